Source: an optimization exercise on an open RTL-to-GDS flow (aim: small area and a short achievable clock period). Production flows keep margins and buffers that such runs may drop. At most, simulation tests tie the RTL to the original design; equivalence was not proved. The runs stand in the order in which they began. Some may have run side by side, so a run need not build on the results above it, and the first need not be the original design. Not every run is shown, and edits may drop behaviour that the tests do not exercise. The RTL of runs 3, 5 to 8, 11, 12, 17 to 19, 22 to 25, 29, 30 and 34 was laid out without a check of its function. No activity file was given, so power comes from the tool's default toggle rates.

==> design/flow/design.v <==
module cmx_add (
    input [31:0] a,
    input [31:0] b,
    input sub_flag,
    output [31:0] c
  );
  wire signed [15:0] a_real = a[15:0];
  wire signed [15:0] a_img = a[31:16];
  wire signed [15:0] b_real = b[15:0];
  wire signed [15:0] b_img = b[31:16];
  wire [15:0] c_real = (sub_flag)? (a_real - b_real):
       a_real + b_real;
  wire [15:0] c_img = (sub_flag)? (a_img - b_img):
       a_img + b_img;
  assign c = {c_img, c_real};     
endmodule
module bfu_internal(
    input [31:0] a,
    input [31:0] b,
    output [31:0] c_plus,
    output [31:0] c_minus
  );
  cmx_add u0_cmx_add_plus(
    .a(a),
    .b(b),
    .sub_flag(1'h0),
    .c(c_plus)
  );
  cmx_add u1_cmx_add_minus(
    .a(a),
    .b(b),
    .sub_flag(1'h1),
    .c(c_minus)
  );
endmodule
module cmx_mult # (parameter AWIDTH = 16, BWIDTH = 16)
  (
    input clk,
    input reset_n,
    input signed [AWIDTH-1:0]      ar, ai,
    input signed [BWIDTH-1:0]      br, bi,
    output signed [AWIDTH+BWIDTH:0] pr, pi
  );
  reg signed [AWIDTH-1:0] ai_d, ai_dd, ai_ddd, ai_dddd   ;
  reg signed [AWIDTH-1:0] ar_d, ar_dd, ar_ddd, ar_dddd   ;
  reg signed [BWIDTH-1:0] bi_d, bi_dd, bi_ddd, br_d, br_dd, br_ddd ;
  reg signed [AWIDTH:0]  addcommon     ;
  reg signed [BWIDTH:0]  addr, addi     ;
  reg signed [AWIDTH+BWIDTH:0] mult0, multr, multi, pr_int, pi_int  ;
  reg signed [AWIDTH+BWIDTH:0] common, commonr1, commonr2   ;
  always @(posedge clk or negedge reset_n)
  begin
    if (!reset_n)
    begin
      ar_d   <= 'h0;
      ar_dd  <= 'h0;
      ai_d   <= 'h0;
      ai_dd  <= 'h0;
      br_d   <= 'h0;
      br_dd  <= 'h0;
      br_ddd <= 'h0;
      bi_d   <= 'h0;
      bi_dd  <= 'h0;
      bi_ddd <= 'h0;
    end
    else
    begin
      ar_d   <= ar;
      ar_dd  <= ar_d;
      ai_d   <= ai;
      ai_dd  <= ai_d;
      br_d   <= br;
      br_dd  <= br_d;
      br_ddd <= br_dd;
      bi_d   <= bi;
      bi_dd  <= bi_d;
      bi_ddd <= bi_dd;
    end
  end
  always @(posedge clk or negedge reset_n)
  begin
    if (!reset_n)
    begin
      addcommon <= 'h0;
      mult0     <= 'h0;
      common    <= 'h0;
    end
    else
    begin
      addcommon <= ar_d - ai_d;
      mult0     <= addcommon * bi_dd;
      common    <= mult0;
    end
  end
  always @(posedge clk or negedge reset_n)
  begin
    if (!reset_n)
    begin
      ar_ddd   <= 'h0;
      ar_dddd  <= 'h0;
      addr     <= 'h0;
      multr    <= 'h0;
      commonr1 <= 'h0;
      pr_int   <= 'h0;
    end
    else
    begin
      ar_ddd   <= ar_dd;
      ar_dddd  <= ar_ddd;
      addr     <= br_ddd - bi_ddd;
      multr    <= addr * ar_dddd;
      commonr1 <= common;
      pr_int   <= multr + commonr1;
    end
  end
  always @(posedge clk or negedge reset_n)
  begin
    if (!reset_n)
    begin
      ai_ddd   <= 'h0;
      ai_dddd  <= 'h0;
      addi     <= 'h0;
      multi    <= 'h0;
      commonr2 <= 'h0;
      pi_int   <= 'h0;
    end
    else
    begin
      ai_ddd   <= ai_dd;
      ai_dddd  <= ai_ddd;
      addi     <= br_ddd + bi_ddd;
      multi    <= addi * ai_dddd;
      commonr2 <= common;
      pi_int   <= multi + commonr2;
    end
  end
  assign pr = pr_int;
  assign pi = pi_int;
endmodule  
module delay_buffer #(
    parameter  BIT_WIDTH = 32,
    parameter  DELAY_STAGES = 6
  ) (
    input clk,
    input reset_n,
    input [BIT_WIDTH-1:0] buf_in,
    output [BIT_WIDTH-1:0] buf_out
  );
  reg [BIT_WIDTH-1:0] r_stages [0:DELAY_STAGES-1];
  integer  i;
  always @(posedge clk or negedge reset_n)
  begin
    if (!reset_n)
    begin
      for (i=0; i<DELAY_STAGES; i=i+1)
      begin
        r_stages[i] <= 'h0;
      end
    end
    else
    begin
      r_stages[0] <= buf_in;
      for (i=0; i<(DELAY_STAGES-1); i=i+1)
      begin
        r_stages[i+1] <= r_stages[i];
      end
    end
  end
  assign buf_out = r_stages[DELAY_STAGES-1];
endmodule
module rom_async (
	addr,
	data
);
	parameter WIDTH = 8;
	parameter DEPTH = 256;
	parameter INIT_F = "";
	localparam ADDRW = $clog2(DEPTH);
	input wire [ADDRW - 1:0] addr;
	output reg [WIDTH - 1:0] data;
	reg [WIDTH - 1:0] memory [0:DEPTH - 1];
	initial begin
		$readmemh("tw_rom_p_8_st_1_q_8.mem", memory);
	end
	always @(*) data = memory[addr];
endmodule
module tw_rom #(parameter ROM_DEPTH = 4,
                  parameter ROM_WIDTH = 32,
                  parameter ROM_FILE = "tw_rom.mem",
                  parameter A_WIDTH = $clog2(ROM_DEPTH)
                 ) (
                   input [A_WIDTH-1:0] addr,
                   output  signed [15:0] tw_real,
                   output  signed [15:0] tw_img
                 );
  rom_async #(
              .WIDTH(ROM_WIDTH),
              .DEPTH(ROM_DEPTH),
              .INIT_F(ROM_FILE)
            ) tw_rom(
              .addr(addr),
              .data({tw_img, tw_real})
            );
endmodule
module bfu_dif_top
  #(parameter  Q_POINT = 8,
    parameter  TW_ROM_DEPTH = 4,
    parameter ADDR_W = $clog2(TW_ROM_DEPTH),
    parameter TW_ROM_FILE = "tw_rom_p_8_st_1_q_8.mem")
   (
     input clk,
     input reset_n,
     input [31:0] a,
     input [31:0] b,
     input [ADDR_W-1:0] tw_addr,
     output [31:0] c_plus,
     output [31:0] c_minus
   );
  reg [31:0] a1, b1;
  reg [1:0]  tw1;
  reg [31:0] p2;
  reg signed [15:0] dr2, di2;
  reg [1:0]  tw2;
  reg [31:0] p3;
  reg signed [16:0] ur3;
  reg signed [17:0] ui3;
  reg k3;
  reg [31:0] p4, p5, p6;
  reg [31:0] m4, m5, m6;
  wire [15:0] sr = a1[15:0] + b1[15:0];
  wire [15:0] si = a1[31:16] + b1[31:16];
  wire [15:0] dr = a1[15:0] - b1[15:0];
  wire [15:0] di = a1[31:16] - b1[31:16];
  reg signed [16:0] ur;
  reg signed [17:0] ui;
  always @(*) begin
    case (tw2)
      2'd0: begin ur = dr2;       ui = di2;        end
      2'd1: begin ur = dr2 + di2; ui = di2 - dr2;  end
      2'd2: begin ur = di2;       ui = -dr2;       end
      default: begin ur = di2 - dr2; ui = -dr2 - di2; end
    endcase
  end
  wire signed [23:0] ur_x = ur3;
  wire signed [23:0] ui_x = ui3;
  wire [23:0] pr = k3 ? (ur_x <<< 8) - (ur_x <<< 6) - (ur_x <<< 4) + (ur_x <<< 2) + ur_x : (ur_x <<< 8);
  wire [23:0] pi = k3 ? (ui_x <<< 8) - (ui_x <<< 6) - (ui_x <<< 4) + (ui_x <<< 2) + ui_x : (ui_x <<< 8);
  always @(posedge clk) begin
    a1 <= a; b1 <= b; tw1 <= tw_addr;
    p2 <= {si, sr}; dr2 <= dr; di2 <= di; tw2 <= tw1;
    p3 <= p2; ur3 <= ur; ui3 <= ui; k3 <= tw2[0];
    p4 <= p3; m4 <= {pi[23:8], pr[23:8]};
    p5 <= p4; m5 <= m4;
    p6 <= p5; m6 <= m5;
  end
  assign c_plus = p6;
  assign c_minus = m6;
endmodule
==> design/flow/tw_rom_p_8_st_1_q_8.mem <==
00000100
FF4B00B5
FF000000
FF4BFF4B
==> design/flow/run.sh <==
#!/bin/bash
# synth_recipe.tcl (not shown) runs the flow's synth.tcl, then flattens the netlist and writes it again
# the make line also repeats each setting of config.mk as NAME=value (left out here)
make -C /OpenROAD-flow-scripts/flow DESIGN_CONFIG=/design/flow/config.mk WORK_HOME=/design/flow/orfs CLKGATE_MAP_FILE= SYNTH_SCRIPT=/design/flow/synth_recipe.tcl finish
==> design/flow/config.mk <==
export PLATFORM = sky130hd
export DESIGN_NAME = bfu_dif_top
export DESIGN_NICKNAME = bfu_dif_top
export VERILOG_FILES = /design/flow/design.v
export SDC_FILE = /design/flow/constraint.sdc
export NUM_CORES = 4
export LEC_CHECK = 0
export CAP_MARGIN = 20
export CORE_MARGIN = 2
export CORE_UTILIZATION = 40
export SLEW_MARGIN = 20
==> design/flow/constraint.sdc <==
create_clock -name core_clock -period 6.5 [get_ports {clk}]
set_input_delay 1.3000 -clock core_clock [delete_from_list [all_inputs] [get_ports {clk}]]
set_output_delay 1.3000 -clock core_clock [all_outputs]
set_load 0.01 [all_outputs]
==> results.json, run 1 <==
{
  "status": "timing/DRC/antenna clean",
  "dieArea_mm2": 0.0479,
  "routed_via_density": 4.73,
  "fin_crit_sh_pct": 71.3,
  "r2r_cells": 17,
  "synth_area_mm2": 0.0185,
  "reg2reg_slack_ps": 1870,
  "wl_um": 36100,
  "clock-sinks": 390,
  "insertion_delay_ps": 580,
  "min_period_ps": 4630,
  "rsz0062_at_grt": "no",
  "cp_top_family": "adder cells",
  "grt_max_degree": 64,
  "max_freq_ghz": 0.216,
  "ant_nets": 0,
  "firstDrtPassIters": 7,
  "r2r-end": "m4[15]",
  "core_area_mm2": 0.0455,
  "synth-main-ff-cell": "dfxtp_1",
  "drive_gt1_share_pct": 5.12,
  "postCtsHoldBufs": 0,
  "synthCells": 1789,
  "cp-startpoint": "ur3[1]",
  "finalNetCount": 2271,
  "cts_buffer_depth": 3,
  "grtUsageTotal_pct": 15.6,
  "synth_edf_count": 0,
  "setup_viol": 0,
  "start_util_pct": 40.6,
  "syn_to_final_growth_pct": 17.8,
  "cts_buffers": 41,
  "clkTransAtPathRegs_ps": 60,
  "critPathLaunchType": "register",
  "synth_top_area_share_pct": 42.2,
  "yosys.area.top_type": "dfxtp_1",
  "cap_viol_max_count": 0,
  "async_flop_share_pct": 0,
  "ys_ff_latch": 390,
  "synth_area_leaders": "dfxtp_1 (42%), ha_1 (12%), fa_1 (10%)",
  "die_w_um": 219,
  "crit_chain": "inv_1, fa_1, inv_1, fa_1, inv_1, fa_1, inv_1, ha_1, a21o_1, a21o_1, a21oi_1, o21ai_0, a211oi_1, o221ai_1, a21oi_1, xnor2_1, a21oi_1",
  "postCtsSetupBuffers": 0,
  "worst_slew_pin_slew_ps": 771,
  "cts_tree": "built",
  "hold_path_class": "reg2reg",
  "cpPeakStageDelay_ps": 540,
  "cts_max_level": 2,
  "antenna_found_initial": 0,
  "path_class": "reg2reg",
  "finClkSkew_ps": 26.8,
  "first_global_vias": 12300,
  "place.gp.congestion": 0.893,
  "netlist_top_cells_count": "dfxtp_1 (390), inv_1 (303), ha_1 (184)",
  "fin_tns_setup_ps": 0,
  "cp_num_cells": 17,
  "first_iter_violations": 560,
  "synth.net_count": 2136,
  "hpwlAfterDp_um": 28100,
  "crit_path_frequent_cell": "inv_1",
  "path_max_fanout": 4,
  "endpoint": "m4[15]",
  "critPathRequiredTime_ps": 6910,
  "slew_headroom_pct": 48.6,
  "path_buf_inv": 4,
  "die_y_um": 219,
  "slowest_stage": "fa_1",
  "ys_warn_count": 1,
  "n_antenna_cell": 0,
  "synth.distinct_cells": 68,
  "io_pins": 132,
  "cp-end-kind": "register",
  "dr_total_vias": 12100,
  "grt_pass1_wl_um": 60200,
  "hold_violations": 0,
  "ys_seq_area_share_pct": 42.2,
  "rows": 78,
  "gr-total-overflow": 0,
  "cts_root_buf": "clkbuf_16",
  "drc": 0,
  "syn_avg_cell_area_um2": 10.3,
  "routedWlPerCell_um": 14.1,
  "slew_violations": 0,
  "port_buffers": 130,
  "arrival_ps": 5050,
  "synth_most_common_cell": "dfxtp_1",
  "timing.rr.start": "ur3[1]",
  "cts_resized": 0
}
final cells by class:
cell class | count | area [um2]
fill | 4250 | 23700
multi-input combinational | 1054 | 9380
sequential | 390 | 7810
timing repair buffer | 133 | 1320
inverter | 304 | 1140
clock buffer | 49 | 1110
tap | 600 | 751
clock inverter | 23 | 255
registers in the layout, summed over array words and instances (netlist names):
signal  flops
dr2        16
p5         32
m5         32
a1         32
tw1         2
m4         32
k3          1
di2        16
p2         30
ur3        17
p3         32
tw2         2
p4         32
ui3        18
m6         32
p6         32
b1         32
metrics by stage:
step           setup slack, ps  hold slack, ps  area [um2]  instances  utilization (%)
2_1_floorplan             2390             310       18500       1789                -
3_3_place_gp              1950             310       20400       2481             44.9
3_5_place_dp              1890             312       20400       2481             44.9
4_1_cts                   1840             309       21800       2553             47.9
5_1_grt                   1590             316       21800       2553             47.9
6_report                  1870             315       21800       2553             47.9
worst reg2reg max path: cells and delay by family (launching register included):
family                     cells  cell delay, ps
adders and majority gates      4            1850
AOI/OAI and AO/OA              8            1790
DFF                            1             390
buffers and inverters          4             290
xor gates and xnor gates       1             130
layer usage:
metal	global-route usage (%)	vias up	part of all wire, %
li1	-	6114	-
met4	6.08	0	2.8
met2	26.2	248	47
met1	20.1	5641	47
met5	0	-	0
met3	2.48	61	3.8
cell families (layout without fill, tap and decap cells):
kind of cell               count (synthesis)  after routing  synth area share (%)
DFF                                      390            390                  42.2
buffers and inverters                    345            509                  7.01
AOI/OAI and AO/OA                        318            318                  10.9
and+or+nand+nor                          287            287                  7.45
adders and majority gates                279            279                  22.7
xor gates and xnor gates                 130            130                  6.16
muxes                                     40             40                  3.45
worst min path at each step:
stage / from / end / slack [ps] / depth (start not counted)
6_report: p5[9] / p6[9] / 320 / 0
3_5_place_dp: p3[21] / p4[21] / 310 / 0
2_1_floorplan: m4[0] / m5[0] / 310 / 0
5_1_grt: p4[8] / p5[8] / 320 / 0
3_3_place_gp: p2[20] / p3[20] / 310 / 0
4_1_cts: p3[7] / p4[7] / 310 / 0
layout by cell type, fill, tap and decap left out, types with 42 or more instances in the layout:
cell             count
clkbuf_16           42
xnor2_1             96
inv_1              303
nand2_1             54
ha_1               184
o21ai_0             68
clkdlybuf4s50_1    130
a21oi_1            101
dfxtp_1            388
fa_1                95
nor2_1              96
Power of run 1 is not shown: default switching activity piles up to over one toggle a cycle in this logic, so the estimate is an artifact.
==> inputs of run 2 (changes only) <==
--- a/design/flow/config.mk
+++ b/design/flow/config.mk
@@ -9,3 +9,4 @@
 export CORE_MARGIN = 2
 export CORE_UTILIZATION = 40
+export SETUP_SLACK_MARGIN = 3.8
 export SLEW_MARGIN = 20
==> run 2 against run 1 <==
  * Clock skew is essentially flat
  * Count of clock-buffer cells in the layout grew 7
  * Hold slack gained 7.0 ps
  * Sequential cell count is the same
  * Final cell count grew 4.2%
  * Synthesized cell count is the same
  * Worst setup slack gained 740 ps
  * First-iteration DRC count shrank 11%
  * Global-route usage grew 1.0 points
  * Highest routed layer unchanged
==> results.json, run 2 <==
{
  "clkTransAtPathRegs_ps": 60,
  "layout_setup_ws_ps": 2610,
  "ys_seq_area_share_pct": 42.2,
  "path_max_fanout": 3,
  "synth.distinct_cells": 68,
  "status": "timing/DRC/antenna clean",
  "critPathRequiredTime_ps": 6930,
  "start_util_pct": 40.6,
  "max_freq_ghz": 0.257,
  "met2_usage_pct": 28.7,
  "port_buffers": 130,
  "cts_root_buf": "clkbuf_16",
  "synth_most_common_cell": "dfxtp_1",
  "synth_area_leaders": "dfxtp_1 (42%), ha_1 (12%), fa_1 (10%)",
  "finClkSkew_ps": 26.9,
  "fin_crit_sh_pct": 59.9,
  "synth_top_family_by_area": "adder cells",
  "dp_slack_ps": 2540,
  "layout_commonest_cell": "dfxtp_1",
  "async_flop_share_pct": 0,
  "netlist_top_cells_count": "dfxtp_1 (390), inv_1 (303), ha_1 (184)",
  "fin_tns_setup_ps": 0,
  "n_antenna_cell": 0,
  "synth_edf_count": 0,
  "routedWlPerCell_um": 14.7,
  "io_pins": 132,
  "rows": 78,
  "syn_avg_cell_area_um2": 10.3,
  "wl_um": 39200,
  "hold_ws_ps": 322,
  "clock-sinks": 390,
  "synth-main-ff-cell": "dfxtp_1",
  "cts_tree": "built",
  "grt_max_degree": 64,
  "synthCells": 1789,
  "insertion_delay_ps": 570,
  "synth-compound-area-share_pct": 10.9,
  "slew_violations": 0,
  "instances_no_fill": 2659,
  "routed_via_density": 4.76,
  "timing.rr.start": "ur3[5]",
  "synth.net_count": 2136,
  "cts_buffer_depth": 3,
  "drive_gt1_share_pct": 23.8,
  "grtUsageTotal_pct": 16.6,
  "cp-end-kind": "register",
  "firstDrtPassIters": 5,
  "ant_nets": 0,
  "dp_cells": 2481,
  "die_y_um": 219,
  "min_period_ps": 3890,
  "cp-startpoint": "ur3[5]",
  "cap_viol_max_count": 0,
  "arrival_ps": 4320,
  "ys_ff_latch": 390,
  "dieArea_mm2": 0.0479,
  "critPathLaunchType": "register",
  "synth_xor_area_share_pct": 6.16,
  "grt_pass1_wl_um": 64400,
  "place.gp.congestion": 0.901,
  "finalNetCount": 2374,
  "hold_path_class": "reg2reg",
  "setup_viol": 0,
  "synthAdderAreaFrac_pct": 22.7,
  "synthMuxAreaShare_pct": 3.45,
  "cts_buffers": 41,
  "grt-busiest-layer": "met2",
  "layout_common_cells": "dfxtp_1 (348), inv_1 (258), ha_1 (140)",
  "synth_area_mm2": 0.0185,
  "ys_warn_count": 1,
  "gr-total-overflow": 0,
  "worstHoldStart": "m4[16]",
  "worst_slew_pin_slew_ps": 818,
  "yosys.area.top_type": "dfxtp_1",
  "core_area_mm2": 0.0455,
  "first_iter_violations": 499,
  "path_class": "reg2reg",
  "grt_use_met1_pct": 21.0,
  "first_global_vias": 13200,
  "syn_to_final_growth_pct": 30.9,
  "cts_max_level": 2,
  "slew_headroom_pct": 45.4,
  "postCtsHoldBufs": 0,
  "yosys.area_share.simple_pct": 7.45,
  "hold_violations": 0,
  "hpwlAfterDp_um": 28400,
  "die_w_um": 219,
  "grtUsageMet3_pct": 2.33,
  "fill_cells": 3978,
  "synth_top_area_share_pct": 42.2,
  "rsz0062_at_grt": "yes",
  "antenna_found_initial": 0,
  "dr_total_vias": 12600,
  "drc": 0
}
run 2: cell counts after synthesis:
No cell type changed its count.
run 2: timing repair:
action                     in CTS  in global routing
pin swaps                     103                 83
setup endpoints to repair     125                 64
resized for setup             237                126
cloned                          0                  0
buffers inserted               66                 37
run 2: metal layers:
metal	share of wire [%]	up-vias	wire (um)
met4	3.1	0	1220
met3	3.9	88	1510
met2	48	249	18900
met5	0	-	0
met1	45	5983	17500
li1	-	6328	-
run 2: critical path: stages, from the launching register on:
cell and delay, ps:
dfxtp_4 360, fa_1 550, inv_2 50, fa_1 490, inv_2 40, fa_1 490
inv_2 50, ha_4 210, a21o_1 160, a21o_1 160, a21oi_2 170, buf_4 140
o21a_1 110, nand2_2 90, buf_4 160, a21o_1 180, a21oi_2 130, xor2_1 140
mux2i_1 90
run 2: final cells by class:
cell class	count	area [um2]	share of cell area [%]
inverter	304	1180	4.89
timing repair buffer	236	2080	8.62
tap	600	751	3.10
clock inverter	19	243	1.00
clock buffer	56	1160	4.81
multi-input combinational	1054	10800	44.8
sequential	390	7930	32.8
run 2: cells by family after synthesis:
| group | after synthesis |
|---|---|
| flops | 390 |
| buf+inv | 345 |
| fa+ha+maj | 279 |
| compound gates | 318 |
| simple gates | 287 |
| xor+xnor | 130 |
| mux | 40 |
run 2: per-stage QoR:
| stage | util, % | area, um2 |
|---|---|---|
| 3_3_place_gp | 45.8 | 20800 |
| 3_5_place_dp | 45.8 | 20800 |
| 6_report | 53.2 | 24200 |
| 4_1_cts | 51.2 | 23300 |
| 5_1_grt | 53.2 | 24200 |
| 2_1_floorplan | - | 18900 |
run 2: final timing paths:
| kind | endpoint | slack (ps) | depth (start not counted) |
|---|---|---|---|
| worst max register to register | m4[9] | 2610 | 18 |
| worst min-delay path | m5[16] | 320 | 0 |
| worst max-delay path | m4[9] | 2610 | 18 |
| worst min register to register | m5[16] | 320 | 0 |
Power of run 2 is left out for the same reason.
==> inputs of run 3 (changes only) <==
--- a/design/flow/design.v
+++ b/design/flow/design.v
@@ -217,40 +217,213 @@
      output [31:0] c_minus
    );
-  reg [31:0] a1, b1;
-  reg [1:0]  tw1;
+  function [11:0] kmul;
+    input k;
+    input [3:0] n;
+    begin
+      kmul[0] = (k & ~n[3] & ~n[2] & ~n[1] & n[0]) | (k & ~n[3] & ~n[2] & n[1] & n[0]) | (k & ~n[3] & n[2] & ~n[1] & n[0]) | (k & ~n[3] & n[2] & n[1] & n[0]) | (k & n[3] & ~n[2] & ~n[1] & n[0]) | (k & n[3] & ~n[2] & n[1] & n[0]) | (k & n[3] & n[2] & ~n[1] & n[0]) | (k & n[3] & n[2] & n[1] & n[0]);
+      kmul[1] = (k & ~n[3] & ~n[2] & n[1] & ~n[0]) | (k & ~n[3] & ~n[2] & n[1] & n[0]) | (k & ~n[3] & n[2] & n[1] & ~n[0]) | (k & ~n[3] & n[2] & n[1] & n[0]) | (k & n[3] & ~n[2] & n[1] & ~n[0]) | (k & n[3] & ~n[2] & n[1] & n[0]) | (k & n[3] & n[2] & n[1] & ~n[0]) | (k & n[3] & n[2] & n[1] & n[0]);
+      kmul[2] = (k & ~n[3] & ~n[2] & ~n[1] & n[0]) | (k & ~n[3] & ~n[2] & n[1] & n[0]) | (k & ~n[3] & n[2] & ~n[1] & ~n[0]) | (k & ~n[3] & n[2] & n[1] & ~n[0]) | (k & n[3] & ~n[2] & ~n[1] & n[0]) | (k & n[3] & ~n[2] & n[1] & n[0]) | (k & n[3] & n[2] & ~n[1] & ~n[0]) | (k & n[3] & n[2] & n[1] & ~n[0]);
+      kmul[3] = (k & ~n[3] & ~n[2] & n[1] & ~n[0]) | (k & ~n[3] & ~n[2] & n[1] & n[0]) | (k & ~n[3] & n[2] & ~n[1] & n[0]) | (k & ~n[3] & n[2] & n[1] & ~n[0]) | (k & n[3] & ~n[2] & ~n[1] & ~n[0]) | (k & n[3] & ~n[2] & ~n[1] & n[0]) | (k & n[3] & n[2] & ~n[1] & ~n[0]) | (k & n[3] & n[2] & n[1] & n[0]);
+      kmul[4] = (k & ~n[3] & ~n[2] & ~n[1] & n[0]) | (k & ~n[3] & ~n[2] & n[1] & n[0]) | (k & ~n[3] & n[2] & ~n[1] & ~n[0]) | (k & ~n[3] & n[2] & n[1] & ~n[0]) | (k & ~n[3] & n[2] & n[1] & n[0]) | (k & n[3] & ~n[2] & ~n[1] & n[0]) | (k & n[3] & ~n[2] & n[1] & ~n[0]) | (k & n[3] & n[2] & ~n[1] & ~n[0]) | (k & n[3] & n[2] & ~n[1] & n[0]) | (k & n[3] & n[2] & n[1] & n[0]);
+      kmul[5] = (k & ~n[3] & ~n[2] & ~n[1] & n[0]) | (k & ~n[3] & ~n[2] & n[1] & ~n[0]) | (k & ~n[3] & n[2] & n[1] & ~n[0]) | (k & ~n[3] & n[2] & n[1] & n[0]) | (k & n[3] & ~n[2] & ~n[1] & ~n[0]) | (k & n[3] & n[2] & ~n[1] & ~n[0]) | (k & n[3] & n[2] & ~n[1] & n[0]) | (k & n[3] & n[2] & n[1] & ~n[0]);
+      kmul[6] = (k & ~n[3] & ~n[2] & n[1] & ~n[0]) | (k & ~n[3] & n[2] & ~n[1] & ~n[0]) | (k & ~n[3] & n[2] & n[1] & n[0]) | (k & n[3] & ~n[2] & ~n[1] & n[0]) | (k & n[3] & ~n[2] & n[1] & n[0]) | (k & n[3] & n[2] & ~n[1] & ~n[0]) | (k & n[3] & n[2] & n[1] & ~n[0]);
+      kmul[7] = (k & ~n[3] & ~n[2] & ~n[1] & n[0]) | (k & ~n[3] & n[2] & ~n[1] & ~n[0]) | (k & ~n[3] & n[2] & ~n[1] & n[0]) | (k & ~n[3] & n[2] & n[1] & n[0]) | (k & n[3] & ~n[2] & ~n[1] & ~n[0]) | (k & n[3] & ~n[2] & n[1] & n[0]) | (k & n[3] & n[2] & n[1] & ~n[0]) | (k & n[3] & n[2] & n[1] & n[0]);
+      kmul[8] = (~k & ~n[3] & ~n[2] & ~n[1] & n[0]) | (~k & ~n[3] & ~n[2] & n[1] & n[0]) | (~k & ~n[3] & n[2] & ~n[1] & n[0]) | (~k & ~n[3] & n[2] & n[1] & n[0]) | (~k & n[3] & ~n[2] & ~n[1] & n[0]) | (~k & n[3] & ~n[2] & n[1] & n[0]) | (~k & n[3] & n[2] & ~n[1] & n[0]) | (~k & n[3] & n[2] & n[1] & n[0]) | (k & ~n[3] & ~n[2] & n[1] & ~n[0]) | (k & ~n[3] & n[2] & ~n[1] & n[0]) | (k & n[3] & ~n[2] & ~n[1] & ~n[0]) | (k & n[3] & ~n[2] & n[1] & ~n[0]) | (k & n[3] & ~n[2] & n[1] & n[0]) | (k & n[3] & n[2] & ~n[1] & n[0]) | (k & n[3] & n[2] & n[1] & ~n[0]);
+      kmul[9] = (~k & ~n[3] & ~n[2] & n[1] & ~n[0]) | (~k & ~n[3] & ~n[2] & n[1] & n[0]) | (~k & ~n[3] & n[2] & n[1] & ~n[0]) | (~k & ~n[3] & n[2] & n[1] & n[0]) | (~k & n[3] & ~n[2] & n[1] & ~n[0]) | (~k & n[3] & ~n[2] & n[1] & n[0]) | (~k & n[3] & n[2] & n[1] & ~n[0]) | (~k & n[3] & n[2] & n[1] & n[0]) | (k & ~n[3] & ~n[2] & n[1] & n[0]) | (k & ~n[3] & n[2] & ~n[1] & ~n[0]) | (k & ~n[3] & n[2] & ~n[1] & n[0]) | (k & n[3] & ~n[2] & ~n[1] & n[0]) | (k & n[3] & ~n[2] & n[1] & ~n[0]) | (k & n[3] & ~n[2] & n[1] & n[0]) | (k & n[3] & n[2] & n[1] & n[0]);
+      kmul[10] = (~k & ~n[3] & n[2] & ~n[1] & ~n[0]) | (~k & ~n[3] & n[2] & ~n[1] & n[0]) | (~k & ~n[3] & n[2] & n[1] & ~n[0]) | (~k & ~n[3] & n[2] & n[1] & n[0]) | (~k & n[3] & n[2] & ~n[1] & ~n[0]) | (~k & n[3] & n[2] & ~n[1] & n[0]) | (~k & n[3] & n[2] & n[1] & ~n[0]) | (~k & n[3] & n[2] & n[1] & n[0]) | (k & ~n[3] & n[2] & n[1] & ~n[0]) | (k & ~n[3] & n[2] & n[1] & n[0]) | (k & n[3] & ~n[2] & ~n[1] & ~n[0]) | (k & n[3] & ~n[2] & ~n[1] & n[0]) | (k & n[3] & ~n[2] & n[1] & ~n[0]) | (k & n[3] & ~n[2] & n[1] & n[0]);
+      kmul[11] = (~k & n[3] & ~n[2] & ~n[1] & ~n[0]) | (~k & n[3] & ~n[2] & ~n[1] & n[0]) | (~k & n[3] & ~n[2] & n[1] & ~n[0]) | (~k & n[3] & ~n[2] & n[1] & n[0]) | (~k & n[3] & n[2] & ~n[1] & ~n[0]) | (~k & n[3] & n[2] & ~n[1] & n[0]) | (~k & n[3] & n[2] & n[1] & ~n[0]) | (~k & n[3] & n[2] & n[1] & n[0]) | (k & n[3] & n[2] & ~n[1] & ~n[0]) | (k & n[3] & n[2] & ~n[1] & n[0]) | (k & n[3] & n[2] & n[1] & ~n[0]) | (k & n[3] & n[2] & n[1] & n[0]);
+    end
+  endfunction
+  function [7:0] kmul_top;
+    input k;
+    input [1:0] n;
+    begin
+      kmul_top[0] = (k & ~n[1] & n[0]) | (k & n[1] & n[0]);
+      kmul_top[1] = (k & n[1] & ~n[0]) | (k & n[1] & n[0]);
+      kmul_top[2] = (k & ~n[1] & n[0]) | (k & n[1] & ~n[0]);
+      kmul_top[3] = (k & n[1] & n[0]);
+      kmul_top[4] = (k & ~n[1] & n[0]) | (k & n[1] & ~n[0]);
+      kmul_top[5] = (k & ~n[1] & n[0]);
+      kmul_top[6] = (k & n[1] & n[0]);
+      kmul_top[7] = (k & ~n[1] & n[0]) | (k & n[1] & ~n[0]);
+    end
+  endfunction
+  function [7:0] kmul_lo;
+    input k;
+    input [7:0] n;
+    reg [11:0] t0, t1;
+    reg [12:0] s;
+    begin
+      t0 = kmul(k, n[3:0]);
+      t1 = kmul(k, n[7:4]);
+      s = {1'b0, t1} + {5'd0, t0[11:4]};
+      kmul_lo = s[11:4];
+    end
+  endfunction
+  wire [8:0] srL = {1'b0, a[7:0]} + {1'b0, b[7:0]};
+  wire [8:0] siL = {1'b0, a[23:16]} + {1'b0, b[23:16]};
+  wire [8:0] ndL = {1'b0, b[7:0]} + {1'b0, ~a[7:0]} + {1'b1};
+  wire [8:0] diL = {1'b0, a[23:16]} + {1'b0, ~b[23:16]} + {1'b1};
+  reg [7:0] sr1, si1, nd1, di1;
+  reg csr1, csi1, cnd1, cdi1;
+  reg [7:0] arh1, aih1, brh1, bih1;
+  reg r1_z2, r1_t3, r1_z0, r1_c;
+  reg i1_nz0, i1_nz2, i1_nt3;
+  reg k1;
+  always @(posedge clk) begin
+    sr1 <= srL[7:0]; si1 <= siL[7:0]; nd1 <= ndL[7:0]; di1 <= diL[7:0];
+    csr1 <= srL[8]; csi1 <= siL[8]; cnd1 <= ndL[8]; cdi1 <= diL[8];
+    arh1 <= a[15:8]; aih1 <= a[31:24]; brh1 <= b[15:8]; bih1 <= b[31:24];
+    r1_z2 <= tw_addr == 2'd2; r1_t3 <= tw_addr == 2'd3; r1_z0 <= tw_addr == 2'd0; r1_c <= ~tw_addr[1];
+    i1_nz0 <= tw_addr != 2'd0; i1_nz2 <= tw_addr != 2'd2; i1_nt3 <= tw_addr != 2'd3;
+    k1 <= tw_addr[0];
+  end
+  wire [8:0] srH = {1'b0, arh1} + {1'b0, brh1} + {csr1};
+  wire [8:0] siH = {1'b0, aih1} + {1'b0, bih1} + {csi1};
+  wire [8:0] ndH = {1'b0, brh1} + {1'b0, ~arh1} + {cnd1};
+  wire [8:0] diH = {1'b0, aih1} + {1'b0, ~bih1} + {cdi1};
+  wire [7:0] xrL = r1_z2 ? 8'd0 : (r1_t3 ? nd1 : ~nd1);
+  wire [7:0] yrL = r1_z0 ? 8'd0 : di1;
+  wire [7:0] xiL = i1_nz0 ? nd1 : 8'd0;
+  wire [7:0] yiL = i1_nz2 ? (i1_nt3 ? di1 : ~di1) : 8'd0;
+  wire [8:0] urL = {1'b0, xrL} + {1'b0, yrL} + {r1_c};
+  wire [8:0] uiL = {1'b0, xiL} + {1'b0, yiL} + {~i1_nt3};
   reg [31:0] p2;
-  reg signed [15:0] dr2, di2;
-  reg [1:0]  tw2;
+  reg [7:0] ndh2, dih2, url2, uil2;
+  reg cur2, cui2, ndz2;
+  reg r2_z2, r2_t3, r2_z0;
+  reg i2_nz0, i2_nz2, i2_nt3;
+  reg k2, nk2;
+  always @(posedge clk) begin
+    p2 <= {siH[7:0], si1, srH[7:0], sr1};
+    ndh2 <= ndH[7:0]; dih2 <= diH[7:0];
+    url2 <= urL[7:0]; uil2 <= uiL[7:0]; cur2 <= urL[8]; cui2 <= uiL[8];
+    ndz2 <= nd1 != 8'd0;
+    r2_z2 <= r1_z2; r2_t3 <= r1_t3; r2_z0 <= r1_z0;
+    i2_nz0 <= i1_nz0; i2_nz2 <= i1_nz2; i2_nt3 <= i1_nt3;
+    k2 <= k1; nk2 <= ~k1;
+  end
+  wire nd_neg = ndh2[7] & (ndh2[6:0] != 7'd0 | ndz2);
+  wire [9:0] ndxH = {{2{nd_neg}}, ndh2};
+  wire [9:0] dixH = {{2{dih2[7]}}, dih2};
+  wire [9:0] xrH = r2_z2 ? 10'd0 : (r2_t3 ? ndxH : ~ndxH);
+  wire [9:0] yrH = r2_z0 ? 10'd0 : dixH;
+  wire [9:0] xiH = i2_nz0 ? ndxH : 10'd0;
+  wire [9:0] yiH = i2_nz2 ? (i2_nt3 ? dixH : ~dixH) : 10'd0;
+  wire [10:0] urH = {1'b0, xrH} + {1'b0, yrH} + {cur2};
+  wire [10:0] uiH = {1'b0, xiH} + {1'b0, yiH} + {cui2};
   reg [31:0] p3;
-  reg signed [16:0] ur3;
-  reg signed [17:0] ui3;
-  reg k3;
-  reg [31:0] p4, p5, p6;
-  reg [31:0] m4, m5, m6;
-  wire [15:0] sr = a1[15:0] + b1[15:0];
-  wire [15:0] si = a1[31:16] + b1[31:16];
-  wire [15:0] dr = a1[15:0] - b1[15:0];
-  wire [15:0] di = a1[31:16] - b1[31:16];
-  reg signed [16:0] ur;
-  reg signed [17:0] ui;
-  always @(*) begin
-    case (tw2)
-      2'd0: begin ur = dr2;       ui = di2;        end
-      2'd1: begin ur = dr2 + di2; ui = di2 - dr2;  end
-      2'd2: begin ur = di2;       ui = -dr2;       end
-      default: begin ur = di2 - dr2; ui = -dr2 - di2; end
-    endcase
-  end
-  wire signed [23:0] ur_x = ur3;
-  wire signed [23:0] ui_x = ui3;
-  wire [23:0] pr = k3 ? (ur_x <<< 8) - (ur_x <<< 6) - (ur_x <<< 4) + (ur_x <<< 2) + ur_x : (ur_x <<< 8);
-  wire [23:0] pi = k3 ? (ui_x <<< 8) - (ui_x <<< 6) - (ui_x <<< 4) + (ui_x <<< 2) + ui_x : (ui_x <<< 8);
-  always @(posedge clk) begin
-    a1 <= a; b1 <= b; tw1 <= tw_addr;
-    p2 <= {si, sr}; dr2 <= dr; di2 <= di; tw2 <= tw1;
-    p3 <= p2; ur3 <= ur; ui3 <= ui; k3 <= tw2[0];
-    p4 <= p3; m4 <= {pi[23:8], pr[23:8]};
-    p5 <= p4; m5 <= m4;
-    p6 <= p5; m6 <= m5;
+  reg [9:0] urh3, uih3;
+  reg [7:0] rq3, iq3;
+  reg k3, nk3;
+  always @(posedge clk) begin
+    p3 <= p2;
+    urh3 <= urH[9:0]; uih3 <= uiH[9:0];
+    rq3 <= kmul_lo(k2, url2); iq3 <= kmul_lo(~nk2, uil2);
+    k3 <= k2; nk3 <= nk2;
+  end
+  wire [11:0] rT2 = kmul(k3, urh3[3:0]), rT3 = kmul(k3, urh3[7:4]);
+  wire [7:0] rT4 = kmul_top(k3, urh3[9:8]);
+  wire rb_cs0 = rq3[0] ^ rT2[0] ^ 1'b0;
+  wire rb_cc0 = (rq3[0] & rT2[0]) | (rq3[0] & 1'b0) | (rT2[0] & 1'b0);
+  wire rb_cs1 = rq3[1] ^ rT2[1] ^ 1'b0;
+  wire rb_cc1 = (rq3[1] & rT2[1]) | (rq3[1] & 1'b0) | (rT2[1] & 1'b0);
+  wire rb_cs2 = rq3[2] ^ rT2[2] ^ 1'b0;
+  wire rb_cc2 = (rq3[2] & rT2[2]) | (rq3[2] & 1'b0) | (rT2[2] & 1'b0);
+  wire rb_cs3 = rq3[3] ^ rT2[3] ^ 1'b0;
+  wire rb_cc3 = (rq3[3] & rT2[3]) | (rq3[3] & 1'b0) | (rT2[3] & 1'b0);
+  wire rb_cs4 = rq3[4] ^ rT2[4] ^ rT3[0];
+  wire rb_cc4 = (rq3[4] & rT2[4]) | (rq3[4] & rT3[0]) | (rT2[4] & rT3[0]);
+  wire rb_cs5 = rq3[5] ^ rT2[5] ^ rT3[1];
+  wire rb_cc5 = (rq3[5] & rT2[5]) | (rq3[5] & rT3[1]) | (rT2[5] & rT3[1]);
+  wire rb_cs6 = rq3[6] ^ rT2[6] ^ rT3[2];
+  wire rb_cc6 = (rq3[6] & rT2[6]) | (rq3[6] & rT3[2]) | (rT2[6] & rT3[2]);
+  wire rb_cs7 = rq3[7] ^ rT2[7] ^ rT3[3];
+  wire rb_cc7 = (rq3[7] & rT2[7]) | (rq3[7] & rT3[3]) | (rT2[7] & rT3[3]);
+  wire [7:0] rbS = {rb_cs7, rb_cs6, rb_cs5, rb_cs4, rb_cs3, rb_cs2, rb_cs1, rb_cs0};
+  wire [7:0] rbC = {rb_cc6, rb_cc5, rb_cc4, rb_cc3, rb_cc2, rb_cc1, rb_cc0, 1'b0};
+  wire [8:0] rsb = {1'b0, rbS} + {1'b0, rbC};
+  wire [7:0] rsbv = rsb[7:0];
+  wire rcba = rsb[8], rcbb = rb_cc7;
+  wire rc_cs0 = rT2[8] ^ rT3[4] ^ rT4[0];
+  wire rc_cc0 = (rT2[8] & rT3[4]) | (rT2[8] & rT4[0]) | (rT3[4] & rT4[0]);
+  wire rc_cs1 = rT2[9] ^ rT3[5] ^ rT4[1];
+  wire rc_cc1 = (rT2[9] & rT3[5]) | (rT2[9] & rT4[1]) | (rT3[5] & rT4[1]);
+  wire rc_cs2 = rT2[10] ^ rT3[6] ^ rT4[2];
+  wire rc_cc2 = (rT2[10] & rT3[6]) | (rT2[10] & rT4[2]) | (rT3[6] & rT4[2]);
+  wire rc_cs3 = rT2[11] ^ rT3[7] ^ rT4[3];
+  wire rc_cc3 = (rT2[11] & rT3[7]) | (rT2[11] & rT4[3]) | (rT3[7] & rT4[3]);
+  wire rc_cs4 = 1'b0 ^ rT3[8] ^ rT4[4];
+  wire rc_cc4 = (1'b0 & rT3[8]) | (1'b0 & rT4[4]) | (rT3[8] & rT4[4]);
+  wire rc_cs5 = 1'b0 ^ rT3[9] ^ rT4[5];
+  wire rc_cc5 = (1'b0 & rT3[9]) | (1'b0 & rT4[5]) | (rT3[9] & rT4[5]);
+  wire rc_cs6 = 1'b0 ^ rT3[10] ^ rT4[6];
+  wire rc_cc6 = (1'b0 & rT3[10]) | (1'b0 & rT4[6]) | (rT3[10] & rT4[6]);
+  wire rc_cs7 = 1'b0 ^ rT3[11] ^ rT4[7];
+  wire rc_cc7 = (1'b0 & rT3[11]) | (1'b0 & rT4[7]) | (rT3[11] & rT4[7]);
+  wire [7:0] rcS = {rc_cs7, rc_cs6, rc_cs5, rc_cs4, rc_cs3, rc_cs2, rc_cs1, rc_cs0};
+  wire [7:0] rcC = {rc_cc6, rc_cc5, rc_cc4, rc_cc3, rc_cc2, rc_cc1, rc_cc0, 1'b0};
+  wire [8:0] rsc = {1'b0, rcS} + {1'b0, rcC};
+  wire [7:0] rscv = rsc[7:0];
+  wire [11:0] iT2 = kmul(~nk3, uih3[3:0]), iT3 = kmul(~nk3, uih3[7:4]);
+  wire [7:0] iT4 = kmul_top(~nk3, uih3[9:8]);
+  wire ib_cs0 = iq3[0] ^ iT2[0] ^ 1'b0;
+  wire ib_cc0 = (iq3[0] & iT2[0]) | (iq3[0] & 1'b0) | (iT2[0] & 1'b0);
+  wire ib_cs1 = iq3[1] ^ iT2[1] ^ 1'b0;
+  wire ib_cc1 = (iq3[1] & iT2[1]) | (iq3[1] & 1'b0) | (iT2[1] & 1'b0);
+  wire ib_cs2 = iq3[2] ^ iT2[2] ^ 1'b0;
+  wire ib_cc2 = (iq3[2] & iT2[2]) | (iq3[2] & 1'b0) | (iT2[2] & 1'b0);
+  wire ib_cs3 = iq3[3] ^ iT2[3] ^ 1'b0;
+  wire ib_cc3 = (iq3[3] & iT2[3]) | (iq3[3] & 1'b0) | (iT2[3] & 1'b0);
+  wire ib_cs4 = iq3[4] ^ iT2[4] ^ iT3[0];
+  wire ib_cc4 = (iq3[4] & iT2[4]) | (iq3[4] & iT3[0]) | (iT2[4] & iT3[0]);
+  wire ib_cs5 = iq3[5] ^ iT2[5] ^ iT3[1];
+  wire ib_cc5 = (iq3[5] & iT2[5]) | (iq3[5] & iT3[1]) | (iT2[5] & iT3[1]);
+  wire ib_cs6 = iq3[6] ^ iT2[6] ^ iT3[2];
+  wire ib_cc6 = (iq3[6] & iT2[6]) | (iq3[6] & iT3[2]) | (iT2[6] & iT3[2]);
+  wire ib_cs7 = iq3[7] ^ iT2[7] ^ iT3[3];
+  wire ib_cc7 = (iq3[7] & iT2[7]) | (iq3[7] & iT3[3]) | (iT2[7] & iT3[3]);
+  wire [7:0] ibS = {ib_cs7, ib_cs6, ib_cs5, ib_cs4, ib_cs3, ib_cs2, ib_cs1, ib_cs0};
+  wire [7:0] ibC = {ib_cc6, ib_cc5, ib_cc4, ib_cc3, ib_cc2, ib_cc1, ib_cc0, 1'b0};
+  wire [8:0] isb = {1'b0, ibS} + {1'b0, ibC};
+  wire [7:0] isbv = isb[7:0];
+  wire icba = isb[8], icbb = ib_cc7;
+  wire ic_cs0 = iT2[8] ^ iT3[4] ^ iT4[0];
+  wire ic_cc0 = (iT2[8] & iT3[4]) | (iT2[8] & iT4[0]) | (iT3[4] & iT4[0]);
+  wire ic_cs1 = iT2[9] ^ iT3[5] ^ iT4[1];
+  wire ic_cc1 = (iT2[9] & iT3[5]) | (iT2[9] & iT4[1]) | (iT3[5] & iT4[1]);
+  wire ic_cs2 = iT2[10] ^ iT3[6] ^ iT4[2];
+  wire ic_cc2 = (iT2[10] & iT3[6]) | (iT2[10] & iT4[2]) | (iT3[6] & iT4[2]);
+  wire ic_cs3 = iT2[11] ^ iT3[7] ^ iT4[3];
+  wire ic_cc3 = (iT2[11] & iT3[7]) | (iT2[11] & iT4[3]) | (iT3[7] & iT4[3]);
+  wire ic_cs4 = 1'b0 ^ iT3[8] ^ iT4[4];
+  wire ic_cc4 = (1'b0 & iT3[8]) | (1'b0 & iT4[4]) | (iT3[8] & iT4[4]);
+  wire ic_cs5 = 1'b0 ^ iT3[9] ^ iT4[5];
+  wire ic_cc5 = (1'b0 & iT3[9]) | (1'b0 & iT4[5]) | (iT3[9] & iT4[5]);
+  wire ic_cs6 = 1'b0 ^ iT3[10] ^ iT4[6];
+  wire ic_cc6 = (1'b0 & iT3[10]) | (1'b0 & iT4[6]) | (iT3[10] & iT4[6]);
+  wire ic_cs7 = 1'b0 ^ iT3[11] ^ iT4[7];
+  wire ic_cc7 = (1'b0 & iT3[11]) | (1'b0 & iT4[7]) | (iT3[11] & iT4[7]);
+  wire [7:0] icS = {ic_cs7, ic_cs6, ic_cs5, ic_cs4, ic_cs3, ic_cs2, ic_cs1, ic_cs0};
+  wire [7:0] icC = {ic_cc6, ic_cc5, ic_cc4, ic_cc3, ic_cc2, ic_cc1, ic_cc0, 1'b0};
+  wire [8:0] isc = {1'b0, icS} + {1'b0, icC};
+  wire [7:0] iscv = isc[7:0];
+  reg [31:0] p4;
+  reg [7:0] rb4, ib4, rr4, ir4;
+  reg rc4a, rc4b, ic4a, ic4b;
+  always @(posedge clk) begin
+    p4 <= p3;
+    rb4 <= rsbv; ib4 <= isbv; rr4 <= rscv; ir4 <= iscv;
+    rc4a <= rcba; rc4b <= rcbb; ic4a <= icba; ic4b <= icbb;
+  end
+  reg [31:0] p5, m5;
+  always @(posedge clk) begin
+    p5 <= p4;
+    m5 <= {ir4 + {6'd0, ic4a} + {6'd0, ic4b}, ib4, rr4 + {6'd0, rc4a} + {6'd0, rc4b}, rb4};
+  end
+  reg [31:0] p6, m6;
+  always @(posedge clk) begin
+    p6 <= p5;
+    m6 <= m5;
   end
   assign c_plus = p6;
--- a/design/flow/config.mk
+++ b/design/flow/config.mk
@@ -9,4 +9,3 @@
 export CORE_MARGIN = 2
 export CORE_UTILIZATION = 40
-export SETUP_SLACK_MARGIN = 3.8
 export SLEW_MARGIN = 20
==> run 3 against run 2 <==
  * Utilization is 5.4 points lower
  * Final area is 15% lower
  * Via count is 12% lower
  * Synthesized area is 6.4% lower
  * Die area is 6.2% lower
  * Final cell count is 8.6% lower
  * Still clean
  * Critical path depth is 6 lower
  * Maximum frequency is 8.7% higher
  * Count of clock-buffer cells in the layout is 1 higher
  * Sequential share of layout area is 7.8 points higher
  * Clock skew is 12 ps lower
  * Sequential cell count is 25 higher
  * Critical path type unchanged
==> results.json, run 3 <==
{
  "cts_max_level": 2,
  "async_flop_share_pct": 0,
  "cts_buffer_depth": 3,
  "fin_tns_setup_ps": 0,
  "crit_path_frequent_cell": "a21oi_1",
  "synth_top_area_share_pct": 48.0,
  "insertion_delay_ps": 560,
  "hold_ws_ps": 320,
  "finalPower_mw": 10.3,
  "antenna_found_initial": 0,
  "drive_gt1_share_pct": 4.50,
  "path_class": "reg2reg",
  "grtUsageTotal_pct": 13.9,
  "synthMuxAreaShare_pct": 0.231,
  "rsz0062_at_grt": "no",
  "clkTransAtPathRegs_ps": 60,
  "hold_path_depth": 0,
  "path_max_fanout": 22,
  "worstHoldStart": "p3[27]",
  "hold_violations": 0,
  "dr_total_vias": 11100,
  "layout_commonest_cell": "dfxtp_1",
  "die_w_um": 212,
  "dp_slack_ps": 2990,
  "slowest_stage": "dfxtp_1",
  "critPathRequiredTime_ps": 6920,
  "slew_headroom_pct": 34.9,
  "arrival_ps": 4000,
  "status": "timing/DRC/antenna clean",
  "cap_viol_max_count": 0,
  "place.gp.congestion": 0.832,
  "start_util_pct": 40.4,
  "timing.rr.start": "k2",
  "grt_max_degree": 33,
  "netlist_top_cells_count": "dfxtp_1 (415), inv_1 (169), ha_1 (142)",
  "fin_crit_sh_pct": 55.1,
  "yosys.area_share.simple_pct": 9.59,
  "ys_warn_count": 1,
  "postCtsHoldBufs": 0,
  "grt_pass1_wl_um": 51200,
  "critPathLaunchType": "register",
  "clock-sinks": 415,
  "synth-compound-area-share_pct": 12.7,
  "postCtsSetupBuffers": 0,
  "synth_xor_area_share_pct": 8.91,
  "synth_edf_count": 0,
  "max_freq_ghz": 0.279,
  "first_global_vias": 11000,
  "finalNetCount": 2064,
  "ys_ff_latch": 415,
  "synth_most_common_cell": "dfxtp_1",
  "synth_area_mm2": 0.0173,
  "synth_top_family_by_area": "adder cells",
  "hpwlAfterDp_um": 22700,
  "worst_slew_pin_slew_ps": 975,
  "p_leak_nw": 9.17,
  "power.density_mw_per_mm2": 504,
  "cpPeakStageDelay_ps": 760,
  "hold_end": "p4[27]",
  "layout_common_cells": "dfxtp_1 (415), inv_1 (169), ha_1 (142)",
  "syn_avg_cell_area_um2": 10.2,
  "peakVddDrop_mv": 0.261,
  "min_period_ps": 3580,
  "gr-total-overflow": 0,
  "cts_buffers": 42,
  "synth-main-ff-cell": "dfxtp_1",
  "cts_root_buf": "clkbuf_16",
  "dieArea_mm2": 0.0450,
  "core_area_mm2": 0.0429,
  "hold_path_class": "reg2reg",
  "ys_seq_area_share_pct": 48.0,
  "die_y_um": 212,
  "synthAdderAreaFrac_pct": 15.5,
  "ant_nets": 0,
  "finClkSkew_ps": 14.7,
  "crit_chain": "inv_1, a21oi_1, o31ai_1, a21oi_1, ha_1, nand4_1, a311o_1, nor4bb_2, o31a_2, or2_1, o31ai_2, a222oi_1",
  "slew_violations": 0,
  "routed_via_density": 4.57,
  "setup_viol": 0,
  "synthCells": 1696,
  "cts_tree": "built",
  "r2r_cells": 12,
  "reg2reg_slack_ps": 2920,
  "syn_to_final_growth_pct": 18.4,
  "routedWlPerCell_um": 12.5,
  "first_iter_violations": 461,
  "cp-end-kind": "register",
  "firstDrtPassIters": 5,
  "layout_setup_ws_ps": 2920,
  "cts_resized": 0,
  "synth_area_leaders": "dfxtp_1 (48%), ha_1 (10%), xnor2_1 (6.3%)",
  "io_pins": 132,
  "synth.distinct_cells": 68,
  "rows": 76,
  "n_antenna_cell": 0,
  "synth.net_count": 1948,
  "wl_um": 30300,
  "drc": 0,
  "yosys.area.top_type": "dfxtp_1",
  "port_buffers": 130,
  "r2r-end": "rq3[5]"
}
-- run 3: cell type report --
cell class / count / area (um2)
clock inverters: 19 / 185
well taps: 585 / 732
multi-input cells: 1053 / 8120
inverters: 170 / 638
fillers: 3986 / 22400
flip-flops and latches: 415 / 8310
repair buffers: 130 / 1300
clock buffers: 57 / 1210
-- run 3: per-stage QoR --
| step | area (um2) | utilization [%] | instances |
|---|---|---|---|
| 6_report | 20500 | 47.8 | 2429 |
| 5_1_grt | 20500 | 47.8 | 2429 |
| 4_1_cts | 20500 | 47.8 | 2429 |
| 3_5_place_dp | 19100 | 44.5 | 2353 |
| 3_3_place_gp | 19100 | 44.5 | 2353 |
| 2_1_floorplan | 17300 | - | 1696 |
-- run 3: how the worst max path moves through the flow --
stage	from	to	cells after the start
2_1_floorplan	urh3[5]	rr4[7]	13
3_3_place_gp	k2	rq3[5]	12
3_5_place_dp	uih3[6]	ir4[7]	14
4_1_cts	uih3[6]	ir4[7]	14
5_1_grt	url2[5]	rq3[5]	13
6_report	k2	rq3[5]	12
-- run 3: worst max-delay path: cells and delay by family, from the launching register on --
kind	cells	cell delay [ps]
flops	1	760
buf+inv	1	350
simple gates	3	650
fa+ha+maj	1	150
compound gates	7	1530
-- run 3: report_power, final --
| group | switching [mW] | total (mW) | internal (mW) |
|---|---|---|---|
| Combinational | 1.97 | 3.93 | 1.96 |
| Sequential | 0.631 | 4.03 | 3.40 |
| Clock | 0.977 | 2.37 | 1.39 |
| Total | 3.58 | 10.3 | 6.75 |
-- run 3: kinds of logic after synthesis --
| group | count (synthesis) |
|---|---|
| DFF | 415 |
| adders and majority gates | 190 |
| AOI/OAI and AO/OA | 349 |
| buffers and inverters | 228 |
| muxes | 4 |
| xor gates and xnor gates | 176 |
| and+or+nand+nor | 334 |
-- run 3: layer usage --
layer | global-route usage [%] | vias to the layer above | routed length [um] | share of wire [%]
met3 | 3.40 | 53 | 1450 | 4.8
met1 | 18.1 | 5046 | 14300 | 47
met5 | 0 | - | 0 | 0
li1 | - | 5823 | - | -
met4 | 4.61 | 0 | 692 | 2.3
met2 | 22.6 | 182 | 13900 | 46
==> inputs of run 4 (changes only) <==
--- a/design/flow/design.v
+++ b/design/flow/design.v
@@ -249,101 +249,237 @@
     end
   endfunction
-  function [7:0] kmul_lo;
-    input k;
-    input [7:0] n;
-    reg [11:0] t0, t1;
-    reg [12:0] s;
-    begin
-      t0 = kmul(k, n[3:0]);
-      t1 = kmul(k, n[7:4]);
-      s = {1'b0, t1} + {5'd0, t0[11:4]};
-      kmul_lo = s[11:4];
-    end
-  endfunction
-  wire [8:0] srL = {1'b0, a[7:0]} + {1'b0, b[7:0]};
-  wire [8:0] siL = {1'b0, a[23:16]} + {1'b0, b[23:16]};
-  wire [8:0] ndL = {1'b0, b[7:0]} + {1'b0, ~a[7:0]} + {1'b1};
-  wire [8:0] diL = {1'b0, a[23:16]} + {1'b0, ~b[23:16]} + {1'b1};
-  reg [7:0] sr1, si1, nd1, di1;
-  reg csr1, csi1, cnd1, cdi1;
-  reg [7:0] arh1, aih1, brh1, bih1;
-  reg r1_z2, r1_t3, r1_z0, r1_c;
-  reg i1_nz0, i1_nz2, i1_nt3;
-  reg k1;
-  always @(posedge clk) begin
-    sr1 <= srL[7:0]; si1 <= siL[7:0]; nd1 <= ndL[7:0]; di1 <= diL[7:0];
-    csr1 <= srL[8]; csi1 <= siL[8]; cnd1 <= ndL[8]; cdi1 <= diL[8];
-    arh1 <= a[15:8]; aih1 <= a[31:24]; brh1 <= b[15:8]; bih1 <= b[31:24];
-    r1_z2 <= tw_addr == 2'd2; r1_t3 <= tw_addr == 2'd3; r1_z0 <= tw_addr == 2'd0; r1_c <= ~tw_addr[1];
-    i1_nz0 <= tw_addr != 2'd0; i1_nz2 <= tw_addr != 2'd2; i1_nt3 <= tw_addr != 2'd3;
-    k1 <= tw_addr[0];
-  end
-  wire [8:0] srH = {1'b0, arh1} + {1'b0, brh1} + {csr1};
-  wire [8:0] siH = {1'b0, aih1} + {1'b0, bih1} + {csi1};
-  wire [8:0] ndH = {1'b0, brh1} + {1'b0, ~arh1} + {cnd1};
-  wire [8:0] diH = {1'b0, aih1} + {1'b0, ~bih1} + {cdi1};
-  wire [7:0] xrL = r1_z2 ? 8'd0 : (r1_t3 ? nd1 : ~nd1);
-  wire [7:0] yrL = r1_z0 ? 8'd0 : di1;
-  wire [7:0] xiL = i1_nz0 ? nd1 : 8'd0;
-  wire [7:0] yiL = i1_nz2 ? (i1_nt3 ? di1 : ~di1) : 8'd0;
-  wire [8:0] urL = {1'b0, xrL} + {1'b0, yrL} + {r1_c};
-  wire [8:0] uiL = {1'b0, xiL} + {1'b0, yiL} + {~i1_nt3};
-  reg [31:0] p2;
-  reg [7:0] ndh2, dih2, url2, uil2;
-  reg cur2, cui2, ndz2;
-  reg r2_z2, r2_t3, r2_z0;
-  reg i2_nz0, i2_nz2, i2_nt3;
-  reg k2, nk2;
-  always @(posedge clk) begin
-    p2 <= {siH[7:0], si1, srH[7:0], sr1};
-    ndh2 <= ndH[7:0]; dih2 <= diH[7:0];
-    url2 <= urL[7:0]; uil2 <= uiL[7:0]; cur2 <= urL[8]; cui2 <= uiL[8];
-    ndz2 <= nd1 != 8'd0;
-    r2_z2 <= r1_z2; r2_t3 <= r1_t3; r2_z0 <= r1_z0;
-    i2_nz0 <= i1_nz0; i2_nz2 <= i1_nz2; i2_nt3 <= i1_nt3;
-    k2 <= k1; nk2 <= ~k1;
-  end
-  wire nd_neg = ndh2[7] & (ndh2[6:0] != 7'd0 | ndz2);
-  wire [9:0] ndxH = {{2{nd_neg}}, ndh2};
-  wire [9:0] dixH = {{2{dih2[7]}}, dih2};
-  wire [9:0] xrH = r2_z2 ? 10'd0 : (r2_t3 ? ndxH : ~ndxH);
-  wire [9:0] yrH = r2_z0 ? 10'd0 : dixH;
-  wire [9:0] xiH = i2_nz0 ? ndxH : 10'd0;
-  wire [9:0] yiH = i2_nz2 ? (i2_nt3 ? dixH : ~dixH) : 10'd0;
-  wire [10:0] urH = {1'b0, xrH} + {1'b0, yrH} + {cur2};
-  wire [10:0] uiH = {1'b0, xiH} + {1'b0, yiH} + {cui2};
+  reg [31:0] a1, b1;
+  reg [1:0] tw1;
+  always @(posedge clk) begin
+    a1 <= a; b1 <= b; tw1 <= tw_addr;
+  end
+  wire [8:0] srL = {1'b0, a1[7:0]} + {1'b0, b1[7:0]};
+  wire [8:0] siL = {1'b0, a1[23:16]} + {1'b0, b1[23:16]};
+  wire [8:0] ndL = {1'b0, b1[7:0]} + {1'b0, ~a1[7:0]} + {1'b1};
+  wire [8:0] diL = {1'b0, a1[23:16]} + {1'b0, ~b1[23:16]} + {1'b1};
+  reg [7:0] sr2, si2, nd2, di2;
+  reg csr2, csi2, cnd2, cdi2;
+  reg [7:0] arh2, aih2, brh2, bih2;
+  reg [1:0] tw2;
+  always @(posedge clk) begin
+    sr2 <= srL[7:0]; si2 <= siL[7:0]; nd2 <= ndL[7:0]; di2 <= diL[7:0];
+    csr2 <= srL[8]; csi2 <= siL[8]; cnd2 <= ndL[8]; cdi2 <= diL[8];
+    arh2 <= a1[15:8]; aih2 <= a1[31:24]; brh2 <= b1[15:8]; bih2 <= b1[31:24];
+    tw2 <= tw1;
+  end
+  wire [8:0] srH = {1'b0, arh2} + {1'b0, brh2} + {csr2};
+  wire [8:0] siH = {1'b0, aih2} + {1'b0, bih2} + {csi2};
+  wire [8:0] ndH = {1'b0, brh2} + {1'b0, ~arh2} + {cnd2};
+  wire [8:0] diH = {1'b0, aih2} + {1'b0, ~bih2} + {cdi2};
+  wire t2_0 = tw2 == 2'd0, t2_2 = tw2 == 2'd2, t2_3 = tw2 == 2'd3;
+  wire [7:0] xrL = t2_2 ? 8'd0 : (t2_3 ? nd2 : ~nd2);
+  wire [7:0] yrL = t2_0 ? 8'd0 : di2;
+  wire [7:0] xiL = t2_0 ? 8'd0 : nd2;
+  wire [7:0] yiL = t2_2 ? 8'd0 : (t2_3 ? ~di2 : di2);
+  wire [8:0] urL = {1'b0, xrL} + {1'b0, yrL} + {~tw2[1]};
+  wire [8:0] uiL = {1'b0, xiL} + {1'b0, yiL} + {t2_3};
   reg [31:0] p3;
-  reg [9:0] urh3, uih3;
-  reg [7:0] rq3, iq3;
-  reg k3, nk3;
-  always @(posedge clk) begin
-    p3 <= p2;
-    urh3 <= urH[9:0]; uih3 <= uiH[9:0];
-    rq3 <= kmul_lo(k2, url2); iq3 <= kmul_lo(~nk2, uil2);
-    k3 <= k2; nk3 <= nk2;
-  end
-  wire [11:0] rT2 = kmul(k3, urh3[3:0]), rT3 = kmul(k3, urh3[7:4]);
-  wire [7:0] rT4 = kmul_top(k3, urh3[9:8]);
-  wire rb_cs0 = rq3[0] ^ rT2[0] ^ 1'b0;
-  wire rb_cc0 = (rq3[0] & rT2[0]) | (rq3[0] & 1'b0) | (rT2[0] & 1'b0);
-  wire rb_cs1 = rq3[1] ^ rT2[1] ^ 1'b0;
-  wire rb_cc1 = (rq3[1] & rT2[1]) | (rq3[1] & 1'b0) | (rT2[1] & 1'b0);
-  wire rb_cs2 = rq3[2] ^ rT2[2] ^ 1'b0;
-  wire rb_cc2 = (rq3[2] & rT2[2]) | (rq3[2] & 1'b0) | (rT2[2] & 1'b0);
-  wire rb_cs3 = rq3[3] ^ rT2[3] ^ 1'b0;
-  wire rb_cc3 = (rq3[3] & rT2[3]) | (rq3[3] & 1'b0) | (rT2[3] & 1'b0);
-  wire rb_cs4 = rq3[4] ^ rT2[4] ^ rT3[0];
-  wire rb_cc4 = (rq3[4] & rT2[4]) | (rq3[4] & rT3[0]) | (rT2[4] & rT3[0]);
-  wire rb_cs5 = rq3[5] ^ rT2[5] ^ rT3[1];
-  wire rb_cc5 = (rq3[5] & rT2[5]) | (rq3[5] & rT3[1]) | (rT2[5] & rT3[1]);
-  wire rb_cs6 = rq3[6] ^ rT2[6] ^ rT3[2];
-  wire rb_cc6 = (rq3[6] & rT2[6]) | (rq3[6] & rT3[2]) | (rT2[6] & rT3[2]);
-  wire rb_cs7 = rq3[7] ^ rT2[7] ^ rT3[3];
-  wire rb_cc7 = (rq3[7] & rT2[7]) | (rq3[7] & rT3[3]) | (rT2[7] & rT3[3]);
+  reg [7:0] ndh3, dih3, url3, uil3;
+  reg cur3, cui3, ndz3;
+  reg [1:0] tw3;
+  always @(posedge clk) begin
+    p3 <= {siH[7:0], si2, srH[7:0], sr2};
+    ndh3 <= ndH[7:0]; dih3 <= diH[7:0];
+    url3 <= urL[7:0]; uil3 <= uiL[7:0]; cur3 <= urL[8]; cui3 <= uiL[8];
+    ndz3 <= nd2 != 8'd0;
+    tw3 <= tw2;
+  end
+  wire nd_neg = ndh3[7] & (ndh3[6:0] != 7'd0 | ndz3);
+  wire [9:0] ndxH = {{2{nd_neg}}, ndh3};
+  wire [9:0] dixH = {{2{dih3[7]}}, dih3};
+  wire t3_0 = tw3 == 2'd0, t3_2 = tw3 == 2'd2, t3_3 = tw3 == 2'd3;
+  wire [9:0] xrH = t3_2 ? 10'd0 : (t3_3 ? ndxH : ~ndxH);
+  wire [9:0] yrH = t3_0 ? 10'd0 : dixH;
+  wire [9:0] xiH = t3_0 ? 10'd0 : ndxH;
+  wire [9:0] yiH = t3_2 ? 10'd0 : (t3_3 ? ~dixH : dixH);
+  wire [10:0] urH = {1'b0, xrH} + {1'b0, yrH} + {cur3};
+  wire [10:0] uiH = {1'b0, xiH} + {1'b0, yiH} + {cui3};
+  reg [31:0] p4;
+  reg [17:0] ur4, ui4;
+  reg k4;
+  always @(posedge clk) begin
+    p4 <= p3;
+    ur4 <= {urH[9:0], url3}; ui4 <= {uiH[9:0], uil3};
+    k4 <= tw3[0];
+  end
+  wire [11:0] rt0 = kmul(k4, ur4[3:0]);
+  wire [11:0] rt1 = kmul(k4, ur4[7:4]);
+  wire [11:0] rt2 = kmul(k4, ur4[11:8]);
+  wire [11:0] rt3 = kmul(k4, ur4[15:12]);
+  wire [4:0] rca = rt0[7:4] + rt1[3:0];
+  wire rb_cs0 = rt1[4] ^ rt2[0] ^ rt0[8];
+  wire rb_cc0 = (rt1[4] & rt2[0]) | (rt1[4] & rt0[8]) | (rt2[0] & rt0[8]);
+  wire rb_cs1 = rt1[5] ^ rt2[1] ^ rt0[9];
+  wire rb_cc1 = (rt1[5] & rt2[1]) | (rt1[5] & rt0[9]) | (rt2[1] & rt0[9]);
+  wire rb_cs2 = rt1[6] ^ rt2[2] ^ rt0[10];
+  wire rb_cc2 = (rt1[6] & rt2[2]) | (rt1[6] & rt0[10]) | (rt2[2] & rt0[10]);
+  wire rb_cs3 = rt1[7] ^ rt2[3] ^ rt0[11];
+  wire rb_cc3 = (rt1[7] & rt2[3]) | (rt1[7] & rt0[11]) | (rt2[3] & rt0[11]);
+  wire rb_cs4 = rt1[8] ^ rt2[4] ^ rt3[0];
+  wire rb_cc4 = (rt1[8] & rt2[4]) | (rt1[8] & rt3[0]) | (rt2[4] & rt3[0]);
+  wire rb_cs5 = rt1[9] ^ rt2[5] ^ rt3[1];
+  wire rb_cc5 = (rt1[9] & rt2[5]) | (rt1[9] & rt3[1]) | (rt2[5] & rt3[1]);
+  wire rb_cs6 = rt1[10] ^ rt2[6] ^ rt3[2];
+  wire rb_cc6 = (rt1[10] & rt2[6]) | (rt1[10] & rt3[2]) | (rt2[6] & rt3[2]);
+  wire rb_cs7 = rt1[11] ^ rt2[7] ^ rt3[3];
+  wire rb_cc7 = (rt1[11] & rt2[7]) | (rt1[11] & rt3[3]) | (rt2[7] & rt3[3]);
   wire [7:0] rbS = {rb_cs7, rb_cs6, rb_cs5, rb_cs4, rb_cs3, rb_cs2, rb_cs1, rb_cs0};
-  wire [7:0] rbC = {rb_cc6, rb_cc5, rb_cc4, rb_cc3, rb_cc2, rb_cc1, rb_cc0, 1'b0};
-  wire [8:0] rsb = {1'b0, rbS} + {1'b0, rbC};
-  wire [7:0] rsbv = rsb[7:0];
-  wire rcba = rsb[8], rcbb = rb_cc7;
+  wire [7:0] rbC = {rb_cc6, rb_cc5, rb_cc4, rb_cc3, rb_cc2, rb_cc1, rb_cc0, rca[4]};
+  wire [7:0] rsb_a = rbS;
+  wire [7:0] rsb_b = rbC;
+  wire rsb_p0 = rsb_a[0] ^ rsb_b[0];
+  wire rsb_g0 = rsb_a[0] & rsb_b[0];
+  wire rsb_p1 = rsb_a[1] ^ rsb_b[1];
+  wire rsb_g1 = rsb_a[1] & rsb_b[1];
+  wire rsb_p2 = rsb_a[2] ^ rsb_b[2];
+  wire rsb_g2 = rsb_a[2] & rsb_b[2];
+  wire rsb_p3 = rsb_a[3] ^ rsb_b[3];
+  wire rsb_g3 = rsb_a[3] & rsb_b[3];
+  wire rsb_p4 = rsb_a[4] ^ rsb_b[4];
+  wire rsb_g4 = rsb_a[4] & rsb_b[4];
+  wire rsb_p5 = rsb_a[5] ^ rsb_b[5];
+  wire rsb_g5 = rsb_a[5] & rsb_b[5];
+  wire rsb_p6 = rsb_a[6] ^ rsb_b[6];
+  wire rsb_g6 = rsb_a[6] & rsb_b[6];
+  wire rsb_p7 = rsb_a[7] ^ rsb_b[7];
+  wire rsb_g7 = rsb_a[7] & rsb_b[7];
+  wire rsb_G0_1 = rsb_g1 | (rsb_p1 & rsb_g0);
+  wire rsb_G0_2 = rsb_g2 | (rsb_p2 & rsb_g1);
+  wire rsb_P0_2 = rsb_p2 & rsb_p1;
+  wire rsb_G0_3 = rsb_g3 | (rsb_p3 & rsb_g2);
+  wire rsb_P0_3 = rsb_p3 & rsb_p2;
+  wire rsb_G0_4 = rsb_g4 | (rsb_p4 & rsb_g3);
+  wire rsb_P0_4 = rsb_p4 & rsb_p3;
+  wire rsb_G0_5 = rsb_g5 | (rsb_p5 & rsb_g4);
+  wire rsb_P0_5 = rsb_p5 & rsb_p4;
+  wire rsb_G0_6 = rsb_g6 | (rsb_p6 & rsb_g5);
+  wire rsb_P0_6 = rsb_p6 & rsb_p5;
+  wire rsb_G0_7 = rsb_g7 | (rsb_p7 & rsb_g6);
+  wire rsb_P0_7 = rsb_p7 & rsb_p6;
+  wire rsb_G1_2 = rsb_G0_2 | (rsb_P0_2 & rsb_g0);
+  wire rsb_G1_3 = rsb_G0_3 | (rsb_P0_3 & rsb_G0_1);
+  wire rsb_G1_4 = rsb_G0_4 | (rsb_P0_4 & rsb_G0_2);
+  wire rsb_P1_4 = rsb_P0_4 & rsb_P0_2;
+  wire rsb_G1_5 = rsb_G0_5 | (rsb_P0_5 & rsb_G0_3);
+  wire rsb_P1_5 = rsb_P0_5 & rsb_P0_3;
+  wire rsb_G1_6 = rsb_G0_6 | (rsb_P0_6 & rsb_G0_4);
+  wire rsb_P1_6 = rsb_P0_6 & rsb_P0_4;
+  wire rsb_G1_7 = rsb_G0_7 | (rsb_P0_7 & rsb_G0_5);
+  wire rsb_P1_7 = rsb_P0_7 & rsb_P0_5;
+  wire rsb_G2_4 = rsb_G1_4 | (rsb_P1_4 & rsb_g0);
+  wire rsb_G2_5 = rsb_G1_5 | (rsb_P1_5 & rsb_G0_1);
+  wire rsb_G2_6 = rsb_G1_6 | (rsb_P1_6 & rsb_G1_2);
+  wire rsb_G2_7 = rsb_G1_7 | (rsb_P1_7 & rsb_G1_3);
+  wire rsb_s0 = rsb_p0;
+  wire rsb_s1 = rsb_p1 ^ rsb_g0;
+  wire rsb_s2 = rsb_p2 ^ rsb_G0_1;
+  wire rsb_s3 = rsb_p3 ^ rsb_G1_2;
+  wire rsb_s4 = rsb_p4 ^ rsb_G1_3;
+  wire rsb_s5 = rsb_p5 ^ rsb_G2_4;
+  wire rsb_s6 = rsb_p6 ^ rsb_G2_5;
+  wire rsb_s7 = rsb_p7 ^ rsb_G2_6;
+  wire [7:0] rsb = {rsb_s7, rsb_s6, rsb_s5, rsb_s4, rsb_s3, rsb_s2, rsb_s1, rsb_s0};
+  wire rsb_co = rsb_G2_7;
+  wire [7:0] rsbv = rsb;
+  wire rcba = rsb_co, rcbb = rb_cc7;
+  wire [11:0] it0 = kmul(k4, ui4[3:0]);
+  wire [11:0] it1 = kmul(k4, ui4[7:4]);
+  wire [11:0] it2 = kmul(k4, ui4[11:8]);
+  wire [11:0] it3 = kmul(k4, ui4[15:12]);
+  wire [4:0] ica = it0[7:4] + it1[3:0];
+  wire ib_cs0 = it1[4] ^ it2[0] ^ it0[8];
+  wire ib_cc0 = (it1[4] & it2[0]) | (it1[4] & it0[8]) | (it2[0] & it0[8]);
+  wire ib_cs1 = it1[5] ^ it2[1] ^ it0[9];
+  wire ib_cc1 = (it1[5] & it2[1]) | (it1[5] & it0[9]) | (it2[1] & it0[9]);
+  wire ib_cs2 = it1[6] ^ it2[2] ^ it0[10];
+  wire ib_cc2 = (it1[6] & it2[2]) | (it1[6] & it0[10]) | (it2[2] & it0[10]);
+  wire ib_cs3 = it1[7] ^ it2[3] ^ it0[11];
+  wire ib_cc3 = (it1[7] & it2[3]) | (it1[7] & it0[11]) | (it2[3] & it0[11]);
+  wire ib_cs4 = it1[8] ^ it2[4] ^ it3[0];
+  wire ib_cc4 = (it1[8] & it2[4]) | (it1[8] & it3[0]) | (it2[4] & it3[0]);
+  wire ib_cs5 = it1[9] ^ it2[5] ^ it3[1];
+  wire ib_cc5 = (it1[9] & it2[5]) | (it1[9] & it3[1]) | (it2[5] & it3[1]);
+  wire ib_cs6 = it1[10] ^ it2[6] ^ it3[2];
+  wire ib_cc6 = (it1[10] & it2[6]) | (it1[10] & it3[2]) | (it2[6] & it3[2]);
+  wire ib_cs7 = it1[11] ^ it2[7] ^ it3[3];
+  wire ib_cc7 = (it1[11] & it2[7]) | (it1[11] & it3[3]) | (it2[7] & it3[3]);
+  wire [7:0] ibS = {ib_cs7, ib_cs6, ib_cs5, ib_cs4, ib_cs3, ib_cs2, ib_cs1, ib_cs0};
+  wire [7:0] ibC = {ib_cc6, ib_cc5, ib_cc4, ib_cc3, ib_cc2, ib_cc1, ib_cc0, ica[4]};
+  wire [7:0] isb_a = ibS;
+  wire [7:0] isb_b = ibC;
+  wire isb_p0 = isb_a[0] ^ isb_b[0];
+  wire isb_g0 = isb_a[0] & isb_b[0];
+  wire isb_p1 = isb_a[1] ^ isb_b[1];
+  wire isb_g1 = isb_a[1] & isb_b[1];
+  wire isb_p2 = isb_a[2] ^ isb_b[2];
+  wire isb_g2 = isb_a[2] & isb_b[2];
+  wire isb_p3 = isb_a[3] ^ isb_b[3];
+  wire isb_g3 = isb_a[3] & isb_b[3];
+  wire isb_p4 = isb_a[4] ^ isb_b[4];
+  wire isb_g4 = isb_a[4] & isb_b[4];
+  wire isb_p5 = isb_a[5] ^ isb_b[5];
+  wire isb_g5 = isb_a[5] & isb_b[5];
+  wire isb_p6 = isb_a[6] ^ isb_b[6];
+  wire isb_g6 = isb_a[6] & isb_b[6];
+  wire isb_p7 = isb_a[7] ^ isb_b[7];
+  wire isb_g7 = isb_a[7] & isb_b[7];
+  wire isb_G0_1 = isb_g1 | (isb_p1 & isb_g0);
+  wire isb_G0_2 = isb_g2 | (isb_p2 & isb_g1);
+  wire isb_P0_2 = isb_p2 & isb_p1;
+  wire isb_G0_3 = isb_g3 | (isb_p3 & isb_g2);
+  wire isb_P0_3 = isb_p3 & isb_p2;
+  wire isb_G0_4 = isb_g4 | (isb_p4 & isb_g3);
+  wire isb_P0_4 = isb_p4 & isb_p3;
+  wire isb_G0_5 = isb_g5 | (isb_p5 & isb_g4);
+  wire isb_P0_5 = isb_p5 & isb_p4;
+  wire isb_G0_6 = isb_g6 | (isb_p6 & isb_g5);
+  wire isb_P0_6 = isb_p6 & isb_p5;
+  wire isb_G0_7 = isb_g7 | (isb_p7 & isb_g6);
+  wire isb_P0_7 = isb_p7 & isb_p6;
+  wire isb_G1_2 = isb_G0_2 | (isb_P0_2 & isb_g0);
+  wire isb_G1_3 = isb_G0_3 | (isb_P0_3 & isb_G0_1);
+  wire isb_G1_4 = isb_G0_4 | (isb_P0_4 & isb_G0_2);
+  wire isb_P1_4 = isb_P0_4 & isb_P0_2;
+  wire isb_G1_5 = isb_G0_5 | (isb_P0_5 & isb_G0_3);
+  wire isb_P1_5 = isb_P0_5 & isb_P0_3;
+  wire isb_G1_6 = isb_G0_6 | (isb_P0_6 & isb_G0_4);
+  wire isb_P1_6 = isb_P0_6 & isb_P0_4;
+  wire isb_G1_7 = isb_G0_7 | (isb_P0_7 & isb_G0_5);
+  wire isb_P1_7 = isb_P0_7 & isb_P0_5;
+  wire isb_G2_4 = isb_G1_4 | (isb_P1_4 & isb_g0);
+  wire isb_G2_5 = isb_G1_5 | (isb_P1_5 & isb_G0_1);
+  wire isb_G2_6 = isb_G1_6 | (isb_P1_6 & isb_G1_2);
+  wire isb_G2_7 = isb_G1_7 | (isb_P1_7 & isb_G1_3);
+  wire isb_s0 = isb_p0;
+  wire isb_s1 = isb_p1 ^ isb_g0;
+  wire isb_s2 = isb_p2 ^ isb_G0_1;
+  wire isb_s3 = isb_p3 ^ isb_G1_2;
+  wire isb_s4 = isb_p4 ^ isb_G1_3;
+  wire isb_s5 = isb_p5 ^ isb_G2_4;
+  wire isb_s6 = isb_p6 ^ isb_G2_5;
+  wire isb_s7 = isb_p7 ^ isb_G2_6;
+  wire [7:0] isb = {isb_s7, isb_s6, isb_s5, isb_s4, isb_s3, isb_s2, isb_s1, isb_s0};
+  wire isb_co = isb_G2_7;
+  wire [7:0] isbv = isb;
+  wire icba = isb_co, icbb = ib_cc7;
+  reg [31:0] p5;
+  reg [7:0] rb5, ib5;
+  reg rc5a, rc5b, ic5a, ic5b;
+  reg [9:0] rh5, ih5;
+  reg k5;
+  always @(posedge clk) begin
+    p5 <= p4;
+    rb5 <= rsbv; ib5 <= isbv;
+    rc5a <= rcba; rc5b <= rcbb; ic5a <= icba; ic5b <= icbb;
+    rh5 <= ur4[17:8]; ih5 <= ui4[17:8];
+    k5 <= k4;
+  end
+  wire [11:0] rT2 = kmul(k5, rh5[3:0]), rT3 = kmul(k5, rh5[7:4]);
+  wire [7:0] rT4 = kmul_top(k5, rh5[9:8]);
   wire rc_cs0 = rT2[8] ^ rT3[4] ^ rT4[0];
   wire rc_cc0 = (rT2[8] & rT3[4]) | (rT2[8] & rT4[0]) | (rT3[4] & rT4[0]);
@@ -363,30 +499,63 @@
   wire rc_cc7 = (1'b0 & rT3[11]) | (1'b0 & rT4[7]) | (rT3[11] & rT4[7]);
   wire [7:0] rcS = {rc_cs7, rc_cs6, rc_cs5, rc_cs4, rc_cs3, rc_cs2, rc_cs1, rc_cs0};
-  wire [7:0] rcC = {rc_cc6, rc_cc5, rc_cc4, rc_cc3, rc_cc2, rc_cc1, rc_cc0, 1'b0};
-  wire [8:0] rsc = {1'b0, rcS} + {1'b0, rcC};
-  wire [7:0] rscv = rsc[7:0];
-  wire [11:0] iT2 = kmul(~nk3, uih3[3:0]), iT3 = kmul(~nk3, uih3[7:4]);
-  wire [7:0] iT4 = kmul_top(~nk3, uih3[9:8]);
-  wire ib_cs0 = iq3[0] ^ iT2[0] ^ 1'b0;
-  wire ib_cc0 = (iq3[0] & iT2[0]) | (iq3[0] & 1'b0) | (iT2[0] & 1'b0);
-  wire ib_cs1 = iq3[1] ^ iT2[1] ^ 1'b0;
-  wire ib_cc1 = (iq3[1] & iT2[1]) | (iq3[1] & 1'b0) | (iT2[1] & 1'b0);
-  wire ib_cs2 = iq3[2] ^ iT2[2] ^ 1'b0;
-  wire ib_cc2 = (iq3[2] & iT2[2]) | (iq3[2] & 1'b0) | (iT2[2] & 1'b0);
-  wire ib_cs3 = iq3[3] ^ iT2[3] ^ 1'b0;
-  wire ib_cc3 = (iq3[3] & iT2[3]) | (iq3[3] & 1'b0) | (iT2[3] & 1'b0);
-  wire ib_cs4 = iq3[4] ^ iT2[4] ^ iT3[0];
-  wire ib_cc4 = (iq3[4] & iT2[4]) | (iq3[4] & iT3[0]) | (iT2[4] & iT3[0]);
-  wire ib_cs5 = iq3[5] ^ iT2[5] ^ iT3[1];
-  wire ib_cc5 = (iq3[5] & iT2[5]) | (iq3[5] & iT3[1]) | (iT2[5] & iT3[1]);
-  wire ib_cs6 = iq3[6] ^ iT2[6] ^ iT3[2];
-  wire ib_cc6 = (iq3[6] & iT2[6]) | (iq3[6] & iT3[2]) | (iT2[6] & iT3[2]);
-  wire ib_cs7 = iq3[7] ^ iT2[7] ^ iT3[3];
-  wire ib_cc7 = (iq3[7] & iT2[7]) | (iq3[7] & iT3[3]) | (iT2[7] & iT3[3]);
-  wire [7:0] ibS = {ib_cs7, ib_cs6, ib_cs5, ib_cs4, ib_cs3, ib_cs2, ib_cs1, ib_cs0};
-  wire [7:0] ibC = {ib_cc6, ib_cc5, ib_cc4, ib_cc3, ib_cc2, ib_cc1, ib_cc0, 1'b0};
-  wire [8:0] isb = {1'b0, ibS} + {1'b0, ibC};
-  wire [7:0] isbv = isb[7:0];
-  wire icba = isb[8], icbb = ib_cc7;
+  wire [7:0] rcC = {rc_cc6, rc_cc5, rc_cc4, rc_cc3, rc_cc2, rc_cc1, rc_cc0, rc5a};
+  wire [7:0] rsc_a = rcS;
+  wire [7:0] rsc_b = rcC;
+  wire rsc_p0 = rsc_a[0] ^ rsc_b[0];
+  wire rsc_g0 = (rsc_a[0] & rsc_b[0]) | (rc5b & (rsc_a[0] ^ rsc_b[0]));
+  wire rsc_p1 = rsc_a[1] ^ rsc_b[1];
+  wire rsc_g1 = rsc_a[1] & rsc_b[1];
+  wire rsc_p2 = rsc_a[2] ^ rsc_b[2];
+  wire rsc_g2 = rsc_a[2] & rsc_b[2];
+  wire rsc_p3 = rsc_a[3] ^ rsc_b[3];
+  wire rsc_g3 = rsc_a[3] & rsc_b[3];
+  wire rsc_p4 = rsc_a[4] ^ rsc_b[4];
+  wire rsc_g4 = rsc_a[4] & rsc_b[4];
+  wire rsc_p5 = rsc_a[5] ^ rsc_b[5];
+  wire rsc_g5 = rsc_a[5] & rsc_b[5];
+  wire rsc_p6 = rsc_a[6] ^ rsc_b[6];
+  wire rsc_g6 = rsc_a[6] & rsc_b[6];
+  wire rsc_p7 = rsc_a[7] ^ rsc_b[7];
+  wire rsc_g7 = rsc_a[7] & rsc_b[7];
+  wire rsc_G0_1 = rsc_g1 | (rsc_p1 & rsc_g0);
+  wire rsc_G0_2 = rsc_g2 | (rsc_p2 & rsc_g1);
+  wire rsc_P0_2 = rsc_p2 & rsc_p1;
+  wire rsc_G0_3 = rsc_g3 | (rsc_p3 & rsc_g2);
+  wire rsc_P0_3 = rsc_p3 & rsc_p2;
+  wire rsc_G0_4 = rsc_g4 | (rsc_p4 & rsc_g3);
+  wire rsc_P0_4 = rsc_p4 & rsc_p3;
+  wire rsc_G0_5 = rsc_g5 | (rsc_p5 & rsc_g4);
+  wire rsc_P0_5 = rsc_p5 & rsc_p4;
+  wire rsc_G0_6 = rsc_g6 | (rsc_p6 & rsc_g5);
+  wire rsc_P0_6 = rsc_p6 & rsc_p5;
+  wire rsc_G0_7 = rsc_g7 | (rsc_p7 & rsc_g6);
+  wire rsc_P0_7 = rsc_p7 & rsc_p6;
+  wire rsc_G1_2 = rsc_G0_2 | (rsc_P0_2 & rsc_g0);
+  wire rsc_G1_3 = rsc_G0_3 | (rsc_P0_3 & rsc_G0_1);
+  wire rsc_G1_4 = rsc_G0_4 | (rsc_P0_4 & rsc_G0_2);
+  wire rsc_P1_4 = rsc_P0_4 & rsc_P0_2;
+  wire rsc_G1_5 = rsc_G0_5 | (rsc_P0_5 & rsc_G0_3);
+  wire rsc_P1_5 = rsc_P0_5 & rsc_P0_3;
+  wire rsc_G1_6 = rsc_G0_6 | (rsc_P0_6 & rsc_G0_4);
+  wire rsc_P1_6 = rsc_P0_6 & rsc_P0_4;
+  wire rsc_G1_7 = rsc_G0_7 | (rsc_P0_7 & rsc_G0_5);
+  wire rsc_P1_7 = rsc_P0_7 & rsc_P0_5;
+  wire rsc_G2_4 = rsc_G1_4 | (rsc_P1_4 & rsc_g0);
+  wire rsc_G2_5 = rsc_G1_5 | (rsc_P1_5 & rsc_G0_1);
+  wire rsc_G2_6 = rsc_G1_6 | (rsc_P1_6 & rsc_G1_2);
+  wire rsc_G2_7 = rsc_G1_7 | (rsc_P1_7 & rsc_G1_3);
+  wire rsc_s0 = rsc_p0 ^ rc5b;
+  wire rsc_s1 = rsc_p1 ^ rsc_g0;
+  wire rsc_s2 = rsc_p2 ^ rsc_G0_1;
+  wire rsc_s3 = rsc_p3 ^ rsc_G1_2;
+  wire rsc_s4 = rsc_p4 ^ rsc_G1_3;
+  wire rsc_s5 = rsc_p5 ^ rsc_G2_4;
+  wire rsc_s6 = rsc_p6 ^ rsc_G2_5;
+  wire rsc_s7 = rsc_p7 ^ rsc_G2_6;
+  wire [7:0] rsc = {rsc_s7, rsc_s6, rsc_s5, rsc_s4, rsc_s3, rsc_s2, rsc_s1, rsc_s0};
+  wire rsc_co = rsc_G2_7;
+  wire [7:0] rscv = rsc;
+  wire [11:0] iT2 = kmul(k5, ih5[3:0]), iT3 = kmul(k5, ih5[7:4]);
+  wire [7:0] iT4 = kmul_top(k5, ih5[9:8]);
   wire ic_cs0 = iT2[8] ^ iT3[4] ^ iT4[0];
   wire ic_cc0 = (iT2[8] & iT3[4]) | (iT2[8] & iT4[0]) | (iT3[4] & iT4[0]);
@@ -406,24 +575,65 @@
   wire ic_cc7 = (1'b0 & iT3[11]) | (1'b0 & iT4[7]) | (iT3[11] & iT4[7]);
   wire [7:0] icS = {ic_cs7, ic_cs6, ic_cs5, ic_cs4, ic_cs3, ic_cs2, ic_cs1, ic_cs0};
-  wire [7:0] icC = {ic_cc6, ic_cc5, ic_cc4, ic_cc3, ic_cc2, ic_cc1, ic_cc0, 1'b0};
-  wire [8:0] isc = {1'b0, icS} + {1'b0, icC};
-  wire [7:0] iscv = isc[7:0];
-  reg [31:0] p4;
-  reg [7:0] rb4, ib4, rr4, ir4;
-  reg rc4a, rc4b, ic4a, ic4b;
-  always @(posedge clk) begin
-    p4 <= p3;
-    rb4 <= rsbv; ib4 <= isbv; rr4 <= rscv; ir4 <= iscv;
-    rc4a <= rcba; rc4b <= rcbb; ic4a <= icba; ic4b <= icbb;
-  end
-  reg [31:0] p5, m5;
-  always @(posedge clk) begin
-    p5 <= p4;
-    m5 <= {ir4 + {6'd0, ic4a} + {6'd0, ic4b}, ib4, rr4 + {6'd0, rc4a} + {6'd0, rc4b}, rb4};
-  end
+  wire [7:0] icC = {ic_cc6, ic_cc5, ic_cc4, ic_cc3, ic_cc2, ic_cc1, ic_cc0, ic5a};
+  wire [7:0] isc_a = icS;
+  wire [7:0] isc_b = icC;
+  wire isc_p0 = isc_a[0] ^ isc_b[0];
+  wire isc_g0 = (isc_a[0] & isc_b[0]) | (ic5b & (isc_a[0] ^ isc_b[0]));
+  wire isc_p1 = isc_a[1] ^ isc_b[1];
+  wire isc_g1 = isc_a[1] & isc_b[1];
+  wire isc_p2 = isc_a[2] ^ isc_b[2];
+  wire isc_g2 = isc_a[2] & isc_b[2];
+  wire isc_p3 = isc_a[3] ^ isc_b[3];
+  wire isc_g3 = isc_a[3] & isc_b[3];
+  wire isc_p4 = isc_a[4] ^ isc_b[4];
+  wire isc_g4 = isc_a[4] & isc_b[4];
+  wire isc_p5 = isc_a[5] ^ isc_b[5];
+  wire isc_g5 = isc_a[5] & isc_b[5];
+  wire isc_p6 = isc_a[6] ^ isc_b[6];
+  wire isc_g6 = isc_a[6] & isc_b[6];
+  wire isc_p7 = isc_a[7] ^ isc_b[7];
+  wire isc_g7 = isc_a[7] & isc_b[7];
+  wire isc_G0_1 = isc_g1 | (isc_p1 & isc_g0);
+  wire isc_G0_2 = isc_g2 | (isc_p2 & isc_g1);
+  wire isc_P0_2 = isc_p2 & isc_p1;
+  wire isc_G0_3 = isc_g3 | (isc_p3 & isc_g2);
+  wire isc_P0_3 = isc_p3 & isc_p2;
+  wire isc_G0_4 = isc_g4 | (isc_p4 & isc_g3);
+  wire isc_P0_4 = isc_p4 & isc_p3;
+  wire isc_G0_5 = isc_g5 | (isc_p5 & isc_g4);
+  wire isc_P0_5 = isc_p5 & isc_p4;
+  wire isc_G0_6 = isc_g6 | (isc_p6 & isc_g5);
+  wire isc_P0_6 = isc_p6 & isc_p5;
+  wire isc_G0_7 = isc_g7 | (isc_p7 & isc_g6);
+  wire isc_P0_7 = isc_p7 & isc_p6;
+  wire isc_G1_2 = isc_G0_2 | (isc_P0_2 & isc_g0);
+  wire isc_G1_3 = isc_G0_3 | (isc_P0_3 & isc_G0_1);
+  wire isc_G1_4 = isc_G0_4 | (isc_P0_4 & isc_G0_2);
+  wire isc_P1_4 = isc_P0_4 & isc_P0_2;
+  wire isc_G1_5 = isc_G0_5 | (isc_P0_5 & isc_G0_3);
+  wire isc_P1_5 = isc_P0_5 & isc_P0_3;
+  wire isc_G1_6 = isc_G0_6 | (isc_P0_6 & isc_G0_4);
+  wire isc_P1_6 = isc_P0_6 & isc_P0_4;
+  wire isc_G1_7 = isc_G0_7 | (isc_P0_7 & isc_G0_5);
+  wire isc_P1_7 = isc_P0_7 & isc_P0_5;
+  wire isc_G2_4 = isc_G1_4 | (isc_P1_4 & isc_g0);
+  wire isc_G2_5 = isc_G1_5 | (isc_P1_5 & isc_G0_1);
+  wire isc_G2_6 = isc_G1_6 | (isc_P1_6 & isc_G1_2);
+  wire isc_G2_7 = isc_G1_7 | (isc_P1_7 & isc_G1_3);
+  wire isc_s0 = isc_p0 ^ ic5b;
+  wire isc_s1 = isc_p1 ^ isc_g0;
+  wire isc_s2 = isc_p2 ^ isc_G0_1;
+  wire isc_s3 = isc_p3 ^ isc_G1_2;
+  wire isc_s4 = isc_p4 ^ isc_G1_3;
+  wire isc_s5 = isc_p5 ^ isc_G2_4;
+  wire isc_s6 = isc_p6 ^ isc_G2_5;
+  wire isc_s7 = isc_p7 ^ isc_G2_6;
+  wire [7:0] isc = {isc_s7, isc_s6, isc_s5, isc_s4, isc_s3, isc_s2, isc_s1, isc_s0};
+  wire isc_co = isc_G2_7;
+  wire [7:0] iscv = isc;
   reg [31:0] p6, m6;
   always @(posedge clk) begin
     p6 <= p5;
-    m6 <= m5;
+    m6 <= {iscv, ib5, rscv, rb5};
   end
   assign c_plus = p6;
==> run 4 against run 3 <==
  * Still clean on timing, DRC and antenna
  * Largest cell class unchanged
  * Critical path type unchanged
  * Final cell count is 2.9% lower
  * Sequential power is 6.5% lower
  * Count of clock-buffer cells in the layout is 3 higher
  * Critical endpoint is now rc5a
==> results.json, run 4 <==
{
  "synth_xor_area_share_pct": 5.75,
  "layout_common_cells": "dfxtp_1 (409), inv_1 (132), clkdlybuf4s50_1 (130)",
  "place.gp.congestion": 0.846,
  "synth_top_family_by_area": "adder cells",
  "async_flop_share_pct": 0,
  "pwr-share-seq_pct": 35.4,
  "synth-main-ff-cell": "dfxtp_1",
  "postCtsHoldBufs": 0,
  "synth_top_area_share_pct": 48.0,
  "rsz0062_at_grt": "no",
  "antenna_found_initial": 1,
  "path_buf_inv": 2,
  "routed_via_density": 4.73,
  "cpPeakStageDelay_ps": 440,
  "hpwlAfterDp_um": 22700,
  "clkTransAtPathRegs_ps": 70,
  "comb_power_share_pct": 39.3,
  "n_antenna_cell": 0,
  "wl_um": 30600,
  "port_buffers": 130,
  "setup_viol": 0,
  "yosys.area.top_type": "dfxtp_1",
  "sw_frac_of_total_pct": 34.4,
  "start_util_pct": 40.6,
  "cts_buffer_depth": 3,
  "core_area_mm2": 0.0420,
  "io_pins": 132,
  "ant_nets": 0,
  "critPathRequiredTime_ps": 6990,
  "synth_most_common_cell": "dfxtp_1",
  "crit_path_frequent_cell": "a21oi_1",
  "synth-compound-area-share_pct": 13.7,
  "max_freq_ghz": 0.286,
  "synth.net_count": 1911,
  "grtUsageTotal_pct": 14.0,
  "firstDrtPassIters": 5,
  "cts_tree": "built",
  "ys_warn_count": 1,
  "finalPower_mw": 10.7,
  "fin_tns_setup_ps": 0,
  "instances_no_fill": 2358,
  "dieArea_mm2": 0.0443,
  "routedWlPerCell_um": 13.0,
  "synth_edf_count": 0,
  "cts_root_buf": "clkbuf_16",
  "grt_pass1_wl_um": 51300,
  "slew_violations": 0,
  "slew_headroom_pct": 38.4,
  "fill_cells": 3868,
  "dr_total_vias": 11100,
  "ys_ff_latch": 409,
  "arrival_ps": 3980,
  "slowest_stage": "dfxtp_1",
  "p_sw_mw": 3.67,
  "power.density_mw_per_mm2": 522,
  "postCtsSetupBuffers": 0,
  "finalNetCount": 2028,
  "hold_ws_ps": 322,
  "layout_commonest_cell": "dfxtp_1",
  "cts_resized": 0,
  "min_period_ps": 3490,
  "crit_chain": "inv_1, nor2_1, nand2_1, o311ai_0, a21oi_1, ha_1, nand3_1, a311oi_1, a21oi_1, o21ai_1, ha_1, inv_1, fa_1, nor2b_1, o21ai_1, a21boi_0, o21ai_0, a21oi_1",
  "synthAdderAreaFrac_pct": 15.3,
  "cap_viol_max_count": 0,
  "syn_to_final_growth_pct": 19.6,
  "netlist_top_cells_count": "dfxtp_1 (409), inv_1 (132), ha_1 (126)",
  "synthMuxAreaShare_pct": 0.998,
  "dp_cells": 2278,
  "die_y_um": 211,
  "drive_gt1_share_pct": 5.17,
  "peakVddDrop_mv": 0.223,
  "gr-total-overflow": 0,
  "grt_max_degree": 46,
  "fin_crit_sh_pct": 53.7,
  "synth_area_mm2": 0.0171,
  "clock-sinks": 409,
  "die_w_um": 211,
  "status": "timing/DRC/antenna clean",
  "syn_avg_cell_area_um2": 10.2,
  "finClkSkew_ps": 13.9,
  "first_iter_violations": 600,
  "p_leak_nw": 9.09,
  "hold_violations": 0,
  "path_class": "reg2reg",
  "critPathLaunchType": "register",
  "insertion_delay_ps": 560,
  "drc": 0,
  "synth_area_leaders": "dfxtp_1 (48%), ha_1 (9.2%), fa_1 (5.9%)",
  "path_max_fanout": 7,
  "synth.distinct_cells": 64,
  "synthCells": 1667,
  "worst_slew_pin_slew_ps": 921,
  "clockPowerShare_pct": 25.3,
  "cp-end-kind": "register",
  "cts_max_level": 2,
  "cts_buffers": 43,
  "p_int_mw": 6.99,
  "cp_top_family": "compound AO/OA/AOI/OAI gates",
  "rows": 75,
  "first_global_vias": 10900,
  "ys_seq_area_share_pct": 48.0,
  "hold_path_class": "reg2reg",
  "yosys.area_share.simple_pct": 11.8
}
run 4: worst paths after layout:
check          from    end  slack, ps  depth (start not counted)
max          ur4[1]   rc5a       3010                         18
min          sr2[1]  p3[1]        320                          0
max reg2reg  ur4[1]   rc5a       3010                         18
min reg2reg  sr2[1]  p3[1]        320                          0
run 4: through the flow:
step / utilization, % / instance area [um2] / setup WS, ps
6_report: 48.5 / 20400 / 3010
2_1_floorplan: - / 17100 / 3410
4_1_cts: 48.5 / 20400 / 3020
5_1_grt: 48.5 / 20400 / 2680
3_3_place_gp: 44.7 / 18800 / 3120
3_5_place_dp: 44.7 / 18800 / 3050
run 4: cell families after synthesis:
| logic type | after synthesis |
|---|---|
| AND/OR/NAND/NOR | 394 |
| AO/OA/AOI/OAI | 360 |
| buffers and inverters | 196 |
| adder cells (fa/ha/maj) | 179 |
| XOR/XNOR | 112 |
| flip-flops | 409 |
| multiplexers | 17 |
run 4: area by class of cell:
class,count,area [um2],area share [%]
Inverter,135,507,2.48
Tap cell,539,674,3.31
Clock buffer,60,1250,6.13
Clock inverter,20,355,1.74
Sequential cell,409,8190,40.1
Timing Repair Buffer,133,1320,6.49
Multi-Input combinational cell,1062,8110,39.7
run 4: metal layers:
metal | global-route usage, % | wire [um]
met2 | 23.0 | 14000
met4 | 5.71 | 837
met1 | 18.3 | 14500
met5 | 0 | 0
met3 | 2.56 | 1260
run 4: power by group through the flow:
stage | combinational [mW] | sequential, mW | clock (mW)
after floorplan | 3.27 | 3.60 | 0
after global placement | 4.12 | 3.80 | 0
after detailed placement | 4.21 | 3.83 | 0
after CTS | 4.25 | 3.78 | 2.78
after global routing | 4.80 | 3.88 | 2.87
final | 4.19 | 3.77 | 2.69
==> inputs of run 5 (changes only) <==
==> design/flow/design.v: back to that of run 3 <==
--- a/design/flow/config.mk
+++ b/design/flow/config.mk
@@ -9,3 +9,4 @@
 export CORE_MARGIN = 2
 export CORE_UTILIZATION = 40
+export SETUP_SLACK_MARGIN = 3.7
 export SLEW_MARGIN = 20
==> run 5 against run 4 <==
  * Still clean
  * Routed wire length grew 7.4%
  * Final area grew 8.2%
  * Combinational power grew 18%
  * Critical path depth shrank 5
  * First-iteration DRC count shrank 27%
  * Utilization grew 2.9 points
  * Die area grew 1.4%
  * Critical path type unchanged
==> results.json, run 5 <==
{
  "ant_nets": 0,
  "hold_path_class": "reg2reg",
  "antenna_found_initial": 1,
  "critPathRequiredTime_ps": 6950,
  "crit_path_frequent_cell": "a211oi_2",
  "cpPeakStageDelay_ps": 370,
  "core_area_mm2": 0.0429,
  "synth.net_count": 1948,
  "wl_um": 32900,
  "n_antenna_cell": 0,
  "synth-main-ff-cell": "dfxtp_1",
  "fin_tns_setup_ps": 0,
  "cts_max_level": 2,
  "layout_setup_ws_ps": 3580,
  "crit_chain": "inv_4, nor2_4, nor2_1, a211oi_2, a211oi_2, ha_1, nand4_1, a311o_1, nor4bb_4, o31a_2, a311oi_1, a211o_1, a222oi_1",
  "finalNetCount": 2165,
  "utilization_pct": 51.5,
  "slew_headroom_pct": 63.6,
  "worstHoldStart": "p5[16]",
  "firstDrtPassIters": 5,
  "cts_buffers": 43,
  "syn_to_final_growth_pct": 27.5,
  "grt_pass1_wl_um": 53300,
  "synth_edf_count": 0,
  "synth_top_area_share_pct": 48.0,
  "ys_ff_latch": 415,
  "min_period_ps": 2920,
  "layout_commonest_cell": "dfxtp_1",
  "comb_power_share_pct": 42.4,
  "pwr-share-seq_pct": 34.3,
  "arrival_ps": 3360,
  "hold_path_depth": 0,
  "start_util_pct": 40.4,
  "drc": 0,
  "io_pins": 132,
  "drive_gt1_share_pct": 17.3,
  "synth_area_mm2": 0.0173,
  "cp-end-kind": "register",
  "hold_end": "p6[16]",
  "dr_total_vias": 11700,
  "cts_buffer_depth": 3,
  "routedWlPerCell_um": 13.0,
  "p_int_mw": 7.68,
  "fill_cells": 3852,
  "sw_frac_of_total_pct": 34.1,
  "reg2reg_slack_ps": 3580,
  "r2r-end": "rq3[5]",
  "max_freq_ghz": 0.343,
  "netlist_top_cells_count": "dfxtp_1 (415), inv_1 (169), ha_1 (142)",
  "rsz0062_at_grt": "yes",
  "layout_common_cells": "dfxtp_1 (374), inv_1 (154), ha_1 (137)",
  "path_class": "reg2reg",
  "clockPowerShare_pct": 23.2,
  "hpwlAfterDp_um": 22900,
  "cap_viol_max_count": 0,
  "p_sw_mw": 3.98,
  "ys_warn_count": 1,
  "synthCells": 1696,
  "hold_violations": 0,
  "peakVddDrop_mv": 0.230,
  "grt_max_degree": 33,
  "die_y_um": 212,
  "worst_slew_pin_slew_ps": 546,
  "hold_ws_ps": 322,
  "slowest_stage": "dfxtp_4",
  "fin_crit_sh_pct": 44.9,
  "rows": 76,
  "place.gp.congestion": 0.831,
  "synth_most_common_cell": "dfxtp_1",
  "clkTransAtPathRegs_ps": 60,
  "postCtsHoldBufs": 0,
  "cp_top_family": "compound AO/OA/AOI/OAI gates",
  "status": "timing/DRC/antenna clean",
  "dieArea_mm2": 0.0450,
  "path_max_fanout": 5,
  "grtUsageTotal_pct": 14.4,
  "clock-sinks": 415,
  "power.density_mw_per_mm2": 528,
  "synth_area_leaders": "dfxtp_1 (48%), ha_1 (10%), xnor2_1 (6.3%)",
  "path_buf_inv": 1,
  "cts_root_buf": "clkbuf_16",
  "p_leak_nw": 9.86,
  "setup_viol": 0,
  "r2r_cells": 13,
  "cts_tree": "built",
  "timing.rr.start": "url2[1]",
  "finClkSkew_ps": 18.3,
  "routed_via_density": 4.61,
  "yosys.area.top_type": "dfxtp_1",
  "slew_violations": 0,
  "first_global_vias": 11400,
  "insertion_delay_ps": 570,
  "dp_slack_ps": 3100,
  "port_buffers": 130,
  "gr-total-overflow": 0,
  "syn_avg_cell_area_um2": 10.2,
  "async_flop_share_pct": 0,
  "synth.distinct_cells": 68,
  "first_iter_violations": 441,
  "critPathLaunchType": "register",
  "die_w_um": 212,
  "ys_seq_area_share_pct": 48.0
}
## run 5: cell types whose count changed after synthesis, moves of 18 or more
| cell | delta |
|---|---|
| xnor2_1 | +64 |
| inv_1 | +37 |
| nand2_1 | -30 |
| nor2b_1 | -29 |
| nor2_1 | +27 |
| nor3_1 | -23 |
| o21bai_1 | +23 |
| a21oi_1 | +21 |
| and2_1 | +18 |
## run 5: logic make-up (layout without fill, tap and decap cells)
logic type | count (synthesis) | count (layout) | synth area share (%)
AO/OA/AOI/OAI | 349 | 350 | 12.7
AND/OR/NAND/NOR | 334 | 334 | 9.59
buffers and inverters | 228 | 476 | 5.10
flip-flops | 415 | 415 | 48.0
adder cells (fa/ha/maj) | 190 | 190 | 15.5
XOR/XNOR | 176 | 176 | 8.91
multiplexers | 4 | 4 | 0.231
## run 5: through the flow
stage / std cells / total power [mW] / cell area (um2)
floorplan: 1696 / 7.09 / 17500
global placement: 2353 / 8.05 / 19200
detailed placement: 2353 / 8.15 / 19200
CTS: 2474 / 11.3 / 21300
global route: 2530 / 12.6 / 22100
finish: 2530 / 11.7 / 22100
## run 5: metal layers
| metal | GRT usage (%) | wire (um) | vias up |
|---|---|---|---|
| met4 | 4.95 | 888 | 2 |
| met1 | 18.2 | 14900 | 5327 |
| met5 | 0 | 13 | - |
| li1 | - | - | 6024 |
| met2 | 24.0 | 15400 | 238 |
| met3 | 3.41 | 1600 | 74 |
## run 5: worst reg2reg max path: stages (launching register included)
cell and delay (ps):
dfxtp_4 370, inv_4 60, nor2_4 110, nor2_1 60, a211oi_2 180, a211oi_2 70
ha_1 300, nand4_1 80, a311o_1 350, nor4bb_4 330, o31a_2 250, a311oi_1 60
a211o_1 240, a222oi_1 320
## run 5: power groups by stage
stage | Combinational (mW) | Sequential, mW | Clock, mW
3_5_place_dp | 4.05 | 4.09 | 0
3_3_place_gp | 3.97 | 4.08 | 0
4_1_cts | 4.45 | 4.02 | 2.80
5_1_grt | 5.56 | 4.11 | 2.90
6_report | 4.95 | 4.00 | 2.71
2_1_floorplan | 3.33 | 3.76 | 0
## run 5: how the worst max path moves through the flow
| stage | startpoint | depth (start not counted) | end |
|---|---|---|---|
| final | url2[1] | 13 | rq3[5] |
| after global routing | url2[1] | 13 | rq3[5] |
| after CTS | url2[2] | 11 | rq3[5] |
| after detailed placement | uil2[2] | 12 | iq3[5] |
| after global placement | a[16] | 11 | cdi1 |
| after floorplan | uih3[3] | 16 | ir4[7] |
## run 5: timing repair
| item | 4_1_cts | 5_1_grt |
|---|---|---|
| pin swaps | 21 | 62 |
| cloned | 1 | 0 |
| setup buffers | 43 | 56 |
| endpoints found under the setup margin | 32 | 34 |
| resized for setup | 91 | 100 |
## run 5: cell type report
type	count	area (um2)	area share [%]
well taps	585	732	3.32
flip-flops and latches	415	8450	38.3
inverters	170	662	3.00
repair buffers	229	2050	9.27
clock inverters	23	414	1.88
clock buffers	54	1190	5.38
multi-input cells	1054	8580	38.9
==> inputs of run 6 (changes only) <==
--- a/design/flow/config.mk
+++ b/design/flow/config.mk
@@ -8,5 +8,6 @@
 export CAP_MARGIN = 20
 export CORE_MARGIN = 2
-export CORE_UTILIZATION = 40
+export CORE_UTILIZATION = 55
+export CTS_BUF_LIST = sky130_fd_sc_hd__clkbuf_8
 export SETUP_SLACK_MARGIN = 3.7
 export SLEW_MARGIN = 20
==> run 6 against run 5 <==
  * Sequential share of layout area is 0.76 points higher
  * Largest power group unchanged
  * Critical path depth stayed put
  * Worst setup slack worse by 47 ps
  * Non-clock buffer count is 11 lower
  * Power is 3.3% lower
  * First-iteration DRC count is 11% lower
  * Sequential cell count stayed put
  * Count of clock-buffer cells in the layout is 23 higher
  * Sequential power hardly changed
  * Maximum frequency is 1.6% lower
==> results.json, run 6 <==
{
  "status": "timing/DRC/antenna clean",
  "synth-main-ff-cell": "dfxtp_1",
  "max_freq_ghz": 0.337,
  "gr-total-overflow": 0,
  "ys_ff_latch": 415,
  "clockPowerShare_pct": 21.0,
  "ys_seq_area_share_pct": 48.0,
  "antenna_found_initial": 1,
  "path_max_fanout": 5,
  "grt_max_degree": 33,
  "p_int_mw": 7.33,
  "drive_gt1_share_pct": 17.9,
  "netlist_top_cells_count": "dfxtp_1 (415), inv_1 (169), ha_1 (142)",
  "finalNetCount": 2177,
  "first_iter_violations": 391,
  "finClkSkew_ps": 41.3,
  "cts_tree": "built",
  "fin_tns_setup_ps": 0,
  "place.gp.congestion": 0.854,
  "hold_path_class": "reg2reg",
  "peakVddDrop_mv": 0.259,
  "layout_commonest_cell": "dfxtp_1",
  "ant_nets": 0,
  "layout_common_cells": "dfxtp_1 (375), inv_1 (168), ha_1 (135)",
  "cp-end-kind": "register",
  "drc": 0,
  "cts_buffers": 66,
  "multi_input_area_mm2": 0.00858,
  "synth_edf_count": 0,
  "start_util_pct": 56.3,
  "critPathRequiredTime_ps": 6940,
  "synth_most_common_cell": "dfxtp_1",
  "synth_area_leaders": "dfxtp_1 (48%), ha_1 (10%), xnor2_1 (6.3%)",
  "clock-sinks": 415,
  "fin_crit_sh_pct": 45.6,
  "dieArea_mm2": 0.0329,
  "path_class": "reg2reg",
  "setup_viol": 0,
  "synth.net_count": 1948,
  "insertion_delay_ps": 590,
  "hpwlAfterDp_um": 21500,
  "dr_total_vias": 11700,
  "cts_max_level": 3,
  "port_buffers": 130,
  "first_global_vias": 11500,
  "n_antenna_cell": 0,
  "cts_buffer_depth": 3,
  "core_area_mm2": 0.0307,
  "worst_slew_pin_slew_ps": 565,
  "die_w_um": 181,
  "p_sw_mw": 3.94,
  "firstDrtPassIters": 4,
  "routedWlPerCell_um": 13.2,
  "routed_via_density": 4.93,
  "async_flop_share_pct": 0,
  "min_period_ps": 2970,
  "seq_area_mm2": 0.00845,
  "pwr-share-seq_pct": 35.5,
  "power.density_mw_per_mm2": 521,
  "comb_power_share_pct": 43.5,
  "yosys.area.top_type": "dfxtp_1",
  "wl_um": 31300,
  "p_leak_nw": 9.88,
  "synthCells": 1696,
  "hold_violations": 0,
  "postCtsHoldBufs": 0,
  "syn_to_final_growth_pct": 25.1,
  "io_pins": 132,
  "rsz0062_at_grt": "yes",
  "sw_frac_of_total_pct": 35.0,
  "hold_ws_ps": 302,
  "arrival_ps": 3410,
  "synth_area_mm2": 0.0173,
  "cts_root_buf": "clkbuf_8",
  "critPathLaunchType": "register",
  "ys_warn_count": 1,
  "grt_pass1_wl_um": 52400,
  "clkTransAtPathRegs_ps": 70,
  "die_y_um": 181,
  "grtUsageTotal_pct": 19.1,
  "slew_headroom_pct": 62.3,
  "synth.distinct_cells": 68,
  "slew_violations": 0,
  "fill_cells": 2392,
  "syn_avg_cell_area_um2": 10.2,
  "synth_top_area_share_pct": 48.0,
  "cap_viol_max_count": 0,
  "rows": 64
}
[run 6: area by class of cell]
type / instances / area share, %
clock buffers: 77 / 4.90
inverters: 170 / 3.04
clock inverters: 42 / 1.90
repair buffers: 218 / 9.19
well taps: 396 / 2.29
flip-flops and latches: 415 / 39.0
multi-input cells: 1054 / 39.7
[run 6: repair_timing]
action                                  in CTS  in global routing
pin swaps                                   36                 53
resized for setup                          106                101
endpoints found under the setup margin      28                 40
setup buffers                               53                 35
cloned                                       1                  0
[run 6: cells by family (layout without fill, tap and decap cells)]
family / Yosys count / after routing / synth area share [%]
buf+inv: 228 / 507 / 5.10
flops: 415 / 415 / 48.0
simple gates: 334 / 334 / 9.59
mux: 4 / 4 / 0.231
xor+xnor: 176 / 176 / 8.91
compound gates: 349 / 350 / 12.7
fa+ha+maj: 190 / 190 / 15.5
[run 6: path summary, 6_finish.rpt]
check / from / endpoint / slack [ps] / depth (start not counted)
max: url2[1] / rq3[5] / 3530 / 13
min: p2[0] / p3[0] / 300 / 0
max reg2reg: url2[1] / rq3[5] / 3530 / 13
min reg2reg: p2[0] / p3[0] / 300 / 0
[run 6: per-stage QoR]
step                      area, um2  setup slack [ps]  power (mW)  utilization, %  std cells
after floorplan               17500              3660        7.09               -       1696
after global placement        19000              3110        7.96            61.6       2164
after detailed placement      19000              3070        8.08            61.6       2164
after CTS                     21100              3560        10.9            68.6       2337
after global routing          21600              3380        12.2            70.4       2372
final                         21600              3530        11.3            70.4       2372
[run 6: power groups by stage]
stage                     registers [mW]  logic, mW  clock network [mW]
after floorplan                     3.76       3.33                   0
after global placement              4.06       3.90                   0
after detailed placement            4.09       4.00                   0
after CTS                           4.01       4.48                2.45
after global routing                4.11       5.51                2.57
final                               4.00       4.91                2.36
[run 6: worst max-delay path, stage by stage, from the launching register on]
cell	delay (ps)
dfxtp_4	390
inv_6	50
nor2_4	120
nor2_1	50
a211oi_1	170
a211oi_1	80
ha_1	310
nand4_1	90
a311o_1	350
nor4bb_2	350
o31a_2	280
or2_4	180
o31ai_2	70
a222oi_1	350
[run 6: per-layer routing]
metal	track usage (%)	vias to the layer above	part of all wire (%)	wire, um
met5	0	-	0	0
met4	6.28	0	2.2	674
met3	4.79	65	5.1	1600
met2	31.9	235	47	14700
met1	24.2	5329	46	14300
li1	-	6062	-	-
==> run 7: too many edits to list; what changed since run 6 <==
design/flow/design.v: 431 -> 1239 lines; modules unchanged: 6
  bfu_dif_top: edited, 227 -> 1035 lines, shown in part
==> module bfu_dif_top, changes in run 7, first 44 of 918 lines <==
@@ -57,8 +57,204 @@
     end
   endfunction
-  wire [8:0] srL = {1'b0, a[7:0]} + {1'b0, b[7:0]};
-  wire [8:0] siL = {1'b0, a[23:16]} + {1'b0, b[23:16]};
-  wire [8:0] ndL = {1'b0, b[7:0]} + {1'b0, ~a[7:0]} + {1'b1};
-  wire [8:0] diL = {1'b0, a[23:16]} + {1'b0, ~b[23:16]} + {1'b1};
+  wire [7:0] srL_a = a[7:0];
+  wire [7:0] srL_b = b[7:0];
+  wire srL_p0 = srL_a[0] ^ srL_b[0];
+  wire srL_g0 = srL_a[0] & srL_b[0];
+  wire srL_p1 = srL_a[1] ^ srL_b[1];
+  wire srL_g1 = srL_a[1] & srL_b[1];
+  wire srL_p2 = srL_a[2] ^ srL_b[2];
+  wire srL_g2 = srL_a[2] & srL_b[2];
+  wire srL_p3 = srL_a[3] ^ srL_b[3];
+  wire srL_g3 = srL_a[3] & srL_b[3];
+  wire srL_p4 = srL_a[4] ^ srL_b[4];
+  wire srL_g4 = srL_a[4] & srL_b[4];
+  wire srL_p5 = srL_a[5] ^ srL_b[5];
+  wire srL_g5 = srL_a[5] & srL_b[5];
+  wire srL_p6 = srL_a[6] ^ srL_b[6];
+  wire srL_g6 = srL_a[6] & srL_b[6];
+  wire srL_p7 = srL_a[7] ^ srL_b[7];
+  wire srL_g7 = srL_a[7] & srL_b[7];
+  wire srL_U0_1 = srL_g1 | (srL_p1 & srL_g0);
+  wire srL_V0_1 = srL_p1 & srL_p0;
+  wire srL_U0_3 = srL_g3 | (srL_p3 & srL_g2);
+  wire srL_V0_3 = srL_p3 & srL_p2;
+  wire srL_U0_5 = srL_g5 | (srL_p5 & srL_g4);
+  wire srL_V0_5 = srL_p5 & srL_p4;
+  wire srL_U0_7 = srL_g7 | (srL_p7 & srL_g6);
+  wire srL_V0_7 = srL_p7 & srL_p6;
+  wire srL_U1_3 = srL_U0_3 | (srL_V0_3 & srL_U0_1);
+  wire srL_V1_3 = srL_V0_3 & srL_V0_1;
+  wire srL_U1_7 = srL_U0_7 | (srL_V0_7 & srL_U0_5);
+  wire srL_V1_7 = srL_V0_7 & srL_V0_5;
+  wire srL_U2_7 = srL_U1_7 | (srL_V1_7 & srL_U1_3);
+  wire srL_V2_7 = srL_V1_7 & srL_V1_3;
+  wire srL_D4_5 = srL_U0_5 | (srL_V0_5 & srL_U1_3);
+  wire srL_E4_5 = srL_V0_5 & srL_V1_3;
+  wire srL_D5_2 = srL_g2 | (srL_p2 & srL_U0_1);
+  wire srL_E5_2 = srL_p2 & srL_V0_1;
+  wire srL_D5_4 = srL_g4 | (srL_p4 & srL_U1_3);
--- a/design/flow/config.mk
+++ b/design/flow/config.mk
@@ -8,6 +8,5 @@
 export CAP_MARGIN = 20
 export CORE_MARGIN = 2
-export CORE_UTILIZATION = 55
-export CTS_BUF_LIST = sky130_fd_sc_hd__clkbuf_8
+export CORE_UTILIZATION = 40
 export SETUP_SLACK_MARGIN = 3.7
 export SLEW_MARGIN = 20
==> run 7 against run 6 <==
  * Register-to-register slack got worse by 240 ps
  * Die area up 34%
  * Largest power group unchanged
  * Synthesized cell count down 8.0%
  * Synthesized area down 2.2%
  * Final cell count is 0.55% lower
  * Hold slack improved by 20 ps
  * Critical path depth up 3
  * Still clean
  * Non-clock buffer count increased by 14
  * Maximum frequency decreased by 7.5%
  * Via count decreased by 6.1%
  * Sequential share of layout area fell by 0.091 points
  * Combinational power decreased by 4.9%
==> results.json, run 7 <==
{
  "grt_max_degree": 34,
  "cts_root_buf": "clkbuf_16",
  "synth_most_common_cell": "dfxtp_1",
  "io_pins": 132,
  "wl_um": 31300,
  "hold_path_class": "reg2reg",
  "finClkSkew_ps": 15.9,
  "synth-main-ff-cell": "dfxtp_1",
  "hold_violations": 0,
  "dr_total_vias": 11000,
  "insertion_delay_ps": 570,
  "firstDrtPassIters": 5,
  "critPathRequiredTime_ps": 6950,
  "ant_nets": 0,
  "n_antenna_cell": 0,
  "utilization_pct": 51.9,
  "ys_warn_count": 1,
  "die_w_um": 210,
  "status": "timing/DRC/antenna clean",
  "netlist_top_cells_count": "dfxtp_1 (415), inv_1 (172), ha_1 (122)",
  "synth_area_leaders": "dfxtp_1 (49%), fa_1 (11%), ha_1 (9.0%)",
  "cap_viol_max_count": 0,
  "port_buffers": 130,
  "async_flop_share_pct": 0,
  "max_freq_ghz": 0.312,
  "gr-total-overflow": 0,
  "cts_max_level": 2,
  "seq_area_mm2": 0.00846,
  "instances_no_fill": 2359,
  "synth_xor_area_share_pct": 6.47,
  "postCtsHoldBufs": 0,
  "syn_to_final_growth_pct": 28.3,
  "slew_violations": 0,
  "die_y_um": 210,
  "setup_viol": 0,
  "synthCells": 1560,
  "rsz0062_at_grt": "yes",
  "p_leak_nw": 9.82,
  "ys_seq_area_share_pct": 49.1,
  "synth_edf_count": 0,
  "synth.net_count": 1840,
  "place.gp.congestion": 0.799,
  "synth_top_area_share_pct": 49.1,
  "cts_tree": "built",
  "core_area_mm2": 0.0419,
  "synth_area_mm2": 0.0169,
  "cts_buffer_depth": 3,
  "start_util_pct": 40.5,
  "multi_input_area_mm2": 0.00840,
  "path_class": "reg2reg",
  "cts_buffers": 44,
  "routed_via_density": 4.66,
  "min_period_ps": 3210,
  "yosys.area.top_type": "dfxtp_1",
  "antenna_found_initial": 0,
  "fin_tns_setup_ps": 0,
  "critPathLaunchType": "register",
  "clock-sinks": 415,
  "slew_headroom_pct": 60.8,
  "hpwlAfterDp_um": 22100,
  "rows": 75,
  "syn_avg_cell_area_um2": 10.9,
  "dieArea_mm2": 0.0440,
  "arrival_ps": 3660,
  "grtUsageTotal_pct": 14.5,
  "fin_crit_sh_pct": 49.3,
  "first_global_vias": 11300,
  "path_max_fanout": 3,
  "grt_pass1_wl_um": 52800,
  "clkTransAtPathRegs_ps": 60,
  "ys_ff_latch": 415,
  "synth.distinct_cells": 64,
  "synth_top_family_by_area": "adder cells",
  "yosys.area_share.simple_pct": 8.99,
  "drive_gt1_share_pct": 19.8,
  "power.density_mw_per_mm2": 511,
  "synthMuxAreaShare_pct": 0.236,
  "synth-compound-area-share_pct": 10.5,
  "worst_slew_pin_slew_ps": 573,
  "drc": 0,
  "cp-end-kind": "register",
  "fill_cells": 3728,
  "layout_commonest_cell": "dfxtp_1",
  "routedWlPerCell_um": 13.3,
  "finalPower_mw": 11.1,
  "peakVddDrop_mv": 0.207,
  "first_iter_violations": 399,
  "synthAdderAreaFrac_pct": 19.8,
  "dp_cells": 2179,
  "layout_common_cells": "dfxtp_1 (369), inv_1 (153), ha_1 (116), clkdlybuf4s50_1 (116), buf_4 (89)",
  "finalNetCount": 2068
}
-- run 7: cell types whose count changed after synthesis, moves of 10 or more --
cell | previous run | this run
xnor2_1 | 124 | 77
fa_1 | 42 | 90
a21oi_1 | 126 | 72
a21o_1 | 32 | 47
o21bai_1 | 40 | 20
ha_1 | 142 | 122
nand2_1 | 74 | 64
nor2_1 | 100 | 90
-- run 7: kinds of logic after synthesis --
kind of cell | after synthesis
buf+inv | 222
mux | 4
simple gates | 309
xor+xnor | 125
compound gates | 271
flops | 415
fa+ha+maj | 214
-- run 7: worst paths after layout --
path                start      to  slack [ps]  cells past startpoint
setup reg to reg  uih3[7]  ir4[7]        3290                     16
setup / recovery  uih3[7]  ir4[7]        3290                     16
hold / removal     p2[19]  p3[19]         320                      0
hold reg to reg    p2[19]  p3[19]         320                      0
-- run 7: what timing repair did --
item                                   CTS  global route
pin swaps                               68            71
setup endpoints to repair               55            42
resized for setup                      156            88
endpoints found under the hold margin    0             0
setup buffers                           64            38
-- run 7: power breakdown --
part / switching [mW] / total, mW / internal, mW
clock network: 1.01 / 2.42 / 1.41
registers: 0.567 / 4.02 / 3.45
logic: 2.27 / 4.67 / 2.39
total: 3.85 / 11.1 / 7.25
-- run 7: cell type report --
| class | instances | share of cell area, % |
|---|---|---|
| multi-input cells | 923 | 38.7 |
| well taps | 539 | 3.11 |
| clock buffers | 56 | 5.37 |
| inverters | 172 | 3.13 |
| flip-flops and latches | 415 | 38.9 |
| clock inverters | 22 | 1.18 |
| repair buffers | 232 | 9.61 |
-- run 7: metal layers --
layer  vias up  GRT usage, %  wire length (um)
met5         -             0                 0
met4         0          5.18               758
met3        66          4.06              1710
met2       210          24.7             15200
met1      5186          17.7             13600
li1       5521             -                 -
-- run 7: worst max-delay path, cell delays in order, from the launching register on --
cell and delay, ps:
dfxtp_4 350, nand2b_4 150, nor2_4 130, a21oi_2 40
o21ai_1 160, nand2b_1 100, fa_1 510, inv_1 60
ha_1 270, a21o_1 160, a21o_1 190, a21o_1 170
a21oi_2 160, fa_2 240, xor2_2 150, xnor2_1 150
xnor2_1 90
-- run 7: metrics by stage --
step                hold slack (ps)  setup slack (ps)  cell area (um2)
CTS                             323              3250            21100
floorplan                       310              3420            17200
finish                          322              3290            21700
global placement                310              2730            18900
global route                    321              3120            21700
detailed placement              312              2700            18900
==> inputs of run 8 (changes only) <==
==> design/flow/design.v: back to that of run 3 <==
==> design/flow/flow/run.sh (new file) <==
#!/bin/bash
# Standard layout, with the ports buffered by buf_2 cells instead of the
# cell buffer_ports picks by default. Each ORFS step logs under orfs/logs/.
set -euo pipefail
bash standard.sh BUFFER_PORTS_ARGS="-buffer_cell sky130_fd_sc_hd__buf_2" finish > standard.log 2>&1
==> design/flow/standard.sh (new file) <==
#!/bin/bash
# synth_recipe.tcl (not shown) runs the flow's synth.tcl, then flattens the netlist and writes it again
# the make line also repeats each setting of config.mk as NAME=value (left out here)
make -C /OpenROAD-flow-scripts/flow DESIGN_CONFIG=/design/flow/config.mk WORK_HOME=/design/flow/orfs CLKGATE_MAP_FILE= SYNTH_SCRIPT=/design/flow/synth_recipe.tcl "${@:-finish}"
removed: design/flow/run.sh
==> run 8 against run 7 <==
  * Utilization decreased by 2.4 points
  * Final area decreased by 2.3%
  * Sequential cell count unchanged
  * Sequential power about the same
  * Register-to-register slack improved by 250 ps
  * Synthesized cell count increased by 8.7%
  * Sequential share of layout area increased by 0.84 points
  * Highest routed layer is now met5
==> results.json, run 8 <==
{
  "status": "timing/DRC/antenna clean",
  "slew_headroom_pct": 72.5,
  "rsz0062_at_grt": "yes",
  "critPathRequiredTime_ps": 6940,
  "cpPeakStageDelay_ps": 390,
  "max_freq_ghz": 0.339,
  "cts_root_buf": "clkbuf_16",
  "first_global_vias": 11400,
  "cts_max_level": 2,
  "fin_tns_setup_ps": 0,
  "antenna_found_initial": 1,
  "cts_tree": "built",
  "critPathLaunchType": "register",
  "synth-main-ff-cell": "dfxtp_1",
  "insertion_delay_ps": 580,
  "io_pins": 132,
  "min_period_ps": 2950,
  "ys_ff_latch": 415,
  "synth_area_mm2": 0.0173,
  "netlist_top_cells_count": "dfxtp_1 (415), inv_1 (169), ha_1 (142)",
  "routedWlPerCell_um": 12.9,
  "layout_commonest_cell": "dfxtp_1",
  "async_flop_share_pct": 0,
  "path_max_fanout": 5,
  "cts_buffer_depth": 3,
  "crit_path_frequent_cell": "a211oi_2",
  "finalNetCount": 2147,
  "slew_violations": 0,
  "start_util_pct": 40.4,
  "routed_via_density": 4.63,
  "clock-sinks": 415,
  "hold_violations": 0,
  "port_buffers": 130,
  "synth.distinct_cells": 68,
  "wl_um": 32500,
  "placed_cell_area_mm2": 0.0186,
  "cts_buffers": 44,
  "place.gp.congestion": 0.871,
  "core_area_mm2": 0.0429,
  "fin_crit_sh_pct": 45.4,
  "worst_slew_pin_slew_ps": 407,
  "synthCells": 1696,
  "peakVddDrop_mv": 0.222,
  "first_iter_violations": 460,
  "grt_pass1_wl_um": 53300,
  "firstDrtPassIters": 5,
  "hold_path_class": "reg2reg",
  "clkTransAtPathRegs_ps": 60,
  "ant_nets": 0,
  "hpwlAfterDp_um": 22600,
  "ys_seq_area_share_pct": 48.0,
  "cap_viol_max_count": 0,
  "dr_total_vias": 11600,
  "p_leak_nw": 9.71,
  "drive_gt1_share_pct": 22.5,
  "grt_max_degree": 33,
  "final_area_mm2": 0.0212,
  "n_antenna_cell": 0,
  "grtUsageTotal_pct": 14.3,
  "power.density_mw_per_mm2": 534,
  "arrival_ps": 3390,
  "dieArea_mm2": 0.0450,
  "utilization_pct": 49.5,
  "die_w_um": 212,
  "die_y_um": 212,
  "gr-total-overflow": 0,
  "slowest_stage": "dfxtp_4",
  "drc": 0,
  "setup_viol": 0,
  "synth_top_area_share_pct": 48.0,
  "synth_area_leaders": "dfxtp_1 (48%), ha_1 (10%), xnor2_1 (6.3%)",
  "cp-end-kind": "register",
  "synth_most_common_cell": "dfxtp_1",
  "layout_common_cells": "dfxtp_1 (376), inv_1 (157), ha_1 (139)",
  "finalPower_mw": 11.3,
  "ys_warn_count": 1,
  "path_class": "reg2reg",
  "finClkSkew_ps": 21.7,
  "syn_to_final_growth_pct": 22.6,
  "synth_edf_count": 0,
  "synth.net_count": 1948,
  "yosys.area.top_type": "dfxtp_1",
  "postCtsHoldBufs": 0,
  "syn_avg_cell_area_um2": 10.2,
  "crit_chain": "inv_6, nor2_4, nor2_2, a211oi_2, a211oi_2, ha_1, nand4_1, a311o_1, nor4bb_2, o31a_2, a311oi_1, a211o_1, a222oi_1",
  "rows": 76
}
## run 8: cell types whose count changed after synthesis, moves of 8 or more
cell and change:
nor3_1 -8, nor2b_1 +8, a21oi_1 +54, nand2_1 +10
o21bai_1 +20, a21o_1 -15, ha_1 +20, nor2_1 +10
fa_1 -48, xnor2_1 +47
## run 8: layer usage
metal  GRT usage (%)  vias to the layer above  wire length, um
li1                -                     5979                -
met1            18.3                     5342            14800
met2            23.7                      242            15100
met3            3.57                       75             1710
met4            4.78                        2              872
met5               0                        -               13
## run 8: kinds of logic after synthesis
logic type      Yosys count  synth area share, %
mux                       4                0.231
compound gates          349                 12.7
fa+ha+maj               190                 15.5
simple gates            334                 9.59
flops                   415                 48.0
buf+inv                 228                 5.10
xor+xnor                176                 8.91
## run 8: per-stage QoR
stage	std cells	hold WS (ps)	worst slack, ps
3_5_place_dp	2354	312	3130
6_report	2513	316	3550
4_1_cts	2476	319	3510
2_1_floorplan	1696	310	3660
5_1_grt	2513	323	3410
3_3_place_gp	2354	310	3150
## run 8: what timing repair did
action	CTS	global route
resized for setup	78	108
setup buffers	42	37
pin swaps	25	55
endpoints found under the setup margin	27	28
cloned	1	0
## run 8: path summary, 6_finish.rpt
kind / cells past startpoint / slack (ps) / end / from
worst max-delay path: 13 / 3550 / rq3[5] / url2[1]
worst min-delay path: 0 / 320 / p3[16] / p2[16]
worst max register to register: 13 / 3550 / rq3[5] / url2[1]
worst min register to register: 0 / 320 / p3[16] / p2[16]
## run 8: where the power goes
part / internal, mW / total, mW / switching [mW]
Combinational: 2.33 / 4.77 / 2.44
Clock: 1.51 / 2.54 / 1.02
Sequential: 3.46 / 4.02 / 0.562
## run 8: final cells by class
class | count | area, um2
Inverter | 170 | 662
Tap cell | 585 | 732
Timing Repair Buffer | 210 | 1250
Clock inverter | 23 | 300
Multi-Input combinational cell | 1054 | 8600
Sequential cell | 415 | 8440
Fill cell | 3897 | 21700
Clock buffer | 56 | 1230
## run 8: worst max-delay path, delay by kind of cell (launching register included)
| kind | cells | cell delay, ps |
|---|---|---|
| adder cells (fa/ha/maj) | 1 | 310 |
| buffers and inverters | 1 | 50 |
| flip-flops | 1 | 390 |
| AND/OR/NAND/NOR | 4 | 620 |
| AO/OA/AOI/OAI | 7 | 1450 |
==> inputs of run 9 (changes only) <==
--- a/design/flow/design.v
+++ b/design/flow/design.v
@@ -249,14 +249,25 @@
     end
   endfunction
-  function [7:0] kmul_lo;
+  function kmul_c;
     input k;
     input [7:0] n;
     reg [11:0] t0, t1;
-    reg [12:0] s;
+    reg [4:0] s;
     begin
       t0 = kmul(k, n[3:0]);
       t1 = kmul(k, n[7:4]);
-      s = {1'b0, t1} + {5'd0, t0[11:4]};
-      kmul_lo = s[11:4];
+      s = {1'b0, t1[3:0]} + {1'b0, t0[7:4]};
+      kmul_c = s[4];
+    end
+  endfunction
+  function [7:0] kmul_q;
+    input k;
+    input [7:0] n;
+    input c;
+    reg [11:0] t0, t1;
+    begin
+      t0 = kmul(k, n[3:0]);
+      t1 = kmul(k, n[7:4]);
+      kmul_q = t1[11:4] + {4'd0, t0[11:8]} + {7'd0, c};
     end
   endfunction
@@ -315,30 +326,42 @@
   reg [31:0] p3;
   reg [9:0] urh3, uih3;
-  reg [7:0] rq3, iq3;
+  reg [7:0] url3, uil3;
+  reg rqc3, iqc3;
   reg k3, nk3;
   always @(posedge clk) begin
     p3 <= p2;
     urh3 <= urH[9:0]; uih3 <= uiH[9:0];
-    rq3 <= kmul_lo(k2, url2); iq3 <= kmul_lo(~nk2, uil2);
+    url3 <= url2; uil3 <= uil2;
+    rqc3 <= kmul_c(k2, url2); iqc3 <= kmul_c(~nk2, uil2);
     k3 <= k2; nk3 <= nk2;
   end
-  wire [11:0] rT2 = kmul(k3, urh3[3:0]), rT3 = kmul(k3, urh3[7:4]);
-  wire [7:0] rT4 = kmul_top(k3, urh3[9:8]);
-  wire rb_cs0 = rq3[0] ^ rT2[0] ^ 1'b0;
-  wire rb_cc0 = (rq3[0] & rT2[0]) | (rq3[0] & 1'b0) | (rT2[0] & 1'b0);
-  wire rb_cs1 = rq3[1] ^ rT2[1] ^ 1'b0;
-  wire rb_cc1 = (rq3[1] & rT2[1]) | (rq3[1] & 1'b0) | (rT2[1] & 1'b0);
-  wire rb_cs2 = rq3[2] ^ rT2[2] ^ 1'b0;
-  wire rb_cc2 = (rq3[2] & rT2[2]) | (rq3[2] & 1'b0) | (rT2[2] & 1'b0);
-  wire rb_cs3 = rq3[3] ^ rT2[3] ^ 1'b0;
-  wire rb_cc3 = (rq3[3] & rT2[3]) | (rq3[3] & 1'b0) | (rT2[3] & 1'b0);
-  wire rb_cs4 = rq3[4] ^ rT2[4] ^ rT3[0];
-  wire rb_cc4 = (rq3[4] & rT2[4]) | (rq3[4] & rT3[0]) | (rT2[4] & rT3[0]);
-  wire rb_cs5 = rq3[5] ^ rT2[5] ^ rT3[1];
-  wire rb_cc5 = (rq3[5] & rT2[5]) | (rq3[5] & rT3[1]) | (rT2[5] & rT3[1]);
-  wire rb_cs6 = rq3[6] ^ rT2[6] ^ rT3[2];
-  wire rb_cc6 = (rq3[6] & rT2[6]) | (rq3[6] & rT3[2]) | (rT2[6] & rT3[2]);
-  wire rb_cs7 = rq3[7] ^ rT2[7] ^ rT3[3];
-  wire rb_cc7 = (rq3[7] & rT2[7]) | (rq3[7] & rT3[3]) | (rT2[7] & rT3[3]);
+  reg [31:0] p4;
+  reg [9:0] urh4, uih4;
+  reg [7:0] rq4, iq4;
+  reg k4, nk4;
+  always @(posedge clk) begin
+    p4 <= p3;
+    urh4 <= urh3; uih4 <= uih3;
+    rq4 <= kmul_q(k3, url3, rqc3); iq4 <= kmul_q(~nk3, uil3, iqc3);
+    k4 <= k3; nk4 <= nk3;
+  end
+  wire [11:0] rT2 = kmul(k4, urh4[3:0]), rT3 = kmul(k4, urh4[7:4]);
+  wire [7:0] rT4 = kmul_top(k4, urh4[9:8]);
+  wire rb_cs0 = rq4[0] ^ rT2[0] ^ 1'b0;
+  wire rb_cc0 = (rq4[0] & rT2[0]) | (rq4[0] & 1'b0) | (rT2[0] & 1'b0);
+  wire rb_cs1 = rq4[1] ^ rT2[1] ^ 1'b0;
+  wire rb_cc1 = (rq4[1] & rT2[1]) | (rq4[1] & 1'b0) | (rT2[1] & 1'b0);
+  wire rb_cs2 = rq4[2] ^ rT2[2] ^ 1'b0;
+  wire rb_cc2 = (rq4[2] & rT2[2]) | (rq4[2] & 1'b0) | (rT2[2] & 1'b0);
+  wire rb_cs3 = rq4[3] ^ rT2[3] ^ 1'b0;
+  wire rb_cc3 = (rq4[3] & rT2[3]) | (rq4[3] & 1'b0) | (rT2[3] & 1'b0);
+  wire rb_cs4 = rq4[4] ^ rT2[4] ^ rT3[0];
+  wire rb_cc4 = (rq4[4] & rT2[4]) | (rq4[4] & rT3[0]) | (rT2[4] & rT3[0]);
+  wire rb_cs5 = rq4[5] ^ rT2[5] ^ rT3[1];
+  wire rb_cc5 = (rq4[5] & rT2[5]) | (rq4[5] & rT3[1]) | (rT2[5] & rT3[1]);
+  wire rb_cs6 = rq4[6] ^ rT2[6] ^ rT3[2];
+  wire rb_cc6 = (rq4[6] & rT2[6]) | (rq4[6] & rT3[2]) | (rT2[6] & rT3[2]);
+  wire rb_cs7 = rq4[7] ^ rT2[7] ^ rT3[3];
+  wire rb_cc7 = (rq4[7] & rT2[7]) | (rq4[7] & rT3[3]) | (rT2[7] & rT3[3]);
   wire [7:0] rbS = {rb_cs7, rb_cs6, rb_cs5, rb_cs4, rb_cs3, rb_cs2, rb_cs1, rb_cs0};
   wire [7:0] rbC = {rb_cc6, rb_cc5, rb_cc4, rb_cc3, rb_cc2, rb_cc1, rb_cc0, 1'b0};
@@ -363,25 +386,23 @@
   wire rc_cc7 = (1'b0 & rT3[11]) | (1'b0 & rT4[7]) | (rT3[11] & rT4[7]);
   wire [7:0] rcS = {rc_cs7, rc_cs6, rc_cs5, rc_cs4, rc_cs3, rc_cs2, rc_cs1, rc_cs0};
-  wire [7:0] rcC = {rc_cc6, rc_cc5, rc_cc4, rc_cc3, rc_cc2, rc_cc1, rc_cc0, 1'b0};
-  wire [8:0] rsc = {1'b0, rcS} + {1'b0, rcC};
-  wire [7:0] rscv = rsc[7:0];
-  wire [11:0] iT2 = kmul(~nk3, uih3[3:0]), iT3 = kmul(~nk3, uih3[7:4]);
-  wire [7:0] iT4 = kmul_top(~nk3, uih3[9:8]);
-  wire ib_cs0 = iq3[0] ^ iT2[0] ^ 1'b0;
-  wire ib_cc0 = (iq3[0] & iT2[0]) | (iq3[0] & 1'b0) | (iT2[0] & 1'b0);
-  wire ib_cs1 = iq3[1] ^ iT2[1] ^ 1'b0;
-  wire ib_cc1 = (iq3[1] & iT2[1]) | (iq3[1] & 1'b0) | (iT2[1] & 1'b0);
-  wire ib_cs2 = iq3[2] ^ iT2[2] ^ 1'b0;
-  wire ib_cc2 = (iq3[2] & iT2[2]) | (iq3[2] & 1'b0) | (iT2[2] & 1'b0);
-  wire ib_cs3 = iq3[3] ^ iT2[3] ^ 1'b0;
-  wire ib_cc3 = (iq3[3] & iT2[3]) | (iq3[3] & 1'b0) | (iT2[3] & 1'b0);
-  wire ib_cs4 = iq3[4] ^ iT2[4] ^ iT3[0];
-  wire ib_cc4 = (iq3[4] & iT2[4]) | (iq3[4] & iT3[0]) | (iT2[4] & iT3[0]);
-  wire ib_cs5 = iq3[5] ^ iT2[5] ^ iT3[1];
-  wire ib_cc5 = (iq3[5] & iT2[5]) | (iq3[5] & iT3[1]) | (iT2[5] & iT3[1]);
-  wire ib_cs6 = iq3[6] ^ iT2[6] ^ iT3[2];
-  wire ib_cc6 = (iq3[6] & iT2[6]) | (iq3[6] & iT3[2]) | (iT2[6] & iT3[2]);
-  wire ib_cs7 = iq3[7] ^ iT2[7] ^ iT3[3];
-  wire ib_cc7 = (iq3[7] & iT2[7]) | (iq3[7] & iT3[3]) | (iT2[7] & iT3[3]);
+  wire [6:0] rcC = {rc_cc6, rc_cc5, rc_cc4, rc_cc3, rc_cc2, rc_cc1, rc_cc0};
+  wire [11:0] iT2 = kmul(~nk4, uih4[3:0]), iT3 = kmul(~nk4, uih4[7:4]);
+  wire [7:0] iT4 = kmul_top(~nk4, uih4[9:8]);
+  wire ib_cs0 = iq4[0] ^ iT2[0] ^ 1'b0;
+  wire ib_cc0 = (iq4[0] & iT2[0]) | (iq4[0] & 1'b0) | (iT2[0] & 1'b0);
+  wire ib_cs1 = iq4[1] ^ iT2[1] ^ 1'b0;
+  wire ib_cc1 = (iq4[1] & iT2[1]) | (iq4[1] & 1'b0) | (iT2[1] & 1'b0);
+  wire ib_cs2 = iq4[2] ^ iT2[2] ^ 1'b0;
+  wire ib_cc2 = (iq4[2] & iT2[2]) | (iq4[2] & 1'b0) | (iT2[2] & 1'b0);
+  wire ib_cs3 = iq4[3] ^ iT2[3] ^ 1'b0;
+  wire ib_cc3 = (iq4[3] & iT2[3]) | (iq4[3] & 1'b0) | (iT2[3] & 1'b0);
+  wire ib_cs4 = iq4[4] ^ iT2[4] ^ iT3[0];
+  wire ib_cc4 = (iq4[4] & iT2[4]) | (iq4[4] & iT3[0]) | (iT2[4] & iT3[0]);
+  wire ib_cs5 = iq4[5] ^ iT2[5] ^ iT3[1];
+  wire ib_cc5 = (iq4[5] & iT2[5]) | (iq4[5] & iT3[1]) | (iT2[5] & iT3[1]);
+  wire ib_cs6 = iq4[6] ^ iT2[6] ^ iT3[2];
+  wire ib_cc6 = (iq4[6] & iT2[6]) | (iq4[6] & iT3[2]) | (iT2[6] & iT3[2]);
+  wire ib_cs7 = iq4[7] ^ iT2[7] ^ iT3[3];
+  wire ib_cc7 = (iq4[7] & iT2[7]) | (iq4[7] & iT3[3]) | (iT2[7] & iT3[3]);
   wire [7:0] ibS = {ib_cs7, ib_cs6, ib_cs5, ib_cs4, ib_cs3, ib_cs2, ib_cs1, ib_cs0};
   wire [7:0] ibC = {ib_cc6, ib_cc5, ib_cc4, ib_cc3, ib_cc2, ib_cc1, ib_cc0, 1'b0};
@@ -406,24 +427,18 @@
   wire ic_cc7 = (1'b0 & iT3[11]) | (1'b0 & iT4[7]) | (iT3[11] & iT4[7]);
   wire [7:0] icS = {ic_cs7, ic_cs6, ic_cs5, ic_cs4, ic_cs3, ic_cs2, ic_cs1, ic_cs0};
-  wire [7:0] icC = {ic_cc6, ic_cc5, ic_cc4, ic_cc3, ic_cc2, ic_cc1, ic_cc0, 1'b0};
-  wire [8:0] isc = {1'b0, icS} + {1'b0, icC};
-  wire [7:0] iscv = isc[7:0];
-  reg [31:0] p4;
-  reg [7:0] rb4, ib4, rr4, ir4;
-  reg rc4a, rc4b, ic4a, ic4b;
-  always @(posedge clk) begin
-    p4 <= p3;
-    rb4 <= rsbv; ib4 <= isbv; rr4 <= rscv; ir4 <= iscv;
-    rc4a <= rcba; rc4b <= rcbb; ic4a <= icba; ic4b <= icbb;
-  end
-  reg [31:0] p5, m5;
+  wire [6:0] icC = {ic_cc6, ic_cc5, ic_cc4, ic_cc3, ic_cc2, ic_cc1, ic_cc0};
+  reg [31:0] p5;
+  reg [7:0] rb5, ib5, rs5, is5;
+  reg [6:0] rk5, ik5;
+  reg rc5a, rc5b, ic5a, ic5b;
   always @(posedge clk) begin
     p5 <= p4;
-    m5 <= {ir4 + {6'd0, ic4a} + {6'd0, ic4b}, ib4, rr4 + {6'd0, rc4a} + {6'd0, rc4b}, rb4};
+    rb5 <= rsbv; ib5 <= isbv; rs5 <= rcS; is5 <= icS; rk5 <= rcC; ik5 <= icC;
+    rc5a <= rcba; rc5b <= rcbb; ic5a <= icba; ic5b <= icbb;
   end
   reg [31:0] p6, m6;
   always @(posedge clk) begin
     p6 <= p5;
-    m6 <= m5;
+    m6 <= {is5 + {ik5, ic5a} + {7'd0, ic5b}, ib5, rs5 + {rk5, rc5a} + {7'd0, rc5b}, rb5};
   end
   assign c_plus = p6;
==> run 9 against run 8 <==
  * Sequential power up 5%
  * Final area down 2.9%
  * Synthesized area up 1.7%
  * Die area up 1.7%
  * Utilization down 1.9 points
  * Global-route usage down 0.65 points
  * Non-clock buffer count down 76
  * Sequential share of layout area up 3.0 points
  * Final cell count down 2.7%
==> results.json, run 9 <==
{
  "drc": 0,
  "first_global_vias": 11000,
  "clockPowerShare_pct": 26.7,
  "timing.rr.start": "uih4[1]",
  "fin_tns_setup_ps": 0,
  "synthCells": 1688,
  "synth_edf_count": 0,
  "synth_top_area_share_pct": 49.7,
  "critPathRequiredTime_ps": 6980,
  "reg2reg_slack_ps": 3830,
  "drive_gt1_share_pct": 14.3,
  "dp_slack_ps": 3170,
  "cp-end-kind": "register",
  "netlist_top_cells_count": "dfxtp_1 (437), ha_1 (138), inv_1 (129)",
  "r2r_cells": 9,
  "layout_commonest_cell": "dfxtp_1",
  "pwr-share-seq_pct": 40.1,
  "ant_nets": 0,
  "wl_met3_um": 1650,
  "synth_area_mm2": 0.0176,
  "start_util_pct": 40.7,
  "layout_setup_ws_ps": 3830,
  "insertion_delay_ps": 590,
  "path_class": "reg2reg",
  "dr_total_vias": 11100,
  "core_area_mm2": 0.0433,
  "fill_cells": 3940,
  "layout_common_cells": "dfxtp_1 (411), ha_1 (138), buf_2 (130)",
  "ys_ff_latch": 437,
  "final_area_mm2": 0.0206,
  "routedLengthMet1_um": 14200,
  "cpPeakStageDelay_ps": 510,
  "seq_area_mm2": 0.00880,
  "routed_via_density": 4.54,
  "slowest_stage": "fa_1",
  "endpoint": "ib5[6]",
  "gr-total-overflow": 0,
  "syn_to_final_growth_pct": 17.0,
  "yosys.area.top_type": "dfxtp_1",
  "ys_seq_area_share_pct": 49.7,
  "hpwlAfterDp_um": 22500,
  "p_int_mw": 6.99,
  "fin_crit_sh_pct": 41.1,
  "routedWlPerCell_um": 12.5,
  "finalNetCount": 2075,
  "placed_cell_area_mm2": 0.0188,
  "cts_tree": "built",
  "place.gp.congestion": 0.813,
  "syn_avg_cell_area_um2": 10.4,
  "synth_most_common_cell": "dfxtp_1",
  "sw_frac_of_total_pct": 33.4,
  "crit_chain": "nor2b_1, xor2_1, nor2_1, a211o_1, fa_1, inv_1, ha_1, or2_2, o21a_1",
  "power.density_mw_per_mm2": 509,
  "slew_violations": 0,
  "hold_path_class": "reg2reg",
  "cts_buffer_depth": 3,
  "p_leak_nw": 9.38,
  "p_sw_mw": 3.50,
  "synth_area_leaders": "dfxtp_1 (50%), ha_1 (9.8%), xnor2_1 (5.3%)",
  "clkTransAtPathRegs_ps": 60,
  "cts_root_buf": "clkbuf_16",
  "slew_headroom_pct": 60.3,
  "worst_slew_pin_slew_ps": 580,
  "ys_warn_count": 1,
  "cap_viol_max_count": 0,
  "die_w_um": 214,
  "wl_met2_um": 13900,
  "cts_buffers": 46,
  "max_freq_ghz": 0.374,
  "grt_pass1_wl_um": 51000,
  "rsz0062_at_grt": "yes",
  "clock-sinks": 437,
  "grtUsageTotal_pct": 13.7,
  "arrival_ps": 3150,
  "io_pins": 132,
  "die_y_um": 214,
  "antenna_found_initial": 1,
  "min_period_ps": 2670,
  "first_iter_violations": 374,
  "status": "timing/DRC/antenna clean",
  "grt_max_degree": 34,
  "cp-startpoint": "uih4[1]",
  "setup_viol": 0,
  "r2r-end": "ib5[6]",
  "multi_input_area_mm2": 0.00823,
  "synth-main-ff-cell": "dfxtp_1",
  "async_flop_share_pct": 0,
  "critPathLaunchType": "register",
  "cts_max_level": 2,
  "port_buffers": 130,
  "hold_violations": 0,
  "comb_power_share_pct": 33.1,
  "peakVddDrop_mv": 0.248,
  "finClkSkew_ps": 25.8,
  "synth.distinct_cells": 60,
  "synth.net_count": 1940,
  "top_layer": "met4",
  "utilization_pct": 47.6,
  "rows": 76,
  "wl_um": 30500,
  "path_max_fanout": 13,
  "firstDrtPassIters": 5,
  "dieArea_mm2": 0.0457
}
[run 9: cell types whose count changed in the layout (fill, tap and decap cells not counted), sizes merged, moves of 5 or more]
cell	change
o21a	+13
and2	+8
o21bai	-17
o31ai	-10
nor3	+9
nor2b	+25
dfxtp	+22
xnor2	-17
buf	-76
inv	-33
a21o	-5
nor2	+23
a21oi	-24
[run 9: area by class of cell]
type	count	area share, %
antenna	1	0.0121
clock buffer	55	6.00
clock inverter	30	2.08
inverter	130	2.38
multi-input combinational	1074	39.9
sequential	437	42.7
tap	585	3.55
timing repair buffer	134	3.30
[run 9: cell families (layout without fill, tap and decap cells)]
group                    after synthesis  after routing  synth area share [%]
other                                  0              1                     0
AO/OA/AOI/OAI                        315            315                  11.4
buffers and inverters                177            349                  3.85
flip-flops                           437            437                  49.7
adder cells (fa/ha/maj)              188            188                  15.3
XOR/XNOR                             163            163                  8.11
multiplexers                           4              4                 0.227
AND/OR/NAND/NOR                      404            404                  11.4
[run 9: power groups by stage]
stage	logic, mW	registers, mW	clock network, mW
finish	3.48	4.21	2.81
global route	4.02	4.33	3.01
CTS	3.49	4.22	2.90
detailed placement	3.45	4.25	0
global placement	3.38	4.23	0
floorplan	2.83	3.97	0
[run 9: per-stage QoR]
stage	instances	hold WS [ps]	power, mW
after global placement	2356	310	7.61
final	2446	316	10.5
after CTS	2441	313	10.6
after detailed placement	2356	312	7.70
after floorplan	1688	310	6.81
after global routing	2445	321	11.4
[run 9: worst max-delay path, delay by kind of cell, from the launching register on]
kind,cells,cell delay (ps)
flip-flops,1,470
adder cells (fa/ha/maj),2,800
AND/OR/NAND/NOR,3,620
AO/OA/AOI/OAI,2,450
buffers and inverters,1,50
XOR/XNOR,1,180
[run 9: per-layer routing]
| layer | GRT usage, % | vias to the layer above |
|---|---|---|
| li1 | - | 5847 |
| met1 | 17.3 | 5014 |
| met2 | 22.5 | 197 |
| met3 | 3.18 | 55 |
| met4 | 5.48 | 0 |
| met5 | 0 | - |
[run 9: worst min-delay path by stage]
stage	from	end	slack, ps	depth (start not counted)
after detailed placement	p4[17]	p5[17]	310	0
after floorplan	rb5[0]	m6[0]	310	0
after CTS	uih3[3]	uih4[3]	310	0
after global routing	uih3[3]	uih4[3]	320	0
final	uih3[3]	uih4[3]	320	0
after global placement	p3[3]	p4[3]	310	0
[run 9: what timing repair did]
| action | in CTS | in global routing |
|---|---|---|
| pin swaps | 0 | 4 |
| cloned | 0 | 0 |
| buffers inserted | 0 | 4 |
| resized for setup | 27 | 27 |
| hold buffers | 0 | 0 |
| endpoints found under the setup margin | 13 | 16 |
==> inputs of run 10 (changes only) <==
--- a/design/flow/config.mk
+++ b/design/flow/config.mk
@@ -9,4 +9,4 @@
 export CORE_MARGIN = 2
 export CORE_UTILIZATION = 40
-export SETUP_SLACK_MARGIN = 3.7
+export SETUP_SLACK_MARGIN = 4.0
 export SLEW_MARGIN = 20
==> run 10 against run 9 <==
  * Die area unchanged
  * Clock power fell by 9.6%
  * Synthesized area unchanged
  * Sequential share of layout area shrank 0.94 points
  * Sequential cell count unchanged
  * Maximum frequency is 7.0% higher
  * Routed wire length grew 1.9%
  * Count of clock-buffer cells in the layout increased by 4
  * Clock skew is 9.5 ps lower
  * Critical path type unchanged
  * Critical endpoint is now rq4[6]
==> results.json, run 10 <==
{
  "status": "timing/DRC/antenna clean",
  "drive_gt1_share_pct": 19.9,
  "synthAdderAreaFrac_pct": 15.3,
  "synthCells": 1688,
  "layout_common_cells": "dfxtp_1 (401), buf_2 (131), ha_1 (128)",
  "ys_seq_area_share_pct": 49.7,
  "placed_cell_area_mm2": 0.0190,
  "cts_root_buf": "clkbuf_16",
  "min_period_ps": 2500,
  "syn_to_final_growth_pct": 20.3,
  "synth_most_common_cell": "dfxtp_1",
  "synth_xor_area_share_pct": 8.11,
  "cts_tree": "built",
  "utilization_pct": 48.9,
  "critPathRequiredTime_ps": 6990,
  "insertion_delay_ps": 570,
  "synth-main-ff-cell": "dfxtp_1",
  "hold_violations": 0,
  "cp-end-kind": "register",
  "final_area_mm2": 0.0212,
  "core_area_mm2": 0.0433,
  "finClkSkew_ps": 16.3,
  "rsz0062_at_grt": "yes",
  "synthMuxAreaShare_pct": 0.227,
  "power.density_mw_per_mm2": 508,
  "grt_max_degree": 34,
  "dieArea_mm2": 0.0457,
  "grt_pass1_wl_um": 51400,
  "slew_headroom_pct": 62.1,
  "ys_warn_count": 1,
  "routedWlPerCell_um": 12.5,
  "die_w_um": 214,
  "arrival_ps": 2990,
  "critPathLaunchType": "register",
  "cap_viol_max_count": 0,
  "io_pins": 132,
  "yosys.area.top_type": "dfxtp_1",
  "yosys.area_share.simple_pct": 11.4,
  "cts_max_level": 2,
  "async_flop_share_pct": 0,
  "synth.net_count": 1940,
  "setup_viol": 0,
  "cts_buffers": 45,
  "synth_edf_count": 0,
  "place.gp.congestion": 0.833,
  "path_max_fanout": 4,
  "wl_um": 31100,
  "synth_area_leaders": "dfxtp_1 (50%), ha_1 (9.8%), xnor2_1 (5.3%)",
  "synth_top_area_share_pct": 49.7,
  "hpwlAfterDp_um": 22700,
  "hold_path_class": "reg2reg",
  "worst_slew_pin_slew_ps": 555,
  "peakVddDrop_mv": 0.252,
  "grtUsageTotal_pct": 13.7,
  "synth.distinct_cells": 60,
  "first_global_vias": 11200,
  "drc": 0,
  "rows": 76,
  "start_util_pct": 40.7,
  "gr-total-overflow": 0,
  "p_leak_nw": 9.56,
  "synth-compound-area-share_pct": 11.4,
  "netlist_top_cells_count": "dfxtp_1 (437), ha_1 (138), inv_1 (129)",
  "clock-sinks": 437,
  "fin_crit_sh_pct": 38.4,
  "fin_tns_setup_ps": 0,
  "syn_avg_cell_area_um2": 10.4,
  "path_class": "reg2reg",
  "antenna_found_initial": 2,
  "dr_total_vias": 11300,
  "ys_ff_latch": 437,
  "synth_top_family_by_area": "adder cells",
  "firstDrtPassIters": 5,
  "layout_commonest_cell": "dfxtp_1",
  "ant_nets": 0,
  "finalNetCount": 2115,
  "synth_area_mm2": 0.0176,
  "slew_violations": 0,
  "routed_via_density": 4.54,
  "clkTransAtPathRegs_ps": 60,
  "cts_buffer_depth": 3,
  "port_buffers": 130,
  "first_iter_violations": 299,
  "max_freq_ghz": 0.401,
  "die_y_um": 214
}
run 10: kinds of logic after synthesis:
family / count (synthesis)
muxes: 4
AOI/OAI and AO/OA: 315
buffers and inverters: 177
DFF: 437
adders and majority gates: 188
xor gates and xnor gates: 163
and+or+nand+nor: 404
run 10: critical path: stages (launching register included):
cell	delay (ps)
dfxtp_2	320
inv_2	80
a21oi_2	60
o21ai_1	140
o31ai_1	80
a22o_1	240
fa_2	390
fa_2	370
a21o_1	160
a21o_1	170
buf_4	150
o211a_1	120
o22ai_1	130
run 10: what timing repair did:
action,CTS,global route
hold buffers,0,0
pin swaps,19,29
buffers inserted,25,20
endpoints found under the setup margin,23,21
gates resized for setup,77,54
run 10: per-layer routing:
metal	vias up	global-route usage [%]	wire, um
li1	5934	-	-
met1	5116	17.3	14200
met2	178	22.8	14500
met3	54	3.81	1640
met4	2	4.38	665
met5	-	0	13
run 10: final cells by class:
| cell class | instances | area (um2) |
|---|---|---|
| flip-flops and latches | 437 | 8850 |
| inverters | 130 | 515 |
| well taps | 585 | 732 |
| repair buffers | 175 | 990 |
| multi-input cells | 1074 | 8610 |
| clock inverters | 22 | 249 |
| fillers | 3935 | 22100 |
| clock buffers | 59 | 1230 |
| diodes | 1 | 2.50 |
run 10: stage by stage:
step | power [mW] | instances | hold WS [ps] | worst slack [ps]
finish | 10.8 | 2483 | 321 | 4000
floorplan | 6.86 | 1688 | 310 | 3870
detailed placement | 7.75 | 2356 | 312 | 3520
global route | 11.6 | 2482 | 328 | 3840
global placement | 7.65 | 2356 | 310 | 3540
CTS | 10.6 | 2462 | 322 | 3980
run 10: worst paths after layout:
kind	startpoint	end	slack (ps)	cells past startpoint
worst max-delay path	url3[1]	rq4[6]	4000	12
worst min-delay path	p4[25]	p5[25]	320	0
worst max register to register	url3[1]	rq4[6]	4000	12
worst min register to register	p4[25]	p5[25]	320	0
run 10: where the power goes:
group | switching (mW) | internal (mW) | total (mW)
Sequential | 0.593 | 3.61 | 4.20
Combinational | 2.00 | 2.02 | 4.01
Clock | 1.04 | 1.50 | 2.54
Total | 3.63 | 7.13 | 10.8
==> inputs of run 11 (changes only) <==
--- a/design/flow/design.v
+++ b/design/flow/design.v
@@ -387,4 +387,6 @@
   wire [7:0] rcS = {rc_cs7, rc_cs6, rc_cs5, rc_cs4, rc_cs3, rc_cs2, rc_cs1, rc_cs0};
   wire [6:0] rcC = {rc_cc6, rc_cc5, rc_cc4, rc_cc3, rc_cc2, rc_cc1, rc_cc0};
+  wire [8:0] rsc = {1'b0, rcS} + {1'b0, {rcC, 1'b0}};
+  wire [7:0] rscv = rsc[7:0];
   wire [11:0] iT2 = kmul(~nk4, uih4[3:0]), iT3 = kmul(~nk4, uih4[7:4]);
   wire [7:0] iT4 = kmul_top(~nk4, uih4[9:8]);
@@ -428,11 +430,12 @@
   wire [7:0] icS = {ic_cs7, ic_cs6, ic_cs5, ic_cs4, ic_cs3, ic_cs2, ic_cs1, ic_cs0};
   wire [6:0] icC = {ic_cc6, ic_cc5, ic_cc4, ic_cc3, ic_cc2, ic_cc1, ic_cc0};
+  wire [8:0] isc = {1'b0, icS} + {1'b0, {icC, 1'b0}};
+  wire [7:0] iscv = isc[7:0];
   reg [31:0] p5;
   reg [7:0] rb5, ib5, rs5, is5;
-  reg [6:0] rk5, ik5;
   reg rc5a, rc5b, ic5a, ic5b;
   always @(posedge clk) begin
     p5 <= p4;
-    rb5 <= rsbv; ib5 <= isbv; rs5 <= rcS; is5 <= icS; rk5 <= rcC; ik5 <= icC;
+    rb5 <= rsbv; ib5 <= isbv; rs5 <= rscv; is5 <= iscv;
     rc5a <= rcba; rc5b <= rcbb; ic5a <= icba; ic5b <= icbb;
   end
@@ -440,5 +443,5 @@
   always @(posedge clk) begin
     p6 <= p5;
-    m6 <= {is5 + {ik5, ic5a} + {7'd0, ic5b}, ib5, rs5 + {rk5, rc5a} + {7'd0, rc5b}, rb5};
+    m6 <= {is5 + {7'd0, ic5a} + {7'd0, ic5b}, ib5, rs5 + {7'd0, rc5a} + {7'd0, rc5b}, rb5};
   end
   assign c_plus = p6;
==> design/flow/flow/run.sh (replaced) <==
#!/bin/bash
# Standard layout, with the ports buffered by buf_2 cells instead of the
# cell buffer_ports picks by default, and a clock tree with larger sink
# clusters and no dummy loads. Each ORFS step logs under orfs/logs/.
set -euo pipefail
bash standard.sh BUFFER_PORTS_ARGS="-buffer_cell sky130_fd_sc_hd__buf_2" \
  CTS_ARGS="-sink_clustering_enable -repair_clock_nets -dont_use_dummy_load -sink_clustering_size 30 -sink_clustering_max_diameter 80" \
  finish > standard.log 2>&1
==> run 11 against run 10 <==
  * Die area is 0.37% lower
  * Combinational power is 21% higher
  * Still clean on timing, DRC and antenna
  * Critical path type unchanged
  * Maximum frequency is 5.9% lower
  * Global-route usage is 0.12 points lower
  * Sequential power is 3% lower
  * Non-clock buffer count is 40 higher
  * Synthesized cell count is 2.0% higher
  * Worst setup slack worse by 160 ps
==> results.json, run 11 <==
{
  "rsz0062_at_grt": "yes",
  "hold_path_class": "reg2reg",
  "drc": 0,
  "r2r-end": "rq4[5]",
  "synth_area_mm2": 0.0175,
  "critPathRequiredTime_ps": 6870,
  "layout_common_cells": "dfxtp_1 (384), inv_1 (135), buf_2 (133)",
  "first_iter_violations": 457,
  "instances_no_fill": 2502,
  "cts_root_buf": "clkbuf_16",
  "synth.net_count": 1976,
  "firstDrtPassIters": 5,
  "path_class": "reg2reg",
  "path_max_fanout": 5,
  "start_util_pct": 40.6,
  "ys_warn_count": 1,
  "min_period_ps": 2650,
  "fin_tns_setup_ps": 0,
  "yosys.area.top_type": "dfxtp_1",
  "clkTransAtPathRegs_ps": 70,
  "port_buffers": 130,
  "grtUsageTotal_pct": 13.6,
  "gr-total-overflow": 0,
  "critPathLaunchType": "register",
  "fin_crit_sh_pct": 40.8,
  "wl_met3_um": 1370,
  "ys_seq_area_share_pct": 48.3,
  "routedLengthMet1_um": 14400,
  "drive_gt1_share_pct": 21.4,
  "worst_slew_pin_slew_ps": 463,
  "die_w_um": 213,
  "synth_edf_count": 0,
  "cts_buffers": 23,
  "routedWlPerCell_um": 12.7,
  "finalPower_mw": 10.3,
  "rows": 76,
  "dr_total_vias": 11600,
  "hold_path_depth": 0,
  "hold_violations": 0,
  "cap_viol_max_count": 0,
  "first_global_vias": 11300,
  "wl_met2_um": 15100,
  "cts_buffer_depth": 3,
  "finalNetCount": 2171,
  "setup_viol": 0,
  "routed_via_density": 4.63,
  "place.gp.congestion": 0.810,
  "clock-sinks": 423,
  "synthCells": 1722,
  "ys_ff_latch": 423,
  "grt_max_degree": 33,
  "die_y_um": 213,
  "syn_avg_cell_area_um2": 10.2,
  "ant_nets": 0,
  "arrival_ps": 3020,
  "hpwlAfterDp_um": 22700,
  "cts_max_level": 1,
  "core_area_mm2": 0.0432,
  "peakVddDrop_mv": 0.222,
  "dp_slack_ps": 3360,
  "power.density_mw_per_mm2": 497,
  "grt_pass1_wl_um": 51800,
  "r2r_cells": 12,
  "top_layer": "met4",
  "cts_tree": "built",
  "timing.rr.start": "url3[6]",
  "synth_top_area_share_pct": 48.3,
  "dp_cells": 2392,
  "worstHoldStart": "uih3[7]",
  "utilization_pct": 48.0,
  "io_pins": 132,
  "finClkSkew_ps": 71.5,
  "async_flop_share_pct": 0,
  "cp-end-kind": "register",
  "syn_to_final_growth_pct": 18.2,
  "slew_violations": 0,
  "synth_most_common_cell": "dfxtp_1",
  "hold_end": "uih4[7]",
  "synth.distinct_cells": 65,
  "synth_area_leaders": "dfxtp_1 (48%), ha_1 (10%), xnor2_1 (5.6%)",
  "layout_setup_ws_ps": 3850,
  "postCtsHoldBufs": 0,
  "reg2reg_slack_ps": 3850,
  "p_leak_nw": 9.34,
  "netlist_top_cells_count": "dfxtp_1 (423), inv_1 (147), ha_1 (140)",
  "synth-main-ff-cell": "dfxtp_1",
  "wl_um": 31700,
  "insertion_delay_ps": 570,
  "antenna_found_initial": 1,
  "slew_headroom_pct": 68.3,
  "status": "timing/DRC/antenna clean",
  "dieArea_mm2": 0.0455,
  "max_freq_ghz": 0.377,
  "layout_commonest_cell": "dfxtp_1"
}
## run 11: area by class of cell
cell class,count,area (um2)
clock buffers,23,576
fillers,3964,22400
flip-flops and latches,423,8590
repair buffers,215,1320
diodes,2,5.00
inverters,155,611
multi-input cells,1099,8910
well taps,585,732
## run 11: cell families after synthesis
kind of cell | share of synthesized area, %
adder cells (fa/ha/maj) | 15.5
XOR/XNOR | 8.39
flip-flops | 48.3
AO/OA/AOI/OAI | 11.9
AND/OR/NAND/NOR | 11.5
multiplexers | 0.114
buffers and inverters | 4.35
## run 11: critical path, stage by stage (launching register included)
cell and delay [ps]:
dfxtp_4 340, nand2b_4 140, or2_4 230, o21ai_1 70
nor2_1 50, o21a_1 190, fa_2 370, buf_6 140
a211oi_4 310, o21bai_4 130, buf_4 150, o32ai_1 250
a21oi_1 110
## run 11: repair_timing
item | 4_1_cts | 5_1_grt
setup endpoints to repair | 34 | 28
setup buffers | 37 | 48
gates resized for setup | 76 | 95
pin swaps | 27 | 68
## run 11: how the worst max path moves through the flow
| stage | startpoint | to | slack [ps] | depth (start not counted) |
|---|---|---|---|---|
| after floorplan | uih4[5] | is5[7] | 3870 | 15 |
| after global placement | k4 | rs5[7] | 3340 | 12 |
| after detailed placement | k4 | rs5[7] | 3360 | 12 |
| after CTS | url3[6] | rq4[6] | 3780 | 13 |
| after global routing | urh4[4] | rs5[7] | 3710 | 10 |
| final | url3[6] | rq4[5] | 3850 | 12 |
## run 11: layer usage
metal	vias up	GRT usage (%)
met2	192	23.6
met3	51	2.67
li1	6035	-
met5	-	0
met4	0	3.66
met1	5304	17.3
## run 11: per-stage QoR
| stage | instance area, um2 | hold slack [ps] |
|---|---|---|
| after floorplan | 17800 | 309 |
| after global placement | 19000 | 309 |
| after detailed placement | 19000 | 312 |
| after CTS | 20000 | 315 |
| after global routing | 20700 | 319 |
| final | 20700 | 314 |
## run 11: report_power, final
| part | total (mW) | internal (mW) | switching [mW] |
|---|---|---|---|
| sequential | 4.07 | 3.51 | 0.563 |
| clock | 1.39 | 0.629 | 0.763 |
| combinational | 4.84 | 2.43 | 2.41 |
==> inputs of run 12 (changes only) <==
--- a/design/flow/design.v
+++ b/design/flow/design.v
@@ -280,5 +280,4 @@
   reg [7:0] arh1, aih1, brh1, bih1;
   reg r1_z2, r1_t3, r1_z0, r1_c;
-  reg i1_nz0, i1_nz2, i1_nt3;
   reg k1;
   always @(posedge clk) begin
@@ -287,5 +286,4 @@
     arh1 <= a[15:8]; aih1 <= a[31:24]; brh1 <= b[15:8]; bih1 <= b[31:24];
     r1_z2 <= tw_addr == 2'd2; r1_t3 <= tw_addr == 2'd3; r1_z0 <= tw_addr == 2'd0; r1_c <= ~tw_addr[1];
-    i1_nz0 <= tw_addr != 2'd0; i1_nz2 <= tw_addr != 2'd2; i1_nt3 <= tw_addr != 2'd3;
     k1 <= tw_addr[0];
   end
@@ -296,14 +294,13 @@
   wire [7:0] xrL = r1_z2 ? 8'd0 : (r1_t3 ? nd1 : ~nd1);
   wire [7:0] yrL = r1_z0 ? 8'd0 : di1;
-  wire [7:0] xiL = i1_nz0 ? nd1 : 8'd0;
-  wire [7:0] yiL = i1_nz2 ? (i1_nt3 ? di1 : ~di1) : 8'd0;
+  wire [7:0] xiL = ~r1_z0 ? nd1 : 8'd0;
+  wire [7:0] yiL = ~r1_z2 ? (~r1_t3 ? di1 : ~di1) : 8'd0;
   wire [8:0] urL = {1'b0, xrL} + {1'b0, yrL} + {r1_c};
-  wire [8:0] uiL = {1'b0, xiL} + {1'b0, yiL} + {~i1_nt3};
+  wire [8:0] uiL = {1'b0, xiL} + {1'b0, yiL} + {r1_t3};
   reg [31:0] p2;
   reg [7:0] ndh2, dih2, url2, uil2;
   reg cur2, cui2, ndz2;
   reg r2_z2, r2_t3, r2_z0;
-  reg i2_nz0, i2_nz2, i2_nt3;
-  reg k2, nk2;
+  reg k2;
   always @(posedge clk) begin
     p2 <= {siH[7:0], si1, srH[7:0], sr1};
@@ -312,6 +309,5 @@
     ndz2 <= nd1 != 8'd0;
     r2_z2 <= r1_z2; r2_t3 <= r1_t3; r2_z0 <= r1_z0;
-    i2_nz0 <= i1_nz0; i2_nz2 <= i1_nz2; i2_nt3 <= i1_nt3;
-    k2 <= k1; nk2 <= ~k1;
+    k2 <= k1;
   end
   wire nd_neg = ndh2[7] & (ndh2[6:0] != 7'd0 | ndz2);
@@ -320,6 +316,6 @@
   wire [9:0] xrH = r2_z2 ? 10'd0 : (r2_t3 ? ndxH : ~ndxH);
   wire [9:0] yrH = r2_z0 ? 10'd0 : dixH;
-  wire [9:0] xiH = i2_nz0 ? ndxH : 10'd0;
-  wire [9:0] yiH = i2_nz2 ? (i2_nt3 ? dixH : ~dixH) : 10'd0;
+  wire [9:0] xiH = ~r2_z0 ? ndxH : 10'd0;
+  wire [9:0] yiH = ~r2_z2 ? (~r2_t3 ? dixH : ~dixH) : 10'd0;
   wire [10:0] urH = {1'b0, xrH} + {1'b0, yrH} + {cur2};
   wire [10:0] uiH = {1'b0, xiH} + {1'b0, yiH} + {cui2};
@@ -328,21 +324,21 @@
   reg [7:0] url3, uil3;
   reg rqc3, iqc3;
-  reg k3, nk3;
+  reg k3;
   always @(posedge clk) begin
     p3 <= p2;
     urh3 <= urH[9:0]; uih3 <= uiH[9:0];
     url3 <= url2; uil3 <= uil2;
-    rqc3 <= kmul_c(k2, url2); iqc3 <= kmul_c(~nk2, uil2);
-    k3 <= k2; nk3 <= nk2;
+    rqc3 <= kmul_c(k2, url2); iqc3 <= kmul_c(k2, uil2);
+    k3 <= k2;
   end
   reg [31:0] p4;
   reg [9:0] urh4, uih4;
   reg [7:0] rq4, iq4;
-  reg k4, nk4;
+  reg k4;
   always @(posedge clk) begin
     p4 <= p3;
     urh4 <= urh3; uih4 <= uih3;
-    rq4 <= kmul_q(k3, url3, rqc3); iq4 <= kmul_q(~nk3, uil3, iqc3);
-    k4 <= k3; nk4 <= nk3;
+    rq4 <= kmul_q(k3, url3, rqc3); iq4 <= kmul_q(k3, uil3, iqc3);
+    k4 <= k3;
   end
   wire [11:0] rT2 = kmul(k4, urh4[3:0]), rT3 = kmul(k4, urh4[7:4]);
@@ -389,6 +385,6 @@
   wire [8:0] rsc = {1'b0, rcS} + {1'b0, {rcC, 1'b0}};
   wire [7:0] rscv = rsc[7:0];
-  wire [11:0] iT2 = kmul(~nk4, uih4[3:0]), iT3 = kmul(~nk4, uih4[7:4]);
-  wire [7:0] iT4 = kmul_top(~nk4, uih4[9:8]);
+  wire [11:0] iT2 = kmul(k4, uih4[3:0]), iT3 = kmul(k4, uih4[7:4]);
+  wire [7:0] iT4 = kmul_top(k4, uih4[9:8]);
   wire ib_cs0 = iq4[0] ^ iT2[0] ^ 1'b0;
   wire ib_cc0 = (iq4[0] & iT2[0]) | (iq4[0] & 1'b0) | (iT2[0] & 1'b0);
==> run 12 against run 11 <==
  * Still clean
  * Clock power increased by 6%
  * Hold slack worse by 40 ps
  * Synthesized area grew 0.86%
  * Power down 0.18%
  * Global-route usage is 0.56 points higher
  * Register-to-register slack worse by 60 ps
  * Sequential power decreased by 1%
  * Final cell count rose by 1.9%
==> results.json, run 12 <==
{
  "rsz0062_at_grt": "yes",
  "hold_ws_ps": 275,
  "ys_seq_area_share_pct": 46.8,
  "cts_buffer_depth": 3,
  "drive_gt1_share_pct": 20.6,
  "min_period_ps": 2710,
  "insertion_delay_ps": 590,
  "path_max_fanout": 10,
  "grt_max_degree": 31,
  "peakVddDrop_mv": 0.248,
  "synth_edf_count": 0,
  "hold_end": "p4[22]",
  "critPathLaunchType": "register",
  "timing.rr.start": "k4",
  "met2_usage_pct": 25.2,
  "fill_cells": 4128,
  "reg2reg_slack_ps": 3790,
  "ys_warn_count": 1,
  "seq_area_mm2": 0.00841,
  "grtUsageMet3_pct": 2.35,
  "routed_via_density": 4.73,
  "path_class": "reg2reg",
  "synth.net_count": 2037,
  "yosys.area.top_type": "dfxtp_1",
  "finalNetCount": 2213,
  "ant_nets": 0,
  "synthCells": 1783,
  "layout_commonest_cell": "dfxtp_1",
  "syn_to_final_growth_pct": 17.7,
  "synth_most_common_cell": "dfxtp_1",
  "hold_path_depth": 0,
  "synth_area_leaders": "dfxtp_1 (47%), ha_1 (9.9%), fa_1 (5.2%)",
  "setup_viol": 0,
  "firstDrtPassIters": 5,
  "fin_tns_setup_ps": 0,
  "slew_headroom_pct": 69.4,
  "dp_slack_ps": 3060,
  "die_y_um": 214,
  "p_leak_nw": 9.39,
  "r2r_cells": 9,
  "synth_area_mm2": 0.0177,
  "critPathRequiredTime_ps": 6950,
  "first_global_vias": 12100,
  "fin_crit_sh_pct": 41.7,
  "cts_max_level": 1,
  "rows": 77,
  "core_area_mm2": 0.0439,
  "grtUsageTotal_pct": 14.2,
  "clkTransAtPathRegs_ps": 100,
  "synth.distinct_cells": 70,
  "drc": 0,
  "cap_viol_max_count": 0,
  "utilization_pct": 47.4,
  "hold_violations": 0,
  "max_freq_ghz": 0.369,
  "power.density_mw_per_mm2": 494,
  "cp-end-kind": "register",
  "grt_pass1_wl_um": 55500,
  "gr-total-overflow": 0,
  "multi_input_area_mm2": 0.00898,
  "io_pins": 132,
  "hold_path_class": "reg2reg",
  "cts_tree": "built",
  "first_iter_violations": 403,
  "worst_slew_pin_slew_ps": 454,
  "layout_setup_ws_ps": 3790,
  "ys_ff_latch": 414,
  "synth_top_area_share_pct": 46.8,
  "r2r-end": "ib5[7]",
  "syn_avg_cell_area_um2": 9.92,
  "place.gp.congestion": 0.820,
  "dp_cells": 2443,
  "port_buffers": 130,
  "finClkSkew_ps": 67.6,
  "start_util_pct": 40.3,
  "slew_violations": 0,
  "instances_no_fill": 2549,
  "worstHoldStart": "p3[22]",
  "status": "timing/DRC/antenna clean",
  "dr_total_vias": 12100,
  "hpwlAfterDp_um": 23300,
  "grt_use_met1_pct": 17.7,
  "dieArea_mm2": 0.0459,
  "cts_root_buf": "clkbuf_16",
  "async_flop_share_pct": 0,
  "routedWlPerCell_um": 12.8,
  "antenna_found_initial": 0,
  "wl_um": 32700,
  "die_w_um": 214,
  "arrival_ps": 3160,
  "cts_buffers": 26,
  "clock-sinks": 414,
  "layout_common_cells": "dfxtp_1 (375), inv_1 (139), buf_2 (130)",
  "netlist_top_cells_count": "dfxtp_1 (414), inv_1 (163), ha_1 (140)",
  "synth-main-ff-cell": "dfxtp_1",
  "grt-busiest-layer": "met2",
  "n_antenna_cell": 0
}
## run 12: changes by cell type after synthesis, moves of 10 or more
cell | previous run | this run
a21oi_1 | 112 | 98
and2_1 | 39 | 17
buf_2 | 2 | 23
inv_1 | 147 | 163
nand2_1 | 80 | 118
nand2b_1 | 36 | 14
nor3_1 | 18 | 35
o211ai_1 | 13 | 29
o21ai_0 | 46 | 71
o21ai_1 | 35 | 1
xnor2_1 | 112 | 93
xor2_1 | 56 | 66
## run 12: repair_timing
action / in CTS / in global routing
gates resized for setup: 99 / 56
buffers inserted: 49 / 27
hold buffers: 0 / 0
gates cloned: 4 / 0
pin swaps: 29 / 29
setup endpoints to repair: 48 / 30
## run 12: final cells by class
| cell class | instances | area share [%] |
|---|---|---|
| Timing Repair inverter | 1 | 0.0240 |
| Clock buffer | 26 | 3.12 |
| Sequential cell | 414 | 40.4 |
| Timing Repair Buffer | 211 | 6.59 |
| Inverter | 164 | 3.18 |
| Multi-Input combinational cell | 1141 | 43.1 |
| Tap cell | 592 | 3.56 |
## run 12: power breakdown
part	internal [mW]	switching, mW	leakage (nW)
Sequential	3.45	0.566	3.50
Clock	0.705	0.768	0.320
Combinational	2.33	2.46	5.57
Total	6.49	3.79	9.39
## run 12: worst max path at each step
stage,start,endpoint,cells past startpoint
after floorplan,uil3[6],iq4[6],12
after global placement,k4,rs5[7],13
after detailed placement,k4,rs5[7],13
after CTS,k4,rs5[7],13
after global routing,urh4[5],rs5[7],11
final,k4,ib5[7],9
## run 12: worst max-delay path, cell delays in order, from the launching register on
cell and delay, ps:
dfxtp_4 360, buf_12 120, clkinvlp_2 390, a21oi_1 340, fa_1 460, ha_1 330, a21oi_1 210, o21bai_1 90
a21oi_1 180, xnor2_1 130
## run 12: through the flow
stage / power (mW) / instance area (um2)
after floorplan: 7.23 / 18100
after global placement: 7.98 / 19000
after detailed placement: 8.10 / 19000
after CTS: 9.98 / 20400
after global routing: 11.2 / 20800
final: 10.3 / 20800
## run 12: cell families (layout without fill, tap and decap cells)
family	count (synthesis)	in the layout	share of synthesized area [%]
flops	414	414	46.8
simple gates	428	428	11.3
xor+xnor	159	159	7.87
fa+ha+maj	193	193	15.5
mux	3	3	0.170
buf+inv	228	402	5.11
compound gates	358	358	13.2
## run 12: per-layer routing
layer  up-vias  part of all wire (%)
li1       6261                     -
met1      5566                    46
met2       176                    48
met3        50                   3.8
met4         0                   2.3
met5         -                     0
==> inputs of run 13 (changes only) <==
==> design/flow/design.v: back to that of run 9 <==
--- a/design/flow/config.mk
+++ b/design/flow/config.mk
@@ -9,4 +9,4 @@
 export CORE_MARGIN = 2
 export CORE_UTILIZATION = 40
-export SETUP_SLACK_MARGIN = 4.0
+export SETUP_SLACK_MARGIN = 4.2
 export SLEW_MARGIN = 20
==> run 13 against run 12 <==
  * Synthesized area is 0.48% lower
  * Via count fell by 6.5%
  * Utilization is 1.0 points higher
  * Sequential share of layout area grew 2.1 points
  * Combinational power shrank 12%
  * Final cell count is 4.0% lower
  * Register-to-register slack improved by 150 ps
  * Worst setup slack better by 150 ps
  * Routed wire length down 5.4%
  * Critical endpoint is now rq4[6]
  * Final area increased by 0.64%
  * Global-route usage decreased by 0.52 points
  * Power shrank 3.8%
==> results.json, run 13 <==
{
  "layout_setup_ws_ps": 3940,
  "seq_area_mm2": 0.00890,
  "first_iter_violations": 365,
  "utilization_pct": 48.4,
  "cts_buffers": 25,
  "hpwlAfterDp_um": 22800,
  "io_pins": 132,
  "cts_max_level": 1,
  "cts_root_buf": "clkbuf_16",
  "worst_slew_pin_slew_ps": 498,
  "slew_headroom_pct": 66.7,
  "finalNetCount": 2115,
  "cts_buffer_depth": 3,
  "final_area_mm2": 0.0210,
  "min_period_ps": 2560,
  "layout_common_cells": "dfxtp_1 (368), ha_1 (124), inv_1 (117), nor2_1 (117), xnor2_1 (105)",
  "n_antenna_cell": 0,
  "cap_viol_max_count": 0,
  "clkTransAtPathRegs_ps": 90,
  "firstDrtPassIters": 4,
  "syn_avg_cell_area_um2": 10.4,
  "first_global_vias": 11100,
  "async_flop_share_pct": 0,
  "placed_cell_area_mm2": 0.0192,
  "ys_warn_count": 1,
  "finalPower_mw": 9.89,
  "cp-end-kind": "register",
  "wl_um": 30900,
  "die_w_um": 214,
  "layout_commonest_cell": "dfxtp_1",
  "gr-total-overflow": 0,
  "drive_gt1_share_pct": 22.2,
  "ys_seq_area_share_pct": 49.7,
  "finClkSkew_ps": 71.5,
  "routedWlPerCell_um": 12.6,
  "path_max_fanout": 5,
  "ys_ff_latch": 437,
  "multi_input_area_mm2": 0.00878,
  "antenna_found_initial": 1,
  "grtUsageTotal_pct": 13.6,
  "crit_chain": "inv_2, a21oi_2, o21ai_1, o31ai_1, a22o_1, fa_2, fa_2, a21o_1, a21o_1, a21oi_2, nor2_1, a21oi_1, o22ai_1",
  "dp_slack_ps": 3520,
  "path_class": "reg2reg",
  "fin_crit_sh_pct": 39.4,
  "hold_violations": 0,
  "synth_area_leaders": "dfxtp_1 (50%), ha_1 (9.8%), xnor2_1 (5.3%)",
  "routed_via_density": 4.61,
  "drc": 0,
  "cpPeakStageDelay_ps": 390,
  "clock-sinks": 437,
  "synth_edf_count": 0,
  "setup_viol": 0,
  "reg2reg_slack_ps": 3940,
  "dr_total_vias": 11300,
  "fill_cells": 3965,
  "fin_tns_setup_ps": 0,
  "path_buf_inv": 1,
  "synth_top_area_share_pct": 49.7,
  "synth_most_common_cell": "dfxtp_1",
  "insertion_delay_ps": 590,
  "core_area_mm2": 0.0433,
  "cts_tree": "built",
  "grt_pass1_wl_um": 51800,
  "synth_area_mm2": 0.0176,
  "synthCells": 1688,
  "yosys.area.top_type": "dfxtp_1",
  "power.density_mw_per_mm2": 472,
  "synth-main-ff-cell": "dfxtp_1",
  "die_y_um": 214,
  "rows": 76,
  "cp_top_family": "compound AO/OA/AOI/OAI gates",
  "peakVddDrop_mv": 0.236,
  "dieArea_mm2": 0.0457,
  "grt_max_degree": 34,
  "arrival_ps": 2960,
  "start_util_pct": 40.7,
  "max_freq_ghz": 0.391,
  "netlist_top_cells_count": "dfxtp_1 (437), ha_1 (138), inv_1 (129)",
  "rsz0062_at_grt": "yes",
  "synth.net_count": 1940,
  "critPathRequiredTime_ps": 6910,
  "slew_violations": 0,
  "status": "timing/DRC/antenna clean",
  "syn_to_final_growth_pct": 19.0,
  "slowest_stage": "fa_2",
  "hold_path_class": "reg2reg",
  "p_leak_nw": 9.37,
  "place.gp.congestion": 0.810,
  "critPathLaunchType": "register",
  "synth.distinct_cells": 60,
  "port_buffers": 130,
  "ant_nets": 0
}
## run 13: cell types whose count changed in the layout (fill, tap and decap cells not counted), sizes merged, moves of 15 or more
| cell | delta |
|---|---|
| dfxtp | +23 |
| inv | -30 |
| nor3 | -15 |
| nand2 | -40 |
| buf | -15 |
| and2 | +27 |
| o211ai | -21 |
| nor2b | +15 |
| nand2b | +15 |
## run 13: logic make-up after synthesis
| group | synth area share [%] |
|---|---|
| and+or+nand+nor | 11.4 |
| adders and majority gates | 15.3 |
| DFF | 49.7 |
| xor gates and xnor gates | 8.11 |
| muxes | 0.227 |
| buffers and inverters | 3.85 |
| AOI/OAI and AO/OA | 11.4 |
## run 13: path summary, 6_finish.rpt
path | startpoint | to | cells past startpoint
worst max-delay path | url3[1] | rq4[6] | 13
worst min-delay path | si1[5] | p2[21] | 0
worst max register to register | url3[1] | rq4[6] | 13
worst min register to register | si1[5] | p2[21] | 0
## run 13: where the power goes
part,switching (mW),internal [mW],total [mW]
sequential,0.605,3.62,4.23
clock,0.791,0.681,1.47
combinational,2.03,2.17,4.20
## run 13: metal layers
layer,share of wire (%),vias to the layer above,track usage [%]
met5,0.042,-,0
met4,2.3,2,3.50
met3,4.7,42,2.61
met2,47,176,23.3
met1,46,5159,17.7
li1,-,5889,-
## run 13: metrics by stage
step | std cells | hold WS, ps
global placement | 2356 | 310
floorplan | 1688 | 310
detailed placement | 2356 | 312
CTS | 2425 | 269
global route | 2446 | 263
finish | 2446 | 265
## run 13: cell type report
class | count | share of cell area [%]
Tap cell | 585 | 3.49
Sequential cell | 437 | 42.5
Clock buffer | 25 | 2.99
Timing Repair Buffer | 195 | 6.62
Inverter | 130 | 2.53
Multi-Input combinational cell | 1074 | 41.9
## run 13: timing repair
item	CTS	global route
pin swaps	37	65
hold endpoints to repair	0	0
hold buffers	0	0
buffers inserted	44	21
gates cloned	0	0
endpoints found under the setup margin	75	82
gates resized for setup	125	80
## run 13: worst reg2reg max path: stages, from the launching register on
cell	delay [ps]
dfxtp_2	330
inv_2	90
a21oi_2	60
o21ai_1	130
o31ai_1	90
a22o_1	260
fa_2	390
fa_2	370
a21o_1	170
a21o_1	180
a21oi_2	130
nor2_1	50
a21oi_1	140
o22ai_1	80
==> inputs of run 14 (changes only) <==
--- a/design/flow/config.mk
+++ b/design/flow/config.mk
@@ -9,4 +9,4 @@
 export CORE_MARGIN = 2
 export CORE_UTILIZATION = 40
-export SETUP_SLACK_MARGIN = 4.2
+export SETUP_SLACK_MARGIN = 4.0
 export SLEW_MARGIN = 20
==> run 14 against run 13 <==
  * Hold slack better by 7.9 ps
  * Sequential share of layout area is 0.80 points higher
  * Die area stayed put
  * Largest power group unchanged
  * Still clean on timing, DRC and antenna
==> results.json, run 14 <==
{
  "status": "timing/DRC/antenna clean",
  "p_int_mw": 6.32,
  "multi_input_area_mm2": 0.00864,
  "hpwlAfterDp_um": 22700,
  "gr-total-overflow": 0,
  "max_freq_ghz": 0.398,
  "synthCells": 1688,
  "finClkSkew_ps": 51.1,
  "insertion_delay_ps": 560,
  "p_sw_mw": 3.38,
  "synth_area_leaders": "dfxtp_1 (50%), ha_1 (9.8%), xnor2_1 (5.3%)",
  "finalNetCount": 2107,
  "clock-sinks": 437,
  "grt_max_degree": 34,
  "dr_total_vias": 11100,
  "drc": 0,
  "drive_gt1_share_pct": 18.6,
  "fin_crit_sh_pct": 38.6,
  "hold_violations": 0,
  "start_util_pct": 40.7,
  "cap_viol_max_count": 0,
  "layout_common_cells": "dfxtp_1 (401), buf_2 (130), ha_1 (128)",
  "core_area_mm2": 0.0433,
  "ant_nets": 0,
  "syn_to_final_growth_pct": 16.2,
  "min_period_ps": 2510,
  "clockPowerShare_pct": 15.1,
  "dieArea_mm2": 0.0457,
  "die_y_um": 214,
  "async_flop_share_pct": 0,
  "cts_root_buf": "clkbuf_16",
  "synth-main-ff-cell": "dfxtp_1",
  "worst_slew_pin_slew_ps": 537,
  "grt_pass1_wl_um": 50200,
  "port_buffers": 130,
  "grtUsageTotal_pct": 13.3,
  "sw_frac_of_total_pct": 34.9,
  "critPathRequiredTime_ps": 6940,
  "first_global_vias": 11000,
  "cts_buffer_depth": 3,
  "synth.net_count": 1940,
  "cp-startpoint": "uil3[5]",
  "final_area_mm2": 0.0205,
  "pwr-share-seq_pct": 43.3,
  "path_max_fanout": 5,
  "cts_max_level": 1,
  "hold_path_class": "reg2reg",
  "syn_avg_cell_area_um2": 10.4,
  "fill_cells": 3993,
  "clkTransAtPathRegs_ps": 100,
  "ys_ff_latch": 437,
  "routed_via_density": 4.56,
  "placed_cell_area_mm2": 0.0190,
  "setup_viol": 0,
  "io_pins": 132,
  "wl_um": 30400,
  "yosys.area.top_type": "dfxtp_1",
  "seq_area_mm2": 0.00885,
  "arrival_ps": 2950,
  "synth_edf_count": 0,
  "ys_warn_count": 1,
  "comb_power_share_pct": 41.6,
  "antenna_found_initial": 2,
  "rows": 76,
  "cts_tree": "built",
  "firstDrtPassIters": 4,
  "timing.rr.start": "uil3[5]",
  "peakVddDrop_mv": 0.240,
  "fin_tns_setup_ps": 0,
  "synth_most_common_cell": "dfxtp_1",
  "synth_top_area_share_pct": 49.7,
  "rsz0062_at_grt": "yes",
  "cp-end-kind": "register",
  "path_class": "reg2reg",
  "slew_headroom_pct": 63.3,
  "synth.distinct_cells": 60,
  "layout_commonest_cell": "dfxtp_1",
  "place.gp.congestion": 0.833,
  "p_leak_nw": 9.23,
  "first_iter_violations": 258,
  "worstHoldStart": "si1[4]",
  "slew_violations": 0,
  "netlist_top_cells_count": "dfxtp_1 (437), ha_1 (138), inv_1 (129)",
  "die_w_um": 214,
  "routedWlPerCell_um": 12.5,
  "ys_seq_area_share_pct": 49.7,
  "critPathLaunchType": "register",
  "power.density_mw_per_mm2": 474,
  "cts_buffers": 25,
  "synth_area_mm2": 0.0176
}
run 14: cell counts after synthesis:
No cell type changed its count.
run 14: logic make-up (layout without fill, tap and decap cells):
| family | after synthesis | after routing | synth area share (%) |
|---|---|---|---|
| other | 0 | 1 | 0 |
| flip-flops | 437 | 437 | 49.7 |
| buffers and inverters | 177 | 342 | 3.85 |
| XOR/XNOR | 163 | 163 | 8.11 |
| AND/OR/NAND/NOR | 404 | 404 | 11.4 |
| AO/OA/AOI/OAI | 315 | 315 | 11.4 |
| adder cells (fa/ha/maj) | 188 | 188 | 15.3 |
| multiplexers | 4 | 4 | 0.227 |
run 14: critical path: stages, from the launching register on:
cell,delay (ps)
dfxtp_4,380
inv_4,70
nand2_4,60
o221ai_4,190
a21oi_2,90
fa_2,440
fa_2,360
a21o_1,160
a21o_1,200
nand2_1,90
o21ai_1,70
a211o_1,300
run 14: worst paths after layout:
| path | to | slack, ps | cells after the start |
|---|---|---|---|
| worst min-delay path | p2[20] | 270 | 0 |
| worst max register to register | iq4[6] | 3990 | 11 |
| worst max-delay path | iq4[6] | 3990 | 11 |
| worst min register to register | p2[20] | 270 | 0 |
run 14: routing by layer:
layer / track usage (%) / share of wire (%) / vias to the layer above / wire (um)
li1: - / - / 5872 / -
met1: 17.0 / 46 / 5053 / 14000
met2: 22.7 / 47 / 155 / 14400
met3: 2.61 / 4.7 / 38 / 1430
met4: 3.71 / 1.7 / 2 / 530
met5: 0 / 0.043 / - / 13
run 14: timing repair:
item | CTS | global route
pin swaps | 20 | 25
gates resized for setup | 79 | 59
setup buffers | 22 | 35
hold buffers | 0 | 0
endpoints found under the setup margin | 23 | 22
run 14: cell type report:
type | count | area share (%)
multi-input cells | 1074 | 42.2
well taps | 585 | 3.58
clock buffers | 25 | 3.06
repair buffers | 187 | 5.38
flip-flops and latches | 437 | 43.3
diodes | 1 | 0.0122
inverters | 130 | 2.51
run 14: stage by stage:
stage	utilization (%)	hold slack (ps)	total power, mW	std cells	setup slack [ps]
floorplan	-	310	6.86	1688	3870
CTS	46.1	274	9.49	2403	3970
finish	47.3	273	9.70	2439	3990
global placement	43.9	310	7.65	2356	3540
global route	47.3	272	10.6	2438	3820
detailed placement	43.9	312	7.75	2356	3520
run 14: power by group through the flow:
stage	Combinational (mW)	Clock, mW	Sequential [mW]
finish	4.03	1.46	4.20
global route	4.60	1.65	4.32
CTS	3.73	1.55	4.21
detailed placement	3.48	0	4.27
global placement	3.40	0	4.25
floorplan	2.88	0	3.98
==> inputs of run 15 (changes only) <==
--- a/design/flow/flow/run.sh
+++ b/design/flow/flow/run.sh
@@ -5,4 +5,4 @@
 set -euo pipefail
 bash standard.sh BUFFER_PORTS_ARGS="-buffer_cell sky130_fd_sc_hd__buf_2" \
-  CTS_ARGS="-sink_clustering_enable -repair_clock_nets -dont_use_dummy_load -sink_clustering_size 30 -sink_clustering_max_diameter 80" \
+  CTS_ARGS="-sink_clustering_enable -repair_clock_nets -dont_use_dummy_load -sink_clustering_size 18 -sink_clustering_max_diameter 60 -buf_list sky130_fd_sc_hd__clkbuf_8" \
   finish > standard.log 2>&1
==> run 15 against run 14 <==
  * Hold slack gained 32 ps
  * Maximum frequency shrank 2.0%
  * Utilization shrank 0.22 points
  * Synthesized cell count is the same
  * Count of clock-buffer cells in the layout grew 12
  * Power shrank 1.2%
  * Largest cell class unchanged
  * Sequential power is essentially flat
  * Die area is the same
  * Non-clock buffer count grew 3
  * Synthesized area is the same
  * Routed wire length grew 1.2%
==> results.json, run 15 <==
{
  "dieArea_mm2": 0.0457,
  "dr_total_vias": 11300,
  "p_sw_mw": 3.41,
  "slew_headroom_pct": 61.8,
  "hold_path_class": "reg2reg",
  "synth_most_common_cell": "dfxtp_1",
  "cts_max_level": 2,
  "cts_buffer_depth": 3,
  "cts_buffers": 37,
  "synthAdderAreaFrac_pct": 15.3,
  "cp-end-kind": "register",
  "rows": 76,
  "fill_cells": 4010,
  "worst_slew_pin_slew_ps": 558,
  "wl_um": 30700,
  "grt_max_degree": 34,
  "postCtsHoldBufs": 0,
  "clock-sinks": 437,
  "synth_area_leaders": "dfxtp_1 (50%), ha_1 (9.8%), xnor2_1 (5.3%)",
  "ys_seq_area_share_pct": 49.7,
  "arrival_ps": 2950,
  "path_max_fanout": 4,
  "rsz0062_at_grt": "yes",
  "place.gp.congestion": 0.833,
  "synthMuxAreaShare_pct": 0.227,
  "layout_commonest_cell": "dfxtp_1",
  "comb_power_share_pct": 42.8,
  "die_y_um": 214,
  "insertion_delay_ps": 610,
  "status": "timing/DRC/antenna clean",
  "pwr-share-seq_pct": 43.7,
  "p_leak_nw": 9.19,
  "min_period_ps": 2560,
  "synth-compound-area-share_pct": 11.4,
  "hpwlAfterDp_um": 22700,
  "critPathRequiredTime_ps": 6890,
  "cap_viol_max_count": 0,
  "die_w_um": 214,
  "power.density_mw_per_mm2": 471,
  "first_global_vias": 11000,
  "synth_xor_area_share_pct": 8.11,
  "cts_root_buf": "clkbuf_8",
  "slew_violations": 0,
  "drc": 0,
  "port_buffers": 130,
  "max_freq_ghz": 0.390,
  "drive_gt1_share_pct": 19.4,
  "finClkSkew_ps": 88.4,
  "io_pins": 132,
  "routed_via_density": 4.59,
  "peakVddDrop_mv": 0.215,
  "routedWlPerCell_um": 12.5,
  "ys_ff_latch": 437,
  "synth.distinct_cells": 60,
  "clkTransAtPathRegs_ps": 90,
  "gr-total-overflow": 0,
  "first_iter_violations": 297,
  "path_class": "reg2reg",
  "yosys.area_share.simple_pct": 11.4,
  "sw_frac_of_total_pct": 35.5,
  "syn_avg_cell_area_um2": 10.4,
  "p_int_mw": 6.18,
  "antenna_found_initial": 2,
  "synth_top_family_by_area": "adder cells",
  "critPathLaunchType": "register",
  "synth_area_mm2": 0.0176,
  "clockPowerShare_pct": 13.5,
  "ys_warn_count": 1,
  "ant_nets": 0,
  "start_util_pct": 40.7,
  "cts_tree": "built",
  "syn_to_final_growth_pct": 15.7,
  "core_area_mm2": 0.0433,
  "synth-main-ff-cell": "dfxtp_1",
  "fin_crit_sh_pct": 39.4,
  "utilization_pct": 47.1,
  "grtUsageTotal_pct": 13.5,
  "async_flop_share_pct": 0,
  "yosys.area.top_type": "dfxtp_1",
  "grt_pass1_wl_um": 50700,
  "synth.net_count": 1940,
  "netlist_top_cells_count": "dfxtp_1 (437), ha_1 (138), inv_1 (129)",
  "layout_common_cells": "dfxtp_1 (401), buf_2 (131), ha_1 (128)",
  "synthCells": 1688,
  "firstDrtPassIters": 4,
  "synth_top_area_share_pct": 49.7,
  "setup_viol": 0,
  "fin_tns_setup_ps": 0,
  "finalNetCount": 2122,
  "synth_edf_count": 0,
  "hold_violations": 0
}
==> run 15: cell counts after synthesis <==
No cell type changed its count.
==> run 15: critical path, cell delays in order, from the launching register on <==
cell and delay (ps):
dfxtp_4 380, buf_4 130, nand2_4 60, o221ai_4 190, a21oi_2 90, fa_2 430, fa_2 350, a21o_1 170
a21o_1 190, nand2_2 80, a21oi_1 60, a211o_1 270
==> run 15: stage by stage <==
step           cell area [um2]  power [mW]  instances  setup slack [ps]  hold WS [ps]
5_1_grt                  20400        10.4       2453              3760           307
3_5_place_dp             19000        7.75       2356              3520           312
3_3_place_gp             19000        7.65       2356              3540           310
2_1_floorplan            17800        6.86       1688              3870           310
6_report                 20400        9.59       2454              3940           305
4_1_cts                  19900        9.41       2426              3910           307
==> run 15: kinds of logic (layout without fill, tap and decap cells) <==
group           Yosys count  after routing
buf+inv                 177            357
fa+ha+maj               188            188
flops                   437            437
simple gates            404            404
other cells               0              1
mux                       4              4
xor+xnor                163            163
compound gates          315            315
==> run 15: path summary, 6_finish.rpt <==
path              cells past startpoint  slack [ps]  startpoint     end
setup / recovery                     11        3940     uil3[6]  iq4[6]
hold / removal                        0         310       p5[3]   p6[3]
setup reg to reg                     11        3940     uil3[6]  iq4[6]
hold reg to reg                       0         310       p5[3]   p6[3]
==> run 15: power groups by stage <==
stage	clock network (mW)	logic, mW	registers, mW
2_1_floorplan	0	2.88	3.98
3_3_place_gp	0	3.40	4.25
3_5_place_dp	0	3.48	4.27
4_1_cts	1.38	3.83	4.20
5_1_grt	1.48	4.67	4.30
6_report	1.30	4.10	4.19
==> run 15: timing repair <==
item	4_1_cts	5_1_grt
pin swaps	23	23
setup buffers	33	27
endpoints found under the setup margin	26	21
gates resized for setup	85	53
==> run 15: routing by layer <==
metal | up-vias | track usage, % | part of all wire (%)
li1 | 5896 | - | -
met1 | 5124 | 17.2 | 46
met2 | 180 | 22.6 | 47
met3 | 55 | 3.02 | 4.8
met4 | 2 | 4.96 | 2.3
met5 | - | 0 | 0.042
==> run 15: area by class of cell <==
class | instances | area (um2) | share of cell area, %
diodes | 1 | 2.50 | 0.0123
clock buffers | 37 | 509 | 2.50
inverters | 130 | 515 | 2.53
multi-input cells | 1074 | 8640 | 42.4
flip-flops and latches | 437 | 8850 | 43.5
well taps | 585 | 732 | 3.59
repair buffers | 190 | 1110 | 5.47
==> inputs of run 16 (changes only) <==
==> design/flow/flow/run.sh (replaced) <==
#!/bin/bash
# Standard layout, with the ports buffered by buf_2 cells instead of the
# cell buffer_ports picks by default, and a clock tree with larger sink
# clusters and no dummy loads. Each ORFS step logs under orfs/logs/.
set -euo pipefail
bash standard.sh BUFFER_PORTS_ARGS="-buffer_cell sky130_fd_sc_hd__buf_2" \
  CTS_ARGS="-sink_clustering_enable -repair_clock_nets -dont_use_dummy_load -sink_clustering_size 30 -sink_clustering_max_diameter 80" \
  finish > standard.log 2>&1
--- a/design/flow/config.mk
+++ b/design/flow/config.mk
@@ -8,5 +8,6 @@
 export CAP_MARGIN = 20
 export CORE_MARGIN = 2
-export CORE_UTILIZATION = 40
+export CORE_UTILIZATION = 60
+export PLACE_DENSITY = 0.75
 export SETUP_SLACK_MARGIN = 4.0
 export SLEW_MARGIN = 20
==> run 16 against run 15 <==
  * Critical path type unchanged
  * Largest cell class unchanged
  * First-iteration DRC count rose by 67%
  * Sequential power barely moved
  * Still clean
  * Largest power group unchanged
  * Hold slack got worse by 9.7 ps
==> results.json, run 16 <==
{
  "status": "timing/DRC/antenna clean",
  "cts_buffers": 18,
  "cpPeakStageDelay_ps": 380,
  "layout_common_cells": "dfxtp_1 (399), buf_2 (130), ha_1 (128)",
  "synthCells": 1688,
  "place.gp.congestion": 0.834,
  "netlist_top_cells_count": "dfxtp_1 (437), ha_1 (138), inv_1 (129)",
  "routed_via_density": 5.08,
  "dp_slack_ps": 3500,
  "synth.distinct_cells": 60,
  "first_global_vias": 11100,
  "syn_avg_cell_area_um2": 10.4,
  "synth_edf_count": 0,
  "path_class": "reg2reg",
  "peakVddDrop_mv": 0.261,
  "cp-end-kind": "register",
  "grtUsageTotal_pct": 18.9,
  "crit_chain": "inv_4, nor2_2, o21ai_1, o31ai_1, a22o_1, fa_2, fa_2, a21o_1, a21o_1, a21oi_2, nor2_1, a21oi_1, o22ai_1",
  "max_freq_ghz": 0.387,
  "dieArea_mm2": 0.0307,
  "fin_crit_sh_pct": 39.8,
  "cap_viol_max_count": 0,
  "yosys.area.top_type": "dfxtp_1",
  "hold_path_class": "reg2reg",
  "cp_top_family": "compound AO/OA/AOI/OAI gates",
  "clkTransAtPathRegs_ps": 100,
  "die_w_um": 175,
  "ys_ff_latch": 437,
  "core_area_mm2": 0.0288,
  "synth-main-ff-cell": "dfxtp_1",
  "cts_max_level": 1,
  "rsz0062_at_grt": "yes",
  "firstDrtPassIters": 5,
  "rows": 62,
  "hpwlAfterDp_um": 21200,
  "path_max_fanout": 5,
  "ys_warn_count": 1,
  "fin_tns_setup_ps": 0,
  "synth_most_common_cell": "dfxtp_1",
  "port_buffers": 130,
  "drive_gt1_share_pct": 18.7,
  "worst_slew_pin_slew_ps": 631,
  "cts_tree": "built",
  "cts_buffer_depth": 3,
  "insertion_delay_ps": 540,
  "synth_area_leaders": "dfxtp_1 (50%), ha_1 (9.8%), xnor2_1 (5.3%)",
  "setup_viol": 0,
  "instances_no_fill": 2230,
  "gr-total-overflow": 0,
  "slowest_stage": "fa_2",
  "fill_cells": 2129,
  "cts_root_buf": "clkbuf_16",
  "path_buf_inv": 1,
  "synth_top_area_share_pct": 49.7,
  "ys_seq_area_share_pct": 49.7,
  "finClkSkew_ps": 61.0,
  "hold_violations": 0,
  "drc": 0,
  "ant_nets": 0,
  "async_flop_share_pct": 0,
  "grt_pass1_wl_um": 49300,
  "p_leak_nw": 9.13,
  "min_period_ps": 2580,
  "first_iter_violations": 495,
  "grt_max_degree": 34,
  "critPathLaunchType": "register",
  "critPathRequiredTime_ps": 6930,
  "dp_cells": 2155,
  "slew_headroom_pct": 56.9,
  "clock-sinks": 437,
  "dr_total_vias": 11300,
  "antenna_found_initial": 2,
  "routedWlPerCell_um": 13.2,
  "start_util_pct": 61.2,
  "arrival_ps": 3020,
  "finalNetCount": 2099,
  "synth.net_count": 1940,
  "power.density_mw_per_mm2": 472,
  "syn_to_final_growth_pct": 13.8,
  "die_y_um": 175,
  "slew_violations": 0,
  "layout_commonest_cell": "dfxtp_1",
  "io_pins": 132,
  "layout_setup_ws_ps": 3920,
  "synth_area_mm2": 0.0176,
  "wl_um": 29400
}
[run 16: cell counts after synthesis]
No cell type changed its count.
[run 16: final timing paths]
check,startpoint,endpoint,slack [ps],cells after the start
worst max register to register,url3[1],rq4[6],3920,13
worst max-delay path,url3[1],rq4[6],3920,13
worst min-delay path,p3[20],p4[20],300,0
worst min register to register,p3[20],p4[20],300,0
[run 16: routing by layer]
metal  track usage [%]  wire length, um
met5                 0                7
met4              4.06              464
met3              3.18             1220
met2              34.1            14600
met1              23.9            13100
[run 16: logic make-up (layout without fill, tap and decap cells)]
group           count (synthesis)  in the layout  synth area share [%]
compound gates                315            315                  11.4
xor+xnor                      163            163                  8.11
fa+ha+maj                     188            188                  15.3
buf+inv                       177            334                  3.85
flops                         437            437                  49.7
mux                             4              4                 0.227
other cells                     0              1                     0
simple gates                  404            404                  11.4
[run 16: cell type report]
class	instances	area, um2	share of cell area, %
diodes	1	2.50	0.0125
clock buffers	18	450	2.25
inverters	130	518	2.59
multi-input cells	1074	8640	43.1
flip-flops and latches	437	8860	44.2
well taps	384	480	2.40
repair buffers	186	1080	5.40
[run 16: power breakdown]
| group | switching (mW) | internal, mW | leakage (nW) | total, mW |
|---|---|---|---|---|
| sequential | 0.590 | 3.60 | 3.69 | 4.19 |
| clock | 0.727 | 0.500 | 0.222 | 1.23 |
| combinational | 2.01 | 2.04 | 5.22 | 4.05 |
[run 16: repair_timing]
item / in CTS / in global routing
gates resized for setup: 79 / 70
pin swaps: 16 / 42
hold buffers: 0 / 0
cloned: 0 / 0
endpoints found under the setup margin: 25 / 22
buffers inserted: 26 / 30
[run 16: per-stage QoR]
stage | hold slack, ps | area [um2] | utilization [%] | total power, mW
after floorplan | 310 | 17800 | - | 6.86
after global placement | 310 | 18700 | 65.1 | 7.52
after detailed placement | 312 | 18700 | 65.1 | 7.66
after CTS | 298 | 19600 | 68.1 | 9.21
after global routing | 301 | 20000 | 69.6 | 10.2
final | 295 | 20000 | 69.6 | 9.46
[run 16: worst register-to-register path: stages, from the launching register on]
cell     delay (ps)
dfxtp_2         350
inv_4            80
nor2_2           40
o21ai_1         130
o31ai_1         110
a22o_1          260
fa_2            380
fa_2            350
a21o_1          160
a21o_1          200
a21oi_2         150
nor2_1           60
a21oi_1         130
o22ai_1          80
==> inputs of run 17 (changes only) <==
--- a/design/flow/design.v
+++ b/design/flow/design.v
@@ -290,8 +290,204 @@
     k1 <= tw_addr[0];
   end
-  wire [8:0] srH = {1'b0, arh1} + {1'b0, brh1} + {csr1};
-  wire [8:0] siH = {1'b0, aih1} + {1'b0, bih1} + {csi1};
-  wire [8:0] ndH = {1'b0, brh1} + {1'b0, ~arh1} + {cnd1};
-  wire [8:0] diH = {1'b0, aih1} + {1'b0, ~bih1} + {cdi1};
+  wire [7:0] srH_a = arh1;
+  wire [7:0] srH_b = brh1;
+  wire srH_p0 = srH_a[0] ^ srH_b[0];
+  wire srH_g0 = (srH_a[0] & srH_b[0]) | (csr1 & (srH_a[0] ^ srH_b[0]));
+  wire srH_p1 = srH_a[1] ^ srH_b[1];
+  wire srH_g1 = srH_a[1] & srH_b[1];
+  wire srH_p2 = srH_a[2] ^ srH_b[2];
+  wire srH_g2 = srH_a[2] & srH_b[2];
+  wire srH_p3 = srH_a[3] ^ srH_b[3];
+  wire srH_g3 = srH_a[3] & srH_b[3];
+  wire srH_p4 = srH_a[4] ^ srH_b[4];
+  wire srH_g4 = srH_a[4] & srH_b[4];
+  wire srH_p5 = srH_a[5] ^ srH_b[5];
+  wire srH_g5 = srH_a[5] & srH_b[5];
+  wire srH_p6 = srH_a[6] ^ srH_b[6];
+  wire srH_g6 = srH_a[6] & srH_b[6];
+  wire srH_p7 = srH_a[7] ^ srH_b[7];
+  wire srH_g7 = srH_a[7] & srH_b[7];
+  wire srH_U0_1 = srH_g1 | (srH_p1 & srH_g0);
+  wire srH_V0_1 = srH_p1 & srH_p0;
+  wire srH_U0_3 = srH_g3 | (srH_p3 & srH_g2);
+  wire srH_V0_3 = srH_p3 & srH_p2;
+  wire srH_U0_5 = srH_g5 | (srH_p5 & srH_g4);
+  wire srH_V0_5 = srH_p5 & srH_p4;
+  wire srH_U0_7 = srH_g7 | (srH_p7 & srH_g6);
+  wire srH_V0_7 = srH_p7 & srH_p6;
+  wire srH_U1_3 = srH_U0_3 | (srH_V0_3 & srH_U0_1);
+  wire srH_V1_3 = srH_V0_3 & srH_V0_1;
+  wire srH_U1_7 = srH_U0_7 | (srH_V0_7 & srH_U0_5);
+  wire srH_V1_7 = srH_V0_7 & srH_V0_5;
+  wire srH_U2_7 = srH_U1_7 | (srH_V1_7 & srH_U1_3);
+  wire srH_V2_7 = srH_V1_7 & srH_V1_3;
+  wire srH_D4_5 = srH_U0_5 | (srH_V0_5 & srH_U1_3);
+  wire srH_E4_5 = srH_V0_5 & srH_V1_3;
+  wire srH_D5_2 = srH_g2 | (srH_p2 & srH_U0_1);
+  wire srH_E5_2 = srH_p2 & srH_V0_1;
+  wire srH_D5_4 = srH_g4 | (srH_p4 & srH_U1_3);
+  wire srH_E5_4 = srH_p4 & srH_V1_3;
+  wire srH_D5_6 = srH_g6 | (srH_p6 & srH_D4_5);
+  wire srH_E5_6 = srH_p6 & srH_E4_5;
+  wire srH_s0 = srH_p0 ^ csr1;
+  wire srH_s1 = srH_p1 ^ srH_g0;
+  wire srH_s2 = srH_p2 ^ srH_U0_1;
+  wire srH_s3 = srH_p3 ^ srH_D5_2;
+  wire srH_s4 = srH_p4 ^ srH_U1_3;
+  wire srH_s5 = srH_p5 ^ srH_D5_4;
+  wire srH_s6 = srH_p6 ^ srH_D4_5;
+  wire srH_s7 = srH_p7 ^ srH_D5_6;
+  wire [7:0] srH = {srH_s7, srH_s6, srH_s5, srH_s4, srH_s3, srH_s2, srH_s1, srH_s0};
+  wire srH_co = srH_U2_7;
+  wire [7:0] siH_a = aih1;
+  wire [7:0] siH_b = bih1;
+  wire siH_p0 = siH_a[0] ^ siH_b[0];
+  wire siH_g0 = (siH_a[0] & siH_b[0]) | (csi1 & (siH_a[0] ^ siH_b[0]));
+  wire siH_p1 = siH_a[1] ^ siH_b[1];
+  wire siH_g1 = siH_a[1] & siH_b[1];
+  wire siH_p2 = siH_a[2] ^ siH_b[2];
+  wire siH_g2 = siH_a[2] & siH_b[2];
+  wire siH_p3 = siH_a[3] ^ siH_b[3];
+  wire siH_g3 = siH_a[3] & siH_b[3];
+  wire siH_p4 = siH_a[4] ^ siH_b[4];
+  wire siH_g4 = siH_a[4] & siH_b[4];
+  wire siH_p5 = siH_a[5] ^ siH_b[5];
+  wire siH_g5 = siH_a[5] & siH_b[5];
+  wire siH_p6 = siH_a[6] ^ siH_b[6];
+  wire siH_g6 = siH_a[6] & siH_b[6];
+  wire siH_p7 = siH_a[7] ^ siH_b[7];
+  wire siH_g7 = siH_a[7] & siH_b[7];
+  wire siH_U0_1 = siH_g1 | (siH_p1 & siH_g0);
+  wire siH_V0_1 = siH_p1 & siH_p0;
+  wire siH_U0_3 = siH_g3 | (siH_p3 & siH_g2);
+  wire siH_V0_3 = siH_p3 & siH_p2;
+  wire siH_U0_5 = siH_g5 | (siH_p5 & siH_g4);
+  wire siH_V0_5 = siH_p5 & siH_p4;
+  wire siH_U0_7 = siH_g7 | (siH_p7 & siH_g6);
+  wire siH_V0_7 = siH_p7 & siH_p6;
+  wire siH_U1_3 = siH_U0_3 | (siH_V0_3 & siH_U0_1);
+  wire siH_V1_3 = siH_V0_3 & siH_V0_1;
+  wire siH_U1_7 = siH_U0_7 | (siH_V0_7 & siH_U0_5);
+  wire siH_V1_7 = siH_V0_7 & siH_V0_5;
+  wire siH_U2_7 = siH_U1_7 | (siH_V1_7 & siH_U1_3);
+  wire siH_V2_7 = siH_V1_7 & siH_V1_3;
+  wire siH_D4_5 = siH_U0_5 | (siH_V0_5 & siH_U1_3);
+  wire siH_E4_5 = siH_V0_5 & siH_V1_3;
+  wire siH_D5_2 = siH_g2 | (siH_p2 & siH_U0_1);
+  wire siH_E5_2 = siH_p2 & siH_V0_1;
+  wire siH_D5_4 = siH_g4 | (siH_p4 & siH_U1_3);
+  wire siH_E5_4 = siH_p4 & siH_V1_3;
+  wire siH_D5_6 = siH_g6 | (siH_p6 & siH_D4_5);
+  wire siH_E5_6 = siH_p6 & siH_E4_5;
+  wire siH_s0 = siH_p0 ^ csi1;
+  wire siH_s1 = siH_p1 ^ siH_g0;
+  wire siH_s2 = siH_p2 ^ siH_U0_1;
+  wire siH_s3 = siH_p3 ^ siH_D5_2;
+  wire siH_s4 = siH_p4 ^ siH_U1_3;
+  wire siH_s5 = siH_p5 ^ siH_D5_4;
+  wire siH_s6 = siH_p6 ^ siH_D4_5;
+  wire siH_s7 = siH_p7 ^ siH_D5_6;
+  wire [7:0] siH = {siH_s7, siH_s6, siH_s5, siH_s4, siH_s3, siH_s2, siH_s1, siH_s0};
+  wire siH_co = siH_U2_7;
+  wire [7:0] ndH_a = brh1;
+  wire [7:0] ndH_b = ~arh1;
+  wire ndH_p0 = ndH_a[0] ^ ndH_b[0];
+  wire ndH_g0 = (ndH_a[0] & ndH_b[0]) | (cnd1 & (ndH_a[0] ^ ndH_b[0]));
+  wire ndH_p1 = ndH_a[1] ^ ndH_b[1];
+  wire ndH_g1 = ndH_a[1] & ndH_b[1];
+  wire ndH_p2 = ndH_a[2] ^ ndH_b[2];
+  wire ndH_g2 = ndH_a[2] & ndH_b[2];
+  wire ndH_p3 = ndH_a[3] ^ ndH_b[3];
+  wire ndH_g3 = ndH_a[3] & ndH_b[3];
+  wire ndH_p4 = ndH_a[4] ^ ndH_b[4];
+  wire ndH_g4 = ndH_a[4] & ndH_b[4];
+  wire ndH_p5 = ndH_a[5] ^ ndH_b[5];
+  wire ndH_g5 = ndH_a[5] & ndH_b[5];
+  wire ndH_p6 = ndH_a[6] ^ ndH_b[6];
+  wire ndH_g6 = ndH_a[6] & ndH_b[6];
+  wire ndH_p7 = ndH_a[7] ^ ndH_b[7];
+  wire ndH_g7 = ndH_a[7] & ndH_b[7];
+  wire ndH_U0_1 = ndH_g1 | (ndH_p1 & ndH_g0);
+  wire ndH_V0_1 = ndH_p1 & ndH_p0;
+  wire ndH_U0_3 = ndH_g3 | (ndH_p3 & ndH_g2);
+  wire ndH_V0_3 = ndH_p3 & ndH_p2;
+  wire ndH_U0_5 = ndH_g5 | (ndH_p5 & ndH_g4);
+  wire ndH_V0_5 = ndH_p5 & ndH_p4;
+  wire ndH_U0_7 = ndH_g7 | (ndH_p7 & ndH_g6);
+  wire ndH_V0_7 = ndH_p7 & ndH_p6;
+  wire ndH_U1_3 = ndH_U0_3 | (ndH_V0_3 & ndH_U0_1);
+  wire ndH_V1_3 = ndH_V0_3 & ndH_V0_1;
+  wire ndH_U1_7 = ndH_U0_7 | (ndH_V0_7 & ndH_U0_5);
+  wire ndH_V1_7 = ndH_V0_7 & ndH_V0_5;
+  wire ndH_U2_7 = ndH_U1_7 | (ndH_V1_7 & ndH_U1_3);
+  wire ndH_V2_7 = ndH_V1_7 & ndH_V1_3;
+  wire ndH_D4_5 = ndH_U0_5 | (ndH_V0_5 & ndH_U1_3);
+  wire ndH_E4_5 = ndH_V0_5 & ndH_V1_3;
+  wire ndH_D5_2 = ndH_g2 | (ndH_p2 & ndH_U0_1);
+  wire ndH_E5_2 = ndH_p2 & ndH_V0_1;
+  wire ndH_D5_4 = ndH_g4 | (ndH_p4 & ndH_U1_3);
+  wire ndH_E5_4 = ndH_p4 & ndH_V1_3;
+  wire ndH_D5_6 = ndH_g6 | (ndH_p6 & ndH_D4_5);
+  wire ndH_E5_6 = ndH_p6 & ndH_E4_5;
+  wire ndH_s0 = ndH_p0 ^ cnd1;
+  wire ndH_s1 = ndH_p1 ^ ndH_g0;
+  wire ndH_s2 = ndH_p2 ^ ndH_U0_1;
+  wire ndH_s3 = ndH_p3 ^ ndH_D5_2;
+  wire ndH_s4 = ndH_p4 ^ ndH_U1_3;
+  wire ndH_s5 = ndH_p5 ^ ndH_D5_4;
+  wire ndH_s6 = ndH_p6 ^ ndH_D4_5;
+  wire ndH_s7 = ndH_p7 ^ ndH_D5_6;
+  wire [7:0] ndH = {ndH_s7, ndH_s6, ndH_s5, ndH_s4, ndH_s3, ndH_s2, ndH_s1, ndH_s0};
+  wire ndH_co = ndH_U2_7;
+  wire [7:0] diH_a = aih1;
+  wire [7:0] diH_b = ~bih1;
+  wire diH_p0 = diH_a[0] ^ diH_b[0];
+  wire diH_g0 = (diH_a[0] & diH_b[0]) | (cdi1 & (diH_a[0] ^ diH_b[0]));
+  wire diH_p1 = diH_a[1] ^ diH_b[1];
+  wire diH_g1 = diH_a[1] & diH_b[1];
+  wire diH_p2 = diH_a[2] ^ diH_b[2];
+  wire diH_g2 = diH_a[2] & diH_b[2];
+  wire diH_p3 = diH_a[3] ^ diH_b[3];
+  wire diH_g3 = diH_a[3] & diH_b[3];
+  wire diH_p4 = diH_a[4] ^ diH_b[4];
+  wire diH_g4 = diH_a[4] & diH_b[4];
+  wire diH_p5 = diH_a[5] ^ diH_b[5];
+  wire diH_g5 = diH_a[5] & diH_b[5];
+  wire diH_p6 = diH_a[6] ^ diH_b[6];
+  wire diH_g6 = diH_a[6] & diH_b[6];
+  wire diH_p7 = diH_a[7] ^ diH_b[7];
+  wire diH_g7 = diH_a[7] & diH_b[7];
+  wire diH_U0_1 = diH_g1 | (diH_p1 & diH_g0);
+  wire diH_V0_1 = diH_p1 & diH_p0;
+  wire diH_U0_3 = diH_g3 | (diH_p3 & diH_g2);
+  wire diH_V0_3 = diH_p3 & diH_p2;
+  wire diH_U0_5 = diH_g5 | (diH_p5 & diH_g4);
+  wire diH_V0_5 = diH_p5 & diH_p4;
+  wire diH_U0_7 = diH_g7 | (diH_p7 & diH_g6);
+  wire diH_V0_7 = diH_p7 & diH_p6;
+  wire diH_U1_3 = diH_U0_3 | (diH_V0_3 & diH_U0_1);
+  wire diH_V1_3 = diH_V0_3 & diH_V0_1;
+  wire diH_U1_7 = diH_U0_7 | (diH_V0_7 & diH_U0_5);
+  wire diH_V1_7 = diH_V0_7 & diH_V0_5;
+  wire diH_U2_7 = diH_U1_7 | (diH_V1_7 & diH_U1_3);
+  wire diH_V2_7 = diH_V1_7 & diH_V1_3;
+  wire diH_D4_5 = diH_U0_5 | (diH_V0_5 & diH_U1_3);
+  wire diH_E4_5 = diH_V0_5 & diH_V1_3;
+  wire diH_D5_2 = diH_g2 | (diH_p2 & diH_U0_1);
+  wire diH_E5_2 = diH_p2 & diH_V0_1;
+  wire diH_D5_4 = diH_g4 | (diH_p4 & diH_U1_3);
+  wire diH_E5_4 = diH_p4 & diH_V1_3;
+  wire diH_D5_6 = diH_g6 | (diH_p6 & diH_D4_5);
+  wire diH_E5_6 = diH_p6 & diH_E4_5;
+  wire diH_s0 = diH_p0 ^ cdi1;
+  wire diH_s1 = diH_p1 ^ diH_g0;
+  wire diH_s2 = diH_p2 ^ diH_U0_1;
+  wire diH_s3 = diH_p3 ^ diH_D5_2;
+  wire diH_s4 = diH_p4 ^ diH_U1_3;
+  wire diH_s5 = diH_p5 ^ diH_D5_4;
+  wire diH_s6 = diH_p6 ^ diH_D4_5;
+  wire diH_s7 = diH_p7 ^ diH_D5_6;
+  wire [7:0] diH = {diH_s7, diH_s6, diH_s5, diH_s4, diH_s3, diH_s2, diH_s1, diH_s0};
+  wire diH_co = diH_U2_7;
   wire [7:0] xrL = r1_z2 ? 8'd0 : (r1_t3 ? nd1 : ~nd1);
   wire [7:0] yrL = r1_z0 ? 8'd0 : di1;
@@ -307,6 +503,6 @@
   reg k2, nk2;
   always @(posedge clk) begin
-    p2 <= {siH[7:0], si1, srH[7:0], sr1};
-    ndh2 <= ndH[7:0]; dih2 <= diH[7:0];
+    p2 <= {siH, si1, srH, sr1};
+    ndh2 <= ndH; dih2 <= diH;
     url2 <= urL[7:0]; uil2 <= uiL[7:0]; cur2 <= urL[8]; cui2 <= uiL[8];
     ndz2 <= nd1 != 8'd0;
@@ -437,8 +633,108 @@
     rc5a <= rcba; rc5b <= rcbb; ic5a <= icba; ic5b <= icbb;
   end
+  wire [7:0] rfin_a = rs5;
+  wire [7:0] rfin_b = {rk5, rc5a};
+  wire rfin_p0 = rfin_a[0] ^ rfin_b[0];
+  wire rfin_g0 = (rfin_a[0] & rfin_b[0]) | (rc5b & (rfin_a[0] ^ rfin_b[0]));
+  wire rfin_p1 = rfin_a[1] ^ rfin_b[1];
+  wire rfin_g1 = rfin_a[1] & rfin_b[1];
+  wire rfin_p2 = rfin_a[2] ^ rfin_b[2];
+  wire rfin_g2 = rfin_a[2] & rfin_b[2];
+  wire rfin_p3 = rfin_a[3] ^ rfin_b[3];
+  wire rfin_g3 = rfin_a[3] & rfin_b[3];
+  wire rfin_p4 = rfin_a[4] ^ rfin_b[4];
+  wire rfin_g4 = rfin_a[4] & rfin_b[4];
+  wire rfin_p5 = rfin_a[5] ^ rfin_b[5];
+  wire rfin_g5 = rfin_a[5] & rfin_b[5];
+  wire rfin_p6 = rfin_a[6] ^ rfin_b[6];
+  wire rfin_g6 = rfin_a[6] & rfin_b[6];
+  wire rfin_p7 = rfin_a[7] ^ rfin_b[7];
+  wire rfin_g7 = rfin_a[7] & rfin_b[7];
+  wire rfin_U0_1 = rfin_g1 | (rfin_p1 & rfin_g0);
+  wire rfin_V0_1 = rfin_p1 & rfin_p0;
+  wire rfin_U0_3 = rfin_g3 | (rfin_p3 & rfin_g2);
+  wire rfin_V0_3 = rfin_p3 & rfin_p2;
+  wire rfin_U0_5 = rfin_g5 | (rfin_p5 & rfin_g4);
+  wire rfin_V0_5 = rfin_p5 & rfin_p4;
+  wire rfin_U0_7 = rfin_g7 | (rfin_p7 & rfin_g6);
+  wire rfin_V0_7 = rfin_p7 & rfin_p6;
+  wire rfin_U1_3 = rfin_U0_3 | (rfin_V0_3 & rfin_U0_1);
+  wire rfin_V1_3 = rfin_V0_3 & rfin_V0_1;
+  wire rfin_U1_7 = rfin_U0_7 | (rfin_V0_7 & rfin_U0_5);
+  wire rfin_V1_7 = rfin_V0_7 & rfin_V0_5;
+  wire rfin_U2_7 = rfin_U1_7 | (rfin_V1_7 & rfin_U1_3);
+  wire rfin_V2_7 = rfin_V1_7 & rfin_V1_3;
+  wire rfin_D4_5 = rfin_U0_5 | (rfin_V0_5 & rfin_U1_3);
+  wire rfin_E4_5 = rfin_V0_5 & rfin_V1_3;
+  wire rfin_D5_2 = rfin_g2 | (rfin_p2 & rfin_U0_1);
+  wire rfin_E5_2 = rfin_p2 & rfin_V0_1;
+  wire rfin_D5_4 = rfin_g4 | (rfin_p4 & rfin_U1_3);
+  wire rfin_E5_4 = rfin_p4 & rfin_V1_3;
+  wire rfin_D5_6 = rfin_g6 | (rfin_p6 & rfin_D4_5);
+  wire rfin_E5_6 = rfin_p6 & rfin_E4_5;
+  wire rfin_s0 = rfin_p0 ^ rc5b;
+  wire rfin_s1 = rfin_p1 ^ rfin_g0;
+  wire rfin_s2 = rfin_p2 ^ rfin_U0_1;
+  wire rfin_s3 = rfin_p3 ^ rfin_D5_2;
+  wire rfin_s4 = rfin_p4 ^ rfin_U1_3;
+  wire rfin_s5 = rfin_p5 ^ rfin_D5_4;
+  wire rfin_s6 = rfin_p6 ^ rfin_D4_5;
+  wire rfin_s7 = rfin_p7 ^ rfin_D5_6;
+  wire [7:0] rfin = {rfin_s7, rfin_s6, rfin_s5, rfin_s4, rfin_s3, rfin_s2, rfin_s1, rfin_s0};
+  wire rfin_co = rfin_U2_7;
+  wire [7:0] ifin_a = is5;
+  wire [7:0] ifin_b = {ik5, ic5a};
+  wire ifin_p0 = ifin_a[0] ^ ifin_b[0];
+  wire ifin_g0 = (ifin_a[0] & ifin_b[0]) | (ic5b & (ifin_a[0] ^ ifin_b[0]));
+  wire ifin_p1 = ifin_a[1] ^ ifin_b[1];
+  wire ifin_g1 = ifin_a[1] & ifin_b[1];
+  wire ifin_p2 = ifin_a[2] ^ ifin_b[2];
+  wire ifin_g2 = ifin_a[2] & ifin_b[2];
+  wire ifin_p3 = ifin_a[3] ^ ifin_b[3];
+  wire ifin_g3 = ifin_a[3] & ifin_b[3];
+  wire ifin_p4 = ifin_a[4] ^ ifin_b[4];
+  wire ifin_g4 = ifin_a[4] & ifin_b[4];
+  wire ifin_p5 = ifin_a[5] ^ ifin_b[5];
+  wire ifin_g5 = ifin_a[5] & ifin_b[5];
+  wire ifin_p6 = ifin_a[6] ^ ifin_b[6];
+  wire ifin_g6 = ifin_a[6] & ifin_b[6];
+  wire ifin_p7 = ifin_a[7] ^ ifin_b[7];
+  wire ifin_g7 = ifin_a[7] & ifin_b[7];
+  wire ifin_U0_1 = ifin_g1 | (ifin_p1 & ifin_g0);
+  wire ifin_V0_1 = ifin_p1 & ifin_p0;
+  wire ifin_U0_3 = ifin_g3 | (ifin_p3 & ifin_g2);
+  wire ifin_V0_3 = ifin_p3 & ifin_p2;
+  wire ifin_U0_5 = ifin_g5 | (ifin_p5 & ifin_g4);
+  wire ifin_V0_5 = ifin_p5 & ifin_p4;
+  wire ifin_U0_7 = ifin_g7 | (ifin_p7 & ifin_g6);
+  wire ifin_V0_7 = ifin_p7 & ifin_p6;
+  wire ifin_U1_3 = ifin_U0_3 | (ifin_V0_3 & ifin_U0_1);
+  wire ifin_V1_3 = ifin_V0_3 & ifin_V0_1;
+  wire ifin_U1_7 = ifin_U0_7 | (ifin_V0_7 & ifin_U0_5);
+  wire ifin_V1_7 = ifin_V0_7 & ifin_V0_5;
+  wire ifin_U2_7 = ifin_U1_7 | (ifin_V1_7 & ifin_U1_3);
+  wire ifin_V2_7 = ifin_V1_7 & ifin_V1_3;
+  wire ifin_D4_5 = ifin_U0_5 | (ifin_V0_5 & ifin_U1_3);
+  wire ifin_E4_5 = ifin_V0_5 & ifin_V1_3;
+  wire ifin_D5_2 = ifin_g2 | (ifin_p2 & ifin_U0_1);
+  wire ifin_E5_2 = ifin_p2 & ifin_V0_1;
+  wire ifin_D5_4 = ifin_g4 | (ifin_p4 & ifin_U1_3);
+  wire ifin_E5_4 = ifin_p4 & ifin_V1_3;
+  wire ifin_D5_6 = ifin_g6 | (ifin_p6 & ifin_D4_5);
+  wire ifin_E5_6 = ifin_p6 & ifin_E4_5;
+  wire ifin_s0 = ifin_p0 ^ ic5b;
+  wire ifin_s1 = ifin_p1 ^ ifin_g0;
+  wire ifin_s2 = ifin_p2 ^ ifin_U0_1;
+  wire ifin_s3 = ifin_p3 ^ ifin_D5_2;
+  wire ifin_s4 = ifin_p4 ^ ifin_U1_3;
+  wire ifin_s5 = ifin_p5 ^ ifin_D5_4;
+  wire ifin_s6 = ifin_p6 ^ ifin_D4_5;
+  wire ifin_s7 = ifin_p7 ^ ifin_D5_6;
+  wire [7:0] ifin = {ifin_s7, ifin_s6, ifin_s5, ifin_s4, ifin_s3, ifin_s2, ifin_s1, ifin_s0};
+  wire ifin_co = ifin_U2_7;
   reg [31:0] p6, m6;
   always @(posedge clk) begin
     p6 <= p5;
-    m6 <= {is5 + {ik5, ic5a} + {7'd0, ic5b}, ib5, rs5 + {rk5, rc5a} + {7'd0, rc5b}, rb5};
+    m6 <= {ifin, ib5, rfin, rb5};
   end
   assign c_plus = p6;
--- a/design/flow/config.mk
+++ b/design/flow/config.mk
@@ -8,6 +8,5 @@
 export CAP_MARGIN = 20
 export CORE_MARGIN = 2
-export CORE_UTILIZATION = 60
-export PLACE_DENSITY = 0.75
+export CORE_UTILIZATION = 40
 export SETUP_SLACK_MARGIN = 4.0
 export SLEW_MARGIN = 20
==> run 17 against run 16 <==
  * Utilization down 23 points
  * First-iteration DRC count shrank 29%
  * Critical endpoint unchanged
  * Still clean
  * Non-clock buffer count decreased by 15
  * Critical path depth is the same
  * Power rose by 1.4%
  * Highest routed layer is now met4
  * Critical path type unchanged
==> results.json, run 17 <==
{
  "syn_avg_cell_area_um2": 10.7,
  "finalNetCount": 2043,
  "start_util_pct": 40.4,
  "netlist_top_cells_count": "dfxtp_1 (437), inv_1 (133), ha_1 (126)",
  "port_buffers": 130,
  "die_y_um": 213,
  "dr_total_vias": 10900,
  "drc": 0,
  "synth_area_leaders": "dfxtp_1 (50%), ha_1 (9.0%), fa_1 (7.4%)",
  "layout_setup_ws_ps": 3890,
  "max_freq_ghz": 0.383,
  "dp_cells": 2303,
  "hpwlAfterDp_um": 22400,
  "slew_violations": 0,
  "synthAdderAreaFrac_pct": 16.6,
  "rows": 76,
  "synth_most_common_cell": "dfxtp_1",
  "hold_ws_ps": 295,
  "critPathLaunchType": "register",
  "r2r_cells": 13,
  "ys_seq_area_share_pct": 50.2,
  "synth-compound-area-share_pct": 11.4,
  "dieArea_mm2": 0.0452,
  "die_w_um": 213,
  "placed_cell_area_mm2": 0.0188,
  "r2r-end": "rq4[6]",
  "wl_um": 30100,
  "clkTransAtPathRegs_ps": 100,
  "layout_commonest_cell": "dfxtp_1",
  "hold_path_class": "reg2reg",
  "synth_top_family_by_area": "adder cells",
  "synth_xor_area_share_pct": 7.14,
  "instances_no_fill": 2368,
  "n_antenna_cell": 0,
  "dp_slack_ps": 3270,
  "cts_buffer_depth": 3,
  "grt_pass1_wl_um": 50400,
  "path_max_fanout": 3,
  "yosys.area_share.simple_pct": 10.4,
  "timing.rr.start": "url3[6]",
  "insertion_delay_ps": 580,
  "reg2reg_slack_ps": 3890,
  "synth_top_area_share_pct": 50.2,
  "status": "timing/DRC/antenna clean",
  "yosys.area.top_type": "dfxtp_1",
  "synthMuxAreaShare_pct": 0.237,
  "min_period_ps": 2610,
  "hold_end": "p3[17]",
  "io_pins": 132,
  "clock-sinks": 437,
  "cts_tree": "built",
  "cap_viol_max_count": 0,
  "firstDrtPassIters": 5,
  "first_global_vias": 10700,
  "final_area_mm2": 0.0201,
  "synthCells": 1634,
  "p_leak_nw": 9.07,
  "first_iter_violations": 353,
  "hold_violations": 0,
  "peakVddDrop_mv": 0.246,
  "finClkSkew_ps": 67.6,
  "cts_max_level": 1,
  "cts_root_buf": "clkbuf_16",
  "setup_viol": 0,
  "synth.distinct_cells": 66,
  "place.gp.congestion": 0.838,
  "layout_common_cells": "dfxtp_1 (401), buf_2 (130), inv_1 (127)",
  "worstHoldStart": "p2[17]",
  "worst_slew_pin_slew_ps": 657,
  "synth_area_mm2": 0.0174,
  "arrival_ps": 3090,
  "fin_tns_setup_ps": 0,
  "cp-end-kind": "register",
  "grtUsageTotal_pct": 13.4,
  "synth_edf_count": 0,
  "hold_path_depth": 0,
  "slew_headroom_pct": 55.1,
  "rsz0062_at_grt": "yes",
  "drive_gt1_share_pct": 18.5,
  "power.density_mw_per_mm2": 477,
  "grt_max_degree": 34,
  "synth-main-ff-cell": "dfxtp_1",
  "routed_via_density": 4.60,
  "routedWlPerCell_um": 12.7,
  "gr-total-overflow": 0,
  "cts_buffers": 24,
  "fin_crit_sh_pct": 40.2,
  "core_area_mm2": 0.0431,
  "ys_ff_latch": 437,
  "syn_to_final_growth_pct": 15.4,
  "async_flop_share_pct": 0,
  "synth.net_count": 1892,
  "critPathRequiredTime_ps": 6980,
  "ant_nets": 0,
  "ys_warn_count": 1,
  "path_class": "reg2reg",
  "antenna_found_initial": 1
}
run 17: cell count changes after synthesis, moves of 4 or more:
cell      before  now
o21ai_1        0   19
fa_1          46   64
o21ai_0       72   54
a21oi_1      102   86
xnor2_1      107   92
ha_1         138  126
nor2_1       123  113
and2_1        46   38
nor2b_1       69   61
xor2_1        56   50
inv_1        129  133
inv_2          0    4
nand2b_1      29   25
o21ba_2        4    0
run 17: cell families after synthesis:
| group | Yosys count |
|---|---|
| muxes | 4 |
| AOI/OAI and AO/OA | 305 |
| xor gates and xnor gates | 142 |
| adders and majority gates | 193 |
| buffers and inverters | 185 |
| and+or+nand+nor | 368 |
| DFF | 437 |
run 17: through the flow:
stage	utilization (%)	power, mW
CTS	45.9	9.47
global route	46.7	10.4
floorplan	-	6.82
finish	46.7	9.60
global placement	43.6	7.63
detailed placement	43.6	7.72
run 17: critical path, stage by stage (launching register included):
cell and delay, ps:
dfxtp_4 340, nand2b_4 140, or2_4 250, o21ai_2 60, nor2_1 50, o21a_1 190
fa_2 370, fa_2 380, a21o_1 170, a21oi_2 140, buf_4 140, o221ai_1 90
o41ai_1 90, a21o_1 130
run 17: final cells by class:
class                      instances  area [um2]
tap                              585         732
fill                            4039       23000
sequential                       437        8850
multi-input combinational       1012        8400
timing repair buffer             171         973
clock buffer                      24         601
inverter                         139         556
run 17: worst max-delay path by stage:
| stage | slack [ps] | from | to | cells after the start |
|---|---|---|---|---|
| floorplan | 3820 | url3[7] | rq4[6] | 13 |
| global placement | 3350 | url3[7] | rq4[6] | 13 |
| detailed placement | 3270 | url3[7] | rq4[6] | 13 |
| CTS | 3830 | url3[6] | rq4[6] | 13 |
| global route | 3780 | url3[6] | rq4[5] | 13 |
| finish | 3890 | url3[6] | rq4[6] | 13 |
run 17: power breakdown:
group / total, mW / leakage [nW] / switching (mW) / internal, mW
logic: 3.94 / 5.08 / 1.99 / 1.95
clock network: 1.44 / 0.296 / 0.788 / 0.655
registers: 4.21 / 3.69 / 0.606 / 3.60
run 17: timing repair:
| item | CTS | global route |
|---|---|---|
| pin swaps | 17 | 26 |
| buffers inserted | 27 | 14 |
| hold buffers | 0 | 0 |
| gates resized for setup | 61 | 65 |
| endpoints found under the setup margin | 25 | 19 |
| hold endpoints to repair | 0 | 0 |
run 17: per-layer routing:
layer | vias up | part of all wire, % | wire, um | global-route usage [%]
met1 | 5027 | 46 | 13900 | 17.4
met4 | 0 | 2.2 | 663 | 3.09
met3 | 44 | 4.8 | 1450 | 2.79
met2 | 173 | 47 | 14100 | 23.0
met5 | - | 0 | 0 | 0
li1 | 5645 | - | - | -
==> inputs of run 18 (changes only) <==
==> design/flow/flow/run.sh (replaced) <==
#!/bin/bash
# Standard layout, with the ports buffered by buf_1 cells instead of the
# cell buffer_ports picks by default, and a clock tree with larger sink
# clusters and no dummy loads. Each ORFS step logs under orfs/logs/.
set -euo pipefail
bash standard.sh BUFFER_PORTS_ARGS="-buffer_cell sky130_fd_sc_hd__buf_1" \
  CTS_ARGS="-sink_clustering_enable -repair_clock_nets -dont_use_dummy_load -sink_clustering_size 30 -sink_clustering_max_diameter 80" \
  finish > standard.log 2>&1
==> run 18 against run 17 <==
  * Power down 0.28%
  * Non-clock buffer count did not move
  * Global-route usage down 0.21 points
  * Die area is the same
  * Final area decreased by 0.80%
  * First-iteration DRC count down 5.9%
  * Sequential share of layout area is 0.33 points higher
  * Critical path depth stayed put
  * Synthesized area unchanged
  * Sequential cell count did not move
  * Still clean
==> results.json, run 18 <==
{
  "cts_buffers": 26,
  "peakVddDrop_mv": 0.229,
  "cts_buffer_depth": 3,
  "clkTransAtPathRegs_ps": 100,
  "antenna_found_initial": 0,
  "cpPeakStageDelay_ps": 370,
  "power.density_mw_per_mm2": 480,
  "hold_path_class": "reg2reg",
  "synth_edf_count": 0,
  "worstHoldStart": "p3[19]",
  "p_sw_mw": 3.40,
  "start_util_pct": 40.4,
  "die_w_um": 213,
  "max_freq_ghz": 0.374,
  "hold_ws_ps": 301,
  "cp-startpoint": "url3[6]",
  "port_buffers": 130,
  "hold_violations": 0,
  "path_max_fanout": 3,
  "critPathLaunchType": "register",
  "pwr-share-seq_pct": 44.0,
  "routedWlPerCell_um": 12.7,
  "syn_avg_cell_area_um2": 10.7,
  "io_pins": 132,
  "dp_slack_ps": 3280,
  "routed_via_density": 4.56,
  "seq_area_mm2": 0.00884,
  "dr_total_vias": 10800,
  "fin_tns_setup_ps": 0,
  "fin_crit_sh_pct": 41.1,
  "first_iter_violations": 332,
  "multi_input_area_mm2": 0.00835,
  "place.gp.congestion": 0.841,
  "finClkSkew_ps": 103,
  "setup_viol": 0,
  "arrival_ps": 3110,
  "layout_setup_ws_ps": 3830,
  "finalNetCount": 2045,
  "finalPower_mw": 9.57,
  "timing.rr.start": "url3[6]",
  "n_antenna_cell": 0,
  "cts_max_level": 1,
  "yosys.area.top_type": "dfxtp_1",
  "layout_common_cells": "dfxtp_1 (403), buf_1 (128), inv_1 (126)",
  "fill_cells": 4036,
  "clock-sinks": 437,
  "cts_tree": "built",
  "ys_ff_latch": 437,
  "dp_cells": 2303,
  "p_leak_nw": 8.71,
  "synth.distinct_cells": 66,
  "synth.net_count": 1892,
  "status": "timing/DRC/antenna clean",
  "critPathRequiredTime_ps": 6930,
  "wl_um": 30000,
  "netlist_top_cells_count": "dfxtp_1 (437), inv_1 (133), ha_1 (126)",
  "rsz0062_at_grt": "yes",
  "gr-total-overflow": 0,
  "rows": 76,
  "drc": 0,
  "firstDrtPassIters": 4,
  "min_period_ps": 2670,
  "ys_warn_count": 1,
  "die_y_um": 213,
  "postCtsHoldBufs": 0,
  "syn_to_final_growth_pct": 14.5,
  "comb_power_share_pct": 40.2,
  "insertion_delay_ps": 590,
  "slowest_stage": "fa_2",
  "grt_max_degree": 34,
  "clockPowerShare_pct": 15.8,
  "worst_slew_pin_slew_ps": 650,
  "slew_violations": 0,
  "synthCells": 1634,
  "hpwlAfterDp_um": 22200,
  "drive_gt1_share_pct": 11.1,
  "p_int_mw": 6.17,
  "async_flop_share_pct": 0,
  "ys_seq_area_share_pct": 50.2,
  "synth_area_mm2": 0.0174,
  "layout_commonest_cell": "dfxtp_1",
  "grtUsageTotal_pct": 13.2,
  "core_area_mm2": 0.0431,
  "synth_area_leaders": "dfxtp_1 (50%), ha_1 (9.0%), fa_1 (7.4%)",
  "synth_top_area_share_pct": 50.2,
  "instances_no_fill": 2370,
  "cap_viol_max_count": 0,
  "crit_chain": "nand2b_4, or2_4, o21ai_2, nor2_1, o21a_1, fa_2, fa_2, a21o_1, a21oi_2, o21ai_1, nand3_1, o21ai_1, a21o_1",
  "grt_pass1_wl_um": 49500,
  "path_class": "reg2reg",
  "slew_headroom_pct": 55.6,
  "ant_nets": 0,
  "cts_root_buf": "clkbuf_16",
  "sw_frac_of_total_pct": 35.5,
  "synth_most_common_cell": "dfxtp_1",
  "cp-end-kind": "register",
  "dieArea_mm2": 0.0452,
  "first_global_vias": 10600,
  "synth-main-ff-cell": "dfxtp_1"
}
## run 18: cell counts after synthesis
No cell type changed its count.
## run 18: critical path: cells and delay by family (launching register included)
family | cells | cell delay [ps]
flip-flops | 1 | 350
AND/OR/NAND/NOR | 4 | 540
adder cells (fa/ha/maj) | 2 | 730
AO/OA/AOI/OAI | 7 | 930
## run 18: cells by family (layout without fill, tap and decap cells)
family	count (synthesis)	count (layout)	synth area share, %
flip-flops	437	437	50.2
AND/OR/NAND/NOR	368	368	10.4
AO/OA/AOI/OAI	305	305	11.4
adder cells (fa/ha/maj)	193	193	16.6
buffers and inverters	185	336	4.06
XOR/XNOR	142	142	7.14
multiplexers	4	4	0.237
## run 18: final timing paths
kind / end / slack [ps] / cells after the start
worst min-delay path: p4[19] / 300 / 0
worst min register to register: p4[19] / 300 / 0
worst max register to register: rq4[6] / 3830 / 13
worst max-delay path: rq4[6] / 3830 / 13
## run 18: what timing repair did
| item | in CTS | in global routing |
|---|---|---|
| pin swaps | 12 | 29 |
| buffers inserted | 17 | 24 |
| setup endpoints to repair | 29 | 23 |
| gates resized for setup | 55 | 63 |
## run 18: power groups by stage
| stage | clock [mW] | combinational (mW) | sequential, mW |
|---|---|---|---|
| after CTS | 1.58 | 3.58 | 4.23 |
| after global routing | 1.67 | 4.40 | 4.33 |
| after detailed placement | 0 | 3.40 | 4.29 |
| after floorplan | 0 | 2.83 | 3.99 |
| after global placement | 0 | 3.33 | 4.27 |
| final | 1.51 | 3.85 | 4.21 |
## run 18: area by class of cell
type                       instances  share of cell area [%]
sequential                       437                    44.3
clock buffer                      26                    3.26
timing repair buffer             171                    4.04
tap                              585                    3.67
inverter                         139                    2.83
multi-input combinational       1012                    41.9
## run 18: routing by layer
metal / wire length [um] / vias up / track usage (%)
li1: - / 5635 / -
met1: 14200 / 4965 / 17.4
met2: 13900 / 166 / 22.2
met3: 1210 / 38 / 2.43
met4: 722 / 0 / 3.52
met5: 0 / - / 0
## run 18: through the flow
step | area [um2] | utilization [%]
global placement | 18600 | 43.3
floorplan | 17600 | -
detailed placement | 18600 | 43.3
global route | 19900 | 46.3
CTS | 19500 | 45.3
finish | 19900 | 46.3
==> inputs of run 19 (changes only) <==
==> design/flow/flow/run.sh (replaced) <==
#!/bin/bash
# Standard layout, with the ports buffered by buf_2 cells instead of the
# cell buffer_ports picks by default, and a clock tree with larger sink
# clusters and no dummy loads. Each ORFS step logs under orfs/logs/.
set -euo pipefail
bash standard.sh BUFFER_PORTS_ARGS="-buffer_cell sky130_fd_sc_hd__buf_2" \
  CTS_ARGS="-sink_clustering_enable -repair_clock_nets -dont_use_dummy_load -sink_clustering_size 18 -sink_clustering_max_diameter 60 -buf_list sky130_fd_sc_hd__clkbuf_8" \
  finish > standard.log 2>&1
==> run 19 against run 18 <==
  * Clock power decreased by 13%
  * Critical endpoint unchanged
  * Final area increased by 0.88%
  * Hold slack got worse by 17 ps
  * Clock skew decreased by 41 ps
  * Via count increased by 1.9%
  * Die area unchanged
  * Final cell count increased by 0.80%
  * Sequential cell count unchanged
  * Largest cell class unchanged
  * Non-clock buffer count increased by 7
==> results.json, run 19 <==
{
  "grt_pass1_wl_um": 50700,
  "clock-sinks": 437,
  "layout_commonest_cell": "dfxtp_1",
  "synth_most_common_cell": "dfxtp_1",
  "synth_top_family_by_area": "adder cells",
  "cpPeakStageDelay_ps": 370,
  "synth_xor_area_share_pct": 7.14,
  "start_util_pct": 40.4,
  "antenna_found_initial": 1,
  "first_global_vias": 10800,
  "synth-main-ff-cell": "dfxtp_1",
  "synthCells": 1634,
  "power.density_mw_per_mm2": 473,
  "ant_nets": 0,
  "io_pins": 132,
  "setup_viol": 0,
  "cp_top_family": "compound AO/OA/AOI/OAI gates",
  "cts_buffer_depth": 3,
  "utilization_pct": 46.7,
  "core_area_mm2": 0.0431,
  "r2r_cells": 13,
  "arrival_ps": 3120,
  "r2r-end": "rq4[6]",
  "synth_area_mm2": 0.0174,
  "n_antenna_cell": 0,
  "dr_total_vias": 11000,
  "fin_crit_sh_pct": 40.4,
  "cts_root_buf": "clkbuf_8",
  "hpwlAfterDp_um": 22400,
  "hold_path_class": "reg2reg",
  "port_buffers": 130,
  "synth_top_area_share_pct": 50.2,
  "critPathLaunchType": "register",
  "synth_area_leaders": "dfxtp_1 (50%), ha_1 (9.0%), fa_1 (7.4%)",
  "cp-end-kind": "register",
  "routed_via_density": 4.61,
  "path_max_fanout": 3,
  "finClkSkew_ps": 61.8,
  "synth.distinct_cells": 66,
  "syn_to_final_growth_pct": 15.5,
  "die_y_um": 213,
  "synth-compound-area-share_pct": 11.4,
  "synth_edf_count": 0,
  "synth.net_count": 1892,
  "cts_buffers": 38,
  "place.gp.congestion": 0.838,
  "syn_avg_cell_area_um2": 10.7,
  "max_freq_ghz": 0.381,
  "grtUsageTotal_pct": 13.7,
  "reg2reg_slack_ps": 3870,
  "grt_max_degree": 34,
  "slew_headroom_pct": 53.9,
  "yosys.area_share.simple_pct": 10.4,
  "insertion_delay_ps": 580,
  "die_w_um": 213,
  "slew_violations": 0,
  "layout_common_cells": "dfxtp_1 (401), buf_2 (130), inv_1 (127)",
  "cts_tree": "built",
  "status": "timing/DRC/antenna clean",
  "p_leak_nw": 9.08,
  "finalPower_mw": 9.51,
  "firstDrtPassIters": 5,
  "clkTransAtPathRegs_ps": 100,
  "postCtsHoldBufs": 0,
  "critPathRequiredTime_ps": 6990,
  "ys_ff_latch": 437,
  "drive_gt1_share_pct": 19.6,
  "path_class": "reg2reg",
  "hold_violations": 0,
  "wl_um": 30500,
  "hold_path_depth": 0,
  "fin_tns_setup_ps": 0,
  "yosys.area.top_type": "dfxtp_1",
  "gr-total-overflow": 0,
  "min_period_ps": 2630,
  "peakVddDrop_mv": 0.212,
  "worst_slew_pin_slew_ps": 674,
  "cap_viol_max_count": 0,
  "ys_warn_count": 1,
  "path_buf_inv": 1,
  "dieArea_mm2": 0.0452,
  "netlist_top_cells_count": "dfxtp_1 (437), inv_1 (133), ha_1 (126)",
  "synthAdderAreaFrac_pct": 16.6,
  "routedWlPerCell_um": 12.8,
  "first_iter_violations": 315,
  "async_flop_share_pct": 0,
  "rows": 76,
  "ys_seq_area_share_pct": 50.2,
  "hold_end": "p2[22]",
  "worstHoldStart": "si1[6]",
  "slowest_stage": "fa_2",
  "cts_max_level": 2,
  "crit_chain": "nand2b_4, or2_4, o21ai_2, nor2_1, o21a_1, fa_2, fa_2, a21o_1, a21oi_2, buf_4, o221ai_2, o41ai_1, a21o_1",
  "drc": 0,
  "synthMuxAreaShare_pct": 0.237,
  "timing.rr.start": "url3[6]",
  "finalNetCount": 2064,
  "rsz0062_at_grt": "yes"
}
[run 19: cell families after synthesis]
group | Yosys count
adders and majority gates | 193
muxes | 4
and+or+nand+nor | 368
xor gates and xnor gates | 142
buffers and inverters | 185
DFF | 437
AOI/OAI and AO/OA | 305
[run 19: how the worst max path moves through the flow]
stage | from | end | slack [ps] | cells after the start
finish | url3[6] | rq4[6] | 3870 | 13
detailed placement | url3[7] | rq4[6] | 3270 | 13
global route | url3[6] | rq4[6] | 3790 | 13
global placement | url3[7] | rq4[6] | 3350 | 13
CTS | url3[6] | rq4[6] | 3790 | 13
floorplan | url3[7] | rq4[6] | 3820 | 13
[run 19: cell type report]
class / count / area (um2)
inverter: 139 / 561
tap: 585 / 732
fill: 4029 / 23000
multi-input combinational: 1012 / 8440
timing repair buffer: 178 / 1020
clock buffer: 38 / 523
sequential: 437 / 8850
[run 19: power breakdown]
part | switching (mW) | internal (mW)
registers | 0.616 | 3.60
logic | 2.01 | 1.97
clock network | 0.789 | 0.523
[run 19: per-stage QoR]
| stage | hold slack (ps) | std cells | setup WS [ps] | instance area, um2 |
|---|---|---|---|---|
| final | 284 | 2389 | 3870 | 20100 |
| after global routing | 286 | 2389 | 3790 | 20100 |
| after CTS | 286 | 2365 | 3790 | 19700 |
| after detailed placement | 312 | 2303 | 3270 | 18800 |
| after global placement | 309 | 2303 | 3350 | 18800 |
| after floorplan | 310 | 1634 | 3820 | 17600 |
[run 19: what timing repair did]
action,CTS,global route
resized for setup,63,71
pin swaps,15,38
hold endpoints to repair,0,0
endpoints found under the setup margin,26,19
buffers inserted,24,24
[run 19: routing by layer]
layer  vias to the layer above  part of all wire [%]  track usage (%)
met2                       180                    47             22.8
met5                         -                     0                0
met4                         0                   1.9             3.74
li1                       5689                     -                -
met3                        40                   5.7             3.96
met1                      5105                    46             17.3
==> inputs of run 20 (changes only) <==
--- a/design/flow/design.v
+++ b/design/flow/design.v
@@ -249,27 +249,4 @@
     end
   endfunction
-  function kmul_c;
-    input k;
-    input [7:0] n;
-    reg [11:0] t0, t1;
-    reg [4:0] s;
-    begin
-      t0 = kmul(k, n[3:0]);
-      t1 = kmul(k, n[7:4]);
-      s = {1'b0, t1[3:0]} + {1'b0, t0[7:4]};
-      kmul_c = s[4];
-    end
-  endfunction
-  function [7:0] kmul_q;
-    input k;
-    input [7:0] n;
-    input c;
-    reg [11:0] t0, t1;
-    begin
-      t0 = kmul(k, n[3:0]);
-      t1 = kmul(k, n[7:4]);
-      kmul_q = t1[11:4] + {4'd0, t0[11:8]} + {7'd0, c};
-    end
-  endfunction
   wire [8:0] srL = {1'b0, a[7:0]} + {1'b0, b[7:0]};
   wire [8:0] siL = {1'b0, a[23:16]} + {1'b0, b[23:16]};
@@ -520,7 +497,12 @@
   wire [10:0] urH = {1'b0, xrH} + {1'b0, yrH} + {cur2};
   wire [10:0] uiH = {1'b0, xiH} + {1'b0, yiH} + {cui2};
+  wire [11:0] rlo_t0 = kmul(k2, url2[3:0]), rlo_t1 = kmul(k2, url2[7:4]);
+  wire [11:0] ilo_t0 = kmul(~nk2, uil2[3:0]), ilo_t1 = kmul(~nk2, uil2[7:4]);
+  wire [4:0] rlo_c = {1'b0, rlo_t0[7:4]} + {1'b0, rlo_t1[3:0]};
+  wire [4:0] ilo_c = {1'b0, ilo_t0[7:4]} + {1'b0, ilo_t1[3:0]};
   reg [31:0] p3;
   reg [9:0] urh3, uih3;
-  reg [7:0] url3, uil3;
+  reg [3:0] rt03, it03;
+  reg [7:0] rt13, it13;
   reg rqc3, iqc3;
   reg k3, nk3;
@@ -528,6 +510,7 @@
     p3 <= p2;
     urh3 <= urH[9:0]; uih3 <= uiH[9:0];
-    url3 <= url2; uil3 <= uil2;
-    rqc3 <= kmul_c(k2, url2); iqc3 <= kmul_c(~nk2, uil2);
+    rt03 <= rlo_t0[11:8]; rt13 <= rlo_t1[11:4];
+    it03 <= ilo_t0[11:8]; it13 <= ilo_t1[11:4];
+    rqc3 <= rlo_c[4]; iqc3 <= ilo_c[4];
     k3 <= k2; nk3 <= nk2;
   end
@@ -539,5 +522,5 @@
     p4 <= p3;
     urh4 <= urh3; uih4 <= uih3;
-    rq4 <= kmul_q(k3, url3, rqc3); iq4 <= kmul_q(~nk3, uil3, iqc3);
+    rq4 <= rt13 + {4'd0, rt03} + {7'd0, rqc3}; iq4 <= it13 + {4'd0, it03} + {7'd0, iqc3};
     k4 <= k3; nk4 <= nk3;
   end
==> design/flow/flow/run.sh (replaced) <==
#!/bin/bash
# Standard layout, with the ports buffered by buf_2 cells instead of the
# cell buffer_ports picks by default, and a clock tree with larger sink
# clusters and no dummy loads. Each ORFS step logs under orfs/logs/.
set -euo pipefail
bash standard.sh BUFFER_PORTS_ARGS="-buffer_cell sky130_fd_sc_hd__buf_2" \
  CTS_ARGS="-sink_clustering_enable -repair_clock_nets -dont_use_dummy_load -sink_clustering_size 30 -sink_clustering_max_diameter 80" \
  finish > standard.log 2>&1
==> run 20 against run 19 <==
  * Still clean on timing, DRC and antenna
  * Sequential cell count up 8
  * Combinational power down 12%
  * Hold slack better by 12 ps
  * Global-route usage down 0.74 points
  * Final cell count down 0.71%
  * Critical path type unchanged
==> results.json, run 20 <==
{
  "worstHoldStart": "uih3[0]",
  "clockPowerShare_pct": 15.6,
  "yosys.area.top_type": "dfxtp_1",
  "antenna_found_initial": 2,
  "grt-busiest-layer": "met2",
  "critPathRequiredTime_ps": 6930,
  "comb_power_share_pct": 38.1,
  "insertion_delay_ps": 570,
  "layout_commonest_cell": "dfxtp_1",
  "ys_ff_latch": 445,
  "firstDrtPassIters": 7,
  "io_pins": 132,
  "met2_usage_pct": 21.6,
  "synth_area_leaders": "dfxtp_1 (51%), ha_1 (9.0%), fa_1 (7.3%)",
  "sw_frac_of_total_pct": 34.7,
  "grt_pass1_wl_um": 48800,
  "rsz0062_at_grt": "yes",
  "placed_cell_area_mm2": 0.0189,
  "p_sw_mw": 3.19,
  "synth_area_mm2": 0.0176,
  "routedWlPerCell_um": 12.4,
  "place.gp.congestion": 0.835,
  "r2r-end": "ic5a",
  "slew_violations": 0,
  "path_class": "reg2reg",
  "synthCells": 1673,
  "grt_use_met1_pct": 17.2,
  "dr_total_vias": 10700,
  "die_y_um": 214,
  "hold_end": "uih4[0]",
  "port_buffers": 130,
  "r2r_cells": 9,
  "core_area_mm2": 0.0433,
  "cts_buffer_depth": 3,
  "finalNetCount": 2046,
  "power.density_mw_per_mm2": 465,
  "fin_crit_sh_pct": 38.4,
  "clock-sinks": 445,
  "grt_max_degree": 34,
  "dieArea_mm2": 0.0457,
  "grtUsageTotal_pct": 12.9,
  "synth-main-ff-cell": "dfxtp_1",
  "synth_top_area_share_pct": 50.7,
  "reg2reg_slack_ps": 4000,
  "syn_avg_cell_area_um2": 10.5,
  "cp-end-kind": "register",
  "netlist_top_cells_count": "dfxtp_1 (445), inv_1 (152), ha_1 (126)",
  "setup_viol": 0,
  "finClkSkew_ps": 57.5,
  "synth_edf_count": 0,
  "drc": 0,
  "synth.distinct_cells": 58,
  "pwr-share-seq_pct": 46.4,
  "first_global_vias": 10400,
  "peakVddDrop_mv": 0.240,
  "async_flop_share_pct": 0,
  "routed_via_density": 4.53,
  "die_w_um": 214,
  "cts_tree": "built",
  "ys_warn_count": 1,
  "synth_most_common_cell": "dfxtp_1",
  "critPathLaunchType": "register",
  "path_max_fanout": 6,
  "wl_um": 29400,
  "hold_violations": 0,
  "status": "timing/DRC/antenna clean",
  "hold_ws_ps": 296,
  "worst_slew_pin_slew_ps": 615,
  "hold_path_depth": 0,
  "start_util_pct": 40.6,
  "cts_root_buf": "clkbuf_16",
  "cts_max_level": 1,
  "cts_buffers": 23,
  "final_area_mm2": 0.0197,
  "hold_path_class": "reg2reg",
  "cap_viol_max_count": 0,
  "grtUsageMet3_pct": 2.37,
  "arrival_ps": 2930,
  "synth.net_count": 1931,
  "min_period_ps": 2500,
  "gr-total-overflow": 0,
  "fin_tns_setup_ps": 0,
  "rows": 76,
  "ys_seq_area_share_pct": 50.7,
  "timing.rr.start": "uih4[3]",
  "p_leak_nw": 9.03,
  "first_iter_violations": 427,
  "max_freq_ghz": 0.401,
  "clkTransAtPathRegs_ps": 100,
  "p_int_mw": 6.00,
  "syn_to_final_growth_pct": 12.2,
  "slew_headroom_pct": 57.9,
  "hpwlAfterDp_um": 22200,
  "drive_gt1_share_pct": 13.1,
  "ant_nets": 0,
  "layout_common_cells": "dfxtp_1 (430), inv_1 (145), buf_2 (130)"
}
==> run 20: changes by cell type after synthesis, moves of 7 or more <==
| cell | change |
|---|---|
| o221ai_1 | -7 |
| buf_2 | +16 |
| o21ai_0 | +11 |
| inv_1 | +19 |
| nor2_1 | +8 |
| nor2b_1 | -16 |
| a31oi_1 | +8 |
| nand2_1 | +22 |
| o21ai_1 | -14 |
| dfxtp_1 | +8 |
| o21bai_1 | -9 |
| clkbuf_1 | -11 |
==> run 20: cells by family (layout without fill, tap and decap cells) <==
| kind of cell | Yosys count | in the layout | synth area share [%] |
|---|---|---|---|
| AO/OA/AOI/OAI | 284 | 284 | 10.1 |
| XOR/XNOR | 144 | 144 | 7.17 |
| adder cells (fa/ha/maj) | 191 | 191 | 16.3 |
| buffers and inverters | 205 | 318 | 4.61 |
| flip-flops | 445 | 445 | 50.7 |
| multiplexers | 3 | 3 | 0.178 |
| other | 0 | 1 | 0 |
| AND/OR/NAND/NOR | 401 | 401 | 10.9 |
==> run 20: power by group through the flow <==
stage               registers, mW  logic [mW]  clock network [mW]
floorplan                    4.05        2.70                   0
CTS                          4.26        3.37                1.51
global placement             4.31        3.23                   0
detailed placement           4.33        3.28                   0
global route                 4.38        4.03                1.59
finish                       4.26        3.49                1.43
==> run 20: critical path, cell delays in order, from the launching register on <==
cell	delay, ps
dfxtp_4	390
nand2b_4	150
a21o_1	190
a2111oi_4	310
fa_1	520
ha_4	280
nand2_1	60
o211ai_1	120
a21o_1	180
a21o_1	180
==> run 20: per-layer routing <==
layer / vias up / share of wire, % / wire [um]
met2: 162 / 46 / 13400
met3: 45 / 4.3 / 1270
li1: 5638 / - / -
met4: 2 / 2.2 / 639
met5: - / 0.048 / 14
met1: 4893 / 48 / 14100
==> run 20: final cells by class <==
type	instances	area [um2]
inverter	153	603
fill	4046	23500
tap	585	732
multi-input combinational	1023	8120
antenna	1	2.50
sequential	445	8960
clock buffer	23	576
timing repair buffer	142	741
==> run 20: repair_timing <==
item	4_1_cts	5_1_grt
resized for setup	31	23
setup endpoints to repair	15	12
pin swaps	4	14
hold buffers	0	0
endpoints found under the hold margin	0	0
setup buffers	5	7
==> run 20: per-stage QoR <==
stage,power [mW],utilization (%),instances,worst slack [ps]
finish,9.18,45.6,2372,4000
global route,10.0,45.6,2372,3890
CTS,9.14,45.2,2364,3960
detailed placement,7.61,43.6,2336,3470
global placement,7.54,43.6,2336,3470
floorplan,6.75,-,1673,3980
==> run 20: worst max path at each step <==
stage | depth (start not counted) | startpoint | slack [ps] | end
after global placement | 9 | k4 | 3470 | rb5[7]
after global routing | 10 | uih4[2] | 3890 | ic5a
final | 9 | uih4[3] | 4000 | ic5a
after floorplan | 10 | uih4[3] | 3980 | ic5a
after detailed placement | 9 | nk4 | 3470 | ib5[7]
after CTS | 12 | uih4[3] | 3960 | ib5[7]
==> inputs of run 21 (changes only) <==
--- a/design/flow/config.mk
+++ b/design/flow/config.mk
@@ -9,4 +9,4 @@
 export CORE_MARGIN = 2
 export CORE_UTILIZATION = 40
-export SETUP_SLACK_MARGIN = 4.0
+export SETUP_SLACK_MARGIN = 4.15
 export SLEW_MARGIN = 20
==> run 21 against run 20 <==
  * Critical path type unchanged
  * Critical endpoint unchanged
  * Clock power about the same
  * Global-route usage is 0.21 points higher
  * Sequential share of layout area down 1.3 points
  * Synthesized cell count stayed put
  * Hold slack worse by 15 ps
  * Via count up 1.3%
  * Non-clock buffer count is 26 higher
==> results.json, run 21 <==
{
  "rsz0062_at_grt": "yes",
  "final_area_mm2": 0.0204,
  "dr_total_vias": 10900,
  "async_flop_share_pct": 0,
  "ant_nets": 0,
  "die_w_um": 214,
  "setup_viol": 0,
  "dp_slack_ps": 3410,
  "status": "timing/DRC/antenna clean",
  "arrival_ps": 2920,
  "clkTransAtPathRegs_ps": 100,
  "instances_no_fill": 2398,
  "layout_common_cells": "dfxtp_1 (401), inv_1 (138), nor2_1 (120)",
  "slew_violations": 0,
  "grtUsageTotal_pct": 13.2,
  "crit_chain": "buf_4, nor2b_4, xor2_1, nor2_1, a211o_1, fa_1, inv_1, ha_1, a21o_1, a21o_1",
  "r2r-end": "ic5a",
  "synth_area_mm2": 0.0176,
  "yosys.area.top_type": "dfxtp_1",
  "routedWlPerCell_um": 12.4,
  "critPathLaunchType": "register",
  "synth_top_family_by_area": "adder cells",
  "synth-compound-area-share_pct": 10.1,
  "drc": 0,
  "path_class": "reg2reg",
  "synthMuxAreaShare_pct": 0.178,
  "layout_commonest_cell": "dfxtp_1",
  "dieArea_mm2": 0.0457,
  "hold_violations": 0,
  "cts_tree": "built",
  "max_freq_ghz": 0.405,
  "cap_viol_max_count": 0,
  "power.density_mw_per_mm2": 465,
  "critPathRequiredTime_ps": 6950,
  "synth_area_leaders": "dfxtp_1 (51%), ha_1 (9.0%), fa_1 (7.3%)",
  "rows": 76,
  "syn_to_final_growth_pct": 16.1,
  "first_global_vias": 10700,
  "layout_setup_ws_ps": 4030,
  "synth_xor_area_share_pct": 7.17,
  "drive_gt1_share_pct": 18.9,
  "cpPeakStageDelay_ps": 510,
  "die_y_um": 214,
  "netlist_top_cells_count": "dfxtp_1 (445), inv_1 (152), ha_1 (126)",
  "routed_via_density": 4.54,
  "cp_top_family": "adder cells",
  "core_area_mm2": 0.0433,
  "cts_max_level": 1,
  "ys_warn_count": 1,
  "slew_headroom_pct": 50.1,
  "peakVddDrop_mv": 0.238,
  "synth_edf_count": 0,
  "synth-main-ff-cell": "dfxtp_1",
  "synthAdderAreaFrac_pct": 16.3,
  "antenna_found_initial": 2,
  "synthCells": 1673,
  "yosys.area_share.simple_pct": 10.9,
  "cts_buffer_depth": 3,
  "synth.net_count": 1931,
  "wl_um": 29800,
  "p_leak_nw": 9.25,
  "synth.distinct_cells": 58,
  "ys_seq_area_share_pct": 50.7,
  "ys_ff_latch": 445,
  "r2r_cells": 10,
  "fin_crit_sh_pct": 38.0,
  "worstHoldStart": "p4[24]",
  "hold_path_depth": 0,
  "hpwlAfterDp_um": 22200,
  "cts_buffers": 23,
  "timing.rr.start": "uih4[3]",
  "synth_top_area_share_pct": 50.7,
  "dp_cells": 2336,
  "io_pins": 132,
  "path_buf_inv": 2,
  "postCtsHoldBufs": 0,
  "grt_max_degree": 31,
  "syn_avg_cell_area_um2": 10.5,
  "finClkSkew_ps": 59.7,
  "place.gp.congestion": 0.827,
  "start_util_pct": 40.6,
  "hold_ws_ps": 282,
  "grt_pass1_wl_um": 49700,
  "fin_tns_setup_ps": 0,
  "cts_root_buf": "clkbuf_16",
  "path_max_fanout": 7,
  "min_period_ps": 2470,
  "synth_most_common_cell": "dfxtp_1",
  "hold_path_class": "reg2reg",
  "insertion_delay_ps": 570,
  "crit_path_frequent_cell": "a21o_1",
  "reg2reg_slack_ps": 4030,
  "clock-sinks": 445,
  "port_buffers": 130,
  "slowest_stage": "fa_1",
  "firstDrtPassIters": 5,
  "hold_end": "p5[24]",
  "placed_cell_area_mm2": 0.0191,
  "finalNetCount": 2072,
  "gr-total-overflow": 0,
  "cp-end-kind": "register",
  "first_iter_violations": 463,
  "worst_slew_pin_slew_ps": 730
}
==> run 21: cell counts after synthesis <==
Identical to the previous run, type by type.
==> run 21: per-layer routing <==
layer	track usage (%)	vias to the layer above	part of all wire, %
met5	0	-	0.024
met4	3.90	2	1.9
met3	2.64	41	5.0
met2	21.8	181	46
met1	17.4	4972	47
li1	-	5679	-
==> run 21: worst max path at each step <==
| stage | start | end | slack (ps) | cells after the start |
|---|---|---|---|---|
| finish | uih4[3] | ic5a | 4030 | 10 |
| global route | uih4[3] | ib5[6] | 3910 | 9 |
| CTS | uih4[3] | ic5a | 4040 | 9 |
| detailed placement | k4 | rb5[7] | 3410 | 9 |
| global placement | k4 | rb5[7] | 3460 | 9 |
| floorplan | a[16] | si1[6] | 3980 | 8 |
==> run 21: repair_timing <==
item                                    CTS  global route
gates cloned                              0             0
pin swaps                                11            20
buffers inserted                         29             9
resized for setup                        68            73
endpoints found under the setup margin   43            55
hold endpoints to repair                  0             0
==> run 21: cell type report <==
class | count | area (um2)
Antenna cell | 1 | 2.50
Clock buffer | 23 | 576
Fill cell | 3976 | 22800
Inverter | 153 | 624
Multi-Input combinational cell | 1023 | 8400
Sequential cell | 445 | 9000
Tap cell | 585 | 732
Timing Repair Buffer | 168 | 1080
==> run 21: cell families after synthesis <==
kind of cell | count (synthesis)
flops | 445
simple gates | 401
compound gates | 284
buf+inv | 205
fa+ha+maj | 191
xor+xnor | 144
mux | 3
==> run 21: through the flow <==
step           total power [mW]  util, %
2_1_floorplan              6.82        -
3_3_place_gp               7.59     44.1
3_5_place_dp               7.67     44.1
4_1_cts                    9.40     46.4
5_1_grt                    10.4     47.2
6_report                   9.50     47.2
==> run 21: where the power goes <==
part,internal (mW),switching [mW],leakage [nW],total (mW)
Combinational,1.93,1.87,5.22,3.81
Sequential,3.67,0.601,3.75,4.27
Clock,0.630,0.789,0.283,1.42
==> inputs of run 22 (changes only) <==
--- a/design/flow/design.v
+++ b/design/flow/design.v
@@ -515,4 +515,104 @@
     k3 <= k2; nk3 <= nk2;
   end
+  wire [7:0] rqa_a = rt13;
+  wire [7:0] rqa_b = {4'd0, rt03};
+  wire rqa_p0 = rqa_a[0] ^ rqa_b[0];
+  wire rqa_g0 = (rqa_a[0] & rqa_b[0]) | (rqc3 & (rqa_a[0] ^ rqa_b[0]));
+  wire rqa_p1 = rqa_a[1] ^ rqa_b[1];
+  wire rqa_g1 = rqa_a[1] & rqa_b[1];
+  wire rqa_p2 = rqa_a[2] ^ rqa_b[2];
+  wire rqa_g2 = rqa_a[2] & rqa_b[2];
+  wire rqa_p3 = rqa_a[3] ^ rqa_b[3];
+  wire rqa_g3 = rqa_a[3] & rqa_b[3];
+  wire rqa_p4 = rqa_a[4] ^ rqa_b[4];
+  wire rqa_g4 = rqa_a[4] & rqa_b[4];
+  wire rqa_p5 = rqa_a[5] ^ rqa_b[5];
+  wire rqa_g5 = rqa_a[5] & rqa_b[5];
+  wire rqa_p6 = rqa_a[6] ^ rqa_b[6];
+  wire rqa_g6 = rqa_a[6] & rqa_b[6];
+  wire rqa_p7 = rqa_a[7] ^ rqa_b[7];
+  wire rqa_g7 = rqa_a[7] & rqa_b[7];
+  wire rqa_U0_1 = rqa_g1 | (rqa_p1 & rqa_g0);
+  wire rqa_V0_1 = rqa_p1 & rqa_p0;
+  wire rqa_U0_3 = rqa_g3 | (rqa_p3 & rqa_g2);
+  wire rqa_V0_3 = rqa_p3 & rqa_p2;
+  wire rqa_U0_5 = rqa_g5 | (rqa_p5 & rqa_g4);
+  wire rqa_V0_5 = rqa_p5 & rqa_p4;
+  wire rqa_U0_7 = rqa_g7 | (rqa_p7 & rqa_g6);
+  wire rqa_V0_7 = rqa_p7 & rqa_p6;
+  wire rqa_U1_3 = rqa_U0_3 | (rqa_V0_3 & rqa_U0_1);
+  wire rqa_V1_3 = rqa_V0_3 & rqa_V0_1;
+  wire rqa_U1_7 = rqa_U0_7 | (rqa_V0_7 & rqa_U0_5);
+  wire rqa_V1_7 = rqa_V0_7 & rqa_V0_5;
+  wire rqa_U2_7 = rqa_U1_7 | (rqa_V1_7 & rqa_U1_3);
+  wire rqa_V2_7 = rqa_V1_7 & rqa_V1_3;
+  wire rqa_D4_5 = rqa_U0_5 | (rqa_V0_5 & rqa_U1_3);
+  wire rqa_E4_5 = rqa_V0_5 & rqa_V1_3;
+  wire rqa_D5_2 = rqa_g2 | (rqa_p2 & rqa_U0_1);
+  wire rqa_E5_2 = rqa_p2 & rqa_V0_1;
+  wire rqa_D5_4 = rqa_g4 | (rqa_p4 & rqa_U1_3);
+  wire rqa_E5_4 = rqa_p4 & rqa_V1_3;
+  wire rqa_D5_6 = rqa_g6 | (rqa_p6 & rqa_D4_5);
+  wire rqa_E5_6 = rqa_p6 & rqa_E4_5;
+  wire rqa_s0 = rqa_p0 ^ rqc3;
+  wire rqa_s1 = rqa_p1 ^ rqa_g0;
+  wire rqa_s2 = rqa_p2 ^ rqa_U0_1;
+  wire rqa_s3 = rqa_p3 ^ rqa_D5_2;
+  wire rqa_s4 = rqa_p4 ^ rqa_U1_3;
+  wire rqa_s5 = rqa_p5 ^ rqa_D5_4;
+  wire rqa_s6 = rqa_p6 ^ rqa_D4_5;
+  wire rqa_s7 = rqa_p7 ^ rqa_D5_6;
+  wire [7:0] rqa = {rqa_s7, rqa_s6, rqa_s5, rqa_s4, rqa_s3, rqa_s2, rqa_s1, rqa_s0};
+  wire rqa_co = rqa_U2_7;
+  wire [7:0] iqa_a = it13;
+  wire [7:0] iqa_b = {4'd0, it03};
+  wire iqa_p0 = iqa_a[0] ^ iqa_b[0];
+  wire iqa_g0 = (iqa_a[0] & iqa_b[0]) | (iqc3 & (iqa_a[0] ^ iqa_b[0]));
+  wire iqa_p1 = iqa_a[1] ^ iqa_b[1];
+  wire iqa_g1 = iqa_a[1] & iqa_b[1];
+  wire iqa_p2 = iqa_a[2] ^ iqa_b[2];
+  wire iqa_g2 = iqa_a[2] & iqa_b[2];
+  wire iqa_p3 = iqa_a[3] ^ iqa_b[3];
+  wire iqa_g3 = iqa_a[3] & iqa_b[3];
+  wire iqa_p4 = iqa_a[4] ^ iqa_b[4];
+  wire iqa_g4 = iqa_a[4] & iqa_b[4];
+  wire iqa_p5 = iqa_a[5] ^ iqa_b[5];
+  wire iqa_g5 = iqa_a[5] & iqa_b[5];
+  wire iqa_p6 = iqa_a[6] ^ iqa_b[6];
+  wire iqa_g6 = iqa_a[6] & iqa_b[6];
+  wire iqa_p7 = iqa_a[7] ^ iqa_b[7];
+  wire iqa_g7 = iqa_a[7] & iqa_b[7];
+  wire iqa_U0_1 = iqa_g1 | (iqa_p1 & iqa_g0);
+  wire iqa_V0_1 = iqa_p1 & iqa_p0;
+  wire iqa_U0_3 = iqa_g3 | (iqa_p3 & iqa_g2);
+  wire iqa_V0_3 = iqa_p3 & iqa_p2;
+  wire iqa_U0_5 = iqa_g5 | (iqa_p5 & iqa_g4);
+  wire iqa_V0_5 = iqa_p5 & iqa_p4;
+  wire iqa_U0_7 = iqa_g7 | (iqa_p7 & iqa_g6);
+  wire iqa_V0_7 = iqa_p7 & iqa_p6;
+  wire iqa_U1_3 = iqa_U0_3 | (iqa_V0_3 & iqa_U0_1);
+  wire iqa_V1_3 = iqa_V0_3 & iqa_V0_1;
+  wire iqa_U1_7 = iqa_U0_7 | (iqa_V0_7 & iqa_U0_5);
+  wire iqa_V1_7 = iqa_V0_7 & iqa_V0_5;
+  wire iqa_U2_7 = iqa_U1_7 | (iqa_V1_7 & iqa_U1_3);
+  wire iqa_V2_7 = iqa_V1_7 & iqa_V1_3;
+  wire iqa_D4_5 = iqa_U0_5 | (iqa_V0_5 & iqa_U1_3);
+  wire iqa_E4_5 = iqa_V0_5 & iqa_V1_3;
+  wire iqa_D5_2 = iqa_g2 | (iqa_p2 & iqa_U0_1);
+  wire iqa_E5_2 = iqa_p2 & iqa_V0_1;
+  wire iqa_D5_4 = iqa_g4 | (iqa_p4 & iqa_U1_3);
+  wire iqa_E5_4 = iqa_p4 & iqa_V1_3;
+  wire iqa_D5_6 = iqa_g6 | (iqa_p6 & iqa_D4_5);
+  wire iqa_E5_6 = iqa_p6 & iqa_E4_5;
+  wire iqa_s0 = iqa_p0 ^ iqc3;
+  wire iqa_s1 = iqa_p1 ^ iqa_g0;
+  wire iqa_s2 = iqa_p2 ^ iqa_U0_1;
+  wire iqa_s3 = iqa_p3 ^ iqa_D5_2;
+  wire iqa_s4 = iqa_p4 ^ iqa_U1_3;
+  wire iqa_s5 = iqa_p5 ^ iqa_D5_4;
+  wire iqa_s6 = iqa_p6 ^ iqa_D4_5;
+  wire iqa_s7 = iqa_p7 ^ iqa_D5_6;
+  wire [7:0] iqa = {iqa_s7, iqa_s6, iqa_s5, iqa_s4, iqa_s3, iqa_s2, iqa_s1, iqa_s0};
+  wire iqa_co = iqa_U2_7;
   reg [31:0] p4;
   reg [9:0] urh4, uih4;
@@ -522,5 +622,5 @@
     p4 <= p3;
     urh4 <= urh3; uih4 <= uih3;
-    rq4 <= rt13 + {4'd0, rt03} + {7'd0, rqc3}; iq4 <= it13 + {4'd0, it03} + {7'd0, iqc3};
+    rq4 <= rqa; iq4 <= iqa;
     k4 <= k3; nk4 <= nk3;
   end
--- a/design/flow/config.mk
+++ b/design/flow/config.mk
@@ -9,4 +9,4 @@
 export CORE_MARGIN = 2
 export CORE_UTILIZATION = 40
-export SETUP_SLACK_MARGIN = 4.15
+export SETUP_SLACK_MARGIN = 4.0
 export SLEW_MARGIN = 20
==> run 22 against run 21 <==
  * Count of clock-buffer cells in the layout grew 1
  * Via count shrank 1.5%
  * Hold slack gained 10 ps
  * Register-to-register slack is essentially flat
  * Synthesized cell count shrank 2.7%
  * First-iteration DRC count shrank 19%
  * Maximum frequency shrank 0.13%
  * Final cell count shrank 2.2%
==> results.json, run 22 <==
{
  "fill_cells": 4054,
  "wl_met2_um": 14000,
  "synth_most_common_cell": "dfxtp_1",
  "firstDrtPassIters": 5,
  "p_int_mw": 6.04,
  "synth_area_mm2": 0.0175,
  "core_area_mm2": 0.0432,
  "cts_tree": "built",
  "netlist_top_cells_count": "dfxtp_1 (445), inv_1 (147), ha_1 (128)",
  "cts_max_level": 1,
  "p_leak_nw": 9.16,
  "synthMuxAreaShare_pct": 0.121,
  "finalPower_mw": 9.22,
  "power.density_mw_per_mm2": 465,
  "ys_seq_area_share_pct": 50.9,
  "peakVddDrop_mv": 0.252,
  "postCtsHoldBufs": 0,
  "slowest_stage": "fa_2",
  "hold_end": "p3[5]",
  "clockPowerShare_pct": 15.8,
  "dr_total_vias": 10700,
  "layout_commonest_cell": "dfxtp_1",
  "drc": 0,
  "die_w_um": 213,
  "worst_slew_pin_slew_ps": 736,
  "clkTransAtPathRegs_ps": 100,
  "grt_pass1_wl_um": 49500,
  "port_buffers": 130,
  "cts_buffer_depth": 3,
  "cp-startpoint": "i1_nt3",
  "rsz0062_at_grt": "yes",
  "sw_frac_of_total_pct": 34.5,
  "first_global_vias": 10500,
  "synthCells": 1628,
  "path_max_fanout": 3,
  "rows": 76,
  "hold_path_class": "reg2reg",
  "r2r-end": "cui2",
  "synth_top_area_share_pct": 50.9,
  "synth_edf_count": 0,
  "die_y_um": 213,
  "synth_xor_area_share_pct": 7.00,
  "synth.distinct_cells": 64,
  "routedWlPerCell_um": 12.9,
  "async_flop_share_pct": 0,
  "finClkSkew_ps": 54.9,
  "start_util_pct": 40.6,
  "wl_met3_um": 1370,
  "r2r_cells": 9,
  "critPathLaunchType": "register",
  "grt_max_degree": 34,
  "hpwlAfterDp_um": 22200,
  "reg2reg_slack_ps": 4030,
  "synthAdderAreaFrac_pct": 16.8,
  "synth.net_count": 1890,
  "comb_power_share_pct": 38.1,
  "synth-compound-area-share_pct": 10.4,
  "grtUsageTotal_pct": 13.2,
  "io_pins": 132,
  "critPathRequiredTime_ps": 6900,
  "gr-total-overflow": 0,
  "worstHoldStart": "p2[5]",
  "dieArea_mm2": 0.0455,
  "hold_violations": 0,
  "hold_path_depth": 0,
  "fin_tns_setup_ps": 0,
  "first_iter_violations": 376,
  "status": "timing/DRC/antenna clean",
  "p_sw_mw": 3.18,
  "wl_um": 30200,
  "syn_to_final_growth_pct": 13.3,
  "timing.rr.start": "i1_nt3",
  "yosys.area_share.simple_pct": 10.4,
  "place.gp.congestion": 0.808,
  "synth_area_leaders": "dfxtp_1 (51%), ha_1 (9.1%), fa_1 (7.5%)",
  "slew_headroom_pct": 50.8,
  "instances_no_fill": 2346,
  "path_class": "reg2reg",
  "crit_chain": "xnor2_1, and2_4, fa_2, fa_2, a21o_1, a21oi_2, o21ai_2, nor4_2, nor3_2",
  "ys_warn_count": 1,
  "clock-sinks": 445,
  "yosys.area.top_type": "dfxtp_1",
  "cpPeakStageDelay_ps": 410,
  "finalNetCount": 2024,
  "top_layer": "met5",
  "setup_viol": 0,
  "cts_buffers": 24,
  "cap_viol_max_count": 0,
  "routed_via_density": 4.57,
  "dp_cells": 2291,
  "synth-main-ff-cell": "dfxtp_1",
  "insertion_delay_ps": 570,
  "arrival_ps": 2870,
  "fin_crit_sh_pct": 38.0,
  "layout_common_cells": "dfxtp_1 (425), inv_1 (140), buf_2 (131)",
  "ys_ff_latch": 445,
  "slew_violations": 0,
  "syn_avg_cell_area_um2": 10.8,
  "max_freq_ghz": 0.404,
  "antenna_found_initial": 2,
  "cts_root_buf": "clkbuf_16",
  "cp-end-kind": "register",
  "crit_path_frequent_cell": "fa_2",
  "synth_top_family_by_area": "adder cells",
  "ant_nets": 0,
  "min_period_ps": 2470,
  "pwr-share-seq_pct": 46.1,
  "drive_gt1_share_pct": 15.1,
  "routedLengthMet1_um": 14100
}
==> run 22: cells by family (layout without fill, tap and decap cells) <==
group	after synthesis	in the layout
adder cells (fa/ha/maj)	196	196
flip-flops	445	445
multiplexers	2	2
buffers and inverters	199	331
other	0	1
AND/OR/NAND/NOR	363	363
XOR/XNOR	140	140
AO/OA/AOI/OAI	283	283
==> run 22: cell type report <==
class,instances,area (um2),share of cell area (%)
antenna,1,2.50,0.0126
tap,585,732,3.69
timing repair buffer,160,878,4.43
sequential,445,8960,45.2
clock buffer,24,601,3.03
multi-input combinational,984,8090,40.8
inverter,147,578,2.91
==> run 22: what timing repair did <==
action                     in CTS  in global routing
setup buffers                   4                 26
resized for setup              34                 38
setup endpoints to repair      15                 15
pin swaps                       3                 18
==> run 22: worst max path at each step <==
stage,slack [ps],to,cells after the start
finish,4030,cui2,9
global route,3890,ic5a,9
CTS,3990,rb5[7],10
detailed placement,3480,rb5[7],10
global placement,3480,rb5[7],10
floorplan,3880,ic5a,10
==> run 22: per-stage QoR <==
| stage | utilization (%) | hold slack (ps) | instance area, um2 | setup WS [ps] |
|---|---|---|---|---|
| CTS | 45.3 | 293 | 19500 | 3990 |
| finish | 46.0 | 292 | 19800 | 4030 |
| detailed placement | 43.5 | 312 | 18800 | 3480 |
| global placement | 43.5 | 310 | 18800 | 3480 |
| floorplan | - | 310 | 17700 | 3880 |
| global route | 46.0 | 303 | 19800 | 3890 |
==> run 22: power groups by stage <==
| stage | combinational (mW) | clock, mW | sequential [mW] |
|---|---|---|---|
| floorplan | 2.62 | 0 | 4.05 |
| global placement | 3.14 | 0 | 4.31 |
| detailed placement | 3.20 | 0 | 4.33 |
| CTS | 3.29 | 1.54 | 4.29 |
| global route | 4.05 | 1.64 | 4.37 |
| finish | 3.51 | 1.46 | 4.25 |
==> run 22: layer usage <==
layer / track usage, % / vias to the layer above
met4: 3.88 / 2
met5: 0 / -
met3: 2.40 / 53
met2: 22.1 / 169
li1: - / 5570
met1: 17.3 / 4917
==> run 22: critical path, delay by kind of cell, from the launching register on <==
family	cells	cell delay, ps
xor+xnor	1	120
simple gates	3	560
compound gates	3	470
flops	1	370
fa+ha+maj	2	780
==> inputs of run 23 (changes only) <==
--- a/design/flow/config.mk
+++ b/design/flow/config.mk
@@ -9,4 +9,4 @@
 export CORE_MARGIN = 2
 export CORE_UTILIZATION = 40
-export SETUP_SLACK_MARGIN = 4.0
+export SETUP_SLACK_MARGIN = 3.85
 export SLEW_MARGIN = 20
==> run 23 against run 22 <==
  * Maximum frequency fell by 3.8%
  * Global-route usage fell by 0.40 points
  * Combinational power fell by 5%
  * Sequential share of layout area rose by 0.61 points
  * Highest routed layer is now met4
==> results.json, run 23 <==
{
  "dp_cells": 2291,
  "syn_to_final_growth_pct": 11.7,
  "top_layer": "met4",
  "r2r_cells": 9,
  "first_global_vias": 10200,
  "core_area_mm2": 0.0432,
  "rsz0062_at_grt": "yes",
  "clkTransAtPathRegs_ps": 90,
  "min_period_ps": 2570,
  "syn_avg_cell_area_um2": 10.8,
  "cts_buffers": 24,
  "fin_crit_sh_pct": 39.5,
  "status": "timing/DRC/antenna clean",
  "p_leak_nw": 9.08,
  "first_iter_violations": 340,
  "cts_max_level": 1,
  "die_w_um": 213,
  "peakVddDrop_mv": 0.241,
  "start_util_pct": 40.6,
  "firstDrtPassIters": 5,
  "io_pins": 132,
  "synth_most_common_cell": "dfxtp_1",
  "utilization_pct": 45.3,
  "arrival_ps": 3050,
  "wl_um": 29000,
  "routedWlPerCell_um": 12.4,
  "hold_path_class": "reg2reg",
  "grt_pass1_wl_um": 48000,
  "netlist_top_cells_count": "dfxtp_1 (445), inv_1 (147), ha_1 (128)",
  "setup_viol": 0,
  "cap_viol_max_count": 0,
  "hold_ws_ps": 286,
  "cts_root_buf": "clkbuf_16",
  "critPathRequiredTime_ps": 6980,
  "grtUsageTotal_pct": 12.8,
  "ys_ff_latch": 445,
  "layout_common_cells": "dfxtp_1 (431), inv_1 (146), buf_2 (130)",
  "drc": 0,
  "power.density_mw_per_mm2": 462,
  "fin_tns_setup_ps": 0,
  "path_max_fanout": 10,
  "ys_warn_count": 1,
  "layout_commonest_cell": "dfxtp_1",
  "rows": 76,
  "max_freq_ghz": 0.389,
  "synthCells": 1628,
  "cts_tree": "built",
  "synth.distinct_cells": 64,
  "place.gp.congestion": 0.839,
  "ant_nets": 0,
  "wl_met2_um": 13200,
  "synth_area_leaders": "dfxtp_1 (51%), ha_1 (9.1%), fa_1 (7.5%)",
  "slew_headroom_pct": 52.5,
  "hold_violations": 0,
  "hold_path_depth": 0,
  "critPathLaunchType": "register",
  "finClkSkew_ps": 71.0,
  "async_flop_share_pct": 0,
  "port_buffers": 130,
  "dieArea_mm2": 0.0455,
  "synth_top_area_share_pct": 50.9,
  "wl_met3_um": 1250,
  "yosys.area.top_type": "dfxtp_1",
  "worst_slew_pin_slew_ps": 711,
  "grt_max_degree": 34,
  "finalPower_mw": 9.04,
  "synth-main-ff-cell": "dfxtp_1",
  "cts_buffer_depth": 3,
  "hpwlAfterDp_um": 21800,
  "die_y_um": 213,
  "finalNetCount": 2008,
  "synth_area_mm2": 0.0175,
  "routedLengthMet1_um": 13900,
  "drive_gt1_share_pct": 12.1,
  "cp-end-kind": "register",
  "clock-sinks": 445,
  "routed_via_density": 4.50,
  "synth.net_count": 1890,
  "instances_no_fill": 2331,
  "antenna_found_initial": 0,
  "path_class": "reg2reg",
  "dr_total_vias": 10500,
  "insertion_delay_ps": 570,
  "slew_violations": 0,
  "reg2reg_slack_ps": 3930,
  "ys_seq_area_share_pct": 50.9,
  "gr-total-overflow": 0,
  "synth_edf_count": 0
}
## run 23: cell counts after synthesis
Identical to the previous run, type by type.
## run 23: per-layer routing
metal,vias to the layer above,global-route usage [%]
met3,47,2.34
met4,0,3.69
met1,4765,16.9
li1,5531,-
met2,153,21.4
met5,-,0
## run 23: final timing paths
kind / startpoint / to
max: urh4[3] / rb5[6]
max reg2reg: urh4[3] / rb5[6]
min: p3[24] / p4[24]
min reg2reg: p3[24] / p4[24]
## run 23: per-stage QoR
stage	setup WS (ps)	cell area [um2]
after CTS	3750	19300
after global routing	3810	19600
final	3930	19600
after global placement	3510	18700
after detailed placement	3490	18700
after floorplan	3850	17500
## run 23: final cells by class
type,count,area [um2]
fillers,4081,23600
diodes,2,5.00
well taps,585,732
inverters,147,556
clock buffers,24,601
repair buffers,144,759
multi-input cells,984,7950
flip-flops and latches,445,8950
## run 23: cells by family after synthesis
group                    synth area share, %
flip-flops                              50.9
AND/OR/NAND/NOR                         10.4
AO/OA/AOI/OAI                           10.4
buffers and inverters                   4.44
adder cells (fa/ha/maj)                 16.8
XOR/XNOR                                7.00
multiplexers                           0.121
## run 23: where the power goes
part | internal (mW) | total (mW) | switching, mW
logic | 1.63 | 3.32 | 1.69
registers | 3.65 | 4.27 | 0.613
clock network | 0.656 | 1.45 | 0.794
## run 23: what timing repair did
item / 4_1_cts / 5_1_grt
pin swaps: 0 / 10
endpoints found under the setup margin: 14 / 14
hold buffers: 0 / 0
gates resized for setup: 16 / 30
buffers inserted: 0 / 14
## run 23: worst max-delay path, cell delays in order, from the launching register on
cell	delay (ps)
dfxtp_2	380
nand2b_1	220
a21o_1	230
a221oi_2	310
fa_1	480
ha_4	310
nand2_1	60
o211ai_1	230
buf_4	150
xor2_1	130
==> inputs of run 24 (changes only) <==
==> design/flow/flow/run.sh (replaced) <==
#!/bin/bash
# Standard layout, with the ports buffered by buf_1 cells instead of the
# cell buffer_ports picks by default, and a clock tree with larger sink
# clusters and no dummy loads. Each ORFS step logs under orfs/logs/.
set -euo pipefail
bash standard.sh BUFFER_PORTS_ARGS="-buffer_cell sky130_fd_sc_hd__buf_1" \
  CTS_ARGS="-sink_clustering_enable -repair_clock_nets -dont_use_dummy_load -sink_clustering_size 30 -sink_clustering_max_diameter 80" \
  finish > standard.log 2>&1
--- a/design/flow/config.mk
+++ b/design/flow/config.mk
@@ -9,4 +9,4 @@
 export CORE_MARGIN = 2
 export CORE_UTILIZATION = 40
-export SETUP_SLACK_MARGIN = 3.85
+export SETUP_SLACK_MARGIN = 4.0
 export SLEW_MARGIN = 20
==> run 24 against run 23 <==
  * Maximum frequency up 0.75%
  * Hold slack improved by 10 ps
  * Critical path depth is the same
  * Register-to-register slack better by 20 ps
  * Critical endpoint is now ib5[6]
  * Highest routed layer is now met5
==> results.json, run 24 <==
{
  "cap_viol_max_count": 0,
  "synth_top_family_by_area": "adder cells",
  "cp-end-kind": "register",
  "power.density_mw_per_mm2": 467,
  "synth-compound-area-share_pct": 10.4,
  "cts_root_buf": "clkbuf_16",
  "fin_crit_sh_pct": 39.2,
  "ys_warn_count": 1,
  "ys_seq_area_share_pct": 50.9,
  "antenna_found_initial": 1,
  "ant_nets": 0,
  "synth_top_area_share_pct": 50.9,
  "drive_gt1_share_pct": 7.35,
  "clkTransAtPathRegs_ps": 100,
  "cpPeakStageDelay_ps": 520,
  "slew_violations": 0,
  "r2r_cells": 9,
  "synth-main-ff-cell": "dfxtp_1",
  "hold_path_class": "reg2reg",
  "peakVddDrop_mv": 0.251,
  "synthAdderAreaFrac_pct": 16.8,
  "synth_edf_count": 0,
  "timing.rr.start": "uih4[3]",
  "slowest_stage": "fa_1",
  "status": "timing/DRC/antenna clean",
  "start_util_pct": 40.6,
  "cts_buffers": 23,
  "arrival_ps": 3010,
  "async_flop_share_pct": 0,
  "first_iter_violations": 462,
  "r2r-end": "ib5[6]",
  "crit_chain": "nand2b_4, a21o_1, a2111oi_4, fa_1, ha_4, nand2_2, o211ai_1, buf_4, xor2_1",
  "routedWlPerCell_um": 12.7,
  "critPathRequiredTime_ps": 6960,
  "hpwlAfterDp_um": 22200,
  "endpoint": "ib5[6]",
  "firstDrtPassIters": 5,
  "dr_total_vias": 10700,
  "path_class": "reg2reg",
  "path_max_fanout": 5,
  "syn_to_final_growth_pct": 12.2,
  "slew_headroom_pct": 54.4,
  "cts_tree": "built",
  "first_global_vias": 10600,
  "die_w_um": 213,
  "synth.net_count": 1890,
  "netlist_top_cells_count": "dfxtp_1 (445), inv_1 (147), ha_1 (128)",
  "gr-total-overflow": 0,
  "synth_area_leaders": "dfxtp_1 (51%), ha_1 (9.1%), fa_1 (7.5%)",
  "grtUsageTotal_pct": 13.2,
  "ys_ff_latch": 445,
  "n_antenna_cell": 0,
  "synth_most_common_cell": "dfxtp_1",
  "synth_xor_area_share_pct": 7.00,
  "grt_max_degree": 34,
  "critPathLaunchType": "register",
  "grt_pass1_wl_um": 49800,
  "seq_area_mm2": 0.00896,
  "multi_input_area_mm2": 0.00810,
  "reg2reg_slack_ps": 3950,
  "syn_avg_cell_area_um2": 10.8,
  "insertion_delay_ps": 560,
  "synthMuxAreaShare_pct": 0.121,
  "rsz0062_at_grt": "yes",
  "clock-sinks": 445,
  "routed_via_density": 4.55,
  "wl_um": 29700,
  "cp-startpoint": "uih4[3]",
  "io_pins": 132,
  "port_buffers": 130,
  "layout_common_cells": "dfxtp_1 (426), inv_1 (140), buf_1 (129)",
  "min_period_ps": 2550,
  "cts_max_level": 1,
  "setup_viol": 0,
  "p_leak_nw": 8.77,
  "worst_slew_pin_slew_ps": 667,
  "fin_tns_setup_ps": 0,
  "layout_commonest_cell": "dfxtp_1",
  "final_area_mm2": 0.0197,
  "placed_cell_area_mm2": 0.0186,
  "die_y_um": 213,
  "yosys.area.top_type": "dfxtp_1",
  "synthCells": 1628,
  "place.gp.congestion": 0.808,
  "synth.distinct_cells": 64,
  "rows": 76,
  "fill_cells": 4144,
  "dieArea_mm2": 0.0455,
  "worstHoldStart": "uih3[0]",
  "finalNetCount": 2019,
  "synth_area_mm2": 0.0175,
  "core_area_mm2": 0.0432,
  "max_freq_ghz": 0.392,
  "cts_buffer_depth": 3,
  "yosys.area_share.simple_pct": 10.4,
  "hold_violations": 0,
  "drc": 0,
  "finClkSkew_ps": 60.2
}
==> run 24: how the worst min path moves through the flow <==
stage / endpoint / slack [ps] / depth (start not counted)
final: uih4[0] / 300 / 0
after floorplan: k4 / 310 / 0
after global routing: uih4[1] / 300 / 0
after detailed placement: m6[17] / 310 / 0
after global placement: p6[31] / 310 / 0
after CTS: urh4[8] / 300 / 0
==> run 24: final cells by class <==
type,instances,share of cell area (%)
multi-input cells,984,41.2
flip-flops and latches,445,45.6
clock buffers,23,2.93
repair buffers,156,3.60
inverters,147,2.94
well taps,585,3.72
==> run 24: repair_timing <==
| item | in CTS | in global routing |
|---|---|---|
| resized for setup | 38 | 29 |
| setup buffers | 13 | 13 |
| setup endpoints to repair | 15 | 21 |
| pin swaps | 5 | 14 |
| hold buffers | 0 | 0 |
==> run 24: per-layer routing <==
layer / GRT usage (%) / wire [um]
met5: 0 / 13
met1: 17.3 / 13900
met4: 3.26 / 554
met2: 22.7 / 13900
met3: 2.35 / 1360
==> run 24: where the power goes <==
group / leakage [nW] / switching [mW] / internal (mW)
sequential: 3.75 / 0.595 / 3.66
combinational: 4.73 / 1.79 / 1.71
clock: 0.283 / 0.798 / 0.631
total: 8.77 / 3.18 / 6.00
==> run 24: per-stage QoR <==
step                setup slack (ps)  utilization, %  std cells  hold WS, ps  power [mW]
floorplan                       3880               -       1628          310        6.67
global placement                3440            43.2       2291          310        7.41
detailed placement              3430            43.2       2291          312        7.49
CTS                             3970            45.0       2327          304        9.12
global route                    3870            45.5       2340          297        10.0
finish                          3950            45.5       2340          297        9.18
==> run 24: critical path, delay by kind of cell, from the launching register on <==
kind	cells	cell delay, ps
simple gates	2	190
buf+inv	1	170
flops	1	380
xor+xnor	1	130
compound gates	3	750
fa+ha+maj	2	830
==> run 24: logic make-up after synthesis <==
group | count (synthesis)
AOI/OAI and AO/OA | 283
xor gates and xnor gates | 140
adders and majority gates | 196
and+or+nand+nor | 363
buffers and inverters | 199
muxes | 2
DFF | 445
==> inputs of run 25 (changes only) <==
==> design/flow/flow/run.sh (replaced) <==
#!/bin/bash
# Standard layout, with the ports buffered by buf_2 cells instead of the
# cell buffer_ports picks by default, and a clock tree with larger sink
# clusters and no dummy loads. Each ORFS step logs under orfs/logs/.
set -euo pipefail
bash standard.sh BUFFER_PORTS_ARGS="-buffer_cell sky130_fd_sc_hd__buf_2" \
  CTS_ARGS="-sink_clustering_enable -repair_clock_nets -dont_use_dummy_load -sink_clustering_size 18 -sink_clustering_max_diameter 60 -buf_list sky130_fd_sc_hd__clkbuf_8" \
  finish > standard.log 2>&1
==> run 25 against run 24 <==
  * Die area is the same
  * Hold slack lost 14 ps
  * Sequential cell count is the same
  * Still clean on timing, DRC and antenna
  * Largest power group unchanged
  * Critical endpoint is now ic5a
==> results.json, run 25 <==
{
  "min_period_ps": 2510,
  "netlist_top_cells_count": "dfxtp_1 (445), inv_1 (147), ha_1 (128)",
  "insertion_delay_ps": 620,
  "fill_cells": 4059,
  "worst_slew_pin_slew_ps": 732,
  "fin_tns_setup_ps": 0,
  "critPathLaunchType": "register",
  "antenna_found_initial": 2,
  "port_buffers": 130,
  "hold_violations": 0,
  "first_iter_violations": 383,
  "cts_tree": "built",
  "finClkSkew_ps": 83.5,
  "placed_cell_area_mm2": 0.0188,
  "instances_no_fill": 2359,
  "power.density_mw_per_mm2": 457,
  "slew_headroom_pct": 51.1,
  "cp-end-kind": "register",
  "status": "timing/DRC/antenna clean",
  "core_area_mm2": 0.0432,
  "routed_via_density": 4.55,
  "utilization_pct": 45.8,
  "dr_total_vias": 10700,
  "grtUsageMet3_pct": 2.54,
  "clock-sinks": 445,
  "cts_root_buf": "clkbuf_8",
  "ant_nets": 0,
  "synth_top_area_share_pct": 50.9,
  "dieArea_mm2": 0.0455,
  "max_freq_ghz": 0.398,
  "dp_cells": 2291,
  "synth.net_count": 1890,
  "p_leak_nw": 9.13,
  "peakVddDrop_mv": 0.203,
  "cts_buffers": 36,
  "final_area_mm2": 0.0198,
  "yosys.area.top_type": "dfxtp_1",
  "hold_ws_ps": 283,
  "place.gp.congestion": 0.808,
  "cap_viol_max_count": 0,
  "ys_warn_count": 1,
  "clkTransAtPathRegs_ps": 100,
  "wl_um": 30000,
  "die_w_um": 213,
  "grt_pass1_wl_um": 49400,
  "rows": 76,
  "hold_path_class": "reg2reg",
  "syn_avg_cell_area_um2": 10.8,
  "async_flop_share_pct": 0,
  "setup_viol": 0,
  "layout_common_cells": "dfxtp_1 (424), inv_1 (141), buf_2 (130)",
  "cts_buffer_depth": 3,
  "io_pins": 132,
  "slew_violations": 0,
  "drive_gt1_share_pct": 15.7,
  "routedWlPerCell_um": 12.7,
  "rsz0062_at_grt": "yes",
  "ys_seq_area_share_pct": 50.9,
  "grt_use_met1_pct": 17.0,
  "synthCells": 1628,
  "synth_area_leaders": "dfxtp_1 (51%), ha_1 (9.1%), fa_1 (7.5%)",
  "first_global_vias": 10600,
  "critPathRequiredTime_ps": 7000,
  "layout_commonest_cell": "dfxtp_1",
  "syn_to_final_growth_pct": 12.9,
  "start_util_pct": 40.6,
  "synth_area_mm2": 0.0175,
  "ys_ff_latch": 445,
  "grtUsageTotal_pct": 13.3,
  "path_class": "reg2reg",
  "firstDrtPassIters": 5,
  "grt-busiest-layer": "met2",
  "gr-total-overflow": 0,
  "hpwlAfterDp_um": 22200,
  "synth_most_common_cell": "dfxtp_1",
  "drc": 0,
  "finalNetCount": 2037,
  "met2_usage_pct": 22.0,
  "cts_max_level": 2,
  "fin_crit_sh_pct": 38.7,
  "path_max_fanout": 5,
  "synth_edf_count": 0,
  "die_y_um": 213,
  "synth.distinct_cells": 64,
  "synth-main-ff-cell": "dfxtp_1",
  "grt_max_degree": 34,
  "arrival_ps": 3020
}
-- run 25: path summary, 6_finish.rpt --
| check | endpoint | slack [ps] | from | depth (start not counted) |
|---|---|---|---|---|
| hold / removal | p6[7] | 280 | p5[7] | 0 |
| hold reg to reg | p6[7] | 280 | p5[7] | 0 |
| setup / recovery | ic5a | 3990 | uih4[3] | 9 |
| setup reg to reg | ic5a | 3990 | uih4[3] | 9 |
-- run 25: layout make-up --
class                           count  area (um2)  share of cell area [%]
Tap cell                          585         732                    3.70
Inverter                          147         578                    2.92
Timing Repair Buffer              161         900                    4.55
Antenna cell                        1        2.50                  0.0127
Multi-Input combinational cell    984        8090                    40.9
Sequential cell                   445        8970                    45.4
Clock buffer                       36         495                    2.51
-- run 25: logic make-up (layout without fill, tap and decap cells) --
kind of cell | count (synthesis) | after routing | synth area share (%)
other cells | 0 | 1 | 0
simple gates | 363 | 363 | 10.4
buf+inv | 199 | 344 | 4.44
compound gates | 283 | 283 | 10.4
fa+ha+maj | 196 | 196 | 16.8
flops | 445 | 445 | 50.9
xor+xnor | 140 | 140 | 7.00
mux | 2 | 2 | 0.121
-- run 25: what timing repair did --
action | in CTS | in global routing
setup endpoints to repair | 15 | 17
hold buffers | 0 | 0
gates resized for setup | 32 | 37
pin swaps | 3 | 22
setup buffers | 2 | 29
-- run 25: metrics by stage --
| step | power, mW | setup WS, ps |
|---|---|---|
| global placement | 7.45 | 3480 |
| floorplan | 6.67 | 3880 |
| detailed placement | 7.53 | 3480 |
| CTS | 8.92 | 3950 |
| finish | 9.03 | 3990 |
| global route | 9.87 | 3840 |
-- run 25: layer usage --
metal | vias up | part of all wire (%)
li1 | 5584 | -
met1 | 4902 | 47
met2 | 176 | 46
met3 | 60 | 4.0
met4 | 2 | 3.0
met5 | - | 0.043
-- run 25: critical path: stages (launching register included) --
cell and delay, ps:
dfxtp_4 360, nand2b_4 160, a21o_1 220, a2111oi_4 370
fa_1 510, ha_4 310, nand2_2 40, o211ai_1 250
a21o_1 160, a21o_1 100
-- run 25: power by group --
| part | internal (mW) | switching [mW] | total, mW |
|---|---|---|---|
| registers | 3.66 | 0.598 | 4.26 |
| logic | 1.72 | 1.76 | 3.48 |
| clock network | 0.498 | 0.792 | 1.29 |
| total | 5.88 | 3.15 | 9.03 |
==> inputs of run 26 (changes only) <==
--- a/design/flow/design.v
+++ b/design/flow/design.v
@@ -515,4 +515,12 @@
     k3 <= k2; nk3 <= nk2;
   end
+  wire [11:0] rx2 = kmul(k3, urh3[3:0]), rx3 = kmul(k3, urh3[7:4]);
+  wire [8:0] rxa = {1'b0, rx2[7:0]} + {1'b0, {rx3[3:0], 4'd0}};
+  wire [7:0] rxv = rxa[7:0];
+  wire rxco = rxa[8];
+  wire [11:0] ix2 = kmul(~nk3, uih3[3:0]), ix3 = kmul(~nk3, uih3[7:4]);
+  wire [8:0] ixa = {1'b0, ix2[7:0]} + {1'b0, {ix3[3:0], 4'd0}};
+  wire [7:0] ixv = ixa[7:0];
+  wire ixco = ixa[8];
   wire [7:0] rqa_a = rt13;
   wire [7:0] rqa_b = {4'd0, rt03};
@@ -617,5 +625,6 @@
   reg [31:0] p4;
   reg [9:0] urh4, uih4;
-  reg [7:0] rq4, iq4;
+  reg [7:0] rq4, iq4, rx4, ix4;
+  reg rxc4, ixc4;
   reg k4, nk4;
   always @(posedge clk) begin
@@ -623,29 +632,12 @@
     urh4 <= urh3; uih4 <= uih3;
     rq4 <= rqa; iq4 <= iqa;
+    rx4 <= rxv; ix4 <= ixv; rxc4 <= rxco; ixc4 <= ixco;
     k4 <= k3; nk4 <= nk3;
   end
   wire [11:0] rT2 = kmul(k4, urh4[3:0]), rT3 = kmul(k4, urh4[7:4]);
   wire [7:0] rT4 = kmul_top(k4, urh4[9:8]);
-  wire rb_cs0 = rq4[0] ^ rT2[0] ^ 1'b0;
-  wire rb_cc0 = (rq4[0] & rT2[0]) | (rq4[0] & 1'b0) | (rT2[0] & 1'b0);
-  wire rb_cs1 = rq4[1] ^ rT2[1] ^ 1'b0;
-  wire rb_cc1 = (rq4[1] & rT2[1]) | (rq4[1] & 1'b0) | (rT2[1] & 1'b0);
-  wire rb_cs2 = rq4[2] ^ rT2[2] ^ 1'b0;
-  wire rb_cc2 = (rq4[2] & rT2[2]) | (rq4[2] & 1'b0) | (rT2[2] & 1'b0);
-  wire rb_cs3 = rq4[3] ^ rT2[3] ^ 1'b0;
-  wire rb_cc3 = (rq4[3] & rT2[3]) | (rq4[3] & 1'b0) | (rT2[3] & 1'b0);
-  wire rb_cs4 = rq4[4] ^ rT2[4] ^ rT3[0];
-  wire rb_cc4 = (rq4[4] & rT2[4]) | (rq4[4] & rT3[0]) | (rT2[4] & rT3[0]);
-  wire rb_cs5 = rq4[5] ^ rT2[5] ^ rT3[1];
-  wire rb_cc5 = (rq4[5] & rT2[5]) | (rq4[5] & rT3[1]) | (rT2[5] & rT3[1]);
-  wire rb_cs6 = rq4[6] ^ rT2[6] ^ rT3[2];
-  wire rb_cc6 = (rq4[6] & rT2[6]) | (rq4[6] & rT3[2]) | (rT2[6] & rT3[2]);
-  wire rb_cs7 = rq4[7] ^ rT2[7] ^ rT3[3];
-  wire rb_cc7 = (rq4[7] & rT2[7]) | (rq4[7] & rT3[3]) | (rT2[7] & rT3[3]);
-  wire [7:0] rbS = {rb_cs7, rb_cs6, rb_cs5, rb_cs4, rb_cs3, rb_cs2, rb_cs1, rb_cs0};
-  wire [7:0] rbC = {rb_cc6, rb_cc5, rb_cc4, rb_cc3, rb_cc2, rb_cc1, rb_cc0, 1'b0};
-  wire [8:0] rsb = {1'b0, rbS} + {1'b0, rbC};
+  wire [8:0] rsb = {1'b0, rq4} + {1'b0, rx4};
   wire [7:0] rsbv = rsb[7:0];
-  wire rcba = rsb[8], rcbb = rb_cc7;
+  wire rcba = rsb[8], rcbb = rxc4;
   wire rc_cs0 = rT2[8] ^ rT3[4] ^ rT4[0];
   wire rc_cc0 = (rT2[8] & rT3[4]) | (rT2[8] & rT4[0]) | (rT3[4] & rT4[0]);
@@ -668,25 +660,7 @@
   wire [11:0] iT2 = kmul(~nk4, uih4[3:0]), iT3 = kmul(~nk4, uih4[7:4]);
   wire [7:0] iT4 = kmul_top(~nk4, uih4[9:8]);
-  wire ib_cs0 = iq4[0] ^ iT2[0] ^ 1'b0;
-  wire ib_cc0 = (iq4[0] & iT2[0]) | (iq4[0] & 1'b0) | (iT2[0] & 1'b0);
-  wire ib_cs1 = iq4[1] ^ iT2[1] ^ 1'b0;
-  wire ib_cc1 = (iq4[1] & iT2[1]) | (iq4[1] & 1'b0) | (iT2[1] & 1'b0);
-  wire ib_cs2 = iq4[2] ^ iT2[2] ^ 1'b0;
-  wire ib_cc2 = (iq4[2] & iT2[2]) | (iq4[2] & 1'b0) | (iT2[2] & 1'b0);
-  wire ib_cs3 = iq4[3] ^ iT2[3] ^ 1'b0;
-  wire ib_cc3 = (iq4[3] & iT2[3]) | (iq4[3] & 1'b0) | (iT2[3] & 1'b0);
-  wire ib_cs4 = iq4[4] ^ iT2[4] ^ iT3[0];
-  wire ib_cc4 = (iq4[4] & iT2[4]) | (iq4[4] & iT3[0]) | (iT2[4] & iT3[0]);
-  wire ib_cs5 = iq4[5] ^ iT2[5] ^ iT3[1];
-  wire ib_cc5 = (iq4[5] & iT2[5]) | (iq4[5] & iT3[1]) | (iT2[5] & iT3[1]);
-  wire ib_cs6 = iq4[6] ^ iT2[6] ^ iT3[2];
-  wire ib_cc6 = (iq4[6] & iT2[6]) | (iq4[6] & iT3[2]) | (iT2[6] & iT3[2]);
-  wire ib_cs7 = iq4[7] ^ iT2[7] ^ iT3[3];
-  wire ib_cc7 = (iq4[7] & iT2[7]) | (iq4[7] & iT3[3]) | (iT2[7] & iT3[3]);
-  wire [7:0] ibS = {ib_cs7, ib_cs6, ib_cs5, ib_cs4, ib_cs3, ib_cs2, ib_cs1, ib_cs0};
-  wire [7:0] ibC = {ib_cc6, ib_cc5, ib_cc4, ib_cc3, ib_cc2, ib_cc1, ib_cc0, 1'b0};
-  wire [8:0] isb = {1'b0, ibS} + {1'b0, ibC};
+  wire [8:0] isb = {1'b0, iq4} + {1'b0, ix4};
   wire [7:0] isbv = isb[7:0];
-  wire icba = isb[8], icbb = ib_cc7;
+  wire icba = isb[8], icbb = ixc4;
   wire ic_cs0 = iT2[8] ^ iT3[4] ^ iT4[0];
   wire ic_cc0 = (iT2[8] & iT3[4]) | (iT2[8] & iT4[0]) | (iT3[4] & iT4[0]);
==> design/flow/flow/run.sh (replaced) <==
#!/bin/bash
# Standard layout, with the ports buffered by buf_2 cells instead of the
# cell buffer_ports picks by default, and a clock tree with larger sink
# clusters and no dummy loads. Each ORFS step logs under orfs/logs/.
set -euo pipefail
bash standard.sh BUFFER_PORTS_ARGS="-buffer_cell sky130_fd_sc_hd__buf_2" \
  CTS_ARGS="-sink_clustering_enable -repair_clock_nets -dont_use_dummy_load -sink_clustering_size 30 -sink_clustering_max_diameter 80" \
  finish > standard.log 2>&1
==> run 26 against run 25 <==
  * First-iteration DRC count is 38% higher
  * Sequential share of layout area rose by 0.99 points
  * Worst setup slack better by 140 ps
  * Sequential cell count up 18
  * Synthesized area rose by 3.1%
  * Synthesized cell count increased by 4.2%
  * Count of clock-buffer cells in the layout shrank 11
  * Clock power is 18% higher
  * Maximum frequency increased by 5.7%
  * Routed wire length up 0.24%
  * Final cell count rose by 1.5%
==> results.json, run 26 <==
{
  "status": "timing/DRC/antenna clean",
  "hold_path_class": "reg2reg",
  "die_y_um": 216,
  "routedWlPerCell_um": 12.6,
  "synthCells": 1696,
  "ys_warn_count": 1,
  "worst_slew_pin_slew_ps": 805,
  "final_area_mm2": 0.0200,
  "routed_via_density": 4.56,
  "clockPowerShare_pct": 16.7,
  "synth.distinct_cells": 58,
  "cap_viol_max_count": 0,
  "port_buffers": 130,
  "r2r-end": "m6[15]",
  "core_area_mm2": 0.0444,
  "first_global_vias": 11000,
  "drc": 0,
  "finalNetCount": 2063,
  "firstDrtPassIters": 4,
  "power.density_mw_per_mm2": 453,
  "rows": 77,
  "gr-total-overflow": 0,
  "grt_max_degree": 31,
  "cp_top_family": "flip-flops",
  "worstHoldStart": "si1[6]",
  "fin_tns_setup_ps": 0,
  "rsz0062_at_grt": "yes",
  "synth_area_leaders": "dfxtp_1 (51%), ha_1 (9.0%), fa_1 (6.7%)",
  "crit_chain": "buf_2",
  "pwr-share-seq_pct": 49.0,
  "cts_buffer_depth": 3,
  "min_period_ps": 2380,
  "place.gp.congestion": 0.800,
  "critPathRequiredTime_ps": 5200,
  "peakVddDrop_mv": 0.211,
  "hold_path_depth": 0,
  "cts_root_buf": "clkbuf_16",
  "start_util_pct": 40.6,
  "cts_max_level": 1,
  "die_w_um": 216,
  "comb_power_share_pct": 34.3,
  "setup_viol": 0,
  "layout_common_cells": "dfxtp_1 (459), inv_1 (136), buf_2 (130)",
  "p_sw_mw": 3.07,
  "p_leak_nw": 9.14,
  "hold_end": "p2[22]",
  "clkTransAtPathRegs_ps": 100,
  "critPathLaunchType": "register",
  "drive_gt1_share_pct": 11.3,
  "yosys.area.top_type": "dfxtp_1",
  "max_freq_ghz": 0.420,
  "ant_nets": 0,
  "sw_frac_of_total_pct": 33.9,
  "cp-end-kind": "output port",
  "antenna_found_initial": 1,
  "path_class": "reg2out",
  "netlist_top_cells_count": "dfxtp_1 (463), inv_1 (143), ha_1 (130)",
  "postCtsHoldBufs": 0,
  "syn_avg_cell_area_um2": 10.6,
  "clock-sinks": 463,
  "path_max_fanout": 1,
  "wl_um": 30100,
  "cts_buffers": 25,
  "syn_to_final_growth_pct": 10.9,
  "finClkSkew_ps": 67.2,
  "timing.rr.start": "rc5a",
  "grtUsageTotal_pct": 13.1,
  "slew_violations": 0,
  "arrival_ps": 1080,
  "finalPower_mw": 9.06,
  "fill_cells": 4200,
  "reg2reg_slack_ps": 4140,
  "hold_ws_ps": 279,
  "placed_cell_area_mm2": 0.0193,
  "path_buf_inv": 1,
  "ys_ff_latch": 463,
  "slew_headroom_pct": 45.0,
  "synth-main-ff-cell": "dfxtp_1",
  "insertion_delay_ps": 590,
  "n_antenna_cell": 0,
  "synth.net_count": 1954,
  "first_iter_violations": 527,
  "dr_total_vias": 10900,
  "slowest_stage": "dfxtp_1",
  "hpwlAfterDp_um": 22900,
  "r2r_cells": 11,
  "hold_violations": 0,
  "synth_edf_count": 0,
  "fin_crit_sh_pct": 36.6,
  "cpPeakStageDelay_ps": 350,
  "synth_most_common_cell": "dfxtp_1",
  "async_flop_share_pct": 0,
  "synth_top_area_share_pct": 51.4,
  "dieArea_mm2": 0.0468,
  "ys_seq_area_share_pct": 51.4,
  "io_pins": 132,
  "grt_pass1_wl_um": 51500,
  "synth_area_mm2": 0.0180,
  "layout_commonest_cell": "dfxtp_1",
  "p_int_mw": 5.99,
  "cts_tree": "built"
}
## run 26: power by group through the flow
stage	combinational [mW]	sequential [mW]	clock, mW
global route	3.62	4.57	1.70
floorplan	2.54	4.23	0
CTS	3.15	4.45	1.60
finish	3.11	4.44	1.52
detailed placement	3.12	4.51	0
global placement	3.04	4.49	0
## run 26: worst max-delay path by stage
stage	from	to	slack [ps]	cells past startpoint
after floorplan	a[16]	di1[6]	3960	8
after global placement	b[0]	sr1[6]	3600	9
after detailed placement	b[0]	sr1[6]	3590	9
after CTS	rc5a	m6[15]	4010	11
after global routing	rc5a	m6[15]	3980	11
final	p6[23]	c_plus[23]	4120	1
## run 26: layout make-up
cell class | instances | area (um2) | share of cell area [%]
Clock buffer | 25 | 626 | 3.13
Tap cell | 592 | 741 | 3.70
Sequential cell | 463 | 9280 | 46.4
Multi-Input combinational cell | 1039 | 8130 | 40.6
Timing Repair Buffer | 133 | 673 | 3.36
Inverter | 143 | 562 | 2.81
## run 26: metal layers
metal	track usage (%)	wire, um	up-vias
met4	3.90	672	2
met5	0	7	-
li1	-	-	5735
met2	22.2	14100	147
met3	2.50	1270	41
met1	16.8	14100	4994
## run 26: cell families (layout without fill, tap and decap cells)
group                      after synthesis  in the layout  share of synthesized area [%]
DFF                                    463            463                           51.4
AOI/OAI and AO/OA                      284            284                           9.82
buffers and inverters                  194            301                           4.23
adders and majority gates              190            190                           15.7
and+or+nand+nor                        415            415                           11.6
muxes                                    3              3                          0.173
xor gates and xnor gates               147            147                           7.13
## run 26: timing repair
item	CTS	global route
setup buffers	1	2
pin swaps	0	8
resized for setup	3	15
setup endpoints to repair	3	10
endpoints found under the hold margin	0	0
## run 26: stage by stage
stage	utilization (%)	setup WS (ps)	std cells
floorplan	-	3960	1696
global placement	43.5	3600	2367
detailed placement	43.5	3590	2367
CTS	44.9	4010	2393
global route	45.0	3980	2395
finish	45.0	4120	2395
==> inputs of run 27 (changes only) <==
--- a/design/flow/config.mk
+++ b/design/flow/config.mk
@@ -9,4 +9,4 @@
 export CORE_MARGIN = 2
 export CORE_UTILIZATION = 40
-export SETUP_SLACK_MARGIN = 4.0
+export SETUP_SLACK_MARGIN = 3.85
 export SLEW_MARGIN = 20
==> run 27 against run 26 <==
  * Synthesized cell count stayed put
  * Critical path depth is 8 higher
  * Sequential cell count stayed put
  * Critical path type is now reg2reg
==> results.json, run 27 <==
{
  "synthCells": 1696,
  "path_max_fanout": 10,
  "cts_tree": "built",
  "cp_num_cells": 9,
  "path_buf_inv": 0,
  "hold_violations": 0,
  "routedWlPerCell_um": 12.3,
  "dieArea_mm2": 0.0468,
  "synth.net_count": 1954,
  "port_buffers": 130,
  "layout_commonest_cell": "dfxtp_1",
  "synth_top_area_share_pct": 51.4,
  "slowest_stage": "fa_1",
  "dp_cells": 2367,
  "synth_most_common_cell": "dfxtp_1",
  "cts_buffers": 26,
  "fin_tns_setup_ps": 0,
  "synth_area_leaders": "dfxtp_1 (51%), ha_1 (9.0%), fa_1 (6.7%)",
  "hpwlAfterDp_um": 22700,
  "status": "timing/DRC/antenna clean",
  "r2r_cells": 9,
  "critPathRequiredTime_ps": 6910,
  "cpPeakStageDelay_ps": 420,
  "instances_no_fill": 2401,
  "antenna_found_initial": 2,
  "syn_to_final_growth_pct": 10.4,
  "grt_pass1_wl_um": 50300,
  "fin_crit_sh_pct": 39.3,
  "wl_um": 29500,
  "setup_viol": 0,
  "core_area_mm2": 0.0444,
  "dr_total_vias": 10900,
  "die_y_um": 216,
  "cts_buffer_depth": 3,
  "gr-total-overflow": 0,
  "drc": 0,
  "critPathLaunchType": "register",
  "cap_viol_max_count": 0,
  "hold_path_class": "reg2reg",
  "peakVddDrop_mv": 0.242,
  "netlist_top_cells_count": "dfxtp_1 (463), inv_1 (143), ha_1 (130)",
  "first_global_vias": 10800,
  "reg2reg_slack_ps": 3950,
  "path_class": "reg2reg",
  "rsz0062_at_grt": "yes",
  "finalNetCount": 2068,
  "finalPower_mw": 9.05,
  "firstDrtPassIters": 6,
  "timing.rr.start": "i1_nt3",
  "power.density_mw_per_mm2": 454,
  "ant_nets": 0,
  "drive_gt1_share_pct": 10.1,
  "clock-sinks": 463,
  "arrival_ps": 2960,
  "yosys.area.top_type": "dfxtp_1",
  "min_period_ps": 2550,
  "placed_cell_area_mm2": 0.0192,
  "r2r-end": "cui2",
  "synth.distinct_cells": 58,
  "synth_edf_count": 0,
  "ys_seq_area_share_pct": 51.4,
  "cts_root_buf": "clkbuf_16",
  "cp_top_family": "adder cells",
  "synth_area_mm2": 0.0180,
  "slew_violations": 0,
  "cp-end-kind": "register",
  "cp-startpoint": "i1_nt3",
  "endpoint": "cui2",
  "slew_headroom_pct": 50.2,
  "first_iter_violations": 481,
  "async_flop_share_pct": 0,
  "cts_max_level": 1,
  "io_pins": 132,
  "clkTransAtPathRegs_ps": 110,
  "crit_path_frequent_cell": "fa_1",
  "p_leak_nw": 9.17,
  "ys_ff_latch": 463,
  "layout_common_cells": "dfxtp_1 (459), inv_1 (143), ha_1 (130), buf_2 (130), nor2_1 (110)",
  "rows": 77,
  "start_util_pct": 40.6,
  "utilization_pct": 44.9,
  "routed_via_density": 4.54,
  "final_area_mm2": 0.0199,
  "postCtsHoldBufs": 0,
  "insertion_delay_ps": 580,
  "ys_warn_count": 1,
  "place.gp.congestion": 0.802,
  "grt_max_degree": 31,
  "grtUsageTotal_pct": 12.8,
  "crit_chain": "xnor2_1, and2_1, fa_1, fa_1, a21o_1, a21oi_1, o21ai_1, nor4_1, nor3_1",
  "synth-main-ff-cell": "dfxtp_1",
  "max_freq_ghz": 0.392,
  "worst_slew_pin_slew_ps": 728,
  "syn_avg_cell_area_um2": 10.6,
  "finClkSkew_ps": 75.7,
  "die_w_um": 216
}
[run 27: changes by cell type in the layout (fill, tap and decap cells not counted), sizes merged]
cell and change:
buf +4, clkbuf +1, diode +1
[run 27: report_power, final]
part | internal [mW] | leakage (nW) | switching [mW] | total (mW)
logic | 1.49 | 4.95 | 1.58 | 3.07
clock network | 0.708 | 0.320 | 0.838 | 1.55
registers | 3.79 | 3.90 | 0.637 | 4.43
[run 27: worst reg2reg max path: stages, from the launching register on]
cell	delay, ps
dfxtp_4	400
xnor2_1	130
and2_1	160
fa_1	410
fa_1	430
a21o_1	180
a21oi_1	210
o21ai_1	130
nor4_1	250
nor3_1	100
[run 27: worst min path at each step]
| stage | startpoint | end | cells past startpoint |
|---|---|---|---|
| 5_1_grt | p4[20] | p5[20] | 0 |
| 3_5_place_dp | sr1[1] | p2[1] | 0 |
| 6_report | p4[20] | p5[20] | 0 |
| 3_3_place_gp | si1[1] | p2[17] | 0 |
| 4_1_cts | p4[20] | p5[20] | 0 |
| 2_1_floorplan | ixc4 | ic5b | 0 |
[run 27: layer usage]
layer | GRT usage [%] | routed length [um]
met1 | 16.7 | 13900
met2 | 21.8 | 13800
met3 | 2.48 | 1350
met4 | 3.08 | 450
met5 | 0 | 11
[run 27: repair_timing]
item / 4_1_cts / 5_1_grt
pin swaps: 0 / 1
gates resized for setup: 1 / 5
setup buffers: 0 / 7
setup endpoints to repair: 2 / 6
[run 27: final cells by class]
class                           instances  area (um2)
Tap cell                              592         741
Multi-Input combinational cell       1039        8020
Timing Repair Buffer                  137         703
Inverter                              143         537
Fill cell                            4152       24500
Clock buffer                           26         651
Sequential cell                       463        9280
Antenna cell                            1        2.50
[run 27: per-stage QoR]
step,hold slack (ps),worst slack (ps)
3_3_place_gp,311,3630
3_5_place_dp,312,3630
2_1_floorplan,310,3870
5_1_grt,245,3790
6_report,251,3950
4_1_cts,252,3860
[run 27: cells by family (layout without fill, tap and decap cells)]
kind of cell / after synthesis / in the layout / synth area share (%)
xor gates and xnor gates: 147 / 147 / 7.13
and+or+nand+nor: 415 / 415 / 11.6
adders and majority gates: 190 / 190 / 15.7
AOI/OAI and AO/OA: 284 / 284 / 9.82
muxes: 3 / 3 / 0.173
buffers and inverters: 194 / 306 / 4.23
DFF: 463 / 463 / 51.4
other: 0 / 1 / 0
==> inputs of run 28 (changes only) <==
--- a/design/flow/config.mk
+++ b/design/flow/config.mk
@@ -9,4 +9,4 @@
 export CORE_MARGIN = 2
 export CORE_UTILIZATION = 40
-export SETUP_SLACK_MARGIN = 3.85
+export SETUP_SLACK_MARGIN = 4.15
 export SLEW_MARGIN = 20
==> run 28 against run 27 <==
  * Still clean
  * Maximum frequency rose by 9.4%
  * Count of clock-buffer cells in the layout unchanged
  * Final area grew 2.5%
  * Die area stayed put
  * Synthesized cell count is the same
  * Clock skew increased by 4.5 ps
  * Sequential power about the same
  * First-iteration DRC count is 16% lower
  * Critical path depth shrank 8
  * Sequential share of layout area decreased by 0.93 points
  * Worst setup slack better by 220 ps
  * Clock power hardly changed
  * Critical path type is now reg2out
  * Critical endpoint is now c_plus[9]
  * Largest power group unchanged
==> results.json, run 28 <==
{
  "status": "timing/DRC/antenna clean",
  "hold_path_class": "reg2reg",
  "routedWlPerCell_um": 12.6,
  "cts_buffer_depth": 3,
  "clock-sinks": 463,
  "layout_commonest_cell": "dfxtp_1",
  "p_int_mw": 6.11,
  "synth.net_count": 1954,
  "netlist_top_cells_count": "dfxtp_1 (463), inv_1 (143), ha_1 (130)",
  "hpwlAfterDp_um": 23200,
  "arrival_ps": 1030,
  "cp-startpoint": "p6[9]",
  "synthAdderAreaFrac_pct": 15.7,
  "core_area_mm2": 0.0444,
  "worst_slew_pin_slew_ps": 698,
  "wl_um": 30100,
  "synth.distinct_cells": 58,
  "io_pins": 132,
  "path_buf_inv": 1,
  "placed_cell_area_mm2": 0.0195,
  "antenna_found_initial": 2,
  "gr-total-overflow": 0,
  "die_y_um": 216,
  "ys_warn_count": 1,
  "port_buffers": 130,
  "p_leak_nw": 9.22,
  "ant_nets": 0,
  "routed_via_density": 4.58,
  "critPathRequiredTime_ps": 5200,
  "grt_max_degree": 31,
  "cts_buffers": 26,
  "finalNetCount": 2065,
  "finClkSkew_ps": 80.2,
  "synth-main-ff-cell": "dfxtp_1",
  "cts_root_buf": "clkbuf_16",
  "power.density_mw_per_mm2": 451,
  "sw_frac_of_total_pct": 33.7,
  "place.gp.congestion": 0.796,
  "drive_gt1_share_pct": 15.2,
  "synth_edf_count": 0,
  "first_global_vias": 11000,
  "timing.rr.start": "i1_nt3",
  "cpPeakStageDelay_ps": 340,
  "synth_most_common_cell": "dfxtp_1",
  "fin_tns_setup_ps": 0,
  "synth_top_family_by_area": "adder cells",
  "slowest_stage": "dfxtp_2",
  "die_w_um": 216,
  "synthMuxAreaShare_pct": 0.173,
  "synth_top_area_share_pct": 51.4,
  "peakVddDrop_mv": 0.228,
  "grt_pass1_wl_um": 51100,
  "rows": 77,
  "syn_to_final_growth_pct": 13.2,
  "comb_power_share_pct": 34.7,
  "max_freq_ghz": 0.429,
  "drc": 0,
  "setup_viol": 0,
  "path_max_fanout": 1,
  "final_area_mm2": 0.0204,
  "min_period_ps": 2330,
  "start_util_pct": 40.6,
  "p_sw_mw": 3.10,
  "fin_crit_sh_pct": 35.9,
  "ys_ff_latch": 463,
  "fill_cells": 4108,
  "cts_tree": "built",
  "synth_xor_area_share_pct": 7.13,
  "firstDrtPassIters": 5,
  "synth_area_mm2": 0.0180,
  "insertion_delay_ps": 590,
  "dieArea_mm2": 0.0468,
  "grtUsageTotal_pct": 13.0,
  "yosys.area_share.simple_pct": 11.6,
  "synth_area_leaders": "dfxtp_1 (51%), ha_1 (9.0%), fa_1 (6.7%)",
  "async_flop_share_pct": 0,
  "synthCells": 1696,
  "rsz0062_at_grt": "yes",
  "hold_violations": 0,
  "yosys.area.top_type": "dfxtp_1",
  "clockPowerShare_pct": 16.9,
  "cp-end-kind": "output port",
  "cp_top_family": "flip-flops",
  "slew_violations": 0,
  "syn_avg_cell_area_um2": 10.6,
  "cap_viol_max_count": 0,
  "critPathLaunchType": "register",
  "pwr-share-seq_pct": 48.4,
  "layout_common_cells": "dfxtp_1 (430), inv_1 (127), ha_1 (118)",
  "cts_max_level": 1,
  "first_iter_violations": 403,
  "n_antenna_cell": 0,
  "synth-compound-area-share_pct": 9.82,
  "worstHoldStart": "p3[17]",
  "crit_chain": "buf_6",
  "slew_headroom_pct": 52.3,
  "ys_seq_area_share_pct": 51.4,
  "clkTransAtPathRegs_ps": 100,
  "path_class": "reg2out",
  "dr_total_vias": 11000
}
==> run 28: cell types whose count changed in the layout (fill, tap and decap cells not counted), moves of 16 or more <==
cell,before,now
buf_2,130,108
dfxtp_1,459,430
dfxtp_2,3,29
inv_1,143,127
fa_2,0,19
fa_1,60,41
buf_6,0,22
==> run 28: layout make-up <==
| cell class | instances | area (um2) | area share [%] |
|---|---|---|---|
| Timing Repair Buffer | 134 | 818 | 4.01 |
| Sequential cell | 463 | 9320 | 45.6 |
| Clock buffer | 26 | 651 | 3.19 |
| Tap cell | 592 | 741 | 3.63 |
| Multi-Input combinational cell | 1039 | 8310 | 40.7 |
| Inverter | 143 | 589 | 2.88 |
==> run 28: through the flow <==
step | setup slack (ps) | hold WS [ps] | cells | utilization, % | total power, mW
2_1_floorplan | 3970 | 310 | 1696 | - | 6.79
3_3_place_gp | 3670 | 310 | 2367 | 43.8 | 7.55
3_5_place_dp | 3660 | 312 | 2367 | 43.8 | 7.66
4_1_cts | 4120 | 275 | 2396 | 45.6 | 9.31
5_1_grt | 4060 | 276 | 2397 | 46.0 | 10.0
6_report | 4170 | 281 | 2397 | 46.0 | 9.21
==> run 28: timing repair <==
item                       CTS  global route
hold endpoints to repair     0             0
pin swaps                    8            10
setup endpoints to repair   31            53
hold buffers                 0             0
gates cloned                 0             0
setup buffers                3             1
gates resized for setup     41            52
==> run 28: power groups by stage <==
stage	combinational [mW]	sequential, mW	clock [mW]
finish	3.20	4.46	1.56
global route	3.69	4.59	1.74
CTS	3.21	4.46	1.64
detailed placement	3.15	4.51	0
global placement	3.07	4.48	0
floorplan	2.56	4.24	0
==> run 28: per-layer routing <==
metal	up-vias	wire length [um]	GRT usage, %
met5	-	23	0
met4	4	754	4.16
met3	50	1280	2.46
met2	172	14100	22.1
met1	5021	13900	16.6
li1	5742	-	-
==> run 28: path summary, 6_finish.rpt <==
kind	endpoint	slack, ps	cells past startpoint
worst max register to register	cui2	4180	9
worst max-delay path	c_plus[9]	4170	1
worst min-delay path	p4[17]	280	0
worst min register to register	p4[17]	280	0
==> run 28: logic make-up (layout without fill, tap and decap cells) <==
logic type / Yosys count / in the layout
XOR/XNOR: 147 / 147
AND/OR/NAND/NOR: 415 / 415
adder cells (fa/ha/maj): 190 / 190
AO/OA/AOI/OAI: 284 / 284
buffers and inverters: 194 / 303
multiplexers: 3 / 3
flip-flops: 463 / 463
==> inputs of run 29 (changes only) <==
--- a/design/flow/design.v
+++ b/design/flow/design.v
@@ -637,7 +637,56 @@
   wire [11:0] rT2 = kmul(k4, urh4[3:0]), rT3 = kmul(k4, urh4[7:4]);
   wire [7:0] rT4 = kmul_top(k4, urh4[9:8]);
-  wire [8:0] rsb = {1'b0, rq4} + {1'b0, rx4};
-  wire [7:0] rsbv = rsb[7:0];
-  wire rcba = rsb[8], rcbb = rxc4;
+  wire [7:0] rsb_a = rq4;
+  wire [7:0] rsb_b = rx4;
+  wire rsb_p0 = rsb_a[0] ^ rsb_b[0];
+  wire rsb_g0 = rsb_a[0] & rsb_b[0];
+  wire rsb_p1 = rsb_a[1] ^ rsb_b[1];
+  wire rsb_g1 = rsb_a[1] & rsb_b[1];
+  wire rsb_p2 = rsb_a[2] ^ rsb_b[2];
+  wire rsb_g2 = rsb_a[2] & rsb_b[2];
+  wire rsb_p3 = rsb_a[3] ^ rsb_b[3];
+  wire rsb_g3 = rsb_a[3] & rsb_b[3];
+  wire rsb_p4 = rsb_a[4] ^ rsb_b[4];
+  wire rsb_g4 = rsb_a[4] & rsb_b[4];
+  wire rsb_p5 = rsb_a[5] ^ rsb_b[5];
+  wire rsb_g5 = rsb_a[5] & rsb_b[5];
+  wire rsb_p6 = rsb_a[6] ^ rsb_b[6];
+  wire rsb_g6 = rsb_a[6] & rsb_b[6];
+  wire rsb_p7 = rsb_a[7] ^ rsb_b[7];
+  wire rsb_g7 = rsb_a[7] & rsb_b[7];
+  wire rsb_U0_1 = rsb_g1 | (rsb_p1 & rsb_g0);
+  wire rsb_V0_1 = rsb_p1 & rsb_p0;
+  wire rsb_U0_3 = rsb_g3 | (rsb_p3 & rsb_g2);
+  wire rsb_V0_3 = rsb_p3 & rsb_p2;
+  wire rsb_U0_5 = rsb_g5 | (rsb_p5 & rsb_g4);
+  wire rsb_V0_5 = rsb_p5 & rsb_p4;
+  wire rsb_U0_7 = rsb_g7 | (rsb_p7 & rsb_g6);
+  wire rsb_V0_7 = rsb_p7 & rsb_p6;
+  wire rsb_U1_3 = rsb_U0_3 | (rsb_V0_3 & rsb_U0_1);
+  wire rsb_V1_3 = rsb_V0_3 & rsb_V0_1;
+  wire rsb_U1_7 = rsb_U0_7 | (rsb_V0_7 & rsb_U0_5);
+  wire rsb_V1_7 = rsb_V0_7 & rsb_V0_5;
+  wire rsb_U2_7 = rsb_U1_7 | (rsb_V1_7 & rsb_U1_3);
+  wire rsb_V2_7 = rsb_V1_7 & rsb_V1_3;
+  wire rsb_D4_5 = rsb_U0_5 | (rsb_V0_5 & rsb_U1_3);
+  wire rsb_E4_5 = rsb_V0_5 & rsb_V1_3;
+  wire rsb_D5_2 = rsb_g2 | (rsb_p2 & rsb_U0_1);
+  wire rsb_E5_2 = rsb_p2 & rsb_V0_1;
+  wire rsb_D5_4 = rsb_g4 | (rsb_p4 & rsb_U1_3);
+  wire rsb_E5_4 = rsb_p4 & rsb_V1_3;
+  wire rsb_D5_6 = rsb_g6 | (rsb_p6 & rsb_D4_5);
+  wire rsb_E5_6 = rsb_p6 & rsb_E4_5;
+  wire rsb_s0 = rsb_p0;
+  wire rsb_s1 = rsb_p1 ^ rsb_g0;
+  wire rsb_s2 = rsb_p2 ^ rsb_U0_1;
+  wire rsb_s3 = rsb_p3 ^ rsb_D5_2;
+  wire rsb_s4 = rsb_p4 ^ rsb_U1_3;
+  wire rsb_s5 = rsb_p5 ^ rsb_D5_4;
+  wire rsb_s6 = rsb_p6 ^ rsb_D4_5;
+  wire rsb_s7 = rsb_p7 ^ rsb_D5_6;
+  wire [7:0] rsb = {rsb_s7, rsb_s6, rsb_s5, rsb_s4, rsb_s3, rsb_s2, rsb_s1, rsb_s0};
+  wire rsb_co = rsb_U2_7;
+  wire [7:0] rsbv = rsb;
+  wire rcba = rsb_co, rcbb = rxc4;
   wire rc_cs0 = rT2[8] ^ rT3[4] ^ rT4[0];
   wire rc_cc0 = (rT2[8] & rT3[4]) | (rT2[8] & rT4[0]) | (rT3[4] & rT4[0]);
@@ -660,7 +709,56 @@
   wire [11:0] iT2 = kmul(~nk4, uih4[3:0]), iT3 = kmul(~nk4, uih4[7:4]);
   wire [7:0] iT4 = kmul_top(~nk4, uih4[9:8]);
-  wire [8:0] isb = {1'b0, iq4} + {1'b0, ix4};
-  wire [7:0] isbv = isb[7:0];
-  wire icba = isb[8], icbb = ixc4;
+  wire [7:0] isb_a = iq4;
+  wire [7:0] isb_b = ix4;
+  wire isb_p0 = isb_a[0] ^ isb_b[0];
+  wire isb_g0 = isb_a[0] & isb_b[0];
+  wire isb_p1 = isb_a[1] ^ isb_b[1];
+  wire isb_g1 = isb_a[1] & isb_b[1];
+  wire isb_p2 = isb_a[2] ^ isb_b[2];
+  wire isb_g2 = isb_a[2] & isb_b[2];
+  wire isb_p3 = isb_a[3] ^ isb_b[3];
+  wire isb_g3 = isb_a[3] & isb_b[3];
+  wire isb_p4 = isb_a[4] ^ isb_b[4];
+  wire isb_g4 = isb_a[4] & isb_b[4];
+  wire isb_p5 = isb_a[5] ^ isb_b[5];
+  wire isb_g5 = isb_a[5] & isb_b[5];
+  wire isb_p6 = isb_a[6] ^ isb_b[6];
+  wire isb_g6 = isb_a[6] & isb_b[6];
+  wire isb_p7 = isb_a[7] ^ isb_b[7];
+  wire isb_g7 = isb_a[7] & isb_b[7];
+  wire isb_U0_1 = isb_g1 | (isb_p1 & isb_g0);
+  wire isb_V0_1 = isb_p1 & isb_p0;
+  wire isb_U0_3 = isb_g3 | (isb_p3 & isb_g2);
+  wire isb_V0_3 = isb_p3 & isb_p2;
+  wire isb_U0_5 = isb_g5 | (isb_p5 & isb_g4);
+  wire isb_V0_5 = isb_p5 & isb_p4;
+  wire isb_U0_7 = isb_g7 | (isb_p7 & isb_g6);
+  wire isb_V0_7 = isb_p7 & isb_p6;
+  wire isb_U1_3 = isb_U0_3 | (isb_V0_3 & isb_U0_1);
+  wire isb_V1_3 = isb_V0_3 & isb_V0_1;
+  wire isb_U1_7 = isb_U0_7 | (isb_V0_7 & isb_U0_5);
+  wire isb_V1_7 = isb_V0_7 & isb_V0_5;
+  wire isb_U2_7 = isb_U1_7 | (isb_V1_7 & isb_U1_3);
+  wire isb_V2_7 = isb_V1_7 & isb_V1_3;
+  wire isb_D4_5 = isb_U0_5 | (isb_V0_5 & isb_U1_3);
+  wire isb_E4_5 = isb_V0_5 & isb_V1_3;
+  wire isb_D5_2 = isb_g2 | (isb_p2 & isb_U0_1);
+  wire isb_E5_2 = isb_p2 & isb_V0_1;
+  wire isb_D5_4 = isb_g4 | (isb_p4 & isb_U1_3);
+  wire isb_E5_4 = isb_p4 & isb_V1_3;
+  wire isb_D5_6 = isb_g6 | (isb_p6 & isb_D4_5);
+  wire isb_E5_6 = isb_p6 & isb_E4_5;
+  wire isb_s0 = isb_p0;
+  wire isb_s1 = isb_p1 ^ isb_g0;
+  wire isb_s2 = isb_p2 ^ isb_U0_1;
+  wire isb_s3 = isb_p3 ^ isb_D5_2;
+  wire isb_s4 = isb_p4 ^ isb_U1_3;
+  wire isb_s5 = isb_p5 ^ isb_D5_4;
+  wire isb_s6 = isb_p6 ^ isb_D4_5;
+  wire isb_s7 = isb_p7 ^ isb_D5_6;
+  wire [7:0] isb = {isb_s7, isb_s6, isb_s5, isb_s4, isb_s3, isb_s2, isb_s1, isb_s0};
+  wire isb_co = isb_U2_7;
+  wire [7:0] isbv = isb;
+  wire icba = isb_co, icbb = ixc4;
   wire ic_cs0 = iT2[8] ^ iT3[4] ^ iT4[0];
   wire ic_cc0 = (iT2[8] & iT3[4]) | (iT2[8] & iT4[0]) | (iT3[4] & iT4[0]);
--- a/design/flow/config.mk
+++ b/design/flow/config.mk
@@ -9,4 +9,4 @@
 export CORE_MARGIN = 2
 export CORE_UTILIZATION = 40
-export SETUP_SLACK_MARGIN = 4.15
+export SETUP_SLACK_MARGIN = 4.0
 export SLEW_MARGIN = 20
==> run 29 against run 28 <==
  * First-iteration DRC count grew 3.2%
  * Routed wire length down 2.3%
  * Synthesized area down 0.35%
  * Clock skew is 25 ps lower
  * Global-route usage decreased by 0.22 points
  * Combinational power fell by 8.8%
  * Synthesized cell count shrank 1.5%
  * Utilization is 0.88 points lower
  * Worst setup slack got worse by 56 ps
  * Critical path depth rose by 7
  * Final area is 2.1% lower
==> results.json, run 29 <==
{
  "r2r-end": "cur2",
  "hold_violations": 0,
  "finalPower_mw": 8.92,
  "hold_path_class": "reg2reg",
  "cp-end-kind": "register",
  "finClkSkew_ps": 55.6,
  "core_area_mm2": 0.0443,
  "synth_top_area_share_pct": 51.5,
  "ant_nets": 0,
  "cp_num_cells": 8,
  "cts_buffers": 26,
  "synth-main-ff-cell": "dfxtp_1",
  "ys_seq_area_share_pct": 51.5,
  "slew_violations": 0,
  "power.density_mw_per_mm2": 446,
  "wl_um": 29400,
  "rsz0062_at_grt": "yes",
  "finalNetCount": 2044,
  "insertion_delay_ps": 570,
  "instances_no_fill": 2373,
  "io_pins": 132,
  "grt_pass1_wl_um": 50100,
  "arrival_ps": 2780,
  "peakVddDrop_mv": 0.222,
  "cts_tree": "built",
  "syn_avg_cell_area_um2": 10.8,
  "fin_tns_setup_ps": 0,
  "syn_to_final_growth_pct": 11.2,
  "postCtsHoldBufs": 0,
  "critPathRequiredTime_ps": 6890,
  "hpwlAfterDp_um": 22600,
  "cap_viol_max_count": 0,
  "seq_area_mm2": 0.00928,
  "layout_commonest_cell": "dfxtp_1",
  "rows": 77,
  "grt_max_degree": 31,
  "synth_most_common_cell": "dfxtp_1",
  "ys_ff_latch": 463,
  "clkTransAtPathRegs_ps": 100,
  "critPathLaunchType": "primary input",
  "p_leak_nw": 9.16,
  "async_flop_share_pct": 0,
  "status": "timing/DRC/antenna clean",
  "cts_buffer_depth": 3,
  "cts_root_buf": "clkbuf_16",
  "start_util_pct": 40.6,
  "worst_slew_pin_slew_ps": 749,
  "synth.distinct_cells": 57,
  "grtUsageTotal_pct": 12.8,
  "setup_viol": 0,
  "path_class": "in2reg",
  "synth_area_leaders": "dfxtp_1 (52%), ha_1 (8.9%), fa_1 (7.3%)",
  "multi_input_area_mm2": 0.00808,
  "dr_total_vias": 10700,
  "synthCells": 1670,
  "die_y_um": 216,
  "place.gp.congestion": 0.782,
  "routed_via_density": 4.52,
  "layout_common_cells": "dfxtp_1 (459), inv_1 (135), buf_2 (129)",
  "slowest_stage": "o41a_1",
  "path_buf_inv": 2,
  "antenna_found_initial": 2,
  "yosys.area.top_type": "dfxtp_1",
  "endpoint": "di1[7]",
  "cts_max_level": 1,
  "reg2reg_slack_ps": 4140,
  "routedWlPerCell_um": 12.4,
  "synth_edf_count": 0,
  "clock-sinks": 463,
  "crit_chain": "clkbuf_4, inv_12, ha_4, nor2b_4, o2111ai_1, nand3_1, o41a_1, xor2_1",
  "drc": 0,
  "first_global_vias": 10700,
  "slew_headroom_pct": 48.8,
  "gr-total-overflow": 0,
  "r2r_cells": 10,
  "ys_warn_count": 1,
  "cp-startpoint": "b[17]",
  "max_freq_ghz": 0.419,
  "dp_cells": 2341,
  "utilization_pct": 45.1,
  "min_period_ps": 2390,
  "port_buffers": 130,
  "drive_gt1_share_pct": 11.3,
  "path_max_fanout": 3,
  "synth_area_mm2": 0.0180,
  "timing.rr.start": "r1_t3",
  "dieArea_mm2": 0.0467,
  "cp_top_family": "compound AO/OA/AOI/OAI gates",
  "first_iter_violations": 416,
  "die_w_um": 216,
  "synth.net_count": 1932,
  "fin_crit_sh_pct": 36.8,
  "fill_cells": 4198,
  "firstDrtPassIters": 6,
  "netlist_top_cells_count": "dfxtp_1 (463), inv_1 (141), ha_1 (128)",
  "cpPeakStageDelay_ps": 390
}
==> run 29: worst register-to-register path, delay by kind of cell (launching register included) <==
| kind | cells | cell delay, ps |
|---|---|---|
| flip-flops | 1 | 470 |
| AO/OA/AOI/OAI | 3 | 590 |
| buffers and inverters | 1 | 60 |
| AND/OR/NAND/NOR | 3 | 380 |
| adder cells (fa/ha/maj) | 2 | 600 |
| XOR/XNOR | 1 | 100 |
==> run 29: cell type report <==
type                       count  area share (%)
multi-input combinational   1015            40.4
timing repair buffer         135            3.45
inverter                     141            2.76
antenna                        1          0.0125
clock buffer                  26            3.25
tap                          592            3.70
sequential                   463            46.4
==> run 29: per-stage QoR <==
| step | worst slack [ps] | hold slack [ps] | instance area [um2] |
|---|---|---|---|
| floorplan | 3910 | 310 | 18100 |
| global placement | 3610 | 310 | 19300 |
| detailed placement | 3540 | 312 | 19300 |
| CTS | 4020 | 283 | 19900 |
| global route | 3990 | 287 | 20000 |
| finish | 4110 | 277 | 20000 |
==> run 29: report_power, final <==
part           switching, mW  leakage, nW  internal, mW  total, mW
Combinational           1.49         4.94          1.43       2.92
Clock                  0.840        0.320         0.708       1.55
Sequential             0.661         3.90          3.80       4.46
==> run 29: timing repair <==
item                                   4_1_cts  5_1_grt
pin swaps                                    0        2
endpoints found under the hold margin        0        0
gates resized for setup                      3        9
buffers inserted                             0        5
setup endpoints to repair                    2       11
==> run 29: worst min-delay path by stage <==
stage | start | endpoint | slack (ps) | depth (start not counted)
after floorplan | ixc4 | ic5b | 310 | 0
after global placement | p5[31] | p6[31] | 310 | 0
after detailed placement | p5[21] | p6[21] | 310 | 0
after CTS | p4[21] | p5[21] | 280 | 0
after global routing | p4[21] | p5[21] | 290 | 0
final | p4[21] | p5[21] | 280 | 0
==> run 29: routing by layer <==
metal | track usage, % | wire, um
met1 | 16.4 | 13800
met2 | 21.9 | 13700
met3 | 2.37 | 1270
met4 | 3.45 | 609
met5 | 0 | 13
==> run 29: logic make-up (layout without fill, tap and decap cells) <==
kind of cell	after synthesis	after routing	synth area share, %
buf+inv	192	302	4.19
compound gates	272	272	9.56
flops	463	463	51.5
xor+xnor	139	139	6.77
other cells	0	1	0
simple gates	408	408	11.6
mux	2	2	0.118
fa+ha+maj	194	194	16.3
==> inputs of run 30 (changes only) <==
--- a/design/flow/design.v
+++ b/design/flow/design.v
@@ -257,5 +257,4 @@
   reg [7:0] arh1, aih1, brh1, bih1;
   reg r1_z2, r1_t3, r1_z0, r1_c;
-  reg i1_nz0, i1_nz2, i1_nt3;
   reg k1;
   always @(posedge clk) begin
@@ -264,5 +263,4 @@
     arh1 <= a[15:8]; aih1 <= a[31:24]; brh1 <= b[15:8]; bih1 <= b[31:24];
     r1_z2 <= tw_addr == 2'd2; r1_t3 <= tw_addr == 2'd3; r1_z0 <= tw_addr == 2'd0; r1_c <= ~tw_addr[1];
-    i1_nz0 <= tw_addr != 2'd0; i1_nz2 <= tw_addr != 2'd2; i1_nt3 <= tw_addr != 2'd3;
     k1 <= tw_addr[0];
   end
@@ -469,14 +467,13 @@
   wire [7:0] xrL = r1_z2 ? 8'd0 : (r1_t3 ? nd1 : ~nd1);
   wire [7:0] yrL = r1_z0 ? 8'd0 : di1;
-  wire [7:0] xiL = i1_nz0 ? nd1 : 8'd0;
-  wire [7:0] yiL = i1_nz2 ? (i1_nt3 ? di1 : ~di1) : 8'd0;
+  wire [7:0] xiL = ~r1_z0 ? nd1 : 8'd0;
+  wire [7:0] yiL = ~r1_z2 ? (~r1_t3 ? di1 : ~di1) : 8'd0;
   wire [8:0] urL = {1'b0, xrL} + {1'b0, yrL} + {r1_c};
-  wire [8:0] uiL = {1'b0, xiL} + {1'b0, yiL} + {~i1_nt3};
+  wire [8:0] uiL = {1'b0, xiL} + {1'b0, yiL} + {r1_t3};
   reg [31:0] p2;
   reg [7:0] ndh2, dih2, url2, uil2;
   reg cur2, cui2, ndz2;
   reg r2_z2, r2_t3, r2_z0;
-  reg i2_nz0, i2_nz2, i2_nt3;
-  reg k2, nk2;
+  reg k2;
   always @(posedge clk) begin
     p2 <= {siH, si1, srH, sr1};
@@ -485,6 +482,5 @@
     ndz2 <= nd1 != 8'd0;
     r2_z2 <= r1_z2; r2_t3 <= r1_t3; r2_z0 <= r1_z0;
-    i2_nz0 <= i1_nz0; i2_nz2 <= i1_nz2; i2_nt3 <= i1_nt3;
-    k2 <= k1; nk2 <= ~k1;
+    k2 <= k1;
   end
   wire nd_neg = ndh2[7] & (ndh2[6:0] != 7'd0 | ndz2);
@@ -493,10 +489,10 @@
   wire [9:0] xrH = r2_z2 ? 10'd0 : (r2_t3 ? ndxH : ~ndxH);
   wire [9:0] yrH = r2_z0 ? 10'd0 : dixH;
-  wire [9:0] xiH = i2_nz0 ? ndxH : 10'd0;
-  wire [9:0] yiH = i2_nz2 ? (i2_nt3 ? dixH : ~dixH) : 10'd0;
+  wire [9:0] xiH = ~r2_z0 ? ndxH : 10'd0;
+  wire [9:0] yiH = ~r2_z2 ? (~r2_t3 ? dixH : ~dixH) : 10'd0;
   wire [10:0] urH = {1'b0, xrH} + {1'b0, yrH} + {cur2};
   wire [10:0] uiH = {1'b0, xiH} + {1'b0, yiH} + {cui2};
   wire [11:0] rlo_t0 = kmul(k2, url2[3:0]), rlo_t1 = kmul(k2, url2[7:4]);
-  wire [11:0] ilo_t0 = kmul(~nk2, uil2[3:0]), ilo_t1 = kmul(~nk2, uil2[7:4]);
+  wire [11:0] ilo_t0 = kmul(k2, uil2[3:0]), ilo_t1 = kmul(k2, uil2[7:4]);
   wire [4:0] rlo_c = {1'b0, rlo_t0[7:4]} + {1'b0, rlo_t1[3:0]};
   wire [4:0] ilo_c = {1'b0, ilo_t0[7:4]} + {1'b0, ilo_t1[3:0]};
@@ -506,5 +502,5 @@
   reg [7:0] rt13, it13;
   reg rqc3, iqc3;
-  reg k3, nk3;
+  reg k3;
   always @(posedge clk) begin
     p3 <= p2;
@@ -513,5 +509,5 @@
     it03 <= ilo_t0[11:8]; it13 <= ilo_t1[11:4];
     rqc3 <= rlo_c[4]; iqc3 <= ilo_c[4];
-    k3 <= k2; nk3 <= nk2;
+    k3 <= k2;
   end
   wire [11:0] rx2 = kmul(k3, urh3[3:0]), rx3 = kmul(k3, urh3[7:4]);
@@ -519,5 +515,5 @@
   wire [7:0] rxv = rxa[7:0];
   wire rxco = rxa[8];
-  wire [11:0] ix2 = kmul(~nk3, uih3[3:0]), ix3 = kmul(~nk3, uih3[7:4]);
+  wire [11:0] ix2 = kmul(k3, uih3[3:0]), ix3 = kmul(k3, uih3[7:4]);
   wire [8:0] ixa = {1'b0, ix2[7:0]} + {1'b0, {ix3[3:0], 4'd0}};
   wire [7:0] ixv = ixa[7:0];
@@ -627,5 +623,5 @@
   reg [7:0] rq4, iq4, rx4, ix4;
   reg rxc4, ixc4;
-  reg k4, nk4;
+  reg k4;
   always @(posedge clk) begin
     p4 <= p3;
@@ -633,60 +629,11 @@
     rq4 <= rqa; iq4 <= iqa;
     rx4 <= rxv; ix4 <= ixv; rxc4 <= rxco; ixc4 <= ixco;
-    k4 <= k3; nk4 <= nk3;
+    k4 <= k3;
   end
   wire [11:0] rT2 = kmul(k4, urh4[3:0]), rT3 = kmul(k4, urh4[7:4]);
   wire [7:0] rT4 = kmul_top(k4, urh4[9:8]);
-  wire [7:0] rsb_a = rq4;
-  wire [7:0] rsb_b = rx4;
-  wire rsb_p0 = rsb_a[0] ^ rsb_b[0];
-  wire rsb_g0 = rsb_a[0] & rsb_b[0];
-  wire rsb_p1 = rsb_a[1] ^ rsb_b[1];
-  wire rsb_g1 = rsb_a[1] & rsb_b[1];
-  wire rsb_p2 = rsb_a[2] ^ rsb_b[2];
-  wire rsb_g2 = rsb_a[2] & rsb_b[2];
-  wire rsb_p3 = rsb_a[3] ^ rsb_b[3];
-  wire rsb_g3 = rsb_a[3] & rsb_b[3];
-  wire rsb_p4 = rsb_a[4] ^ rsb_b[4];
-  wire rsb_g4 = rsb_a[4] & rsb_b[4];
-  wire rsb_p5 = rsb_a[5] ^ rsb_b[5];
-  wire rsb_g5 = rsb_a[5] & rsb_b[5];
-  wire rsb_p6 = rsb_a[6] ^ rsb_b[6];
-  wire rsb_g6 = rsb_a[6] & rsb_b[6];
-  wire rsb_p7 = rsb_a[7] ^ rsb_b[7];
-  wire rsb_g7 = rsb_a[7] & rsb_b[7];
-  wire rsb_U0_1 = rsb_g1 | (rsb_p1 & rsb_g0);
-  wire rsb_V0_1 = rsb_p1 & rsb_p0;
-  wire rsb_U0_3 = rsb_g3 | (rsb_p3 & rsb_g2);
-  wire rsb_V0_3 = rsb_p3 & rsb_p2;
-  wire rsb_U0_5 = rsb_g5 | (rsb_p5 & rsb_g4);
-  wire rsb_V0_5 = rsb_p5 & rsb_p4;
-  wire rsb_U0_7 = rsb_g7 | (rsb_p7 & rsb_g6);
-  wire rsb_V0_7 = rsb_p7 & rsb_p6;
-  wire rsb_U1_3 = rsb_U0_3 | (rsb_V0_3 & rsb_U0_1);
-  wire rsb_V1_3 = rsb_V0_3 & rsb_V0_1;
-  wire rsb_U1_7 = rsb_U0_7 | (rsb_V0_7 & rsb_U0_5);
-  wire rsb_V1_7 = rsb_V0_7 & rsb_V0_5;
-  wire rsb_U2_7 = rsb_U1_7 | (rsb_V1_7 & rsb_U1_3);
-  wire rsb_V2_7 = rsb_V1_7 & rsb_V1_3;
-  wire rsb_D4_5 = rsb_U0_5 | (rsb_V0_5 & rsb_U1_3);
-  wire rsb_E4_5 = rsb_V0_5 & rsb_V1_3;
-  wire rsb_D5_2 = rsb_g2 | (rsb_p2 & rsb_U0_1);
-  wire rsb_E5_2 = rsb_p2 & rsb_V0_1;
-  wire rsb_D5_4 = rsb_g4 | (rsb_p4 & rsb_U1_3);
-  wire rsb_E5_4 = rsb_p4 & rsb_V1_3;
-  wire rsb_D5_6 = rsb_g6 | (rsb_p6 & rsb_D4_5);
-  wire rsb_E5_6 = rsb_p6 & rsb_E4_5;
-  wire rsb_s0 = rsb_p0;
-  wire rsb_s1 = rsb_p1 ^ rsb_g0;
-  wire rsb_s2 = rsb_p2 ^ rsb_U0_1;
-  wire rsb_s3 = rsb_p3 ^ rsb_D5_2;
-  wire rsb_s4 = rsb_p4 ^ rsb_U1_3;
-  wire rsb_s5 = rsb_p5 ^ rsb_D5_4;
-  wire rsb_s6 = rsb_p6 ^ rsb_D4_5;
-  wire rsb_s7 = rsb_p7 ^ rsb_D5_6;
-  wire [7:0] rsb = {rsb_s7, rsb_s6, rsb_s5, rsb_s4, rsb_s3, rsb_s2, rsb_s1, rsb_s0};
-  wire rsb_co = rsb_U2_7;
-  wire [7:0] rsbv = rsb;
-  wire rcba = rsb_co, rcbb = rxc4;
+  wire [8:0] rsb = {1'b0, rq4} + {1'b0, rx4};
+  wire [7:0] rsbv = rsb[7:0];
+  wire rcba = rsb[8], rcbb = rxc4;
   wire rc_cs0 = rT2[8] ^ rT3[4] ^ rT4[0];
   wire rc_cc0 = (rT2[8] & rT3[4]) | (rT2[8] & rT4[0]) | (rT3[4] & rT4[0]);
@@ -707,58 +654,9 @@
   wire [7:0] rcS = {rc_cs7, rc_cs6, rc_cs5, rc_cs4, rc_cs3, rc_cs2, rc_cs1, rc_cs0};
   wire [6:0] rcC = {rc_cc6, rc_cc5, rc_cc4, rc_cc3, rc_cc2, rc_cc1, rc_cc0};
-  wire [11:0] iT2 = kmul(~nk4, uih4[3:0]), iT3 = kmul(~nk4, uih4[7:4]);
-  wire [7:0] iT4 = kmul_top(~nk4, uih4[9:8]);
-  wire [7:0] isb_a = iq4;
-  wire [7:0] isb_b = ix4;
-  wire isb_p0 = isb_a[0] ^ isb_b[0];
-  wire isb_g0 = isb_a[0] & isb_b[0];
-  wire isb_p1 = isb_a[1] ^ isb_b[1];
-  wire isb_g1 = isb_a[1] & isb_b[1];
-  wire isb_p2 = isb_a[2] ^ isb_b[2];
-  wire isb_g2 = isb_a[2] & isb_b[2];
-  wire isb_p3 = isb_a[3] ^ isb_b[3];
-  wire isb_g3 = isb_a[3] & isb_b[3];
-  wire isb_p4 = isb_a[4] ^ isb_b[4];
-  wire isb_g4 = isb_a[4] & isb_b[4];
-  wire isb_p5 = isb_a[5] ^ isb_b[5];
-  wire isb_g5 = isb_a[5] & isb_b[5];
-  wire isb_p6 = isb_a[6] ^ isb_b[6];
-  wire isb_g6 = isb_a[6] & isb_b[6];
-  wire isb_p7 = isb_a[7] ^ isb_b[7];
-  wire isb_g7 = isb_a[7] & isb_b[7];
-  wire isb_U0_1 = isb_g1 | (isb_p1 & isb_g0);
-  wire isb_V0_1 = isb_p1 & isb_p0;
-  wire isb_U0_3 = isb_g3 | (isb_p3 & isb_g2);
-  wire isb_V0_3 = isb_p3 & isb_p2;
-  wire isb_U0_5 = isb_g5 | (isb_p5 & isb_g4);
-  wire isb_V0_5 = isb_p5 & isb_p4;
-  wire isb_U0_7 = isb_g7 | (isb_p7 & isb_g6);
-  wire isb_V0_7 = isb_p7 & isb_p6;
-  wire isb_U1_3 = isb_U0_3 | (isb_V0_3 & isb_U0_1);
-  wire isb_V1_3 = isb_V0_3 & isb_V0_1;
-  wire isb_U1_7 = isb_U0_7 | (isb_V0_7 & isb_U0_5);
-  wire isb_V1_7 = isb_V0_7 & isb_V0_5;
-  wire isb_U2_7 = isb_U1_7 | (isb_V1_7 & isb_U1_3);
-  wire isb_V2_7 = isb_V1_7 & isb_V1_3;
-  wire isb_D4_5 = isb_U0_5 | (isb_V0_5 & isb_U1_3);
-  wire isb_E4_5 = isb_V0_5 & isb_V1_3;
-  wire isb_D5_2 = isb_g2 | (isb_p2 & isb_U0_1);
-  wire isb_E5_2 = isb_p2 & isb_V0_1;
-  wire isb_D5_4 = isb_g4 | (isb_p4 & isb_U1_3);
-  wire isb_E5_4 = isb_p4 & isb_V1_3;
-  wire isb_D5_6 = isb_g6 | (isb_p6 & isb_D4_5);
-  wire isb_E5_6 = isb_p6 & isb_E4_5;
-  wire isb_s0 = isb_p0;
-  wire isb_s1 = isb_p1 ^ isb_g0;
-  wire isb_s2 = isb_p2 ^ isb_U0_1;
-  wire isb_s3 = isb_p3 ^ isb_D5_2;
-  wire isb_s4 = isb_p4 ^ isb_U1_3;
-  wire isb_s5 = isb_p5 ^ isb_D5_4;
-  wire isb_s6 = isb_p6 ^ isb_D4_5;
-  wire isb_s7 = isb_p7 ^ isb_D5_6;
-  wire [7:0] isb = {isb_s7, isb_s6, isb_s5, isb_s4, isb_s3, isb_s2, isb_s1, isb_s0};
-  wire isb_co = isb_U2_7;
-  wire [7:0] isbv = isb;
-  wire icba = isb_co, icbb = ixc4;
+  wire [11:0] iT2 = kmul(k4, uih4[3:0]), iT3 = kmul(k4, uih4[7:4]);
+  wire [7:0] iT4 = kmul_top(k4, uih4[9:8]);
+  wire [8:0] isb = {1'b0, iq4} + {1'b0, ix4};
+  wire [7:0] isbv = isb[7:0];
+  wire icba = isb[8], icbb = ixc4;
   wire ic_cs0 = iT2[8] ^ iT3[4] ^ iT4[0];
   wire ic_cc0 = (iT2[8] & iT3[4]) | (iT2[8] & iT4[0]) | (iT3[4] & iT4[0]);
==> run 30 against run 29 <==
  * Still clean
  * Routed wire length increased by 2.6%
  * Combinational power increased by 6.8%
  * Clock power increased by 3%
  * Final area about the same
  * Die area decreased by 0.63%
  * Global-route usage increased by 0.27 points
  * Utilization increased by 0.19 points
  * Via count increased by 2.1%
  * Clock skew increased by 19 ps
  * Maximum frequency decreased by 1.6%
  * Sequential share of layout area decreased by 0.80 points
  * Power increased by 2.0%
  * Highest routed layer unchanged
==> results.json, run 30 <==
{
  "firstDrtPassIters": 5,
  "ys_ff_latch": 454,
  "start_util_pct": 40.5,
  "io_pins": 132,
  "synth_area_mm2": 0.0179,
  "drive_gt1_share_pct": 12.3,
  "routed_via_density": 4.59,
  "crit_chain": "buf_2",
  "syn_to_final_growth_pct": 11.9,
  "cts_buffers": 28,
  "hold_violations": 0,
  "drc": 0,
  "fin_crit_sh_pct": 37.3,
  "peakVddDrop_mv": 0.233,
  "r2r_cells": 11,
  "layout_setup_ws_ps": 4070,
  "fin_tns_setup_ps": 0,
  "async_flop_share_pct": 0,
  "seq_area_mm2": 0.00911,
  "path_buf_inv": 1,
  "first_global_vias": 10900,
  "synth_top_area_share_pct": 50.9,
  "hold_path_depth": 0,
  "critPathLaunchType": "register",
  "utilization_pct": 45.3,
  "worst_slew_pin_slew_ps": 758,
  "port_buffers": 130,
  "synthCells": 1686,
  "yosys.area.top_type": "dfxtp_1",
  "antenna_found_initial": 3,
  "place.gp.congestion": 0.820,
  "ys_warn_count": 1,
  "die_y_um": 215,
  "finClkSkew_ps": 74.8,
  "cts_max_level": 1,
  "cp_top_family": "flip-flops",
  "p_leak_nw": 9.15,
  "setup_viol": 0,
  "cp_num_cells": 1,
  "layout_commonest_cell": "dfxtp_1",
  "slew_headroom_pct": 48.2,
  "min_period_ps": 2430,
  "rows": 77,
  "ys_seq_area_share_pct": 50.9,
  "cpPeakStageDelay_ps": 380,
  "dieArea_mm2": 0.0464,
  "clkTransAtPathRegs_ps": 100,
  "grt_max_degree": 31,
  "cts_root_buf": "clkbuf_16",
  "dp_slack_ps": 3420,
  "layout_common_cells": "dfxtp_1 (445), inv_1 (136), buf_2 (130)",
  "wl_um": 30200,
  "status": "timing/DRC/antenna clean",
  "power.density_mw_per_mm2": 455,
  "critPathRequiredTime_ps": 5200,
  "first_iter_violations": 539,
  "cap_viol_max_count": 0,
  "slowest_stage": "dfxtp_1",
  "cp-end-kind": "output port",
  "arrival_ps": 1130,
  "netlist_top_cells_count": "dfxtp_1 (454), inv_1 (145), ha_1 (130)",
  "synth_edf_count": 0,
  "fill_cells": 4189,
  "routedWlPerCell_um": 12.6,
  "rsz0062_at_grt": "no",
  "insertion_delay_ps": 600,
  "path_class": "reg2out",
  "synth_most_common_cell": "dfxtp_1",
  "synth.distinct_cells": 52,
  "clock-sinks": 454,
  "grt_pass1_wl_um": 51200,
  "cts_tree": "built",
  "synth_area_leaders": "dfxtp_1 (51%), ha_1 (9.1%), fa_1 (6.7%)",
  "synth-main-ff-cell": "dfxtp_1",
  "core_area_mm2": 0.0441,
  "hold_path_class": "reg2reg",
  "finalNetCount": 2053,
  "die_w_um": 215,
  "path_max_fanout": 1,
  "syn_avg_cell_area_um2": 10.6,
  "ant_nets": 0,
  "synth.net_count": 1944,
  "gr-total-overflow": 0,
  "hpwlAfterDp_um": 22900,
  "dr_total_vias": 11000,
  "grtUsageTotal_pct": 13.0,
  "max_freq_ghz": 0.412,
  "multi_input_area_mm2": 0.00813,
  "cts_buffer_depth": 3,
  "slew_violations": 0
}
[run 30: cell types whose count changed after synthesis, moves of 6 or more]
cell,change
o21ai_0,+6
fa_1,-6
xor2_1,+9
nand3_1,+7
a21oi_1,+10
a211oi_1,+7
buf_2,+6
dfxtp_1,-9
and2_1,-27
o211a_1,+6
[run 30: kinds of logic after synthesis]
family          synth area share [%]
compound gates                  10.9
xor+xnor                        7.11
fa+ha+maj                       15.9
buf+inv                         4.49
flops                           50.9
mux                            0.112
simple gates                    10.6
[run 30: final timing paths]
kind	start	to	slack, ps
max reg2reg	rc5a	m6[15]	4110
max	p6[22]	c_plus[22]	4070
min	p5[23]	p6[23]	260
min reg2reg	p5[23]	p6[23]	260
[run 30: metrics by stage]
step	std cells	total power [mW]	cell area, um2	hold WS (ps)
finish	2386	9.10	20000	264
global route	2385	9.89	20000	258
CTS	2384	9.21	19900	269
detailed placement	2351	7.57	19200	312
global placement	2351	7.45	19200	310
floorplan	1686	6.70	18000	310
[run 30: cell type report]
cell class	count	share of cell area, %
flip-flops and latches	454	45.6
multi-input cells	1027	40.7
well taps	592	3.70
repair buffers	137	3.52
clock buffers	28	3.50
inverters	147	2.99
diodes	1	0.0125
[run 30: repair_timing]
action / CTS / global route
setup buffers: 5 / 1
gates resized for setup: 13 / 25
endpoints found under the setup margin: 30 / 13
gates cloned: 0 / 0
pin swaps: 1 / 7
hold buffers: 0 / 0
[run 30: power by group]
group | switching [mW] | internal, mW
clock network | 0.836 | 0.759
registers | 0.648 | 3.74
logic | 1.62 | 1.50
[run 30: routing by layer]
layer	vias to the layer above	routed length [um]	track usage, %
met2	189	13600	21.3
met4	2	718	4.23
met5	-	13	0
met3	47	1220	2.20
met1	4998	14600	17.6
li1	5719	-	-
==> inputs of run 31 (changes only) <==
==> design/flow/design.v: back to that of run 26 <==
--- a/design/flow/flow/run.sh
+++ b/design/flow/flow/run.sh
@@ -5,4 +5,4 @@
 set -euo pipefail
 bash standard.sh BUFFER_PORTS_ARGS="-buffer_cell sky130_fd_sc_hd__buf_2" \
-  CTS_ARGS="-sink_clustering_enable -repair_clock_nets -dont_use_dummy_load -sink_clustering_size 30 -sink_clustering_max_diameter 80" \
+  CTS_ARGS="-sink_clustering_enable -repair_clock_nets -dont_use_dummy_load -sink_clustering_size 18 -sink_clustering_max_diameter 60 -buf_list sky130_fd_sc_hd__clkbuf_8" \
   finish > standard.log 2>&1
==> run 31 against run 30 <==
  * Critical path depth did not move
  * Clock skew fell by 15 ps
  * Critical endpoint is now c_plus[23]
  * Via count rose by 0.62%
==> results.json, run 31 <==
{
  "synth_most_common_cell": "dfxtp_1",
  "power.density_mw_per_mm2": 449,
  "layout_common_cells": "dfxtp_1 (456), inv_1 (137), buf_2 (130)",
  "cts_max_level": 2,
  "critPathRequiredTime_ps": 5200,
  "ys_seq_area_share_pct": 51.4,
  "slowest_stage": "dfxtp_1",
  "dieArea_mm2": 0.0468,
  "syn_avg_cell_area_um2": 10.6,
  "clock-sinks": 463,
  "dp_slack_ps": 3590,
  "fin_tns_setup_ps": 0,
  "grtUsageTotal_pct": 13.3,
  "netlist_top_cells_count": "dfxtp_1 (463), inv_1 (143), ha_1 (130)",
  "yosys.area.top_type": "dfxtp_1",
  "async_flop_share_pct": 0,
  "die_y_um": 216,
  "routed_via_density": 4.57,
  "status": "timing/DRC/antenna clean",
  "path_buf_inv": 1,
  "core_area_mm2": 0.0444,
  "clkTransAtPathRegs_ps": 100,
  "gr-total-overflow": 0,
  "finClkSkew_ps": 59.5,
  "slew_headroom_pct": 45.1,
  "synth.distinct_cells": 58,
  "peakVddDrop_mv": 0.267,
  "routedWlPerCell_um": 12.6,
  "min_period_ps": 2400,
  "synthCells": 1696,
  "wl_um": 30400,
  "drc": 0,
  "postCtsHoldBufs": 0,
  "finalNetCount": 2078,
  "instances_no_fill": 2411,
  "antenna_found_initial": 0,
  "syn_to_final_growth_pct": 10.5,
  "path_class": "reg2out",
  "hold_violations": 0,
  "port_buffers": 130,
  "dr_total_vias": 11000,
  "cap_viol_max_count": 0,
  "hold_path_class": "reg2reg",
  "die_w_um": 216,
  "cp-end-kind": "output port",
  "synth_edf_count": 0,
  "synth-main-ff-cell": "dfxtp_1",
  "critPathLaunchType": "register",
  "drive_gt1_share_pct": 12.1,
  "arrival_ps": 1100,
  "ant_nets": 0,
  "grt_max_degree": 22,
  "cts_buffers": 40,
  "io_pins": 132,
  "synth_area_mm2": 0.0180,
  "layout_setup_ws_ps": 4100,
  "max_freq_ghz": 0.416,
  "worst_slew_pin_slew_ps": 803,
  "firstDrtPassIters": 5,
  "ys_warn_count": 1,
  "start_util_pct": 40.6,
  "insertion_delay_ps": 620,
  "crit_chain": "buf_2",
  "synth.net_count": 1954,
  "fill_cells": 4214,
  "dp_cells": 2367,
  "first_iter_violations": 535,
  "synth_top_area_share_pct": 51.4,
  "place.gp.congestion": 0.800,
  "rsz0062_at_grt": "yes",
  "grt_pass1_wl_um": 51700,
  "layout_commonest_cell": "dfxtp_1",
  "cts_buffer_depth": 3,
  "first_global_vias": 11000,
  "setup_viol": 0,
  "finalPower_mw": 8.95,
  "cts_root_buf": "clkbuf_8",
  "fin_crit_sh_pct": 37.0,
  "hpwlAfterDp_um": 22900,
  "slew_violations": 0,
  "p_leak_nw": 9.12,
  "cpPeakStageDelay_ps": 350,
  "rows": 77,
  "cp_top_family": "flip-flops",
  "ys_ff_latch": 463,
  "hold_ws_ps": 286,
  "path_max_fanout": 1,
  "synth_area_leaders": "dfxtp_1 (51%), ha_1 (9.0%), fa_1 (6.7%)",
  "cts_tree": "built"
}
run 31: what timing repair did:
item                                    in CTS  in global routing
resized for setup                            3                 19
endpoints found under the setup margin       3                 11
setup buffers                                1                  2
hold endpoints to repair                     0                  0
pin swaps                                    0                  8
run 31: metal layers:
metal  vias up  track usage (%)  routed length, um  part of all wire (%)
met5         -                0                  0                     0
met4         0             5.50                821                   2.7
met2       177             21.9              14000                    46
met3        56             2.86               1340                   4.4
met1      5032             17.0              14200                    47
li1       5758                -                  -                     -
run 31: cell families (layout without fill, tap and decap cells):
group / Yosys count / count (layout) / share of synthesized area (%)
flops: 463 / 463 / 51.4
simple gates: 415 / 415 / 11.6
compound gates: 284 / 284 / 9.82
buf+inv: 194 / 316 / 4.23
fa+ha+maj: 190 / 190 / 15.7
xor+xnor: 147 / 147 / 7.13
mux: 3 / 3 / 0.173
other cells: 0 / 1 / 0
run 31: worst paths after layout:
kind	start	cells past startpoint	slack, ps	end
worst min-delay path	p5[4]	0	290	p6[4]
worst max register to register	ic5b	10	4130	m6[31]
worst max-delay path	p6[23]	1	4100	c_plus[23]
worst min register to register	p5[4]	0	290	p6[4]
run 31: area by class of cell:
cell class              instances  area (um2)  area share [%]
diodes                          1        2.50          0.0125
clock buffers                  40         551            2.76
inverters                     143         562            2.82
multi-input cells            1039        8130            40.7
flip-flops and latches        463        9290            46.6
well taps                     592         741            3.71
repair buffers                133         673            3.38
run 31: where the power goes:
part | switching [mW] | leakage (nW) | internal [mW]
combinational | 1.59 | 4.93 | 1.52
sequential | 0.646 | 3.90 | 3.79
clock | 0.851 | 0.288 | 0.551
total | 3.08 | 9.12 | 5.86
run 31: through the flow:
step                      utilization, %  cell area (um2)
final                               44.9            19900
after global routing                44.9            19900
after CTS                           44.8            19900
after detailed placement            43.5            19300
after global placement              43.5            19300
after floorplan                        -            18200
==> inputs of run 32 (changes only) <==
--- a/design/flow/config.mk
+++ b/design/flow/config.mk
@@ -8,5 +8,6 @@
 export CAP_MARGIN = 20
 export CORE_MARGIN = 2
-export CORE_UTILIZATION = 40
+export CORE_UTILIZATION = 55
+export PLACE_DENSITY = 0.7
 export SETUP_SLACK_MARGIN = 4.0
 export SLEW_MARGIN = 20
==> run 32 against run 31 <==
  * Final cell count down 6.3%
  * Highest routed layer is now met5
  * Non-clock buffer count up 3
  * Still clean on timing, DRC and antenna
  * Final area down 1.2%
  * First-iteration DRC count down 1.1%
==> results.json, run 32 <==
{
  "antenna_found_initial": 2,
  "hpwlAfterDp_um": 21100,
  "cp_top_family": "adder cells",
  "routed_via_density": 4.88,
  "min_period_ps": 2380,
  "synth_top_area_share_pct": 51.4,
  "rsz0062_at_grt": "yes",
  "slew_violations": 0,
  "cap_viol_max_count": 0,
  "slew_headroom_pct": 50.4,
  "die_w_um": 185,
  "drive_gt1_share_pct": 11.7,
  "cts_buffers": 35,
  "critPathLaunchType": "primary input",
  "layout_common_cells": "dfxtp_1 (459), inv_1 (138), buf_2 (130)",
  "start_util_pct": 55.6,
  "ys_ff_latch": 463,
  "cpPeakStageDelay_ps": 340,
  "grtUsageTotal_pct": 16.6,
  "path_class": "in2reg",
  "crit_chain": "buf_2, ha_1, inv_1, fa_2, o21bai_1, a21oi_1, o21bai_1, a21oi_1, xor2_1",
  "ant_nets": 0,
  "clkTransAtPathRegs_ps": 110,
  "utilization_pct": 60.7,
  "clock-sinks": 463,
  "synth_edf_count": 0,
  "hold_violations": 0,
  "ys_warn_count": 1,
  "synth-main-ff-cell": "dfxtp_1",
  "peakVddDrop_mv": 0.206,
  "place.gp.congestion": 0.863,
  "cts_tree": "built",
  "hold_path_class": "reg2reg",
  "port_buffers": 130,
  "fin_tns_setup_ps": 0,
  "rows": 66,
  "worst_slew_pin_slew_ps": 726,
  "hold_path_depth": 0,
  "arrival_ps": 2800,
  "grt_pass1_wl_um": 47200,
  "synth_area_mm2": 0.0180,
  "setup_viol": 0,
  "layout_commonest_cell": "dfxtp_1",
  "cts_buffer_depth": 3,
  "path_buf_inv": 2,
  "synth_most_common_cell": "dfxtp_1",
  "gr-total-overflow": 0,
  "first_iter_violations": 529,
  "netlist_top_cells_count": "dfxtp_1 (463), inv_1 (143), ha_1 (130)",
  "core_area_mm2": 0.0325,
  "cp-end-kind": "register",
  "io_pins": 132,
  "synthCells": 1696,
  "grt_max_degree": 22,
  "slowest_stage": "fa_2",
  "firstDrtPassIters": 5,
  "fin_crit_sh_pct": 36.7,
  "max_freq_ghz": 0.420,
  "wl_um": 28000,
  "critPathRequiredTime_ps": 6920,
  "finClkSkew_ps": 62.3,
  "power.density_mw_per_mm2": 446,
  "insertion_delay_ps": 570,
  "async_flop_share_pct": 0,
  "finalNetCount": 2076,
  "syn_avg_cell_area_um2": 10.6,
  "routedWlPerCell_um": 12.4,
  "cts_max_level": 2,
  "synth.net_count": 1954,
  "dr_total_vias": 11000,
  "yosys.area.top_type": "dfxtp_1",
  "first_global_vias": 10500,
  "cts_root_buf": "clkbuf_8",
  "die_y_um": 185,
  "ys_seq_area_share_pct": 51.4,
  "synth_area_leaders": "dfxtp_1 (51%), ha_1 (9.0%), fa_1 (6.7%)",
  "p_leak_nw": 9.09,
  "status": "timing/DRC/antenna clean",
  "path_max_fanout": 2,
  "fill_cells": 2659,
  "r2r_cells": 9,
  "synth.distinct_cells": 58,
  "drc": 0,
  "cp_num_cells": 9,
  "syn_to_final_growth_pct": 9.14,
  "dieArea_mm2": 0.0343
}
run 32: cell counts after synthesis:
Identical to the previous run, type by type.
run 32: cell families after synthesis:
| group | Yosys count | share of synthesized area, % |
|---|---|---|
| buffers and inverters | 194 | 4.23 |
| xor gates and xnor gates | 147 | 7.13 |
| muxes | 3 | 0.173 |
| AOI/OAI and AO/OA | 284 | 9.82 |
| adders and majority gates | 190 | 15.7 |
| DFF | 463 | 51.4 |
| and+or+nand+nor | 415 | 11.6 |
run 32: what timing repair did:
action | 4_1_cts | 5_1_grt
setup endpoints to repair | 5 | 12
setup buffers | 0 | 6
hold buffers | 0 | 0
gates resized for setup | 5 | 11
pin swaps | 0 | 4
hold endpoints to repair | 0 | 0
run 32: metrics by stage:
| stage | setup slack [ps] | area (um2) | power [mW] | hold slack [ps] | cells |
|---|---|---|---|---|---|
| 6_report | 4120 | 19700 | 8.79 | 301 | 2259 |
| 5_1_grt | 3950 | 19700 | 9.57 | 306 | 2259 |
| 4_1_cts | 4010 | 19600 | 8.88 | 307 | 2252 |
| 3_5_place_dp | 3560 | 19100 | 7.57 | 312 | 2217 |
| 3_3_place_gp | 3600 | 19100 | 7.42 | 310 | 2217 |
| 2_1_floorplan | 3960 | 18200 | 6.78 | 310 | 1696 |
run 32: worst register-to-register path, stage by stage, from the launching register on:
cell and delay, ps:
dfxtp_4 390, xnor2_1 130, and2_1 170, fa_2 360
fa_2 360, a21o_1 180, a21oi_2 170, o21ai_1 120
nor4_2 230, nor3_1 90
run 32: layout make-up:
cell class,count,area [um2],area share (%)
Antenna cell,1,2.50,0.0127
Tap cell,442,553,2.81
Timing Repair Buffer,136,696,3.53
Inverter,143,562,2.85
Clock buffer,35,482,2.45
Sequential cell,463,9280,47.1
Multi-Input combinational cell,1039,8120,41.2
run 32: worst paths after layout:
path,startpoint,to,slack [ps]
hold / removal,sr1[5],p2[5],300
hold reg to reg,sr1[5],p2[5],300
setup / recovery,b[0],sr1[6],4120
setup reg to reg,i1_nt3,cui2,4130
run 32: power by group:
group	internal, mW	switching (mW)	total, mW	leakage [nW]
combinational	1.51	1.56	3.08	4.94
sequential	3.79	0.631	4.42	3.90
clock	0.486	0.803	1.29	0.252
run 32: per-layer routing:
metal  wire length, um  global-route usage (%)  vias to the layer above
met3              1380                    3.70                       51
met1             13000                    21.4                     4997
met2             13000                    28.1                      209
li1                  -                       -                     5762
met4               567                    4.86                        2
met5                13                       0                        -
==> inputs of run 33 (changes only) <==
--- a/design/flow/config.mk
+++ b/design/flow/config.mk
@@ -8,6 +8,5 @@
 export CAP_MARGIN = 20
 export CORE_MARGIN = 2
-export CORE_UTILIZATION = 55
-export PLACE_DENSITY = 0.7
-export SETUP_SLACK_MARGIN = 4.0
+export CORE_UTILIZATION = 40
+export SETUP_SLACK_MARGIN = 4.1
 export SLEW_MARGIN = 20
==> run 33 against run 32 <==
  * Power increased by 2.6%
  * Non-clock buffer count increased by 1
  * Utilization decreased by 15 points
  * Die area increased by 37%
  * Routed wire length increased by 9.1%
  * Count of clock-buffer cells in the layout increased by 3
  * Sequential cell count unchanged
  * Combinational power increased by 4%
  * Clock power increased by 5%
  * Maximum frequency increased by 0.84%
  * Sequential share of layout area decreased by 1.2 points
  * Sequential power about the same
==> results.json, run 33 <==
{
  "cp-end-kind": "output port",
  "layout_setup_ws_ps": 4140,
  "finalNetCount": 2080,
  "clkTransAtPathRegs_ps": 110,
  "drc": 0,
  "port_buffers": 130,
  "place.gp.congestion": 0.793,
  "min_period_ps": 2360,
  "cts_buffers": 38,
  "slew_violations": 0,
  "fin_tns_setup_ps": 0,
  "fin_crit_sh_pct": 36.4,
  "hold_violations": 0,
  "cts_root_buf": "clkbuf_8",
  "firstDrtPassIters": 5,
  "rsz0062_at_grt": "yes",
  "path_max_fanout": 1,
  "ys_seq_area_share_pct": 51.4,
  "fill_cells": 4120,
  "cap_viol_max_count": 0,
  "clock-sinks": 463,
  "routed_via_density": 4.57,
  "worst_slew_pin_slew_ps": 717,
  "slew_headroom_pct": 51.0,
  "yosys.area.top_type": "dfxtp_1",
  "syn_to_final_growth_pct": 12.3,
  "die_y_um": 216,
  "max_freq_ghz": 0.423,
  "arrival_ps": 1060,
  "ys_warn_count": 1,
  "critPathLaunchType": "register",
  "die_w_um": 216,
  "wl_um": 30500,
  "peakVddDrop_mv": 0.257,
  "dp_slack_ps": 3640,
  "drive_gt1_share_pct": 15.1,
  "status": "timing/DRC/antenna clean",
  "path_buf_inv": 1,
  "synth.net_count": 1954,
  "rows": 77,
  "layout_commonest_cell": "dfxtp_1",
  "p_leak_nw": 9.18,
  "ant_nets": 0,
  "core_area_mm2": 0.0444,
  "hpwlAfterDp_um": 23000,
  "async_flop_share_pct": 0,
  "first_iter_violations": 388,
  "path_class": "reg2out",
  "synth.distinct_cells": 58,
  "antenna_found_initial": 3,
  "synthCells": 1696,
  "synth_most_common_cell": "dfxtp_1",
  "cts_max_level": 2,
  "postCtsHoldBufs": 0,
  "dr_total_vias": 11000,
  "hold_ws_ps": 281,
  "grtUsageTotal_pct": 13.2,
  "routedWlPerCell_um": 12.6,
  "cpPeakStageDelay_ps": 340,
  "grt_max_degree": 22,
  "grt_pass1_wl_um": 51200,
  "layout_common_cells": "dfxtp_1 (434), inv_1 (129), ha_1 (119)",
  "dieArea_mm2": 0.0468,
  "first_global_vias": 10900,
  "slowest_stage": "dfxtp_2",
  "crit_chain": "buf_6",
  "synth_top_area_share_pct": 51.4,
  "cts_buffer_depth": 3,
  "critPathRequiredTime_ps": 5200,
  "hold_path_class": "reg2reg",
  "finalPower_mw": 9.02,
  "synth_edf_count": 0,
  "syn_avg_cell_area_um2": 10.6,
  "gr-total-overflow": 0,
  "power.density_mw_per_mm2": 445,
  "synth_area_leaders": "dfxtp_1 (51%), ha_1 (9.0%), fa_1 (6.7%)",
  "synth_area_mm2": 0.0180,
  "synth-main-ff-cell": "dfxtp_1",
  "ys_ff_latch": 463,
  "netlist_top_cells_count": "dfxtp_1 (463), inv_1 (143), ha_1 (130)",
  "cp_top_family": "flip-flops",
  "insertion_delay_ps": 590,
  "cts_tree": "built",
  "io_pins": 132,
  "finClkSkew_ps": 50.1,
  "setup_viol": 0,
  "start_util_pct": 40.6
}
run 33: report_power, final:
part / internal [mW] / switching, mW / total, mW
Clock: 0.525 / 0.835 / 1.36
Sequential: 3.80 / 0.648 / 4.45
Combinational: 1.58 / 1.62 / 3.20
Total: 5.91 / 3.11 / 9.02
run 33: cells by family (layout without fill, tap and decap cells):
logic type	Yosys count	count (layout)	share of synthesized area, %
flops	463	463	51.4
simple gates	415	415	11.6
compound gates	284	284	9.82
buf+inv	194	318	4.23
fa+ha+maj	190	190	15.7
xor+xnor	147	147	7.13
mux	3	3	0.173
other cells	0	1	0
run 33: worst paths after layout:
check	startpoint	depth (start not counted)	slack [ps]	end
setup / recovery	p6[23]	1	4140	c_plus[23]
hold / removal	sr1[6]	0	280	p2[6]
setup reg to reg	rc5a	11	4190	m6[15]
hold reg to reg	sr1[6]	0	280	p2[6]
run 33: area by class of cell:
| cell class | instances | area, um2 | share of cell area (%) |
|---|---|---|---|
| Clock buffer | 38 | 523 | 2.58 |
| Antenna cell | 1 | 2.50 | 0.0123 |
| Multi-Input combinational cell | 1039 | 8280 | 40.9 |
| Sequential cell | 463 | 9320 | 46.0 |
| Tap cell | 592 | 741 | 3.65 |
| Inverter | 143 | 589 | 2.91 |
| Timing Repair Buffer | 137 | 816 | 4.02 |
run 33: stage by stage:
step           area, um2  utilization [%]  cells
6_report           20300             45.6   2413
2_1_floorplan      18300                -   1696
3_3_place_gp       19400             43.8   2367
3_5_place_dp       19400             43.8   2367
5_1_grt            20300             45.6   2413
4_1_cts            20100             45.2   2408
run 33: what timing repair did:
item	4_1_cts	5_1_grt
resized for setup	36	44
setup endpoints to repair	36	43
setup buffers	3	4
pin swaps	6	13
run 33: metal layers:
metal / up-vias / track usage, % / wire, um
met5: - / 0 / 26
met4: 4 / 5.18 / 873
met3: 58 / 2.98 / 1300
met2: 148 / 22.2 / 14200
met1: 5053 / 16.4 / 14100
li1: 5768 / - / -
==> inputs of run 34 (changes only) <==
--- a/design/flow/design.v
+++ b/design/flow/design.v
@@ -516,11 +516,109 @@
   end
   wire [11:0] rx2 = kmul(k3, urh3[3:0]), rx3 = kmul(k3, urh3[7:4]);
-  wire [8:0] rxa = {1'b0, rx2[7:0]} + {1'b0, {rx3[3:0], 4'd0}};
-  wire [7:0] rxv = rxa[7:0];
-  wire rxco = rxa[8];
+  wire [7:0] rxa_a = rx2[7:0];
+  wire [7:0] rxa_b = {rx3[3:0], 4'd0};
+  wire rxa_p0 = rxa_a[0] ^ rxa_b[0];
+  wire rxa_g0 = rxa_a[0] & rxa_b[0];
+  wire rxa_p1 = rxa_a[1] ^ rxa_b[1];
+  wire rxa_g1 = rxa_a[1] & rxa_b[1];
+  wire rxa_p2 = rxa_a[2] ^ rxa_b[2];
+  wire rxa_g2 = rxa_a[2] & rxa_b[2];
+  wire rxa_p3 = rxa_a[3] ^ rxa_b[3];
+  wire rxa_g3 = rxa_a[3] & rxa_b[3];
+  wire rxa_p4 = rxa_a[4] ^ rxa_b[4];
+  wire rxa_g4 = rxa_a[4] & rxa_b[4];
+  wire rxa_p5 = rxa_a[5] ^ rxa_b[5];
+  wire rxa_g5 = rxa_a[5] & rxa_b[5];
+  wire rxa_p6 = rxa_a[6] ^ rxa_b[6];
+  wire rxa_g6 = rxa_a[6] & rxa_b[6];
+  wire rxa_p7 = rxa_a[7] ^ rxa_b[7];
+  wire rxa_g7 = rxa_a[7] & rxa_b[7];
+  wire rxa_U0_1 = rxa_g1 | (rxa_p1 & rxa_g0);
+  wire rxa_V0_1 = rxa_p1 & rxa_p0;
+  wire rxa_U0_3 = rxa_g3 | (rxa_p3 & rxa_g2);
+  wire rxa_V0_3 = rxa_p3 & rxa_p2;
+  wire rxa_U0_5 = rxa_g5 | (rxa_p5 & rxa_g4);
+  wire rxa_V0_5 = rxa_p5 & rxa_p4;
+  wire rxa_U0_7 = rxa_g7 | (rxa_p7 & rxa_g6);
+  wire rxa_V0_7 = rxa_p7 & rxa_p6;
+  wire rxa_U1_3 = rxa_U0_3 | (rxa_V0_3 & rxa_U0_1);
+  wire rxa_V1_3 = rxa_V0_3 & rxa_V0_1;
+  wire rxa_U1_7 = rxa_U0_7 | (rxa_V0_7 & rxa_U0_5);
+  wire rxa_V1_7 = rxa_V0_7 & rxa_V0_5;
+  wire rxa_U2_7 = rxa_U1_7 | (rxa_V1_7 & rxa_U1_3);
+  wire rxa_V2_7 = rxa_V1_7 & rxa_V1_3;
+  wire rxa_D4_5 = rxa_U0_5 | (rxa_V0_5 & rxa_U1_3);
+  wire rxa_E4_5 = rxa_V0_5 & rxa_V1_3;
+  wire rxa_D5_2 = rxa_g2 | (rxa_p2 & rxa_U0_1);
+  wire rxa_E5_2 = rxa_p2 & rxa_V0_1;
+  wire rxa_D5_4 = rxa_g4 | (rxa_p4 & rxa_U1_3);
+  wire rxa_E5_4 = rxa_p4 & rxa_V1_3;
+  wire rxa_D5_6 = rxa_g6 | (rxa_p6 & rxa_D4_5);
+  wire rxa_E5_6 = rxa_p6 & rxa_E4_5;
+  wire rxa_s0 = rxa_p0;
+  wire rxa_s1 = rxa_p1 ^ rxa_g0;
+  wire rxa_s2 = rxa_p2 ^ rxa_U0_1;
+  wire rxa_s3 = rxa_p3 ^ rxa_D5_2;
+  wire rxa_s4 = rxa_p4 ^ rxa_U1_3;
+  wire rxa_s5 = rxa_p5 ^ rxa_D5_4;
+  wire rxa_s6 = rxa_p6 ^ rxa_D4_5;
+  wire rxa_s7 = rxa_p7 ^ rxa_D5_6;
+  wire [7:0] rxa = {rxa_s7, rxa_s6, rxa_s5, rxa_s4, rxa_s3, rxa_s2, rxa_s1, rxa_s0};
+  wire rxa_co = rxa_U2_7;
+  wire [7:0] rxv = rxa;
+  wire rxco = rxa_co;
   wire [11:0] ix2 = kmul(~nk3, uih3[3:0]), ix3 = kmul(~nk3, uih3[7:4]);
-  wire [8:0] ixa = {1'b0, ix2[7:0]} + {1'b0, {ix3[3:0], 4'd0}};
-  wire [7:0] ixv = ixa[7:0];
-  wire ixco = ixa[8];
+  wire [7:0] ixa_a = ix2[7:0];
+  wire [7:0] ixa_b = {ix3[3:0], 4'd0};
+  wire ixa_p0 = ixa_a[0] ^ ixa_b[0];
+  wire ixa_g0 = ixa_a[0] & ixa_b[0];
+  wire ixa_p1 = ixa_a[1] ^ ixa_b[1];
+  wire ixa_g1 = ixa_a[1] & ixa_b[1];
+  wire ixa_p2 = ixa_a[2] ^ ixa_b[2];
+  wire ixa_g2 = ixa_a[2] & ixa_b[2];
+  wire ixa_p3 = ixa_a[3] ^ ixa_b[3];
+  wire ixa_g3 = ixa_a[3] & ixa_b[3];
+  wire ixa_p4 = ixa_a[4] ^ ixa_b[4];
+  wire ixa_g4 = ixa_a[4] & ixa_b[4];
+  wire ixa_p5 = ixa_a[5] ^ ixa_b[5];
+  wire ixa_g5 = ixa_a[5] & ixa_b[5];
+  wire ixa_p6 = ixa_a[6] ^ ixa_b[6];
+  wire ixa_g6 = ixa_a[6] & ixa_b[6];
+  wire ixa_p7 = ixa_a[7] ^ ixa_b[7];
+  wire ixa_g7 = ixa_a[7] & ixa_b[7];
+  wire ixa_U0_1 = ixa_g1 | (ixa_p1 & ixa_g0);
+  wire ixa_V0_1 = ixa_p1 & ixa_p0;
+  wire ixa_U0_3 = ixa_g3 | (ixa_p3 & ixa_g2);
+  wire ixa_V0_3 = ixa_p3 & ixa_p2;
+  wire ixa_U0_5 = ixa_g5 | (ixa_p5 & ixa_g4);
+  wire ixa_V0_5 = ixa_p5 & ixa_p4;
+  wire ixa_U0_7 = ixa_g7 | (ixa_p7 & ixa_g6);
+  wire ixa_V0_7 = ixa_p7 & ixa_p6;
+  wire ixa_U1_3 = ixa_U0_3 | (ixa_V0_3 & ixa_U0_1);
+  wire ixa_V1_3 = ixa_V0_3 & ixa_V0_1;
+  wire ixa_U1_7 = ixa_U0_7 | (ixa_V0_7 & ixa_U0_5);
+  wire ixa_V1_7 = ixa_V0_7 & ixa_V0_5;
+  wire ixa_U2_7 = ixa_U1_7 | (ixa_V1_7 & ixa_U1_3);
+  wire ixa_V2_7 = ixa_V1_7 & ixa_V1_3;
+  wire ixa_D4_5 = ixa_U0_5 | (ixa_V0_5 & ixa_U1_3);
+  wire ixa_E4_5 = ixa_V0_5 & ixa_V1_3;
+  wire ixa_D5_2 = ixa_g2 | (ixa_p2 & ixa_U0_1);
+  wire ixa_E5_2 = ixa_p2 & ixa_V0_1;
+  wire ixa_D5_4 = ixa_g4 | (ixa_p4 & ixa_U1_3);
+  wire ixa_E5_4 = ixa_p4 & ixa_V1_3;
+  wire ixa_D5_6 = ixa_g6 | (ixa_p6 & ixa_D4_5);
+  wire ixa_E5_6 = ixa_p6 & ixa_E4_5;
+  wire ixa_s0 = ixa_p0;
+  wire ixa_s1 = ixa_p1 ^ ixa_g0;
+  wire ixa_s2 = ixa_p2 ^ ixa_U0_1;
+  wire ixa_s3 = ixa_p3 ^ ixa_D5_2;
+  wire ixa_s4 = ixa_p4 ^ ixa_U1_3;
+  wire ixa_s5 = ixa_p5 ^ ixa_D5_4;
+  wire ixa_s6 = ixa_p6 ^ ixa_D4_5;
+  wire ixa_s7 = ixa_p7 ^ ixa_D5_6;
+  wire [7:0] ixa = {ixa_s7, ixa_s6, ixa_s5, ixa_s4, ixa_s3, ixa_s2, ixa_s1, ixa_s0};
+  wire ixa_co = ixa_U2_7;
+  wire [7:0] ixv = ixa;
+  wire ixco = ixa_co;
   wire [7:0] rqa_a = rt13;
   wire [7:0] rqa_b = {4'd0, rt03};
@@ -637,7 +735,56 @@
   wire [11:0] rT2 = kmul(k4, urh4[3:0]), rT3 = kmul(k4, urh4[7:4]);
   wire [7:0] rT4 = kmul_top(k4, urh4[9:8]);
-  wire [8:0] rsb = {1'b0, rq4} + {1'b0, rx4};
-  wire [7:0] rsbv = rsb[7:0];
-  wire rcba = rsb[8], rcbb = rxc4;
+  wire [7:0] rsb_a = rq4;
+  wire [7:0] rsb_b = rx4;
+  wire rsb_p0 = rsb_a[0] ^ rsb_b[0];
+  wire rsb_g0 = rsb_a[0] & rsb_b[0];
+  wire rsb_p1 = rsb_a[1] ^ rsb_b[1];
+  wire rsb_g1 = rsb_a[1] & rsb_b[1];
+  wire rsb_p2 = rsb_a[2] ^ rsb_b[2];
+  wire rsb_g2 = rsb_a[2] & rsb_b[2];
+  wire rsb_p3 = rsb_a[3] ^ rsb_b[3];
+  wire rsb_g3 = rsb_a[3] & rsb_b[3];
+  wire rsb_p4 = rsb_a[4] ^ rsb_b[4];
+  wire rsb_g4 = rsb_a[4] & rsb_b[4];
+  wire rsb_p5 = rsb_a[5] ^ rsb_b[5];
+  wire rsb_g5 = rsb_a[5] & rsb_b[5];
+  wire rsb_p6 = rsb_a[6] ^ rsb_b[6];
+  wire rsb_g6 = rsb_a[6] & rsb_b[6];
+  wire rsb_p7 = rsb_a[7] ^ rsb_b[7];
+  wire rsb_g7 = rsb_a[7] & rsb_b[7];
+  wire rsb_U0_1 = rsb_g1 | (rsb_p1 & rsb_g0);
+  wire rsb_V0_1 = rsb_p1 & rsb_p0;
+  wire rsb_U0_3 = rsb_g3 | (rsb_p3 & rsb_g2);
+  wire rsb_V0_3 = rsb_p3 & rsb_p2;
+  wire rsb_U0_5 = rsb_g5 | (rsb_p5 & rsb_g4);
+  wire rsb_V0_5 = rsb_p5 & rsb_p4;
+  wire rsb_U0_7 = rsb_g7 | (rsb_p7 & rsb_g6);
+  wire rsb_V0_7 = rsb_p7 & rsb_p6;
+  wire rsb_U1_3 = rsb_U0_3 | (rsb_V0_3 & rsb_U0_1);
+  wire rsb_V1_3 = rsb_V0_3 & rsb_V0_1;
+  wire rsb_U1_7 = rsb_U0_7 | (rsb_V0_7 & rsb_U0_5);
+  wire rsb_V1_7 = rsb_V0_7 & rsb_V0_5;
+  wire rsb_U2_7 = rsb_U1_7 | (rsb_V1_7 & rsb_U1_3);
+  wire rsb_V2_7 = rsb_V1_7 & rsb_V1_3;
+  wire rsb_D4_5 = rsb_U0_5 | (rsb_V0_5 & rsb_U1_3);
+  wire rsb_E4_5 = rsb_V0_5 & rsb_V1_3;
+  wire rsb_D5_2 = rsb_g2 | (rsb_p2 & rsb_U0_1);
+  wire rsb_E5_2 = rsb_p2 & rsb_V0_1;
+  wire rsb_D5_4 = rsb_g4 | (rsb_p4 & rsb_U1_3);
+  wire rsb_E5_4 = rsb_p4 & rsb_V1_3;
+  wire rsb_D5_6 = rsb_g6 | (rsb_p6 & rsb_D4_5);
+  wire rsb_E5_6 = rsb_p6 & rsb_E4_5;
+  wire rsb_s0 = rsb_p0;
+  wire rsb_s1 = rsb_p1 ^ rsb_g0;
+  wire rsb_s2 = rsb_p2 ^ rsb_U0_1;
+  wire rsb_s3 = rsb_p3 ^ rsb_D5_2;
+  wire rsb_s4 = rsb_p4 ^ rsb_U1_3;
+  wire rsb_s5 = rsb_p5 ^ rsb_D5_4;
+  wire rsb_s6 = rsb_p6 ^ rsb_D4_5;
+  wire rsb_s7 = rsb_p7 ^ rsb_D5_6;
+  wire [7:0] rsb = {rsb_s7, rsb_s6, rsb_s5, rsb_s4, rsb_s3, rsb_s2, rsb_s1, rsb_s0};
+  wire rsb_co = rsb_U2_7;
+  wire [7:0] rsbv = rsb;
+  wire rcba = rsb_co, rcbb = rxc4;
   wire rc_cs0 = rT2[8] ^ rT3[4] ^ rT4[0];
   wire rc_cc0 = (rT2[8] & rT3[4]) | (rT2[8] & rT4[0]) | (rT3[4] & rT4[0]);
@@ -660,7 +807,56 @@
   wire [11:0] iT2 = kmul(~nk4, uih4[3:0]), iT3 = kmul(~nk4, uih4[7:4]);
   wire [7:0] iT4 = kmul_top(~nk4, uih4[9:8]);
-  wire [8:0] isb = {1'b0, iq4} + {1'b0, ix4};
-  wire [7:0] isbv = isb[7:0];
-  wire icba = isb[8], icbb = ixc4;
+  wire [7:0] isb_a = iq4;
+  wire [7:0] isb_b = ix4;
+  wire isb_p0 = isb_a[0] ^ isb_b[0];
+  wire isb_g0 = isb_a[0] & isb_b[0];
+  wire isb_p1 = isb_a[1] ^ isb_b[1];
+  wire isb_g1 = isb_a[1] & isb_b[1];
+  wire isb_p2 = isb_a[2] ^ isb_b[2];
+  wire isb_g2 = isb_a[2] & isb_b[2];
+  wire isb_p3 = isb_a[3] ^ isb_b[3];
+  wire isb_g3 = isb_a[3] & isb_b[3];
+  wire isb_p4 = isb_a[4] ^ isb_b[4];
+  wire isb_g4 = isb_a[4] & isb_b[4];
+  wire isb_p5 = isb_a[5] ^ isb_b[5];
+  wire isb_g5 = isb_a[5] & isb_b[5];
+  wire isb_p6 = isb_a[6] ^ isb_b[6];
+  wire isb_g6 = isb_a[6] & isb_b[6];
+  wire isb_p7 = isb_a[7] ^ isb_b[7];
+  wire isb_g7 = isb_a[7] & isb_b[7];
+  wire isb_U0_1 = isb_g1 | (isb_p1 & isb_g0);
+  wire isb_V0_1 = isb_p1 & isb_p0;
+  wire isb_U0_3 = isb_g3 | (isb_p3 & isb_g2);
+  wire isb_V0_3 = isb_p3 & isb_p2;
+  wire isb_U0_5 = isb_g5 | (isb_p5 & isb_g4);
+  wire isb_V0_5 = isb_p5 & isb_p4;
+  wire isb_U0_7 = isb_g7 | (isb_p7 & isb_g6);
+  wire isb_V0_7 = isb_p7 & isb_p6;
+  wire isb_U1_3 = isb_U0_3 | (isb_V0_3 & isb_U0_1);
+  wire isb_V1_3 = isb_V0_3 & isb_V0_1;
+  wire isb_U1_7 = isb_U0_7 | (isb_V0_7 & isb_U0_5);
+  wire isb_V1_7 = isb_V0_7 & isb_V0_5;
+  wire isb_U2_7 = isb_U1_7 | (isb_V1_7 & isb_U1_3);
+  wire isb_V2_7 = isb_V1_7 & isb_V1_3;
+  wire isb_D4_5 = isb_U0_5 | (isb_V0_5 & isb_U1_3);
+  wire isb_E4_5 = isb_V0_5 & isb_V1_3;
+  wire isb_D5_2 = isb_g2 | (isb_p2 & isb_U0_1);
+  wire isb_E5_2 = isb_p2 & isb_V0_1;
+  wire isb_D5_4 = isb_g4 | (isb_p4 & isb_U1_3);
+  wire isb_E5_4 = isb_p4 & isb_V1_3;
+  wire isb_D5_6 = isb_g6 | (isb_p6 & isb_D4_5);
+  wire isb_E5_6 = isb_p6 & isb_E4_5;
+  wire isb_s0 = isb_p0;
+  wire isb_s1 = isb_p1 ^ isb_g0;
+  wire isb_s2 = isb_p2 ^ isb_U0_1;
+  wire isb_s3 = isb_p3 ^ isb_D5_2;
+  wire isb_s4 = isb_p4 ^ isb_U1_3;
+  wire isb_s5 = isb_p5 ^ isb_D5_4;
+  wire isb_s6 = isb_p6 ^ isb_D4_5;
+  wire isb_s7 = isb_p7 ^ isb_D5_6;
+  wire [7:0] isb = {isb_s7, isb_s6, isb_s5, isb_s4, isb_s3, isb_s2, isb_s1, isb_s0};
+  wire isb_co = isb_U2_7;
+  wire [7:0] isbv = isb;
+  wire icba = isb_co, icbb = ixc4;
   wire ic_cs0 = iT2[8] ^ iT3[4] ^ iT4[0];
   wire ic_cc0 = (iT2[8] & iT3[4]) | (iT2[8] & iT4[0]) | (iT3[4] & iT4[0]);
==> run 34 against run 33 <==
  * Non-clock buffer count rose by 7
  * Sequential power barely moved
  * Maximum frequency decreased by 1.1%
  * Routed wire length fell by 1.9%
  * Final cell count shrank 1.5%
  * Worst setup slack worse by 27 ps
  * Hold slack lost 23 ps
  * Combinational power shrank 6%
  * Largest cell class unchanged
  * Sequential cell count unchanged
  * First-iteration DRC count up 33%
  * Register-to-register slack got worse by 80 ps
  * Final area about the same
==> results.json, run 34 <==
{
  "critPathRequiredTime_ps": 7040,
  "cts_tree": "built",
  "fin_tns_setup_ps": 0,
  "first_iter_violations": 515,
  "rows": 77,
  "cts_root_buf": "clkbuf_8",
  "layout_commonest_cell": "dfxtp_1",
  "die_y_um": 215,
  "worstHoldStart": "p4[7]",
  "hpwlAfterDp_um": 22600,
  "finClkSkew_ps": 63.2,
  "cap_viol_max_count": 0,
  "utilization_pct": 45.9,
  "synth_area_leaders": "dfxtp_1 (52%), ha_1 (8.8%), fa_1 (7.6%)",
  "clkTransAtPathRegs_ps": 100,
  "antenna_found_initial": 1,
  "ys_ff_latch": 463,
  "max_freq_ghz": 0.418,
  "synth.net_count": 1910,
  "netlist_top_cells_count": "dfxtp_1 (463), inv_1 (136), ha_1 (126)",
  "cp-end-kind": "register",
  "synth_top_area_share_pct": 51.9,
  "start_util_pct": 40.5,
  "async_flop_share_pct": 0,
  "ys_seq_area_share_pct": 51.9,
  "die_w_um": 215,
  "cts_buffer_depth": 3,
  "drive_gt1_share_pct": 17.0,
  "status": "timing/DRC/antenna clean",
  "yosys.area.top_type": "dfxtp_1",
  "insertion_delay_ps": 620,
  "fin_crit_sh_pct": 36.8,
  "port_buffers": 130,
  "syn_to_final_growth_pct": 13.3,
  "r2r-end": "uih3[6]",
  "grt_max_degree": 22,
  "worst_slew_pin_slew_ps": 687,
  "layout_common_cells": "dfxtp_1 (423), inv_1 (124), ha_1 (115)",
  "first_global_vias": 10900,
  "hold_violations": 0,
  "path_max_fanout": 2,
  "cts_max_level": 2,
  "yosys.area_share.simple_pct": 11.0,
  "finalNetCount": 2048,
  "gr-total-overflow": 0,
  "peakVddDrop_mv": 0.225,
  "critPathLaunchType": "register",
  "place.gp.congestion": 0.804,
  "clock-sinks": 463,
  "synthCells": 1648,
  "rsz0062_at_grt": "yes",
  "hold_path_depth": 0,
  "dr_total_vias": 10800,
  "reg2reg_slack_ps": 4110,
  "grt_pass1_wl_um": 51000,
  "r2r_cells": 10,
  "timing.rr.start": "dih2[0]",
  "dieArea_mm2": 0.0464,
  "ys_warn_count": 1,
  "synth_top_family_by_area": "adder cells",
  "routed_via_density": 4.54,
  "power.density_mw_per_mm2": 439,
  "synth-compound-area-share_pct": 9.83,
  "setup_viol": 0,
  "slew_violations": 0,
  "arrival_ps": 2930,
  "finalPower_mw": 8.89,
  "grtUsageTotal_pct": 13.2,
  "slew_headroom_pct": 53.0,
  "wl_um": 29900,
  "routedWlPerCell_um": 12.6,
  "p_leak_nw": 9.21,
  "ant_nets": 0,
  "synth_most_common_cell": "dfxtp_1",
  "core_area_mm2": 0.0441,
  "cts_buffers": 41,
  "min_period_ps": 2390,
  "placed_cell_area_mm2": 0.0193,
  "hold_end": "p5[7]",
  "io_pins": 132,
  "drc": 0,
  "synthMuxAreaShare_pct": 0.0560,
  "synth-main-ff-cell": "dfxtp_1",
  "synth_edf_count": 0,
  "synthAdderAreaFrac_pct": 16.4,
  "synth_xor_area_share_pct": 6.76,
  "synth.distinct_cells": 58,
  "firstDrtPassIters": 5,
  "synth_area_mm2": 0.0179,
  "path_class": "reg2reg",
  "final_area_mm2": 0.0203,
  "syn_avg_cell_area_um2": 10.8,
  "hold_path_class": "reg2reg"
}
## run 34: cell count changes after synthesis, moves of 6 or more
cell     change
xnor2_1     -17
nand2_1     -11
fa_1         +8
xor2_1       +8
a21o_1       +7
inv_1        -7
a21oi_1      -6
buf_2        -6
or3_1        -6
## run 34: layer usage
layer  part of all wire (%)  GRT usage, %  vias to the layer above
li1                       -             -                     5615
met1                     46          16.7                     4942
met2                     46          22.0                      168
met3                    4.7          3.51                       62
met4                    2.8          4.51                        2
met5                  0.040             0                        -
## run 34: critical path, stage by stage, from the launching register on
cell	delay, ps
dfxtp_2	340
xnor2_1	120
and2_1	170
fa_2	350
fa_2	350
a21o_1	190
a21o_1	210
a21oi_2	190
buf_4	130
o21bai_1	60
xor2_1	200
## run 34: power by group
part	leakage (nW)	switching, mW	internal [mW]	total [mW]
combinational	5.01	1.52	1.49	3.01
sequential	3.90	0.661	3.81	4.47
clock	0.295	0.839	0.563	1.40
total	9.21	3.02	5.87	8.89
## run 34: what timing repair did
action                     CTS  global route
resized for setup           52            54
hold endpoints to repair     0             0
hold buffers                 0             0
setup endpoints to repair   51            58
setup buffers                5             9
pin swaps                    4            24
## run 34: through the flow
stage,hold WS (ps),cells,worst slack (ps)
5_1_grt,249,2376,4020
6_report,259,2377,4110
3_5_place_dp,312,2321,3650
2_1_floorplan,310,1648,3970
3_3_place_gp,310,2321,3670
4_1_cts,266,2367,4040
## run 34: cells by family after synthesis
logic type,count (synthesis)
AND/OR/NAND/NOR,388
buffers and inverters,185
flip-flops,463
adder cells (fa/ha/maj),194
multiplexers,1
XOR/XNOR,138
AO/OA/AOI/OAI,279
## run 34: worst max path at each step
stage | startpoint | endpoint | slack, ps | cells past startpoint
CTS | p6[8] | c_plus[8] | 4040 | 1
global placement | a[16] | di1[6] | 3670 | 9
finish | dih2[0] | uih3[6] | 4110 | 10
global route | i1_nt3 | cui2 | 4020 | 9
detailed placement | a[16] | di1[6] | 3650 | 9
floorplan | a[16] | di1[6] | 3970 | 8
## run 34: area by class of cell
cell class	count	area, um2
inverters	136	548
repair buffers	144	893
fillers	4168	23900
diodes	1	2.50
multi-input cells	1000	8170
well taps	592	741
flip-flops and latches	463	9330
clock buffers	41	564
==> inputs of run 35 (changes only) <==
==> design/flow/design.v: back to that of run 26 <==
--- a/design/flow/config.mk
+++ b/design/flow/config.mk
@@ -11,2 +11,3 @@
 export SETUP_SLACK_MARGIN = 4.1
 export SLEW_MARGIN = 20
+export TNS_END_PERCENT = 10
==> run 35 against run 34 <==
  * Global-route usage increased by 0.10 points
  * Count of clock-buffer cells in the layout up 2
  * Power rose by 1.3%
  * Critical path depth is 9 lower
  * Largest power group unchanged
==> results.json, run 35 <==
{
  "insertion_delay_ps": 630,
  "critPathLaunchType": "register",
  "dieArea_mm2": 0.0468,
  "crit_chain": "buf_2",
  "arrival_ps": 1100,
  "hold_violations": 0,
  "postCtsHoldBufs": 0,
  "netlist_top_cells_count": "dfxtp_1 (463), inv_1 (143), ha_1 (130)",
  "cts_buffer_depth": 3,
  "hold_path_class": "reg2reg",
  "die_y_um": 216,
  "core_area_mm2": 0.0444,
  "syn_to_final_growth_pct": 10.8,
  "sw_frac_of_total_pct": 34.4,
  "first_global_vias": 11100,
  "worst_slew_pin_slew_ps": 684,
  "grt_max_degree": 22,
  "finalNetCount": 2088,
  "ys_warn_count": 1,
  "synth_edf_count": 0,
  "fin_crit_sh_pct": 36.8,
  "firstDrtPassIters": 4,
  "routedWlPerCell_um": 12.6,
  "setup_viol": 0,
  "cts_tree": "built",
  "grtUsageTotal_pct": 13.3,
  "dr_total_vias": 11000,
  "synth_area_leaders": "dfxtp_1 (51%), ha_1 (9.0%), fa_1 (6.7%)",
  "slowest_stage": "dfxtp_1",
  "cts_root_buf": "clkbuf_8",
  "first_iter_violations": 401,
  "comb_power_share_pct": 34.6,
  "path_buf_inv": 1,
  "cts_max_level": 2,
  "n_antenna_cell": 0,
  "start_util_pct": 40.6,
  "ys_seq_area_share_pct": 51.4,
  "synth.net_count": 1954,
  "pwr-share-seq_pct": 49.3,
  "critPathRequiredTime_ps": 5200,
  "grt_pass1_wl_um": 51800,
  "clockPowerShare_pct": 16.1,
  "finalPower_mw": 9.01,
  "dp_slack_ps": 3640,
  "clock-sinks": 463,
  "port_buffers": 130,
  "wl_um": 30600,
  "layout_setup_ws_ps": 4100,
  "gr-total-overflow": 0,
  "async_flop_share_pct": 0,
  "path_max_fanout": 1,
  "slew_violations": 0,
  "slew_headroom_pct": 53.2,
  "io_pins": 132,
  "final_area_mm2": 0.0200,
  "layout_commonest_cell": "dfxtp_1",
  "drive_gt1_share_pct": 12.7,
  "hold_ws_ps": 282,
  "power.density_mw_per_mm2": 450,
  "synthCells": 1696,
  "p_leak_nw": 9.17,
  "hpwlAfterDp_um": 23100,
  "finClkSkew_ps": 94.6,
  "status": "timing/DRC/antenna clean",
  "clkTransAtPathRegs_ps": 100,
  "p_int_mw": 5.91,
  "syn_avg_cell_area_um2": 10.6,
  "path_class": "reg2out",
  "synth_area_mm2": 0.0180,
  "place.gp.congestion": 0.793,
  "yosys.area.top_type": "dfxtp_1",
  "ant_nets": 0,
  "synth_top_area_share_pct": 51.4,
  "rsz0062_at_grt": "yes",
  "layout_common_cells": "dfxtp_1 (454), inv_1 (137), buf_2 (129)",
  "min_period_ps": 2400,
  "peakVddDrop_mv": 0.219,
  "p_sw_mw": 3.10,
  "cap_viol_max_count": 0,
  "cp_top_family": "flip-flops",
  "die_w_um": 216,
  "ys_ff_latch": 463,
  "drc": 0,
  "max_freq_ghz": 0.418,
  "antenna_found_initial": 2,
  "synth_most_common_cell": "dfxtp_1",
  "synth-main-ff-cell": "dfxtp_1",
  "placed_cell_area_mm2": 0.0193,
  "rows": 77,
  "fin_tns_setup_ps": 0,
  "synth.distinct_cells": 58,
  "routed_via_density": 4.56,
  "cts_buffers": 43,
  "cpPeakStageDelay_ps": 320,
  "cp-end-kind": "output port"
}
## run 35: changes by cell type in the layout (fill, tap and decap cells not counted), sizes merged, moves of 5 or more
cell   before  now
or3         2    8
xor2       64   56
inv       136  143
a21oi      90   96
a21o       34   27
xnor2      74   91
nor2      105  110
nand4       1    6
nand2      66   77
fa         68   60
## run 35: what timing repair did
action,in CTS,in global routing
endpoints found under the setup margin,41,47
setup buffers,0,10
pin swaps,0,13
gates resized for setup,9,22
## run 35: area by class of cell
type	count	area [um2]
Clock buffer	43	592
Inverter	143	547
Sequential cell	463	9290
Multi-Input combinational cell	1039	8110
Tap cell	592	741
Timing Repair Buffer	140	732
Fill cell	4186	24400
## run 35: stage by stage
stage / std cells / utilization [%]
after floorplan: 1696 / -
after global placement: 2367 / 43.4
after detailed placement: 2367 / 43.4
after CTS: 2410 / 44.8
after global routing: 2420 / 45.0
final: 2420 / 45.0
## run 35: metal layers
metal / vias to the layer above / share of wire (%) / global-route usage [%]
met5: - / 0.088 / 0
met4: 4 / 2.5 / 5.16
met3: 59 / 4.7 / 3.02
met2: 164 / 47 / 22.2
met1: 5056 / 46 / 16.8
li1: 5760 / - / -
## run 35: power groups by stage
stage	Combinational (mW)	Clock, mW	Sequential, mW
floorplan	2.54	0	4.23
global placement	3.04	0	4.48
detailed placement	3.12	0	4.52
CTS	3.15	1.55	4.45
global route	3.62	1.64	4.58
finish	3.12	1.45	4.44
## run 35: cells by family (layout without fill, tap and decap cells)
family                   Yosys count  count (layout)  synth area share, %
flip-flops                       463             463                 51.4
AND/OR/NAND/NOR                  415             415                 11.6
AO/OA/AOI/OAI                    284             284                 9.82
buffers and inverters            194             326                 4.23
adder cells (fa/ha/maj)          190             190                 15.7
XOR/XNOR                         147             147                 7.13
multiplexers                       3               3                0.173
## run 35: final timing paths
kind,endpoint,from,cells past startpoint,slack [ps]
max,c_plus[22],p6[22],1,4100
min,p3[21],p2[21],0,280
min reg2reg,p3[21],p2[21],0,280
max reg2reg,m6[15],rs5[0],11,4100
==> inputs of run 36 (changes only) <==
--- a/design/flow/config.mk
+++ b/design/flow/config.mk
@@ -9,5 +9,5 @@
 export CORE_MARGIN = 2
 export CORE_UTILIZATION = 40
+export GPL_TIMING_DRIVEN = 0
 export SETUP_SLACK_MARGIN = 4.1
 export SLEW_MARGIN = 20
-export TNS_END_PERCENT = 10
==> run 36 against run 35 <==
  * Final area up 2.7%
  * Maximum frequency decreased by 0.19%
  * Worst setup slack lost 4.5 ps
  * Sequential cell count is the same
==> results.json, run 36 <==
{
  "reg2reg_slack_ps": 4190,
  "start_util_pct": 40.6,
  "worst_slew_pin_slew_ps": 782,
  "gr-total-overflow": 0,
  "clkTransAtPathRegs_ps": 100,
  "grtUsageTotal_pct": 13.4,
  "pwr-share-seq_pct": 46.7,
  "multi_input_area_mm2": 0.00831,
  "place.gp.congestion": 0.804,
  "cts_buffers": 38,
  "power.density_mw_per_mm2": 442,
  "cts_root_buf": "clkbuf_8",
  "r2r_cells": 11,
  "cts_buffer_depth": 3,
  "synthCells": 1696,
  "comb_power_share_pct": 38.3,
  "die_y_um": 216,
  "n_antenna_cell": 0,
  "max_freq_ghz": 0.417,
  "grt_max_degree": 19,
  "grt_use_met1_pct": 16.7,
  "cap_viol_max_count": 0,
  "slew_headroom_pct": 46.6,
  "synth.distinct_cells": 58,
  "finClkSkew_ps": 79.3,
  "layout_common_cells": "dfxtp_1 (440), buf_2 (128), inv_1 (127)",
  "fin_crit_sh_pct": 36.9,
  "rsz0062_at_grt": "yes",
  "setup_viol": 0,
  "p_sw_mw": 3.13,
  "clock-sinks": 463,
  "slowest_stage": "dfxtp_2",
  "worstHoldStart": "ib5[0]",
  "hold_end": "m6[16]",
  "path_buf_inv": 1,
  "cts_tree": "built",
  "synth.net_count": 1954,
  "postCtsHoldBufs": 0,
  "ys_seq_area_share_pct": 51.4,
  "cp_top_family": "flip-flops",
  "firstDrtPassIters": 5,
  "path_max_fanout": 1,
  "clockPowerShare_pct": 15.0,
  "timing.rr.start": "rs5[0]",
  "hold_path_class": "reg2reg",
  "async_flop_share_pct": 0,
  "finalPower_mw": 9.09,
  "routedWlPerCell_um": 12.6,
  "cts_max_level": 2,
  "syn_to_final_growth_pct": 13.9,
  "finalNetCount": 2130,
  "rows": 77,
  "first_global_vias": 11400,
  "drc": 0,
  "arrival_ps": 1100,
  "p_leak_nw": 9.34,
  "cp-end-kind": "output port",
  "syn_avg_cell_area_um2": 10.6,
  "netlist_top_cells_count": "dfxtp_1 (463), inv_1 (143), ha_1 (130)",
  "yosys.area.top_type": "dfxtp_1",
  "synth_edf_count": 0,
  "min_period_ps": 2400,
  "insertion_delay_ps": 620,
  "drive_gt1_share_pct": 16.3,
  "critPathLaunchType": "register",
  "synth_area_mm2": 0.0180,
  "layout_commonest_cell": "dfxtp_1",
  "status": "timing/DRC/antenna clean",
  "first_iter_violations": 395,
  "hpwlAfterDp_um": 23700,
  "r2r-end": "m6[15]",
  "seq_area_mm2": 0.00930,
  "hold_path_depth": 0,
  "fill_cells": 4101,
  "grtUsageMet3_pct": 2.76,
  "wl_um": 31000,
  "critPathRequiredTime_ps": 5200,
  "synth_area_leaders": "dfxtp_1 (51%), ha_1 (9.0%), fa_1 (6.7%)",
  "ys_warn_count": 1,
  "port_buffers": 130,
  "synth_top_area_share_pct": 51.4,
  "io_pins": 132,
  "die_w_um": 216,
  "fin_tns_setup_ps": 0,
  "slew_violations": 0,
  "dieArea_mm2": 0.0468,
  "ys_ff_latch": 463,
  "path_class": "reg2out",
  "grt-busiest-layer": "met2",
  "grt_pass1_wl_um": 52200,
  "p_int_mw": 5.96,
  "core_area_mm2": 0.0444,
  "synth-main-ff-cell": "dfxtp_1",
  "cpPeakStageDelay_ps": 370,
  "sw_frac_of_total_pct": 34.5,
  "crit_chain": "buf_6",
  "hold_violations": 0,
  "ant_nets": 0,
  "routed_via_density": 4.56,
  "synth_most_common_cell": "dfxtp_1",
  "met2_usage_pct": 22.6,
  "antenna_found_initial": 2,
  "dr_total_vias": 11200,
  "peakVddDrop_mv": 0.255
}
[run 36: per-stage QoR]
| stage | std cells | worst slack (ps) | hold WS [ps] | area (um2) | utilization [%] |
|---|---|---|---|---|---|
| floorplan | 1696 | 3970 | 310 | 18300 | - |
| global placement | 2418 | 3660 | 310 | 19700 | 44.4 |
| detailed placement | 2418 | 3630 | 312 | 19700 | 44.4 |
| CTS | 2460 | 4040 | 299 | 20400 | 46.0 |
| global route | 2462 | 4030 | 296 | 20600 | 46.3 |
| finish | 2462 | 4100 | 299 | 20600 | 46.3 |
[run 36: what timing repair did]
| action | CTS | global route |
|---|---|---|
| setup buffers | 4 | 2 |
| setup endpoints to repair | 41 | 45 |
| pin swaps | 12 | 13 |
| resized for setup | 54 | 36 |
[run 36: cell families after synthesis]
| kind of cell | synth area share [%] |
|---|---|
| AOI/OAI and AO/OA | 9.82 |
| DFF | 51.4 |
| adders and majority gates | 15.7 |
| muxes | 0.173 |
| xor gates and xnor gates | 7.13 |
| and+or+nand+nor | 11.6 |
| buffers and inverters | 4.23 |
[run 36: power by group through the flow]
stage                     registers (mW)  logic [mW]  clock network, mW
final                               4.24        3.48               1.36
after global routing                4.36        4.00               1.55
after CTS                           4.26        3.49               1.46
after detailed placement            4.31        3.41                  0
after global placement              4.29        3.33                  0
after floorplan                     4.23        2.55                  0
[run 36: cell type report]
class	instances	share of cell area (%)
inverters	143	2.87
plain buffers	51	1.38
flip-flops and latches	463	45.2
well taps	592	3.60
clock buffers	38	2.54
repair buffers	136	3.93
multi-input cells	1039	40.4
[run 36: routing by layer]
layer | up-vias | part of all wire [%]
met5 | - | 0.084
met4 | 4 | 2.9
met3 | 64 | 4.2
met2 | 179 | 46
met1 | 5129 | 47
li1 | 5858 | -
[run 36: worst max path at each step]
stage / cells past startpoint / end / startpoint / slack, ps
floorplan: 8 / di1[6] / a[16] / 3970
global placement: 9 / nd1[6] / b[0] / 3660
detailed placement: 9 / sr1[6] / b[0] / 3630
CTS: 1 / c_plus[22] / p6[22] / 4040
global route: 11 / cur2 / r1_t3 / 4030
finish: 1 / c_plus[22] / p6[22] / 4100

==> static timing again, ports no longer ideal <==
Ports are ideal in the flow. The routed layouts listed here were re-timed in OpenROAD. Step 1 (the two cells are an assumption about what drives the block):
set clk [get_ports {clk}]
set_driving_cell -lib_cell sky130_fd_sc_hd__clkbuf_16 $clk
set_driving_cell -lib_cell sky130_fd_sc_hd__buf_2 [delete_from_list [all_inputs] $clk]
Step 2 adds t to the input delays and takes it off the output delays; t is the mean of the earliest and latest rising clock arrival at the registers after step 1. Input paths then give back, and output paths get back, about the clock's delay inside the block. Three values: no drivers, after step 1, after step 2; two values: the first two.
| run | t (ns) | setup WS [ns] | clock arrival spread, ns |
|---|---|---|---|
| run 1 | 0.618 | 1.867 / 1.867 / 1.867 | 0.027 / 0.028 |
| run 2 | 0.619 | 2.609 / 2.609 / 2.609 | 0.027 / 0.027 |
| run 3 | 0.605 | 2.921 / 2.921 / 2.921 | 0.016 / 0.016 |
| run 4 | 0.604 | 3.010 / 3.010 / 3.010 | 0.016 / 0.016 |
| run 5 | 0.617 | 3.581 / 3.581 / 3.201 | 0.020 / 0.020 |
| run 6 | 0.617 | 3.534 / 3.534 / 3.188 | 0.044 / 0.043 |
| run 7 | 0.617 | 3.293 / 3.293 / 3.180 | 0.018 / 0.019 |
| run 8 | 0.622 | 3.548 / 3.548 / 3.484 | 0.025 / 0.024 |
| run 9 | 0.625 | 3.829 / 3.829 / 3.418 | 0.028 / 0.027 |
| run 10 | 0.615 | 4.004 / 4.004 / 3.498 | 0.016 / 0.017 |
| run 11 | 0.579 | 3.848 / 3.848 / 3.601 | 0.092 / 0.092 |
| run 12 | 0.605 | 3.792 / 3.792 / 3.554 | 0.077 / 0.077 |
| run 13 | 0.594 | 3.941 / 3.941 / 3.625 | 0.096 / 0.096 |
| run 14 | 0.595 | 3.988 / 3.988 / 3.520 | 0.061 / 0.061 |
| run 15 | 0.611 | 3.936 / 3.936 / 3.461 | 0.105 / 0.105 |
| run 16 | 0.556 | 3.915 / 3.915 / 3.510 | 0.063 / 0.062 |
| run 17 | 0.595 | 3.888 / 3.888 / 3.527 | 0.080 / 0.080 |
| run 18 | 0.599 | 3.826 / 3.826 / 3.550 | 0.107 / 0.107 |
| run 19 | 0.619 | 3.872 / 3.872 / 3.502 | 0.099 / 0.099 |
| run 20 | 0.597 | 4.003 / 4.003 / 3.608 | 0.058 / 0.057 |
| run 21 | 0.596 | 4.030 / 4.030 / 3.667 | 0.062 / 0.062 |
| run 22 | 0.591 | 4.027 / 4.027 / 3.534 | 0.055 / 0.055 |
| run 23 | 0.586 | 3.931 / 3.931 / 3.565 | 0.073 / 0.073 |
| run 24 | 0.590 | 3.950 / 3.950 / 3.544 | 0.062 / 0.062 |
| run 25 | 0.623 | 3.985 / 3.985 / 3.534 | 0.086 / 0.086 |
| run 26 | 0.612 | 4.121 / 4.067 / 3.596 | 0.070 / 0.070 |
| run 27 | 0.599 | 3.949 / 3.949 / 3.640 | 0.077 / 0.076 |
| run 28 | 0.598 | 4.167 / 4.115 / 3.640 | 0.082 / 0.082 |
| run 29 | 0.599 | 4.111 / 4.060 / 3.541 | 0.073 / 0.073 |
| run 30 | 0.613 | 4.073 / 4.017 / 3.542 | 0.075 / 0.075 |
| run 31 | 0.639 | 4.095 / 4.047 / 3.570 | 0.060 / 0.060 |
| run 32 | 0.583 | 4.117 / 4.126 / 3.557 | 0.067 / 0.067 |
| run 33 | 0.627 | 4.136 / 4.083 / 3.633 | 0.065 / 0.065 |
| run 34 | 0.635 | 4.110 / 4.059 / 3.652 | 0.085 / 0.085 |
| run 35 | 0.627 | 4.105 / 4.057 / 3.680 | 0.098 / 0.097 |
| run 36 | 0.631 | 4.100 / 4.052 / 3.650 | 0.081 / 0.081 |
After both steps setup and hold are still met in every run listed. The setup slack of run 29, which loses most, moves by -0.051 ns with the drivers and by -0.570 ns with both steps.
